Context: an optimization exercise on an open-source flow, tuned for small area and a short achievable clock period. The choices shown serve that exercise and are no tape-out recipe.
At most, simulation tests tie the RTL to the original design; equivalence was not proved.
Order is by start time. A run may have started before the one above it ended, and the first run may already hold edits.
Not every run is shown, and edits may drop behaviour that the tests do not exercise.
No functional check of the RTL was part of runs 1, 2 and 4.

--- flow/design.v ---
module AccumulatorScale(
  input         clock,
                reset,
  output        io_in_ready,	 
  input         io_in_valid,	 
  input  [31:0] io_in_bits_acc_read_resp_data_0_0,	 
                io_in_bits_acc_read_resp_data_1_0,	 
                io_in_bits_acc_read_resp_data_2_0,	 
                io_in_bits_acc_read_resp_data_3_0,	 
                io_in_bits_acc_read_resp_data_4_0,	 
                io_in_bits_acc_read_resp_data_5_0,	 
                io_in_bits_acc_read_resp_data_6_0,	 
                io_in_bits_acc_read_resp_data_7_0,	 
  input         io_in_bits_acc_read_resp_fromDMA,	 
  input  [31:0] io_in_bits_acc_read_resp_scale_bits,	 
  input  [2:0]  io_in_bits_acc_read_resp_act,	 
  input  [1:0]  io_in_bits_acc_read_resp_acc_bank_id,	 
  input         io_out_ready,	 
  output        io_out_valid,	 
  output [31:0] io_out_bits_full_data_0_0,	 
                io_out_bits_full_data_1_0,	 
                io_out_bits_full_data_2_0,	 
                io_out_bits_full_data_3_0,	 
                io_out_bits_full_data_4_0,	 
                io_out_bits_full_data_5_0,	 
                io_out_bits_full_data_6_0,	 
                io_out_bits_full_data_7_0,	 
  output [7:0]  io_out_bits_data_0_0,	 
                io_out_bits_data_1_0,	 
                io_out_bits_data_2_0,	 
                io_out_bits_data_3_0,	 
                io_out_bits_data_4_0,	 
                io_out_bits_data_5_0,	 
                io_out_bits_data_6_0,	 
                io_out_bits_data_7_0,	 
  output [1:0]  io_out_bits_acc_bank_id,	 
  output        io_out_bits_fromDMA	 
);
  wire [31:0] _pipe_out_p_io_out_bits_resp_data_0_0;	 
  wire [31:0] _pipe_out_p_io_out_bits_resp_data_1_0;	 
  wire [31:0] _pipe_out_p_io_out_bits_resp_data_2_0;	 
  wire [31:0] _pipe_out_p_io_out_bits_resp_data_3_0;	 
  wire [31:0] _pipe_out_p_io_out_bits_resp_data_4_0;	 
  wire [31:0] _pipe_out_p_io_out_bits_resp_data_5_0;	 
  wire [31:0] _pipe_out_p_io_out_bits_resp_data_6_0;	 
  wire [31:0] _pipe_out_p_io_out_bits_resp_data_7_0;	 
  wire [31:0] _activated_data_e_scaled_rec_fn_to_in_7_io_out;	 
  wire [2:0]  _activated_data_e_scaled_rec_fn_to_in_7_io_intExceptionFlags;	 
  wire [32:0] _activated_data_e_scaled_muladder_7_io_out;	 
  wire [32:0] _activated_data_e_scaled_in_to_rec_fn_7_io_out;	 
  wire [31:0] _activated_data_e_scaled_rec_fn_to_in_6_io_out;	 
  wire [2:0]  _activated_data_e_scaled_rec_fn_to_in_6_io_intExceptionFlags;	 
  wire [32:0] _activated_data_e_scaled_muladder_6_io_out;	 
  wire [32:0] _activated_data_e_scaled_in_to_rec_fn_6_io_out;	 
  wire [31:0] _activated_data_e_scaled_rec_fn_to_in_5_io_out;	 
  wire [2:0]  _activated_data_e_scaled_rec_fn_to_in_5_io_intExceptionFlags;	 
  wire [32:0] _activated_data_e_scaled_muladder_5_io_out;	 
  wire [32:0] _activated_data_e_scaled_in_to_rec_fn_5_io_out;	 
  wire [31:0] _activated_data_e_scaled_rec_fn_to_in_4_io_out;	 
  wire [2:0]  _activated_data_e_scaled_rec_fn_to_in_4_io_intExceptionFlags;	 
  wire [32:0] _activated_data_e_scaled_muladder_4_io_out;	 
  wire [32:0] _activated_data_e_scaled_in_to_rec_fn_4_io_out;	 
  wire [31:0] _activated_data_e_scaled_rec_fn_to_in_3_io_out;	 
  wire [2:0]  _activated_data_e_scaled_rec_fn_to_in_3_io_intExceptionFlags;	 
  wire [32:0] _activated_data_e_scaled_muladder_3_io_out;	 
  wire [32:0] _activated_data_e_scaled_in_to_rec_fn_3_io_out;	 
  wire [31:0] _activated_data_e_scaled_rec_fn_to_in_2_io_out;	 
  wire [2:0]  _activated_data_e_scaled_rec_fn_to_in_2_io_intExceptionFlags;	 
  wire [32:0] _activated_data_e_scaled_muladder_2_io_out;	 
  wire [32:0] _activated_data_e_scaled_in_to_rec_fn_2_io_out;	 
  wire [31:0] _activated_data_e_scaled_rec_fn_to_in_1_io_out;	 
  wire [2:0]  _activated_data_e_scaled_rec_fn_to_in_1_io_intExceptionFlags;	 
  wire [32:0] _activated_data_e_scaled_muladder_1_io_out;	 
  wire [32:0] _activated_data_e_scaled_in_to_rec_fn_1_io_out;	 
  wire [31:0] _activated_data_e_scaled_rec_fn_to_in_io_out;	 
  wire [2:0]  _activated_data_e_scaled_rec_fn_to_in_io_intExceptionFlags;	 
  wire [32:0] _activated_data_e_scaled_muladder_io_out;	 
  wire [32:0] _activated_data_e_scaled_in_to_rec_fn_io_out;	 
  wire        _GEN = io_in_bits_acc_read_resp_act != 3'h1;	 
  wire        activated_data_e_scaled_f_rec_rawIn_isZeroExpIn = io_in_bits_acc_read_resp_scale_bits[30:23] == 8'h0;	 
  wire [4:0]  activated_data_e_scaled_f_rec_rawIn_normDist = io_in_bits_acc_read_resp_scale_bits[22] ? 5'h0 : io_in_bits_acc_read_resp_scale_bits[21] ? 5'h1 : io_in_bits_acc_read_resp_scale_bits[20] ? 5'h2 : io_in_bits_acc_read_resp_scale_bits[19] ? 5'h3 : io_in_bits_acc_read_resp_scale_bits[18] ? 5'h4 : io_in_bits_acc_read_resp_scale_bits[17] ? 5'h5 : io_in_bits_acc_read_resp_scale_bits[16] ? 5'h6 : io_in_bits_acc_read_resp_scale_bits[15] ? 5'h7 : io_in_bits_acc_read_resp_scale_bits[14] ? 5'h8 : io_in_bits_acc_read_resp_scale_bits[13] ? 5'h9 : io_in_bits_acc_read_resp_scale_bits[12] ? 5'hA : io_in_bits_acc_read_resp_scale_bits[11] ? 5'hB : io_in_bits_acc_read_resp_scale_bits[10] ? 5'hC : io_in_bits_acc_read_resp_scale_bits[9] ? 5'hD : io_in_bits_acc_read_resp_scale_bits[8] ? 5'hE : io_in_bits_acc_read_resp_scale_bits[7] ? 5'hF : io_in_bits_acc_read_resp_scale_bits[6] ? 5'h10 : io_in_bits_acc_read_resp_scale_bits[5] ? 5'h11 : io_in_bits_acc_read_resp_scale_bits[4] ? 5'h12 : io_in_bits_acc_read_resp_scale_bits[3] ? 5'h13 : io_in_bits_acc_read_resp_scale_bits[2] ? 5'h14 : io_in_bits_acc_read_resp_scale_bits[1] ? 5'h15 : 5'h16;	 
  wire [53:0] _activated_data_e_scaled_f_rec_rawIn_subnormFract_T = {31'h0, io_in_bits_acc_read_resp_scale_bits[22:0]} << activated_data_e_scaled_f_rec_rawIn_normDist;	 
  wire [8:0]  _activated_data_e_scaled_f_rec_rawIn_adjustedExp_T_4 = (activated_data_e_scaled_f_rec_rawIn_isZeroExpIn ? {4'hF, ~activated_data_e_scaled_f_rec_rawIn_normDist} : {1'h0, io_in_bits_acc_read_resp_scale_bits[30:23]}) + {7'h20, activated_data_e_scaled_f_rec_rawIn_isZeroExpIn ? 2'h2 : 2'h1};	 
  wire [2:0]  _activated_data_e_scaled_f_rec_T_1 = activated_data_e_scaled_f_rec_rawIn_isZeroExpIn & ~(|(io_in_bits_acc_read_resp_scale_bits[22:0])) ? 3'h0 : _activated_data_e_scaled_f_rec_rawIn_adjustedExp_T_4[8:6];	 
  wire [31:0] activated_data_e_scaled = _activated_data_e_scaled_rec_fn_to_in_io_intExceptionFlags[1] ? (_activated_data_e_scaled_muladder_io_out[32] ? 32'h80000000 : 32'h7FFFFFFF) : _activated_data_e_scaled_rec_fn_to_in_io_out;	 
  wire [7:0]  activated_data_0_0 = $signed(activated_data_e_scaled) > 32'sh7F ? 8'h7F : $signed(activated_data_e_scaled) < -32'sh80 ? 8'h80 : activated_data_e_scaled[7:0];	 
  wire        activated_data_e_scaled_f_rec_rawIn_isZeroExpIn_1 = io_in_bits_acc_read_resp_scale_bits[30:23] == 8'h0;	 
  wire [4:0]  activated_data_e_scaled_f_rec_rawIn_normDist_1 = io_in_bits_acc_read_resp_scale_bits[22] ? 5'h0 : io_in_bits_acc_read_resp_scale_bits[21] ? 5'h1 : io_in_bits_acc_read_resp_scale_bits[20] ? 5'h2 : io_in_bits_acc_read_resp_scale_bits[19] ? 5'h3 : io_in_bits_acc_read_resp_scale_bits[18] ? 5'h4 : io_in_bits_acc_read_resp_scale_bits[17] ? 5'h5 : io_in_bits_acc_read_resp_scale_bits[16] ? 5'h6 : io_in_bits_acc_read_resp_scale_bits[15] ? 5'h7 : io_in_bits_acc_read_resp_scale_bits[14] ? 5'h8 : io_in_bits_acc_read_resp_scale_bits[13] ? 5'h9 : io_in_bits_acc_read_resp_scale_bits[12] ? 5'hA : io_in_bits_acc_read_resp_scale_bits[11] ? 5'hB : io_in_bits_acc_read_resp_scale_bits[10] ? 5'hC : io_in_bits_acc_read_resp_scale_bits[9] ? 5'hD : io_in_bits_acc_read_resp_scale_bits[8] ? 5'hE : io_in_bits_acc_read_resp_scale_bits[7] ? 5'hF : io_in_bits_acc_read_resp_scale_bits[6] ? 5'h10 : io_in_bits_acc_read_resp_scale_bits[5] ? 5'h11 : io_in_bits_acc_read_resp_scale_bits[4] ? 5'h12 : io_in_bits_acc_read_resp_scale_bits[3] ? 5'h13 : io_in_bits_acc_read_resp_scale_bits[2] ? 5'h14 : io_in_bits_acc_read_resp_scale_bits[1] ? 5'h15 : 5'h16;	 
  wire [53:0] _activated_data_e_scaled_f_rec_rawIn_subnormFract_T_2 = {31'h0, io_in_bits_acc_read_resp_scale_bits[22:0]} << activated_data_e_scaled_f_rec_rawIn_normDist_1;	 
  wire [8:0]  _activated_data_e_scaled_f_rec_rawIn_adjustedExp_T_9 = (activated_data_e_scaled_f_rec_rawIn_isZeroExpIn_1 ? {4'hF, ~activated_data_e_scaled_f_rec_rawIn_normDist_1} : {1'h0, io_in_bits_acc_read_resp_scale_bits[30:23]}) + {7'h20, activated_data_e_scaled_f_rec_rawIn_isZeroExpIn_1 ? 2'h2 : 2'h1};	 
  wire [2:0]  _activated_data_e_scaled_f_rec_T_9 = activated_data_e_scaled_f_rec_rawIn_isZeroExpIn_1 & ~(|(io_in_bits_acc_read_resp_scale_bits[22:0])) ? 3'h0 : _activated_data_e_scaled_f_rec_rawIn_adjustedExp_T_9[8:6];	 
  wire [31:0] activated_data_e_scaled_1 = _activated_data_e_scaled_rec_fn_to_in_1_io_intExceptionFlags[1] ? (_activated_data_e_scaled_muladder_1_io_out[32] ? 32'h80000000 : 32'h7FFFFFFF) : _activated_data_e_scaled_rec_fn_to_in_1_io_out;	 
  wire [7:0]  activated_data_1_0 = $signed(activated_data_e_scaled_1) > 32'sh7F ? 8'h7F : $signed(activated_data_e_scaled_1) < -32'sh80 ? 8'h80 : activated_data_e_scaled_1[7:0];	 
  wire        activated_data_e_scaled_f_rec_rawIn_isZeroExpIn_2 = io_in_bits_acc_read_resp_scale_bits[30:23] == 8'h0;	 
  wire [4:0]  activated_data_e_scaled_f_rec_rawIn_normDist_2 = io_in_bits_acc_read_resp_scale_bits[22] ? 5'h0 : io_in_bits_acc_read_resp_scale_bits[21] ? 5'h1 : io_in_bits_acc_read_resp_scale_bits[20] ? 5'h2 : io_in_bits_acc_read_resp_scale_bits[19] ? 5'h3 : io_in_bits_acc_read_resp_scale_bits[18] ? 5'h4 : io_in_bits_acc_read_resp_scale_bits[17] ? 5'h5 : io_in_bits_acc_read_resp_scale_bits[16] ? 5'h6 : io_in_bits_acc_read_resp_scale_bits[15] ? 5'h7 : io_in_bits_acc_read_resp_scale_bits[14] ? 5'h8 : io_in_bits_acc_read_resp_scale_bits[13] ? 5'h9 : io_in_bits_acc_read_resp_scale_bits[12] ? 5'hA : io_in_bits_acc_read_resp_scale_bits[11] ? 5'hB : io_in_bits_acc_read_resp_scale_bits[10] ? 5'hC : io_in_bits_acc_read_resp_scale_bits[9] ? 5'hD : io_in_bits_acc_read_resp_scale_bits[8] ? 5'hE : io_in_bits_acc_read_resp_scale_bits[7] ? 5'hF : io_in_bits_acc_read_resp_scale_bits[6] ? 5'h10 : io_in_bits_acc_read_resp_scale_bits[5] ? 5'h11 : io_in_bits_acc_read_resp_scale_bits[4] ? 5'h12 : io_in_bits_acc_read_resp_scale_bits[3] ? 5'h13 : io_in_bits_acc_read_resp_scale_bits[2] ? 5'h14 : io_in_bits_acc_read_resp_scale_bits[1] ? 5'h15 : 5'h16;	 
  wire [53:0] _activated_data_e_scaled_f_rec_rawIn_subnormFract_T_4 = {31'h0, io_in_bits_acc_read_resp_scale_bits[22:0]} << activated_data_e_scaled_f_rec_rawIn_normDist_2;	 
  wire [8:0]  _activated_data_e_scaled_f_rec_rawIn_adjustedExp_T_14 = (activated_data_e_scaled_f_rec_rawIn_isZeroExpIn_2 ? {4'hF, ~activated_data_e_scaled_f_rec_rawIn_normDist_2} : {1'h0, io_in_bits_acc_read_resp_scale_bits[30:23]}) + {7'h20, activated_data_e_scaled_f_rec_rawIn_isZeroExpIn_2 ? 2'h2 : 2'h1};	 
  wire [2:0]  _activated_data_e_scaled_f_rec_T_17 = activated_data_e_scaled_f_rec_rawIn_isZeroExpIn_2 & ~(|(io_in_bits_acc_read_resp_scale_bits[22:0])) ? 3'h0 : _activated_data_e_scaled_f_rec_rawIn_adjustedExp_T_14[8:6];	 
  wire [31:0] activated_data_e_scaled_2 = _activated_data_e_scaled_rec_fn_to_in_2_io_intExceptionFlags[1] ? (_activated_data_e_scaled_muladder_2_io_out[32] ? 32'h80000000 : 32'h7FFFFFFF) : _activated_data_e_scaled_rec_fn_to_in_2_io_out;	 
  wire [7:0]  activated_data_2_0 = $signed(activated_data_e_scaled_2) > 32'sh7F ? 8'h7F : $signed(activated_data_e_scaled_2) < -32'sh80 ? 8'h80 : activated_data_e_scaled_2[7:0];	 
  wire        activated_data_e_scaled_f_rec_rawIn_isZeroExpIn_3 = io_in_bits_acc_read_resp_scale_bits[30:23] == 8'h0;	 
  wire [4:0]  activated_data_e_scaled_f_rec_rawIn_normDist_3 = io_in_bits_acc_read_resp_scale_bits[22] ? 5'h0 : io_in_bits_acc_read_resp_scale_bits[21] ? 5'h1 : io_in_bits_acc_read_resp_scale_bits[20] ? 5'h2 : io_in_bits_acc_read_resp_scale_bits[19] ? 5'h3 : io_in_bits_acc_read_resp_scale_bits[18] ? 5'h4 : io_in_bits_acc_read_resp_scale_bits[17] ? 5'h5 : io_in_bits_acc_read_resp_scale_bits[16] ? 5'h6 : io_in_bits_acc_read_resp_scale_bits[15] ? 5'h7 : io_in_bits_acc_read_resp_scale_bits[14] ? 5'h8 : io_in_bits_acc_read_resp_scale_bits[13] ? 5'h9 : io_in_bits_acc_read_resp_scale_bits[12] ? 5'hA : io_in_bits_acc_read_resp_scale_bits[11] ? 5'hB : io_in_bits_acc_read_resp_scale_bits[10] ? 5'hC : io_in_bits_acc_read_resp_scale_bits[9] ? 5'hD : io_in_bits_acc_read_resp_scale_bits[8] ? 5'hE : io_in_bits_acc_read_resp_scale_bits[7] ? 5'hF : io_in_bits_acc_read_resp_scale_bits[6] ? 5'h10 : io_in_bits_acc_read_resp_scale_bits[5] ? 5'h11 : io_in_bits_acc_read_resp_scale_bits[4] ? 5'h12 : io_in_bits_acc_read_resp_scale_bits[3] ? 5'h13 : io_in_bits_acc_read_resp_scale_bits[2] ? 5'h14 : io_in_bits_acc_read_resp_scale_bits[1] ? 5'h15 : 5'h16;	 
  wire [53:0] _activated_data_e_scaled_f_rec_rawIn_subnormFract_T_6 = {31'h0, io_in_bits_acc_read_resp_scale_bits[22:0]} << activated_data_e_scaled_f_rec_rawIn_normDist_3;	 
  wire [8:0]  _activated_data_e_scaled_f_rec_rawIn_adjustedExp_T_19 = (activated_data_e_scaled_f_rec_rawIn_isZeroExpIn_3 ? {4'hF, ~activated_data_e_scaled_f_rec_rawIn_normDist_3} : {1'h0, io_in_bits_acc_read_resp_scale_bits[30:23]}) + {7'h20, activated_data_e_scaled_f_rec_rawIn_isZeroExpIn_3 ? 2'h2 : 2'h1};	 
  wire [2:0]  _activated_data_e_scaled_f_rec_T_25 = activated_data_e_scaled_f_rec_rawIn_isZeroExpIn_3 & ~(|(io_in_bits_acc_read_resp_scale_bits[22:0])) ? 3'h0 : _activated_data_e_scaled_f_rec_rawIn_adjustedExp_T_19[8:6];	 
  wire [31:0] activated_data_e_scaled_3 = _activated_data_e_scaled_rec_fn_to_in_3_io_intExceptionFlags[1] ? (_activated_data_e_scaled_muladder_3_io_out[32] ? 32'h80000000 : 32'h7FFFFFFF) : _activated_data_e_scaled_rec_fn_to_in_3_io_out;	 
  wire [7:0]  activated_data_3_0 = $signed(activated_data_e_scaled_3) > 32'sh7F ? 8'h7F : $signed(activated_data_e_scaled_3) < -32'sh80 ? 8'h80 : activated_data_e_scaled_3[7:0];	 
  wire        activated_data_e_scaled_f_rec_rawIn_isZeroExpIn_4 = io_in_bits_acc_read_resp_scale_bits[30:23] == 8'h0;	 
  wire [4:0]  activated_data_e_scaled_f_rec_rawIn_normDist_4 = io_in_bits_acc_read_resp_scale_bits[22] ? 5'h0 : io_in_bits_acc_read_resp_scale_bits[21] ? 5'h1 : io_in_bits_acc_read_resp_scale_bits[20] ? 5'h2 : io_in_bits_acc_read_resp_scale_bits[19] ? 5'h3 : io_in_bits_acc_read_resp_scale_bits[18] ? 5'h4 : io_in_bits_acc_read_resp_scale_bits[17] ? 5'h5 : io_in_bits_acc_read_resp_scale_bits[16] ? 5'h6 : io_in_bits_acc_read_resp_scale_bits[15] ? 5'h7 : io_in_bits_acc_read_resp_scale_bits[14] ? 5'h8 : io_in_bits_acc_read_resp_scale_bits[13] ? 5'h9 : io_in_bits_acc_read_resp_scale_bits[12] ? 5'hA : io_in_bits_acc_read_resp_scale_bits[11] ? 5'hB : io_in_bits_acc_read_resp_scale_bits[10] ? 5'hC : io_in_bits_acc_read_resp_scale_bits[9] ? 5'hD : io_in_bits_acc_read_resp_scale_bits[8] ? 5'hE : io_in_bits_acc_read_resp_scale_bits[7] ? 5'hF : io_in_bits_acc_read_resp_scale_bits[6] ? 5'h10 : io_in_bits_acc_read_resp_scale_bits[5] ? 5'h11 : io_in_bits_acc_read_resp_scale_bits[4] ? 5'h12 : io_in_bits_acc_read_resp_scale_bits[3] ? 5'h13 : io_in_bits_acc_read_resp_scale_bits[2] ? 5'h14 : io_in_bits_acc_read_resp_scale_bits[1] ? 5'h15 : 5'h16;	 
  wire [53:0] _activated_data_e_scaled_f_rec_rawIn_subnormFract_T_8 = {31'h0, io_in_bits_acc_read_resp_scale_bits[22:0]} << activated_data_e_scaled_f_rec_rawIn_normDist_4;	 
  wire [8:0]  _activated_data_e_scaled_f_rec_rawIn_adjustedExp_T_24 = (activated_data_e_scaled_f_rec_rawIn_isZeroExpIn_4 ? {4'hF, ~activated_data_e_scaled_f_rec_rawIn_normDist_4} : {1'h0, io_in_bits_acc_read_resp_scale_bits[30:23]}) + {7'h20, activated_data_e_scaled_f_rec_rawIn_isZeroExpIn_4 ? 2'h2 : 2'h1};	 
  wire [2:0]  _activated_data_e_scaled_f_rec_T_33 = activated_data_e_scaled_f_rec_rawIn_isZeroExpIn_4 & ~(|(io_in_bits_acc_read_resp_scale_bits[22:0])) ? 3'h0 : _activated_data_e_scaled_f_rec_rawIn_adjustedExp_T_24[8:6];	 
  wire [31:0] activated_data_e_scaled_4 = _activated_data_e_scaled_rec_fn_to_in_4_io_intExceptionFlags[1] ? (_activated_data_e_scaled_muladder_4_io_out[32] ? 32'h80000000 : 32'h7FFFFFFF) : _activated_data_e_scaled_rec_fn_to_in_4_io_out;	 
  wire [7:0]  activated_data_4_0 = $signed(activated_data_e_scaled_4) > 32'sh7F ? 8'h7F : $signed(activated_data_e_scaled_4) < -32'sh80 ? 8'h80 : activated_data_e_scaled_4[7:0];	 
  wire        activated_data_e_scaled_f_rec_rawIn_isZeroExpIn_5 = io_in_bits_acc_read_resp_scale_bits[30:23] == 8'h0;	 
  wire [4:0]  activated_data_e_scaled_f_rec_rawIn_normDist_5 = io_in_bits_acc_read_resp_scale_bits[22] ? 5'h0 : io_in_bits_acc_read_resp_scale_bits[21] ? 5'h1 : io_in_bits_acc_read_resp_scale_bits[20] ? 5'h2 : io_in_bits_acc_read_resp_scale_bits[19] ? 5'h3 : io_in_bits_acc_read_resp_scale_bits[18] ? 5'h4 : io_in_bits_acc_read_resp_scale_bits[17] ? 5'h5 : io_in_bits_acc_read_resp_scale_bits[16] ? 5'h6 : io_in_bits_acc_read_resp_scale_bits[15] ? 5'h7 : io_in_bits_acc_read_resp_scale_bits[14] ? 5'h8 : io_in_bits_acc_read_resp_scale_bits[13] ? 5'h9 : io_in_bits_acc_read_resp_scale_bits[12] ? 5'hA : io_in_bits_acc_read_resp_scale_bits[11] ? 5'hB : io_in_bits_acc_read_resp_scale_bits[10] ? 5'hC : io_in_bits_acc_read_resp_scale_bits[9] ? 5'hD : io_in_bits_acc_read_resp_scale_bits[8] ? 5'hE : io_in_bits_acc_read_resp_scale_bits[7] ? 5'hF : io_in_bits_acc_read_resp_scale_bits[6] ? 5'h10 : io_in_bits_acc_read_resp_scale_bits[5] ? 5'h11 : io_in_bits_acc_read_resp_scale_bits[4] ? 5'h12 : io_in_bits_acc_read_resp_scale_bits[3] ? 5'h13 : io_in_bits_acc_read_resp_scale_bits[2] ? 5'h14 : io_in_bits_acc_read_resp_scale_bits[1] ? 5'h15 : 5'h16;	 
  wire [53:0] _activated_data_e_scaled_f_rec_rawIn_subnormFract_T_10 = {31'h0, io_in_bits_acc_read_resp_scale_bits[22:0]} << activated_data_e_scaled_f_rec_rawIn_normDist_5;	 
  wire [8:0]  _activated_data_e_scaled_f_rec_rawIn_adjustedExp_T_29 = (activated_data_e_scaled_f_rec_rawIn_isZeroExpIn_5 ? {4'hF, ~activated_data_e_scaled_f_rec_rawIn_normDist_5} : {1'h0, io_in_bits_acc_read_resp_scale_bits[30:23]}) + {7'h20, activated_data_e_scaled_f_rec_rawIn_isZeroExpIn_5 ? 2'h2 : 2'h1};	 
  wire [2:0]  _activated_data_e_scaled_f_rec_T_41 = activated_data_e_scaled_f_rec_rawIn_isZeroExpIn_5 & ~(|(io_in_bits_acc_read_resp_scale_bits[22:0])) ? 3'h0 : _activated_data_e_scaled_f_rec_rawIn_adjustedExp_T_29[8:6];	 
  wire [31:0] activated_data_e_scaled_5 = _activated_data_e_scaled_rec_fn_to_in_5_io_intExceptionFlags[1] ? (_activated_data_e_scaled_muladder_5_io_out[32] ? 32'h80000000 : 32'h7FFFFFFF) : _activated_data_e_scaled_rec_fn_to_in_5_io_out;	 
  wire [7:0]  activated_data_5_0 = $signed(activated_data_e_scaled_5) > 32'sh7F ? 8'h7F : $signed(activated_data_e_scaled_5) < -32'sh80 ? 8'h80 : activated_data_e_scaled_5[7:0];	 
  wire        activated_data_e_scaled_f_rec_rawIn_isZeroExpIn_6 = io_in_bits_acc_read_resp_scale_bits[30:23] == 8'h0;	 
  wire [4:0]  activated_data_e_scaled_f_rec_rawIn_normDist_6 = io_in_bits_acc_read_resp_scale_bits[22] ? 5'h0 : io_in_bits_acc_read_resp_scale_bits[21] ? 5'h1 : io_in_bits_acc_read_resp_scale_bits[20] ? 5'h2 : io_in_bits_acc_read_resp_scale_bits[19] ? 5'h3 : io_in_bits_acc_read_resp_scale_bits[18] ? 5'h4 : io_in_bits_acc_read_resp_scale_bits[17] ? 5'h5 : io_in_bits_acc_read_resp_scale_bits[16] ? 5'h6 : io_in_bits_acc_read_resp_scale_bits[15] ? 5'h7 : io_in_bits_acc_read_resp_scale_bits[14] ? 5'h8 : io_in_bits_acc_read_resp_scale_bits[13] ? 5'h9 : io_in_bits_acc_read_resp_scale_bits[12] ? 5'hA : io_in_bits_acc_read_resp_scale_bits[11] ? 5'hB : io_in_bits_acc_read_resp_scale_bits[10] ? 5'hC : io_in_bits_acc_read_resp_scale_bits[9] ? 5'hD : io_in_bits_acc_read_resp_scale_bits[8] ? 5'hE : io_in_bits_acc_read_resp_scale_bits[7] ? 5'hF : io_in_bits_acc_read_resp_scale_bits[6] ? 5'h10 : io_in_bits_acc_read_resp_scale_bits[5] ? 5'h11 : io_in_bits_acc_read_resp_scale_bits[4] ? 5'h12 : io_in_bits_acc_read_resp_scale_bits[3] ? 5'h13 : io_in_bits_acc_read_resp_scale_bits[2] ? 5'h14 : io_in_bits_acc_read_resp_scale_bits[1] ? 5'h15 : 5'h16;	 
  wire [53:0] _activated_data_e_scaled_f_rec_rawIn_subnormFract_T_12 = {31'h0, io_in_bits_acc_read_resp_scale_bits[22:0]} << activated_data_e_scaled_f_rec_rawIn_normDist_6;	 
  wire [8:0]  _activated_data_e_scaled_f_rec_rawIn_adjustedExp_T_34 = (activated_data_e_scaled_f_rec_rawIn_isZeroExpIn_6 ? {4'hF, ~activated_data_e_scaled_f_rec_rawIn_normDist_6} : {1'h0, io_in_bits_acc_read_resp_scale_bits[30:23]}) + {7'h20, activated_data_e_scaled_f_rec_rawIn_isZeroExpIn_6 ? 2'h2 : 2'h1};	 
  wire [2:0]  _activated_data_e_scaled_f_rec_T_49 = activated_data_e_scaled_f_rec_rawIn_isZeroExpIn_6 & ~(|(io_in_bits_acc_read_resp_scale_bits[22:0])) ? 3'h0 : _activated_data_e_scaled_f_rec_rawIn_adjustedExp_T_34[8:6];	 
  wire [31:0] activated_data_e_scaled_6 = _activated_data_e_scaled_rec_fn_to_in_6_io_intExceptionFlags[1] ? (_activated_data_e_scaled_muladder_6_io_out[32] ? 32'h80000000 : 32'h7FFFFFFF) : _activated_data_e_scaled_rec_fn_to_in_6_io_out;	 
  wire [7:0]  activated_data_6_0 = $signed(activated_data_e_scaled_6) > 32'sh7F ? 8'h7F : $signed(activated_data_e_scaled_6) < -32'sh80 ? 8'h80 : activated_data_e_scaled_6[7:0];	 
  wire        activated_data_e_scaled_f_rec_rawIn_isZeroExpIn_7 = io_in_bits_acc_read_resp_scale_bits[30:23] == 8'h0;	 
  wire [4:0]  activated_data_e_scaled_f_rec_rawIn_normDist_7 = io_in_bits_acc_read_resp_scale_bits[22] ? 5'h0 : io_in_bits_acc_read_resp_scale_bits[21] ? 5'h1 : io_in_bits_acc_read_resp_scale_bits[20] ? 5'h2 : io_in_bits_acc_read_resp_scale_bits[19] ? 5'h3 : io_in_bits_acc_read_resp_scale_bits[18] ? 5'h4 : io_in_bits_acc_read_resp_scale_bits[17] ? 5'h5 : io_in_bits_acc_read_resp_scale_bits[16] ? 5'h6 : io_in_bits_acc_read_resp_scale_bits[15] ? 5'h7 : io_in_bits_acc_read_resp_scale_bits[14] ? 5'h8 : io_in_bits_acc_read_resp_scale_bits[13] ? 5'h9 : io_in_bits_acc_read_resp_scale_bits[12] ? 5'hA : io_in_bits_acc_read_resp_scale_bits[11] ? 5'hB : io_in_bits_acc_read_resp_scale_bits[10] ? 5'hC : io_in_bits_acc_read_resp_scale_bits[9] ? 5'hD : io_in_bits_acc_read_resp_scale_bits[8] ? 5'hE : io_in_bits_acc_read_resp_scale_bits[7] ? 5'hF : io_in_bits_acc_read_resp_scale_bits[6] ? 5'h10 : io_in_bits_acc_read_resp_scale_bits[5] ? 5'h11 : io_in_bits_acc_read_resp_scale_bits[4] ? 5'h12 : io_in_bits_acc_read_resp_scale_bits[3] ? 5'h13 : io_in_bits_acc_read_resp_scale_bits[2] ? 5'h14 : io_in_bits_acc_read_resp_scale_bits[1] ? 5'h15 : 5'h16;	 
  wire [53:0] _activated_data_e_scaled_f_rec_rawIn_subnormFract_T_14 = {31'h0, io_in_bits_acc_read_resp_scale_bits[22:0]} << activated_data_e_scaled_f_rec_rawIn_normDist_7;	 
  wire [8:0]  _activated_data_e_scaled_f_rec_rawIn_adjustedExp_T_39 = (activated_data_e_scaled_f_rec_rawIn_isZeroExpIn_7 ? {4'hF, ~activated_data_e_scaled_f_rec_rawIn_normDist_7} : {1'h0, io_in_bits_acc_read_resp_scale_bits[30:23]}) + {7'h20, activated_data_e_scaled_f_rec_rawIn_isZeroExpIn_7 ? 2'h2 : 2'h1};	 
  wire [2:0]  _activated_data_e_scaled_f_rec_T_57 = activated_data_e_scaled_f_rec_rawIn_isZeroExpIn_7 & ~(|(io_in_bits_acc_read_resp_scale_bits[22:0])) ? 3'h0 : _activated_data_e_scaled_f_rec_rawIn_adjustedExp_T_39[8:6];	 
  wire [31:0] activated_data_e_scaled_7 = _activated_data_e_scaled_rec_fn_to_in_7_io_intExceptionFlags[1] ? (_activated_data_e_scaled_muladder_7_io_out[32] ? 32'h80000000 : 32'h7FFFFFFF) : _activated_data_e_scaled_rec_fn_to_in_7_io_out;	 
  wire [7:0]  activated_data_7_0 = $signed(activated_data_e_scaled_7) > 32'sh7F ? 8'h7F : $signed(activated_data_e_scaled_7) < -32'sh80 ? 8'h80 : activated_data_e_scaled_7[7:0];	 
  INToRecFN_4 activated_data_e_scaled_in_to_rec_fn (	 
    .io_in  (_GEN | $signed(io_in_bits_acc_read_resp_data_0_0) > -32'sh1 ? io_in_bits_acc_read_resp_data_0_0 : 32'h0),	 
    .io_out (_activated_data_e_scaled_in_to_rec_fn_io_out)
  );
  MulAddRecFN activated_data_e_scaled_muladder (	 
    .io_a   (_activated_data_e_scaled_in_to_rec_fn_io_out),	 
    .io_b   ({io_in_bits_acc_read_resp_scale_bits[31], _activated_data_e_scaled_f_rec_T_1[2:1], _activated_data_e_scaled_f_rec_T_1[0] | (&(_activated_data_e_scaled_f_rec_rawIn_adjustedExp_T_4[8:7])) & (|(io_in_bits_acc_read_resp_scale_bits[22:0])), _activated_data_e_scaled_f_rec_rawIn_adjustedExp_T_4[5:0], activated_data_e_scaled_f_rec_rawIn_isZeroExpIn ? {_activated_data_e_scaled_f_rec_rawIn_subnormFract_T[21:0], 1'h0} : io_in_bits_acc_read_resp_scale_bits[22:0]}),	 
    .io_out (_activated_data_e_scaled_muladder_io_out)
  );
  RecFNToIN_4 activated_data_e_scaled_rec_fn_to_in (	 
    .io_in                (_activated_data_e_scaled_muladder_io_out),	 
    .io_out               (_activated_data_e_scaled_rec_fn_to_in_io_out),
    .io_intExceptionFlags (_activated_data_e_scaled_rec_fn_to_in_io_intExceptionFlags)
  );
  INToRecFN_4 activated_data_e_scaled_in_to_rec_fn_1 (	 
    .io_in  (_GEN | $signed(io_in_bits_acc_read_resp_data_1_0) > -32'sh1 ? io_in_bits_acc_read_resp_data_1_0 : 32'h0),	 
    .io_out (_activated_data_e_scaled_in_to_rec_fn_1_io_out)
  );
  MulAddRecFN activated_data_e_scaled_muladder_1 (	 
    .io_a   (_activated_data_e_scaled_in_to_rec_fn_1_io_out),	 
    .io_b   ({io_in_bits_acc_read_resp_scale_bits[31], _activated_data_e_scaled_f_rec_T_9[2:1], _activated_data_e_scaled_f_rec_T_9[0] | (&(_activated_data_e_scaled_f_rec_rawIn_adjustedExp_T_9[8:7])) & (|(io_in_bits_acc_read_resp_scale_bits[22:0])), _activated_data_e_scaled_f_rec_rawIn_adjustedExp_T_9[5:0], activated_data_e_scaled_f_rec_rawIn_isZeroExpIn_1 ? {_activated_data_e_scaled_f_rec_rawIn_subnormFract_T_2[21:0], 1'h0} : io_in_bits_acc_read_resp_scale_bits[22:0]}),	 
    .io_out (_activated_data_e_scaled_muladder_1_io_out)
  );
  RecFNToIN_4 activated_data_e_scaled_rec_fn_to_in_1 (	 
    .io_in                (_activated_data_e_scaled_muladder_1_io_out),	 
    .io_out               (_activated_data_e_scaled_rec_fn_to_in_1_io_out),
    .io_intExceptionFlags (_activated_data_e_scaled_rec_fn_to_in_1_io_intExceptionFlags)
  );
  INToRecFN_4 activated_data_e_scaled_in_to_rec_fn_2 (	 
    .io_in  (_GEN | $signed(io_in_bits_acc_read_resp_data_2_0) > -32'sh1 ? io_in_bits_acc_read_resp_data_2_0 : 32'h0),	 
    .io_out (_activated_data_e_scaled_in_to_rec_fn_2_io_out)
  );
  MulAddRecFN activated_data_e_scaled_muladder_2 (	 
    .io_a   (_activated_data_e_scaled_in_to_rec_fn_2_io_out),	 
    .io_b   ({io_in_bits_acc_read_resp_scale_bits[31], _activated_data_e_scaled_f_rec_T_17[2:1], _activated_data_e_scaled_f_rec_T_17[0] | (&(_activated_data_e_scaled_f_rec_rawIn_adjustedExp_T_14[8:7])) & (|(io_in_bits_acc_read_resp_scale_bits[22:0])), _activated_data_e_scaled_f_rec_rawIn_adjustedExp_T_14[5:0], activated_data_e_scaled_f_rec_rawIn_isZeroExpIn_2 ? {_activated_data_e_scaled_f_rec_rawIn_subnormFract_T_4[21:0], 1'h0} : io_in_bits_acc_read_resp_scale_bits[22:0]}),	 
    .io_out (_activated_data_e_scaled_muladder_2_io_out)
  );
  RecFNToIN_4 activated_data_e_scaled_rec_fn_to_in_2 (	 
    .io_in                (_activated_data_e_scaled_muladder_2_io_out),	 
    .io_out               (_activated_data_e_scaled_rec_fn_to_in_2_io_out),
    .io_intExceptionFlags (_activated_data_e_scaled_rec_fn_to_in_2_io_intExceptionFlags)
  );
  INToRecFN_4 activated_data_e_scaled_in_to_rec_fn_3 (	 
    .io_in  (_GEN | $signed(io_in_bits_acc_read_resp_data_3_0) > -32'sh1 ? io_in_bits_acc_read_resp_data_3_0 : 32'h0),	 
    .io_out (_activated_data_e_scaled_in_to_rec_fn_3_io_out)
  );
  MulAddRecFN activated_data_e_scaled_muladder_3 (	 
    .io_a   (_activated_data_e_scaled_in_to_rec_fn_3_io_out),	 
    .io_b   ({io_in_bits_acc_read_resp_scale_bits[31], _activated_data_e_scaled_f_rec_T_25[2:1], _activated_data_e_scaled_f_rec_T_25[0] | (&(_activated_data_e_scaled_f_rec_rawIn_adjustedExp_T_19[8:7])) & (|(io_in_bits_acc_read_resp_scale_bits[22:0])), _activated_data_e_scaled_f_rec_rawIn_adjustedExp_T_19[5:0], activated_data_e_scaled_f_rec_rawIn_isZeroExpIn_3 ? {_activated_data_e_scaled_f_rec_rawIn_subnormFract_T_6[21:0], 1'h0} : io_in_bits_acc_read_resp_scale_bits[22:0]}),	 
    .io_out (_activated_data_e_scaled_muladder_3_io_out)
  );
  RecFNToIN_4 activated_data_e_scaled_rec_fn_to_in_3 (	 
    .io_in                (_activated_data_e_scaled_muladder_3_io_out),	 
    .io_out               (_activated_data_e_scaled_rec_fn_to_in_3_io_out),
    .io_intExceptionFlags (_activated_data_e_scaled_rec_fn_to_in_3_io_intExceptionFlags)
  );
  INToRecFN_4 activated_data_e_scaled_in_to_rec_fn_4 (	 
    .io_in  (_GEN | $signed(io_in_bits_acc_read_resp_data_4_0) > -32'sh1 ? io_in_bits_acc_read_resp_data_4_0 : 32'h0),	 
    .io_out (_activated_data_e_scaled_in_to_rec_fn_4_io_out)
  );
  MulAddRecFN activated_data_e_scaled_muladder_4 (	 
    .io_a   (_activated_data_e_scaled_in_to_rec_fn_4_io_out),	 
    .io_b   ({io_in_bits_acc_read_resp_scale_bits[31], _activated_data_e_scaled_f_rec_T_33[2:1], _activated_data_e_scaled_f_rec_T_33[0] | (&(_activated_data_e_scaled_f_rec_rawIn_adjustedExp_T_24[8:7])) & (|(io_in_bits_acc_read_resp_scale_bits[22:0])), _activated_data_e_scaled_f_rec_rawIn_adjustedExp_T_24[5:0], activated_data_e_scaled_f_rec_rawIn_isZeroExpIn_4 ? {_activated_data_e_scaled_f_rec_rawIn_subnormFract_T_8[21:0], 1'h0} : io_in_bits_acc_read_resp_scale_bits[22:0]}),	 
    .io_out (_activated_data_e_scaled_muladder_4_io_out)
  );
  RecFNToIN_4 activated_data_e_scaled_rec_fn_to_in_4 (	 
    .io_in                (_activated_data_e_scaled_muladder_4_io_out),	 
    .io_out               (_activated_data_e_scaled_rec_fn_to_in_4_io_out),
    .io_intExceptionFlags (_activated_data_e_scaled_rec_fn_to_in_4_io_intExceptionFlags)
  );
  INToRecFN_4 activated_data_e_scaled_in_to_rec_fn_5 (	 
    .io_in  (_GEN | $signed(io_in_bits_acc_read_resp_data_5_0) > -32'sh1 ? io_in_bits_acc_read_resp_data_5_0 : 32'h0),	 
    .io_out (_activated_data_e_scaled_in_to_rec_fn_5_io_out)
  );
  MulAddRecFN activated_data_e_scaled_muladder_5 (	 
    .io_a   (_activated_data_e_scaled_in_to_rec_fn_5_io_out),	 
    .io_b   ({io_in_bits_acc_read_resp_scale_bits[31], _activated_data_e_scaled_f_rec_T_41[2:1], _activated_data_e_scaled_f_rec_T_41[0] | (&(_activated_data_e_scaled_f_rec_rawIn_adjustedExp_T_29[8:7])) & (|(io_in_bits_acc_read_resp_scale_bits[22:0])), _activated_data_e_scaled_f_rec_rawIn_adjustedExp_T_29[5:0], activated_data_e_scaled_f_rec_rawIn_isZeroExpIn_5 ? {_activated_data_e_scaled_f_rec_rawIn_subnormFract_T_10[21:0], 1'h0} : io_in_bits_acc_read_resp_scale_bits[22:0]}),	 
    .io_out (_activated_data_e_scaled_muladder_5_io_out)
  );
  RecFNToIN_4 activated_data_e_scaled_rec_fn_to_in_5 (	 
    .io_in                (_activated_data_e_scaled_muladder_5_io_out),	 
    .io_out               (_activated_data_e_scaled_rec_fn_to_in_5_io_out),
    .io_intExceptionFlags (_activated_data_e_scaled_rec_fn_to_in_5_io_intExceptionFlags)
  );
  INToRecFN_4 activated_data_e_scaled_in_to_rec_fn_6 (	 
    .io_in  (_GEN | $signed(io_in_bits_acc_read_resp_data_6_0) > -32'sh1 ? io_in_bits_acc_read_resp_data_6_0 : 32'h0),	 
    .io_out (_activated_data_e_scaled_in_to_rec_fn_6_io_out)
  );
  MulAddRecFN activated_data_e_scaled_muladder_6 (	 
    .io_a   (_activated_data_e_scaled_in_to_rec_fn_6_io_out),	 
    .io_b   ({io_in_bits_acc_read_resp_scale_bits[31], _activated_data_e_scaled_f_rec_T_49[2:1], _activated_data_e_scaled_f_rec_T_49[0] | (&(_activated_data_e_scaled_f_rec_rawIn_adjustedExp_T_34[8:7])) & (|(io_in_bits_acc_read_resp_scale_bits[22:0])), _activated_data_e_scaled_f_rec_rawIn_adjustedExp_T_34[5:0], activated_data_e_scaled_f_rec_rawIn_isZeroExpIn_6 ? {_activated_data_e_scaled_f_rec_rawIn_subnormFract_T_12[21:0], 1'h0} : io_in_bits_acc_read_resp_scale_bits[22:0]}),	 
    .io_out (_activated_data_e_scaled_muladder_6_io_out)
  );
  RecFNToIN_4 activated_data_e_scaled_rec_fn_to_in_6 (	 
    .io_in                (_activated_data_e_scaled_muladder_6_io_out),	 
    .io_out               (_activated_data_e_scaled_rec_fn_to_in_6_io_out),
    .io_intExceptionFlags (_activated_data_e_scaled_rec_fn_to_in_6_io_intExceptionFlags)
  );
  INToRecFN_4 activated_data_e_scaled_in_to_rec_fn_7 (	 
    .io_in  (_GEN | $signed(io_in_bits_acc_read_resp_data_7_0) > -32'sh1 ? io_in_bits_acc_read_resp_data_7_0 : 32'h0),	 
    .io_out (_activated_data_e_scaled_in_to_rec_fn_7_io_out)
  );
  MulAddRecFN activated_data_e_scaled_muladder_7 (	 
    .io_a   (_activated_data_e_scaled_in_to_rec_fn_7_io_out),	 
    .io_b   ({io_in_bits_acc_read_resp_scale_bits[31], _activated_data_e_scaled_f_rec_T_57[2:1], _activated_data_e_scaled_f_rec_T_57[0] | (&(_activated_data_e_scaled_f_rec_rawIn_adjustedExp_T_39[8:7])) & (|(io_in_bits_acc_read_resp_scale_bits[22:0])), _activated_data_e_scaled_f_rec_rawIn_adjustedExp_T_39[5:0], activated_data_e_scaled_f_rec_rawIn_isZeroExpIn_7 ? {_activated_data_e_scaled_f_rec_rawIn_subnormFract_T_14[21:0], 1'h0} : io_in_bits_acc_read_resp_scale_bits[22:0]}),	 
    .io_out (_activated_data_e_scaled_muladder_7_io_out)
  );
  RecFNToIN_4 activated_data_e_scaled_rec_fn_to_in_7 (	 
    .io_in                (_activated_data_e_scaled_muladder_7_io_out),	 
    .io_out               (_activated_data_e_scaled_rec_fn_to_in_7_io_out),
    .io_intExceptionFlags (_activated_data_e_scaled_rec_fn_to_in_7_io_intExceptionFlags)
  );
  Pipeline_9 pipe_out_p (	 
    .clock                        (clock),
    .reset                        (reset),
    .io_in_ready                  (io_in_ready),
    .io_in_valid                  (io_in_valid),
    .io_in_bits_resp_data_0_0     ({{24{activated_data_0_0[7]}}, activated_data_0_0}),	 
    .io_in_bits_resp_data_1_0     ({{24{activated_data_1_0[7]}}, activated_data_1_0}),	 
    .io_in_bits_resp_data_2_0     ({{24{activated_data_2_0[7]}}, activated_data_2_0}),	 
    .io_in_bits_resp_data_3_0     ({{24{activated_data_3_0[7]}}, activated_data_3_0}),	 
    .io_in_bits_resp_data_4_0     ({{24{activated_data_4_0[7]}}, activated_data_4_0}),	 
    .io_in_bits_resp_data_5_0     ({{24{activated_data_5_0[7]}}, activated_data_5_0}),	 
    .io_in_bits_resp_data_6_0     ({{24{activated_data_6_0[7]}}, activated_data_6_0}),	 
    .io_in_bits_resp_data_7_0     ({{24{activated_data_7_0[7]}}, activated_data_7_0}),	 
    .io_in_bits_resp_fromDMA      (io_in_bits_acc_read_resp_fromDMA),
    .io_in_bits_resp_acc_bank_id  (io_in_bits_acc_read_resp_acc_bank_id),
    .io_in_bits_full_data_0_0     (io_in_bits_acc_read_resp_data_0_0),
    .io_in_bits_full_data_1_0     (io_in_bits_acc_read_resp_data_1_0),
    .io_in_bits_full_data_2_0     (io_in_bits_acc_read_resp_data_2_0),
    .io_in_bits_full_data_3_0     (io_in_bits_acc_read_resp_data_3_0),
    .io_in_bits_full_data_4_0     (io_in_bits_acc_read_resp_data_4_0),
    .io_in_bits_full_data_5_0     (io_in_bits_acc_read_resp_data_5_0),
    .io_in_bits_full_data_6_0     (io_in_bits_acc_read_resp_data_6_0),
    .io_in_bits_full_data_7_0     (io_in_bits_acc_read_resp_data_7_0),
    .io_out_ready                 (io_out_ready),
    .io_out_valid                 (io_out_valid),
    .io_out_bits_resp_data_0_0    (_pipe_out_p_io_out_bits_resp_data_0_0),
    .io_out_bits_resp_data_1_0    (_pipe_out_p_io_out_bits_resp_data_1_0),
    .io_out_bits_resp_data_2_0    (_pipe_out_p_io_out_bits_resp_data_2_0),
    .io_out_bits_resp_data_3_0    (_pipe_out_p_io_out_bits_resp_data_3_0),
    .io_out_bits_resp_data_4_0    (_pipe_out_p_io_out_bits_resp_data_4_0),
    .io_out_bits_resp_data_5_0    (_pipe_out_p_io_out_bits_resp_data_5_0),
    .io_out_bits_resp_data_6_0    (_pipe_out_p_io_out_bits_resp_data_6_0),
    .io_out_bits_resp_data_7_0    (_pipe_out_p_io_out_bits_resp_data_7_0),
    .io_out_bits_resp_fromDMA     (io_out_bits_fromDMA),
    .io_out_bits_resp_acc_bank_id (io_out_bits_acc_bank_id),
    .io_out_bits_full_data_0_0    (io_out_bits_full_data_0_0),
    .io_out_bits_full_data_1_0    (io_out_bits_full_data_1_0),
    .io_out_bits_full_data_2_0    (io_out_bits_full_data_2_0),
    .io_out_bits_full_data_3_0    (io_out_bits_full_data_3_0),
    .io_out_bits_full_data_4_0    (io_out_bits_full_data_4_0),
    .io_out_bits_full_data_5_0    (io_out_bits_full_data_5_0),
    .io_out_bits_full_data_6_0    (io_out_bits_full_data_6_0),
    .io_out_bits_full_data_7_0    (io_out_bits_full_data_7_0)
  );
  assign io_out_bits_data_0_0 = _pipe_out_p_io_out_bits_resp_data_0_0[7:0];	 
  assign io_out_bits_data_1_0 = _pipe_out_p_io_out_bits_resp_data_1_0[7:0];	 
  assign io_out_bits_data_2_0 = _pipe_out_p_io_out_bits_resp_data_2_0[7:0];	 
  assign io_out_bits_data_3_0 = _pipe_out_p_io_out_bits_resp_data_3_0[7:0];	 
  assign io_out_bits_data_4_0 = _pipe_out_p_io_out_bits_resp_data_4_0[7:0];	 
  assign io_out_bits_data_5_0 = _pipe_out_p_io_out_bits_resp_data_5_0[7:0];	 
  assign io_out_bits_data_6_0 = _pipe_out_p_io_out_bits_resp_data_6_0[7:0];	 
  assign io_out_bits_data_7_0 = _pipe_out_p_io_out_bits_resp_data_7_0[7:0];	 
endmodule
module Pipeline_9(
  input         clock,
                reset,
  output        io_in_ready,	 
  input         io_in_valid,	 
  input  [31:0] io_in_bits_resp_data_0_0,	 
                io_in_bits_resp_data_1_0,	 
                io_in_bits_resp_data_2_0,	 
                io_in_bits_resp_data_3_0,	 
                io_in_bits_resp_data_4_0,	 
                io_in_bits_resp_data_5_0,	 
                io_in_bits_resp_data_6_0,	 
                io_in_bits_resp_data_7_0,	 
  input         io_in_bits_resp_fromDMA,	 
  input  [1:0]  io_in_bits_resp_acc_bank_id,	 
  input  [31:0] io_in_bits_full_data_0_0,	 
                io_in_bits_full_data_1_0,	 
                io_in_bits_full_data_2_0,	 
                io_in_bits_full_data_3_0,	 
                io_in_bits_full_data_4_0,	 
                io_in_bits_full_data_5_0,	 
                io_in_bits_full_data_6_0,	 
                io_in_bits_full_data_7_0,	 
  input         io_out_ready,	 
  output        io_out_valid,	 
  output [31:0] io_out_bits_resp_data_0_0,	 
                io_out_bits_resp_data_1_0,	 
                io_out_bits_resp_data_2_0,	 
                io_out_bits_resp_data_3_0,	 
                io_out_bits_resp_data_4_0,	 
                io_out_bits_resp_data_5_0,	 
                io_out_bits_resp_data_6_0,	 
                io_out_bits_resp_data_7_0,	 
  output        io_out_bits_resp_fromDMA,	 
  output [1:0]  io_out_bits_resp_acc_bank_id,	 
  output [31:0] io_out_bits_full_data_0_0,	 
                io_out_bits_full_data_1_0,	 
                io_out_bits_full_data_2_0,	 
                io_out_bits_full_data_3_0,	 
                io_out_bits_full_data_4_0,	 
                io_out_bits_full_data_5_0,	 
                io_out_bits_full_data_6_0,	 
                io_out_bits_full_data_7_0	 
);
  wire        stalling_6;	 
  wire        stalling_5;	 
  wire        stalling_4;	 
  wire        stalling_3;	 
  wire        stalling_2;	 
  wire        stalling_1;	 
  reg  [31:0] stages_0_resp_data_0_0;	 
  reg  [31:0] stages_0_resp_data_1_0;	 
  reg  [31:0] stages_0_resp_data_2_0;	 
  reg  [31:0] stages_0_resp_data_3_0;	 
  reg  [31:0] stages_0_resp_data_4_0;	 
  reg  [31:0] stages_0_resp_data_5_0;	 
  reg  [31:0] stages_0_resp_data_6_0;	 
  reg  [31:0] stages_0_resp_data_7_0;	 
  reg         stages_0_resp_fromDMA;	 
  reg  [1:0]  stages_0_resp_acc_bank_id;	 
  reg  [31:0] stages_0_full_data_0_0;	 
  reg  [31:0] stages_0_full_data_1_0;	 
  reg  [31:0] stages_0_full_data_2_0;	 
  reg  [31:0] stages_0_full_data_3_0;	 
  reg  [31:0] stages_0_full_data_4_0;	 
  reg  [31:0] stages_0_full_data_5_0;	 
  reg  [31:0] stages_0_full_data_6_0;	 
  reg  [31:0] stages_0_full_data_7_0;	 
  reg  [31:0] stages_1_resp_data_0_0;	 
  reg  [31:0] stages_1_resp_data_1_0;	 
  reg  [31:0] stages_1_resp_data_2_0;	 
  reg  [31:0] stages_1_resp_data_3_0;	 
  reg  [31:0] stages_1_resp_data_4_0;	 
  reg  [31:0] stages_1_resp_data_5_0;	 
  reg  [31:0] stages_1_resp_data_6_0;	 
  reg  [31:0] stages_1_resp_data_7_0;	 
  reg         stages_1_resp_fromDMA;	 
  reg  [1:0]  stages_1_resp_acc_bank_id;	 
  reg  [31:0] stages_1_full_data_0_0;	 
  reg  [31:0] stages_1_full_data_1_0;	 
  reg  [31:0] stages_1_full_data_2_0;	 
  reg  [31:0] stages_1_full_data_3_0;	 
  reg  [31:0] stages_1_full_data_4_0;	 
  reg  [31:0] stages_1_full_data_5_0;	 
  reg  [31:0] stages_1_full_data_6_0;	 
  reg  [31:0] stages_1_full_data_7_0;	 
  reg  [31:0] stages_2_resp_data_0_0;	 
  reg  [31:0] stages_2_resp_data_1_0;	 
  reg  [31:0] stages_2_resp_data_2_0;	 
  reg  [31:0] stages_2_resp_data_3_0;	 
  reg  [31:0] stages_2_resp_data_4_0;	 
  reg  [31:0] stages_2_resp_data_5_0;	 
  reg  [31:0] stages_2_resp_data_6_0;	 
  reg  [31:0] stages_2_resp_data_7_0;	 
  reg         stages_2_resp_fromDMA;	 
  reg  [1:0]  stages_2_resp_acc_bank_id;	 
  reg  [31:0] stages_2_full_data_0_0;	 
  reg  [31:0] stages_2_full_data_1_0;	 
  reg  [31:0] stages_2_full_data_2_0;	 
  reg  [31:0] stages_2_full_data_3_0;	 
  reg  [31:0] stages_2_full_data_4_0;	 
  reg  [31:0] stages_2_full_data_5_0;	 
  reg  [31:0] stages_2_full_data_6_0;	 
  reg  [31:0] stages_2_full_data_7_0;	 
  reg  [31:0] stages_3_resp_data_0_0;	 
  reg  [31:0] stages_3_resp_data_1_0;	 
  reg  [31:0] stages_3_resp_data_2_0;	 
  reg  [31:0] stages_3_resp_data_3_0;	 
  reg  [31:0] stages_3_resp_data_4_0;	 
  reg  [31:0] stages_3_resp_data_5_0;	 
  reg  [31:0] stages_3_resp_data_6_0;	 
  reg  [31:0] stages_3_resp_data_7_0;	 
  reg         stages_3_resp_fromDMA;	 
  reg  [1:0]  stages_3_resp_acc_bank_id;	 
  reg  [31:0] stages_3_full_data_0_0;	 
  reg  [31:0] stages_3_full_data_1_0;	 
  reg  [31:0] stages_3_full_data_2_0;	 
  reg  [31:0] stages_3_full_data_3_0;	 
  reg  [31:0] stages_3_full_data_4_0;	 
  reg  [31:0] stages_3_full_data_5_0;	 
  reg  [31:0] stages_3_full_data_6_0;	 
  reg  [31:0] stages_3_full_data_7_0;	 
  reg  [31:0] stages_4_resp_data_0_0;	 
  reg  [31:0] stages_4_resp_data_1_0;	 
  reg  [31:0] stages_4_resp_data_2_0;	 
  reg  [31:0] stages_4_resp_data_3_0;	 
  reg  [31:0] stages_4_resp_data_4_0;	 
  reg  [31:0] stages_4_resp_data_5_0;	 
  reg  [31:0] stages_4_resp_data_6_0;	 
  reg  [31:0] stages_4_resp_data_7_0;	 
  reg         stages_4_resp_fromDMA;	 
  reg  [1:0]  stages_4_resp_acc_bank_id;	 
  reg  [31:0] stages_4_full_data_0_0;	 
  reg  [31:0] stages_4_full_data_1_0;	 
  reg  [31:0] stages_4_full_data_2_0;	 
  reg  [31:0] stages_4_full_data_3_0;	 
  reg  [31:0] stages_4_full_data_4_0;	 
  reg  [31:0] stages_4_full_data_5_0;	 
  reg  [31:0] stages_4_full_data_6_0;	 
  reg  [31:0] stages_4_full_data_7_0;	 
  reg  [31:0] stages_5_resp_data_0_0;	 
  reg  [31:0] stages_5_resp_data_1_0;	 
  reg  [31:0] stages_5_resp_data_2_0;	 
  reg  [31:0] stages_5_resp_data_3_0;	 
  reg  [31:0] stages_5_resp_data_4_0;	 
  reg  [31:0] stages_5_resp_data_5_0;	 
  reg  [31:0] stages_5_resp_data_6_0;	 
  reg  [31:0] stages_5_resp_data_7_0;	 
  reg         stages_5_resp_fromDMA;	 
  reg  [1:0]  stages_5_resp_acc_bank_id;	 
  reg  [31:0] stages_5_full_data_0_0;	 
  reg  [31:0] stages_5_full_data_1_0;	 
  reg  [31:0] stages_5_full_data_2_0;	 
  reg  [31:0] stages_5_full_data_3_0;	 
  reg  [31:0] stages_5_full_data_4_0;	 
  reg  [31:0] stages_5_full_data_5_0;	 
  reg  [31:0] stages_5_full_data_6_0;	 
  reg  [31:0] stages_5_full_data_7_0;	 
  reg  [31:0] stages_6_resp_data_0_0;	 
  reg  [31:0] stages_6_resp_data_1_0;	 
  reg  [31:0] stages_6_resp_data_2_0;	 
  reg  [31:0] stages_6_resp_data_3_0;	 
  reg  [31:0] stages_6_resp_data_4_0;	 
  reg  [31:0] stages_6_resp_data_5_0;	 
  reg  [31:0] stages_6_resp_data_6_0;	 
  reg  [31:0] stages_6_resp_data_7_0;	 
  reg         stages_6_resp_fromDMA;	 
  reg  [1:0]  stages_6_resp_acc_bank_id;	 
  reg  [31:0] stages_6_full_data_0_0;	 
  reg  [31:0] stages_6_full_data_1_0;	 
  reg  [31:0] stages_6_full_data_2_0;	 
  reg  [31:0] stages_6_full_data_3_0;	 
  reg  [31:0] stages_6_full_data_4_0;	 
  reg  [31:0] stages_6_full_data_5_0;	 
  reg  [31:0] stages_6_full_data_6_0;	 
  reg  [31:0] stages_6_full_data_7_0;	 
  reg  [31:0] stages_7_resp_data_0_0;	 
  reg  [31:0] stages_7_resp_data_1_0;	 
  reg  [31:0] stages_7_resp_data_2_0;	 
  reg  [31:0] stages_7_resp_data_3_0;	 
  reg  [31:0] stages_7_resp_data_4_0;	 
  reg  [31:0] stages_7_resp_data_5_0;	 
  reg  [31:0] stages_7_resp_data_6_0;	 
  reg  [31:0] stages_7_resp_data_7_0;	 
  reg         stages_7_resp_fromDMA;	 
  reg  [1:0]  stages_7_resp_acc_bank_id;	 
  reg  [31:0] stages_7_full_data_0_0;	 
  reg  [31:0] stages_7_full_data_1_0;	 
  reg  [31:0] stages_7_full_data_2_0;	 
  reg  [31:0] stages_7_full_data_3_0;	 
  reg  [31:0] stages_7_full_data_4_0;	 
  reg  [31:0] stages_7_full_data_5_0;	 
  reg  [31:0] stages_7_full_data_6_0;	 
  reg  [31:0] stages_7_full_data_7_0;	 
  reg         valids_0;	 
  reg         valids_1;	 
  reg         valids_2;	 
  reg         valids_3;	 
  reg         valids_4;	 
  reg         valids_5;	 
  reg         valids_6;	 
  reg         valids_7;	 
  wire        stalling_7 = valids_7 & ~io_out_ready;	 
  wire        stalling_0 = valids_0 & stalling_1;	 
  assign stalling_1 = valids_1 & stalling_2;	 
  assign stalling_2 = valids_2 & stalling_3;	 
  assign stalling_3 = valids_3 & stalling_4;	 
  assign stalling_4 = valids_4 & stalling_5;	 
  assign stalling_5 = valids_5 & stalling_6;	 
  assign stalling_6 = valids_6 & stalling_7;	 
  wire        _GEN = ~stalling_0 & io_in_valid;	 
  always @(posedge clock) begin
    if (_GEN) begin	 
      stages_0_resp_data_0_0 <= io_in_bits_resp_data_0_0;	 
      stages_0_resp_data_1_0 <= io_in_bits_resp_data_1_0;	 
      stages_0_resp_data_2_0 <= io_in_bits_resp_data_2_0;	 
      stages_0_resp_data_3_0 <= io_in_bits_resp_data_3_0;	 
      stages_0_resp_data_4_0 <= io_in_bits_resp_data_4_0;	 
      stages_0_resp_data_5_0 <= io_in_bits_resp_data_5_0;	 
      stages_0_resp_data_6_0 <= io_in_bits_resp_data_6_0;	 
      stages_0_resp_data_7_0 <= io_in_bits_resp_data_7_0;	 
      stages_0_resp_fromDMA <= io_in_bits_resp_fromDMA;	 
      stages_0_resp_acc_bank_id <= io_in_bits_resp_acc_bank_id;	 
      stages_0_full_data_0_0 <= io_in_bits_full_data_0_0;	 
      stages_0_full_data_1_0 <= io_in_bits_full_data_1_0;	 
      stages_0_full_data_2_0 <= io_in_bits_full_data_2_0;	 
      stages_0_full_data_3_0 <= io_in_bits_full_data_3_0;	 
      stages_0_full_data_4_0 <= io_in_bits_full_data_4_0;	 
      stages_0_full_data_5_0 <= io_in_bits_full_data_5_0;	 
      stages_0_full_data_6_0 <= io_in_bits_full_data_6_0;	 
      stages_0_full_data_7_0 <= io_in_bits_full_data_7_0;	 
    end
    if (~stalling_1) begin	 
      stages_1_resp_data_0_0 <= stages_0_resp_data_0_0;	 
      stages_1_resp_data_1_0 <= stages_0_resp_data_1_0;	 
      stages_1_resp_data_2_0 <= stages_0_resp_data_2_0;	 
      stages_1_resp_data_3_0 <= stages_0_resp_data_3_0;	 
      stages_1_resp_data_4_0 <= stages_0_resp_data_4_0;	 
      stages_1_resp_data_5_0 <= stages_0_resp_data_5_0;	 
      stages_1_resp_data_6_0 <= stages_0_resp_data_6_0;	 
      stages_1_resp_data_7_0 <= stages_0_resp_data_7_0;	 
      stages_1_resp_fromDMA <= stages_0_resp_fromDMA;	 
      stages_1_resp_acc_bank_id <= stages_0_resp_acc_bank_id;	 
      stages_1_full_data_0_0 <= stages_0_full_data_0_0;	 
      stages_1_full_data_1_0 <= stages_0_full_data_1_0;	 
      stages_1_full_data_2_0 <= stages_0_full_data_2_0;	 
      stages_1_full_data_3_0 <= stages_0_full_data_3_0;	 
      stages_1_full_data_4_0 <= stages_0_full_data_4_0;	 
      stages_1_full_data_5_0 <= stages_0_full_data_5_0;	 
      stages_1_full_data_6_0 <= stages_0_full_data_6_0;	 
      stages_1_full_data_7_0 <= stages_0_full_data_7_0;	 
    end
    if (~stalling_2) begin	 
      stages_2_resp_data_0_0 <= stages_1_resp_data_0_0;	 
      stages_2_resp_data_1_0 <= stages_1_resp_data_1_0;	 
      stages_2_resp_data_2_0 <= stages_1_resp_data_2_0;	 
      stages_2_resp_data_3_0 <= stages_1_resp_data_3_0;	 
      stages_2_resp_data_4_0 <= stages_1_resp_data_4_0;	 
      stages_2_resp_data_5_0 <= stages_1_resp_data_5_0;	 
      stages_2_resp_data_6_0 <= stages_1_resp_data_6_0;	 
      stages_2_resp_data_7_0 <= stages_1_resp_data_7_0;	 
      stages_2_resp_fromDMA <= stages_1_resp_fromDMA;	 
      stages_2_resp_acc_bank_id <= stages_1_resp_acc_bank_id;	 
      stages_2_full_data_0_0 <= stages_1_full_data_0_0;	 
      stages_2_full_data_1_0 <= stages_1_full_data_1_0;	 
      stages_2_full_data_2_0 <= stages_1_full_data_2_0;	 
      stages_2_full_data_3_0 <= stages_1_full_data_3_0;	 
      stages_2_full_data_4_0 <= stages_1_full_data_4_0;	 
      stages_2_full_data_5_0 <= stages_1_full_data_5_0;	 
      stages_2_full_data_6_0 <= stages_1_full_data_6_0;	 
      stages_2_full_data_7_0 <= stages_1_full_data_7_0;	 
    end
    if (~stalling_3) begin	 
      stages_3_resp_data_0_0 <= stages_2_resp_data_0_0;	 
      stages_3_resp_data_1_0 <= stages_2_resp_data_1_0;	 
      stages_3_resp_data_2_0 <= stages_2_resp_data_2_0;	 
      stages_3_resp_data_3_0 <= stages_2_resp_data_3_0;	 
      stages_3_resp_data_4_0 <= stages_2_resp_data_4_0;	 
      stages_3_resp_data_5_0 <= stages_2_resp_data_5_0;	 
      stages_3_resp_data_6_0 <= stages_2_resp_data_6_0;	 
      stages_3_resp_data_7_0 <= stages_2_resp_data_7_0;	 
      stages_3_resp_fromDMA <= stages_2_resp_fromDMA;	 
      stages_3_resp_acc_bank_id <= stages_2_resp_acc_bank_id;	 
      stages_3_full_data_0_0 <= stages_2_full_data_0_0;	 
      stages_3_full_data_1_0 <= stages_2_full_data_1_0;	 
      stages_3_full_data_2_0 <= stages_2_full_data_2_0;	 
      stages_3_full_data_3_0 <= stages_2_full_data_3_0;	 
      stages_3_full_data_4_0 <= stages_2_full_data_4_0;	 
      stages_3_full_data_5_0 <= stages_2_full_data_5_0;	 
      stages_3_full_data_6_0 <= stages_2_full_data_6_0;	 
      stages_3_full_data_7_0 <= stages_2_full_data_7_0;	 
    end
    if (~stalling_4) begin	 
      stages_4_resp_data_0_0 <= stages_3_resp_data_0_0;	 
      stages_4_resp_data_1_0 <= stages_3_resp_data_1_0;	 
      stages_4_resp_data_2_0 <= stages_3_resp_data_2_0;	 
      stages_4_resp_data_3_0 <= stages_3_resp_data_3_0;	 
      stages_4_resp_data_4_0 <= stages_3_resp_data_4_0;	 
      stages_4_resp_data_5_0 <= stages_3_resp_data_5_0;	 
      stages_4_resp_data_6_0 <= stages_3_resp_data_6_0;	 
      stages_4_resp_data_7_0 <= stages_3_resp_data_7_0;	 
      stages_4_resp_fromDMA <= stages_3_resp_fromDMA;	 
      stages_4_resp_acc_bank_id <= stages_3_resp_acc_bank_id;	 
      stages_4_full_data_0_0 <= stages_3_full_data_0_0;	 
      stages_4_full_data_1_0 <= stages_3_full_data_1_0;	 
      stages_4_full_data_2_0 <= stages_3_full_data_2_0;	 
      stages_4_full_data_3_0 <= stages_3_full_data_3_0;	 
      stages_4_full_data_4_0 <= stages_3_full_data_4_0;	 
      stages_4_full_data_5_0 <= stages_3_full_data_5_0;	 
      stages_4_full_data_6_0 <= stages_3_full_data_6_0;	 
      stages_4_full_data_7_0 <= stages_3_full_data_7_0;	 
    end
    if (~stalling_5) begin	 
      stages_5_resp_data_0_0 <= stages_4_resp_data_0_0;	 
      stages_5_resp_data_1_0 <= stages_4_resp_data_1_0;	 
      stages_5_resp_data_2_0 <= stages_4_resp_data_2_0;	 
      stages_5_resp_data_3_0 <= stages_4_resp_data_3_0;	 
      stages_5_resp_data_4_0 <= stages_4_resp_data_4_0;	 
      stages_5_resp_data_5_0 <= stages_4_resp_data_5_0;	 
      stages_5_resp_data_6_0 <= stages_4_resp_data_6_0;	 
      stages_5_resp_data_7_0 <= stages_4_resp_data_7_0;	 
      stages_5_resp_fromDMA <= stages_4_resp_fromDMA;	 
      stages_5_resp_acc_bank_id <= stages_4_resp_acc_bank_id;	 
      stages_5_full_data_0_0 <= stages_4_full_data_0_0;	 
      stages_5_full_data_1_0 <= stages_4_full_data_1_0;	 
      stages_5_full_data_2_0 <= stages_4_full_data_2_0;	 
      stages_5_full_data_3_0 <= stages_4_full_data_3_0;	 
      stages_5_full_data_4_0 <= stages_4_full_data_4_0;	 
      stages_5_full_data_5_0 <= stages_4_full_data_5_0;	 
      stages_5_full_data_6_0 <= stages_4_full_data_6_0;	 
      stages_5_full_data_7_0 <= stages_4_full_data_7_0;	 
    end
    if (~stalling_6) begin	 
      stages_6_resp_data_0_0 <= stages_5_resp_data_0_0;	 
      stages_6_resp_data_1_0 <= stages_5_resp_data_1_0;	 
      stages_6_resp_data_2_0 <= stages_5_resp_data_2_0;	 
      stages_6_resp_data_3_0 <= stages_5_resp_data_3_0;	 
      stages_6_resp_data_4_0 <= stages_5_resp_data_4_0;	 
      stages_6_resp_data_5_0 <= stages_5_resp_data_5_0;	 
      stages_6_resp_data_6_0 <= stages_5_resp_data_6_0;	 
      stages_6_resp_data_7_0 <= stages_5_resp_data_7_0;	 
      stages_6_resp_fromDMA <= stages_5_resp_fromDMA;	 
      stages_6_resp_acc_bank_id <= stages_5_resp_acc_bank_id;	 
      stages_6_full_data_0_0 <= stages_5_full_data_0_0;	 
      stages_6_full_data_1_0 <= stages_5_full_data_1_0;	 
      stages_6_full_data_2_0 <= stages_5_full_data_2_0;	 
      stages_6_full_data_3_0 <= stages_5_full_data_3_0;	 
      stages_6_full_data_4_0 <= stages_5_full_data_4_0;	 
      stages_6_full_data_5_0 <= stages_5_full_data_5_0;	 
      stages_6_full_data_6_0 <= stages_5_full_data_6_0;	 
      stages_6_full_data_7_0 <= stages_5_full_data_7_0;	 
    end
    if (~stalling_7) begin	 
      stages_7_resp_data_0_0 <= stages_6_resp_data_0_0;	 
      stages_7_resp_data_1_0 <= stages_6_resp_data_1_0;	 
      stages_7_resp_data_2_0 <= stages_6_resp_data_2_0;	 
      stages_7_resp_data_3_0 <= stages_6_resp_data_3_0;	 
      stages_7_resp_data_4_0 <= stages_6_resp_data_4_0;	 
      stages_7_resp_data_5_0 <= stages_6_resp_data_5_0;	 
      stages_7_resp_data_6_0 <= stages_6_resp_data_6_0;	 
      stages_7_resp_data_7_0 <= stages_6_resp_data_7_0;	 
      stages_7_resp_fromDMA <= stages_6_resp_fromDMA;	 
      stages_7_resp_acc_bank_id <= stages_6_resp_acc_bank_id;	 
      stages_7_full_data_0_0 <= stages_6_full_data_0_0;	 
      stages_7_full_data_1_0 <= stages_6_full_data_1_0;	 
      stages_7_full_data_2_0 <= stages_6_full_data_2_0;	 
      stages_7_full_data_3_0 <= stages_6_full_data_3_0;	 
      stages_7_full_data_4_0 <= stages_6_full_data_4_0;	 
      stages_7_full_data_5_0 <= stages_6_full_data_5_0;	 
      stages_7_full_data_6_0 <= stages_6_full_data_6_0;	 
      stages_7_full_data_7_0 <= stages_6_full_data_7_0;	 
    end
    if (reset) begin
      valids_0 <= 1'h0;	 
      valids_1 <= 1'h0;	 
      valids_2 <= 1'h0;	 
      valids_3 <= 1'h0;	 
      valids_4 <= 1'h0;	 
      valids_5 <= 1'h0;	 
      valids_6 <= 1'h0;	 
      valids_7 <= 1'h0;	 
    end
    else begin
      valids_0 <= _GEN | stalling_1 & valids_0;	 
      valids_1 <= valids_0 | stalling_2 & valids_1;	 
      valids_2 <= valids_1 | stalling_3 & valids_2;	 
      valids_3 <= valids_2 | stalling_4 & valids_3;	 
      valids_4 <= valids_3 | stalling_5 & valids_4;	 
      valids_5 <= valids_4 | stalling_6 & valids_5;	 
      valids_6 <= valids_5 | stalling_7 & valids_6;	 
      valids_7 <= valids_6 | ~io_out_ready & valids_7;	 
    end
  end  
  assign io_in_ready = ~stalling_0;	 
  assign io_out_valid = valids_7;	 
  assign io_out_bits_resp_data_0_0 = stages_7_resp_data_0_0;	 
  assign io_out_bits_resp_data_1_0 = stages_7_resp_data_1_0;	 
  assign io_out_bits_resp_data_2_0 = stages_7_resp_data_2_0;	 
  assign io_out_bits_resp_data_3_0 = stages_7_resp_data_3_0;	 
  assign io_out_bits_resp_data_4_0 = stages_7_resp_data_4_0;	 
  assign io_out_bits_resp_data_5_0 = stages_7_resp_data_5_0;	 
  assign io_out_bits_resp_data_6_0 = stages_7_resp_data_6_0;	 
  assign io_out_bits_resp_data_7_0 = stages_7_resp_data_7_0;	 
  assign io_out_bits_resp_fromDMA = stages_7_resp_fromDMA;	 
  assign io_out_bits_resp_acc_bank_id = stages_7_resp_acc_bank_id;	 
  assign io_out_bits_full_data_0_0 = stages_7_full_data_0_0;	 
  assign io_out_bits_full_data_1_0 = stages_7_full_data_1_0;	 
  assign io_out_bits_full_data_2_0 = stages_7_full_data_2_0;	 
  assign io_out_bits_full_data_3_0 = stages_7_full_data_3_0;	 
  assign io_out_bits_full_data_4_0 = stages_7_full_data_4_0;	 
  assign io_out_bits_full_data_5_0 = stages_7_full_data_5_0;	 
  assign io_out_bits_full_data_6_0 = stages_7_full_data_6_0;	 
  assign io_out_bits_full_data_7_0 = stages_7_full_data_7_0;	 
endmodule
module INToRecFN_4(
  input  [31:0] io_in,	 
  output [32:0] io_out	 
);
  wire [31:0] intAsRawFloat_absIn = io_in[31] ? 32'h0 - io_in : io_in;	 
  wire [4:0]  intAsRawFloat_adjustedNormDist = intAsRawFloat_absIn[31] ? 5'h0 : intAsRawFloat_absIn[30] ? 5'h1 : intAsRawFloat_absIn[29] ? 5'h2 : intAsRawFloat_absIn[28] ? 5'h3 : intAsRawFloat_absIn[27] ? 5'h4 : intAsRawFloat_absIn[26] ? 5'h5 : intAsRawFloat_absIn[25] ? 5'h6 : intAsRawFloat_absIn[24] ? 5'h7 : intAsRawFloat_absIn[23] ? 5'h8 : intAsRawFloat_absIn[22] ? 5'h9 : intAsRawFloat_absIn[21] ? 5'hA : intAsRawFloat_absIn[20] ? 5'hB : intAsRawFloat_absIn[19] ? 5'hC : intAsRawFloat_absIn[18] ? 5'hD : intAsRawFloat_absIn[17] ? 5'hE : intAsRawFloat_absIn[16] ? 5'hF : intAsRawFloat_absIn[15] ? 5'h10 : intAsRawFloat_absIn[14] ? 5'h11 : intAsRawFloat_absIn[13] ? 5'h12 : intAsRawFloat_absIn[12] ? 5'h13 : intAsRawFloat_absIn[11] ? 5'h14 : intAsRawFloat_absIn[10] ? 5'h15 : intAsRawFloat_absIn[9] ? 5'h16 : intAsRawFloat_absIn[8] ? 5'h17 : intAsRawFloat_absIn[7] ? 5'h18 : intAsRawFloat_absIn[6] ? 5'h19 : intAsRawFloat_absIn[5] ? 5'h1A : intAsRawFloat_absIn[4] ? 5'h1B : intAsRawFloat_absIn[3] ? 5'h1C : intAsRawFloat_absIn[2] ? 5'h1D : {4'hF, ~(intAsRawFloat_absIn[1])};	 
  wire [62:0] _intAsRawFloat_sig_T = {31'h0, intAsRawFloat_absIn} << intAsRawFloat_adjustedNormDist;	 
  RoundAnyRawFNToRecFN_8 roundAnyRawFNToRecFN (	 
    .io_in_isZero (~(_intAsRawFloat_sig_T[31])),	 
    .io_in_sign   (io_in[31]),	 
    .io_in_sExp   ({3'h2, ~intAsRawFloat_adjustedNormDist}),	 
    .io_in_sig    ({1'h0, _intAsRawFloat_sig_T[31:0]}),	 
    .io_out       (io_out)
  );
endmodule
module RoundAnyRawFNToRecFN_8(
  input         io_in_isZero,	 
                io_in_sign,	 
  input  [7:0]  io_in_sExp,	 
  input  [32:0] io_in_sig,	 
  output [32:0] io_out	 
);
  wire [25:0] roundedSig = io_in_sig[7] ? {1'h0, io_in_sig[32:8]} + 26'h1 & {25'h1FFFFFF, ~(io_in_sig[7] & io_in_sig[6:0] == 7'h0)} : {1'h0, io_in_sig[32:8]};	 
  assign io_out = {io_in_sign, {io_in_sExp[7], io_in_sExp} + {7'h0, roundedSig[25:24]} + 9'hC0 & ~(io_in_isZero ? 9'h1C0 : 9'h0), io_in_isZero ? 23'h0 : roundedSig[22:0]};	 
endmodule
module MulAddRecFN(
  input  [32:0] io_a,	 
                io_b,	 
  output [32:0] io_out	 
);
  wire        _mulAddRecFNToRaw_postMul_io_invalidExc;	 
  wire        _mulAddRecFNToRaw_postMul_io_rawOut_isNaN;	 
  wire        _mulAddRecFNToRaw_postMul_io_rawOut_isInf;	 
  wire        _mulAddRecFNToRaw_postMul_io_rawOut_isZero;	 
  wire        _mulAddRecFNToRaw_postMul_io_rawOut_sign;	 
  wire [9:0]  _mulAddRecFNToRaw_postMul_io_rawOut_sExp;	 
  wire [26:0] _mulAddRecFNToRaw_postMul_io_rawOut_sig;	 
  wire [23:0] _mulAddRecFNToRaw_preMul_io_mulAddA;	 
  wire [23:0] _mulAddRecFNToRaw_preMul_io_mulAddB;	 
  wire [47:0] _mulAddRecFNToRaw_preMul_io_mulAddC;	 
  wire        _mulAddRecFNToRaw_preMul_io_toPostMul_isSigNaNAny;	 
  wire        _mulAddRecFNToRaw_preMul_io_toPostMul_isNaNAOrB;	 
  wire        _mulAddRecFNToRaw_preMul_io_toPostMul_isInfA;	 
  wire        _mulAddRecFNToRaw_preMul_io_toPostMul_isZeroA;	 
  wire        _mulAddRecFNToRaw_preMul_io_toPostMul_isInfB;	 
  wire        _mulAddRecFNToRaw_preMul_io_toPostMul_isZeroB;	 
  wire        _mulAddRecFNToRaw_preMul_io_toPostMul_signProd;	 
  wire [9:0]  _mulAddRecFNToRaw_preMul_io_toPostMul_sExpSum;	 
  wire        _mulAddRecFNToRaw_preMul_io_toPostMul_doSubMags;	 
  wire [25:0] _mulAddRecFNToRaw_preMul_io_toPostMul_highAlignedSigC;	 
  wire        _mulAddRecFNToRaw_preMul_io_toPostMul_bit0AlignedSigC;	 
  MulAddRecFNToRaw_preMul mulAddRecFNToRaw_preMul (	 
    .io_a                         (io_a),
    .io_b                         (io_b),
    .io_mulAddA                   (_mulAddRecFNToRaw_preMul_io_mulAddA),
    .io_mulAddB                   (_mulAddRecFNToRaw_preMul_io_mulAddB),
    .io_mulAddC                   (_mulAddRecFNToRaw_preMul_io_mulAddC),
    .io_toPostMul_isSigNaNAny     (_mulAddRecFNToRaw_preMul_io_toPostMul_isSigNaNAny),
    .io_toPostMul_isNaNAOrB       (_mulAddRecFNToRaw_preMul_io_toPostMul_isNaNAOrB),
    .io_toPostMul_isInfA          (_mulAddRecFNToRaw_preMul_io_toPostMul_isInfA),
    .io_toPostMul_isZeroA         (_mulAddRecFNToRaw_preMul_io_toPostMul_isZeroA),
    .io_toPostMul_isInfB          (_mulAddRecFNToRaw_preMul_io_toPostMul_isInfB),
    .io_toPostMul_isZeroB         (_mulAddRecFNToRaw_preMul_io_toPostMul_isZeroB),
    .io_toPostMul_signProd        (_mulAddRecFNToRaw_preMul_io_toPostMul_signProd),
    .io_toPostMul_sExpSum         (_mulAddRecFNToRaw_preMul_io_toPostMul_sExpSum),
    .io_toPostMul_doSubMags       (_mulAddRecFNToRaw_preMul_io_toPostMul_doSubMags),
    .io_toPostMul_highAlignedSigC (_mulAddRecFNToRaw_preMul_io_toPostMul_highAlignedSigC),
    .io_toPostMul_bit0AlignedSigC (_mulAddRecFNToRaw_preMul_io_toPostMul_bit0AlignedSigC)
  );
  MulAddRecFNToRaw_postMul mulAddRecFNToRaw_postMul (	 
    .io_fromPreMul_isSigNaNAny     (_mulAddRecFNToRaw_preMul_io_toPostMul_isSigNaNAny),	 
    .io_fromPreMul_isNaNAOrB       (_mulAddRecFNToRaw_preMul_io_toPostMul_isNaNAOrB),	 
    .io_fromPreMul_isInfA          (_mulAddRecFNToRaw_preMul_io_toPostMul_isInfA),	 
    .io_fromPreMul_isZeroA         (_mulAddRecFNToRaw_preMul_io_toPostMul_isZeroA),	 
    .io_fromPreMul_isInfB          (_mulAddRecFNToRaw_preMul_io_toPostMul_isInfB),	 
    .io_fromPreMul_isZeroB         (_mulAddRecFNToRaw_preMul_io_toPostMul_isZeroB),	 
    .io_fromPreMul_signProd        (_mulAddRecFNToRaw_preMul_io_toPostMul_signProd),	 
    .io_fromPreMul_sExpSum         (_mulAddRecFNToRaw_preMul_io_toPostMul_sExpSum),	 
    .io_fromPreMul_doSubMags       (_mulAddRecFNToRaw_preMul_io_toPostMul_doSubMags),	 
    .io_fromPreMul_highAlignedSigC (_mulAddRecFNToRaw_preMul_io_toPostMul_highAlignedSigC),	 
    .io_fromPreMul_bit0AlignedSigC (_mulAddRecFNToRaw_preMul_io_toPostMul_bit0AlignedSigC),	 
    .io_mulAddResult               ({1'h0, {24'h0, _mulAddRecFNToRaw_preMul_io_mulAddA} * {24'h0, _mulAddRecFNToRaw_preMul_io_mulAddB}} + {1'h0, _mulAddRecFNToRaw_preMul_io_mulAddC}),	 
    .io_invalidExc                 (_mulAddRecFNToRaw_postMul_io_invalidExc),
    .io_rawOut_isNaN               (_mulAddRecFNToRaw_postMul_io_rawOut_isNaN),
    .io_rawOut_isInf               (_mulAddRecFNToRaw_postMul_io_rawOut_isInf),
    .io_rawOut_isZero              (_mulAddRecFNToRaw_postMul_io_rawOut_isZero),
    .io_rawOut_sign                (_mulAddRecFNToRaw_postMul_io_rawOut_sign),
    .io_rawOut_sExp                (_mulAddRecFNToRaw_postMul_io_rawOut_sExp),
    .io_rawOut_sig                 (_mulAddRecFNToRaw_postMul_io_rawOut_sig)
  );
  RoundRawFNToRecFN roundRawFNToRecFN (	 
    .io_invalidExc (_mulAddRecFNToRaw_postMul_io_invalidExc),	 
    .io_in_isNaN   (_mulAddRecFNToRaw_postMul_io_rawOut_isNaN),	 
    .io_in_isInf   (_mulAddRecFNToRaw_postMul_io_rawOut_isInf),	 
    .io_in_isZero  (_mulAddRecFNToRaw_postMul_io_rawOut_isZero),	 
    .io_in_sign    (_mulAddRecFNToRaw_postMul_io_rawOut_sign),	 
    .io_in_sExp    (_mulAddRecFNToRaw_postMul_io_rawOut_sExp),	 
    .io_in_sig     (_mulAddRecFNToRaw_postMul_io_rawOut_sig),	 
    .io_out        (io_out)
  );
endmodule
module MulAddRecFNToRaw_preMul(
  input  [32:0] io_a,	 
                io_b,	 
  output [23:0] io_mulAddA,	 
                io_mulAddB,	 
  output [47:0] io_mulAddC,	 
  output        io_toPostMul_isSigNaNAny,	 
                io_toPostMul_isNaNAOrB,	 
                io_toPostMul_isInfA,	 
                io_toPostMul_isZeroA,	 
                io_toPostMul_isInfB,	 
                io_toPostMul_isZeroB,	 
                io_toPostMul_signProd,	 
  output [9:0]  io_toPostMul_sExpSum,	 
  output        io_toPostMul_doSubMags,	 
  output [25:0] io_toPostMul_highAlignedSigC,	 
  output        io_toPostMul_bit0AlignedSigC	 
);
  wire        rawA_isNaN = (&(io_a[31:30])) & io_a[29];	 
  wire        rawB_isNaN = (&(io_b[31:30])) & io_b[29];	 
  wire        _signProd_T = io_a[32] ^ io_b[32];	 
  wire [10:0] _sExpAlignedProd_T_1 = {2'h0, io_a[31:23]} + {2'h0, io_b[31:23]} - 11'hE5;	 
  wire [77:0] mainAlignedSigC = $signed($signed({78{_signProd_T}}) >>> (~(|(io_a[31:29])) | ~(|(io_b[31:29])) | $signed(_sExpAlignedProd_T_1) < 11'sh0 ? 7'h0 : _sExpAlignedProd_T_1[9:0] < 10'h4A ? _sExpAlignedProd_T_1[6:0] : 7'h4A));	 
  assign io_mulAddA = {|(io_a[31:29]), io_a[22:0]};	 
  assign io_mulAddB = {|(io_b[31:29]), io_b[22:0]};	 
  assign io_mulAddC = mainAlignedSigC[50:3];	 
  assign io_toPostMul_isSigNaNAny = rawA_isNaN & ~(io_a[22]) | rawB_isNaN & ~(io_b[22]);	 
  assign io_toPostMul_isNaNAOrB = rawA_isNaN | rawB_isNaN;	 
  assign io_toPostMul_isInfA = (&(io_a[31:30])) & ~(io_a[29]);	 
  assign io_toPostMul_isZeroA = ~(|(io_a[31:29]));	 
  assign io_toPostMul_isInfB = (&(io_b[31:30])) & ~(io_b[29]);	 
  assign io_toPostMul_isZeroB = ~(|(io_b[31:29]));	 
  assign io_toPostMul_signProd = _signProd_T;	 
  assign io_toPostMul_sExpSum = _sExpAlignedProd_T_1[9:0] - 10'h18;	 
  assign io_toPostMul_doSubMags = _signProd_T;	 
  assign io_toPostMul_highAlignedSigC = mainAlignedSigC[76:51];	 
  assign io_toPostMul_bit0AlignedSigC = _signProd_T ? (&(mainAlignedSigC[2:0])) : (|(mainAlignedSigC[2:0]));	 
endmodule
module MulAddRecFNToRaw_postMul(
  input         io_fromPreMul_isSigNaNAny,	 
                io_fromPreMul_isNaNAOrB,	 
                io_fromPreMul_isInfA,	 
                io_fromPreMul_isZeroA,	 
                io_fromPreMul_isInfB,	 
                io_fromPreMul_isZeroB,	 
                io_fromPreMul_signProd,	 
  input  [9:0]  io_fromPreMul_sExpSum,	 
  input         io_fromPreMul_doSubMags,	 
  input  [25:0] io_fromPreMul_highAlignedSigC,	 
  input         io_fromPreMul_bit0AlignedSigC,	 
  input  [48:0] io_mulAddResult,	 
  output        io_invalidExc,	 
                io_rawOut_isNaN,	 
                io_rawOut_isInf,	 
                io_rawOut_isZero,	 
                io_rawOut_sign,	 
  output [9:0]  io_rawOut_sExp,	 
  output [26:0] io_rawOut_sig	 
);
  wire [2:0]   _sigSum_T_3 = io_mulAddResult[48] ? io_fromPreMul_highAlignedSigC[2:0] + 3'h1 : io_fromPreMul_highAlignedSigC[2:0];	 
  wire [50:0]  notCDom_absSigSum = _sigSum_T_3[2] ? ~{_sigSum_T_3[1:0], io_mulAddResult[47:0], io_fromPreMul_bit0AlignedSigC} : {_sigSum_T_3[1:0], io_mulAddResult[47:0], io_fromPreMul_bit0AlignedSigC} + {50'h0, io_fromPreMul_doSubMags};	 
  wire [4:0]   notCDom_normDistReduced2 = notCDom_absSigSum[50] ? 5'h0 : (|(notCDom_absSigSum[49:48])) ? 5'h1 : (|(notCDom_absSigSum[47:46])) ? 5'h2 : (|(notCDom_absSigSum[45:44])) ? 5'h3 : (|(notCDom_absSigSum[43:42])) ? 5'h4 : (|(notCDom_absSigSum[41:40])) ? 5'h5 : (|(notCDom_absSigSum[39:38])) ? 5'h6 : (|(notCDom_absSigSum[37:36])) ? 5'h7 : (|(notCDom_absSigSum[35:34])) ? 5'h8 : (|(notCDom_absSigSum[33:32])) ? 5'h9 : (|(notCDom_absSigSum[31:30])) ? 5'hA : (|(notCDom_absSigSum[29:28])) ? 5'hB : (|(notCDom_absSigSum[27:26])) ? 5'hC : (|(notCDom_absSigSum[25:24])) ? 5'hD : (|(notCDom_absSigSum[23:22])) ? 5'hE : (|(notCDom_absSigSum[21:20])) ? 5'hF : (|(notCDom_absSigSum[19:18])) ? 5'h10 : (|(notCDom_absSigSum[17:16])) ? 5'h11 : (|(notCDom_absSigSum[15:14])) ? 5'h12 : (|(notCDom_absSigSum[13:12])) ? 5'h13 : (|(notCDom_absSigSum[11:10])) ? 5'h14 : (|(notCDom_absSigSum[9:8])) ? 5'h15 : (|(notCDom_absSigSum[7:6])) ? 5'h16 : (|(notCDom_absSigSum[5:4])) ? 5'h17 : {4'hC, ~(|(notCDom_absSigSum[3:2]))};	 
  wire [113:0] _notCDom_mainSig_T = {63'h0, notCDom_absSigSum} << {108'h0, notCDom_normDistReduced2, 1'h0};	 
  wire [16:0]  notCDom_reduced4SigExtra_shift = $signed(17'sh10000 >>> ~(notCDom_normDistReduced2[4:1]));	 
  wire         notCDom_completeCancellation = _notCDom_mainSig_T[51:50] == 2'h0;	 
  wire         notNaN_isInfProd = io_fromPreMul_isInfA | io_fromPreMul_isInfB;	 
  wire         _notNaN_addZeros_T = io_fromPreMul_isZeroA | io_fromPreMul_isZeroB;	 
  assign io_invalidExc = io_fromPreMul_isSigNaNAny | io_fromPreMul_isInfA & io_fromPreMul_isZeroB | io_fromPreMul_isZeroA & io_fromPreMul_isInfB;	 
  assign io_rawOut_isNaN = io_fromPreMul_isNaNAOrB;
  assign io_rawOut_isInf = notNaN_isInfProd;	 
  assign io_rawOut_isZero = _notNaN_addZeros_T | notCDom_completeCancellation;	 
  assign io_rawOut_sign = notNaN_isInfProd & io_fromPreMul_signProd | _notNaN_addZeros_T & io_fromPreMul_signProd & (io_fromPreMul_signProd ^ io_fromPreMul_doSubMags) | ~notNaN_isInfProd & ~_notNaN_addZeros_T & ~notCDom_completeCancellation & (io_fromPreMul_signProd ^ _sigSum_T_3[2]);	 
  assign io_rawOut_sExp = io_fromPreMul_sExpSum - {4'h0, notCDom_normDistReduced2, 1'h0};	 
  assign io_rawOut_sig = {_notCDom_mainSig_T[51:26], (|(_notCDom_mainSig_T[25:23])) | (|({|{|(notCDom_absSigSum[23:22]), |(notCDom_absSigSum[21:20])}, |{|(notCDom_absSigSum[19:18]), |(notCDom_absSigSum[17:16])}, |{|(notCDom_absSigSum[15:14]), |(notCDom_absSigSum[13:12])}, |{|(notCDom_absSigSum[11:10]), |(notCDom_absSigSum[9:8])}, |{|(notCDom_absSigSum[7:6]), |(notCDom_absSigSum[5:4])}, |{|(notCDom_absSigSum[3:2]), |(notCDom_absSigSum[1:0])}} & {notCDom_reduced4SigExtra_shift[1], notCDom_reduced4SigExtra_shift[2], notCDom_reduced4SigExtra_shift[3], notCDom_reduced4SigExtra_shift[4], notCDom_reduced4SigExtra_shift[5], notCDom_reduced4SigExtra_shift[6]}))};	 
endmodule
module RoundRawFNToRecFN(
  input         io_invalidExc,	 
                io_in_isNaN,	 
                io_in_isInf,	 
                io_in_isZero,	 
                io_in_sign,	 
  input  [9:0]  io_in_sExp,	 
  input  [26:0] io_in_sig,	 
  output [32:0] io_out	 
);
  RoundAnyRawFNToRecFN_1 roundAnyRawFNToRecFN (	 
    .io_invalidExc (io_invalidExc),
    .io_in_isNaN   (io_in_isNaN),
    .io_in_isInf   (io_in_isInf),
    .io_in_isZero  (io_in_isZero),
    .io_in_sign    (io_in_sign),
    .io_in_sExp    (io_in_sExp),
    .io_in_sig     (io_in_sig),
    .io_out        (io_out)
  );
endmodule
module RoundAnyRawFNToRecFN_1(
  input         io_invalidExc,	 
                io_in_isNaN,	 
                io_in_isInf,	 
                io_in_isZero,	 
                io_in_sign,	 
  input  [9:0]  io_in_sExp,	 
  input  [26:0] io_in_sig,	 
  output [32:0] io_out	 
);
  wire [8:0]  _roundMask_T_1 = ~(io_in_sExp[8:0]);	 
  wire [64:0] _GEN = {59'h0, _roundMask_T_1[5:0]};	 
  wire [64:0] roundMask_shift = $signed(65'sh10000000000000000 >>> _GEN);	 
  wire [64:0] roundMask_shift_1 = $signed(65'sh10000000000000000 >>> _GEN);	 
  wire [24:0] _roundMask_T_73 = _roundMask_T_1[8] ? (_roundMask_T_1[7] ? {~(_roundMask_T_1[6] ? 22'h0 : ~{roundMask_shift[42], roundMask_shift[43], roundMask_shift[44], roundMask_shift[45], roundMask_shift[46], {{roundMask_shift[47:46], roundMask_shift[49]} & 3'h5, 1'h0} | {roundMask_shift[49:48], roundMask_shift[51:50]} & 4'h5, roundMask_shift[51], roundMask_shift[52], roundMask_shift[53], roundMask_shift[54], roundMask_shift[55], roundMask_shift[56], roundMask_shift[57], roundMask_shift[58], roundMask_shift[59], roundMask_shift[60], roundMask_shift[61], roundMask_shift[62], roundMask_shift[63]}), 3'h7} : {22'h0, _roundMask_T_1[6] ? {roundMask_shift_1[0], roundMask_shift_1[1], roundMask_shift_1[2]} : 3'h0}) : 25'h0;	 
  wire        _GEN_0 = _roundMask_T_73[0] | io_in_sig[26];	 
  wire [25:0] _GEN_1 = {_roundMask_T_73[24:1], _GEN_0, 1'h1};	 
  wire [25:0] _roundPosBit_T = io_in_sig[26:1] & {1'h1, ~(_roundMask_T_73[24:1]), ~_GEN_0} & _GEN_1;	 
  wire [25:0] roundedSig = (|_roundPosBit_T) ? {1'h0, io_in_sig[26:2] | {_roundMask_T_73[24:1], _GEN_0}} + 26'h1 & ~((|_roundPosBit_T) & (io_in_sig[25:0] & _GEN_1) == 26'h0 ? {_roundMask_T_73[24:1], _GEN_0, 1'h1} : 26'h0) : {1'h0, io_in_sig[26:2] & {~(_roundMask_T_73[24:1]), ~_GEN_0}};	 
  wire [10:0] sRoundedExp = {io_in_sExp[9], io_in_sExp} + {9'h0, roundedSig[25:24]};	 
  wire        common_totalUnderflow = $signed(sRoundedExp) < 11'sh6B;	 
  wire        isNaNOut = io_invalidExc | io_in_isNaN;	 
  wire        notNaN_isInfOut = io_in_isInf | ~isNaNOut & ~io_in_isInf & ~io_in_isZero & $signed(sRoundedExp[10:7]) > 4'sh2;	 
  assign io_out = {~isNaNOut & io_in_sign, sRoundedExp[8:0] & ~(io_in_isZero | common_totalUnderflow ? 9'h1C0 : 9'h0) & {2'h3, ~notNaN_isInfOut, 6'h3F} | (notNaN_isInfOut ? 9'h180 : 9'h0) | (isNaNOut ? 9'h1C0 : 9'h0), isNaNOut | io_in_isZero | common_totalUnderflow ? {isNaNOut, 22'h0} : io_in_sig[26] ? roundedSig[23:1] : roundedSig[22:0]};	 
endmodule
module RecFNToIN_4(
  input  [32:0] io_in,	 
  output [31:0] io_out,	 
  output [2:0]  io_intExceptionFlags	 
);
  wire        rawIn_isNaN = (&(io_in[31:30])) & io_in[29];	 
  wire [54:0] shiftedSig = {31'h0, io_in[31], io_in[22:0]} << (io_in[31] ? io_in[27:23] : 5'h0);	 
  wire [1:0]  _roundIncr_near_even_T_6 = {shiftedSig[22], |(shiftedSig[21:0])};	 
  wire        roundIncr_near_even = io_in[31] & ((&(shiftedSig[23:22])) | (&_roundIncr_near_even_T_6)) | ~(io_in[31]) & (&(io_in[30:23])) & (|_roundIncr_near_even_T_6);	 
  wire [31:0] complUnroundedInt = {32{io_in[32]}} ^ shiftedSig[54:23];	 
  wire        magGeOne_atOverflowEdge = io_in[30:23] == 8'h1F;	 
  wire        common_overflow = io_in[31] & ((|(io_in[30:28])) | (io_in[32] ? magGeOne_atOverflowEdge & ((|(shiftedSig[53:23])) | roundIncr_near_even) : magGeOne_atOverflowEdge | io_in[30:23] == 8'h1E & (&(shiftedSig[52:23])) & roundIncr_near_even));	 
  wire        invalidExc = rawIn_isNaN | (&(io_in[31:30])) & ~(io_in[29]);	 
  wire        excSign = ~rawIn_isNaN & io_in[32];	 
  assign io_out = invalidExc | common_overflow ? {excSign, {31{~excSign}}} : roundIncr_near_even ^ io_in[32] ? complUnroundedInt + 32'h1 : complUnroundedInt;	 
  assign io_intExceptionFlags = {invalidExc, ~invalidExc & common_overflow, ~invalidExc & ~common_overflow & (io_in[31] ? (|_roundIncr_near_even_T_6) : (|(io_in[31:29])))};	 
endmodule
--- flow/run.sh ---
#!/bin/bash
# synth_recipe.tcl (not shown) runs the flow's synth.tcl, then flattens the netlist and writes it again
# the make line also repeats each setting of config.mk as NAME=value (left out here)
make -C /OpenROAD-flow-scripts/flow DESIGN_CONFIG=/design/flow/config.mk WORK_HOME=/design/flow/orfs CLKGATE_MAP_FILE= SYNTH_SCRIPT=/design/flow/synth_recipe.tcl finish
--- flow/config.mk ---
export PLATFORM = sky130hd
export DESIGN_NAME = AccumulatorScale
export DESIGN_NICKNAME = AccumulatorScale
export VERILOG_FILES = /design/flow/design.v
export SDC_FILE = /design/flow/constraint.sdc
export NUM_CORES = 8
export LEC_CHECK = 0
export CAP_MARGIN = 20
export CORE_MARGIN = 2
export CORE_UTILIZATION = 40
export SLEW_MARGIN = 20
--- flow/constraint.sdc ---
create_clock -name core_clock -period 48.0 [get_ports {clock}]
set_input_delay 9.6000 -clock core_clock [delete_from_list [all_inputs] [get_ports {clock}]]
set_output_delay 9.6000 -clock core_clock [all_outputs]
set_load 0.01 [all_outputs]
==> metrics.md, run 1 <==
| Metric | Value |
|---|---|
| Clk sinks | 2592 |
| Total GRT Usage | 36.2% |
| Min-Delay Path Class | flip-flop to flip-flop |
| Post-CTS setup repair buffer count | 0 |
| Inserted Clock Buffers | 293 |
| Pre-antenna DRT Iters | 9 |
| EDFF count, synth | 2584 |
| Initial antenna violation count | 183 |
| Vias | 388k |
| Overflow after GRT | 0 |
| IO Pins | 623 |
| Worst EP required | 48.82 ns |
| Syn. warnings | 1 |
| Status | timing/DRC/antenna clean |
| Initial Util | 40.1% |
| Maximum clock frequency | 0.0219 GHz |
| Routed len/inst | 30.9 microns |
| Post-route clock skew | 0.131 ns |
| Max cap viols | 0 |
| CTS tree | built |
| Clock transition at path regs | 0.06 ns |
| Largest net degree at the start of global routing | 128 |
| Post-synthesis cell area | 398000 sq um |
| Die height | 1000 microns |
| Cell row count | 366 |
| Number of remaining DRC errors | 0 |
| Crit end category | flip-flop |
| Filler cells | 98.4k |
| Max Slew Vio Count | 0 |
| Unrepaired setup endpoints after global routing | no |
| Startpoint Class | primary input |
| Die Area | 1000000 sq um |
| Largest fanout on the critical path | 58 |
| Setup TNS | 0 ns |
| Sequential area share after synthesis | 19.5% |
| Synth Flop Type | edfxtp_1 |
| Avg Synthesized Cell Area | 8.46 sq um |
| Crit Path Class | primary input to flip-flop |
| Longest Clk Path Bufs | 5 |
| Most common cell on crit path | a21oi_1 |
| Bufs and invs on worst path | 16 |
| Vias in the first global route | 385k |
| Hold_buf cts | 0 |
| # port buffers | 622 |
| Slowest stage delay, CP | 0.99 ns |
| Critical Path AT | 46.51 ns |
| Fin Hold WS | 0.318 ns |
| First-pass GRT wire length | 2710000 microns |
| Delay-heaviest family, CP | simple AND/OR/NAND/NOR gates |
| Die width | 1000 microns |
| Tcrit/Tclk final | 95.2% |
| HPWL Detailed | 1490000 microns |
| FF+latch area | 77800 sq um |
| Cts repair resizes | 0 |
| Synth-to-Final Area Change | 9.23% |
| Yosys cell types | 189 |
| Rel. slew slack | 11.4% |
| Initial detailed-routing violation count | 45.9k |
| Area of the multi-input gates | 291000 sq um |
| Fin. Hold Viols | 0 |
| Layout cells sized above 1 | 7.58% |
| Nets@finish | 53.3k |
| Antenna Nets Post-Route | 0 |
| Synth Register Bits | 2592 |
| Total Wirelength | 1870000 microns |
| Async set or reset register ratio after synthesis | 0% |
| Clock latency (worst-skew pair) | 1.09 ns |
| Final min period | 45.68 ns |
| Core area | 992000 sq um |
| H-tree depth | 5 |
| DR vias/cell | 6.41 |
| Final setup violation count | 0 |
| Slowest cell on the critical path | clkinv_1 |
| Mapped Cells | 47.0k |
| Clock Tree Root | clkbuf_16 |
| Final RePlAce weighted congestion | 1.04 |
| Worst Tran Pin Value | 1.29 ns |
[placed cells by master, fill, tap and decap left out, drive strengths merged, types with 245 or more instances in the layout]
master | netlist | layout
nand2 | 5098 | 5098
xor2 | 495 | 495
and3 | 470 | 470
o21ai | 1957 | 1957
o211ai | 604 | 604
inv | 5630 | 5651
or2 | 245 | 245
nor3 | 1410 | 1410
xnor2 | 1054 | 1054
or3 | 415 | 415
and2 | 836 | 836
ha | 1673 | 1673
edfxtp | 2584 | 2584
nand2b | 301 | 301
mux2i | 881 | 881
a21o | 397 | 397
o31ai | 357 | 357
fa | 4256 | 4256
nand4 | 580 | 580
buf | 607 | 1644
clkbuf | 1917 | 342
nand3 | 1297 | 1297
nor2 | 4696 | 4696
a211oi | 570 | 570
o22ai | 356 | 356
a21oi | 2197 | 2197
a31oi | 517 | 517
nor4 | 562 | 562
a22oi | 301 | 301
clkdlybuf4s50 | 2 | 617
[worst paths after layout]
path | slack (ns) | startpoint | cells past startpoint | endpoint
worst max-delay path | 2.32 | io_in_bits_acc_read_resp_act[0] | 116 | pipe_out_p.stages_0_resp_data_2_0[4]
worst min-delay path | 0.32 | pipe_out_p.stages_2_full_data_5_0[3] | 0 | pipe_out_p.stages_3_full_data_5_0[3]
worst max register to register | 40.98 | pipe_out_p.valids_7 | 12 | pipe_out_p.stages_1_resp_data_0_0[7]
worst min register to register | 0.32 | pipe_out_p.stages_2_full_data_5_0[3] | 0 | pipe_out_p.stages_3_full_data_5_0[3]
[Yosys cell counts (all sizes together) (125+ instances only)]
library cell | n | area [sq um]
ha | 1673 | 20900
a311oi | 125 | 1230
clkbuf | 1917 | 7840
mux2 | 240 | 2700
fa | 4256 | 85200
inv | 5630 | 21100
a221oi | 210 | 1910
a21boi | 134 | 1020
a22oi | 301 | 2290
mux2i | 881 | 8840
xnor2 | 1054 | 9250
o311ai | 130 | 1250
nand2b | 301 | 1890
o21bai | 130 | 983
nand4 | 580 | 3690
o2111ai | 187 | 1660
nor3 | 1410 | 7290
buf | 607 | 3370
and3 | 470 | 2950
a21oi | 2197 | 11100
o22ai | 356 | 2240
nor2 | 4696 | 17700
o211ai | 604 | 4590
nand2 | 5098 | 19200
o21a | 233 | 1750
edfxtp | 2584 | 77600
a211o | 178 | 1570
o21ai | 1957 | 9880
o211a | 130 | 1310
a211oi | 570 | 4420
a31oi | 517 | 3290
and4 | 174 | 1530
a21o | 397 | 3000
o31ai | 357 | 2740
nor2b | 159 | 995
and2 | 836 | 5250
nor4 | 562 | 3990
or2 | 245 | 1530
xor2 | 495 | 4340
nand3 | 1297 | 6560
or4 | 184 | 1400
o221ai | 224 | 1980
or3 | 415 | 2620
a2111oi | 188 | 1900
[cell families after synthesis]
| family | synth area share (%) |
|---|---|
| simple gates | 20.3 |
| compound gates | 18.9 |
| buf+inv | 8.17 |
| fa+ha+maj | 26.7 |
| flops | 19.5 |
| xor+xnor | 3.43 |
| mux | 2.98 |
| other cells | 0.000943 |
[per-stage QoR]
step / area [sq um] / util [%] / setup WS (ns) / instances
2_1_floorplan: 398000 / - / 7.28 / 47000
3_3_place_gp: 425000 / 42.8 / 2.42 / 60000
3_5_place_dp: 425000 / 42.8 / 2.26 / 60000
4_1_cts: 434000 / 43.7 / 3.22 / 60500
5_1_grt: 434000 / 43.8 / 0.348 / 60500
6_report: 435000 / 43.8 / 2.32 / 60600
[per-layer routing]
metal  vias to the layer above  share of wire (%)  track usage [%]
met3                      5049                 10             8.31
met1                    194000                 39             46.5
li1                     166000                  -                -
met2                     23200                 44             56.5
met5                         -              0.034                0
met4                        86                6.6             20.0
[final cells by class]
class / instances / share of cell area (%)
multi-input combinational: 36200 / 66.9
sequential: 2592 / 17.9
inverter: 5664 / 4.90
timing repair buffer: 2262 / 4.38
tap: 13200 / 3.81
clock buffer: 341 / 1.76
clock inverter: 156 / 0.316
antenna: 136 / 0.0783
Power of run 1 is left out: the tool's default activity adds up to more than one toggle a clock period on the data nets, which glitch-free logic cannot reach.
==> run 2: changes to the inputs <==
==> flow/design.v (replaced) <==
module AccumulatorScale(
  input         clock,
  input         reset,
  output        io_in_ready,
  input         io_in_valid,
  input  [31:0] io_in_bits_acc_read_resp_data_0_0,
  input  [31:0] io_in_bits_acc_read_resp_data_1_0,
  input  [31:0] io_in_bits_acc_read_resp_data_2_0,
  input  [31:0] io_in_bits_acc_read_resp_data_3_0,
  input  [31:0] io_in_bits_acc_read_resp_data_4_0,
  input  [31:0] io_in_bits_acc_read_resp_data_5_0,
  input  [31:0] io_in_bits_acc_read_resp_data_6_0,
  input  [31:0] io_in_bits_acc_read_resp_data_7_0,
  input         io_in_bits_acc_read_resp_fromDMA,
  input  [31:0] io_in_bits_acc_read_resp_scale_bits,
  input  [2:0]  io_in_bits_acc_read_resp_act,
  input  [1:0]  io_in_bits_acc_read_resp_acc_bank_id,
  input         io_out_ready,
  output        io_out_valid,
  output [31:0] io_out_bits_full_data_0_0,
  output [31:0] io_out_bits_full_data_1_0,
  output [31:0] io_out_bits_full_data_2_0,
  output [31:0] io_out_bits_full_data_3_0,
  output [31:0] io_out_bits_full_data_4_0,
  output [31:0] io_out_bits_full_data_5_0,
  output [31:0] io_out_bits_full_data_6_0,
  output [31:0] io_out_bits_full_data_7_0,
  output [7:0]  io_out_bits_data_0_0,
  output [7:0]  io_out_bits_data_1_0,
  output [7:0]  io_out_bits_data_2_0,
  output [7:0]  io_out_bits_data_3_0,
  output [7:0]  io_out_bits_data_4_0,
  output [7:0]  io_out_bits_data_5_0,
  output [7:0]  io_out_bits_data_6_0,
  output [7:0]  io_out_bits_data_7_0,
  output [1:0]  io_out_bits_acc_bank_id,
  output        io_out_bits_fromDMA
);
  reg  [7:0]   valid;
  wire [7:0]   stalled;
  assign stalled[7] = valid[7] & ~io_out_ready;
  genvar g;
  generate for (g = 0; g < 7; g = g + 1) begin : stall_chain
    assign stalled[g] = valid[g] & stalled[g + 1];
  end endgenerate
  wire         load0 = io_in_valid & ~stalled[0];
  assign io_in_ready  = ~stalled[0];
  assign io_out_valid = valid[7];
  always @(posedge clock) begin
    if (reset) valid <= 8'h0;
    else valid <= {valid[6:0], load0} | (valid & stalled);
  end
  reg [255:0] fd0, fd1, fd2, fd3, fd4, fd5, fd6, fd7;
  reg [2:0]   sb0, sb1, sb2, sb3, sb4, sb5, sb6, sb7;
  reg [32:0]  sc0, sc1, sc2, sc3, sc4, sc5, sc6;
  reg [63:0]  res7;
  wire [63:0] res6;
  always @(posedge clock) begin
    if (load0) begin
      fd0 <= {io_in_bits_acc_read_resp_data_7_0, io_in_bits_acc_read_resp_data_6_0, io_in_bits_acc_read_resp_data_5_0, io_in_bits_acc_read_resp_data_4_0, io_in_bits_acc_read_resp_data_3_0, io_in_bits_acc_read_resp_data_2_0, io_in_bits_acc_read_resp_data_1_0, io_in_bits_acc_read_resp_data_0_0};
      sb0 <= {io_in_bits_acc_read_resp_acc_bank_id, io_in_bits_acc_read_resp_fromDMA};
      sc0 <= {io_in_bits_acc_read_resp_act == 3'd1, io_in_bits_acc_read_resp_scale_bits};
    end
    if (~stalled[1]) begin fd1 <= fd0; sb1 <= sb0; sc1 <= sc0; end
    if (~stalled[2]) begin fd2 <= fd1; sb2 <= sb1; sc2 <= sc1; end
    if (~stalled[3]) begin fd3 <= fd2; sb3 <= sb2; sc3 <= sc2; end
    if (~stalled[4]) begin fd4 <= fd3; sb4 <= sb3; sc4 <= sc3; end
    if (~stalled[5]) begin fd5 <= fd4; sb5 <= sb4; sc5 <= sc4; end
    if (~stalled[6]) begin fd6 <= fd5; sb6 <= sb5; sc6 <= sc5; end
    if (~stalled[7]) begin fd7 <= fd6; sb7 <= sb6; res7 <= res6; end
  end
  ScaleRow scale_row (
    .x     (fd6),
    .relu  (sc6[32]),
    .scale (sc6[31:0]),
    .y     (res6)
  );
  assign io_out_bits_full_data_0_0 = fd7[31:0];
  assign io_out_bits_full_data_1_0 = fd7[63:32];
  assign io_out_bits_full_data_2_0 = fd7[95:64];
  assign io_out_bits_full_data_3_0 = fd7[127:96];
  assign io_out_bits_full_data_4_0 = fd7[159:128];
  assign io_out_bits_full_data_5_0 = fd7[191:160];
  assign io_out_bits_full_data_6_0 = fd7[223:192];
  assign io_out_bits_full_data_7_0 = fd7[255:224];
  assign io_out_bits_data_0_0 = res7[7:0];
  assign io_out_bits_data_1_0 = res7[15:8];
  assign io_out_bits_data_2_0 = res7[23:16];
  assign io_out_bits_data_3_0 = res7[31:24];
  assign io_out_bits_data_4_0 = res7[39:32];
  assign io_out_bits_data_5_0 = res7[47:40];
  assign io_out_bits_data_6_0 = res7[55:48];
  assign io_out_bits_data_7_0 = res7[63:56];
  assign io_out_bits_fromDMA     = sb7[0];
  assign io_out_bits_acc_bank_id = sb7[2:1];
endmodule
module ScaleLane(
  input  [31:0] x,       
  input         relu,    
  input  [23:0] m1,      
  input  [25:0] m3,      
  input  [7:0]  es,      
  input         ssign,   
  input         sinf,    
  input         snan,    
  input         szero,   
  output [7:0]  y
);
  wire sx = x[31] & ~relu;
  wire zx = ~|x | (x[31] & relu);
  wire [31:0] below;    
  assign below[0] = 1'b0;
  genvar gi;
  generate for (gi = 1; gi < 32; gi = gi + 1) begin : pfx
    assign below[gi] = below[gi-1] | x[gi-1];
  end endgenerate
  wire [31:0] mag = x ^ (below & {32{sx}});
  wire z16 = ~|mag[31:16];
  wire [31:0] n1 = z16 ? {mag[15:0], 16'd0} : mag;
  wire z8 = ~|n1[31:24];
  wire [31:0] n2 = z8 ? {n1[23:0], 8'd0} : n1;
  wire z4 = ~|n2[31:28];
  wire [31:0] n3 = z4 ? {n2[27:0], 4'd0} : n2;
  wire z2 = ~|n3[31:30];
  wire [31:0] n4 = z2 ? {n3[29:0], 2'd0} : n3;
  wire z1 = ~n4[31];
  wire [30:0] n5 = z1 ? n4[29:0] << 1 : n4[30:0];
  wire [4:0] lz = {z16, z8, z4, z2, z1};
  wire [23:0] T = {1'b1, n5[30:8]};
  wire inc = n5[7] & (n5[8] | (|n5[6:0]));    
  wire e0_1 = T[0] & ~T[1];
  wire e0_2 = ~T[0] & T[1];
  wire e0_3 = T[0] & T[1];
  wire pn0_0 = ~((e0_1 & m1[0]) | (e0_3 & m3[0]));
  wire pn0_1; PPS upn0_1 (.e1(e0_1), .e2(e0_2), .e3(e0_3), .a(m1[1]), .b(m1[0]), .c(m3[1]), .pn(pn0_1));
  wire pn0_2; PPS upn0_2 (.e1(e0_1), .e2(e0_2), .e3(e0_3), .a(m1[2]), .b(m1[1]), .c(m3[2]), .pn(pn0_2));
  wire pn0_3; PPS upn0_3 (.e1(e0_1), .e2(e0_2), .e3(e0_3), .a(m1[3]), .b(m1[2]), .c(m3[3]), .pn(pn0_3));
  wire pn0_4; PPS upn0_4 (.e1(e0_1), .e2(e0_2), .e3(e0_3), .a(m1[4]), .b(m1[3]), .c(m3[4]), .pn(pn0_4));
  wire pn0_5; PPS upn0_5 (.e1(e0_1), .e2(e0_2), .e3(e0_3), .a(m1[5]), .b(m1[4]), .c(m3[5]), .pn(pn0_5));
  wire pn0_6; PPS upn0_6 (.e1(e0_1), .e2(e0_2), .e3(e0_3), .a(m1[6]), .b(m1[5]), .c(m3[6]), .pn(pn0_6));
  wire pn0_7; PPS upn0_7 (.e1(e0_1), .e2(e0_2), .e3(e0_3), .a(m1[7]), .b(m1[6]), .c(m3[7]), .pn(pn0_7));
  wire pn0_8; PPS upn0_8 (.e1(e0_1), .e2(e0_2), .e3(e0_3), .a(m1[8]), .b(m1[7]), .c(m3[8]), .pn(pn0_8));
  wire pn0_9; PPS upn0_9 (.e1(e0_1), .e2(e0_2), .e3(e0_3), .a(m1[9]), .b(m1[8]), .c(m3[9]), .pn(pn0_9));
  wire pn0_10; PPS upn0_10 (.e1(e0_1), .e2(e0_2), .e3(e0_3), .a(m1[10]), .b(m1[9]), .c(m3[10]), .pn(pn0_10));
  wire pn0_11; PPS upn0_11 (.e1(e0_1), .e2(e0_2), .e3(e0_3), .a(m1[11]), .b(m1[10]), .c(m3[11]), .pn(pn0_11));
  wire pn0_12; PPS upn0_12 (.e1(e0_1), .e2(e0_2), .e3(e0_3), .a(m1[12]), .b(m1[11]), .c(m3[12]), .pn(pn0_12));
  wire pn0_13; PPS upn0_13 (.e1(e0_1), .e2(e0_2), .e3(e0_3), .a(m1[13]), .b(m1[12]), .c(m3[13]), .pn(pn0_13));
  wire pn0_14; PPS upn0_14 (.e1(e0_1), .e2(e0_2), .e3(e0_3), .a(m1[14]), .b(m1[13]), .c(m3[14]), .pn(pn0_14));
  wire pn0_15; PPS upn0_15 (.e1(e0_1), .e2(e0_2), .e3(e0_3), .a(m1[15]), .b(m1[14]), .c(m3[15]), .pn(pn0_15));
  wire pn0_16; PPS upn0_16 (.e1(e0_1), .e2(e0_2), .e3(e0_3), .a(m1[16]), .b(m1[15]), .c(m3[16]), .pn(pn0_16));
  wire pn0_17; PPS upn0_17 (.e1(e0_1), .e2(e0_2), .e3(e0_3), .a(m1[17]), .b(m1[16]), .c(m3[17]), .pn(pn0_17));
  wire pn0_18; PPS upn0_18 (.e1(e0_1), .e2(e0_2), .e3(e0_3), .a(m1[18]), .b(m1[17]), .c(m3[18]), .pn(pn0_18));
  wire pn0_19; PPS upn0_19 (.e1(e0_1), .e2(e0_2), .e3(e0_3), .a(m1[19]), .b(m1[18]), .c(m3[19]), .pn(pn0_19));
  wire pn0_20; PPS upn0_20 (.e1(e0_1), .e2(e0_2), .e3(e0_3), .a(m1[20]), .b(m1[19]), .c(m3[20]), .pn(pn0_20));
  wire pn0_21; PPS upn0_21 (.e1(e0_1), .e2(e0_2), .e3(e0_3), .a(m1[21]), .b(m1[20]), .c(m3[21]), .pn(pn0_21));
  wire pn0_22; PPS upn0_22 (.e1(e0_1), .e2(e0_2), .e3(e0_3), .a(m1[22]), .b(m1[21]), .c(m3[22]), .pn(pn0_22));
  wire pn0_23; PPS upn0_23 (.e1(e0_1), .e2(e0_2), .e3(e0_3), .a(m1[23]), .b(m1[22]), .c(m3[23]), .pn(pn0_23));
  wire pn0_24 = ~((e0_2 & m1[23]) | (e0_3 & m3[24]));
  wire pn0_25 = ~(e0_3 & m3[25]);
  wire e1_1 = T[2] & ~T[3];
  wire e1_2 = ~T[2] & T[3];
  wire e1_3 = T[2] & T[3];
  wire pn1_0 = ~((e1_1 & m1[0]) | (e1_3 & m3[0]));
  wire pn1_1; PPS upn1_1 (.e1(e1_1), .e2(e1_2), .e3(e1_3), .a(m1[1]), .b(m1[0]), .c(m3[1]), .pn(pn1_1));
  wire pn1_2; PPS upn1_2 (.e1(e1_1), .e2(e1_2), .e3(e1_3), .a(m1[2]), .b(m1[1]), .c(m3[2]), .pn(pn1_2));
  wire pn1_3; PPS upn1_3 (.e1(e1_1), .e2(e1_2), .e3(e1_3), .a(m1[3]), .b(m1[2]), .c(m3[3]), .pn(pn1_3));
  wire pn1_4; PPS upn1_4 (.e1(e1_1), .e2(e1_2), .e3(e1_3), .a(m1[4]), .b(m1[3]), .c(m3[4]), .pn(pn1_4));
  wire pn1_5; PPS upn1_5 (.e1(e1_1), .e2(e1_2), .e3(e1_3), .a(m1[5]), .b(m1[4]), .c(m3[5]), .pn(pn1_5));
  wire pn1_6; PPS upn1_6 (.e1(e1_1), .e2(e1_2), .e3(e1_3), .a(m1[6]), .b(m1[5]), .c(m3[6]), .pn(pn1_6));
  wire pn1_7; PPS upn1_7 (.e1(e1_1), .e2(e1_2), .e3(e1_3), .a(m1[7]), .b(m1[6]), .c(m3[7]), .pn(pn1_7));
  wire pn1_8; PPS upn1_8 (.e1(e1_1), .e2(e1_2), .e3(e1_3), .a(m1[8]), .b(m1[7]), .c(m3[8]), .pn(pn1_8));
  wire pn1_9; PPS upn1_9 (.e1(e1_1), .e2(e1_2), .e3(e1_3), .a(m1[9]), .b(m1[8]), .c(m3[9]), .pn(pn1_9));
  wire pn1_10; PPS upn1_10 (.e1(e1_1), .e2(e1_2), .e3(e1_3), .a(m1[10]), .b(m1[9]), .c(m3[10]), .pn(pn1_10));
  wire pn1_11; PPS upn1_11 (.e1(e1_1), .e2(e1_2), .e3(e1_3), .a(m1[11]), .b(m1[10]), .c(m3[11]), .pn(pn1_11));
  wire pn1_12; PPS upn1_12 (.e1(e1_1), .e2(e1_2), .e3(e1_3), .a(m1[12]), .b(m1[11]), .c(m3[12]), .pn(pn1_12));
  wire pn1_13; PPS upn1_13 (.e1(e1_1), .e2(e1_2), .e3(e1_3), .a(m1[13]), .b(m1[12]), .c(m3[13]), .pn(pn1_13));
  wire pn1_14; PPS upn1_14 (.e1(e1_1), .e2(e1_2), .e3(e1_3), .a(m1[14]), .b(m1[13]), .c(m3[14]), .pn(pn1_14));
  wire pn1_15; PPS upn1_15 (.e1(e1_1), .e2(e1_2), .e3(e1_3), .a(m1[15]), .b(m1[14]), .c(m3[15]), .pn(pn1_15));
  wire pn1_16; PPS upn1_16 (.e1(e1_1), .e2(e1_2), .e3(e1_3), .a(m1[16]), .b(m1[15]), .c(m3[16]), .pn(pn1_16));
  wire pn1_17; PPS upn1_17 (.e1(e1_1), .e2(e1_2), .e3(e1_3), .a(m1[17]), .b(m1[16]), .c(m3[17]), .pn(pn1_17));
  wire pn1_18; PPS upn1_18 (.e1(e1_1), .e2(e1_2), .e3(e1_3), .a(m1[18]), .b(m1[17]), .c(m3[18]), .pn(pn1_18));
  wire pn1_19; PPS upn1_19 (.e1(e1_1), .e2(e1_2), .e3(e1_3), .a(m1[19]), .b(m1[18]), .c(m3[19]), .pn(pn1_19));
  wire pn1_20; PPS upn1_20 (.e1(e1_1), .e2(e1_2), .e3(e1_3), .a(m1[20]), .b(m1[19]), .c(m3[20]), .pn(pn1_20));
  wire pn1_21; PPS upn1_21 (.e1(e1_1), .e2(e1_2), .e3(e1_3), .a(m1[21]), .b(m1[20]), .c(m3[21]), .pn(pn1_21));
  wire pn1_22; PPS upn1_22 (.e1(e1_1), .e2(e1_2), .e3(e1_3), .a(m1[22]), .b(m1[21]), .c(m3[22]), .pn(pn1_22));
  wire pn1_23; PPS upn1_23 (.e1(e1_1), .e2(e1_2), .e3(e1_3), .a(m1[23]), .b(m1[22]), .c(m3[23]), .pn(pn1_23));
  wire pn1_24 = ~((e1_2 & m1[23]) | (e1_3 & m3[24]));
  wire pn1_25 = ~(e1_3 & m3[25]);
  wire e2_1 = T[4] & ~T[5];
  wire e2_2 = ~T[4] & T[5];
  wire e2_3 = T[4] & T[5];
  wire pn2_0 = ~((e2_1 & m1[0]) | (e2_3 & m3[0]));
  wire pn2_1; PPS upn2_1 (.e1(e2_1), .e2(e2_2), .e3(e2_3), .a(m1[1]), .b(m1[0]), .c(m3[1]), .pn(pn2_1));
  wire pn2_2; PPS upn2_2 (.e1(e2_1), .e2(e2_2), .e3(e2_3), .a(m1[2]), .b(m1[1]), .c(m3[2]), .pn(pn2_2));
  wire pn2_3; PPS upn2_3 (.e1(e2_1), .e2(e2_2), .e3(e2_3), .a(m1[3]), .b(m1[2]), .c(m3[3]), .pn(pn2_3));
  wire pn2_4; PPS upn2_4 (.e1(e2_1), .e2(e2_2), .e3(e2_3), .a(m1[4]), .b(m1[3]), .c(m3[4]), .pn(pn2_4));
  wire pn2_5; PPS upn2_5 (.e1(e2_1), .e2(e2_2), .e3(e2_3), .a(m1[5]), .b(m1[4]), .c(m3[5]), .pn(pn2_5));
  wire pn2_6; PPS upn2_6 (.e1(e2_1), .e2(e2_2), .e3(e2_3), .a(m1[6]), .b(m1[5]), .c(m3[6]), .pn(pn2_6));
  wire pn2_7; PPS upn2_7 (.e1(e2_1), .e2(e2_2), .e3(e2_3), .a(m1[7]), .b(m1[6]), .c(m3[7]), .pn(pn2_7));
  wire pn2_8; PPS upn2_8 (.e1(e2_1), .e2(e2_2), .e3(e2_3), .a(m1[8]), .b(m1[7]), .c(m3[8]), .pn(pn2_8));
  wire pn2_9; PPS upn2_9 (.e1(e2_1), .e2(e2_2), .e3(e2_3), .a(m1[9]), .b(m1[8]), .c(m3[9]), .pn(pn2_9));
  wire pn2_10; PPS upn2_10 (.e1(e2_1), .e2(e2_2), .e3(e2_3), .a(m1[10]), .b(m1[9]), .c(m3[10]), .pn(pn2_10));
  wire pn2_11; PPS upn2_11 (.e1(e2_1), .e2(e2_2), .e3(e2_3), .a(m1[11]), .b(m1[10]), .c(m3[11]), .pn(pn2_11));
  wire pn2_12; PPS upn2_12 (.e1(e2_1), .e2(e2_2), .e3(e2_3), .a(m1[12]), .b(m1[11]), .c(m3[12]), .pn(pn2_12));
  wire pn2_13; PPS upn2_13 (.e1(e2_1), .e2(e2_2), .e3(e2_3), .a(m1[13]), .b(m1[12]), .c(m3[13]), .pn(pn2_13));
  wire pn2_14; PPS upn2_14 (.e1(e2_1), .e2(e2_2), .e3(e2_3), .a(m1[14]), .b(m1[13]), .c(m3[14]), .pn(pn2_14));
  wire pn2_15; PPS upn2_15 (.e1(e2_1), .e2(e2_2), .e3(e2_3), .a(m1[15]), .b(m1[14]), .c(m3[15]), .pn(pn2_15));
  wire pn2_16; PPS upn2_16 (.e1(e2_1), .e2(e2_2), .e3(e2_3), .a(m1[16]), .b(m1[15]), .c(m3[16]), .pn(pn2_16));
  wire pn2_17; PPS upn2_17 (.e1(e2_1), .e2(e2_2), .e3(e2_3), .a(m1[17]), .b(m1[16]), .c(m3[17]), .pn(pn2_17));
  wire pn2_18; PPS upn2_18 (.e1(e2_1), .e2(e2_2), .e3(e2_3), .a(m1[18]), .b(m1[17]), .c(m3[18]), .pn(pn2_18));
  wire pn2_19; PPS upn2_19 (.e1(e2_1), .e2(e2_2), .e3(e2_3), .a(m1[19]), .b(m1[18]), .c(m3[19]), .pn(pn2_19));
  wire pn2_20; PPS upn2_20 (.e1(e2_1), .e2(e2_2), .e3(e2_3), .a(m1[20]), .b(m1[19]), .c(m3[20]), .pn(pn2_20));
  wire pn2_21; PPS upn2_21 (.e1(e2_1), .e2(e2_2), .e3(e2_3), .a(m1[21]), .b(m1[20]), .c(m3[21]), .pn(pn2_21));
  wire pn2_22; PPS upn2_22 (.e1(e2_1), .e2(e2_2), .e3(e2_3), .a(m1[22]), .b(m1[21]), .c(m3[22]), .pn(pn2_22));
  wire pn2_23; PPS upn2_23 (.e1(e2_1), .e2(e2_2), .e3(e2_3), .a(m1[23]), .b(m1[22]), .c(m3[23]), .pn(pn2_23));
  wire pn2_24 = ~((e2_2 & m1[23]) | (e2_3 & m3[24]));
  wire pn2_25 = ~(e2_3 & m3[25]);
  wire e3_1 = T[6] & ~T[7];
  wire e3_2 = ~T[6] & T[7];
  wire e3_3 = T[6] & T[7];
  wire pn3_0 = ~((e3_1 & m1[0]) | (e3_3 & m3[0]));
  wire pn3_1; PPS upn3_1 (.e1(e3_1), .e2(e3_2), .e3(e3_3), .a(m1[1]), .b(m1[0]), .c(m3[1]), .pn(pn3_1));
  wire pn3_2; PPS upn3_2 (.e1(e3_1), .e2(e3_2), .e3(e3_3), .a(m1[2]), .b(m1[1]), .c(m3[2]), .pn(pn3_2));
  wire pn3_3; PPS upn3_3 (.e1(e3_1), .e2(e3_2), .e3(e3_3), .a(m1[3]), .b(m1[2]), .c(m3[3]), .pn(pn3_3));
  wire pn3_4; PPS upn3_4 (.e1(e3_1), .e2(e3_2), .e3(e3_3), .a(m1[4]), .b(m1[3]), .c(m3[4]), .pn(pn3_4));
  wire pn3_5; PPS upn3_5 (.e1(e3_1), .e2(e3_2), .e3(e3_3), .a(m1[5]), .b(m1[4]), .c(m3[5]), .pn(pn3_5));
  wire pn3_6; PPS upn3_6 (.e1(e3_1), .e2(e3_2), .e3(e3_3), .a(m1[6]), .b(m1[5]), .c(m3[6]), .pn(pn3_6));
  wire pn3_7; PPS upn3_7 (.e1(e3_1), .e2(e3_2), .e3(e3_3), .a(m1[7]), .b(m1[6]), .c(m3[7]), .pn(pn3_7));
  wire pn3_8; PPS upn3_8 (.e1(e3_1), .e2(e3_2), .e3(e3_3), .a(m1[8]), .b(m1[7]), .c(m3[8]), .pn(pn3_8));
  wire pn3_9; PPS upn3_9 (.e1(e3_1), .e2(e3_2), .e3(e3_3), .a(m1[9]), .b(m1[8]), .c(m3[9]), .pn(pn3_9));
  wire pn3_10; PPS upn3_10 (.e1(e3_1), .e2(e3_2), .e3(e3_3), .a(m1[10]), .b(m1[9]), .c(m3[10]), .pn(pn3_10));
  wire pn3_11; PPS upn3_11 (.e1(e3_1), .e2(e3_2), .e3(e3_3), .a(m1[11]), .b(m1[10]), .c(m3[11]), .pn(pn3_11));
  wire pn3_12; PPS upn3_12 (.e1(e3_1), .e2(e3_2), .e3(e3_3), .a(m1[12]), .b(m1[11]), .c(m3[12]), .pn(pn3_12));
  wire pn3_13; PPS upn3_13 (.e1(e3_1), .e2(e3_2), .e3(e3_3), .a(m1[13]), .b(m1[12]), .c(m3[13]), .pn(pn3_13));
  wire pn3_14; PPS upn3_14 (.e1(e3_1), .e2(e3_2), .e3(e3_3), .a(m1[14]), .b(m1[13]), .c(m3[14]), .pn(pn3_14));
  wire pn3_15; PPS upn3_15 (.e1(e3_1), .e2(e3_2), .e3(e3_3), .a(m1[15]), .b(m1[14]), .c(m3[15]), .pn(pn3_15));
  wire pn3_16; PPS upn3_16 (.e1(e3_1), .e2(e3_2), .e3(e3_3), .a(m1[16]), .b(m1[15]), .c(m3[16]), .pn(pn3_16));
  wire pn3_17; PPS upn3_17 (.e1(e3_1), .e2(e3_2), .e3(e3_3), .a(m1[17]), .b(m1[16]), .c(m3[17]), .pn(pn3_17));
  wire pn3_18; PPS upn3_18 (.e1(e3_1), .e2(e3_2), .e3(e3_3), .a(m1[18]), .b(m1[17]), .c(m3[18]), .pn(pn3_18));
  wire pn3_19; PPS upn3_19 (.e1(e3_1), .e2(e3_2), .e3(e3_3), .a(m1[19]), .b(m1[18]), .c(m3[19]), .pn(pn3_19));
  wire pn3_20; PPS upn3_20 (.e1(e3_1), .e2(e3_2), .e3(e3_3), .a(m1[20]), .b(m1[19]), .c(m3[20]), .pn(pn3_20));
  wire pn3_21; PPS upn3_21 (.e1(e3_1), .e2(e3_2), .e3(e3_3), .a(m1[21]), .b(m1[20]), .c(m3[21]), .pn(pn3_21));
  wire pn3_22; PPS upn3_22 (.e1(e3_1), .e2(e3_2), .e3(e3_3), .a(m1[22]), .b(m1[21]), .c(m3[22]), .pn(pn3_22));
  wire pn3_23; PPS upn3_23 (.e1(e3_1), .e2(e3_2), .e3(e3_3), .a(m1[23]), .b(m1[22]), .c(m3[23]), .pn(pn3_23));
  wire pn3_24 = ~((e3_2 & m1[23]) | (e3_3 & m3[24]));
  wire pn3_25 = ~(e3_3 & m3[25]);
  wire e4_1 = T[8] & ~T[9];
  wire e4_2 = ~T[8] & T[9];
  wire e4_3 = T[8] & T[9];
  wire pn4_0 = ~((e4_1 & m1[0]) | (e4_3 & m3[0]));
  wire pn4_1; PPS upn4_1 (.e1(e4_1), .e2(e4_2), .e3(e4_3), .a(m1[1]), .b(m1[0]), .c(m3[1]), .pn(pn4_1));
  wire pn4_2; PPS upn4_2 (.e1(e4_1), .e2(e4_2), .e3(e4_3), .a(m1[2]), .b(m1[1]), .c(m3[2]), .pn(pn4_2));
  wire pn4_3; PPS upn4_3 (.e1(e4_1), .e2(e4_2), .e3(e4_3), .a(m1[3]), .b(m1[2]), .c(m3[3]), .pn(pn4_3));
  wire pn4_4; PPS upn4_4 (.e1(e4_1), .e2(e4_2), .e3(e4_3), .a(m1[4]), .b(m1[3]), .c(m3[4]), .pn(pn4_4));
  wire pn4_5; PPS upn4_5 (.e1(e4_1), .e2(e4_2), .e3(e4_3), .a(m1[5]), .b(m1[4]), .c(m3[5]), .pn(pn4_5));
  wire pn4_6; PPS upn4_6 (.e1(e4_1), .e2(e4_2), .e3(e4_3), .a(m1[6]), .b(m1[5]), .c(m3[6]), .pn(pn4_6));
  wire pn4_7; PPS upn4_7 (.e1(e4_1), .e2(e4_2), .e3(e4_3), .a(m1[7]), .b(m1[6]), .c(m3[7]), .pn(pn4_7));
  wire pn4_8; PPS upn4_8 (.e1(e4_1), .e2(e4_2), .e3(e4_3), .a(m1[8]), .b(m1[7]), .c(m3[8]), .pn(pn4_8));
  wire pn4_9; PPS upn4_9 (.e1(e4_1), .e2(e4_2), .e3(e4_3), .a(m1[9]), .b(m1[8]), .c(m3[9]), .pn(pn4_9));
  wire pn4_10; PPS upn4_10 (.e1(e4_1), .e2(e4_2), .e3(e4_3), .a(m1[10]), .b(m1[9]), .c(m3[10]), .pn(pn4_10));
  wire pn4_11; PPS upn4_11 (.e1(e4_1), .e2(e4_2), .e3(e4_3), .a(m1[11]), .b(m1[10]), .c(m3[11]), .pn(pn4_11));
  wire pn4_12; PPS upn4_12 (.e1(e4_1), .e2(e4_2), .e3(e4_3), .a(m1[12]), .b(m1[11]), .c(m3[12]), .pn(pn4_12));
  wire pn4_13; PPS upn4_13 (.e1(e4_1), .e2(e4_2), .e3(e4_3), .a(m1[13]), .b(m1[12]), .c(m3[13]), .pn(pn4_13));
  wire pn4_14; PPS upn4_14 (.e1(e4_1), .e2(e4_2), .e3(e4_3), .a(m1[14]), .b(m1[13]), .c(m3[14]), .pn(pn4_14));
  wire pn4_15; PPS upn4_15 (.e1(e4_1), .e2(e4_2), .e3(e4_3), .a(m1[15]), .b(m1[14]), .c(m3[15]), .pn(pn4_15));
  wire pn4_16; PPS upn4_16 (.e1(e4_1), .e2(e4_2), .e3(e4_3), .a(m1[16]), .b(m1[15]), .c(m3[16]), .pn(pn4_16));
  wire pn4_17; PPS upn4_17 (.e1(e4_1), .e2(e4_2), .e3(e4_3), .a(m1[17]), .b(m1[16]), .c(m3[17]), .pn(pn4_17));
  wire pn4_18; PPS upn4_18 (.e1(e4_1), .e2(e4_2), .e3(e4_3), .a(m1[18]), .b(m1[17]), .c(m3[18]), .pn(pn4_18));
  wire pn4_19; PPS upn4_19 (.e1(e4_1), .e2(e4_2), .e3(e4_3), .a(m1[19]), .b(m1[18]), .c(m3[19]), .pn(pn4_19));
  wire pn4_20; PPS upn4_20 (.e1(e4_1), .e2(e4_2), .e3(e4_3), .a(m1[20]), .b(m1[19]), .c(m3[20]), .pn(pn4_20));
  wire pn4_21; PPS upn4_21 (.e1(e4_1), .e2(e4_2), .e3(e4_3), .a(m1[21]), .b(m1[20]), .c(m3[21]), .pn(pn4_21));
  wire pn4_22; PPS upn4_22 (.e1(e4_1), .e2(e4_2), .e3(e4_3), .a(m1[22]), .b(m1[21]), .c(m3[22]), .pn(pn4_22));
  wire pn4_23; PPS upn4_23 (.e1(e4_1), .e2(e4_2), .e3(e4_3), .a(m1[23]), .b(m1[22]), .c(m3[23]), .pn(pn4_23));
  wire pn4_24 = ~((e4_2 & m1[23]) | (e4_3 & m3[24]));
  wire pn4_25 = ~(e4_3 & m3[25]);
  wire e5_1 = T[10] & ~T[11];
  wire e5_2 = ~T[10] & T[11];
  wire e5_3 = T[10] & T[11];
  wire pn5_0 = ~((e5_1 & m1[0]) | (e5_3 & m3[0]));
  wire pn5_1; PPS upn5_1 (.e1(e5_1), .e2(e5_2), .e3(e5_3), .a(m1[1]), .b(m1[0]), .c(m3[1]), .pn(pn5_1));
  wire pn5_2; PPS upn5_2 (.e1(e5_1), .e2(e5_2), .e3(e5_3), .a(m1[2]), .b(m1[1]), .c(m3[2]), .pn(pn5_2));
  wire pn5_3; PPS upn5_3 (.e1(e5_1), .e2(e5_2), .e3(e5_3), .a(m1[3]), .b(m1[2]), .c(m3[3]), .pn(pn5_3));
  wire pn5_4; PPS upn5_4 (.e1(e5_1), .e2(e5_2), .e3(e5_3), .a(m1[4]), .b(m1[3]), .c(m3[4]), .pn(pn5_4));
  wire pn5_5; PPS upn5_5 (.e1(e5_1), .e2(e5_2), .e3(e5_3), .a(m1[5]), .b(m1[4]), .c(m3[5]), .pn(pn5_5));
  wire pn5_6; PPS upn5_6 (.e1(e5_1), .e2(e5_2), .e3(e5_3), .a(m1[6]), .b(m1[5]), .c(m3[6]), .pn(pn5_6));
  wire pn5_7; PPS upn5_7 (.e1(e5_1), .e2(e5_2), .e3(e5_3), .a(m1[7]), .b(m1[6]), .c(m3[7]), .pn(pn5_7));
  wire pn5_8; PPS upn5_8 (.e1(e5_1), .e2(e5_2), .e3(e5_3), .a(m1[8]), .b(m1[7]), .c(m3[8]), .pn(pn5_8));
  wire pn5_9; PPS upn5_9 (.e1(e5_1), .e2(e5_2), .e3(e5_3), .a(m1[9]), .b(m1[8]), .c(m3[9]), .pn(pn5_9));
  wire pn5_10; PPS upn5_10 (.e1(e5_1), .e2(e5_2), .e3(e5_3), .a(m1[10]), .b(m1[9]), .c(m3[10]), .pn(pn5_10));
  wire pn5_11; PPS upn5_11 (.e1(e5_1), .e2(e5_2), .e3(e5_3), .a(m1[11]), .b(m1[10]), .c(m3[11]), .pn(pn5_11));
  wire pn5_12; PPS upn5_12 (.e1(e5_1), .e2(e5_2), .e3(e5_3), .a(m1[12]), .b(m1[11]), .c(m3[12]), .pn(pn5_12));
  wire pn5_13; PPS upn5_13 (.e1(e5_1), .e2(e5_2), .e3(e5_3), .a(m1[13]), .b(m1[12]), .c(m3[13]), .pn(pn5_13));
  wire pn5_14; PPS upn5_14 (.e1(e5_1), .e2(e5_2), .e3(e5_3), .a(m1[14]), .b(m1[13]), .c(m3[14]), .pn(pn5_14));
  wire pn5_15; PPS upn5_15 (.e1(e5_1), .e2(e5_2), .e3(e5_3), .a(m1[15]), .b(m1[14]), .c(m3[15]), .pn(pn5_15));
  wire pn5_16; PPS upn5_16 (.e1(e5_1), .e2(e5_2), .e3(e5_3), .a(m1[16]), .b(m1[15]), .c(m3[16]), .pn(pn5_16));
  wire pn5_17; PPS upn5_17 (.e1(e5_1), .e2(e5_2), .e3(e5_3), .a(m1[17]), .b(m1[16]), .c(m3[17]), .pn(pn5_17));
  wire pn5_18; PPS upn5_18 (.e1(e5_1), .e2(e5_2), .e3(e5_3), .a(m1[18]), .b(m1[17]), .c(m3[18]), .pn(pn5_18));
  wire pn5_19; PPS upn5_19 (.e1(e5_1), .e2(e5_2), .e3(e5_3), .a(m1[19]), .b(m1[18]), .c(m3[19]), .pn(pn5_19));
  wire pn5_20; PPS upn5_20 (.e1(e5_1), .e2(e5_2), .e3(e5_3), .a(m1[20]), .b(m1[19]), .c(m3[20]), .pn(pn5_20));
  wire pn5_21; PPS upn5_21 (.e1(e5_1), .e2(e5_2), .e3(e5_3), .a(m1[21]), .b(m1[20]), .c(m3[21]), .pn(pn5_21));
  wire pn5_22; PPS upn5_22 (.e1(e5_1), .e2(e5_2), .e3(e5_3), .a(m1[22]), .b(m1[21]), .c(m3[22]), .pn(pn5_22));
  wire pn5_23; PPS upn5_23 (.e1(e5_1), .e2(e5_2), .e3(e5_3), .a(m1[23]), .b(m1[22]), .c(m3[23]), .pn(pn5_23));
  wire pn5_24 = ~((e5_2 & m1[23]) | (e5_3 & m3[24]));
  wire pn5_25 = ~(e5_3 & m3[25]);
  wire e6_1 = T[12] & ~T[13];
  wire e6_2 = ~T[12] & T[13];
  wire e6_3 = T[12] & T[13];
  wire pn6_0 = ~((e6_1 & m1[0]) | (e6_3 & m3[0]));
  wire pn6_1; PPS upn6_1 (.e1(e6_1), .e2(e6_2), .e3(e6_3), .a(m1[1]), .b(m1[0]), .c(m3[1]), .pn(pn6_1));
  wire pn6_2; PPS upn6_2 (.e1(e6_1), .e2(e6_2), .e3(e6_3), .a(m1[2]), .b(m1[1]), .c(m3[2]), .pn(pn6_2));
  wire pn6_3; PPS upn6_3 (.e1(e6_1), .e2(e6_2), .e3(e6_3), .a(m1[3]), .b(m1[2]), .c(m3[3]), .pn(pn6_3));
  wire pn6_4; PPS upn6_4 (.e1(e6_1), .e2(e6_2), .e3(e6_3), .a(m1[4]), .b(m1[3]), .c(m3[4]), .pn(pn6_4));
  wire pn6_5; PPS upn6_5 (.e1(e6_1), .e2(e6_2), .e3(e6_3), .a(m1[5]), .b(m1[4]), .c(m3[5]), .pn(pn6_5));
  wire pn6_6; PPS upn6_6 (.e1(e6_1), .e2(e6_2), .e3(e6_3), .a(m1[6]), .b(m1[5]), .c(m3[6]), .pn(pn6_6));
  wire pn6_7; PPS upn6_7 (.e1(e6_1), .e2(e6_2), .e3(e6_3), .a(m1[7]), .b(m1[6]), .c(m3[7]), .pn(pn6_7));
  wire pn6_8; PPS upn6_8 (.e1(e6_1), .e2(e6_2), .e3(e6_3), .a(m1[8]), .b(m1[7]), .c(m3[8]), .pn(pn6_8));
  wire pn6_9; PPS upn6_9 (.e1(e6_1), .e2(e6_2), .e3(e6_3), .a(m1[9]), .b(m1[8]), .c(m3[9]), .pn(pn6_9));
  wire pn6_10; PPS upn6_10 (.e1(e6_1), .e2(e6_2), .e3(e6_3), .a(m1[10]), .b(m1[9]), .c(m3[10]), .pn(pn6_10));
  wire pn6_11; PPS upn6_11 (.e1(e6_1), .e2(e6_2), .e3(e6_3), .a(m1[11]), .b(m1[10]), .c(m3[11]), .pn(pn6_11));
  wire pn6_12; PPS upn6_12 (.e1(e6_1), .e2(e6_2), .e3(e6_3), .a(m1[12]), .b(m1[11]), .c(m3[12]), .pn(pn6_12));
  wire pn6_13; PPS upn6_13 (.e1(e6_1), .e2(e6_2), .e3(e6_3), .a(m1[13]), .b(m1[12]), .c(m3[13]), .pn(pn6_13));
  wire pn6_14; PPS upn6_14 (.e1(e6_1), .e2(e6_2), .e3(e6_3), .a(m1[14]), .b(m1[13]), .c(m3[14]), .pn(pn6_14));
  wire pn6_15; PPS upn6_15 (.e1(e6_1), .e2(e6_2), .e3(e6_3), .a(m1[15]), .b(m1[14]), .c(m3[15]), .pn(pn6_15));
  wire pn6_16; PPS upn6_16 (.e1(e6_1), .e2(e6_2), .e3(e6_3), .a(m1[16]), .b(m1[15]), .c(m3[16]), .pn(pn6_16));
  wire pn6_17; PPS upn6_17 (.e1(e6_1), .e2(e6_2), .e3(e6_3), .a(m1[17]), .b(m1[16]), .c(m3[17]), .pn(pn6_17));
  wire pn6_18; PPS upn6_18 (.e1(e6_1), .e2(e6_2), .e3(e6_3), .a(m1[18]), .b(m1[17]), .c(m3[18]), .pn(pn6_18));
  wire pn6_19; PPS upn6_19 (.e1(e6_1), .e2(e6_2), .e3(e6_3), .a(m1[19]), .b(m1[18]), .c(m3[19]), .pn(pn6_19));
  wire pn6_20; PPS upn6_20 (.e1(e6_1), .e2(e6_2), .e3(e6_3), .a(m1[20]), .b(m1[19]), .c(m3[20]), .pn(pn6_20));
  wire pn6_21; PPS upn6_21 (.e1(e6_1), .e2(e6_2), .e3(e6_3), .a(m1[21]), .b(m1[20]), .c(m3[21]), .pn(pn6_21));
  wire pn6_22; PPS upn6_22 (.e1(e6_1), .e2(e6_2), .e3(e6_3), .a(m1[22]), .b(m1[21]), .c(m3[22]), .pn(pn6_22));
  wire pn6_23; PPS upn6_23 (.e1(e6_1), .e2(e6_2), .e3(e6_3), .a(m1[23]), .b(m1[22]), .c(m3[23]), .pn(pn6_23));
  wire pn6_24 = ~((e6_2 & m1[23]) | (e6_3 & m3[24]));
  wire pn6_25 = ~(e6_3 & m3[25]);
  wire e7_1 = T[14] & ~T[15];
  wire e7_2 = ~T[14] & T[15];
  wire e7_3 = T[14] & T[15];
  wire pn7_0 = ~((e7_1 & m1[0]) | (e7_3 & m3[0]));
  wire pn7_1; PPS upn7_1 (.e1(e7_1), .e2(e7_2), .e3(e7_3), .a(m1[1]), .b(m1[0]), .c(m3[1]), .pn(pn7_1));
  wire pn7_2; PPS upn7_2 (.e1(e7_1), .e2(e7_2), .e3(e7_3), .a(m1[2]), .b(m1[1]), .c(m3[2]), .pn(pn7_2));
  wire pn7_3; PPS upn7_3 (.e1(e7_1), .e2(e7_2), .e3(e7_3), .a(m1[3]), .b(m1[2]), .c(m3[3]), .pn(pn7_3));
  wire pn7_4; PPS upn7_4 (.e1(e7_1), .e2(e7_2), .e3(e7_3), .a(m1[4]), .b(m1[3]), .c(m3[4]), .pn(pn7_4));
  wire pn7_5; PPS upn7_5 (.e1(e7_1), .e2(e7_2), .e3(e7_3), .a(m1[5]), .b(m1[4]), .c(m3[5]), .pn(pn7_5));
  wire pn7_6; PPS upn7_6 (.e1(e7_1), .e2(e7_2), .e3(e7_3), .a(m1[6]), .b(m1[5]), .c(m3[6]), .pn(pn7_6));
  wire pn7_7; PPS upn7_7 (.e1(e7_1), .e2(e7_2), .e3(e7_3), .a(m1[7]), .b(m1[6]), .c(m3[7]), .pn(pn7_7));
  wire pn7_8; PPS upn7_8 (.e1(e7_1), .e2(e7_2), .e3(e7_3), .a(m1[8]), .b(m1[7]), .c(m3[8]), .pn(pn7_8));
  wire pn7_9; PPS upn7_9 (.e1(e7_1), .e2(e7_2), .e3(e7_3), .a(m1[9]), .b(m1[8]), .c(m3[9]), .pn(pn7_9));
  wire pn7_10; PPS upn7_10 (.e1(e7_1), .e2(e7_2), .e3(e7_3), .a(m1[10]), .b(m1[9]), .c(m3[10]), .pn(pn7_10));
  wire pn7_11; PPS upn7_11 (.e1(e7_1), .e2(e7_2), .e3(e7_3), .a(m1[11]), .b(m1[10]), .c(m3[11]), .pn(pn7_11));
  wire pn7_12; PPS upn7_12 (.e1(e7_1), .e2(e7_2), .e3(e7_3), .a(m1[12]), .b(m1[11]), .c(m3[12]), .pn(pn7_12));
  wire pn7_13; PPS upn7_13 (.e1(e7_1), .e2(e7_2), .e3(e7_3), .a(m1[13]), .b(m1[12]), .c(m3[13]), .pn(pn7_13));
  wire pn7_14; PPS upn7_14 (.e1(e7_1), .e2(e7_2), .e3(e7_3), .a(m1[14]), .b(m1[13]), .c(m3[14]), .pn(pn7_14));
  wire pn7_15; PPS upn7_15 (.e1(e7_1), .e2(e7_2), .e3(e7_3), .a(m1[15]), .b(m1[14]), .c(m3[15]), .pn(pn7_15));
  wire pn7_16; PPS upn7_16 (.e1(e7_1), .e2(e7_2), .e3(e7_3), .a(m1[16]), .b(m1[15]), .c(m3[16]), .pn(pn7_16));
  wire pn7_17; PPS upn7_17 (.e1(e7_1), .e2(e7_2), .e3(e7_3), .a(m1[17]), .b(m1[16]), .c(m3[17]), .pn(pn7_17));
  wire pn7_18; PPS upn7_18 (.e1(e7_1), .e2(e7_2), .e3(e7_3), .a(m1[18]), .b(m1[17]), .c(m3[18]), .pn(pn7_18));
  wire pn7_19; PPS upn7_19 (.e1(e7_1), .e2(e7_2), .e3(e7_3), .a(m1[19]), .b(m1[18]), .c(m3[19]), .pn(pn7_19));
  wire pn7_20; PPS upn7_20 (.e1(e7_1), .e2(e7_2), .e3(e7_3), .a(m1[20]), .b(m1[19]), .c(m3[20]), .pn(pn7_20));
  wire pn7_21; PPS upn7_21 (.e1(e7_1), .e2(e7_2), .e3(e7_3), .a(m1[21]), .b(m1[20]), .c(m3[21]), .pn(pn7_21));
  wire pn7_22; PPS upn7_22 (.e1(e7_1), .e2(e7_2), .e3(e7_3), .a(m1[22]), .b(m1[21]), .c(m3[22]), .pn(pn7_22));
  wire pn7_23; PPS upn7_23 (.e1(e7_1), .e2(e7_2), .e3(e7_3), .a(m1[23]), .b(m1[22]), .c(m3[23]), .pn(pn7_23));
  wire pn7_24 = ~((e7_2 & m1[23]) | (e7_3 & m3[24]));
  wire pn7_25 = ~(e7_3 & m3[25]);
  wire e8_1 = T[16] & ~T[17];
  wire e8_2 = ~T[16] & T[17];
  wire e8_3 = T[16] & T[17];
  wire pn8_0 = ~((e8_1 & m1[0]) | (e8_3 & m3[0]));
  wire pn8_1; PPS upn8_1 (.e1(e8_1), .e2(e8_2), .e3(e8_3), .a(m1[1]), .b(m1[0]), .c(m3[1]), .pn(pn8_1));
  wire pn8_2; PPS upn8_2 (.e1(e8_1), .e2(e8_2), .e3(e8_3), .a(m1[2]), .b(m1[1]), .c(m3[2]), .pn(pn8_2));
  wire pn8_3; PPS upn8_3 (.e1(e8_1), .e2(e8_2), .e3(e8_3), .a(m1[3]), .b(m1[2]), .c(m3[3]), .pn(pn8_3));
  wire pn8_4; PPS upn8_4 (.e1(e8_1), .e2(e8_2), .e3(e8_3), .a(m1[4]), .b(m1[3]), .c(m3[4]), .pn(pn8_4));
  wire pn8_5; PPS upn8_5 (.e1(e8_1), .e2(e8_2), .e3(e8_3), .a(m1[5]), .b(m1[4]), .c(m3[5]), .pn(pn8_5));
  wire pn8_6; PPS upn8_6 (.e1(e8_1), .e2(e8_2), .e3(e8_3), .a(m1[6]), .b(m1[5]), .c(m3[6]), .pn(pn8_6));
  wire pn8_7; PPS upn8_7 (.e1(e8_1), .e2(e8_2), .e3(e8_3), .a(m1[7]), .b(m1[6]), .c(m3[7]), .pn(pn8_7));
  wire pn8_8; PPS upn8_8 (.e1(e8_1), .e2(e8_2), .e3(e8_3), .a(m1[8]), .b(m1[7]), .c(m3[8]), .pn(pn8_8));
  wire pn8_9; PPS upn8_9 (.e1(e8_1), .e2(e8_2), .e3(e8_3), .a(m1[9]), .b(m1[8]), .c(m3[9]), .pn(pn8_9));
  wire pn8_10; PPS upn8_10 (.e1(e8_1), .e2(e8_2), .e3(e8_3), .a(m1[10]), .b(m1[9]), .c(m3[10]), .pn(pn8_10));
  wire pn8_11; PPS upn8_11 (.e1(e8_1), .e2(e8_2), .e3(e8_3), .a(m1[11]), .b(m1[10]), .c(m3[11]), .pn(pn8_11));
  wire pn8_12; PPS upn8_12 (.e1(e8_1), .e2(e8_2), .e3(e8_3), .a(m1[12]), .b(m1[11]), .c(m3[12]), .pn(pn8_12));
  wire pn8_13; PPS upn8_13 (.e1(e8_1), .e2(e8_2), .e3(e8_3), .a(m1[13]), .b(m1[12]), .c(m3[13]), .pn(pn8_13));
  wire pn8_14; PPS upn8_14 (.e1(e8_1), .e2(e8_2), .e3(e8_3), .a(m1[14]), .b(m1[13]), .c(m3[14]), .pn(pn8_14));
  wire pn8_15; PPS upn8_15 (.e1(e8_1), .e2(e8_2), .e3(e8_3), .a(m1[15]), .b(m1[14]), .c(m3[15]), .pn(pn8_15));
  wire pn8_16; PPS upn8_16 (.e1(e8_1), .e2(e8_2), .e3(e8_3), .a(m1[16]), .b(m1[15]), .c(m3[16]), .pn(pn8_16));
  wire pn8_17; PPS upn8_17 (.e1(e8_1), .e2(e8_2), .e3(e8_3), .a(m1[17]), .b(m1[16]), .c(m3[17]), .pn(pn8_17));
  wire pn8_18; PPS upn8_18 (.e1(e8_1), .e2(e8_2), .e3(e8_3), .a(m1[18]), .b(m1[17]), .c(m3[18]), .pn(pn8_18));
  wire pn8_19; PPS upn8_19 (.e1(e8_1), .e2(e8_2), .e3(e8_3), .a(m1[19]), .b(m1[18]), .c(m3[19]), .pn(pn8_19));
  wire pn8_20; PPS upn8_20 (.e1(e8_1), .e2(e8_2), .e3(e8_3), .a(m1[20]), .b(m1[19]), .c(m3[20]), .pn(pn8_20));
  wire pn8_21; PPS upn8_21 (.e1(e8_1), .e2(e8_2), .e3(e8_3), .a(m1[21]), .b(m1[20]), .c(m3[21]), .pn(pn8_21));
  wire pn8_22; PPS upn8_22 (.e1(e8_1), .e2(e8_2), .e3(e8_3), .a(m1[22]), .b(m1[21]), .c(m3[22]), .pn(pn8_22));
  wire pn8_23; PPS upn8_23 (.e1(e8_1), .e2(e8_2), .e3(e8_3), .a(m1[23]), .b(m1[22]), .c(m3[23]), .pn(pn8_23));
  wire pn8_24 = ~((e8_2 & m1[23]) | (e8_3 & m3[24]));
  wire pn8_25 = ~(e8_3 & m3[25]);
  wire e9_1 = T[18] & ~T[19];
  wire e9_2 = ~T[18] & T[19];
  wire e9_3 = T[18] & T[19];
  wire pn9_0 = ~((e9_1 & m1[0]) | (e9_3 & m3[0]));
  wire pn9_1; PPS upn9_1 (.e1(e9_1), .e2(e9_2), .e3(e9_3), .a(m1[1]), .b(m1[0]), .c(m3[1]), .pn(pn9_1));
  wire pn9_2; PPS upn9_2 (.e1(e9_1), .e2(e9_2), .e3(e9_3), .a(m1[2]), .b(m1[1]), .c(m3[2]), .pn(pn9_2));
  wire pn9_3; PPS upn9_3 (.e1(e9_1), .e2(e9_2), .e3(e9_3), .a(m1[3]), .b(m1[2]), .c(m3[3]), .pn(pn9_3));
  wire pn9_4; PPS upn9_4 (.e1(e9_1), .e2(e9_2), .e3(e9_3), .a(m1[4]), .b(m1[3]), .c(m3[4]), .pn(pn9_4));
  wire pn9_5; PPS upn9_5 (.e1(e9_1), .e2(e9_2), .e3(e9_3), .a(m1[5]), .b(m1[4]), .c(m3[5]), .pn(pn9_5));
  wire pn9_6; PPS upn9_6 (.e1(e9_1), .e2(e9_2), .e3(e9_3), .a(m1[6]), .b(m1[5]), .c(m3[6]), .pn(pn9_6));
  wire pn9_7; PPS upn9_7 (.e1(e9_1), .e2(e9_2), .e3(e9_3), .a(m1[7]), .b(m1[6]), .c(m3[7]), .pn(pn9_7));
  wire pn9_8; PPS upn9_8 (.e1(e9_1), .e2(e9_2), .e3(e9_3), .a(m1[8]), .b(m1[7]), .c(m3[8]), .pn(pn9_8));
  wire pn9_9; PPS upn9_9 (.e1(e9_1), .e2(e9_2), .e3(e9_3), .a(m1[9]), .b(m1[8]), .c(m3[9]), .pn(pn9_9));
  wire pn9_10; PPS upn9_10 (.e1(e9_1), .e2(e9_2), .e3(e9_3), .a(m1[10]), .b(m1[9]), .c(m3[10]), .pn(pn9_10));
  wire pn9_11; PPS upn9_11 (.e1(e9_1), .e2(e9_2), .e3(e9_3), .a(m1[11]), .b(m1[10]), .c(m3[11]), .pn(pn9_11));
  wire pn9_12; PPS upn9_12 (.e1(e9_1), .e2(e9_2), .e3(e9_3), .a(m1[12]), .b(m1[11]), .c(m3[12]), .pn(pn9_12));
  wire pn9_13; PPS upn9_13 (.e1(e9_1), .e2(e9_2), .e3(e9_3), .a(m1[13]), .b(m1[12]), .c(m3[13]), .pn(pn9_13));
  wire pn9_14; PPS upn9_14 (.e1(e9_1), .e2(e9_2), .e3(e9_3), .a(m1[14]), .b(m1[13]), .c(m3[14]), .pn(pn9_14));
  wire pn9_15; PPS upn9_15 (.e1(e9_1), .e2(e9_2), .e3(e9_3), .a(m1[15]), .b(m1[14]), .c(m3[15]), .pn(pn9_15));
  wire pn9_16; PPS upn9_16 (.e1(e9_1), .e2(e9_2), .e3(e9_3), .a(m1[16]), .b(m1[15]), .c(m3[16]), .pn(pn9_16));
  wire pn9_17; PPS upn9_17 (.e1(e9_1), .e2(e9_2), .e3(e9_3), .a(m1[17]), .b(m1[16]), .c(m3[17]), .pn(pn9_17));
  wire pn9_18; PPS upn9_18 (.e1(e9_1), .e2(e9_2), .e3(e9_3), .a(m1[18]), .b(m1[17]), .c(m3[18]), .pn(pn9_18));
  wire pn9_19; PPS upn9_19 (.e1(e9_1), .e2(e9_2), .e3(e9_3), .a(m1[19]), .b(m1[18]), .c(m3[19]), .pn(pn9_19));
  wire pn9_20; PPS upn9_20 (.e1(e9_1), .e2(e9_2), .e3(e9_3), .a(m1[20]), .b(m1[19]), .c(m3[20]), .pn(pn9_20));
  wire pn9_21; PPS upn9_21 (.e1(e9_1), .e2(e9_2), .e3(e9_3), .a(m1[21]), .b(m1[20]), .c(m3[21]), .pn(pn9_21));
  wire pn9_22; PPS upn9_22 (.e1(e9_1), .e2(e9_2), .e3(e9_3), .a(m1[22]), .b(m1[21]), .c(m3[22]), .pn(pn9_22));
  wire pn9_23; PPS upn9_23 (.e1(e9_1), .e2(e9_2), .e3(e9_3), .a(m1[23]), .b(m1[22]), .c(m3[23]), .pn(pn9_23));
  wire pn9_24 = ~((e9_2 & m1[23]) | (e9_3 & m3[24]));
  wire pn9_25 = ~(e9_3 & m3[25]);
  wire e10_1 = T[20] & ~T[21];
  wire e10_2 = ~T[20] & T[21];
  wire e10_3 = T[20] & T[21];
  wire pn10_0 = ~((e10_1 & m1[0]) | (e10_3 & m3[0]));
  wire pn10_1; PPS upn10_1 (.e1(e10_1), .e2(e10_2), .e3(e10_3), .a(m1[1]), .b(m1[0]), .c(m3[1]), .pn(pn10_1));
  wire pn10_2; PPS upn10_2 (.e1(e10_1), .e2(e10_2), .e3(e10_3), .a(m1[2]), .b(m1[1]), .c(m3[2]), .pn(pn10_2));
  wire pn10_3; PPS upn10_3 (.e1(e10_1), .e2(e10_2), .e3(e10_3), .a(m1[3]), .b(m1[2]), .c(m3[3]), .pn(pn10_3));
  wire pn10_4; PPS upn10_4 (.e1(e10_1), .e2(e10_2), .e3(e10_3), .a(m1[4]), .b(m1[3]), .c(m3[4]), .pn(pn10_4));
  wire pn10_5; PPS upn10_5 (.e1(e10_1), .e2(e10_2), .e3(e10_3), .a(m1[5]), .b(m1[4]), .c(m3[5]), .pn(pn10_5));
  wire pn10_6; PPS upn10_6 (.e1(e10_1), .e2(e10_2), .e3(e10_3), .a(m1[6]), .b(m1[5]), .c(m3[6]), .pn(pn10_6));
  wire pn10_7; PPS upn10_7 (.e1(e10_1), .e2(e10_2), .e3(e10_3), .a(m1[7]), .b(m1[6]), .c(m3[7]), .pn(pn10_7));
  wire pn10_8; PPS upn10_8 (.e1(e10_1), .e2(e10_2), .e3(e10_3), .a(m1[8]), .b(m1[7]), .c(m3[8]), .pn(pn10_8));
  wire pn10_9; PPS upn10_9 (.e1(e10_1), .e2(e10_2), .e3(e10_3), .a(m1[9]), .b(m1[8]), .c(m3[9]), .pn(pn10_9));
  wire pn10_10; PPS upn10_10 (.e1(e10_1), .e2(e10_2), .e3(e10_3), .a(m1[10]), .b(m1[9]), .c(m3[10]), .pn(pn10_10));
  wire pn10_11; PPS upn10_11 (.e1(e10_1), .e2(e10_2), .e3(e10_3), .a(m1[11]), .b(m1[10]), .c(m3[11]), .pn(pn10_11));
  wire pn10_12; PPS upn10_12 (.e1(e10_1), .e2(e10_2), .e3(e10_3), .a(m1[12]), .b(m1[11]), .c(m3[12]), .pn(pn10_12));
  wire pn10_13; PPS upn10_13 (.e1(e10_1), .e2(e10_2), .e3(e10_3), .a(m1[13]), .b(m1[12]), .c(m3[13]), .pn(pn10_13));
  wire pn10_14; PPS upn10_14 (.e1(e10_1), .e2(e10_2), .e3(e10_3), .a(m1[14]), .b(m1[13]), .c(m3[14]), .pn(pn10_14));
  wire pn10_15; PPS upn10_15 (.e1(e10_1), .e2(e10_2), .e3(e10_3), .a(m1[15]), .b(m1[14]), .c(m3[15]), .pn(pn10_15));
  wire pn10_16; PPS upn10_16 (.e1(e10_1), .e2(e10_2), .e3(e10_3), .a(m1[16]), .b(m1[15]), .c(m3[16]), .pn(pn10_16));
  wire pn10_17; PPS upn10_17 (.e1(e10_1), .e2(e10_2), .e3(e10_3), .a(m1[17]), .b(m1[16]), .c(m3[17]), .pn(pn10_17));
  wire pn10_18; PPS upn10_18 (.e1(e10_1), .e2(e10_2), .e3(e10_3), .a(m1[18]), .b(m1[17]), .c(m3[18]), .pn(pn10_18));
  wire pn10_19; PPS upn10_19 (.e1(e10_1), .e2(e10_2), .e3(e10_3), .a(m1[19]), .b(m1[18]), .c(m3[19]), .pn(pn10_19));
  wire pn10_20; PPS upn10_20 (.e1(e10_1), .e2(e10_2), .e3(e10_3), .a(m1[20]), .b(m1[19]), .c(m3[20]), .pn(pn10_20));
  wire pn10_21; PPS upn10_21 (.e1(e10_1), .e2(e10_2), .e3(e10_3), .a(m1[21]), .b(m1[20]), .c(m3[21]), .pn(pn10_21));
  wire pn10_22; PPS upn10_22 (.e1(e10_1), .e2(e10_2), .e3(e10_3), .a(m1[22]), .b(m1[21]), .c(m3[22]), .pn(pn10_22));
  wire pn10_23; PPS upn10_23 (.e1(e10_1), .e2(e10_2), .e3(e10_3), .a(m1[23]), .b(m1[22]), .c(m3[23]), .pn(pn10_23));
  wire pn10_24 = ~((e10_2 & m1[23]) | (e10_3 & m3[24]));
  wire pn10_25 = ~(e10_3 & m3[25]);
  wire pn11_0 = ~(T[22] ? m3[0] : 1'b0);
  wire pn11_1 = ~(T[22] ? m3[1] : m1[0]);
  wire pn11_2 = ~(T[22] ? m3[2] : m1[1]);
  wire pn11_3 = ~(T[22] ? m3[3] : m1[2]);
  wire pn11_4 = ~(T[22] ? m3[4] : m1[3]);
  wire pn11_5 = ~(T[22] ? m3[5] : m1[4]);
  wire pn11_6 = ~(T[22] ? m3[6] : m1[5]);
  wire pn11_7 = ~(T[22] ? m3[7] : m1[6]);
  wire pn11_8 = ~(T[22] ? m3[8] : m1[7]);
  wire pn11_9 = ~(T[22] ? m3[9] : m1[8]);
  wire pn11_10 = ~(T[22] ? m3[10] : m1[9]);
  wire pn11_11 = ~(T[22] ? m3[11] : m1[10]);
  wire pn11_12 = ~(T[22] ? m3[12] : m1[11]);
  wire pn11_13 = ~(T[22] ? m3[13] : m1[12]);
  wire pn11_14 = ~(T[22] ? m3[14] : m1[13]);
  wire pn11_15 = ~(T[22] ? m3[15] : m1[14]);
  wire pn11_16 = ~(T[22] ? m3[16] : m1[15]);
  wire pn11_17 = ~(T[22] ? m3[17] : m1[16]);
  wire pn11_18 = ~(T[22] ? m3[18] : m1[17]);
  wire pn11_19 = ~(T[22] ? m3[19] : m1[18]);
  wire pn11_20 = ~(T[22] ? m3[20] : m1[19]);
  wire pn11_21 = ~(T[22] ? m3[21] : m1[20]);
  wire pn11_22 = ~(T[22] ? m3[22] : m1[21]);
  wire pn11_23 = ~(T[22] ? m3[23] : m1[22]);
  wire pn11_24 = ~(T[22] ? m3[24] : m1[23]);
  wire pn11_25 = ~(T[22] ? m3[25] : 1'b0);
  wire pni_0 = ~(inc & m1[0]);
  wire pni_1 = ~(inc & m1[1]);
  wire pni_2 = ~(inc & m1[2]);
  wire pni_3 = ~(inc & m1[3]);
  wire pni_4 = ~(inc & m1[4]);
  wire pni_5 = ~(inc & m1[5]);
  wire pni_6 = ~(inc & m1[6]);
  wire pni_7 = ~(inc & m1[7]);
  wire pni_8 = ~(inc & m1[8]);
  wire pni_9 = ~(inc & m1[9]);
  wire pni_10 = ~(inc & m1[10]);
  wire pni_11 = ~(inc & m1[11]);
  wire pni_12 = ~(inc & m1[12]);
  wire pni_13 = ~(inc & m1[13]);
  wire pni_14 = ~(inc & m1[14]);
  wire pni_15 = ~(inc & m1[15]);
  wire pni_16 = ~(inc & m1[16]);
  wire pni_17 = ~(inc & m1[17]);
  wire pni_18 = ~(inc & m1[18]);
  wire pni_19 = ~(inc & m1[19]);
  wire pni_20 = ~(inc & m1[20]);
  wire pni_21 = ~(inc & m1[21]);
  wire pni_22 = ~(inc & m1[22]);
  wire pni_23 = ~(inc & m1[23]);
  wire s1, c2;
  HAN us1 (.an(pn0_16), .bn(pn1_14), .sn(s1), .con(c2));
  wire s3, c4;
  FA us3 (.a(pn0_17), .b(pn1_15), .ci(pn2_13), .s(s3), .co(c4));
  wire s5, c6;
  FA us5 (.a(pn0_18), .b(pn1_16), .ci(pn2_14), .s(s5), .co(c6));
  wire s7, c8;
  HAN us7 (.an(pn3_12), .bn(pn4_10), .sn(s7), .con(c8));
  wire s9, c10;
  FA us9 (.a(pn0_19), .b(pn1_17), .ci(pn2_15), .s(s9), .co(c10));
  wire s11, c12;
  FA us11 (.a(pn3_13), .b(pn4_11), .ci(pn5_9), .s(s11), .co(c12));
  wire s13, c14;
  FA us13 (.a(pn0_20), .b(pn1_18), .ci(pn2_16), .s(s13), .co(c14));
  wire s15, c16;
  FA us15 (.a(pn3_14), .b(pn4_12), .ci(pn5_10), .s(s15), .co(c16));
  wire s17, c18;
  HAN us17 (.an(pn6_8), .bn(pn7_6), .sn(s17), .con(c18));
  wire s19, c20;
  FA us19 (.a(pn0_21), .b(pn1_19), .ci(pn2_17), .s(s19), .co(c20));
  wire s21, c22;
  FA us21 (.a(pn3_15), .b(pn4_13), .ci(pn5_11), .s(s21), .co(c22));
  wire s23, c24;
  FA us23 (.a(pn6_9), .b(pn7_7), .ci(pn8_5), .s(s23), .co(c24));
  wire s25, c26;
  FA us25 (.a(pn0_22), .b(pn1_20), .ci(pn2_18), .s(s25), .co(c26));
  wire s27, c28;
  FA us27 (.a(pn3_16), .b(pn4_14), .ci(pn5_12), .s(s27), .co(c28));
  wire s29, c30;
  FA us29 (.a(pn6_10), .b(pn7_8), .ci(pn8_6), .s(s29), .co(c30));
  wire s31, c32;
  HAN us31 (.an(pn9_4), .bn(pn10_2), .sn(s31), .con(c32));
  wire s33, c34;
  FA us33 (.a(pn0_23), .b(pn1_21), .ci(pn2_19), .s(s33), .co(c34));
  wire s35, c36;
  FA us35 (.a(pn3_17), .b(pn4_15), .ci(pn5_13), .s(s35), .co(c36));
  wire s37, c38;
  FA us37 (.a(pn6_11), .b(pn7_9), .ci(pn8_7), .s(s37), .co(c38));
  wire s39, c40;
  FA us39 (.a(pn9_5), .b(pn10_3), .ci(pn11_1), .s(s39), .co(c40));
  wire s41, c42;
  FA us41 (.a(pn0_24), .b(pn1_22), .ci(pn2_20), .s(s41), .co(c42));
  wire s43, c44;
  FA us43 (.a(pn3_18), .b(pn4_16), .ci(pn5_14), .s(s43), .co(c44));
  wire s45, c46;
  FA us45 (.a(pn6_12), .b(pn7_10), .ci(pn8_8), .s(s45), .co(c46));
  wire s47, c48;
  HAN us47 (.an(pn9_6), .bn(pn10_4), .sn(s47), .con(c48));
  wire s49, c50;
  FA us49 (.a(pn0_25), .b(pn1_23), .ci(pn2_21), .s(s49), .co(c50));
  wire s51, c52;
  FA us51 (.a(pn3_19), .b(pn4_17), .ci(pn5_15), .s(s51), .co(c52));
  wire s53, c54;
  FA us53 (.a(pn6_13), .b(pn7_11), .ci(pn8_9), .s(s53), .co(c54));
  wire s55, c56;
  HAN us55 (.an(pn9_7), .bn(pn10_5), .sn(s55), .con(c56));
  wire s57, c58;
  FA us57 (.a(pn1_24), .b(pn2_22), .ci(pn3_20), .s(s57), .co(c58));
  wire s59, c60;
  FA us59 (.a(pn4_18), .b(pn5_16), .ci(pn6_14), .s(s59), .co(c60));
  wire s61, c62;
  FA us61 (.a(pn7_12), .b(pn8_10), .ci(pn9_8), .s(s61), .co(c62));
  wire s63, c64;
  FA us63 (.a(pn1_25), .b(pn2_23), .ci(pn3_21), .s(s63), .co(c64));
  wire s65, c66;
  FA us65 (.a(pn4_19), .b(pn5_17), .ci(pn6_15), .s(s65), .co(c66));
  wire s67, c68;
  HAN us67 (.an(pn7_13), .bn(pn8_11), .sn(s67), .con(c68));
  wire s69, c70;
  FA us69 (.a(pn2_24), .b(pn3_22), .ci(pn4_20), .s(s69), .co(c70));
  wire s71, c72;
  FA us71 (.a(pn5_18), .b(pn6_16), .ci(pn7_14), .s(s71), .co(c72));
  wire s73, c74;
  FA us73 (.a(pn2_25), .b(pn3_23), .ci(pn4_21), .s(s73), .co(c74));
  wire s75, c76;
  HAN us75 (.an(pn5_19), .bn(pn6_17), .sn(s75), .con(c76));
  wire s77, c78;
  FA us77 (.a(pn3_24), .b(pn4_22), .ci(pn5_20), .s(s77), .co(c78));
  wire s79, c80;
  HAN us79 (.an(pn3_25), .bn(pn4_23), .sn(s79), .con(c80));
  wire s81, c82;
  HAN us81 (.an(pn0_10), .bn(pn1_8), .sn(s81), .con(c82));
  wire s83, c84;
  FA us83 (.a(pn0_11), .b(pn1_9), .ci(pn2_7), .s(s83), .co(c84));
  wire s85, c86;
  FA us85 (.a(pn0_12), .b(pn1_10), .ci(pn2_8), .s(s85), .co(c86));
  wire s87, c88;
  HAN us87 (.an(pn3_6), .bn(pn4_4), .sn(s87), .con(c88));
  wire s89, c90;
  FA us89 (.a(pn0_13), .b(pn1_11), .ci(pn2_9), .s(s89), .co(c90));
  wire s91, c92;
  FA us91 (.a(pn3_7), .b(pn4_5), .ci(pn5_3), .s(s91), .co(c92));
  wire s93, c94;
  FA us93 (.a(pn0_14), .b(pn1_12), .ci(pn2_10), .s(s93), .co(c94));
  wire s95, c96;
  FA us95 (.a(pn3_8), .b(pn4_6), .ci(pn5_4), .s(s95), .co(c96));
  wire s97, c98;
  HAN us97 (.an(pn6_2), .bn(pn7_0), .sn(s97), .con(c98));
  wire s99, c100;
  FA us99 (.a(pn0_15), .b(pn1_13), .ci(pn2_11), .s(s99), .co(c100));
  wire s101, c102;
  FA us101 (.a(pn3_9), .b(pn4_7), .ci(pn5_5), .s(s101), .co(c102));
  wire s103, c104;
  FA us103 (.a(pn6_3), .b(pn7_1), .ci(pni_15), .s(s103), .co(c104));
  wire s105, c106;
  FA us105 (.a(s1), .b(pn2_12), .ci(pn3_10), .s(s105), .co(c106));
  wire s107, c108;
  FA us107 (.a(pn4_8), .b(pn5_6), .ci(pn6_4), .s(s107), .co(c108));
  wire s109, c110;
  FA us109 (.a(pn7_2), .b(pn8_0), .ci(pni_16), .s(s109), .co(c110));
  wire s111, c112;
  FA us111 (.a(s3), .b(pn3_11), .ci(pn4_9), .s(s111), .co(c112));
  wire s113, c114;
  FA us113 (.a(pn5_7), .b(pn6_5), .ci(pn7_3), .s(s113), .co(c114));
  wire s115, c116;
  FA us115 (.a(pn8_1), .b(pni_17), .ci(c2), .s(s115), .co(c116));
  wire s117, c118;
  FA us117 (.a(s5), .b(s7), .ci(pn5_8), .s(s117), .co(c118));
  wire s119, c120;
  FA us119 (.a(pn6_6), .b(pn7_4), .ci(pn8_2), .s(s119), .co(c120));
  wire s121, c122;
  FA us121 (.a(pn9_0), .b(pni_18), .ci(c4), .s(s121), .co(c122));
  wire s123, c124;
  FA us123 (.a(s9), .b(s11), .ci(pn6_7), .s(s123), .co(c124));
  wire s125, c126;
  FA us125 (.a(pn7_5), .b(pn8_3), .ci(pn9_1), .s(s125), .co(c126));
  wire s127, c128;
  FA us127 (.a(pni_19), .b(c6), .ci(c8), .s(s127), .co(c128));
  wire s129, c130;
  FA us129 (.a(s13), .b(s15), .ci(s17), .s(s129), .co(c130));
  wire s131, c132;
  FA us131 (.a(pn8_4), .b(pn9_2), .ci(pn10_0), .s(s131), .co(c132));
  wire s133, c134;
  FA us133 (.a(pni_20), .b(c10), .ci(c12), .s(s133), .co(c134));
  wire s135, c136;
  FA us135 (.a(s19), .b(s21), .ci(s23), .s(s135), .co(c136));
  wire s137, c138;
  FA us137 (.a(pn9_3), .b(pn10_1), .ci(pni_21), .s(s137), .co(c138));
  wire s139, c140;
  FA us139 (.a(c14), .b(c16), .ci(c18), .s(s139), .co(c140));
  wire s141, c142;
  FA us141 (.a(s25), .b(s27), .ci(s29), .s(s141), .co(c142));
  wire s143, c144;
  FA us143 (.a(s31), .b(pn11_0), .ci(pni_22), .s(s143), .co(c144));
  wire s145, c146;
  FA us145 (.a(c20), .b(c22), .ci(c24), .s(s145), .co(c146));
  wire s147, c148;
  FA us147 (.a(s33), .b(s35), .ci(s37), .s(s147), .co(c148));
  wire s149, c150;
  FA us149 (.a(s39), .b(pni_23), .ci(c26), .s(s149), .co(c150));
  wire s151, c152;
  FA us151 (.a(c28), .b(c30), .ci(c32), .s(s151), .co(c152));
  wire s153, c154;
  FA us153 (.a(s41), .b(s43), .ci(s45), .s(s153), .co(c154));
  wire s155, c156;
  FA us155 (.a(s47), .b(pn11_2), .ci(c34), .s(s155), .co(c156));
  wire s157, c158;
  FA us157 (.a(c36), .b(c38), .ci(c40), .s(s157), .co(c158));
  wire s159, c160;
  FA us159 (.a(s49), .b(s51), .ci(s53), .s(s159), .co(c160));
  wire s161, c162;
  FA us161 (.a(s55), .b(pn11_3), .ci(c42), .s(s161), .co(c162));
  wire s163, c164;
  FA us163 (.a(c44), .b(c46), .ci(c48), .s(s163), .co(c164));
  wire s165, c166;
  FA us165 (.a(s57), .b(s59), .ci(s61), .s(s165), .co(c166));
  wire s167, c168;
  FA us167 (.a(pn10_6), .b(pn11_4), .ci(c50), .s(s167), .co(c168));
  wire s169, c170;
  FA us169 (.a(c52), .b(c54), .ci(c56), .s(s169), .co(c170));
  wire s171, c172;
  FA us171 (.a(s63), .b(s65), .ci(s67), .s(s171), .co(c172));
  wire s173, c174;
  FA us173 (.a(pn9_9), .b(pn10_7), .ci(pn11_5), .s(s173), .co(c174));
  wire s175, c176;
  FA us175 (.a(c58), .b(c60), .ci(c62), .s(s175), .co(c176));
  wire s177, c178;
  FA us177 (.a(s69), .b(s71), .ci(pn8_12), .s(s177), .co(c178));
  wire s179, c180;
  FA us179 (.a(pn9_10), .b(pn10_8), .ci(pn11_6), .s(s179), .co(c180));
  wire s181, c182;
  FA us181 (.a(c64), .b(c66), .ci(c68), .s(s181), .co(c182));
  wire s183, c184;
  FA us183 (.a(s73), .b(s75), .ci(pn7_15), .s(s183), .co(c184));
  wire s185, c186;
  FA us185 (.a(pn8_13), .b(pn9_11), .ci(pn10_9), .s(s185), .co(c186));
  wire s187, c188;
  FA us187 (.a(pn11_7), .b(c70), .ci(c72), .s(s187), .co(c188));
  wire s189, c190;
  FA us189 (.a(s77), .b(pn6_18), .ci(pn7_16), .s(s189), .co(c190));
  wire s191, c192;
  FA us191 (.a(pn8_14), .b(pn9_12), .ci(pn10_10), .s(s191), .co(c192));
  wire s193, c194;
  FA us193 (.a(pn11_8), .b(c74), .ci(c76), .s(s193), .co(c194));
  wire s195, c196;
  FA us195 (.a(s79), .b(pn5_21), .ci(pn6_19), .s(s195), .co(c196));
  wire s197, c198;
  FA us197 (.a(pn7_17), .b(pn8_15), .ci(pn9_13), .s(s197), .co(c198));
  wire s199, c200;
  FA us199 (.a(pn10_11), .b(pn11_9), .ci(c78), .s(s199), .co(c200));
  wire s201, c202;
  FA us201 (.a(pn4_24), .b(pn5_22), .ci(pn6_20), .s(s201), .co(c202));
  wire s203, c204;
  FA us203 (.a(pn7_18), .b(pn8_16), .ci(pn9_14), .s(s203), .co(c204));
  wire s205, c206;
  FA us205 (.a(pn10_12), .b(pn11_10), .ci(c80), .s(s205), .co(c206));
  wire s207, c208;
  FA us207 (.a(pn4_25), .b(pn5_23), .ci(pn6_21), .s(s207), .co(c208));
  wire s209, c210;
  FA us209 (.a(pn7_19), .b(pn8_17), .ci(pn9_15), .s(s209), .co(c210));
  wire s211, c212;
  HAN us211 (.an(pn10_13), .bn(pn11_11), .sn(s211), .con(c212));
  wire s213, c214;
  FA us213 (.a(pn5_24), .b(pn6_22), .ci(pn7_20), .s(s213), .co(c214));
  wire s215, c216;
  FA us215 (.a(pn8_18), .b(pn9_16), .ci(pn10_14), .s(s215), .co(c216));
  wire s217, c218;
  FA us217 (.a(pn5_25), .b(pn6_23), .ci(pn7_21), .s(s217), .co(c218));
  wire s219, c220;
  HAN us219 (.an(pn8_19), .bn(pn9_17), .sn(s219), .con(c220));
  wire s221, c222;
  FA us221 (.a(pn6_24), .b(pn7_22), .ci(pn8_20), .s(s221), .co(c222));
  wire s223, c224;
  HAN us223 (.an(pn6_25), .bn(pn7_23), .sn(s223), .con(c224));
  wire s225, c226;
  HAN us225 (.an(pn0_6), .bn(pn1_4), .sn(s225), .con(c226));
  wire s227, c228;
  FA us227 (.a(pn0_7), .b(pn1_5), .ci(pn2_3), .s(s227), .co(c228));
  wire s229, c230;
  FA us229 (.a(pn0_8), .b(pn1_6), .ci(pn2_4), .s(s229), .co(c230));
  wire s231, c232;
  HAN us231 (.an(pn3_2), .bn(pn4_0), .sn(s231), .con(c232));
  wire s233, c234;
  FA us233 (.a(pn0_9), .b(pn1_7), .ci(pn2_5), .s(s233), .co(c234));
  wire s235, c236;
  FA us235 (.a(pn3_3), .b(pn4_1), .ci(pni_9), .s(s235), .co(c236));
  wire s237, c238;
  FA us237 (.a(s81), .b(pn2_6), .ci(pn3_4), .s(s237), .co(c238));
  wire s239, c240;
  FA us239 (.a(pn4_2), .b(pn5_0), .ci(pni_10), .s(s239), .co(c240));
  wire s241, c242;
  FA us241 (.a(s83), .b(pn3_5), .ci(pn4_3), .s(s241), .co(c242));
  wire s243, c244;
  FA us243 (.a(pn5_1), .b(pni_11), .ci(c82), .s(s243), .co(c244));
  wire s245, c246;
  FA us245 (.a(s85), .b(s87), .ci(pn5_2), .s(s245), .co(c246));
  wire s247, c248;
  FA us247 (.a(pn6_0), .b(pni_12), .ci(c84), .s(s247), .co(c248));
  wire s249, c250;
  FA us249 (.a(s89), .b(s91), .ci(pn6_1), .s(s249), .co(c250));
  wire s251, c252;
  FA us251 (.a(pni_13), .b(c86), .ci(c88), .s(s251), .co(c252));
  wire s253, c254;
  FA us253 (.a(s93), .b(s95), .ci(s97), .s(s253), .co(c254));
  wire s255, c256;
  FA us255 (.a(pni_14), .b(c90), .ci(c92), .s(s255), .co(c256));
  wire s257, c258;
  FA us257 (.a(s99), .b(s101), .ci(s103), .s(s257), .co(c258));
  wire s259, c260;
  FA us259 (.a(c94), .b(c96), .ci(c98), .s(s259), .co(c260));
  wire s261, c262;
  FA us261 (.a(s105), .b(s107), .ci(s109), .s(s261), .co(c262));
  wire s263, c264;
  FA us263 (.a(c100), .b(c102), .ci(c104), .s(s263), .co(c264));
  wire s265, c266;
  FA us265 (.a(s111), .b(s113), .ci(s115), .s(s265), .co(c266));
  wire s267, c268;
  FA us267 (.a(c106), .b(c108), .ci(c110), .s(s267), .co(c268));
  wire s269, c270;
  FA us269 (.a(s117), .b(s119), .ci(s121), .s(s269), .co(c270));
  wire s271, c272;
  FA us271 (.a(c112), .b(c114), .ci(c116), .s(s271), .co(c272));
  wire s273, c274;
  FA us273 (.a(s123), .b(s125), .ci(s127), .s(s273), .co(c274));
  wire s275, c276;
  FA us275 (.a(c118), .b(c120), .ci(c122), .s(s275), .co(c276));
  wire s277, c278;
  FA us277 (.a(s129), .b(s131), .ci(s133), .s(s277), .co(c278));
  wire s279, c280;
  FA us279 (.a(c124), .b(c126), .ci(c128), .s(s279), .co(c280));
  wire s281, c282;
  FA us281 (.a(s135), .b(s137), .ci(s139), .s(s281), .co(c282));
  wire s283, c284;
  FA us283 (.a(c130), .b(c132), .ci(c134), .s(s283), .co(c284));
  wire s285, c286;
  FA us285 (.a(s141), .b(s143), .ci(s145), .s(s285), .co(c286));
  wire s287, c288;
  FA us287 (.a(c136), .b(c138), .ci(c140), .s(s287), .co(c288));
  wire s289, c290;
  FA us289 (.a(s147), .b(s149), .ci(s151), .s(s289), .co(c290));
  wire s291, c292;
  FA us291 (.a(c142), .b(c144), .ci(c146), .s(s291), .co(c292));
  wire s293, c294;
  FA us293 (.a(s153), .b(s155), .ci(s157), .s(s293), .co(c294));
  wire s295, c296;
  FA us295 (.a(c148), .b(c150), .ci(c152), .s(s295), .co(c296));
  wire s297, c298;
  FA us297 (.a(s159), .b(s161), .ci(s163), .s(s297), .co(c298));
  wire s299, c300;
  FA us299 (.a(c154), .b(c156), .ci(c158), .s(s299), .co(c300));
  wire s301, c302;
  FA us301 (.a(s165), .b(s167), .ci(s169), .s(s301), .co(c302));
  wire s303, c304;
  FA us303 (.a(c160), .b(c162), .ci(c164), .s(s303), .co(c304));
  wire s305, c306;
  FA us305 (.a(s171), .b(s173), .ci(s175), .s(s305), .co(c306));
  wire s307, c308;
  FA us307 (.a(c166), .b(c168), .ci(c170), .s(s307), .co(c308));
  wire s309, c310;
  FA us309 (.a(s177), .b(s179), .ci(s181), .s(s309), .co(c310));
  wire s311, c312;
  FA us311 (.a(c172), .b(c174), .ci(c176), .s(s311), .co(c312));
  wire s313, c314;
  FA us313 (.a(s183), .b(s185), .ci(s187), .s(s313), .co(c314));
  wire s315, c316;
  FA us315 (.a(c178), .b(c180), .ci(c182), .s(s315), .co(c316));
  wire s317, c318;
  FA us317 (.a(s189), .b(s191), .ci(s193), .s(s317), .co(c318));
  wire s319, c320;
  FA us319 (.a(c184), .b(c186), .ci(c188), .s(s319), .co(c320));
  wire s321, c322;
  FA us321 (.a(s195), .b(s197), .ci(s199), .s(s321), .co(c322));
  wire s323, c324;
  FA us323 (.a(c190), .b(c192), .ci(c194), .s(s323), .co(c324));
  wire s325, c326;
  FA us325 (.a(s201), .b(s203), .ci(s205), .s(s325), .co(c326));
  wire s327, c328;
  FA us327 (.a(c196), .b(c198), .ci(c200), .s(s327), .co(c328));
  wire s329, c330;
  FA us329 (.a(s207), .b(s209), .ci(s211), .s(s329), .co(c330));
  wire s331, c332;
  FA us331 (.a(c202), .b(c204), .ci(c206), .s(s331), .co(c332));
  wire s333, c334;
  FA us333 (.a(s213), .b(s215), .ci(pn11_12), .s(s333), .co(c334));
  wire s335, c336;
  FA us335 (.a(c208), .b(c210), .ci(c212), .s(s335), .co(c336));
  wire s337, c338;
  FA us337 (.a(s217), .b(s219), .ci(pn10_15), .s(s337), .co(c338));
  wire s339, c340;
  FA us339 (.a(pn11_13), .b(c214), .ci(c216), .s(s339), .co(c340));
  wire s341, c342;
  FA us341 (.a(s221), .b(pn9_18), .ci(pn10_16), .s(s341), .co(c342));
  wire s343, c344;
  FA us343 (.a(pn11_14), .b(c218), .ci(c220), .s(s343), .co(c344));
  wire s345, c346;
  FA us345 (.a(s223), .b(pn8_21), .ci(pn9_19), .s(s345), .co(c346));
  wire s347, c348;
  FA us347 (.a(pn10_17), .b(pn11_15), .ci(c222), .s(s347), .co(c348));
  wire s349, c350;
  FA us349 (.a(pn7_24), .b(pn8_22), .ci(pn9_20), .s(s349), .co(c350));
  wire s351, c352;
  FA us351 (.a(pn10_18), .b(pn11_16), .ci(c224), .s(s351), .co(c352));
  wire s353, c354;
  FA us353 (.a(pn7_25), .b(pn8_23), .ci(pn9_21), .s(s353), .co(c354));
  wire s355, c356;
  HAN us355 (.an(pn10_19), .bn(pn11_17), .sn(s355), .con(c356));
  wire s357, c358;
  FA us357 (.a(pn8_24), .b(pn9_22), .ci(pn10_20), .s(s357), .co(c358));
  wire s359, c360;
  HAN us359 (.an(pn8_25), .bn(pn9_23), .sn(s359), .con(c360));
  wire s361, c362;
  HAN us361 (.an(pn0_4), .bn(pn1_2), .sn(s361), .con(c362));
  wire s363, c364;
  FA us363 (.a(pn0_5), .b(pn1_3), .ci(pn2_1), .s(s363), .co(c364));
  wire s365, c366;
  FA us365 (.a(s225), .b(pn2_2), .ci(pn3_0), .s(s365), .co(c366));
  wire s367, c368;
  FA us367 (.a(s227), .b(pn3_1), .ci(pni_7), .s(s367), .co(c368));
  wire s369, c370;
  FA us369 (.a(s229), .b(s231), .ci(pni_8), .s(s369), .co(c370));
  wire s371, c372;
  FA us371 (.a(s233), .b(s235), .ci(c230), .s(s371), .co(c372));
  wire s373, c374;
  FA us373 (.a(s237), .b(s239), .ci(c234), .s(s373), .co(c374));
  wire s375, c376;
  FA us375 (.a(s241), .b(s243), .ci(c238), .s(s375), .co(c376));
  wire s377, c378;
  FA us377 (.a(s245), .b(s247), .ci(c242), .s(s377), .co(c378));
  wire s379, c380;
  FA us379 (.a(s249), .b(s251), .ci(c246), .s(s379), .co(c380));
  wire s381, c382;
  FA us381 (.a(s253), .b(s255), .ci(c250), .s(s381), .co(c382));
  wire s383, c384;
  FA us383 (.a(s257), .b(s259), .ci(c254), .s(s383), .co(c384));
  wire s385, c386;
  FA us385 (.a(s261), .b(s263), .ci(c258), .s(s385), .co(c386));
  wire s387, c388;
  FA us387 (.a(s265), .b(s267), .ci(c262), .s(s387), .co(c388));
  wire s389, c390;
  FA us389 (.a(s269), .b(s271), .ci(c266), .s(s389), .co(c390));
  wire s391, c392;
  FA us391 (.a(s273), .b(s275), .ci(c270), .s(s391), .co(c392));
  wire s393, c394;
  FA us393 (.a(s277), .b(s279), .ci(c274), .s(s393), .co(c394));
  wire s395, c396;
  FA us395 (.a(s281), .b(s283), .ci(c278), .s(s395), .co(c396));
  wire s397, c398;
  FA us397 (.a(s285), .b(s287), .ci(c282), .s(s397), .co(c398));
  wire s399, c400;
  FA us399 (.a(s289), .b(s291), .ci(c286), .s(s399), .co(c400));
  wire s401, c402;
  FA us401 (.a(s293), .b(s295), .ci(c290), .s(s401), .co(c402));
  wire s403, c404;
  FA us403 (.a(s297), .b(s299), .ci(c294), .s(s403), .co(c404));
  wire s405, c406;
  FA us405 (.a(s301), .b(s303), .ci(c298), .s(s405), .co(c406));
  wire s407, c408;
  FA us407 (.a(s305), .b(s307), .ci(c302), .s(s407), .co(c408));
  wire s409, c410;
  FA us409 (.a(s309), .b(s311), .ci(c306), .s(s409), .co(c410));
  wire s411, c412;
  FA us411 (.a(s313), .b(s315), .ci(c310), .s(s411), .co(c412));
  wire s413, c414;
  FA us413 (.a(s317), .b(s319), .ci(c314), .s(s413), .co(c414));
  wire s415, c416;
  FA us415 (.a(s321), .b(s323), .ci(c318), .s(s415), .co(c416));
  wire s417, c418;
  FA us417 (.a(s325), .b(s327), .ci(c322), .s(s417), .co(c418));
  wire s419, c420;
  FA us419 (.a(s329), .b(s331), .ci(c326), .s(s419), .co(c420));
  wire s421, c422;
  FA us421 (.a(s333), .b(s335), .ci(c330), .s(s421), .co(c422));
  wire s423, c424;
  FA us423 (.a(s337), .b(s339), .ci(c334), .s(s423), .co(c424));
  wire s425, c426;
  FA us425 (.a(s341), .b(s343), .ci(c338), .s(s425), .co(c426));
  wire s427, c428;
  FA us427 (.a(s345), .b(s347), .ci(c342), .s(s427), .co(c428));
  wire s429, c430;
  FA us429 (.a(s349), .b(s351), .ci(c346), .s(s429), .co(c430));
  wire s431, c432;
  FA us431 (.a(s353), .b(s355), .ci(c350), .s(s431), .co(c432));
  wire s433, c434;
  FA us433 (.a(s357), .b(pn11_18), .ci(c354), .s(s433), .co(c434));
  wire s435, c436;
  FA us435 (.a(s359), .b(pn10_21), .ci(pn11_19), .s(s435), .co(c436));
  wire s437, c438;
  FA us437 (.a(pn9_24), .b(pn10_22), .ci(pn11_20), .s(s437), .co(c438));
  wire s439, c440;
  HAN us439 (.an(pn9_25), .bn(pn10_23), .sn(s439), .con(c440));
  wire s441, c442;
  HAN us441 (.an(pn0_2), .bn(pn1_0), .sn(s441), .con(c442));
  wire s443, c444;
  FA us443 (.a(pn0_3), .b(pn1_1), .ci(pni_3), .s(s443), .co(c444));
  wire s445, c446;
  FA us445 (.a(s361), .b(pn2_0), .ci(pni_4), .s(s445), .co(c446));
  wire s447, c448;
  FA us447 (.a(s363), .b(pni_5), .ci(c362), .s(s447), .co(c448));
  wire s449, c450;
  FA us449 (.a(s365), .b(pni_6), .ci(c364), .s(s449), .co(c450));
  wire s451, c452;
  FA us451 (.a(s367), .b(c226), .ci(c366), .s(s451), .co(c452));
  wire s453, c454;
  FA us453 (.a(s369), .b(c228), .ci(c368), .s(s453), .co(c454));
  wire s455, c456;
  FA us455 (.a(s371), .b(c232), .ci(c370), .s(s455), .co(c456));
  wire s457, c458;
  FA us457 (.a(s373), .b(c236), .ci(c372), .s(s457), .co(c458));
  wire s459, c460;
  FA us459 (.a(s375), .b(c240), .ci(c374), .s(s459), .co(c460));
  wire s461, c462;
  FA us461 (.a(s377), .b(c244), .ci(c376), .s(s461), .co(c462));
  wire s463, c464;
  FA us463 (.a(s379), .b(c248), .ci(c378), .s(s463), .co(c464));
  wire s465, c466;
  FA us465 (.a(s381), .b(c252), .ci(c380), .s(s465), .co(c466));
  wire s467, c468;
  FA us467 (.a(s383), .b(c256), .ci(c382), .s(s467), .co(c468));
  wire s469, c470;
  FA us469 (.a(s385), .b(c260), .ci(c384), .s(s469), .co(c470));
  wire s471, c472;
  FA us471 (.a(s387), .b(c264), .ci(c386), .s(s471), .co(c472));
  wire s473, c474;
  FA us473 (.a(s389), .b(c268), .ci(c388), .s(s473), .co(c474));
  wire s475, c476;
  FA us475 (.a(s391), .b(c272), .ci(c390), .s(s475), .co(c476));
  wire s477, c478;
  FA us477 (.a(s393), .b(c276), .ci(c392), .s(s477), .co(c478));
  wire s479, c480;
  FA us479 (.a(s395), .b(c280), .ci(c394), .s(s479), .co(c480));
  wire s481, c482;
  FA us481 (.a(s397), .b(c284), .ci(c396), .s(s481), .co(c482));
  wire s483, c484;
  FA us483 (.a(s399), .b(c288), .ci(c398), .s(s483), .co(c484));
  wire s485, c486;
  FA us485 (.a(s401), .b(c292), .ci(c400), .s(s485), .co(c486));
  wire s487, c488;
  FA us487 (.a(s403), .b(c296), .ci(c402), .s(s487), .co(c488));
  wire s489, c490;
  FA us489 (.a(s405), .b(c300), .ci(c404), .s(s489), .co(c490));
  wire s491, c492;
  FA us491 (.a(s407), .b(c304), .ci(c406), .s(s491), .co(c492));
  wire s493, c494;
  FA us493 (.a(s409), .b(c308), .ci(c408), .s(s493), .co(c494));
  wire s495, c496;
  FA us495 (.a(s411), .b(c312), .ci(c410), .s(s495), .co(c496));
  wire s497, c498;
  FA us497 (.a(s413), .b(c316), .ci(c412), .s(s497), .co(c498));
  wire s499, c500;
  FA us499 (.a(s415), .b(c320), .ci(c414), .s(s499), .co(c500));
  wire s501, c502;
  FA us501 (.a(s417), .b(c324), .ci(c416), .s(s501), .co(c502));
  wire s503, c504;
  FA us503 (.a(s419), .b(c328), .ci(c418), .s(s503), .co(c504));
  wire s505, c506;
  FA us505 (.a(s421), .b(c332), .ci(c420), .s(s505), .co(c506));
  wire s507, c508;
  FA us507 (.a(s423), .b(c336), .ci(c422), .s(s507), .co(c508));
  wire s509, c510;
  FA us509 (.a(s425), .b(c340), .ci(c424), .s(s509), .co(c510));
  wire s511, c512;
  FA us511 (.a(s427), .b(c344), .ci(c426), .s(s511), .co(c512));
  wire s513, c514;
  FA us513 (.a(s429), .b(c348), .ci(c428), .s(s513), .co(c514));
  wire s515, c516;
  FA us515 (.a(s431), .b(c352), .ci(c430), .s(s515), .co(c516));
  wire s517, c518;
  FA us517 (.a(s433), .b(c356), .ci(c432), .s(s517), .co(c518));
  wire s519, c520;
  FA us519 (.a(s435), .b(c358), .ci(c434), .s(s519), .co(c520));
  wire s521, c522;
  FA us521 (.a(s437), .b(c360), .ci(c436), .s(s521), .co(c522));
  wire s523, c524;
  FA us523 (.a(s439), .b(pn11_21), .ci(c438), .s(s523), .co(c524));
  wire s525, c526;
  FA us525 (.a(pn10_24), .b(pn11_22), .ci(c440), .s(s525), .co(c526));
  wire s527, c528;
  HAN us527 (.an(pn10_25), .bn(pn11_23), .sn(s527), .con(c528));
  wire [47:0] ra = {~pn11_25, ~pn11_24, ~s527, ~s525, ~s523, ~s521, ~s519, ~s517, ~s515, ~s513, ~s511, ~s509, ~s507, ~s505, ~s503, ~s501, ~s499, ~s497, ~s495, ~s493, ~s491, ~s489, ~s487, ~s485, ~s483, ~s481, ~s479, ~s477, ~s475, ~s473, ~s471, ~s469, ~s467, ~s465, ~s463, ~s461, ~s459, ~s457, ~s455, ~s453, ~s451, ~s449, ~s447, ~s445, ~s443, ~s441, ~pn0_1, ~pn0_0};
  wire [47:0] rb = {1'b0, ~c528, ~c526, ~c524, ~c522, ~c520, ~c518, ~c516, ~c514, ~c512, ~c510, ~c508, ~c506, ~c504, ~c502, ~c500, ~c498, ~c496, ~c494, ~c492, ~c490, ~c488, ~c486, ~c484, ~c482, ~c480, ~c478, ~c476, ~c474, ~c472, ~c470, ~c468, ~c466, ~c464, ~c462, ~c460, ~c458, ~c456, ~c454, ~c452, ~c450, ~c448, ~c446, ~c444, ~c442, ~pni_2, ~pni_1, ~pni_0};
  wire [47:0] gg = ra & rb;
  wire [47:0] pp = ra ^ rb;
  wire bg529 = gg[1] | (pp[1] & gg[0]);
  wire bg531 = gg[3] | (pp[3] & gg[2]);
  wire bp532 = pp[3] & pp[2];
  wire bg533 = gg[5] | (pp[5] & gg[4]);
  wire bp534 = pp[5] & pp[4];
  wire bg535 = gg[7] | (pp[7] & gg[6]);
  wire bp536 = pp[7] & pp[6];
  wire bg537 = gg[9] | (pp[9] & gg[8]);
  wire bp538 = pp[9] & pp[8];
  wire bg539 = gg[11] | (pp[11] & gg[10]);
  wire bp540 = pp[11] & pp[10];
  wire bg541 = gg[13] | (pp[13] & gg[12]);
  wire bp542 = pp[13] & pp[12];
  wire bg543 = gg[15] | (pp[15] & gg[14]);
  wire bp544 = pp[15] & pp[14];
  wire bg545 = gg[17] | (pp[17] & gg[16]);
  wire bp546 = pp[17] & pp[16];
  wire bg547 = gg[19] | (pp[19] & gg[18]);
  wire bp548 = pp[19] & pp[18];
  wire bg549 = gg[21] | (pp[21] & gg[20]);
  wire bp550 = pp[21] & pp[20];
  wire bg551 = gg[23] | (pp[23] & gg[22]);
  wire bp552 = pp[23] & pp[22];
  wire bg553 = gg[25] | (pp[25] & gg[24]);
  wire bp554 = pp[25] & pp[24];
  wire bg555 = gg[27] | (pp[27] & gg[26]);
  wire bp556 = pp[27] & pp[26];
  wire bg557 = gg[29] | (pp[29] & gg[28]);
  wire bp558 = pp[29] & pp[28];
  wire bg559 = gg[31] | (pp[31] & gg[30]);
  wire bp560 = pp[31] & pp[30];
  wire bg561 = gg[33] | (pp[33] & gg[32]);
  wire bp562 = pp[33] & pp[32];
  wire bg563 = gg[35] | (pp[35] & gg[34]);
  wire bp564 = pp[35] & pp[34];
  wire bg565 = gg[37] | (pp[37] & gg[36]);
  wire bp566 = pp[37] & pp[36];
  wire bg567 = gg[39] | (pp[39] & gg[38]);
  wire bp568 = pp[39] & pp[38];
  wire bg569 = gg[41] | (pp[41] & gg[40]);
  wire bp570 = pp[41] & pp[40];
  wire bg571 = gg[43] | (pp[43] & gg[42]);
  wire bp572 = pp[43] & pp[42];
  wire bg573 = gg[45] | (pp[45] & gg[44]);
  wire bp574 = pp[45] & pp[44];
  wire bg575 = gg[47] | (pp[47] & gg[46]);
  wire bp576 = pp[47] & pp[46];
  wire bg577 = bg531 | (bp532 & bg529);
  wire bg579 = bg535 | (bp536 & bg533);
  wire bp580 = bp536 & bp534;
  wire bg581 = bg539 | (bp540 & bg537);
  wire bp582 = bp540 & bp538;
  wire bg583 = bg543 | (bp544 & bg541);
  wire bp584 = bp544 & bp542;
  wire bg585 = bg547 | (bp548 & bg545);
  wire bp586 = bp548 & bp546;
  wire bg587 = bg551 | (bp552 & bg549);
  wire bp588 = bp552 & bp550;
  wire bg589 = bg555 | (bp556 & bg553);
  wire bp590 = bp556 & bp554;
  wire bg591 = bg559 | (bp560 & bg557);
  wire bp592 = bp560 & bp558;
  wire bg593 = bg563 | (bp564 & bg561);
  wire bp594 = bp564 & bp562;
  wire bg595 = bg567 | (bp568 & bg565);
  wire bp596 = bp568 & bp566;
  wire bg597 = bg571 | (bp572 & bg569);
  wire bp598 = bp572 & bp570;
  wire bg599 = bg575 | (bp576 & bg573);
  wire bp600 = bp576 & bp574;
  wire bg601 = bg579 | (bp580 & bg577);
  wire bg603 = bg583 | (bp584 & bg581);
  wire bp604 = bp584 & bp582;
  wire bg605 = bg587 | (bp588 & bg585);
  wire bp606 = bp588 & bp586;
  wire bg607 = bg591 | (bp592 & bg589);
  wire bp608 = bp592 & bp590;
  wire bg609 = bg595 | (bp596 & bg593);
  wire bp610 = bp596 & bp594;
  wire bg611 = bg599 | (bp600 & bg597);
  wire bp612 = bp600 & bp598;
  wire bg613 = bg603 | (bp604 & bg601);
  wire bg615 = bg607 | (bp608 & bg605);
  wire bp616 = bp608 & bp606;
  wire bg617 = bg611 | (bp612 & bg609);
  wire bp618 = bp612 & bp610;
  wire bg619 = bg615 | (bp616 & bg613);
  wire bg621 = bg617 | (bp618 & bg619);
  wire bg623 = bg605 | (bp606 & bg613);
  wire bg625 = bg609 | (bp610 & bg619);
  wire bg627 = bg581 | (bp582 & bg601);
  wire bg629 = bg585 | (bp586 & bg613);
  wire bg631 = bg589 | (bp590 & bg623);
  wire bg633 = bg593 | (bp594 & bg619);
  wire bg635 = bg597 | (bp598 & bg625);
  wire bg637 = bg533 | (bp534 & bg577);
  wire bg639 = bg537 | (bp538 & bg601);
  wire bg641 = bg541 | (bp542 & bg627);
  wire bg643 = bg545 | (bp546 & bg613);
  wire bg645 = bg549 | (bp550 & bg629);
  wire bg647 = bg553 | (bp554 & bg623);
  wire bg649 = bg557 | (bp558 & bg631);
  wire bg651 = bg561 | (bp562 & bg619);
  wire bg653 = bg565 | (bp566 & bg633);
  wire bg655 = bg569 | (bp570 & bg625);
  wire bg657 = bg573 | (bp574 & bg635);
  wire bg659 = gg[2] | (pp[2] & bg529);
  wire bg661 = gg[4] | (pp[4] & bg577);
  wire bg663 = gg[6] | (pp[6] & bg637);
  wire bg665 = gg[8] | (pp[8] & bg601);
  wire bg667 = gg[10] | (pp[10] & bg639);
  wire bg669 = gg[12] | (pp[12] & bg627);
  wire bg671 = gg[14] | (pp[14] & bg641);
  wire bg673 = gg[16] | (pp[16] & bg613);
  wire bg675 = gg[18] | (pp[18] & bg643);
  wire bg677 = gg[20] | (pp[20] & bg629);
  wire bg679 = gg[22] | (pp[22] & bg645);
  wire bg681 = gg[24] | (pp[24] & bg623);
  wire bg683 = gg[26] | (pp[26] & bg647);
  wire bg685 = gg[28] | (pp[28] & bg631);
  wire bg687 = gg[30] | (pp[30] & bg649);
  wire bg689 = gg[32] | (pp[32] & bg619);
  wire bg691 = gg[34] | (pp[34] & bg651);
  wire bg693 = gg[36] | (pp[36] & bg633);
  wire bg695 = gg[38] | (pp[38] & bg653);
  wire bg697 = gg[40] | (pp[40] & bg625);
  wire bg699 = gg[42] | (pp[42] & bg655);
  wire bg701 = gg[44] | (pp[44] & bg635);
  wire bg703 = gg[46] | (pp[46] & bg657);
  wire [47:0] cy = {bg703, bg657, bg701, bg635, bg699, bg655, bg697, bg625, bg695, bg653, bg693, bg633, bg691, bg651, bg689, bg619, bg687, bg649, bg685, bg631, bg683, bg647, bg681, bg623, bg679, bg645, bg677, bg629, bg675, bg643, bg673, bg613, bg671, bg641, bg669, bg627, bg667, bg639, bg665, bg601, bg663, bg637, bg661, bg577, bg659, bg529, gg[0], 1'b0};
  wire [47:0] Q = pp ^ cy;    
  wire q47 = Q[47];
  wire [8:0] el = {1'b0, es} - {4'd0, lz};
  wire hlo = ~el[8] & (el[7:0] > 8'd102);    
  wire hhi = el[8] | (el[7:0] < 8'd94);      
  wire [3:0] sh = 8'd102 - el[7:0];           
  wire [16:0] qs = Q[47:31] >> sh;
  wire [7:0] A = qs[16:9];                    
  wire H = qs[8];                             
  wire [7:0] mm = (8'd1 << sh) - 8'd1;        
  wire mid_zero = ~|Q[38:24] & (q47 | ~Q[23]) & ~|(Q[46:39] & mm);
  wire mid_ones = &Q[38:24] & (q47 | Q[23]) & &(Q[46:39] | ~mm);
  wire L0 = q47 ? Q[24] : Q[23];
  wire G  = q47 ? Q[23] : Q[22];
  wire S  = (|Q[21:0]) | (q47 & Q[22]);
  wire incF = G & (S | L0);
  wire dlt = incF ? (mid_ones ? (H | A[0]) : H) : (H & (~mid_zero | A[0]));
  wire neg = sx ^ ssign;
  wire [7:0] ymag = (A ^ {8{neg}}) + {7'd0, dlt ^ neg};
  wire satR = A[7] | ((A == 8'd127) & dlt);
  wire [7:0] ysat = neg ? 8'h80 : 8'h7F;
  assign y = (snan | (sinf & zx)) ? 8'h7F :
             sinf ? ysat :
             (szero | zx | hhi) ? 8'h00 :
             (hlo | satR) ? ysat : ymag;
endmodule
module FA(input a, input b, input ci, output s, output co);
  assign s  = a ^ b ^ ci;
  assign co = (a & b) | (a & ci) | (b & ci);
endmodule
module HA(input a, input b, output s, output co);
  assign s  = a ^ b;
  assign co = a & b;
endmodule
module HAN(input an, input bn, output sn, output con);
  assign sn  = ~(an ^ bn);
  assign con = an | bn;
endmodule
module PPS(input e1, input e2, input e3, input a, input b, input c, output pn);
  assign pn = ~((e1 & a) | (e2 & b) | (e3 & c));
endmodule
module ScaleRow(
  input  [255:0] x,
  input          relu,
  input  [31:0]  scale,
  output [63:0]  y
);
  wire [7:0]  es = scale[30:23];
  wire [23:0] m1 = {1'b1, scale[22:0]};
  wire [25:0] m3 = {2'b0, m1} + {1'b0, m1, 1'b0};
  wire        emax = &es;
  wire        fz = ~|scale[22:0];
  genvar k;
  generate for (k = 0; k < 8; k = k + 1) begin : lane
    ScaleLane l (
      .x(x[k*32 +: 32]), .relu(relu), .m1(m1), .m3(m3), .es(es), .ssign(scale[31]),
      .sinf(emax & fz), .snan(emax & ~fz), .szero(~|es), .y(y[k*8 +: 8])
    );
  end endgenerate
endmodule
--- a/flow/config.mk
+++ b/flow/config.mk
@@ -5,7 +5,10 @@
 export SDC_FILE = /design/flow/constraint.sdc
 export NUM_CORES = 8
 export LEC_CHECK = 0
+export ABC_AREA = 1
 export CAP_MARGIN = 20
 export CORE_MARGIN = 2
 export CORE_UTILIZATION = 40
 export SLEW_MARGIN = 20
+export SYNTH_HIERARCHICAL = 1
+export SYNTH_MINIMUM_KEEP_SIZE = 0
==> run 2 against run 1 <==
  * Count of clock-buffer cells in the layout decreased by 39
  * Critical path type is now primary input to primary output
  * Synthesized cell count decreased by 39%
  * Routed wire length decreased by 55%
  * Still clean on timing, DRC and antenna
  * Sequential share of layout area increased by 10 points
  * Final cell count decreased by 38%
==> metrics.md, run 2 <==
| Metric | Value |
|---|---|
| Status | timing/DRC/antenna clean |
| Bufs and invs on worst path | 3 (-13) |
| Wl on met1 | 340000 microns (-54%) |
| H-tree depth | 4 (-1) |
| Fin. Hold Viols | 0 (unchanged) |
| Most instantiated cells after synthesis | nand2_1 (11.3k), inv_1 (5142), edfxtp_1 (2367), fa_1 (2121), nor2_2 (2088) |
| Core area | 564000 sq um (-43%) |
| Sequential area share after synthesis | 31.5% (+12 points) |
| Vias in the first global route | 190k (-51%) |
| Die height | 756 microns (-24%) |
| Slowest cell on the critical path | nor3_4 |
| Post-synthesis cell area | 226000 sq um (-43%) |
| DR vias/cell | 5.21 (-19%) |
| Async set or reset register ratio after synthesis | 0% (unchanged) |
| Die Area | 572000 sq um (-43%) |
| Clock Tree Root | clkbuf_16 |
| Final min period | 21.76 ns (-23.92 ns) |
| Crit Path Class | primary input to primary output |
| Layout cells sized above 1 | 11.8% (+4.3 points) |
| Met2 WL | 348000 microns (-58%) |
| Post-synthesis mux area share | 0.814% (-2.2 points) |
| Routed len/inst | 22.1 microns (-29%) |
| Synth Flop Type | edfxtp_1 |
| Startpoint Class | primary input |
| Metal3 WL | 102000 microns (-45%) |
| Largest fanout on the critical path | 26 (-55%) |
| Cell row count | 276 (-25%) |
| Synth Register Bits | 2375 (-8.4%) |
| Overflow after GRT | 0 (unchanged) |
| Final setup violation count | 0 (unchanged) |
| Max Slew Vio Count | 0 (unchanged) |
| Yosys cell types | 57 (-70%) |
| Clk sinks | 2375 (-8.4%) |
| Worst Tran Pin Value | 1.30 ns (+0.00132 ns) |
| Min-Delay Path Class | flip-flop to flip-flop |
| Total GRT Usage | 28.6% (-7.6 points) |
| Antenna Nets Post-Route | 0 (unchanged) |
| Critical Path, Cell by Cell | clkdlybuf4s50_1 > inv_1 > nand4_4 > nor3_4 > nand4_2 > clkdlybuf4s50_1 |
| Tcrit/Tclk final | 45.3% (-50 points) |
| Synth area leaders | edfxtp_1 (31%), fa_1 (19%), nand2_1 (19%) |
| Setup TNS | 0 ns (unchanged) |
| Critical Path AT | 12.16 ns (-34.35 ns) |
| Delay-heaviest family, CP | simple AND/OR/NAND/NOR gates |
| Initial antenna violation count | 42 (-77%) |
| Maximum clock frequency | 0.0459 GHz (+110%) |
| First-pass GRT wire length | 1230000 microns (-55%) |
| Slowest stage delay, CP | 0.64 ns (-0.35 ns) |
| Compound-Gate Fraction of Synth Area | 4.31% (-15 points) |
| Largest net degree at the start of global routing | 101 (-21%) |
| Crit end category | primary output |
| Synth-to-Final Area Change | 12.2% |
| Longest Clk Path Bufs | 4 (-1) |
| IO Pins | 623 (unchanged) |
| Simple-Gate Fraction of Synth Area | 30.2% (+9.9 points) |
| Most frequent cells in the layout | nand2_1 (11.2k), inv_1 (5139), edfxtp_1 (2367) |
| Syn. warnings | 7 (+6) |
| Post-synthesis adder-cell area fraction | 22.5% (-4.2 points) |
| EDFF count, synth | 2367 (-8.4%) |
| Inserted Clock Buffers | 242 (-17%) |
| HPWL Detailed | 548000 microns (-63%) |
| Post-Synth XOR/XNOR Area | 1.37% (-2.1 points) |
| Nets@finish | 33.2k (-38%) |
| Final RePlAce weighted congestion | 0.939 (-10%) |
| Total Wirelength | 835000 microns (-55%) |
| Max cap viols | 0 (unchanged) |
| Clock latency (worst-skew pair) | 1.00 ns (-0.09 ns) |
| Number of remaining DRC errors | 0 (unchanged) |
| Pre-antenna DRT Iters | 9 (unchanged) |
| Filler cells | 55.3k (-44%) |
| Mapped Cells | 28.8k (-39%) |
| Worst EP required | 38.40 ns (-10.42 ns) |
| Hold_buf cts | 0 (unchanged) |
| Top routing layer used | met5 |
| Largest family of logic cells by synthesized area | simple AND/OR/NAND/NOR gates |
| Synth top area share | 31.4% (+10 points) |
| Initial Util | 40.1% (about the same) |
| Avg Synthesized Cell Area | 7.85 sq um (-7.2%) |
| Initial detailed-routing violation count | 21.6k (-53%) |
| Most frequent cell after synthesis | nand2_1 |
| Most common cell on crit path | clkdlybuf4s50_1 |
| Leading area contributor after synthesis | edfxtp_1 |
| Post-route clock skew | 0.0786 ns (-0.0525 ns) |
| # port buffers | 622 (unchanged) |
| Most common cell after layout, fill and taps aside | nand2_1 |
| Rel. slew slack | 12.7% (+1.2 points) |
| Cts repair resizes | 0 (unchanged) |
| CTS tree | built |
| Clock transition at path regs | 0.06 ns (about the same) |
| Die width | 756 microns (-24%) |
| Vias | 197k (-49%) |
| Unrepaired setup endpoints after global routing | no |
| Post-CTS setup repair buffer count | 0 (unchanged) |
## run 2: cell types whose count changed in the layout (fill, tap and decap cells not counted), sizes merged, moves of 562 or more
cell / previous run / this run
and2: 836 / 8
buf: 1644 / 544
o21ai: 1957 / 1178
a21oi: 2197 / 249
o211ai: 604 / 40
nand2: 5098 / 11560
mux2i: 881 / 184
nor2: 4696 / 3148
fa: 4256 / 2121
xnor2: 1054 / 80
a211oi: 570 / 8
nor3: 1410 / 30
ha: 1673 / 674
## run 2: logic make-up after synthesis
logic type / after synthesis
DFF: 2375
xor gates and xnor gates: 353
buffers and inverters: 5536
AOI/OAI and AO/OA: 1756
and+or+nand+nor: 15800
adders and majority gates: 2795
other: 1
muxes: 184
## run 2: final cells by class
cell class / count / area (sq um) / area share, %
diodes: 36 / 90.1 / 0.0355
clock buffers: 302 / 6280 / 2.47
clock inverters: 138 / 1560 / 0.614
inverters: 5255 / 19800 / 7.78
multi-input cells: 21000 / 135000 / 53.1
flip-flops and latches: 2375 / 71200 / 28.1
well taps: 7506 / 9390 / 3.70
repair buffers: 1166 / 10700 / 4.21
## run 2: path summary, 6_finish.rpt
kind	start	slack (ns)	cells past startpoint	to
setup / recovery	io_out_ready	26.24	6	io_in_ready
hold / removal	fd1[97]	0.37	0	fd2[97]
setup reg to reg	sc6[32]	31.10	79	res7[21]
hold reg to reg	fd1[97]	0.37	0	fd2[97]
## run 2: worst reg2reg max path: cells and delay by family, from the launching register on
family | cells | cell delay (ns)
flops | 1 | 0.86
compound gates | 13 | 4.13
xor+xnor | 1 | 0.13
fa+ha+maj | 8 | 3.48
buf+inv | 9 | 1.98
simple gates | 48 | 6.12
## run 2: stage by stage
stage / hold WS [ns] / setup WS (ns) / area, sq um / util, % / cells
global route: 0.375 / 26.05 / 254000 / 45.0 / 37800
floorplan: 0.400 / 22.87 / 227000 / - / 28900
global placement: 0.400 / 26.24 / 246000 / 43.6 / 37300
finish: 0.369 / 26.24 / 254000 / 45.0 / 37800
detailed placement: 0.405 / 26.23 / 246000 / 43.6 / 37300
CTS: 0.330 / 26.19 / 254000 / 45.0 / 37800
## run 2: modules after synthesis (local to each module, per instance)
module / area, sq um / cells / copies in the design / flip-flops and latches
AccumulatorScale: 71400 / 2406 / 1 / 2375
PPS: 25.0 / 6 / 2024 / 0
ScaleRow: 2010 / 391 / 1 / 0
HAN: 27.5 / 5 / 184 / 0
ScaleLane: 7320 / 1380 / 8 / 0
FA: 20.0 / 1 / 1928 / 0
## run 2: metal layers
layer	up-vias	GRT usage (%)
met5	-	0
met4	28	12.9
met3	2355	8.51
met2	10900	42.4
met1	93200	38.5
li1	90400	-
Power of run 2 is left out for the same reason.
==> run 3: changes to the inputs <==
--- a/flow/design.v
+++ b/flow/design.v
@@ -36,19 +36,31 @@
   output [1:0]  io_out_bits_acc_bank_id,
   output        io_out_bits_fromDMA
 );
-  reg  [7:0]   valid;
+  reg          valid_0, valid_1, valid_2, valid_3, valid_4, valid_5, valid_6, valid_7;
+  wire [7:0]   valid = {valid_7, valid_6, valid_5, valid_4, valid_3, valid_2, valid_1, valid_0};
   wire [7:0]   stalled;
-  assign stalled[7] = valid[7] & ~io_out_ready;
+  assign stalled[7] = valid_7 & ~io_out_ready;
   genvar g;
   generate for (g = 0; g < 7; g = g + 1) begin : stall_chain
     assign stalled[g] = valid[g] & stalled[g + 1];
   end endgenerate
   wire         load0 = io_in_valid & ~stalled[0];
   assign io_in_ready  = ~stalled[0];
-  assign io_out_valid = valid[7];
+  assign io_out_valid = valid_7;
   always @(posedge clock) begin
-    if (reset) valid <= 8'h0;
-    else valid <= {valid[6:0], load0} | (valid & stalled);
+    if (reset) begin
+      valid_0 <= 1'b0; valid_1 <= 1'b0; valid_2 <= 1'b0; valid_3 <= 1'b0;
+      valid_4 <= 1'b0; valid_5 <= 1'b0; valid_6 <= 1'b0; valid_7 <= 1'b0;
+    end else begin
+      valid_0 <= load0 | stalled[1] & valid_0;
+      valid_1 <= valid_0 | stalled[2] & valid_1;
+      valid_2 <= valid_1 | stalled[3] & valid_2;
+      valid_3 <= valid_2 | stalled[4] & valid_3;
+      valid_4 <= valid_3 | stalled[5] & valid_4;
+      valid_5 <= valid_4 | stalled[6] & valid_5;
+      valid_6 <= valid_5 | stalled[7] & valid_6;
+      valid_7 <= valid_6 | ~io_out_ready & valid_7;
+    end
   end
   reg [255:0] fd0, fd1, fd2, fd3, fd4, fd5, fd6, fd7;
   reg [2:0]   sb0, sb1, sb2, sb3, sb4, sb5, sb6, sb7;
==> run 3 against run 2 <==
  * Still clean on timing, DRC and antenna
  * Clock skew is 0.058 ns higher
  * Maximum frequency grew 3.0%
  * Count of clock-buffer cells in the layout shrank 22
  * Area after synthesis about the same
  * Critical path type unchanged
  * Critical endpoint unchanged
  * Largest cell class unchanged
==> metrics.md, run 3 <==
| Metric | Value |
|---|---|
| Status | timing/DRC/antenna clean |
| Simple-Gate Fraction of Synth Area | 30.2% (about the same) |
| Worst Tran Pin Value | 1.26 ns (-0.0312 ns) |
| Sequential area share after synthesis | 31.5% (about the same) |
| Syn. warnings | 7 (unchanged) |
| Async set or reset register ratio after synthesis | 0% (unchanged) |
| Final setup violation count | 0 (unchanged) |
| Most instantiated cells after synthesis | nand2_1 (11.3k), inv_1 (5152), edfxtp_1 (2367), fa_1 (2121), nor2_2 (2089) |
| Initial detailed-routing violation count | 21.8k (+0.83%) |
| Worst EP required | 38.40 ns (about the same) |
| Avg Synthesized Cell Area | 7.85 sq um (about the same) |
| Delay-heaviest family, CP | buffers and inverters |
| R2R cell count | 80 (+1.3%) |
| Compound-Gate Fraction of Synth Area | 4.31% (about the same) |
| Startpoint Class | primary input |
| Final RePlAce weighted congestion | 0.936 (-0.34%) |
| Pre-antenna DRT Iters | 9 (unchanged) |
| Most common cell after layout, fill and taps aside | nand2_1 |
| Layout cells sized above 1 | 12.0% (+0.11 points) |
| Slowest stage delay, CP | 0.55 ns (-0.09 ns) |
| Total GRT Usage | 29.3% (+0.70 points) |
| Nets@finish | 33.2k (+0.075%) |
| Inserted Clock Buffers | 236 (-2.5%) |
| Crit end category | primary output |
| Launch point of the worst reg-to-reg path | sc6[32] |
| EDFF count, synth | 2367 (unchanged) |
| Max cap viols | 0 (unchanged) |
| H-tree depth | 4 (unchanged) |
| Cts repair resizes | 0 (unchanged) |
| DR vias/cell | 5.21 (+0.15%) |
| Post-route clock skew | 0.137 ns (+0.0582 ns) |
| Unrepaired setup endpoints after global routing | no |
| Final min period | 21.13 ns (-0.637 ns) |
| Most common cell on crit path | clkdlybuf4s50_1 |
| Setup TNS | 0 ns (unchanged) |
| Post-synthesis mux area share | 0.814% (about the same) |
| Yosys cell types | 58 (+1.8%) |
| Initial antenna violation count | 35 (-17%) |
| WP depth | 6 (unchanged) |
| Antenna Nets Post-Route | 0 (unchanged) |
| Synth-to-Final Area Change | 12.3% |
| Routed len/inst | 22.6 microns (+2.3%) |
| Min-Delay Path Class | flip-flop to flip-flop |
| Tcrit/Tclk final | 44.0% (-1.3 points) |
| Most frequent cell after synthesis | nand2_1 |
| Clk sinks | 2375 (unchanged) |
| Post-synthesis adder-cell area fraction | 22.5% (about the same) |
| Critical Path, Cell by Cell | clkdlybuf4s50_1 > inv_1 > nand4_4 > nor3_4 > nand4_2 > clkdlybuf4s50_1 |
| CP startpoint | io_out_ready |
| Critical Path AT | 11.53 ns (-0.63 ns) |
| Clock latency (worst-skew pair) | 1.02 ns (+0.02 ns) |
| Slowest cell on the critical path | clkdlybuf4s50_1 |
| First-pass GRT wire length | 1250000 microns (+1.9%) |
| Largest family of logic cells by synthesized area | simple AND/OR/NAND/NOR gates |
| Post-CTS setup repair buffer count | 0 (unchanged) |
| Bufs and invs on worst path | 3 (unchanged) |
| Largest fanout on the critical path | 5 (-81%) |
| Die height | 756 microns (unchanged) |
| Vias | 197k (+0.22%) |
| Rel. slew slack | 15.5% (+2.8 points) |
| Largest net degree at the start of global routing | 135 (+34%) |
| Synth top area share | 31.4% (about the same) |
| Total Wirelength | 854000 microns (+2.3%) |
| Crit Reg-Reg Endpoint | res7[44] |
| Hold_buf cts | 0 (unchanged) |
| Post-synthesis cell area | 226000 sq um (about the same) |
| Slack of the worst reg-to-reg path | 31.44 ns (+0.34 ns) |
| Setup crit end | io_in_ready |
| Die Area | 572000 sq um (unchanged) |
| Initial Util | 40.1% (about the same) |
| Core area | 564000 sq um (unchanged) |
| Synth area leaders | edfxtp_1 (31%), fa_1 (19%), nand2_1 (19%) |
| Synth Register Bits | 2375 (unchanged) |
| Cell row count | 276 (unchanged) |
| Max Slew Vio Count | 0 (unchanged) |
| Post-Synth XOR/XNOR Area | 1.37% (+0.0077 points) |
| HPWL Detailed | 561000 microns (+2.3%) |
| Die width | 756 microns (unchanged) |
| Mapped Cells | 28.8k (+0.031%) |
| Clock Tree Root | clkbuf_16 |
| CTS tree | built |
| # port buffers | 622 (unchanged) |
| Maximum clock frequency | 0.0473 GHz (+3.0%) |
| Leading area contributor after synthesis | edfxtp_1 |
| Overflow after GRT | 0 (unchanged) |
| Number of remaining DRC errors | 0 (unchanged) |
| Synth Flop Type | edfxtp_1 |
| Clock transition at path regs | 0.06 ns (about the same) |
| Longest Clk Path Bufs | 4 (unchanged) |
| Fin. Hold Viols | 0 (unchanged) |
| Crit Path Class | primary input to primary output |
| IO Pins | 623 (unchanged) |
| Most frequent cells in the layout | nand2_1 (11.3k), inv_1 (5149), edfxtp_1 (2367) |
| Vias in the first global route | 191k (+0.41%) |
[run 3: worst min path at each step]
stage               slack (ns)        to  startpoint  cells after the start
floorplan                 0.40    fd1[0]      fd0[0]                      0
CTS                       0.33  fd3[247]    fd2[247]                      0
global route              0.34  fd5[216]    fd4[216]                      0
detailed placement        0.40  fd1[123]    fd0[123]                      0
global placement          0.40  fd5[104]    fd4[104]                      0
finish                    0.32  fd3[247]    fd2[247]                      0
[run 3: layer usage]
metal / share of wire, % / up-vias / global-route usage (%) / routed length, microns
met5: 0.020 / - / 0.0758 / 172
met4: 5.9 / 20 / 14.3 / 50300
met3: 12 / 2374 / 7.93 / 98700
met2: 42 / 10700 / 43.7 / 357000
met1: 41 / 93700 / 39.3 / 348000
li1: - / 90500 / - / -
[run 3: metrics by stage]
stage / worst slack (ns) / instance area (sq um) / instances / util (%) / hold WS, ns
after detailed placement: 26.88 / 246000 / 37400 / 43.6 / 0.405
after global placement: 26.89 / 246000 / 37400 / 43.6 / 0.400
after floorplan: 22.87 / 227000 / 29000 / - / 0.400
final: 26.87 / 254000 / 37800 / 45.1 / 0.319
after global routing: 26.75 / 254000 / 37800 / 45.0 / 0.340
after CTS: 26.86 / 254000 / 37800 / 45.0 / 0.325
[run 3: kinds of logic (layout without fill, tap and decap cells)]
family / Yosys count / in the layout
xor gates and xnor gates: 355 / 355
and+or+nand+nor: 15800 / 15800
muxes: 184 / 184
adders and majority gates: 2795 / 2795
AOI/OAI and AO/OA: 1758 / 1758
buffers and inverters: 5538 / 6889
DFF: 2375 / 2375
other: 1 / 146
[run 3: cell type report]
cell class                 count  area (sq um)
fill                       55400        310000
sequential                  2375         71200
inverter                    5257         19800
clock buffer                 280          6150
clock inverter               164          1820
antenna                       26          65.1
multi-input combinational  21000        135000
timing repair buffer        1188         10800
tap                         7506          9390
[run 3: worst register-to-register path: cells and delay by family (launching register included)]
family                     cells  cell delay, ns
buffers and inverters         10            2.21
and+or+nand+nor               47            5.83
adders and majority gates      9            3.88
AOI/OAI and AO/OA             12            3.66
xor gates and xnor gates       2            0.29
DFF                            1            0.40
[run 3: Yosys stat by module (local to each module, per instance)]
module            cells inside  cell area (sq um)  copies in the design
AccumulatorScale          2406              71400                     1
FA                           1               20.0                  1928
HAN                          5               27.5                   184
ScaleLane                 1380               7320                     8
PPS                          6               25.0                  2024
ScaleRow                   400               2010                     1
Power of run 3 is left out for the same reason.
==> run 4: too many edits to list; what changed since run 3 <==
flow/design.v: 1233 -> 1774 lines; modules unchanged: 3
  AccumulatorScale: edited, 108 -> 108 lines
  ScaleRow: edited, 19 -> 158 lines
  ScaleLane: edited, 1091 -> 1398 lines, shown in part
  LaneNorm: new, 50 lines
  LaneRound: new, 40 lines
  ReadyGate: new, 3 lines
  HXNOR: new, 3 lines
  HOR: new, 3 lines
  removed: HAN
==> module AccumulatorScale, changes in run 4 <==
@@ -45,7 +45,7 @@
     assign stalled[g] = valid[g] & stalled[g + 1];
   end endgenerate
   wire         load0 = io_in_valid & ~stalled[0];
-  assign io_in_ready  = ~stalled[0];
+  ReadyGate ready_gate (.all_valid(&valid), .out_ready(io_out_ready), .in_ready(io_in_ready));
   assign io_out_valid = valid_7;
   always @(posedge clock) begin
     if (reset) begin
==> module ScaleRow as of run 4 <==
module ScaleRow(
  input  [255:0] x,
  input          relu,
  input  [31:0]  scale,
  output [63:0]  y
);
  wire [7:0]  es = scale[30:23];
  wire [23:0] m1 = {1'b1, scale[22:0]};
  wire g1 = m1[1] & m1[0];
  wire p2 = m1[1] ^ m1[0];
  wire g3 = m1[2] & m1[1];
  wire p4 = m1[2] ^ m1[1];
  wire g5 = m1[3] & m1[2];
  wire p6 = m1[3] ^ m1[2];
  wire g7 = m1[4] & m1[3];
  wire p8 = m1[4] ^ m1[3];
  wire g9 = m1[5] & m1[4];
  wire p10 = m1[5] ^ m1[4];
  wire g11 = m1[6] & m1[5];
  wire p12 = m1[6] ^ m1[5];
  wire g13 = m1[7] & m1[6];
  wire p14 = m1[7] ^ m1[6];
  wire g15 = m1[8] & m1[7];
  wire p16 = m1[8] ^ m1[7];
  wire g17 = m1[9] & m1[8];
  wire p18 = m1[9] ^ m1[8];
  wire g19 = m1[10] & m1[9];
  wire p20 = m1[10] ^ m1[9];
  wire g21 = m1[11] & m1[10];
  wire p22 = m1[11] ^ m1[10];
  wire g23 = m1[12] & m1[11];
  wire p24 = m1[12] ^ m1[11];
  wire g25 = m1[13] & m1[12];
  wire p26 = m1[13] ^ m1[12];
  wire g27 = m1[14] & m1[13];
  wire p28 = m1[14] ^ m1[13];
  wire g29 = m1[15] & m1[14];
  wire p30 = m1[15] ^ m1[14];
  wire g31 = m1[16] & m1[15];
  wire p32 = m1[16] ^ m1[15];
  wire g33 = m1[17] & m1[16];
  wire p34 = m1[17] ^ m1[16];
  wire g35 = m1[18] & m1[17];
  wire p36 = m1[18] ^ m1[17];
  wire g37 = m1[19] & m1[18];
  wire p38 = m1[19] ^ m1[18];
  wire g39 = m1[20] & m1[19];
  wire p40 = m1[20] ^ m1[19];
  wire g41 = m1[21] & m1[20];
  wire p42 = m1[21] ^ m1[20];
  wire g43 = m1[22] & m1[21];
  wire p44 = m1[22] ^ m1[21];
  wire g45 = m1[23] & m1[22];
  wire p46 = m1[23] ^ m1[22];
  wire bg47 = g1 | (p2 & 1'b0);
  wire bg48 = g5 | (p6 & g3);
  wire bp49 = p6 & p4;
  wire bg50 = g9 | (p10 & g7);
  wire bp51 = p10 & p8;
  wire bg52 = g13 | (p14 & g11);
  wire bp53 = p14 & p12;
  wire bg54 = g17 | (p18 & g15);
  wire bp55 = p18 & p16;
  wire bg56 = g21 | (p22 & g19);
  wire bp57 = p22 & p20;
  wire bg58 = g25 | (p26 & g23);
  wire bp59 = p26 & p24;
  wire bg60 = g29 | (p30 & g27);
  wire bp61 = p30 & p28;
  wire bg62 = g33 | (p34 & g31);
  wire bp63 = p34 & p32;
  wire bg64 = g37 | (p38 & g35);
  wire bp65 = p38 & p36;
  wire bg66 = g41 | (p42 & g39);
  wire bp67 = p42 & p40;
  wire bg68 = g45 | (p46 & g43);
  wire bp69 = p46 & p44;
  wire bg70 = 1'b0 | (1'b0 & 1'b0);
  wire bp71 = 1'b0 & m1[23];
  wire bg72 = bg48 | (bp49 & bg47);
  wire bg73 = bg52 | (bp53 & bg50);
  wire bp74 = bp53 & bp51;
  wire bg75 = bg56 | (bp57 & bg54);
  wire bp76 = bp57 & bp55;
  wire bg77 = bg60 | (bp61 & bg58);
  wire bp78 = bp61 & bp59;
  wire bg79 = bg64 | (bp65 & bg62);
  wire bp80 = bp65 & bp63;
  wire bg81 = bg68 | (bp69 & bg66);
  wire bp82 = bp69 & bp67;
  wire bg83 = bg73 | (bp74 & bg72);
  wire bg84 = bg77 | (bp78 & bg75);
  wire bp85 = bp78 & bp76;
  wire bg86 = bg81 | (bp82 & bg79);
  wire bp87 = bp82 & bp80;
  wire bg88 = bg84 | (bp85 & bg83);
  wire bg89 = bg86 | (bp87 & bg88);
  wire bg90 = bg75 | (bp76 & bg83);
  wire bg91 = bg79 | (bp80 & bg88);
  wire bg92 = bg50 | (bp51 & bg72);
  wire bg93 = bg54 | (bp55 & bg83);
  wire bg94 = bg58 | (bp59 & bg90);
  wire bg95 = bg62 | (bp63 & bg88);
  wire bg96 = bg66 | (bp67 & bg91);
  wire bg97 = bg70 | (bp71 & bg89);
  wire bg98 = g3 | (p4 & bg47);
  wire bg99 = g7 | (p8 & bg72);
  wire bg100 = g11 | (p12 & bg92);
  wire bg101 = g15 | (p16 & bg83);
  wire bg102 = g19 | (p20 & bg93);
  wire bg103 = g23 | (p24 & bg90);
  wire bg104 = g27 | (p28 & bg94);
  wire bg105 = g31 | (p32 & bg88);
  wire bg106 = g35 | (p36 & bg95);
  wire bg107 = g39 | (p40 & bg91);
  wire bg108 = g43 | (p44 & bg96);
  wire bg109 = 1'b0 | (m1[23] & bg89);
  wire [25:0] m3;
  assign m3[0] = m1[0];
  assign m3[1] = p2 ^ 1'b0;
  assign m3[2] = p4 ^ bg47;
  assign m3[3] = p6 ^ bg98;
  assign m3[4] = p8 ^ bg72;
  assign m3[5] = p10 ^ bg99;
  assign m3[6] = p12 ^ bg92;
  assign m3[7] = p14 ^ bg100;
  assign m3[8] = p16 ^ bg83;
  assign m3[9] = p18 ^ bg101;
  assign m3[10] = p20 ^ bg93;
  assign m3[11] = p22 ^ bg102;
  assign m3[12] = p24 ^ bg90;
  assign m3[13] = p26 ^ bg103;
  assign m3[14] = p28 ^ bg94;
  assign m3[15] = p30 ^ bg104;
  assign m3[16] = p32 ^ bg88;
  assign m3[17] = p34 ^ bg105;
  assign m3[18] = p36 ^ bg95;
  assign m3[19] = p38 ^ bg106;
  assign m3[20] = p40 ^ bg91;
  assign m3[21] = p42 ^ bg107;
  assign m3[22] = p44 ^ bg96;
  assign m3[23] = p46 ^ bg108;
  assign m3[24] = m1[23] ^ bg89;
  assign m3[25] = 1'b0 ^ bg109;
  wire [8:0]  e102 = 9'd102 - {1'b0, es};
  wire        emax = &es;
  wire        fz = ~|scale[22:0];
  wire        sinf = emax & fz;
  wire        snan = emax & ~fz;
  wire        szero = ~|es;
  genvar k;
  generate for (k = 0; k < 8; k = k + 1) begin : lane
    ScaleLane l (
      .x(x[k*32 +: 32]), .relu(relu), .m1(m1[22:0]), .m3(m3), .e102(e102), .ssign(scale[31]),
      .sinf(sinf), .snan(snan), .szero(szero), .y(y[k*8 +: 8])
    );
  end endgenerate
endmodule
==> module ScaleLane as of run 4, first 58 of 1398 lines <==
module ScaleLane(
  input  [31:0] x,       
  input         relu,    
  input  [22:0] m1,      
  input  [25:0] m3,      
  input  [8:0]  e102,    
  input         ssign,   
  input         sinf,    
  input         snan,    
  input         szero,   
  output [7:0]  y
);
  wire sx, zx, inc;
  wire [4:0] lz;
  wire [23:0] T;
  LaneNorm u_norm (.x(x), .relu(relu), .sx(sx), .zx(zx), .lz(lz), .T(T), .inc(inc));
  wire [2:0] d0 = {1'b0, T[1:0]} + {2'b0, inc};
  wire e0_1 = d0 == 3'd1;
  wire e0_2 = d0 == 3'd2;
  wire e0_3 = d0 == 3'd3;
  wire e0_4 = d0[2];
  wire e1_1 = T[2] & ~T[3];
  wire e1_2 = ~T[2] & T[3];
  wire e1_3 = T[2] & T[3];
  wire e2_1 = T[4] & ~T[5];
  wire e2_2 = ~T[4] & T[5];
  wire e2_3 = T[4] & T[5];
  wire e3_1 = T[6] & ~T[7];
  wire e3_2 = ~T[6] & T[7];
  wire e3_3 = T[6] & T[7];
  wire e4_1 = T[8] & ~T[9];
  wire e4_2 = ~T[8] & T[9];
  wire e4_3 = T[8] & T[9];
  wire e5_1 = T[10] & ~T[11];
  wire e5_2 = ~T[10] & T[11];
  wire e5_3 = T[10] & T[11];
  wire e6_1 = T[12] & ~T[13];
  wire e6_2 = ~T[12] & T[13];
  wire e6_3 = T[12] & T[13];
  wire e7_1 = T[14] & ~T[15];
  wire e7_2 = ~T[14] & T[15];
  wire e7_3 = T[14] & T[15];
  wire e8_1 = T[16] & ~T[17];
  wire e8_2 = ~T[16] & T[17];
  wire e8_3 = T[16] & T[17];
  wire e9_1 = T[18] & ~T[19];
  wire e9_2 = ~T[18] & T[19];
  wire e9_3 = T[18] & T[19];
  wire e10_1 = T[20] & ~T[21];
  wire e10_2 = ~T[20] & T[21];
  wire e10_3 = T[20] & T[21];
  wire pn0_0 = ~((e0_1 & m1[0]) | (e0_3 & m3[0]));
  wire pn0_1;
  PPS upn0_1 (.e1(e0_1), .e2(e0_2), .e3(e0_3), .a(m1[1]), .b(m1[0]), .c(m3[1]), .pn(pn0_1));
  wire pn0_2a;
  PPS upn0_2 (.e1(e0_1), .e2(e0_2), .e3(e0_3), .a(m1[2]), .b(m1[1]), .c(m3[2]), .pn(pn0_2a));
  wire pn0_2 = pn0_2a & ~(e0_4 & m1[0]);
  wire pn0_3a;
==> module LaneNorm as of run 4 <==
module LaneNorm(
  input  [31:0] x,
  input         relu,
  output        sx,
  output        zx,
  output [4:0]  lz,
  output [23:0] T,
  output        inc
);
  assign sx = x[31] & ~relu;
  wire [31:0] o1, o2, o3, o4, o5;
  genvar i;
  generate for (i = 0; i < 32; i = i + 1) begin : sk
    assign o1[i] = (i % 2 >= 1)  ? x[i]  | x[(i / 2) * 2]           : x[i];
    assign o2[i] = (i % 4 >= 2)  ? o1[i] | o1[(i / 4) * 4 + 1]      : o1[i];
    assign o3[i] = (i % 8 >= 4)  ? o2[i] | o2[(i / 8) * 8 + 3]      : o2[i];
    assign o4[i] = (i % 16 >= 8) ? o3[i] | o3[(i / 16) * 16 + 7]    : o3[i];
    assign o5[i] = (i >= 16)     ? o4[i] | o4[15]                   : o4[i];
  end endgenerate
  assign zx = ~o5[31] | (x[31] & relu);
  wire [31:0] mag = x ^ ({o5[30:0], 1'b0} & {32{sx}});
  wire [15:0] z2;
  wire [7:0]  z4;
  wire [3:0]  z8;
  generate for (i = 0; i < 16; i = i + 1) begin : zz2
    assign z2[i] = ~(mag[2*i] | mag[2*i+1]);
  end endgenerate
  generate for (i = 0; i < 8; i = i + 1) begin : zz4
    assign z4[i] = z2[2*i] & z2[2*i+1];
  end endgenerate
  generate for (i = 0; i < 4; i = i + 1) begin : zz8
    assign z8[i] = z4[2*i] & z4[2*i+1];
  end endgenerate
  wire l4 = z8[2] & z8[3];
  wire l3 = l4 ? z8[1] : z8[3];
  wire [1:0] s43 = {l4, l3};
  wire l2 = s43 == 2'b11 ? z4[1] : s43 == 2'b10 ? z4[3] : s43 == 2'b01 ? z4[5] : z4[7];
  wire [2:0] ns42 = ~{l4, l3, l2};
  wire l1 = z2[{ns42, 1'b1}];
  wire [3:0] ns41 = ~{l4, l3, l2, l1};
  wire l0 = ~mag[{ns41, 1'b1}];
  assign lz = {l4, l3, l2, l1, l0};
  wire [31:0] n1 = l4 ? {mag[15:0], 16'd0} : mag;
  wire [31:0] n2 = l3 ? {n1[23:0], 8'd0} : n1;
  wire [31:0] n3 = l2 ? {n2[27:0], 4'd0} : n2;
  wire [31:0] n4 = l1 ? {n3[29:0], 2'd0} : n3;
  wire [30:0] n5 = l0 ? n4[29:0] << 1 : n4[30:0];
  assign T = {1'b1, n5[30:8]};
  assign inc = n5[7] & (n5[8] | (|n5[6:0]));
endmodule
==> module LaneRound as of run 4 <==
module LaneRound(
  input  [47:0] Q,
  input  [4:0]  lz,
  input  [8:0]  e102,
  input         sx,
  input         zx,
  input         ssign,
  input         sinf,
  input         snan,
  input         szero,
  output [7:0]  y
);
  wire [8:0] t = e102 + {4'd0, lz};           
  wire hlo = t[8];                            
  wire hhi = ~t[8] & (t[7:4] != 4'd0 | t[3] & (t[2:0] != 3'd0));    
  wire [3:0] sh = t[3:0];
  wire q47 = Q[47];
  wire [16:0] qs = Q[47:31] >> sh;
  wire [7:0] A = qs[16:9];                    
  wire H = qs[8];                             
  wire [7:0] mm = (8'd1 << sh) - 8'd1;        
  wire mid_zero = ~|Q[38:24] & (q47 | ~Q[23]) & ~|(Q[46:39] & mm);
  wire mid_ones = &Q[38:24] & (q47 | Q[23]) & &(Q[46:39] | ~mm);
  wire L0 = q47 ? Q[24] : Q[23];
  wire G  = q47 ? Q[23] : Q[22];
  wire S  = (|Q[21:0]) | (q47 & Q[22]);
  wire incF = G & (S | L0);
  wire dlt = incF ? (mid_ones ? (H | A[0]) : H) : (H & (~mid_zero | A[0]));
  wire neg = sx ^ ssign;
  wire [7:0] An = A ^ {8{neg}};
  wire [7:0] Aup = An + 8'd1;
  wire [7:0] ysat = neg ? 8'h80 : 8'h7F;
  wire force7f = snan | (sinf & zx);
  wire force0 = ~sinf & (szero | zx | hhi);
  wire sat0 = sinf | hlo | A[7];
  wire sat1 = sat0 | (A == 8'd127);
  wire [7:0] y0 = force7f ? 8'h7F : force0 ? 8'h00 : sat0 ? ysat : (neg ? Aup : An);
  wire [7:0] y1 = force7f ? 8'h7F : force0 ? 8'h00 : sat1 ? ysat : (neg ? An : Aup);
  assign y = dlt ? y1 : y0;
endmodule
==> module ReadyGate as of run 4 <==
module ReadyGate(input all_valid, input out_ready, output in_ready);
  assign in_ready = ~all_valid | out_ready;
endmodule
==> module HXNOR as of run 4 <==
module HXNOR(input a, input b, output y);
  assign y = ~(a ^ b);
endmodule
==> module HOR as of run 4 <==
module HOR(input a, input b, output y);
  assign y = a | b;
endmodule
removed: flow/run.sh
==> flow/flow/run.sh (new file) <==
#!/bin/bash
# Layout flow: the standard ORFS flow, with one change to synthesis: the
# technology mapping (ABC) is run per module with scripts chosen for area
# (see myabc.tcl). Registers are untouched by that step; the script checks
# that the netlist keeps the standard synthesis's registers (names and cell
# types) and falls back to the standard netlist if not.
set -uo pipefail
W=$PWD
F=$W/flow
R=$W/orfs/results/sky130hd/AccumulatorScale/base
EXTRA_VARS="$(cat $F/extra_vars.txt 2>/dev/null | tr '\n' ' ')"

# 1. standard synthesis (reference for the registers)
bash standard.sh synth > $W/log_synth_std.log 2>&1 || { echo "standard synth failed"; exit 1; }
cp $R/1_2_yosys.v $W/std_1_2_yosys.v

# 2. own synthesis: ORFS synth.tcl with the abc call replaced
sed 's|^\(\s*\)log_cmd abc {\*}\$abc_args|\1source $::env(MYABC_TCL)|' $FLOW_HOME/scripts/synth.tcl > $W/my_synth.tcl
grep -q 'MYABC_TCL' $W/my_synth.tcl || { echo "patch of synth.tcl failed"; exit 1; }
sed "s|source \$::env(SCRIPTS_DIR)/synth.tcl|source $W/my_synth.tcl|" synth_recipe.tcl > $W/my_synth_recipe.tcl
grep -q "my_synth.tcl" $W/my_synth_recipe.tcl || { echo "patch of synth_recipe.tcl failed"; exit 1; }
sed "s|SYNTH_SCRIPT=[^ ]*|SYNTH_SCRIPT=$W/my_synth_recipe.tcl|" standard.sh > $W/my_synth.sh
export MYABC_TCL=$F/myabc.tcl MYABC_DIR=$F
if bash $W/my_synth.sh do-yosys > $W/log_synth_own.log 2>&1 && \
   python3 $F/regcheck.py $W/std_1_2_yosys.v $R/1_2_yosys.v > $W/log_regcheck.log 2>&1; then
  echo "own synthesis used"
else
  echo "own synthesis not used; standard netlist restored"
  cp $W/std_1_2_yosys.v $R/1_2_yosys.v
fi
rm -f $R/1_synth.odb $R/1_synth.sdc
touch $R/1_2_yosys.v

# 3. the rest of the standard flow (optionally with extra ORFS variables)
sed "s|\"\${@:-finish}\"|$EXTRA_VARS \"\${@:-finish}\"|" standard.sh > $W/my_standard.sh
bash $W/my_standard.sh finish > $W/log_layout.log 2>&1 || { echo "layout failed"; tail -20 $W/log_layout.log; exit 1; }
test -f out/final.def || { echo "no final.def"; exit 1; }
echo "done"
==> flow/flow/abc_cell.scr (new file) <==
strash; dch; amap; topo; stime -c
==> flow/flow/abc_lane.scr (new file) <==
strash; dch; map -D 3000; topo; stime -c; upsize -c; dnsize -c
==> flow/flow/abc_norm.scr (new file) <==
strash; dch; map -D 3000; topo; stime -c; upsize -c; dnsize -c
==> flow/flow/abc_round.scr (new file) <==
strash; dch; map -D 2500; topo; stime -c; upsize -c; dnsize -c
==> flow/flow/extra_vars.txt (new file) <==
BUFFER_PORTS_ARGS="-buffer_cell sky130_fd_sc_hd__buf_1"
SETUP_SLACK_MARGIN=28
==> flow/flow/myabc.tcl (new file) <==
# Technology mapping, run per module (sourced by synth.tcl in place of its
# single abc call). abc_args holds ORFS's arguments: liberty, dont_use, constr.
set myabc_base {}
set myabc_skip 0
foreach a $abc_args {
  if {$myabc_skip} { set myabc_skip 0; continue }
  if {$a eq "-script" || $a eq "-D"} { set myabc_skip 1; continue }
  lappend myabc_base $a
}
set myabc_dir $::env(MYABC_DIR)
set myabc_mods {}
foreach l [split [tee -q -s result.string ls] "\n"] {
  set t [string trim $l]
  if {$t ne "" && ![string match "*modules:" $t] && ![string match "*:" $t]} { lappend myabc_mods $t }
}
proc myabc_run {script mods} {
  global myabc_base myabc_mods
  foreach m $mods {
    if {[lsearch -exact $myabc_mods $m] < 0} { continue }
    log_cmd abc -script $script {*}$myabc_base $m
  }
}
# small cell modules: area-optimal mapping (each becomes one or two cells)
myabc_run $myabc_dir/abc_cell.scr {PPS HXOR HNOR HXNOR HOR HA ReadyGate}
# datapath modules on the critical path: delay-constrained mapping
myabc_run $myabc_dir/abc_norm.scr {LaneNorm}
myabc_run $myabc_dir/abc_round.scr {LaneRound}
myabc_run $myabc_dir/abc_lane.scr {ScaleLane ScaleRow}
# whatever is left (pipeline control): ORFS's own script
log_cmd abc -script $::env(SCRIPTS_DIR)/abc_area.script {*}$myabc_base -D 48000
==> flow/flow/regcheck.py (new file) <==
#!/usr/bin/env python3
"""Compare the sequential cells (instance name -> cell type) of two netlists."""
import re, sys
SEQ = re.compile(r'^\s*(sky130_fd_sc_hd__(?:e?dfx\w*|df\w*|sdf\w*|dl\w*))\s+(\S+)\s*\(', re.M)
def regs(path):
    txt = open(path).read()
    out = {}
    for typ, name in SEQ.findall(txt):
        out[name] = re.sub(r'_\d+$', '', typ)
    return out
a, b = regs(sys.argv[1]), regs(sys.argv[2])
print(f"standard: {len(a)} registers, own: {len(b)} registers")
bad = 0
for n in sorted(set(a) | set(b)):
    if a.get(n) != b.get(n):
        bad += 1
        if bad <= 20:
            print("mismatch", n, a.get(n), b.get(n))
print("mismatches:", bad)
sys.exit(1 if bad or not a else 0)
==> flow/standard.sh (new file) <==
#!/bin/bash
# synth_recipe.tcl (not shown) runs the flow's synth.tcl, then flattens the netlist and writes it again
# the make line also repeats each setting of config.mk as NAME=value (left out here)
make -C /OpenROAD-flow-scripts/flow DESIGN_CONFIG=/design/flow/config.mk WORK_HOME=/design/flow/orfs CLKGATE_MAP_FILE= SYNTH_SCRIPT=/design/flow/synth_recipe.tcl "${@:-finish}"
--- a/flow/config.mk
+++ b/flow/config.mk
@@ -7,8 +7,12 @@
 export LEC_CHECK = 0
 export ABC_AREA = 1
 export CAP_MARGIN = 20
+export CELL_PAD_IN_SITES_DETAIL_PLACEMENT = 1
+export CELL_PAD_IN_SITES_GLOBAL_PLACEMENT = 1
 export CORE_MARGIN = 2
-export CORE_UTILIZATION = 40
+export CORE_UTILIZATION = 35
+export CTS_BUF_LIST = sky130_fd_sc_hd__clkbuf_8
+export PLACE_DENSITY = 0.5
 export SLEW_MARGIN = 20
 export SYNTH_HIERARCHICAL = 1
 export SYNTH_MINIMUM_KEEP_SIZE = 0
==> run 4 against run 3 <==
  * Still clean on timing, DRC and antenna
  * Via count shrank 23%
  * Routed wire length shrank 6.0%
  * Synthesized cell count down 48%
==> metrics.md, run 4 <==
| Metric | Value |
|---|---|
| Final min period | 19.59 ns (-1.53 ns) |
| Cts repair resizes | 0 (unchanged) |
| Mapped Cells | 15.1k (-48%) |
| H-tree depth | 5 (+1) |
| Core area | 520000 sq um (-7.9%) |
| Hold_buf cts | 0 (unchanged) |
| Non-Filler Instances | 23.8k (-37%) |
| Cell Area, Placed | 198000 sq um (-20%) |
| Setup WS pre-CTS | 28.39 ns (+1.51 ns) |
| Unrepaired setup endpoints after global routing | no |
| Vias in the first global route | 157k (-18%) |
| Max cap viols | 0 (unchanged) |
| Crit path setup slack, layout | 28.41 ns (+1.53 ns) |
| Crit Path Class | primary input to primary output |
| Number of remaining DRC errors | 0 (unchanged) |
| Initial detailed-routing violation count | 27.2k (+25%) |
| Post-CTS setup repair buffer count | 0 (unchanged) |
| Routed len/inst | 33.7 microns (+49%) |
| Status | timing/DRC/antenna clean |
| Max Slew Vio Count | 0 (unchanged) |
| Die width | 726 microns (-4.0%) |
| Most common cell after layout, fill and taps aside | edfxtp_1 |
| Min-Delay Path Class | flip-flop to flip-flop |
| Vias | 152k (-23%) |
| Most frequent cells in the layout | edfxtp_1 (2367), fa_1 (1943), a222oi_1 (1936) |
| Clock latency (worst-skew pair) | 1.31 ns (+0.29 ns) |
| Final setup violation count | 0 (unchanged) |
| Fin. Hold Viols | 0 (unchanged) |
| CTS tree | built |
| Overflow after GRT | 0 (unchanged) |
| Critical Path AT | 9.99 ns (-1.54 ns) |
| Final RePlAce weighted congestion | 0.899 (-3.9%) |
| Dpl cells | 23.1k (-38%) |
| Clk sinks | 2375 (unchanged) |
| First-pass GRT wire length | 1140000 microns (-8.8%) |
| Post-route clock skew | 0.245 ns (+0.109 ns) |
| Total Wirelength | 803000 microns (-6.0%) |
| Largest fanout on the critical path | 2 (-3) |
| Die height | 726 microns (-4.0%) |
| Worst Hold Depth | 0 (unchanged) |
| Avg Synthesized Cell Area | 12.1 sq um (+54%) |
| Setup TNS | 0 ns (unchanged) |
| Antenna Nets Post-Route | 0 (unchanged) |
| Synth-to-Final Area Change | 12.6% |
| Startpoint Class | primary input |
| Syn. warnings | 7 (unchanged) |
| HPWL Detailed | 525000 microns (-6.5%) |
| Maximum clock frequency | 0.0510 GHz (+7.8%) |
| Largest net degree at the start of global routing | 134 (-0.74%) |
| Rel. slew slack | 10.6% (-4.9 points) |
| R2R cell count | 60 (-25%) |
| Post-synthesis cell area | 182000 sq um (-19%) |
| Filler cells | 56.3k (+1.6%) |
| Longest Clk Path Bufs | 4 (unchanged) |
| Tcrit/Tclk final | 40.8% (-3.2 points) |
| Crit end category | primary output |
| Layout cells sized above 1 | 10.1% (-1.8 points) |
| Pre-antenna DRT Iters | 17 (+8) |
| Inserted Clock Buffers | 391 (+66%) |
| Clock Tree Root | clkbuf_8 |
| Design Area, Final | 205000 sq um (-19%) |
| Clock transition at path regs | 0.07 ns (about the same) |
| IO Pins | 623 (unchanged) |
| Area of the multi-input gates | 106000 sq um (-22%) |
| Die Area | 527000 sq um (-7.9%) |
| Initial antenna violation count | 33 (-5.7%) |
| FF+latch area | 71200 sq um (unchanged) |
| Worst EP required | 38.40 ns (about the same) |
| Total GRT Usage | 29.4% (+0.098 points) |
| Worst Tran Pin Value | 1.33 ns (+0.0620 ns) |
| Cell row count | 265 (-4.0%) |
| Initial Util | 35.1% (-5.1 points) |
| Nets@finish | 19.3k (-42%) |
| DR vias/cell | 6.38 (+22%) |
| # port buffers | 622 (unchanged) |
[run 4: per-layer routing]
layer  share of wire, %  global-route usage (%)
met1                 43                    41.9
met4                4.4                    11.7
met2                 42                    42.5
met3                 10                    7.69
met5              0.034                   0.272
[run 4: stage by stage]
| stage | utilization [%] | hold WS [ns] |
|---|---|---|
| floorplan | - | 0.400 |
| finish | 39.5 | 0.214 |
| global route | 39.5 | 0.169 |
| global placement | 38.0 | 0.400 |
| detailed placement | 38.0 | 0.405 |
| CTS | 39.4 | 0.178 |
[run 4: layout make-up]
class / instances / area share [%]
multi-input combinational: 11300 / 51.6
clock buffer: 392 / 2.63
tap: 6942 / 4.23
clock inverter: 314 / 0.906
inverter: 1377 / 2.62
sequential: 2375 / 34.7
timing repair buffer: 1146 / 3.23
antenna: 18 / 0.0220
[run 4: worst max-delay path, cell delays in order]
cell and delay, ns:
buf_1 0.13, nand2b_1 0.12, buf_1 0.14
[run 4: worst paths after layout]
check               start  slack, ns     endpoint
max reg2reg       sc6[32]      31.21     res7[22]
min               sc5[29]       0.21      sc6[29]
max          io_out_ready      28.41  io_in_ready
min reg2reg       sc5[29]       0.21      sc6[29]
Power of run 4 is left out for the same reason.
==> run 5: changes to the inputs <==
--- a/flow/design.v
+++ b/flow/design.v
@@ -279,7 +279,46 @@
   wire sx, zx, inc;
   wire [4:0] lz;
   wire [23:0] T;
-  LaneNorm u_norm (.x(x), .relu(relu), .sx(sx), .zx(zx), .lz(lz), .T(T), .inc(inc));
+  assign sx = x[31] & ~relu;
+  wire [31:0] o1, o2, o3, o4, o5;
+  genvar i;
+  generate for (i = 0; i < 32; i = i + 1) begin : sk
+    assign o1[i] = (i % 2 >= 1)  ? x[i]  | x[(i / 2) * 2]           : x[i];
+    assign o2[i] = (i % 4 >= 2)  ? o1[i] | o1[(i / 4) * 4 + 1]      : o1[i];
+    assign o3[i] = (i % 8 >= 4)  ? o2[i] | o2[(i / 8) * 8 + 3]      : o2[i];
+    assign o4[i] = (i % 16 >= 8) ? o3[i] | o3[(i / 16) * 16 + 7]    : o3[i];
+    assign o5[i] = (i >= 16)     ? o4[i] | o4[15]                   : o4[i];
+  end endgenerate
+  assign zx = ~o5[31] | (x[31] & relu);
+  wire [31:0] mag = x ^ ({o5[30:0], 1'b0} & {32{sx}});
+  wire [15:0] z2;
+  wire [7:0]  z4;
+  wire [3:0]  z8;
+  generate for (i = 0; i < 16; i = i + 1) begin : zz2
+    assign z2[i] = ~(mag[2*i] | mag[2*i+1]);
+  end endgenerate
+  generate for (i = 0; i < 8; i = i + 1) begin : zz4
+    assign z4[i] = z2[2*i] & z2[2*i+1];
+  end endgenerate
+  generate for (i = 0; i < 4; i = i + 1) begin : zz8
+    assign z8[i] = z4[2*i] & z4[2*i+1];
+  end endgenerate
+  wire l4 = z8[2] & z8[3];
+  wire l3 = l4 ? z8[1] : z8[3];
+  wire [1:0] lzsel43 = {l4, l3};
+  wire l2 = lzsel43 == 2'b11 ? z4[1] : lzsel43 == 2'b10 ? z4[3] : lzsel43 == 2'b01 ? z4[5] : z4[7];
+  wire [2:0] lzn42 = ~{l4, l3, l2};
+  wire l1 = z2[{lzn42, 1'b1}];
+  wire [3:0] lzn41 = ~{l4, l3, l2, l1};
+  wire l0 = ~mag[{lzn41, 1'b1}];
+  assign lz = {l4, l3, l2, l1, l0};
+  wire [31:0] n1 = l4 ? {mag[15:0], 16'd0} : mag;
+  wire [31:0] n2 = l3 ? {n1[23:0], 8'd0} : n1;
+  wire [31:0] n3 = l2 ? {n2[27:0], 4'd0} : n2;
+  wire [31:0] n4 = l1 ? {n3[29:0], 2'd0} : n3;
+  wire [30:0] n5 = l0 ? n4[29:0] << 1 : n4[30:0];
+  assign T = {1'b1, n5[30:8]};
+  assign inc = n5[7] & (n5[8] | (|n5[6:0]));
   wire [2:0] d0 = {1'b0, T[1:0]} + {2'b0, inc};
   wire e0_1 = d0 == 3'd1;
   wire e0_2 = d0 == 3'd2;
@@ -316,551 +355,309 @@
   wire e10_2 = ~T[20] & T[21];
   wire e10_3 = T[20] & T[21];
   wire pn0_0 = ~((e0_1 & m1[0]) | (e0_3 & m3[0]));
-  wire pn0_1;
-  PPS upn0_1 (.e1(e0_1), .e2(e0_2), .e3(e0_3), .a(m1[1]), .b(m1[0]), .c(m3[1]), .pn(pn0_1));
-  wire pn0_2a;
-  PPS upn0_2 (.e1(e0_1), .e2(e0_2), .e3(e0_3), .a(m1[2]), .b(m1[1]), .c(m3[2]), .pn(pn0_2a));
+  wire pn0_1 = ~((e0_1 & m1[1]) | (e0_2 & m1[0]) | (e0_3 & m3[1]));
+  wire pn0_2a = ~((e0_1 & m1[2]) | (e0_2 & m1[1]) | (e0_3 & m3[2]));
   wire pn0_2 = pn0_2a & ~(e0_4 & m1[0]);
-  wire pn0_3a;
-  PPS upn0_3 (.e1(e0_1), .e2(e0_2), .e3(e0_3), .a(m1[3]), .b(m1[2]), .c(m3[3]), .pn(pn0_3a));
+  wire pn0_3a = ~((e0_1 & m1[3]) | (e0_2 & m1[2]) | (e0_3 & m3[3]));
   wire pn0_3 = pn0_3a & ~(e0_4 & m1[1]);
-  wire pn0_4a;
-  PPS upn0_4 (.e1(e0_1), .e2(e0_2), .e3(e0_3), .a(m1[4]), .b(m1[3]), .c(m3[4]), .pn(pn0_4a));
+  wire pn0_4a = ~((e0_1 & m1[4]) | (e0_2 & m1[3]) | (e0_3 & m3[4]));
   wire pn0_4 = pn0_4a & ~(e0_4 & m1[2]);
-  wire pn0_5a;
-  PPS upn0_5 (.e1(e0_1), .e2(e0_2), .e3(e0_3), .a(m1[5]), .b(m1[4]), .c(m3[5]), .pn(pn0_5a));
+  wire pn0_5a = ~((e0_1 & m1[5]) | (e0_2 & m1[4]) | (e0_3 & m3[5]));
   wire pn0_5 = pn0_5a & ~(e0_4 & m1[3]);
-  wire pn0_6a;
-  PPS upn0_6 (.e1(e0_1), .e2(e0_2), .e3(e0_3), .a(m1[6]), .b(m1[5]), .c(m3[6]), .pn(pn0_6a));
+  wire pn0_6a = ~((e0_1 & m1[6]) | (e0_2 & m1[5]) | (e0_3 & m3[6]));
   wire pn0_6 = pn0_6a & ~(e0_4 & m1[4]);
-  wire pn0_7a;
-  PPS upn0_7 (.e1(e0_1), .e2(e0_2), .e3(e0_3), .a(m1[7]), .b(m1[6]), .c(m3[7]), .pn(pn0_7a));
+  wire pn0_7a = ~((e0_1 & m1[7]) | (e0_2 & m1[6]) | (e0_3 & m3[7]));
   wire pn0_7 = pn0_7a & ~(e0_4 & m1[5]);
-  wire pn0_8a;
-  PPS upn0_8 (.e1(e0_1), .e2(e0_2), .e3(e0_3), .a(m1[8]), .b(m1[7]), .c(m3[8]), .pn(pn0_8a));
+  wire pn0_8a = ~((e0_1 & m1[8]) | (e0_2 & m1[7]) | (e0_3 & m3[8]));
   wire pn0_8 = pn0_8a & ~(e0_4 & m1[6]);
-  wire pn0_9a;
-  PPS upn0_9 (.e1(e0_1), .e2(e0_2), .e3(e0_3), .a(m1[9]), .b(m1[8]), .c(m3[9]), .pn(pn0_9a));
+  wire pn0_9a = ~((e0_1 & m1[9]) | (e0_2 & m1[8]) | (e0_3 & m3[9]));
   wire pn0_9 = pn0_9a & ~(e0_4 & m1[7]);
-  wire pn0_10a;
-  PPS upn0_10 (.e1(e0_1), .e2(e0_2), .e3(e0_3), .a(m1[10]), .b(m1[9]), .c(m3[10]), .pn(pn0_10a));
+  wire pn0_10a = ~((e0_1 & m1[10]) | (e0_2 & m1[9]) | (e0_3 & m3[10]));
   wire pn0_10 = pn0_10a & ~(e0_4 & m1[8]);
-  wire pn0_11a;
-  PPS upn0_11 (.e1(e0_1), .e2(e0_2), .e3(e0_3), .a(m1[11]), .b(m1[10]), .c(m3[11]), .pn(pn0_11a));
+  wire pn0_11a = ~((e0_1 & m1[11]) | (e0_2 & m1[10]) | (e0_3 & m3[11]));
   wire pn0_11 = pn0_11a & ~(e0_4 & m1[9]);
-  wire pn0_12a;
-  PPS upn0_12 (.e1(e0_1), .e2(e0_2), .e3(e0_3), .a(m1[12]), .b(m1[11]), .c(m3[12]), .pn(pn0_12a));
+  wire pn0_12a = ~((e0_1 & m1[12]) | (e0_2 & m1[11]) | (e0_3 & m3[12]));
   wire pn0_12 = pn0_12a & ~(e0_4 & m1[10]);
-  wire pn0_13a;
-  PPS upn0_13 (.e1(e0_1), .e2(e0_2), .e3(e0_3), .a(m1[13]), .b(m1[12]), .c(m3[13]), .pn(pn0_13a));
+  wire pn0_13a = ~((e0_1 & m1[13]) | (e0_2 & m1[12]) | (e0_3 & m3[13]));
   wire pn0_13 = pn0_13a & ~(e0_4 & m1[11]);
-  wire pn0_14a;
-  PPS upn0_14 (.e1(e0_1), .e2(e0_2), .e3(e0_3), .a(m1[14]), .b(m1[13]), .c(m3[14]), .pn(pn0_14a));
+  wire pn0_14a = ~((e0_1 & m1[14]) | (e0_2 & m1[13]) | (e0_3 & m3[14]));
   wire pn0_14 = pn0_14a & ~(e0_4 & m1[12]);
-  wire pn0_15a;
-  PPS upn0_15 (.e1(e0_1), .e2(e0_2), .e3(e0_3), .a(m1[15]), .b(m1[14]), .c(m3[15]), .pn(pn0_15a));
+  wire pn0_15a = ~((e0_1 & m1[15]) | (e0_2 & m1[14]) | (e0_3 & m3[15]));
   wire pn0_15 = pn0_15a & ~(e0_4 & m1[13]);
-  wire pn0_16a;
-  PPS upn0_16 (.e1(e0_1), .e2(e0_2), .e3(e0_3), .a(m1[16]), .b(m1[15]), .c(m3[16]), .pn(pn0_16a));
+  wire pn0_16a = ~((e0_1 & m1[16]) | (e0_2 & m1[15]) | (e0_3 & m3[16]));
   wire pn0_16 = pn0_16a & ~(e0_4 & m1[14]);
-  wire pn0_17a;
-  PPS upn0_17 (.e1(e0_1), .e2(e0_2), .e3(e0_3), .a(m1[17]), .b(m1[16]), .c(m3[17]), .pn(pn0_17a));
+  wire pn0_17a = ~((e0_1 & m1[17]) | (e0_2 & m1[16]) | (e0_3 & m3[17]));
   wire pn0_17 = pn0_17a & ~(e0_4 & m1[15]);
-  wire pn0_18a;
-  PPS upn0_18 (.e1(e0_1), .e2(e0_2), .e3(e0_3), .a(m1[18]), .b(m1[17]), .c(m3[18]), .pn(pn0_18a));
+  wire pn0_18a = ~((e0_1 & m1[18]) | (e0_2 & m1[17]) | (e0_3 & m3[18]));
   wire pn0_18 = pn0_18a & ~(e0_4 & m1[16]);
-  wire pn0_19a;
-  PPS upn0_19 (.e1(e0_1), .e2(e0_2), .e3(e0_3), .a(m1[19]), .b(m1[18]), .c(m3[19]), .pn(pn0_19a));
+  wire pn0_19a = ~((e0_1 & m1[19]) | (e0_2 & m1[18]) | (e0_3 & m3[19]));
   wire pn0_19 = pn0_19a & ~(e0_4 & m1[17]);
-  wire pn0_20a;
-  PPS upn0_20 (.e1(e0_1), .e2(e0_2), .e3(e0_3), .a(m1[20]), .b(m1[19]), .c(m3[20]), .pn(pn0_20a));
+  wire pn0_20a = ~((e0_1 & m1[20]) | (e0_2 & m1[19]) | (e0_3 & m3[20]));
   wire pn0_20 = pn0_20a & ~(e0_4 & m1[18]);
-  wire pn0_21a;
-  PPS upn0_21 (.e1(e0_1), .e2(e0_2), .e3(e0_3), .a(m1[21]), .b(m1[20]), .c(m3[21]), .pn(pn0_21a));
+  wire pn0_21a = ~((e0_1 & m1[21]) | (e0_2 & m1[20]) | (e0_3 & m3[21]));
   wire pn0_21 = pn0_21a & ~(e0_4 & m1[19]);
-  wire pn0_22a;
-  PPS upn0_22 (.e1(e0_1), .e2(e0_2), .e3(e0_3), .a(m1[22]), .b(m1[21]), .c(m3[22]), .pn(pn0_22a));
+  wire pn0_22a = ~((e0_1 & m1[22]) | (e0_2 & m1[21]) | (e0_3 & m3[22]));
   wire pn0_22 = pn0_22a & ~(e0_4 & m1[20]);
   wire pn0_23 = ~(e0_1 | (e0_2 & m1[22]) | (e0_3 & m3[23]) | (e0_4 & m1[21]));
   wire pn0_24 = ~(e0_2 | (e0_3 & m3[24]) | (e0_4 & m1[22]));
   wire pn0_25 = ~((e0_3 & m3[25]) | e0_4);
   wire pn1_0 = ~((e1_1 & m1[0]) | (e1_3 & m3[0]));
-  wire pn1_1;
-  PPS upn1_1 (.e1(e1_1), .e2(e1_2), .e3(e1_3), .a(m1[1]), .b(m1[0]), .c(m3[1]), .pn(pn1_1));
-  wire pn1_2;
-  PPS upn1_2 (.e1(e1_1), .e2(e1_2), .e3(e1_3), .a(m1[2]), .b(m1[1]), .c(m3[2]), .pn(pn1_2));
-  wire pn1_3;
-  PPS upn1_3 (.e1(e1_1), .e2(e1_2), .e3(e1_3), .a(m1[3]), .b(m1[2]), .c(m3[3]), .pn(pn1_3));
-  wire pn1_4;
-  PPS upn1_4 (.e1(e1_1), .e2(e1_2), .e3(e1_3), .a(m1[4]), .b(m1[3]), .c(m3[4]), .pn(pn1_4));
-  wire pn1_5;
-  PPS upn1_5 (.e1(e1_1), .e2(e1_2), .e3(e1_3), .a(m1[5]), .b(m1[4]), .c(m3[5]), .pn(pn1_5));
-  wire pn1_6;
-  PPS upn1_6 (.e1(e1_1), .e2(e1_2), .e3(e1_3), .a(m1[6]), .b(m1[5]), .c(m3[6]), .pn(pn1_6));
-  wire pn1_7;
-  PPS upn1_7 (.e1(e1_1), .e2(e1_2), .e3(e1_3), .a(m1[7]), .b(m1[6]), .c(m3[7]), .pn(pn1_7));
-  wire pn1_8;
-  PPS upn1_8 (.e1(e1_1), .e2(e1_2), .e3(e1_3), .a(m1[8]), .b(m1[7]), .c(m3[8]), .pn(pn1_8));
-  wire pn1_9;
-  PPS upn1_9 (.e1(e1_1), .e2(e1_2), .e3(e1_3), .a(m1[9]), .b(m1[8]), .c(m3[9]), .pn(pn1_9));
-  wire pn1_10;
-  PPS upn1_10 (.e1(e1_1), .e2(e1_2), .e3(e1_3), .a(m1[10]), .b(m1[9]), .c(m3[10]), .pn(pn1_10));
-  wire pn1_11;
-  PPS upn1_11 (.e1(e1_1), .e2(e1_2), .e3(e1_3), .a(m1[11]), .b(m1[10]), .c(m3[11]), .pn(pn1_11));
-  wire pn1_12;
-  PPS upn1_12 (.e1(e1_1), .e2(e1_2), .e3(e1_3), .a(m1[12]), .b(m1[11]), .c(m3[12]), .pn(pn1_12));
-  wire pn1_13;
-  PPS upn1_13 (.e1(e1_1), .e2(e1_2), .e3(e1_3), .a(m1[13]), .b(m1[12]), .c(m3[13]), .pn(pn1_13));
-  wire pn1_14;
-  PPS upn1_14 (.e1(e1_1), .e2(e1_2), .e3(e1_3), .a(m1[14]), .b(m1[13]), .c(m3[14]), .pn(pn1_14));
-  wire pn1_15;
-  PPS upn1_15 (.e1(e1_1), .e2(e1_2), .e3(e1_3), .a(m1[15]), .b(m1[14]), .c(m3[15]), .pn(pn1_15));
-  wire pn1_16;
-  PPS upn1_16 (.e1(e1_1), .e2(e1_2), .e3(e1_3), .a(m1[16]), .b(m1[15]), .c(m3[16]), .pn(pn1_16));
-  wire pn1_17;
-  PPS upn1_17 (.e1(e1_1), .e2(e1_2), .e3(e1_3), .a(m1[17]), .b(m1[16]), .c(m3[17]), .pn(pn1_17));
-  wire pn1_18;
-  PPS upn1_18 (.e1(e1_1), .e2(e1_2), .e3(e1_3), .a(m1[18]), .b(m1[17]), .c(m3[18]), .pn(pn1_18));
-  wire pn1_19;
-  PPS upn1_19 (.e1(e1_1), .e2(e1_2), .e3(e1_3), .a(m1[19]), .b(m1[18]), .c(m3[19]), .pn(pn1_19));
-  wire pn1_20;
-  PPS upn1_20 (.e1(e1_1), .e2(e1_2), .e3(e1_3), .a(m1[20]), .b(m1[19]), .c(m3[20]), .pn(pn1_20));
-  wire pn1_21;
-  PPS upn1_21 (.e1(e1_1), .e2(e1_2), .e3(e1_3), .a(m1[21]), .b(m1[20]), .c(m3[21]), .pn(pn1_21));
-  wire pn1_22;
-  PPS upn1_22 (.e1(e1_1), .e2(e1_2), .e3(e1_3), .a(m1[22]), .b(m1[21]), .c(m3[22]), .pn(pn1_22));
+  wire pn1_1 = ~((e1_1 & m1[1]) | (e1_2 & m1[0]) | (e1_3 & m3[1]));
+  wire pn1_2 = ~((e1_1 & m1[2]) | (e1_2 & m1[1]) | (e1_3 & m3[2]));
+  wire pn1_3 = ~((e1_1 & m1[3]) | (e1_2 & m1[2]) | (e1_3 & m3[3]));
+  wire pn1_4 = ~((e1_1 & m1[4]) | (e1_2 & m1[3]) | (e1_3 & m3[4]));
+  wire pn1_5 = ~((e1_1 & m1[5]) | (e1_2 & m1[4]) | (e1_3 & m3[5]));
+  wire pn1_6 = ~((e1_1 & m1[6]) | (e1_2 & m1[5]) | (e1_3 & m3[6]));
+  wire pn1_7 = ~((e1_1 & m1[7]) | (e1_2 & m1[6]) | (e1_3 & m3[7]));
+  wire pn1_8 = ~((e1_1 & m1[8]) | (e1_2 & m1[7]) | (e1_3 & m3[8]));
+  wire pn1_9 = ~((e1_1 & m1[9]) | (e1_2 & m1[8]) | (e1_3 & m3[9]));
+  wire pn1_10 = ~((e1_1 & m1[10]) | (e1_2 & m1[9]) | (e1_3 & m3[10]));
+  wire pn1_11 = ~((e1_1 & m1[11]) | (e1_2 & m1[10]) | (e1_3 & m3[11]));
+  wire pn1_12 = ~((e1_1 & m1[12]) | (e1_2 & m1[11]) | (e1_3 & m3[12]));
+  wire pn1_13 = ~((e1_1 & m1[13]) | (e1_2 & m1[12]) | (e1_3 & m3[13]));
+  wire pn1_14 = ~((e1_1 & m1[14]) | (e1_2 & m1[13]) | (e1_3 & m3[14]));
+  wire pn1_15 = ~((e1_1 & m1[15]) | (e1_2 & m1[14]) | (e1_3 & m3[15]));
+  wire pn1_16 = ~((e1_1 & m1[16]) | (e1_2 & m1[15]) | (e1_3 & m3[16]));
+  wire pn1_17 = ~((e1_1 & m1[17]) | (e1_2 & m1[16]) | (e1_3 & m3[17]));
+  wire pn1_18 = ~((e1_1 & m1[18]) | (e1_2 & m1[17]) | (e1_3 & m3[18]));
+  wire pn1_19 = ~((e1_1 & m1[19]) | (e1_2 & m1[18]) | (e1_3 & m3[19]));
+  wire pn1_20 = ~((e1_1 & m1[20]) | (e1_2 & m1[19]) | (e1_3 & m3[20]));
+  wire pn1_21 = ~((e1_1 & m1[21]) | (e1_2 & m1[20]) | (e1_3 & m3[21]));
+  wire pn1_22 = ~((e1_1 & m1[22]) | (e1_2 & m1[21]) | (e1_3 & m3[22]));
   wire pn1_23 = ~(e1_1 | (e1_2 & m1[22]) | (e1_3 & m3[23]));
   wire pn1_24 = ~(e1_2 | (e1_3 & m3[24]));
   wire pn1_25 = ~((e1_3 & m3[25]));
   wire pn2_0 = ~((e2_1 & m1[0]) | (e2_3 & m3[0]));
-  wire pn2_1;
-  PPS upn2_1 (.e1(e2_1), .e2(e2_2), .e3(e2_3), .a(m1[1]), .b(m1[0]), .c(m3[1]), .pn(pn2_1));
-  wire pn2_2;
-  PPS upn2_2 (.e1(e2_1), .e2(e2_2), .e3(e2_3), .a(m1[2]), .b(m1[1]), .c(m3[2]), .pn(pn2_2));
-  wire pn2_3;
-  PPS upn2_3 (.e1(e2_1), .e2(e2_2), .e3(e2_3), .a(m1[3]), .b(m1[2]), .c(m3[3]), .pn(pn2_3));
-  wire pn2_4;
-  PPS upn2_4 (.e1(e2_1), .e2(e2_2), .e3(e2_3), .a(m1[4]), .b(m1[3]), .c(m3[4]), .pn(pn2_4));
-  wire pn2_5;
-  PPS upn2_5 (.e1(e2_1), .e2(e2_2), .e3(e2_3), .a(m1[5]), .b(m1[4]), .c(m3[5]), .pn(pn2_5));
-  wire pn2_6;
-  PPS upn2_6 (.e1(e2_1), .e2(e2_2), .e3(e2_3), .a(m1[6]), .b(m1[5]), .c(m3[6]), .pn(pn2_6));
-  wire pn2_7;
-  PPS upn2_7 (.e1(e2_1), .e2(e2_2), .e3(e2_3), .a(m1[7]), .b(m1[6]), .c(m3[7]), .pn(pn2_7));
-  wire pn2_8;
-  PPS upn2_8 (.e1(e2_1), .e2(e2_2), .e3(e2_3), .a(m1[8]), .b(m1[7]), .c(m3[8]), .pn(pn2_8));
-  wire pn2_9;
-  PPS upn2_9 (.e1(e2_1), .e2(e2_2), .e3(e2_3), .a(m1[9]), .b(m1[8]), .c(m3[9]), .pn(pn2_9));
-  wire pn2_10;
-  PPS upn2_10 (.e1(e2_1), .e2(e2_2), .e3(e2_3), .a(m1[10]), .b(m1[9]), .c(m3[10]), .pn(pn2_10));
-  wire pn2_11;
-  PPS upn2_11 (.e1(e2_1), .e2(e2_2), .e3(e2_3), .a(m1[11]), .b(m1[10]), .c(m3[11]), .pn(pn2_11));
-  wire pn2_12;
-  PPS upn2_12 (.e1(e2_1), .e2(e2_2), .e3(e2_3), .a(m1[12]), .b(m1[11]), .c(m3[12]), .pn(pn2_12));
-  wire pn2_13;
-  PPS upn2_13 (.e1(e2_1), .e2(e2_2), .e3(e2_3), .a(m1[13]), .b(m1[12]), .c(m3[13]), .pn(pn2_13));
-  wire pn2_14;
-  PPS upn2_14 (.e1(e2_1), .e2(e2_2), .e3(e2_3), .a(m1[14]), .b(m1[13]), .c(m3[14]), .pn(pn2_14));
-  wire pn2_15;
-  PPS upn2_15 (.e1(e2_1), .e2(e2_2), .e3(e2_3), .a(m1[15]), .b(m1[14]), .c(m3[15]), .pn(pn2_15));
-  wire pn2_16;
-  PPS upn2_16 (.e1(e2_1), .e2(e2_2), .e3(e2_3), .a(m1[16]), .b(m1[15]), .c(m3[16]), .pn(pn2_16));
-  wire pn2_17;
-  PPS upn2_17 (.e1(e2_1), .e2(e2_2), .e3(e2_3), .a(m1[17]), .b(m1[16]), .c(m3[17]), .pn(pn2_17));
-  wire pn2_18;
-  PPS upn2_18 (.e1(e2_1), .e2(e2_2), .e3(e2_3), .a(m1[18]), .b(m1[17]), .c(m3[18]), .pn(pn2_18));
-  wire pn2_19;
-  PPS upn2_19 (.e1(e2_1), .e2(e2_2), .e3(e2_3), .a(m1[19]), .b(m1[18]), .c(m3[19]), .pn(pn2_19));
-  wire pn2_20;
-  PPS upn2_20 (.e1(e2_1), .e2(e2_2), .e3(e2_3), .a(m1[20]), .b(m1[19]), .c(m3[20]), .pn(pn2_20));
-  wire pn2_21;
-  PPS upn2_21 (.e1(e2_1), .e2(e2_2), .e3(e2_3), .a(m1[21]), .b(m1[20]), .c(m3[21]), .pn(pn2_21));
-  wire pn2_22;
-  PPS upn2_22 (.e1(e2_1), .e2(e2_2), .e3(e2_3), .a(m1[22]), .b(m1[21]), .c(m3[22]), .pn(pn2_22));
+  wire pn2_1 = ~((e2_1 & m1[1]) | (e2_2 & m1[0]) | (e2_3 & m3[1]));
+  wire pn2_2 = ~((e2_1 & m1[2]) | (e2_2 & m1[1]) | (e2_3 & m3[2]));
+  wire pn2_3 = ~((e2_1 & m1[3]) | (e2_2 & m1[2]) | (e2_3 & m3[3]));
+  wire pn2_4 = ~((e2_1 & m1[4]) | (e2_2 & m1[3]) | (e2_3 & m3[4]));
+  wire pn2_5 = ~((e2_1 & m1[5]) | (e2_2 & m1[4]) | (e2_3 & m3[5]));
+  wire pn2_6 = ~((e2_1 & m1[6]) | (e2_2 & m1[5]) | (e2_3 & m3[6]));
+  wire pn2_7 = ~((e2_1 & m1[7]) | (e2_2 & m1[6]) | (e2_3 & m3[7]));
+  wire pn2_8 = ~((e2_1 & m1[8]) | (e2_2 & m1[7]) | (e2_3 & m3[8]));
+  wire pn2_9 = ~((e2_1 & m1[9]) | (e2_2 & m1[8]) | (e2_3 & m3[9]));
+  wire pn2_10 = ~((e2_1 & m1[10]) | (e2_2 & m1[9]) | (e2_3 & m3[10]));
+  wire pn2_11 = ~((e2_1 & m1[11]) | (e2_2 & m1[10]) | (e2_3 & m3[11]));
+  wire pn2_12 = ~((e2_1 & m1[12]) | (e2_2 & m1[11]) | (e2_3 & m3[12]));
+  wire pn2_13 = ~((e2_1 & m1[13]) | (e2_2 & m1[12]) | (e2_3 & m3[13]));
+  wire pn2_14 = ~((e2_1 & m1[14]) | (e2_2 & m1[13]) | (e2_3 & m3[14]));
+  wire pn2_15 = ~((e2_1 & m1[15]) | (e2_2 & m1[14]) | (e2_3 & m3[15]));
+  wire pn2_16 = ~((e2_1 & m1[16]) | (e2_2 & m1[15]) | (e2_3 & m3[16]));
+  wire pn2_17 = ~((e2_1 & m1[17]) | (e2_2 & m1[16]) | (e2_3 & m3[17]));
+  wire pn2_18 = ~((e2_1 & m1[18]) | (e2_2 & m1[17]) | (e2_3 & m3[18]));
+  wire pn2_19 = ~((e2_1 & m1[19]) | (e2_2 & m1[18]) | (e2_3 & m3[19]));
+  wire pn2_20 = ~((e2_1 & m1[20]) | (e2_2 & m1[19]) | (e2_3 & m3[20]));
+  wire pn2_21 = ~((e2_1 & m1[21]) | (e2_2 & m1[20]) | (e2_3 & m3[21]));
+  wire pn2_22 = ~((e2_1 & m1[22]) | (e2_2 & m1[21]) | (e2_3 & m3[22]));
   wire pn2_23 = ~(e2_1 | (e2_2 & m1[22]) | (e2_3 & m3[23]));
   wire pn2_24 = ~(e2_2 | (e2_3 & m3[24]));
   wire pn2_25 = ~((e2_3 & m3[25]));
   wire pn3_0 = ~((e3_1 & m1[0]) | (e3_3 & m3[0]));
-  wire pn3_1;
-  PPS upn3_1 (.e1(e3_1), .e2(e3_2), .e3(e3_3), .a(m1[1]), .b(m1[0]), .c(m3[1]), .pn(pn3_1));
-  wire pn3_2;
-  PPS upn3_2 (.e1(e3_1), .e2(e3_2), .e3(e3_3), .a(m1[2]), .b(m1[1]), .c(m3[2]), .pn(pn3_2));
-  wire pn3_3;
-  PPS upn3_3 (.e1(e3_1), .e2(e3_2), .e3(e3_3), .a(m1[3]), .b(m1[2]), .c(m3[3]), .pn(pn3_3));
-  wire pn3_4;
-  PPS upn3_4 (.e1(e3_1), .e2(e3_2), .e3(e3_3), .a(m1[4]), .b(m1[3]), .c(m3[4]), .pn(pn3_4));
-  wire pn3_5;
-  PPS upn3_5 (.e1(e3_1), .e2(e3_2), .e3(e3_3), .a(m1[5]), .b(m1[4]), .c(m3[5]), .pn(pn3_5));
-  wire pn3_6;
-  PPS upn3_6 (.e1(e3_1), .e2(e3_2), .e3(e3_3), .a(m1[6]), .b(m1[5]), .c(m3[6]), .pn(pn3_6));
-  wire pn3_7;
-  PPS upn3_7 (.e1(e3_1), .e2(e3_2), .e3(e3_3), .a(m1[7]), .b(m1[6]), .c(m3[7]), .pn(pn3_7));
-  wire pn3_8;
-  PPS upn3_8 (.e1(e3_1), .e2(e3_2), .e3(e3_3), .a(m1[8]), .b(m1[7]), .c(m3[8]), .pn(pn3_8));
-  wire pn3_9;
-  PPS upn3_9 (.e1(e3_1), .e2(e3_2), .e3(e3_3), .a(m1[9]), .b(m1[8]), .c(m3[9]), .pn(pn3_9));
-  wire pn3_10;
-  PPS upn3_10 (.e1(e3_1), .e2(e3_2), .e3(e3_3), .a(m1[10]), .b(m1[9]), .c(m3[10]), .pn(pn3_10));
-  wire pn3_11;
-  PPS upn3_11 (.e1(e3_1), .e2(e3_2), .e3(e3_3), .a(m1[11]), .b(m1[10]), .c(m3[11]), .pn(pn3_11));
-  wire pn3_12;
-  PPS upn3_12 (.e1(e3_1), .e2(e3_2), .e3(e3_3), .a(m1[12]), .b(m1[11]), .c(m3[12]), .pn(pn3_12));
-  wire pn3_13;
-  PPS upn3_13 (.e1(e3_1), .e2(e3_2), .e3(e3_3), .a(m1[13]), .b(m1[12]), .c(m3[13]), .pn(pn3_13));
-  wire pn3_14;
-  PPS upn3_14 (.e1(e3_1), .e2(e3_2), .e3(e3_3), .a(m1[14]), .b(m1[13]), .c(m3[14]), .pn(pn3_14));
-  wire pn3_15;
-  PPS upn3_15 (.e1(e3_1), .e2(e3_2), .e3(e3_3), .a(m1[15]), .b(m1[14]), .c(m3[15]), .pn(pn3_15));
-  wire pn3_16;
-  PPS upn3_16 (.e1(e3_1), .e2(e3_2), .e3(e3_3), .a(m1[16]), .b(m1[15]), .c(m3[16]), .pn(pn3_16));
-  wire pn3_17;
-  PPS upn3_17 (.e1(e3_1), .e2(e3_2), .e3(e3_3), .a(m1[17]), .b(m1[16]), .c(m3[17]), .pn(pn3_17));
-  wire pn3_18;
-  PPS upn3_18 (.e1(e3_1), .e2(e3_2), .e3(e3_3), .a(m1[18]), .b(m1[17]), .c(m3[18]), .pn(pn3_18));
-  wire pn3_19;
-  PPS upn3_19 (.e1(e3_1), .e2(e3_2), .e3(e3_3), .a(m1[19]), .b(m1[18]), .c(m3[19]), .pn(pn3_19));
-  wire pn3_20;
-  PPS upn3_20 (.e1(e3_1), .e2(e3_2), .e3(e3_3), .a(m1[20]), .b(m1[19]), .c(m3[20]), .pn(pn3_20));
-  wire pn3_21;
-  PPS upn3_21 (.e1(e3_1), .e2(e3_2), .e3(e3_3), .a(m1[21]), .b(m1[20]), .c(m3[21]), .pn(pn3_21));
-  wire pn3_22;
-  PPS upn3_22 (.e1(e3_1), .e2(e3_2), .e3(e3_3), .a(m1[22]), .b(m1[21]), .c(m3[22]), .pn(pn3_22));
+  wire pn3_1 = ~((e3_1 & m1[1]) | (e3_2 & m1[0]) | (e3_3 & m3[1]));
+  wire pn3_2 = ~((e3_1 & m1[2]) | (e3_2 & m1[1]) | (e3_3 & m3[2]));
+  wire pn3_3 = ~((e3_1 & m1[3]) | (e3_2 & m1[2]) | (e3_3 & m3[3]));
+  wire pn3_4 = ~((e3_1 & m1[4]) | (e3_2 & m1[3]) | (e3_3 & m3[4]));
+  wire pn3_5 = ~((e3_1 & m1[5]) | (e3_2 & m1[4]) | (e3_3 & m3[5]));
+  wire pn3_6 = ~((e3_1 & m1[6]) | (e3_2 & m1[5]) | (e3_3 & m3[6]));
+  wire pn3_7 = ~((e3_1 & m1[7]) | (e3_2 & m1[6]) | (e3_3 & m3[7]));
+  wire pn3_8 = ~((e3_1 & m1[8]) | (e3_2 & m1[7]) | (e3_3 & m3[8]));
+  wire pn3_9 = ~((e3_1 & m1[9]) | (e3_2 & m1[8]) | (e3_3 & m3[9]));
+  wire pn3_10 = ~((e3_1 & m1[10]) | (e3_2 & m1[9]) | (e3_3 & m3[10]));
+  wire pn3_11 = ~((e3_1 & m1[11]) | (e3_2 & m1[10]) | (e3_3 & m3[11]));
+  wire pn3_12 = ~((e3_1 & m1[12]) | (e3_2 & m1[11]) | (e3_3 & m3[12]));
+  wire pn3_13 = ~((e3_1 & m1[13]) | (e3_2 & m1[12]) | (e3_3 & m3[13]));
+  wire pn3_14 = ~((e3_1 & m1[14]) | (e3_2 & m1[13]) | (e3_3 & m3[14]));
+  wire pn3_15 = ~((e3_1 & m1[15]) | (e3_2 & m1[14]) | (e3_3 & m3[15]));
+  wire pn3_16 = ~((e3_1 & m1[16]) | (e3_2 & m1[15]) | (e3_3 & m3[16]));
+  wire pn3_17 = ~((e3_1 & m1[17]) | (e3_2 & m1[16]) | (e3_3 & m3[17]));
+  wire pn3_18 = ~((e3_1 & m1[18]) | (e3_2 & m1[17]) | (e3_3 & m3[18]));
+  wire pn3_19 = ~((e3_1 & m1[19]) | (e3_2 & m1[18]) | (e3_3 & m3[19]));
+  wire pn3_20 = ~((e3_1 & m1[20]) | (e3_2 & m1[19]) | (e3_3 & m3[20]));
+  wire pn3_21 = ~((e3_1 & m1[21]) | (e3_2 & m1[20]) | (e3_3 & m3[21]));
+  wire pn3_22 = ~((e3_1 & m1[22]) | (e3_2 & m1[21]) | (e3_3 & m3[22]));
   wire pn3_23 = ~(e3_1 | (e3_2 & m1[22]) | (e3_3 & m3[23]));
   wire pn3_24 = ~(e3_2 | (e3_3 & m3[24]));
   wire pn3_25 = ~((e3_3 & m3[25]));
   wire pn4_0 = ~((e4_1 & m1[0]) | (e4_3 & m3[0]));
-  wire pn4_1;
-  PPS upn4_1 (.e1(e4_1), .e2(e4_2), .e3(e4_3), .a(m1[1]), .b(m1[0]), .c(m3[1]), .pn(pn4_1));
-  wire pn4_2;
-  PPS upn4_2 (.e1(e4_1), .e2(e4_2), .e3(e4_3), .a(m1[2]), .b(m1[1]), .c(m3[2]), .pn(pn4_2));
-  wire pn4_3;
-  PPS upn4_3 (.e1(e4_1), .e2(e4_2), .e3(e4_3), .a(m1[3]), .b(m1[2]), .c(m3[3]), .pn(pn4_3));
-  wire pn4_4;
-  PPS upn4_4 (.e1(e4_1), .e2(e4_2), .e3(e4_3), .a(m1[4]), .b(m1[3]), .c(m3[4]), .pn(pn4_4));
-  wire pn4_5;
-  PPS upn4_5 (.e1(e4_1), .e2(e4_2), .e3(e4_3), .a(m1[5]), .b(m1[4]), .c(m3[5]), .pn(pn4_5));
-  wire pn4_6;
-  PPS upn4_6 (.e1(e4_1), .e2(e4_2), .e3(e4_3), .a(m1[6]), .b(m1[5]), .c(m3[6]), .pn(pn4_6));
-  wire pn4_7;
-  PPS upn4_7 (.e1(e4_1), .e2(e4_2), .e3(e4_3), .a(m1[7]), .b(m1[6]), .c(m3[7]), .pn(pn4_7));
-  wire pn4_8;
-  PPS upn4_8 (.e1(e4_1), .e2(e4_2), .e3(e4_3), .a(m1[8]), .b(m1[7]), .c(m3[8]), .pn(pn4_8));
-  wire pn4_9;
-  PPS upn4_9 (.e1(e4_1), .e2(e4_2), .e3(e4_3), .a(m1[9]), .b(m1[8]), .c(m3[9]), .pn(pn4_9));
-  wire pn4_10;
-  PPS upn4_10 (.e1(e4_1), .e2(e4_2), .e3(e4_3), .a(m1[10]), .b(m1[9]), .c(m3[10]), .pn(pn4_10));
-  wire pn4_11;
-  PPS upn4_11 (.e1(e4_1), .e2(e4_2), .e3(e4_3), .a(m1[11]), .b(m1[10]), .c(m3[11]), .pn(pn4_11));
-  wire pn4_12;
-  PPS upn4_12 (.e1(e4_1), .e2(e4_2), .e3(e4_3), .a(m1[12]), .b(m1[11]), .c(m3[12]), .pn(pn4_12));
-  wire pn4_13;
-  PPS upn4_13 (.e1(e4_1), .e2(e4_2), .e3(e4_3), .a(m1[13]), .b(m1[12]), .c(m3[13]), .pn(pn4_13));
-  wire pn4_14;
-  PPS upn4_14 (.e1(e4_1), .e2(e4_2), .e3(e4_3), .a(m1[14]), .b(m1[13]), .c(m3[14]), .pn(pn4_14));
-  wire pn4_15;
-  PPS upn4_15 (.e1(e4_1), .e2(e4_2), .e3(e4_3), .a(m1[15]), .b(m1[14]), .c(m3[15]), .pn(pn4_15));
-  wire pn4_16;
-  PPS upn4_16 (.e1(e4_1), .e2(e4_2), .e3(e4_3), .a(m1[16]), .b(m1[15]), .c(m3[16]), .pn(pn4_16));
-  wire pn4_17;
-  PPS upn4_17 (.e1(e4_1), .e2(e4_2), .e3(e4_3), .a(m1[17]), .b(m1[16]), .c(m3[17]), .pn(pn4_17));
-  wire pn4_18;
-  PPS upn4_18 (.e1(e4_1), .e2(e4_2), .e3(e4_3), .a(m1[18]), .b(m1[17]), .c(m3[18]), .pn(pn4_18));
-  wire pn4_19;
-  PPS upn4_19 (.e1(e4_1), .e2(e4_2), .e3(e4_3), .a(m1[19]), .b(m1[18]), .c(m3[19]), .pn(pn4_19));
-  wire pn4_20;
-  PPS upn4_20 (.e1(e4_1), .e2(e4_2), .e3(e4_3), .a(m1[20]), .b(m1[19]), .c(m3[20]), .pn(pn4_20));
-  wire pn4_21;
-  PPS upn4_21 (.e1(e4_1), .e2(e4_2), .e3(e4_3), .a(m1[21]), .b(m1[20]), .c(m3[21]), .pn(pn4_21));
-  wire pn4_22;
-  PPS upn4_22 (.e1(e4_1), .e2(e4_2), .e3(e4_3), .a(m1[22]), .b(m1[21]), .c(m3[22]), .pn(pn4_22));
+  wire pn4_1 = ~((e4_1 & m1[1]) | (e4_2 & m1[0]) | (e4_3 & m3[1]));
+  wire pn4_2 = ~((e4_1 & m1[2]) | (e4_2 & m1[1]) | (e4_3 & m3[2]));
+  wire pn4_3 = ~((e4_1 & m1[3]) | (e4_2 & m1[2]) | (e4_3 & m3[3]));
+  wire pn4_4 = ~((e4_1 & m1[4]) | (e4_2 & m1[3]) | (e4_3 & m3[4]));
+  wire pn4_5 = ~((e4_1 & m1[5]) | (e4_2 & m1[4]) | (e4_3 & m3[5]));
+  wire pn4_6 = ~((e4_1 & m1[6]) | (e4_2 & m1[5]) | (e4_3 & m3[6]));
+  wire pn4_7 = ~((e4_1 & m1[7]) | (e4_2 & m1[6]) | (e4_3 & m3[7]));
+  wire pn4_8 = ~((e4_1 & m1[8]) | (e4_2 & m1[7]) | (e4_3 & m3[8]));
+  wire pn4_9 = ~((e4_1 & m1[9]) | (e4_2 & m1[8]) | (e4_3 & m3[9]));
+  wire pn4_10 = ~((e4_1 & m1[10]) | (e4_2 & m1[9]) | (e4_3 & m3[10]));
+  wire pn4_11 = ~((e4_1 & m1[11]) | (e4_2 & m1[10]) | (e4_3 & m3[11]));
+  wire pn4_12 = ~((e4_1 & m1[12]) | (e4_2 & m1[11]) | (e4_3 & m3[12]));
+  wire pn4_13 = ~((e4_1 & m1[13]) | (e4_2 & m1[12]) | (e4_3 & m3[13]));
+  wire pn4_14 = ~((e4_1 & m1[14]) | (e4_2 & m1[13]) | (e4_3 & m3[14]));
+  wire pn4_15 = ~((e4_1 & m1[15]) | (e4_2 & m1[14]) | (e4_3 & m3[15]));
+  wire pn4_16 = ~((e4_1 & m1[16]) | (e4_2 & m1[15]) | (e4_3 & m3[16]));
+  wire pn4_17 = ~((e4_1 & m1[17]) | (e4_2 & m1[16]) | (e4_3 & m3[17]));
+  wire pn4_18 = ~((e4_1 & m1[18]) | (e4_2 & m1[17]) | (e4_3 & m3[18]));
+  wire pn4_19 = ~((e4_1 & m1[19]) | (e4_2 & m1[18]) | (e4_3 & m3[19]));
+  wire pn4_20 = ~((e4_1 & m1[20]) | (e4_2 & m1[19]) | (e4_3 & m3[20]));
+  wire pn4_21 = ~((e4_1 & m1[21]) | (e4_2 & m1[20]) | (e4_3 & m3[21]));
+  wire pn4_22 = ~((e4_1 & m1[22]) | (e4_2 & m1[21]) | (e4_3 & m3[22]));
   wire pn4_23 = ~(e4_1 | (e4_2 & m1[22]) | (e4_3 & m3[23]));
   wire pn4_24 = ~(e4_2 | (e4_3 & m3[24]));
   wire pn4_25 = ~((e4_3 & m3[25]));
   wire pn5_0 = ~((e5_1 & m1[0]) | (e5_3 & m3[0]));
-  wire pn5_1;
-  PPS upn5_1 (.e1(e5_1), .e2(e5_2), .e3(e5_3), .a(m1[1]), .b(m1[0]), .c(m3[1]), .pn(pn5_1));
-  wire pn5_2;
-  PPS upn5_2 (.e1(e5_1), .e2(e5_2), .e3(e5_3), .a(m1[2]), .b(m1[1]), .c(m3[2]), .pn(pn5_2));
-  wire pn5_3;
-  PPS upn5_3 (.e1(e5_1), .e2(e5_2), .e3(e5_3), .a(m1[3]), .b(m1[2]), .c(m3[3]), .pn(pn5_3));
-  wire pn5_4;
-  PPS upn5_4 (.e1(e5_1), .e2(e5_2), .e3(e5_3), .a(m1[4]), .b(m1[3]), .c(m3[4]), .pn(pn5_4));
-  wire pn5_5;
-  PPS upn5_5 (.e1(e5_1), .e2(e5_2), .e3(e5_3), .a(m1[5]), .b(m1[4]), .c(m3[5]), .pn(pn5_5));
-  wire pn5_6;
-  PPS upn5_6 (.e1(e5_1), .e2(e5_2), .e3(e5_3), .a(m1[6]), .b(m1[5]), .c(m3[6]), .pn(pn5_6));
-  wire pn5_7;
-  PPS upn5_7 (.e1(e5_1), .e2(e5_2), .e3(e5_3), .a(m1[7]), .b(m1[6]), .c(m3[7]), .pn(pn5_7));
-  wire pn5_8;
-  PPS upn5_8 (.e1(e5_1), .e2(e5_2), .e3(e5_3), .a(m1[8]), .b(m1[7]), .c(m3[8]), .pn(pn5_8));
-  wire pn5_9;
-  PPS upn5_9 (.e1(e5_1), .e2(e5_2), .e3(e5_3), .a(m1[9]), .b(m1[8]), .c(m3[9]), .pn(pn5_9));
-  wire pn5_10;
-  PPS upn5_10 (.e1(e5_1), .e2(e5_2), .e3(e5_3), .a(m1[10]), .b(m1[9]), .c(m3[10]), .pn(pn5_10));
-  wire pn5_11;
-  PPS upn5_11 (.e1(e5_1), .e2(e5_2), .e3(e5_3), .a(m1[11]), .b(m1[10]), .c(m3[11]), .pn(pn5_11));
-  wire pn5_12;
-  PPS upn5_12 (.e1(e5_1), .e2(e5_2), .e3(e5_3), .a(m1[12]), .b(m1[11]), .c(m3[12]), .pn(pn5_12));
-  wire pn5_13;
-  PPS upn5_13 (.e1(e5_1), .e2(e5_2), .e3(e5_3), .a(m1[13]), .b(m1[12]), .c(m3[13]), .pn(pn5_13));
-  wire pn5_14;
-  PPS upn5_14 (.e1(e5_1), .e2(e5_2), .e3(e5_3), .a(m1[14]), .b(m1[13]), .c(m3[14]), .pn(pn5_14));
-  wire pn5_15;
-  PPS upn5_15 (.e1(e5_1), .e2(e5_2), .e3(e5_3), .a(m1[15]), .b(m1[14]), .c(m3[15]), .pn(pn5_15));
-  wire pn5_16;
-  PPS upn5_16 (.e1(e5_1), .e2(e5_2), .e3(e5_3), .a(m1[16]), .b(m1[15]), .c(m3[16]), .pn(pn5_16));
-  wire pn5_17;
-  PPS upn5_17 (.e1(e5_1), .e2(e5_2), .e3(e5_3), .a(m1[17]), .b(m1[16]), .c(m3[17]), .pn(pn5_17));
-  wire pn5_18;
-  PPS upn5_18 (.e1(e5_1), .e2(e5_2), .e3(e5_3), .a(m1[18]), .b(m1[17]), .c(m3[18]), .pn(pn5_18));
-  wire pn5_19;
-  PPS upn5_19 (.e1(e5_1), .e2(e5_2), .e3(e5_3), .a(m1[19]), .b(m1[18]), .c(m3[19]), .pn(pn5_19));
-  wire pn5_20;
-  PPS upn5_20 (.e1(e5_1), .e2(e5_2), .e3(e5_3), .a(m1[20]), .b(m1[19]), .c(m3[20]), .pn(pn5_20));
-  wire pn5_21;
-  PPS upn5_21 (.e1(e5_1), .e2(e5_2), .e3(e5_3), .a(m1[21]), .b(m1[20]), .c(m3[21]), .pn(pn5_21));
-  wire pn5_22;
-  PPS upn5_22 (.e1(e5_1), .e2(e5_2), .e3(e5_3), .a(m1[22]), .b(m1[21]), .c(m3[22]), .pn(pn5_22));
+  wire pn5_1 = ~((e5_1 & m1[1]) | (e5_2 & m1[0]) | (e5_3 & m3[1]));
+  wire pn5_2 = ~((e5_1 & m1[2]) | (e5_2 & m1[1]) | (e5_3 & m3[2]));
+  wire pn5_3 = ~((e5_1 & m1[3]) | (e5_2 & m1[2]) | (e5_3 & m3[3]));
+  wire pn5_4 = ~((e5_1 & m1[4]) | (e5_2 & m1[3]) | (e5_3 & m3[4]));
+  wire pn5_5 = ~((e5_1 & m1[5]) | (e5_2 & m1[4]) | (e5_3 & m3[5]));
+  wire pn5_6 = ~((e5_1 & m1[6]) | (e5_2 & m1[5]) | (e5_3 & m3[6]));
+  wire pn5_7 = ~((e5_1 & m1[7]) | (e5_2 & m1[6]) | (e5_3 & m3[7]));
+  wire pn5_8 = ~((e5_1 & m1[8]) | (e5_2 & m1[7]) | (e5_3 & m3[8]));
+  wire pn5_9 = ~((e5_1 & m1[9]) | (e5_2 & m1[8]) | (e5_3 & m3[9]));
+  wire pn5_10 = ~((e5_1 & m1[10]) | (e5_2 & m1[9]) | (e5_3 & m3[10]));
+  wire pn5_11 = ~((e5_1 & m1[11]) | (e5_2 & m1[10]) | (e5_3 & m3[11]));
+  wire pn5_12 = ~((e5_1 & m1[12]) | (e5_2 & m1[11]) | (e5_3 & m3[12]));
+  wire pn5_13 = ~((e5_1 & m1[13]) | (e5_2 & m1[12]) | (e5_3 & m3[13]));
+  wire pn5_14 = ~((e5_1 & m1[14]) | (e5_2 & m1[13]) | (e5_3 & m3[14]));
+  wire pn5_15 = ~((e5_1 & m1[15]) | (e5_2 & m1[14]) | (e5_3 & m3[15]));
+  wire pn5_16 = ~((e5_1 & m1[16]) | (e5_2 & m1[15]) | (e5_3 & m3[16]));
+  wire pn5_17 = ~((e5_1 & m1[17]) | (e5_2 & m1[16]) | (e5_3 & m3[17]));
+  wire pn5_18 = ~((e5_1 & m1[18]) | (e5_2 & m1[17]) | (e5_3 & m3[18]));
+  wire pn5_19 = ~((e5_1 & m1[19]) | (e5_2 & m1[18]) | (e5_3 & m3[19]));
+  wire pn5_20 = ~((e5_1 & m1[20]) | (e5_2 & m1[19]) | (e5_3 & m3[20]));
+  wire pn5_21 = ~((e5_1 & m1[21]) | (e5_2 & m1[20]) | (e5_3 & m3[21]));
+  wire pn5_22 = ~((e5_1 & m1[22]) | (e5_2 & m1[21]) | (e5_3 & m3[22]));
   wire pn5_23 = ~(e5_1 | (e5_2 & m1[22]) | (e5_3 & m3[23]));
   wire pn5_24 = ~(e5_2 | (e5_3 & m3[24]));
   wire pn5_25 = ~((e5_3 & m3[25]));
   wire pn6_0 = ~((e6_1 & m1[0]) | (e6_3 & m3[0]));
-  wire pn6_1;
-  PPS upn6_1 (.e1(e6_1), .e2(e6_2), .e3(e6_3), .a(m1[1]), .b(m1[0]), .c(m3[1]), .pn(pn6_1));
-  wire pn6_2;
-  PPS upn6_2 (.e1(e6_1), .e2(e6_2), .e3(e6_3), .a(m1[2]), .b(m1[1]), .c(m3[2]), .pn(pn6_2));
-  wire pn6_3;
-  PPS upn6_3 (.e1(e6_1), .e2(e6_2), .e3(e6_3), .a(m1[3]), .b(m1[2]), .c(m3[3]), .pn(pn6_3));
-  wire pn6_4;
-  PPS upn6_4 (.e1(e6_1), .e2(e6_2), .e3(e6_3), .a(m1[4]), .b(m1[3]), .c(m3[4]), .pn(pn6_4));
-  wire pn6_5;
-  PPS upn6_5 (.e1(e6_1), .e2(e6_2), .e3(e6_3), .a(m1[5]), .b(m1[4]), .c(m3[5]), .pn(pn6_5));
-  wire pn6_6;
-  PPS upn6_6 (.e1(e6_1), .e2(e6_2), .e3(e6_3), .a(m1[6]), .b(m1[5]), .c(m3[6]), .pn(pn6_6));
-  wire pn6_7;
-  PPS upn6_7 (.e1(e6_1), .e2(e6_2), .e3(e6_3), .a(m1[7]), .b(m1[6]), .c(m3[7]), .pn(pn6_7));
-  wire pn6_8;
-  PPS upn6_8 (.e1(e6_1), .e2(e6_2), .e3(e6_3), .a(m1[8]), .b(m1[7]), .c(m3[8]), .pn(pn6_8));
-  wire pn6_9;
-  PPS upn6_9 (.e1(e6_1), .e2(e6_2), .e3(e6_3), .a(m1[9]), .b(m1[8]), .c(m3[9]), .pn(pn6_9));
-  wire pn6_10;
-  PPS upn6_10 (.e1(e6_1), .e2(e6_2), .e3(e6_3), .a(m1[10]), .b(m1[9]), .c(m3[10]), .pn(pn6_10));
-  wire pn6_11;
-  PPS upn6_11 (.e1(e6_1), .e2(e6_2), .e3(e6_3), .a(m1[11]), .b(m1[10]), .c(m3[11]), .pn(pn6_11));
-  wire pn6_12;
-  PPS upn6_12 (.e1(e6_1), .e2(e6_2), .e3(e6_3), .a(m1[12]), .b(m1[11]), .c(m3[12]), .pn(pn6_12));
-  wire pn6_13;
-  PPS upn6_13 (.e1(e6_1), .e2(e6_2), .e3(e6_3), .a(m1[13]), .b(m1[12]), .c(m3[13]), .pn(pn6_13));
-  wire pn6_14;
-  PPS upn6_14 (.e1(e6_1), .e2(e6_2), .e3(e6_3), .a(m1[14]), .b(m1[13]), .c(m3[14]), .pn(pn6_14));
-  wire pn6_15;
-  PPS upn6_15 (.e1(e6_1), .e2(e6_2), .e3(e6_3), .a(m1[15]), .b(m1[14]), .c(m3[15]), .pn(pn6_15));
-  wire pn6_16;
-  PPS upn6_16 (.e1(e6_1), .e2(e6_2), .e3(e6_3), .a(m1[16]), .b(m1[15]), .c(m3[16]), .pn(pn6_16));
-  wire pn6_17;
-  PPS upn6_17 (.e1(e6_1), .e2(e6_2), .e3(e6_3), .a(m1[17]), .b(m1[16]), .c(m3[17]), .pn(pn6_17));
-  wire pn6_18;
-  PPS upn6_18 (.e1(e6_1), .e2(e6_2), .e3(e6_3), .a(m1[18]), .b(m1[17]), .c(m3[18]), .pn(pn6_18));
-  wire pn6_19;
-  PPS upn6_19 (.e1(e6_1), .e2(e6_2), .e3(e6_3), .a(m1[19]), .b(m1[18]), .c(m3[19]), .pn(pn6_19));
-  wire pn6_20;
-  PPS upn6_20 (.e1(e6_1), .e2(e6_2), .e3(e6_3), .a(m1[20]), .b(m1[19]), .c(m3[20]), .pn(pn6_20));
-  wire pn6_21;
-  PPS upn6_21 (.e1(e6_1), .e2(e6_2), .e3(e6_3), .a(m1[21]), .b(m1[20]), .c(m3[21]), .pn(pn6_21));
-  wire pn6_22;
-  PPS upn6_22 (.e1(e6_1), .e2(e6_2), .e3(e6_3), .a(m1[22]), .b(m1[21]), .c(m3[22]), .pn(pn6_22));
+  wire pn6_1 = ~((e6_1 & m1[1]) | (e6_2 & m1[0]) | (e6_3 & m3[1]));
+  wire pn6_2 = ~((e6_1 & m1[2]) | (e6_2 & m1[1]) | (e6_3 & m3[2]));
+  wire pn6_3 = ~((e6_1 & m1[3]) | (e6_2 & m1[2]) | (e6_3 & m3[3]));
+  wire pn6_4 = ~((e6_1 & m1[4]) | (e6_2 & m1[3]) | (e6_3 & m3[4]));
+  wire pn6_5 = ~((e6_1 & m1[5]) | (e6_2 & m1[4]) | (e6_3 & m3[5]));
+  wire pn6_6 = ~((e6_1 & m1[6]) | (e6_2 & m1[5]) | (e6_3 & m3[6]));
+  wire pn6_7 = ~((e6_1 & m1[7]) | (e6_2 & m1[6]) | (e6_3 & m3[7]));
+  wire pn6_8 = ~((e6_1 & m1[8]) | (e6_2 & m1[7]) | (e6_3 & m3[8]));
+  wire pn6_9 = ~((e6_1 & m1[9]) | (e6_2 & m1[8]) | (e6_3 & m3[9]));
+  wire pn6_10 = ~((e6_1 & m1[10]) | (e6_2 & m1[9]) | (e6_3 & m3[10]));
+  wire pn6_11 = ~((e6_1 & m1[11]) | (e6_2 & m1[10]) | (e6_3 & m3[11]));
+  wire pn6_12 = ~((e6_1 & m1[12]) | (e6_2 & m1[11]) | (e6_3 & m3[12]));
+  wire pn6_13 = ~((e6_1 & m1[13]) | (e6_2 & m1[12]) | (e6_3 & m3[13]));
+  wire pn6_14 = ~((e6_1 & m1[14]) | (e6_2 & m1[13]) | (e6_3 & m3[14]));
+  wire pn6_15 = ~((e6_1 & m1[15]) | (e6_2 & m1[14]) | (e6_3 & m3[15]));
+  wire pn6_16 = ~((e6_1 & m1[16]) | (e6_2 & m1[15]) | (e6_3 & m3[16]));
+  wire pn6_17 = ~((e6_1 & m1[17]) | (e6_2 & m1[16]) | (e6_3 & m3[17]));
+  wire pn6_18 = ~((e6_1 & m1[18]) | (e6_2 & m1[17]) | (e6_3 & m3[18]));
+  wire pn6_19 = ~((e6_1 & m1[19]) | (e6_2 & m1[18]) | (e6_3 & m3[19]));
+  wire pn6_20 = ~((e6_1 & m1[20]) | (e6_2 & m1[19]) | (e6_3 & m3[20]));
+  wire pn6_21 = ~((e6_1 & m1[21]) | (e6_2 & m1[20]) | (e6_3 & m3[21]));
+  wire pn6_22 = ~((e6_1 & m1[22]) | (e6_2 & m1[21]) | (e6_3 & m3[22]));
   wire pn6_23 = ~(e6_1 | (e6_2 & m1[22]) | (e6_3 & m3[23]));
   wire pn6_24 = ~(e6_2 | (e6_3 & m3[24]));
   wire pn6_25 = ~((e6_3 & m3[25]));
   wire pn7_0 = ~((e7_1 & m1[0]) | (e7_3 & m3[0]));
-  wire pn7_1;
-  PPS upn7_1 (.e1(e7_1), .e2(e7_2), .e3(e7_3), .a(m1[1]), .b(m1[0]), .c(m3[1]), .pn(pn7_1));
-  wire pn7_2;
-  PPS upn7_2 (.e1(e7_1), .e2(e7_2), .e3(e7_3), .a(m1[2]), .b(m1[1]), .c(m3[2]), .pn(pn7_2));
-  wire pn7_3;
-  PPS upn7_3 (.e1(e7_1), .e2(e7_2), .e3(e7_3), .a(m1[3]), .b(m1[2]), .c(m3[3]), .pn(pn7_3));
-  wire pn7_4;
-  PPS upn7_4 (.e1(e7_1), .e2(e7_2), .e3(e7_3), .a(m1[4]), .b(m1[3]), .c(m3[4]), .pn(pn7_4));
-  wire pn7_5;
-  PPS upn7_5 (.e1(e7_1), .e2(e7_2), .e3(e7_3), .a(m1[5]), .b(m1[4]), .c(m3[5]), .pn(pn7_5));
-  wire pn7_6;
-  PPS upn7_6 (.e1(e7_1), .e2(e7_2), .e3(e7_3), .a(m1[6]), .b(m1[5]), .c(m3[6]), .pn(pn7_6));
-  wire pn7_7;
-  PPS upn7_7 (.e1(e7_1), .e2(e7_2), .e3(e7_3), .a(m1[7]), .b(m1[6]), .c(m3[7]), .pn(pn7_7));
-  wire pn7_8;
-  PPS upn7_8 (.e1(e7_1), .e2(e7_2), .e3(e7_3), .a(m1[8]), .b(m1[7]), .c(m3[8]), .pn(pn7_8));
-  wire pn7_9;
-  PPS upn7_9 (.e1(e7_1), .e2(e7_2), .e3(e7_3), .a(m1[9]), .b(m1[8]), .c(m3[9]), .pn(pn7_9));
-  wire pn7_10;
-  PPS upn7_10 (.e1(e7_1), .e2(e7_2), .e3(e7_3), .a(m1[10]), .b(m1[9]), .c(m3[10]), .pn(pn7_10));
-  wire pn7_11;
-  PPS upn7_11 (.e1(e7_1), .e2(e7_2), .e3(e7_3), .a(m1[11]), .b(m1[10]), .c(m3[11]), .pn(pn7_11));
-  wire pn7_12;
-  PPS upn7_12 (.e1(e7_1), .e2(e7_2), .e3(e7_3), .a(m1[12]), .b(m1[11]), .c(m3[12]), .pn(pn7_12));
-  wire pn7_13;
-  PPS upn7_13 (.e1(e7_1), .e2(e7_2), .e3(e7_3), .a(m1[13]), .b(m1[12]), .c(m3[13]), .pn(pn7_13));
-  wire pn7_14;
-  PPS upn7_14 (.e1(e7_1), .e2(e7_2), .e3(e7_3), .a(m1[14]), .b(m1[13]), .c(m3[14]), .pn(pn7_14));
-  wire pn7_15;
-  PPS upn7_15 (.e1(e7_1), .e2(e7_2), .e3(e7_3), .a(m1[15]), .b(m1[14]), .c(m3[15]), .pn(pn7_15));
-  wire pn7_16;
-  PPS upn7_16 (.e1(e7_1), .e2(e7_2), .e3(e7_3), .a(m1[16]), .b(m1[15]), .c(m3[16]), .pn(pn7_16));
-  wire pn7_17;
-  PPS upn7_17 (.e1(e7_1), .e2(e7_2), .e3(e7_3), .a(m1[17]), .b(m1[16]), .c(m3[17]), .pn(pn7_17));
-  wire pn7_18;
-  PPS upn7_18 (.e1(e7_1), .e2(e7_2), .e3(e7_3), .a(m1[18]), .b(m1[17]), .c(m3[18]), .pn(pn7_18));
-  wire pn7_19;
-  PPS upn7_19 (.e1(e7_1), .e2(e7_2), .e3(e7_3), .a(m1[19]), .b(m1[18]), .c(m3[19]), .pn(pn7_19));
-  wire pn7_20;
-  PPS upn7_20 (.e1(e7_1), .e2(e7_2), .e3(e7_3), .a(m1[20]), .b(m1[19]), .c(m3[20]), .pn(pn7_20));
-  wire pn7_21;
-  PPS upn7_21 (.e1(e7_1), .e2(e7_2), .e3(e7_3), .a(m1[21]), .b(m1[20]), .c(m3[21]), .pn(pn7_21));
-  wire pn7_22;
-  PPS upn7_22 (.e1(e7_1), .e2(e7_2), .e3(e7_3), .a(m1[22]), .b(m1[21]), .c(m3[22]), .pn(pn7_22));
+  wire pn7_1 = ~((e7_1 & m1[1]) | (e7_2 & m1[0]) | (e7_3 & m3[1]));
+  wire pn7_2 = ~((e7_1 & m1[2]) | (e7_2 & m1[1]) | (e7_3 & m3[2]));
+  wire pn7_3 = ~((e7_1 & m1[3]) | (e7_2 & m1[2]) | (e7_3 & m3[3]));
+  wire pn7_4 = ~((e7_1 & m1[4]) | (e7_2 & m1[3]) | (e7_3 & m3[4]));
+  wire pn7_5 = ~((e7_1 & m1[5]) | (e7_2 & m1[4]) | (e7_3 & m3[5]));
+  wire pn7_6 = ~((e7_1 & m1[6]) | (e7_2 & m1[5]) | (e7_3 & m3[6]));
+  wire pn7_7 = ~((e7_1 & m1[7]) | (e7_2 & m1[6]) | (e7_3 & m3[7]));
+  wire pn7_8 = ~((e7_1 & m1[8]) | (e7_2 & m1[7]) | (e7_3 & m3[8]));
+  wire pn7_9 = ~((e7_1 & m1[9]) | (e7_2 & m1[8]) | (e7_3 & m3[9]));
+  wire pn7_10 = ~((e7_1 & m1[10]) | (e7_2 & m1[9]) | (e7_3 & m3[10]));
+  wire pn7_11 = ~((e7_1 & m1[11]) | (e7_2 & m1[10]) | (e7_3 & m3[11]));
+  wire pn7_12 = ~((e7_1 & m1[12]) | (e7_2 & m1[11]) | (e7_3 & m3[12]));
+  wire pn7_13 = ~((e7_1 & m1[13]) | (e7_2 & m1[12]) | (e7_3 & m3[13]));
+  wire pn7_14 = ~((e7_1 & m1[14]) | (e7_2 & m1[13]) | (e7_3 & m3[14]));
+  wire pn7_15 = ~((e7_1 & m1[15]) | (e7_2 & m1[14]) | (e7_3 & m3[15]));
+  wire pn7_16 = ~((e7_1 & m1[16]) | (e7_2 & m1[15]) | (e7_3 & m3[16]));
+  wire pn7_17 = ~((e7_1 & m1[17]) | (e7_2 & m1[16]) | (e7_3 & m3[17]));
+  wire pn7_18 = ~((e7_1 & m1[18]) | (e7_2 & m1[17]) | (e7_3 & m3[18]));
+  wire pn7_19 = ~((e7_1 & m1[19]) | (e7_2 & m1[18]) | (e7_3 & m3[19]));
+  wire pn7_20 = ~((e7_1 & m1[20]) | (e7_2 & m1[19]) | (e7_3 & m3[20]));
+  wire pn7_21 = ~((e7_1 & m1[21]) | (e7_2 & m1[20]) | (e7_3 & m3[21]));
+  wire pn7_22 = ~((e7_1 & m1[22]) | (e7_2 & m1[21]) | (e7_3 & m3[22]));
   wire pn7_23 = ~(e7_1 | (e7_2 & m1[22]) | (e7_3 & m3[23]));
   wire pn7_24 = ~(e7_2 | (e7_3 & m3[24]));
   wire pn7_25 = ~((e7_3 & m3[25]));
   wire pn8_0 = ~((e8_1 & m1[0]) | (e8_3 & m3[0]));
-  wire pn8_1;
-  PPS upn8_1 (.e1(e8_1), .e2(e8_2), .e3(e8_3), .a(m1[1]), .b(m1[0]), .c(m3[1]), .pn(pn8_1));
-  wire pn8_2;
-  PPS upn8_2 (.e1(e8_1), .e2(e8_2), .e3(e8_3), .a(m1[2]), .b(m1[1]), .c(m3[2]), .pn(pn8_2));
-  wire pn8_3;
-  PPS upn8_3 (.e1(e8_1), .e2(e8_2), .e3(e8_3), .a(m1[3]), .b(m1[2]), .c(m3[3]), .pn(pn8_3));
-  wire pn8_4;
-  PPS upn8_4 (.e1(e8_1), .e2(e8_2), .e3(e8_3), .a(m1[4]), .b(m1[3]), .c(m3[4]), .pn(pn8_4));
-  wire pn8_5;
-  PPS upn8_5 (.e1(e8_1), .e2(e8_2), .e3(e8_3), .a(m1[5]), .b(m1[4]), .c(m3[5]), .pn(pn8_5));
-  wire pn8_6;
-  PPS upn8_6 (.e1(e8_1), .e2(e8_2), .e3(e8_3), .a(m1[6]), .b(m1[5]), .c(m3[6]), .pn(pn8_6));
-  wire pn8_7;
-  PPS upn8_7 (.e1(e8_1), .e2(e8_2), .e3(e8_3), .a(m1[7]), .b(m1[6]), .c(m3[7]), .pn(pn8_7));
-  wire pn8_8;
-  PPS upn8_8 (.e1(e8_1), .e2(e8_2), .e3(e8_3), .a(m1[8]), .b(m1[7]), .c(m3[8]), .pn(pn8_8));
-  wire pn8_9;
-  PPS upn8_9 (.e1(e8_1), .e2(e8_2), .e3(e8_3), .a(m1[9]), .b(m1[8]), .c(m3[9]), .pn(pn8_9));
-  wire pn8_10;
-  PPS upn8_10 (.e1(e8_1), .e2(e8_2), .e3(e8_3), .a(m1[10]), .b(m1[9]), .c(m3[10]), .pn(pn8_10));
-  wire pn8_11;
-  PPS upn8_11 (.e1(e8_1), .e2(e8_2), .e3(e8_3), .a(m1[11]), .b(m1[10]), .c(m3[11]), .pn(pn8_11));
-  wire pn8_12;
-  PPS upn8_12 (.e1(e8_1), .e2(e8_2), .e3(e8_3), .a(m1[12]), .b(m1[11]), .c(m3[12]), .pn(pn8_12));
-  wire pn8_13;
-  PPS upn8_13 (.e1(e8_1), .e2(e8_2), .e3(e8_3), .a(m1[13]), .b(m1[12]), .c(m3[13]), .pn(pn8_13));
-  wire pn8_14;
-  PPS upn8_14 (.e1(e8_1), .e2(e8_2), .e3(e8_3), .a(m1[14]), .b(m1[13]), .c(m3[14]), .pn(pn8_14));
-  wire pn8_15;
-  PPS upn8_15 (.e1(e8_1), .e2(e8_2), .e3(e8_3), .a(m1[15]), .b(m1[14]), .c(m3[15]), .pn(pn8_15));
-  wire pn8_16;
-  PPS upn8_16 (.e1(e8_1), .e2(e8_2), .e3(e8_3), .a(m1[16]), .b(m1[15]), .c(m3[16]), .pn(pn8_16));
-  wire pn8_17;
-  PPS upn8_17 (.e1(e8_1), .e2(e8_2), .e3(e8_3), .a(m1[17]), .b(m1[16]), .c(m3[17]), .pn(pn8_17));
-  wire pn8_18;
-  PPS upn8_18 (.e1(e8_1), .e2(e8_2), .e3(e8_3), .a(m1[18]), .b(m1[17]), .c(m3[18]), .pn(pn8_18));
-  wire pn8_19;
-  PPS upn8_19 (.e1(e8_1), .e2(e8_2), .e3(e8_3), .a(m1[19]), .b(m1[18]), .c(m3[19]), .pn(pn8_19));
-  wire pn8_20;
-  PPS upn8_20 (.e1(e8_1), .e2(e8_2), .e3(e8_3), .a(m1[20]), .b(m1[19]), .c(m3[20]), .pn(pn8_20));
-  wire pn8_21;
-  PPS upn8_21 (.e1(e8_1), .e2(e8_2), .e3(e8_3), .a(m1[21]), .b(m1[20]), .c(m3[21]), .pn(pn8_21));
-  wire pn8_22;
-  PPS upn8_22 (.e1(e8_1), .e2(e8_2), .e3(e8_3), .a(m1[22]), .b(m1[21]), .c(m3[22]), .pn(pn8_22));
+  wire pn8_1 = ~((e8_1 & m1[1]) | (e8_2 & m1[0]) | (e8_3 & m3[1]));
+  wire pn8_2 = ~((e8_1 & m1[2]) | (e8_2 & m1[1]) | (e8_3 & m3[2]));
+  wire pn8_3 = ~((e8_1 & m1[3]) | (e8_2 & m1[2]) | (e8_3 & m3[3]));
+  wire pn8_4 = ~((e8_1 & m1[4]) | (e8_2 & m1[3]) | (e8_3 & m3[4]));
+  wire pn8_5 = ~((e8_1 & m1[5]) | (e8_2 & m1[4]) | (e8_3 & m3[5]));
+  wire pn8_6 = ~((e8_1 & m1[6]) | (e8_2 & m1[5]) | (e8_3 & m3[6]));
+  wire pn8_7 = ~((e8_1 & m1[7]) | (e8_2 & m1[6]) | (e8_3 & m3[7]));
+  wire pn8_8 = ~((e8_1 & m1[8]) | (e8_2 & m1[7]) | (e8_3 & m3[8]));
+  wire pn8_9 = ~((e8_1 & m1[9]) | (e8_2 & m1[8]) | (e8_3 & m3[9]));
+  wire pn8_10 = ~((e8_1 & m1[10]) | (e8_2 & m1[9]) | (e8_3 & m3[10]));
+  wire pn8_11 = ~((e8_1 & m1[11]) | (e8_2 & m1[10]) | (e8_3 & m3[11]));
+  wire pn8_12 = ~((e8_1 & m1[12]) | (e8_2 & m1[11]) | (e8_3 & m3[12]));
+  wire pn8_13 = ~((e8_1 & m1[13]) | (e8_2 & m1[12]) | (e8_3 & m3[13]));
+  wire pn8_14 = ~((e8_1 & m1[14]) | (e8_2 & m1[13]) | (e8_3 & m3[14]));
+  wire pn8_15 = ~((e8_1 & m1[15]) | (e8_2 & m1[14]) | (e8_3 & m3[15]));
+  wire pn8_16 = ~((e8_1 & m1[16]) | (e8_2 & m1[15]) | (e8_3 & m3[16]));
+  wire pn8_17 = ~((e8_1 & m1[17]) | (e8_2 & m1[16]) | (e8_3 & m3[17]));
+  wire pn8_18 = ~((e8_1 & m1[18]) | (e8_2 & m1[17]) | (e8_3 & m3[18]));
+  wire pn8_19 = ~((e8_1 & m1[19]) | (e8_2 & m1[18]) | (e8_3 & m3[19]));
+  wire pn8_20 = ~((e8_1 & m1[20]) | (e8_2 & m1[19]) | (e8_3 & m3[20]));
+  wire pn8_21 = ~((e8_1 & m1[21]) | (e8_2 & m1[20]) | (e8_3 & m3[21]));
+  wire pn8_22 = ~((e8_1 & m1[22]) | (e8_2 & m1[21]) | (e8_3 & m3[22]));
   wire pn8_23 = ~(e8_1 | (e8_2 & m1[22]) | (e8_3 & m3[23]));
   wire pn8_24 = ~(e8_2 | (e8_3 & m3[24]));
   wire pn8_25 = ~((e8_3 & m3[25]));
   wire pn9_0 = ~((e9_1 & m1[0]) | (e9_3 & m3[0]));
-  wire pn9_1;
-  PPS upn9_1 (.e1(e9_1), .e2(e9_2), .e3(e9_3), .a(m1[1]), .b(m1[0]), .c(m3[1]), .pn(pn9_1));
-  wire pn9_2;
-  PPS upn9_2 (.e1(e9_1), .e2(e9_2), .e3(e9_3), .a(m1[2]), .b(m1[1]), .c(m3[2]), .pn(pn9_2));
-  wire pn9_3;
-  PPS upn9_3 (.e1(e9_1), .e2(e9_2), .e3(e9_3), .a(m1[3]), .b(m1[2]), .c(m3[3]), .pn(pn9_3));
-  wire pn9_4;
-  PPS upn9_4 (.e1(e9_1), .e2(e9_2), .e3(e9_3), .a(m1[4]), .b(m1[3]), .c(m3[4]), .pn(pn9_4));
-  wire pn9_5;
-  PPS upn9_5 (.e1(e9_1), .e2(e9_2), .e3(e9_3), .a(m1[5]), .b(m1[4]), .c(m3[5]), .pn(pn9_5));
-  wire pn9_6;
-  PPS upn9_6 (.e1(e9_1), .e2(e9_2), .e3(e9_3), .a(m1[6]), .b(m1[5]), .c(m3[6]), .pn(pn9_6));
-  wire pn9_7;
-  PPS upn9_7 (.e1(e9_1), .e2(e9_2), .e3(e9_3), .a(m1[7]), .b(m1[6]), .c(m3[7]), .pn(pn9_7));
-  wire pn9_8;
-  PPS upn9_8 (.e1(e9_1), .e2(e9_2), .e3(e9_3), .a(m1[8]), .b(m1[7]), .c(m3[8]), .pn(pn9_8));
-  wire pn9_9;
-  PPS upn9_9 (.e1(e9_1), .e2(e9_2), .e3(e9_3), .a(m1[9]), .b(m1[8]), .c(m3[9]), .pn(pn9_9));
-  wire pn9_10;
-  PPS upn9_10 (.e1(e9_1), .e2(e9_2), .e3(e9_3), .a(m1[10]), .b(m1[9]), .c(m3[10]), .pn(pn9_10));
-  wire pn9_11;
-  PPS upn9_11 (.e1(e9_1), .e2(e9_2), .e3(e9_3), .a(m1[11]), .b(m1[10]), .c(m3[11]), .pn(pn9_11));
-  wire pn9_12;
-  PPS upn9_12 (.e1(e9_1), .e2(e9_2), .e3(e9_3), .a(m1[12]), .b(m1[11]), .c(m3[12]), .pn(pn9_12));
-  wire pn9_13;
-  PPS upn9_13 (.e1(e9_1), .e2(e9_2), .e3(e9_3), .a(m1[13]), .b(m1[12]), .c(m3[13]), .pn(pn9_13));
-  wire pn9_14;
-  PPS upn9_14 (.e1(e9_1), .e2(e9_2), .e3(e9_3), .a(m1[14]), .b(m1[13]), .c(m3[14]), .pn(pn9_14));
-  wire pn9_15;
-  PPS upn9_15 (.e1(e9_1), .e2(e9_2), .e3(e9_3), .a(m1[15]), .b(m1[14]), .c(m3[15]), .pn(pn9_15));
-  wire pn9_16;
-  PPS upn9_16 (.e1(e9_1), .e2(e9_2), .e3(e9_3), .a(m1[16]), .b(m1[15]), .c(m3[16]), .pn(pn9_16));
-  wire pn9_17;
-  PPS upn9_17 (.e1(e9_1), .e2(e9_2), .e3(e9_3), .a(m1[17]), .b(m1[16]), .c(m3[17]), .pn(pn9_17));
-  wire pn9_18;
-  PPS upn9_18 (.e1(e9_1), .e2(e9_2), .e3(e9_3), .a(m1[18]), .b(m1[17]), .c(m3[18]), .pn(pn9_18));
-  wire pn9_19;
-  PPS upn9_19 (.e1(e9_1), .e2(e9_2), .e3(e9_3), .a(m1[19]), .b(m1[18]), .c(m3[19]), .pn(pn9_19));
-  wire pn9_20;
-  PPS upn9_20 (.e1(e9_1), .e2(e9_2), .e3(e9_3), .a(m1[20]), .b(m1[19]), .c(m3[20]), .pn(pn9_20));
-  wire pn9_21;
-  PPS upn9_21 (.e1(e9_1), .e2(e9_2), .e3(e9_3), .a(m1[21]), .b(m1[20]), .c(m3[21]), .pn(pn9_21));
-  wire pn9_22;
-  PPS upn9_22 (.e1(e9_1), .e2(e9_2), .e3(e9_3), .a(m1[22]), .b(m1[21]), .c(m3[22]), .pn(pn9_22));
+  wire pn9_1 = ~((e9_1 & m1[1]) | (e9_2 & m1[0]) | (e9_3 & m3[1]));
+  wire pn9_2 = ~((e9_1 & m1[2]) | (e9_2 & m1[1]) | (e9_3 & m3[2]));
+  wire pn9_3 = ~((e9_1 & m1[3]) | (e9_2 & m1[2]) | (e9_3 & m3[3]));
+  wire pn9_4 = ~((e9_1 & m1[4]) | (e9_2 & m1[3]) | (e9_3 & m3[4]));
+  wire pn9_5 = ~((e9_1 & m1[5]) | (e9_2 & m1[4]) | (e9_3 & m3[5]));
+  wire pn9_6 = ~((e9_1 & m1[6]) | (e9_2 & m1[5]) | (e9_3 & m3[6]));
+  wire pn9_7 = ~((e9_1 & m1[7]) | (e9_2 & m1[6]) | (e9_3 & m3[7]));
+  wire pn9_8 = ~((e9_1 & m1[8]) | (e9_2 & m1[7]) | (e9_3 & m3[8]));
+  wire pn9_9 = ~((e9_1 & m1[9]) | (e9_2 & m1[8]) | (e9_3 & m3[9]));
+  wire pn9_10 = ~((e9_1 & m1[10]) | (e9_2 & m1[9]) | (e9_3 & m3[10]));
+  wire pn9_11 = ~((e9_1 & m1[11]) | (e9_2 & m1[10]) | (e9_3 & m3[11]));
+  wire pn9_12 = ~((e9_1 & m1[12]) | (e9_2 & m1[11]) | (e9_3 & m3[12]));
+  wire pn9_13 = ~((e9_1 & m1[13]) | (e9_2 & m1[12]) | (e9_3 & m3[13]));
+  wire pn9_14 = ~((e9_1 & m1[14]) | (e9_2 & m1[13]) | (e9_3 & m3[14]));
+  wire pn9_15 = ~((e9_1 & m1[15]) | (e9_2 & m1[14]) | (e9_3 & m3[15]));
+  wire pn9_16 = ~((e9_1 & m1[16]) | (e9_2 & m1[15]) | (e9_3 & m3[16]));
+  wire pn9_17 = ~((e9_1 & m1[17]) | (e9_2 & m1[16]) | (e9_3 & m3[17]));
+  wire pn9_18 = ~((e9_1 & m1[18]) | (e9_2 & m1[17]) | (e9_3 & m3[18]));
+  wire pn9_19 = ~((e9_1 & m1[19]) | (e9_2 & m1[18]) | (e9_3 & m3[19]));
+  wire pn9_20 = ~((e9_1 & m1[20]) | (e9_2 & m1[19]) | (e9_3 & m3[20]));
+  wire pn9_21 = ~((e9_1 & m1[21]) | (e9_2 & m1[20]) | (e9_3 & m3[21]));
+  wire pn9_22 = ~((e9_1 & m1[22]) | (e9_2 & m1[21]) | (e9_3 & m3[22]));
   wire pn9_23 = ~(e9_1 | (e9_2 & m1[22]) | (e9_3 & m3[23]));
   wire pn9_24 = ~(e9_2 | (e9_3 & m3[24]));
   wire pn9_25 = ~((e9_3 & m3[25]));
   wire pn10_0 = ~((e10_1 & m1[0]) | (e10_3 & m3[0]));
-  wire pn10_1;
-  PPS upn10_1 (.e1(e10_1), .e2(e10_2), .e3(e10_3), .a(m1[1]), .b(m1[0]), .c(m3[1]), .pn(pn10_1));
-  wire pn10_2;
-  PPS upn10_2 (.e1(e10_1), .e2(e10_2), .e3(e10_3), .a(m1[2]), .b(m1[1]), .c(m3[2]), .pn(pn10_2));
-  wire pn10_3;
-  PPS upn10_3 (.e1(e10_1), .e2(e10_2), .e3(e10_3), .a(m1[3]), .b(m1[2]), .c(m3[3]), .pn(pn10_3));
-  wire pn10_4;
-  PPS upn10_4 (.e1(e10_1), .e2(e10_2), .e3(e10_3), .a(m1[4]), .b(m1[3]), .c(m3[4]), .pn(pn10_4));
-  wire pn10_5;
-  PPS upn10_5 (.e1(e10_1), .e2(e10_2), .e3(e10_3), .a(m1[5]), .b(m1[4]), .c(m3[5]), .pn(pn10_5));
-  wire pn10_6;
-  PPS upn10_6 (.e1(e10_1), .e2(e10_2), .e3(e10_3), .a(m1[6]), .b(m1[5]), .c(m3[6]), .pn(pn10_6));
-  wire pn10_7;
-  PPS upn10_7 (.e1(e10_1), .e2(e10_2), .e3(e10_3), .a(m1[7]), .b(m1[6]), .c(m3[7]), .pn(pn10_7));
-  wire pn10_8;
-  PPS upn10_8 (.e1(e10_1), .e2(e10_2), .e3(e10_3), .a(m1[8]), .b(m1[7]), .c(m3[8]), .pn(pn10_8));
-  wire pn10_9;
-  PPS upn10_9 (.e1(e10_1), .e2(e10_2), .e3(e10_3), .a(m1[9]), .b(m1[8]), .c(m3[9]), .pn(pn10_9));
-  wire pn10_10;
-  PPS upn10_10 (.e1(e10_1), .e2(e10_2), .e3(e10_3), .a(m1[10]), .b(m1[9]), .c(m3[10]), .pn(pn10_10));
-  wire pn10_11;
-  PPS upn10_11 (.e1(e10_1), .e2(e10_2), .e3(e10_3), .a(m1[11]), .b(m1[10]), .c(m3[11]), .pn(pn10_11));
-  wire pn10_12;
-  PPS upn10_12 (.e1(e10_1), .e2(e10_2), .e3(e10_3), .a(m1[12]), .b(m1[11]), .c(m3[12]), .pn(pn10_12));
-  wire pn10_13;
-  PPS upn10_13 (.e1(e10_1), .e2(e10_2), .e3(e10_3), .a(m1[13]), .b(m1[12]), .c(m3[13]), .pn(pn10_13));
-  wire pn10_14;
-  PPS upn10_14 (.e1(e10_1), .e2(e10_2), .e3(e10_3), .a(m1[14]), .b(m1[13]), .c(m3[14]), .pn(pn10_14));
-  wire pn10_15;
-  PPS upn10_15 (.e1(e10_1), .e2(e10_2), .e3(e10_3), .a(m1[15]), .b(m1[14]), .c(m3[15]), .pn(pn10_15));
-  wire pn10_16;
-  PPS upn10_16 (.e1(e10_1), .e2(e10_2), .e3(e10_3), .a(m1[16]), .b(m1[15]), .c(m3[16]), .pn(pn10_16));
-  wire pn10_17;
-  PPS upn10_17 (.e1(e10_1), .e2(e10_2), .e3(e10_3), .a(m1[17]), .b(m1[16]), .c(m3[17]), .pn(pn10_17));
-  wire pn10_18;
-  PPS upn10_18 (.e1(e10_1), .e2(e10_2), .e3(e10_3), .a(m1[18]), .b(m1[17]), .c(m3[18]), .pn(pn10_18));
-  wire pn10_19;
-  PPS upn10_19 (.e1(e10_1), .e2(e10_2), .e3(e10_3), .a(m1[19]), .b(m1[18]), .c(m3[19]), .pn(pn10_19));
-  wire pn10_20;
-  PPS upn10_20 (.e1(e10_1), .e2(e10_2), .e3(e10_3), .a(m1[20]), .b(m1[19]), .c(m3[20]), .pn(pn10_20));
-  wire pn10_21;
-  PPS upn10_21 (.e1(e10_1), .e2(e10_2), .e3(e10_3), .a(m1[21]), .b(m1[20]), .c(m3[21]), .pn(pn10_21));
-  wire pn10_22;
-  PPS upn10_22 (.e1(e10_1), .e2(e10_2), .e3(e10_3), .a(m1[22]), .b(m1[21]), .c(m3[22]), .pn(pn10_22));
+  wire pn10_1 = ~((e10_1 & m1[1]) | (e10_2 & m1[0]) | (e10_3 & m3[1]));
+  wire pn10_2 = ~((e10_1 & m1[2]) | (e10_2 & m1[1]) | (e10_3 & m3[2]));
+  wire pn10_3 = ~((e10_1 & m1[3]) | (e10_2 & m1[2]) | (e10_3 & m3[3]));
+  wire pn10_4 = ~((e10_1 & m1[4]) | (e10_2 & m1[3]) | (e10_3 & m3[4]));
+  wire pn10_5 = ~((e10_1 & m1[5]) | (e10_2 & m1[4]) | (e10_3 & m3[5]));
+  wire pn10_6 = ~((e10_1 & m1[6]) | (e10_2 & m1[5]) | (e10_3 & m3[6]));
+  wire pn10_7 = ~((e10_1 & m1[7]) | (e10_2 & m1[6]) | (e10_3 & m3[7]));
+  wire pn10_8 = ~((e10_1 & m1[8]) | (e10_2 & m1[7]) | (e10_3 & m3[8]));
+  wire pn10_9 = ~((e10_1 & m1[9]) | (e10_2 & m1[8]) | (e10_3 & m3[9]));
+  wire pn10_10 = ~((e10_1 & m1[10]) | (e10_2 & m1[9]) | (e10_3 & m3[10]));
+  wire pn10_11 = ~((e10_1 & m1[11]) | (e10_2 & m1[10]) | (e10_3 & m3[11]));
+  wire pn10_12 = ~((e10_1 & m1[12]) | (e10_2 & m1[11]) | (e10_3 & m3[12]));
+  wire pn10_13 = ~((e10_1 & m1[13]) | (e10_2 & m1[12]) | (e10_3 & m3[13]));
+  wire pn10_14 = ~((e10_1 & m1[14]) | (e10_2 & m1[13]) | (e10_3 & m3[14]));
+  wire pn10_15 = ~((e10_1 & m1[15]) | (e10_2 & m1[14]) | (e10_3 & m3[15]));
+  wire pn10_16 = ~((e10_1 & m1[16]) | (e10_2 & m1[15]) | (e10_3 & m3[16]));
+  wire pn10_17 = ~((e10_1 & m1[17]) | (e10_2 & m1[16]) | (e10_3 & m3[17]));
+  wire pn10_18 = ~((e10_1 & m1[18]) | (e10_2 & m1[17]) | (e10_3 & m3[18]));
+  wire pn10_19 = ~((e10_1 & m1[19]) | (e10_2 & m1[18]) | (e10_3 & m3[19]));
+  wire pn10_20 = ~((e10_1 & m1[20]) | (e10_2 & m1[19]) | (e10_3 & m3[20]));
+  wire pn10_21 = ~((e10_1 & m1[21]) | (e10_2 & m1[20]) | (e10_3 & m3[21]));
+  wire pn10_22 = ~((e10_1 & m1[22]) | (e10_2 & m1[21]) | (e10_3 & m3[22]));
   wire pn10_23 = ~(e10_1 | (e10_2 & m1[22]) | (e10_3 & m3[23]));
   wire pn10_24 = ~(e10_2 | (e10_3 & m3[24]));
   wire pn10_25 = ~((e10_3 & m3[25]));
@@ -1660,70 +1457,6 @@
   assign Q[45] = ~(p568 ^ bg699);
   assign Q[46] = ~(p570 ^ bg677);
   assign Q[47] = ~(~pn11_25 ^ bg700);
-  LaneRound u_round (.Q(Q), .lz(lz), .e102(e102), .sx(sx), .zx(zx), .ssign(ssign), .sinf(sinf), .snan(snan), .szero(szero), .y(y));
-endmodule
-module LaneNorm(
-  input  [31:0] x,
-  input         relu,
-  output        sx,
-  output        zx,
-  output [4:0]  lz,
-  output [23:0] T,
-  output        inc
-);
-  assign sx = x[31] & ~relu;
-  wire [31:0] o1, o2, o3, o4, o5;
-  genvar i;
-  generate for (i = 0; i < 32; i = i + 1) begin : sk
-    assign o1[i] = (i % 2 >= 1)  ? x[i]  | x[(i / 2) * 2]           : x[i];
-    assign o2[i] = (i % 4 >= 2)  ? o1[i] | o1[(i / 4) * 4 + 1]      : o1[i];
-    assign o3[i] = (i % 8 >= 4)  ? o2[i] | o2[(i / 8) * 8 + 3]      : o2[i];
-    assign o4[i] = (i % 16 >= 8) ? o3[i] | o3[(i / 16) * 16 + 7]    : o3[i];
-    assign o5[i] = (i >= 16)     ? o4[i] | o4[15]                   : o4[i];
-  end endgenerate
-  assign zx = ~o5[31] | (x[31] & relu);
-  wire [31:0] mag = x ^ ({o5[30:0], 1'b0} & {32{sx}});
-  wire [15:0] z2;
-  wire [7:0]  z4;
-  wire [3:0]  z8;
-  generate for (i = 0; i < 16; i = i + 1) begin : zz2
-    assign z2[i] = ~(mag[2*i] | mag[2*i+1]);
-  end endgenerate
-  generate for (i = 0; i < 8; i = i + 1) begin : zz4
-    assign z4[i] = z2[2*i] & z2[2*i+1];
-  end endgenerate
-  generate for (i = 0; i < 4; i = i + 1) begin : zz8
-    assign z8[i] = z4[2*i] & z4[2*i+1];
-  end endgenerate
-  wire l4 = z8[2] & z8[3];
-  wire l3 = l4 ? z8[1] : z8[3];
-  wire [1:0] s43 = {l4, l3};
-  wire l2 = s43 == 2'b11 ? z4[1] : s43 == 2'b10 ? z4[3] : s43 == 2'b01 ? z4[5] : z4[7];
-  wire [2:0] ns42 = ~{l4, l3, l2};
-  wire l1 = z2[{ns42, 1'b1}];
-  wire [3:0] ns41 = ~{l4, l3, l2, l1};
-  wire l0 = ~mag[{ns41, 1'b1}];
-  assign lz = {l4, l3, l2, l1, l0};
-  wire [31:0] n1 = l4 ? {mag[15:0], 16'd0} : mag;
-  wire [31:0] n2 = l3 ? {n1[23:0], 8'd0} : n1;
-  wire [31:0] n3 = l2 ? {n2[27:0], 4'd0} : n2;
-  wire [31:0] n4 = l1 ? {n3[29:0], 2'd0} : n3;
-  wire [30:0] n5 = l0 ? n4[29:0] << 1 : n4[30:0];
-  assign T = {1'b1, n5[30:8]};
-  assign inc = n5[7] & (n5[8] | (|n5[6:0]));
-endmodule
-module LaneRound(
-  input  [47:0] Q,
-  input  [4:0]  lz,
-  input  [8:0]  e102,
-  input         sx,
-  input         zx,
-  input         ssign,
-  input         sinf,
-  input         snan,
-  input         szero,
-  output [7:0]  y
-);
   wire [8:0] t = e102 + {4'd0, lz};           
   wire hlo = t[8];                            
   wire hhi = ~t[8] & (t[7:4] != 4'd0 | t[3] & (t[2:0] != 3'd0));    
==> flow/flow/run.sh (replaced) <==
#!/bin/bash
# Layout flow: the standard ORFS flow (standard.sh, synthesis included,
# unchanged) with extra ORFS variables for the layout steps, read from
# extra_vars.txt beside this script: the cell used for the port buffers and
# the setup margin that timing repair aims for.
# Each tool's output goes to log_layout.log in the work folder (and ORFS's
# own per-step logs under orfs/logs).
set -uo pipefail
W=$PWD
EXTRA_VARS="$(cat $W/flow/extra_vars.txt | tr '\n' ' ')"
sed "s|\"\${@:-finish}\"|$EXTRA_VARS \"\${@:-finish}\"|" standard.sh > $W/my_standard.sh
grep -q "SETUP_SLACK_MARGIN" $W/my_standard.sh || { echo "could not add the extra variables"; exit 1; }
bash $W/my_standard.sh finish > $W/log_layout.log 2>&1 || { echo "layout failed"; tail -20 $W/log_layout.log; exit 1; }
test -f out/final.def || { echo "no final.def"; exit 1; }
echo "done"
--- a/flow/config.mk
+++ b/flow/config.mk
@@ -10,9 +10,11 @@
 export CELL_PAD_IN_SITES_DETAIL_PLACEMENT = 1
 export CELL_PAD_IN_SITES_GLOBAL_PLACEMENT = 1
 export CORE_MARGIN = 2
-export CORE_UTILIZATION = 35
+export CORE_UTILIZATION = 30
 export CTS_BUF_LIST = sky130_fd_sc_hd__clkbuf_8
-export PLACE_DENSITY = 0.5
+export CTS_CLUSTER_DIAMETER = 50
+export CTS_CLUSTER_SIZE = 16
+export PLACE_DENSITY = 0.45
 export SLEW_MARGIN = 20
 export SYNTH_HIERARCHICAL = 1
 export SYNTH_MINIMUM_KEEP_SIZE = 0
removed: flow/flow/abc_cell.scr
removed: flow/flow/abc_lane.scr
removed: flow/flow/abc_norm.scr
removed: flow/flow/abc_round.scr
removed: flow/flow/myabc.tcl
removed: flow/flow/regcheck.py
==> run 5 against run 4 <==
  * Worst hold slack improved by 0.12 ns
  * Critical path depth grew 1
  * Still clean
  * Core utilization decreased by 6.5 points
  * Global-route usage fell by 2.4 points
  * Maximum frequency is 0.23% lower
  * First-iteration DRC count down 44%
  * Register-to-register slack better by 0.96 ns
  * Routed wire length grew 16%
==> metrics.md, run 5 <==
| Metric | Value |
|---|---|
| Status | timing/DRC/antenna clean |
| Final setup violation count | 0 (unchanged) |
| Min-Delay Path Class | flip-flop to flip-flop |
| Synth top area share | 35.7% |
| Total Wirelength | 931000 microns (+16%) |
| Overflow after GRT | 0 (unchanged) |
| Most instantiated cells after synthesis | nand2_1 (4042), inv_1 (2790), edfxtp_1 (2367), a21oi_1 (2062), o22ai_1 (2032) |
| Setup crit end | io_in_ready |
| Initial detailed-routing violation count | 15.3k (-44%) |
| Critical Path AT | 10.04 ns (+0.05 ns) |
| Inserted Clock Buffers | 245 (-37%) |
| Synth area leaders | edfxtp_1 (36%), fa_1 (20%), nand2_1 (7.6%) |
| Pre-antenna DRT Iters | 9 (-8) |
| Largest net degree at the start of global routing | 89 (-34%) |
| First-pass GRT wire length | 1330000 microns (+16%) |
| Slowest cell on the critical path | buf_1 |
| Clk sinks | 2375 (unchanged) |
| R2R cell count | 71 (+18%) |
| Die height | 819 microns (+13%) |
| GR peak layer | met2 |
| Hold path start | sc5[15] |
| Post-synthesis cell area | 199000 sq um (+9.4%) |
| Vias in the first global route | 179k (+14%) |
| Mapped Cells | 22.0k (+46%) |
| Launch point of the worst reg-to-reg path | sc6[32] |
| Critical Path, Cell by Cell | buf_1 > inv_1 > nand2_1 > buf_1 |
| Tcrit/Tclk final | 40.9% (+0.095 points) |
| Nets@finish | 24.9k (+29%) |
| Slack of the worst reg-to-reg path | 32.17 ns (+0.96 ns) |
| # port buffers | 622 (unchanged) |
| M3 GR Usage | 4.90% (-2.8 points) |
| Total GRT Usage | 27.0% (-2.4 points) |
| Worst Tran Pin Value | 1.18 ns (-0.142 ns) |
| Rel. slew slack | 20.3% (+9.7 points) |
| Clock latency (worst-skew pair) | 1.27 ns (-0.04 ns) |
| Dpl cells | 30.8k (+33%) |
| Synth Register Bits | 2375 |
| Core area | 663000 sq um (+27%) |
| Setup TNS | 0 ns (unchanged) |
| Yosys cell types | 58 |
| Async set or reset register ratio after synthesis | 0% |
| Layout cells sized above 1 | 8.33% (-1.8 points) |
| Vias | 172k (+13%) |
| IO Pins | 623 (unchanged) |
| Max Slew Vio Count | 0 (unchanged) |
| Die Area | 671000 sq um (+27%) |
| Max cap viols | 0 (unchanged) |
| Post-route clock skew | 0.134 ns (-0.111 ns) |
| Most common cell after layout, fill and taps aside | nand2_1 |
| Cell Area, Placed | 213000 sq um (+7.4%) |
| Bufs and invs on worst path | 3 (+1) |
| Synth-to-Final Area Change | 9.53% |
| Syn. warnings | 7 (unchanged) |
| Cts repair resizes | 0 (unchanged) |
| Final RePlAce weighted congestion | 0.927 (+3.2%) |
| Hold_buf cts | 0 (unchanged) |
| Avg Synthesized Cell Area | 9.08 sq um (-25%) |
| Most frequent cells in the layout | nand2_1 (4037), inv_1 (2792), edfxtp_1 (2367) |
| Slowest stage delay, CP | 0.16 ns (+0.02 ns) |
| GR met1 Demand/Resource | 38.0% (-3.9 points) |
| DR vias/cell | 5.51 (-14%) |
| GRT met2 Usage | 41.5% (-1.0 points) |
| Worst EP required | 38.40 ns (about the same) |
| Crit Reg-Reg Endpoint | res7[4] |
| Initial antenna violation count | 42 (+27%) |
| Startpoint Class | primary input |
| H-tree depth | 4 (-1) |
| Non-Filler Instances | 31.3k (+31%) |
| Synth Flop Type | edfxtp_1 |
| Design Area, Final | 218000 sq um (+6.4%) |
| Cell row count | 299 (+13%) |
| Fin. Hold Viols | 0 (unchanged) |
| Final min period | 19.64 ns (+0.0456 ns) |
| Antenna Nets Post-Route | 0 (unchanged) |
| Sequential area share after synthesis | 35.7% |
| Leading area contributor after synthesis | edfxtp_1 |
| EDFF count, synth | 2367 |
| Longest Clk Path Bufs | 4 (unchanged) |
| HPWL Detailed | 676000 microns (+29%) |
| WP depth | 4 (+1) |
| Maximum clock frequency | 0.0509 GHz (-0.23%) |
| Crit end category | primary output |
| Clock transition at path regs | 0.09 ns (+0.02 ns) |
| Most frequent cell after synthesis | nand2_1 |
| Initial Util | 30.1% (-5.0 points) |
| Unrepaired setup endpoints after global routing | no |
| Clock Tree Root | clkbuf_8 |
| Delay-heaviest family, CP | buffers and inverters |
| Post-CTS setup repair buffer count | 0 (unchanged) |
| CP startpoint | io_out_ready |
| Largest fanout on the critical path | 2 (unchanged) |
| Routed len/inst | 29.8 microns (-12%) |
| CTS tree | built |
| Number of remaining DRC errors | 0 (unchanged) |
| Crit Path Class | primary input to primary output |
| Most common cell on crit path | buf_1 |
| Die width | 819 microns (+13%) |
[run 5: changes by cell type in the layout (fill, tap and decap cells not counted), sizes merged, moves of 336 or more]
cell,previous run,this run
nand2,1431,4248
inv,397,3041
a222oi,1936,0
o22ai,128,2032
a21oi,624,2071
clkinv,1277,304
nand3,286,809
mux2i,360,24
[run 5: layer usage]
| layer | routed length (microns) | share of wire [%] | vias to the layer above |
|---|---|---|---|
| li1 | - | - | 75600 |
| met1 | 418000 | 45 | 87600 |
| met2 | 405000 | 43 | 7347 |
| met3 | 67400 | 7.2 | 1829 |
| met4 | 40600 | 4.4 | 14 |
| met5 | 89 | 0.0096 | - |
[run 5: worst register-to-register path: cells and delay by family (launching register included)]
family | cells | cell delay (ns)
and+or+nand+nor | 43 | 6.09
AOI/OAI and AO/OA | 11 | 3.38
adders and majority gates | 7 | 3.25
buffers and inverters | 9 | 2.24
DFF | 1 | 0.39
xor gates and xnor gates | 1 | 0.18
[run 5: final cells by class]
type	count	area [sq um]
diodes	15	37.5
inverters	3192	12000
repair buffers	1161	6680
multi-input cells	15200	112000
flip-flops and latches	2375	71200
well taps	8879	11100
fillers	76500	444000
clock inverters	199	2250
clock buffers	247	3400
[run 5: worst min path at each step]
| stage | cells past startpoint | endpoint | slack [ns] |
|---|---|---|---|
| floorplan | 0 | fd1[0] | 0.40 |
| global placement | 0 | fd6[45] | 0.40 |
| detailed placement | 0 | fd3[21] | 0.41 |
| CTS | 0 | sc6[15] | 0.28 |
| global route | 0 | fd5[55] | 0.33 |
| finish | 0 | sc6[15] | 0.34 |
[run 5: cell families after synthesis]
kind of cell	Yosys count	synth area share, %
DFF	2375	35.7
adders and majority gates	2399	22.4
and+or+nand+nor	6651	15.1
xor gates and xnor gates	257	1.13
muxes	24	0.121
buffers and inverters	4393	8.51
AOI/OAI and AO/OA	5861	17.1
[run 5: metrics by stage]
| step | utilization, % | hold slack [ns] | setup slack [ns] |
|---|---|---|---|
| 2_1_floorplan | - | 0.400 | 28.28 |
| 3_3_place_gp | 32.1 | 0.400 | 28.30 |
| 3_5_place_dp | 32.1 | 0.405 | 28.33 |
| 4_1_cts | 32.9 | 0.281 | 28.33 |
| 5_1_grt | 32.9 | 0.329 | 28.30 |
| 6_report | 33.0 | 0.338 | 28.36 |
[run 5: modules after synthesis, one instance, submodules excluded]
module            cells inside  times used
ReadyGate                    2           1
FA                           1        1752
HXNOR                        5         168
ScaleLane                 2031           8
ScaleRow                   204           1
AccumulatorScale          2410           1
HOR                          3         168
Power of run 5 is left out for the same reason.
==> run 6: too many edits to list; what changed since run 5 <==
flow/design.v: 1507 -> 1485 lines; modules unchanged: 8
  ScaleLane: edited, 1221 -> 1199 lines, shown in part
==> module ScaleLane as of run 6, first 49 of 1199 lines <==
module ScaleLane(
  input  [31:0] x,       
  input         relu,    
  input  [22:0] m1,      
  input  [25:0] m3,      
  input  [8:0]  e102,    
  input         ssign,   
  input         sinf,    
  input         snan,    
  input         szero,   
  output [7:0]  y
);
  wire sx, zx, inc;
  wire [4:0] lz;
  wire [23:0] T;
  assign sx = x[31] & ~relu;
  wire [31:0] o1, o2, o3, o4, o5;
  genvar i;
  generate for (i = 0; i < 32; i = i + 1) begin : sk
    assign o1[i] = (i % 2 >= 1)  ? x[i]  | x[(i / 2) * 2]           : x[i];
    assign o2[i] = (i % 4 >= 2)  ? o1[i] | o1[(i / 4) * 4 + 1]      : o1[i];
    assign o3[i] = (i % 8 >= 4)  ? o2[i] | o2[(i / 8) * 8 + 3]      : o2[i];
    assign o4[i] = (i % 16 >= 8) ? o3[i] | o3[(i / 16) * 16 + 7]    : o3[i];
    assign o5[i] = (i >= 16)     ? o4[i] | o4[15]                   : o4[i];
  end endgenerate
  assign zx = ~o5[31] | (x[31] & relu);
  wire [31:0] mag = x ^ ({o5[30:0], 1'b0} & {32{sx}});
  wire [15:0] z2;
  wire [7:0]  z4;
  wire [3:0]  z8;
  generate for (i = 0; i < 16; i = i + 1) begin : zz2
    assign z2[i] = ~(mag[2*i] | mag[2*i+1]);
  end endgenerate
  generate for (i = 0; i < 8; i = i + 1) begin : zz4
    assign z4[i] = z2[2*i] & z2[2*i+1];
  end endgenerate
  generate for (i = 0; i < 4; i = i + 1) begin : zz8
    assign z8[i] = z4[2*i] & z4[2*i+1];
  end endgenerate
  wire l4 = z8[2] & z8[3];
  wire l3 = l4 ? z8[1] : z8[3];
  wire [1:0] lzsel43 = {l4, l3};
  wire l2 = lzsel43 == 2'b11 ? z4[1] : lzsel43 == 2'b10 ? z4[3] : lzsel43 == 2'b01 ? z4[5] : z4[7];
  wire [2:0] lzn42 = ~{l4, l3, l2};
  wire l1 = z2[{lzn42, 1'b1}];
  wire [3:0] lzn41 = ~{l4, l3, l2, l1};
  wire l0 = ~mag[{lzn41, 1'b1}];
  assign lz = {l4, l3, l2, l1, l0};
  wire [31:0] n1 = l4 ? {mag[15:0], 16'd0} : mag;
==> run 6 against run 5 <==
  * Global-route usage shrank 1.1 points
  * Register-to-register slack got worse by 1.6 ns
  * Critical path depth unchanged
  * Clock skew is 0.016 ns higher
  * Still clean on timing, DRC and antenna
  * Count of clock-buffer cells in the layout fell by 12
  * Final cell count fell by 5.1%
==> metrics.md, run 6 <==
| Metric | Value |
|---|---|
| Pre-antenna DRT Iters | 6 (-3) |
| H-tree depth | 4 (unchanged) |
| Startpoint Class | primary input |
| Slowest cell on the critical path | buf_1 |
| Post-synthesis cell area | 198000 sq um (-0.83%) |
| Routed len/inst | 29.9 microns (+0.39%) |
| Clock latency (worst-skew pair) | 1.21 ns (-0.06 ns) |
| Worst Tran Pin Value | 1.16 ns (-0.0228 ns) |
| Filler cells | 75.0k (-1.9%) |
| Total Wirelength | 887000 microns (-4.7%) |
| Leading area contributor after synthesis | edfxtp_1 |
| Final min period | 19.60 ns (-0.0393 ns) |
| Synth Flop Type | edfxtp_1 |
| # port buffers | 622 (unchanged) |
| Min-Delay Path Class | flip-flop to flip-flop |
| Most frequent cell after synthesis | nand2_1 |
| Final RePlAce weighted congestion | 0.876 (-5.5%) |
| Hold_buf cts | 0 (unchanged) |
| Synth Register Bits | 2375 (unchanged) |
| Rel. slew slack | 22.1% (+1.8 points) |
| DR vias/cell | 5.56 (+0.83%) |
| Max Slew Vio Count | 0 (unchanged) |
| Synth-to-Final Area Change | 8.87% |
| Mapped Cells | 20.8k (-5.4%) |
| Syn. warnings | 7 (unchanged) |
| Clock Tree Root | clkbuf_8 |
| Most common cell after layout, fill and taps aside | nand2_1 |
| Post-route clock skew | 0.150 ns (+0.0157 ns) |
| CTS tree | built |
| Post-CTS setup repair buffer count | 0 (unchanged) |
| Longest Clk Path Bufs | 4 (unchanged) |
| EDFF count, synth | 2367 (unchanged) |
| Crit end category | primary output |
| Most frequent cells in the layout | nand2_1 (5053), edfxtp_1 (2367), inv_1 (2205) |
| Overflow after GRT | 0 (unchanged) |
| Tcrit/Tclk final | 40.8% (-0.082 points) |
| Clk sinks | 2375 (unchanged) |
| Fin. Hold Viols | 0 (unchanged) |
| Cts repair resizes | 0 (unchanged) |
| Status | timing/DRC/antenna clean |
| Total GRT Usage | 25.8% (-1.1 points) |
| Sequential area share after synthesis | 36.0% (+0.30 points) |
| Setup TNS | 0 ns (unchanged) |
| Unrepaired setup endpoints after global routing | no |
| Initial detailed-routing violation count | 14.3k (-6.4%) |
| Initial antenna violation count | 41 (-2.4%) |
| Critical Path AT | 10.00 ns (-0.04 ns) |
| Die Area | 665000 sq um (-0.82%) |
| Die width | 816 microns (-0.41%) |
| Synth top area share | 36.0% (+0.30 points) |
| Yosys cell types | 61 (+5.2%) |
| Antenna Nets Post-Route | 0 (unchanged) |
| Largest net degree at the start of global routing | 112 (+26%) |
| Inserted Clock Buffers | 235 (-4.1%) |
| Avg Synthesized Cell Area | 9.52 sq um (+4.8%) |
| Crit Path Class | primary input to primary output |
| Number of remaining DRC errors | 0 (unchanged) |
| Initial Util | 30.1% (-0.030 points) |
| Die height | 816 microns (-0.41%) |
| Async set or reset register ratio after synthesis | 0% (unchanged) |
| Maximum clock frequency | 0.0510 GHz (+0.20%) |
| Synth area leaders | edfxtp_1 (36%), fa_1 (20%), nand2_1 (9.6%) |
| Critical Path, Cell by Cell | buf_1 > inv_1 > nand2_1 > buf_1 |
| First-pass GRT wire length | 1270000 microns (-4.0%) |
| HPWL Detailed | 626000 microns (-7.3%) |
| Bufs and invs on worst path | 3 (unchanged) |
| Largest fanout on the critical path | 2 (unchanged) |
| Core area | 658000 sq um (-0.73%) |
| Most common cell on crit path | buf_1 |
| Slowest stage delay, CP | 0.15 ns (about the same) |
| Final setup violation count | 0 (unchanged) |
| Clock transition at path regs | 0.09 ns (about the same) |
| Layout cells sized above 1 | 7.25% (-1.1 points) |
| Worst EP required | 38.40 ns (about the same) |
| IO Pins | 623 (unchanged) |
| Vias | 165k (-4.3%) |
| Cell row count | 298 (-0.33%) |
| Delay-heaviest family, CP | buffers and inverters |
| Max cap viols | 0 (unchanged) |
| Most instantiated cells after synthesis | nand2_1 (5058), edfxtp_1 (2367), inv_1 (2198), fa_1 (1955), o221ai_1 (1816) |
| Vias in the first global route | 174k (-3.3%) |
| Nets@finish | 23.6k (-5.0%) |
## run 6: cell types whose count changed after synthesis, sizes merged, moves of 736 or more
cell,delta
o221ai,+1808
o22ai,-1736
a21oi,-1584
nand2,+976
inv,-736
## run 6: per-module statistics from Yosys (local to each module, per instance)
module	cells inside	copies in the design	area [sq um]	flip-flops and latches
AccumulatorScale	2410	1	71400	2375
FA	1	1752	20.0	0
HA	1	168	12.5	0
ReadyGate	2	1	7.51	0
ScaleLane	2030	8	11000	0
ScaleRow	204	1	1420	0
## run 6: path summary, 6_finish.rpt
path,start,endpoint,slack (ns),cells after the start
setup / recovery,io_out_ready,io_in_ready,28.40,4
hold / removal,fd5[38],fd6[38],0.32,0
setup reg to reg,sc6[32],res7[36],30.53,72
hold reg to reg,fd5[38],fd6[38],0.32,0
## run 6: area by class of cell
cell class	count	area, sq um	area share (%)
diodes	21	52.6	0.0244
well taps	8700	10900	5.06
clock buffers	235	3230	1.50
repair buffers	1167	6680	3.10
multi-input cells	14700	112000	52.2
flip-flops and latches	2375	71200	33.1
inverters	2272	8550	3.97
clock inverters	182	2130	0.991
## run 6: cell families (layout without fill, tap and decap cells)
group | count (synthesis) | after routing | share of synthesized area (%)
AO/OA/AOI/OAI | 4261 | 4261 | 15.1
other | 0 | 21 | 0
XOR/XNOR | 281 | 281 | 1.24
flip-flops | 2375 | 2375 | 36.0
adder cells (fa/ha/maj) | 2559 | 2559 | 23.6
multiplexers | 32 | 32 | 0.162
AND/OR/NAND/NOR | 7579 | 7579 | 16.6
buffers and inverters | 3689 | 3856 | 7.24
## run 6: metrics by stage
step	hold slack [ns]	instance area [sq um]	setup slack, ns	std cells	utilization (%)
after floorplan	0.400	198000	28.28	20800	-
after global routing	0.308	215000	28.37	29600	32.7
after global placement	0.400	210000	28.33	29200	31.9
after CTS	0.314	215000	28.39	29600	32.7
final	0.324	215000	28.40	29700	32.7
after detailed placement	0.405	210000	28.40	29200	31.9
## run 6: layer usage
layer	GRT usage [%]	up-vias	share of wire, %
met5	0	-	0.0094
li1	-	72100	-
met1	35.1	84900	44
met2	41.8	6349	46
met3	4.47	1522	6.6
met4	8.59	12	3.7
## run 6: worst register-to-register path, delay by kind of cell (launching register included)
family / cells / cell delay [ns]
adders and majority gates: 8 / 3.12
buffers and inverters: 11 / 2.98
AOI/OAI and AO/OA: 13 / 3.64
and+or+nand+nor: 38 / 6.29
DFF: 1 / 0.72
xor gates and xnor gates: 2 / 0.43
Power of run 6 is left out for the same reason.
==> run 7: changes to the inputs <==
--- a/flow/design.v
+++ b/flow/design.v
@@ -280,45 +280,27 @@
   wire [4:0] lz;
   wire [23:0] T;
   assign sx = x[31] & ~relu;
-  wire [31:0] o1, o2, o3, o4, o5;
-  genvar i;
-  generate for (i = 0; i < 32; i = i + 1) begin : sk
-    assign o1[i] = (i % 2 >= 1)  ? x[i]  | x[(i / 2) * 2]           : x[i];
-    assign o2[i] = (i % 4 >= 2)  ? o1[i] | o1[(i / 4) * 4 + 1]      : o1[i];
-    assign o3[i] = (i % 8 >= 4)  ? o2[i] | o2[(i / 8) * 8 + 3]      : o2[i];
-    assign o4[i] = (i % 16 >= 8) ? o3[i] | o3[(i / 16) * 16 + 7]    : o3[i];
-    assign o5[i] = (i >= 16)     ? o4[i] | o4[15]                   : o4[i];
+  assign zx = ~|x | (x[31] & relu);
+  wire [31:0] below;    
+  assign below[0] = 1'b0;
+  genvar gi;
+  generate for (gi = 1; gi < 32; gi = gi + 1) begin : pfx
+    assign below[gi] = below[gi-1] | x[gi-1];
   end endgenerate
-  assign zx = ~o5[31] | (x[31] & relu);
-  wire [31:0] mag = x ^ ({o5[30:0], 1'b0} & {32{sx}});
-  wire [15:0] z2;
-  wire [7:0]  z4;
-  wire [3:0]  z8;
-  generate for (i = 0; i < 16; i = i + 1) begin : zz2
-    assign z2[i] = ~(mag[2*i] | mag[2*i+1]);
-  end endgenerate
-  generate for (i = 0; i < 8; i = i + 1) begin : zz4
-    assign z4[i] = z2[2*i] & z2[2*i+1];
-  end endgenerate
-  generate for (i = 0; i < 4; i = i + 1) begin : zz8
-    assign z8[i] = z4[2*i] & z4[2*i+1];
-  end endgenerate
-  wire l4 = z8[2] & z8[3];
-  wire l3 = l4 ? z8[1] : z8[3];
-  wire [1:0] lzsel43 = {l4, l3};
-  wire l2 = lzsel43 == 2'b11 ? z4[1] : lzsel43 == 2'b10 ? z4[3] : lzsel43 == 2'b01 ? z4[5] : z4[7];
-  wire [2:0] lzn42 = ~{l4, l3, l2};
-  wire l1 = z2[{lzn42, 1'b1}];
-  wire [3:0] lzn41 = ~{l4, l3, l2, l1};
-  wire l0 = ~mag[{lzn41, 1'b1}];
-  assign lz = {l4, l3, l2, l1, l0};
-  wire [31:0] n1 = l4 ? {mag[15:0], 16'd0} : mag;
-  wire [31:0] n2 = l3 ? {n1[23:0], 8'd0} : n1;
-  wire [31:0] n3 = l2 ? {n2[27:0], 4'd0} : n2;
-  wire [31:0] n4 = l1 ? {n3[29:0], 2'd0} : n3;
-  wire [30:0] n5 = l0 ? n4[29:0] << 1 : n4[30:0];
+  wire [31:0] mag = x ^ (below & {32{sx}});
+  wire z16 = ~|mag[31:16];
+  wire [31:0] n1 = z16 ? {mag[15:0], 16'd0} : mag;
+  wire z8 = ~|n1[31:24];
+  wire [31:0] n2 = z8 ? {n1[23:0], 8'd0} : n1;
+  wire z4 = ~|n2[31:28];
+  wire [31:0] n3 = z4 ? {n2[27:0], 4'd0} : n2;
+  wire z2 = ~|n3[31:30];
+  wire [31:0] n4 = z2 ? {n3[29:0], 2'd0} : n3;
+  wire z1 = ~n4[31];
+  wire [30:0] n5 = z1 ? n4[29:0] << 1 : n4[30:0];
+  assign lz = {z16, z8, z4, z2, z1};
   assign T = {1'b1, n5[30:8]};
-  assign inc = n5[7] & (n5[8] | (|n5[6:0]));
+  assign inc = n5[7] & (n5[8] | (|n5[6:0]));    
   wire [2:0] d0 = {1'b0, T[1:0]} + {2'b0, inc};
   wire e0_1 = d0 == 3'd1;
   wire e0_2 = d0 == 3'd2;
==> run 7 against run 6 <==
  * Critical path depth stayed put
  * Worst setup slack worse by 0.031 ns
  * Via count is 1.1% lower
  * Area after synthesis decreased by 0.55%
  * Highest routed layer unchanged
  * Final cell count fell by 0.81%
  * Count of clock-buffer cells in the layout increased by 7
  * Worst hold slack improved by 0.0056 ns
  * Clock skew increased by 0.038 ns
  * Register-to-register slack improved by 1.4 ns
  * Still clean
==> metrics.md, run 7 <==
| Metric | Value |
|---|---|
| Bufs and invs on worst path | 3 (unchanged) |
| Synth Register Bits | 2375 (unchanged) |
| Post-route clock skew | 0.187 ns (+0.0376 ns) |
| Post-CTS setup repair buffer count | 0 (unchanged) |
| CTS tree | built |
| Vias in the first global route | 170k (-1.8%) |
| Slowest cell on the critical path | buf_1 |
| Async set or reset register ratio after synthesis | 0% (unchanged) |
| Critical Path, Cell by Cell | buf_1 > inv_1 > nand2_1 > buf_1 |
| Clock Tree Root | clkbuf_8 |
| Delay-heaviest family, CP | buffers and inverters |
| Initial Util | 30.1% (about the same) |
| Maximum clock frequency | 0.0509 GHz (-0.16%) |
| Synth area leaders | edfxtp_1 (36%), fa_1 (20%), nand2_1 (9.4%) |
| R2R cell count | 66 (-8.3%) |
| Max Slew Vio Count | 0 (unchanged) |
| Crit path setup slack, layout | 28.37 ns (-0.0314 ns) |
| Critical Path AT | 10.03 ns (+0.03 ns) |
| Synth-to-Final Area Change | 9.46% |
| Longest Clk Path Bufs | 4 (unchanged) |
| Die width | 814 microns (-0.27%) |
| Largest net degree at the start of global routing | 83 (-26%) |
| Syn. warnings | 7 (unchanged) |
| Most common cell after layout, fill and taps aside | nand2_1 |
| Worst Hold Depth | 0 (unchanged) |
| Most common cell on crit path | buf_1 |
| Clock latency (worst-skew pair) | 1.27 ns (+0.06 ns) |
| Filler cells | 74.0k (-1.3%) |
| IO Pins | 623 (unchanged) |
| Core area | 654000 sq um (-0.62%) |
| Layout cells sized above 1 | 9.01% (+1.8 points) |
| DR vias/cell | 5.54 (-0.33%) |
| H-tree depth | 4 (unchanged) |
| Overflow after GRT | 0 (unchanged) |
| Hold_buf cts | 0 (unchanged) |
| Cts repair resizes | 0 (unchanged) |
| Avg Synthesized Cell Area | 9.66 sq um (+1.5%) |
| Fin. Hold Viols | 0 (unchanged) |
| Worst EP required | 38.40 ns (about the same) |
| Status | timing/DRC/antenna clean |
| Initial antenna violation count | 41 (unchanged) |
| Total Wirelength | 894000 microns (+0.76%) |
| Post-synthesis cell area | 197000 sq um (-0.55%) |
| HPWL Detailed | 645000 microns (+3.0%) |
| Hold Path Sink | fd3[63] |
| Final setup violation count | 0 (unchanged) |
| Setup TNS | 0 ns (unchanged) |
| Yosys cell types | 62 (+1.6%) |
| Min-Delay Path Class | flip-flop to flip-flop |
| Vias | 163k (-1.1%) |
| Mapped Cells | 20.4k (-2.0%) |
| First-pass GRT wire length | 1270000 microns (-0.13%) |
| Clock transition at path regs | 0.10 ns (about the same) |
| # port buffers | 622 (unchanged) |
| Most frequent cell after synthesis | nand2_1 |
| Initial detailed-routing violation count | 14.3k (-0.45%) |
| Launch point of the worst reg-to-reg path | sc6[32] |
| Antenna Nets Post-Route | 0 (unchanged) |
| Utilization after layout | 32.9% (+0.20 points) |
| Crit Path Class | primary input to primary output |
| WP depth | 4 (unchanged) |
| Crit end category | primary output |
| Largest fanout on the critical path | 2 (unchanged) |
| Final min period | 19.63 ns (+0.0314 ns) |
| Fin Hold WS | 0.330 ns (+0.00562 ns) |
| Inserted Clock Buffers | 240 (+2.1%) |
| Routed len/inst | 30.4 microns (+1.6%) |
| Most instantiated cells after synthesis | nand2_1 (4930), edfxtp_1 (2367), inv_1 (1958), fa_1 (1947), o221ai_1 (1872) |
| Nets@finish | 23.4k (-1.1%) |
| Pre-antenna DRT Iters | 8 (+2) |
| Rel. slew slack | 20.7% (-1.4 points) |
| Leading area contributor after synthesis | edfxtp_1 |
| Cell row count | 297 (-0.34%) |
| Synth Flop Type | edfxtp_1 |
| Most frequent cells in the layout | nand2_1 (4925), edfxtp_1 (2367), inv_1 (1962) |
| Sequential area share after synthesis | 36.2% (+0.20 points) |
| Clk sinks | 2375 (unchanged) |
| Slowest stage delay, CP | 0.15 ns (about the same) |
| Unrepaired setup endpoints after global routing | no |
| Final RePlAce weighted congestion | 0.889 (+1.5%) |
| Number of remaining DRC errors | 0 (unchanged) |
| Max cap viols | 0 (unchanged) |
| Setup WS pre-CTS | 28.35 ns (-0.0503 ns) |
| Tcrit/Tclk final | 40.9% (+0.065 points) |
| Synth top area share | 36.2% (+0.20 points) |
| Startpoint Class | primary input |
| Die height | 814 microns (-0.27%) |
| Slack of the worst reg-to-reg path | 31.91 ns (+1.38 ns) |
| Total GRT Usage | 26.3% (+0.45 points) |
| Worst Tran Pin Value | 1.19 ns (+0.0266 ns) |
| Die Area | 662000 sq um (-0.54%) |
| Crit Reg-Reg Endpoint | res7[52] |
| EDFF count, synth | 2367 (unchanged) |
| Hold path start | fd2[63] |
==> run 7: cell count changes after synthesis, moves of 56 or more <==
cell      previous run  this run
buf_2               64       200
clkbuf_1          1161       873
nor2_1            1002       842
o22ai_1            296       232
inv_2               50       186
o21ai_0           1209      1121
nand2_2            102       206
o21ai_1             40       160
clkinv_1            24       120
a21oi_1            478       382
o221ai_1          1816      1872
nand2_1           5058      4930
xor2_1             191       255
inv_1             2198      1958
==> run 7: cells by family after synthesis <==
kind of cell	count (synthesis)	synth area share [%]
buffers and inverters	3521	6.99
XOR/XNOR	337	1.50
multiplexers	8	0.0407
flip-flops	2375	36.2
AO/OA/AOI/OAI	4133	14.8
adder cells (fa/ha/maj)	2543	23.6
AND/OR/NAND/NOR	7435	16.8
==> run 7: through the flow <==
stage / instances / area [sq um]
after floorplan: 20400 / 197000
after global placement: 29000 / 209000
after detailed placement: 29000 / 209000
after CTS: 29400 / 215000
after global routing: 29400 / 215000
final: 29400 / 215000
==> run 7: how the worst max path moves through the flow <==
| stage | from | to | slack [ns] |
|---|---|---|---|
| after floorplan | io_out_ready | fd2[0] | 28.28 |
| after global placement | io_out_ready | io_in_ready | 28.34 |
| after detailed placement | io_out_ready | io_in_ready | 28.35 |
| after CTS | io_out_ready | io_in_ready | 28.35 |
| after global routing | io_out_ready | io_in_ready | 28.33 |
| final | io_out_ready | io_in_ready | 28.37 |
==> run 7: final cells by class <==
class / count / area [sq um] / share of cell area, %
Clock buffer: 242 / 3330 / 1.55
Timing Repair Buffer: 1179 / 6730 / 3.13
Inverter: 2272 / 8560 / 3.98
Clock inverter: 197 / 2430 / 1.13
Multi-Input combinational cell: 14500 / 112000 / 52.0
Tap cell: 8671 / 10800 / 5.04
Sequential cell: 2375 / 71200 / 33.1
Antenna cell: 32 / 80.1 / 0.0372
==> run 7: routing by layer <==
layer  up-vias  track usage, %  part of all wire, %  wire length [microns]
li1      71200               -                    -                      -
met1     83500            36.0                   44                 394000
met2      6645            40.9                   44                 395000
met3      1670            5.86                  7.6                  68000
met4        26            9.40                  4.1                  36400
met5         -               0                0.019                    173
==> run 7: worst register-to-register path, delay by kind of cell, from the launching register on <==
kind	cells	cell delay, ns
buffers and inverters	9	2.44
DFF	1	0.37
xor gates and xnor gates	1	0.23
adders and majority gates	7	2.98
and+or+nand+nor	34	5.65
AOI/OAI and AO/OA	15	4.04
==> run 7: per-module statistics from Yosys (local to each module, per instance) <==
| module | flops+latches | copies in the design | cells inside | cell area (sq um) |
|---|---|---|---|---|
| ReadyGate | 0 | 1 | 2 | 7.51 |
| HA | 0 | 168 | 1 | 12.5 |
| FA | 0 | 1752 | 1 | 20.0 |
| AccumulatorScale | 2375 | 1 | 2410 | 71400 |
| ScaleRow | 0 | 1 | 204 | 1420 |
| ScaleLane | 0 | 8 | 1977 | 10800 |
Power of run 7 is left out for the same reason.
==> run 8: changes to the inputs <==
==> flow/design.v: back to that of run 6 <==
==> flow/flow/run.sh (replaced) <==
#!/bin/bash
# Layout flow: the standard ORFS flow (standard.sh) with two changes.
#  1. After the standard synthesis, every combinational cell is set to the
#     smallest drive strength of its family (downsize.py; same function and
#     pins, registers untouched); the layout's repair steps size up again
#     where timing or slew needs it.
#  2. Extra ORFS variables for the layout steps, from extra_vars.txt: the
#     cell used for the port buffers and the setup margin that timing repair
#     aims for.
# Each step's output goes to a log_*.log file in the work folder (and ORFS's
# own per-step logs under orfs/logs).
set -uo pipefail
W=$PWD
R=$W/orfs/results/sky130hd/AccumulatorScale/base
EXTRA_VARS="$(cat $W/flow/extra_vars.txt | tr '\n' ' ')"
sed "s|\"\${@:-finish}\"|$EXTRA_VARS \"\${@:-finish}\"|" standard.sh > $W/my_standard.sh
grep -q "SETUP_SLACK_MARGIN" $W/my_standard.sh || { echo "could not add the extra variables"; exit 1; }
bash $W/my_standard.sh synth > $W/log_synth.log 2>&1 || { echo "synthesis failed"; exit 1; }
cp $R/1_2_yosys.v $W/synth_1_2_yosys.v
if python3 $W/flow/downsize.py $FLOW_HOME/platforms/sky130hd/lib/sky130_fd_sc_hd__tt_025C_1v80.lib $W/synth_1_2_yosys.v $R/1_2_yosys.v > $W/log_downsize.log 2>&1; then
  rm -f $R/1_synth.odb $R/1_synth.sdc
  touch $R/1_2_yosys.v
else
  echo "downsize step failed; the synthesis netlist is used as it is"
  cp $W/synth_1_2_yosys.v $R/1_2_yosys.v
fi
bash $W/my_standard.sh finish > $W/log_layout.log 2>&1 || { echo "layout failed"; tail -20 $W/log_layout.log; exit 1; }
test -f out/final.def || { echo "no final.def"; exit 1; }
echo "done"
==> flow/flow/downsize.py (new file) <==
#!/usr/bin/env python3
"""Replace each combinational cell of a netlist by the smallest-area cell of
the same family (same name but for the drive-strength suffix) that has the
same pins. Flip-flops are left alone. Usage: downsize.py LIB IN OUT"""
import re, sys
lib = open(sys.argv[1]).read()

def group(text, start):
    i = text.index("{", start); d = 0
    for j in range(i, len(text)):
        if text[j] == "{": d += 1
        elif text[j] == "}":
            d -= 1
            if d == 0: return text[i + 1:j]

cells = {}
for m in re.finditer(r'\n    cell \("(sky130_fd_sc_hd__\w+)"\)', lib):
    body = group(lib, m.end())
    area = float(re.search(r'area : ([\d.]+)', body).group(1))
    pins = tuple(sorted(re.findall(r'\bpin \("(\w+)"\)', body)))
    dont = 'dont_use : true' in body
    cells[m.group(1)] = (area, pins, dont)
fam = {}
for c in cells:
    mm = re.match(r'(sky130_fd_sc_hd__[a-z0-9]+(?:_[a-z0-9]+)*?)_(\d+)$', c)
    if mm: fam.setdefault(mm.group(1), []).append(c)
best = {}
for f, cs in fam.items():
    for c in cs:
        opts = [d for d in cs if cells[d][1] == cells[c][1] and not cells[d][2]]
        best[c] = min(opts, key=lambda d: cells[d][0])
txt = open(sys.argv[2]).read()
skip = re.compile(r'df|dl|sdf|edf|clkbuf|clkdly|dlygate|dlymetal|conb|lpflow|probe|tap|fill|decap')
n = 0
lines = txt.split("\n")
for i, l in enumerate(lines):
    mm = re.match(r'^(\s*)(sky130_fd_sc_hd__\w+)(\s.*)$', l)
    if mm:
        c = mm.group(2)
        if not skip.search(c) and c in best and best[c] != c:
            lines[i] = mm.group(1) + best[c] + mm.group(3)
            n += 1
open(sys.argv[3], "w").write("\n".join(lines))
sys.stderr.write(f"downsized {n} cells\n")
==> run 8 against run 7 <==
  * Cell area shrank 0.51%
  * Global-route usage grew 0.69 points
  * Routed wire length grew 1.9%
  * Maximum frequency grew 0.43%
  * Critical path type unchanged
  * Critical endpoint unchanged
  * Largest cell class unchanged
==> metrics.md, run 8 <==
| Metric | Value |
|---|---|
| Hold_buf cts | 0 (unchanged) |
| HPWL Detailed | 650000 microns (+0.83%) |
| Layout cells sized above 1 | 5.49% (-3.5 points) |
| Cts repair resizes | 0 (unchanged) |
| Die Area | 655000 sq um (-0.98%) |
| Most frequent cells in the layout | nand2_1 (5219), edfxtp_1 (2367), inv_1 (2255) |
| Largest fanout on the critical path | 2 (unchanged) |
| Mapped Cells | 20.8k (+2.1%) |
| Routed len/inst | 30.6 microns (+0.83%) |
| Slowest cell on the critical path | buf_1 |
| IO Pins | 623 (unchanged) |
| Max cap viols | 0 (unchanged) |
| Avg Synthesized Cell Area | 9.37 sq um (-3.0%) |
| Vias in the first global route | 174k (+1.9%) |
| Clock Tree Root | clkbuf_8 |
| Cell row count | 295 (-0.67%) |
| DR vias/cell | 5.57 (+0.43%) |
| Total GRT Usage | 27.0% (+0.69 points) |
| Vias | 166k (+1.5%) |
| Final setup violation count | 0 (unchanged) |
| Maximum clock frequency | 0.0512 GHz (+0.43%) |
| Core area | 646000 sq um (-1.2%) |
| Syn. warnings | 7 (unchanged) |
| Post-route clock skew | 0.132 ns (-0.0555 ns) |
| Initial detailed-routing violation count | 14.8k (+3.5%) |
| Initial antenna violation count | 47 (+15%) |
| Number of remaining DRC errors | 0 (unchanged) |
| Overflow after GRT | 0 (unchanged) |
| Most common cell after layout, fill and taps aside | nand2_1 |
| Launch point of the worst reg-to-reg path | fd6[40] |
| Final min period | 19.55 ns (-0.0849 ns) |
| CTS tree | built |
| Startpoint Class | primary input |
| Clock transition at path regs | 0.09 ns (about the same) |
| Nets@finish | 23.8k (+1.7%) |
| Filler cells | 74.1k (+0.082%) |
| Die height | 810 microns (-0.49%) |
| Total Wirelength | 911000 microns (+1.9%) |
| Rel. slew slack | 18.4% (-2.3 points) |
| Crit end category | primary output |
| Clk sinks | 2375 (unchanged) |
| Post-synthesis cell area | 195000 sq um (-0.98%) |
| Worst Tran Pin Value | 1.22 ns (+0.0291 ns) |
| Synth-to-Final Area Change | 9.98% |
| Fin. Hold Viols | 0 (unchanged) |
| Min-Delay Path Class | flip-flop to flip-flop |
| Longest Clk Path Bufs | 4 (unchanged) |
| Hold path start | sc4[13] |
| Post-CTS setup repair buffer count | 0 (unchanged) |
| CP startpoint | io_out_ready |
| Clock latency (worst-skew pair) | 1.21 ns (-0.06 ns) |
| Largest net degree at the start of global routing | 94 (+13%) |
| Setup TNS | 0 ns (unchanged) |
| Most common cell on crit path | buf_1 |
| Worst EP required | 38.40 ns (about the same) |
| # port buffers | 622 (unchanged) |
| Critical Path AT | 9.95 ns (-0.08 ns) |
| First-pass GRT wire length | 1300000 microns (+2.1%) |
| Unrepaired setup endpoints after global routing | no |
| Initial Util | 30.1% (+0.061 points) |
| Tcrit/Tclk final | 40.7% (-0.18 points) |
| H-tree depth | 5 (+1) |
| Antenna Nets Post-Route | 0 (unchanged) |
| Die width | 810 microns (-0.49%) |
| Pre-antenna DRT Iters | 6 (-2) |
| Crit Path Class | primary input to primary output |
| Max Slew Vio Count | 0 (unchanged) |
| Final RePlAce weighted congestion | 0.885 (-0.41%) |
| Slowest stage delay, CP | 0.15 ns (about the same) |
| Inserted Clock Buffers | 269 (+12%) |
| Status | timing/DRC/antenna clean |
| Critical Path, Cell by Cell | buf_1 > inv_1 > nand2_1 > buf_1 |
run 8: worst paths after layout:
path / endpoint / slack, ns / depth (start not counted)
worst max-delay path: io_in_ready / 28.45 / 4
worst min-delay path: sc5[13] / 0.33 / 0
worst max register to register: res7[11] / 29.92 / 71
worst min register to register: sc5[13] / 0.33 / 0
run 8: cell type report:
cell class	instances	area, sq um	share of cell area [%]
multi-input combinational	14700	110000	51.4
clock buffer	269	3700	1.73
timing repair buffer	1283	7480	3.49
sequential	2375	71200	33.3
inverter	2272	8550	3.99
antenna	13	32.5	0.0152
clock inverter	211	2330	1.09
tap	8613	10800	5.03
run 8: metal layers:
| layer | GRT usage [%] | vias up | part of all wire [%] |
|---|---|---|---|
| met2 | 41.8 | 6726 | 44 |
| met5 | 0.0511 | - | 0.040 |
| met3 | 5.89 | 1698 | 7.7 |
| li1 | - | 72400 | - |
| met4 | 10.1 | 46 | 4.4 |
| met1 | 37.0 | 84700 | 44 |
run 8: worst max-delay path: cells and delay by family:
family | cells | cell delay [ns]
buf+inv | 3 | 0.30
simple gates | 1 | 0.06
run 8: per-stage QoR:
| step | instance area, sq um | worst slack (ns) | std cells | hold WS, ns | util (%) |
|---|---|---|---|---|---|
| 2_1_floorplan | 195000 | 28.70 | 20800 | 0.400 | - |
| 3_3_place_gp | 208000 | 28.38 | 29300 | 0.400 | 32.2 |
| 3_5_place_dp | 208000 | 28.44 | 29300 | 0.405 | 32.2 |
| 4_1_cts | 214000 | 28.43 | 29700 | 0.325 | 33.1 |
| 5_1_grt | 214000 | 28.24 | 29700 | 0.348 | 33.1 |
| 6_report | 214000 | 28.45 | 29700 | 0.334 | 33.1 |
Power of run 8 is left out for the same reason.
==> run 9: changes to the inputs <==
--- a/flow/config.mk
+++ b/flow/config.mk
@@ -11,9 +11,9 @@
 export CELL_PAD_IN_SITES_GLOBAL_PLACEMENT = 1
 export CORE_MARGIN = 2
 export CORE_UTILIZATION = 30
-export CTS_BUF_LIST = sky130_fd_sc_hd__clkbuf_8
-export CTS_CLUSTER_DIAMETER = 50
-export CTS_CLUSTER_SIZE = 16
+export CTS_BUF_LIST = sky130_fd_sc_hd__clkbuf_16
+export CTS_CLUSTER_DIAMETER = 80
+export CTS_CLUSTER_SIZE = 30
 export PLACE_DENSITY = 0.45
 export SLEW_MARGIN = 20
 export SYNTH_HIERARCHICAL = 1
==> run 9 against run 8 <==
  * First-iteration DRC count decreased by 1.3%
  * Die area unchanged
  * Routed wire length decreased by 0.29%
  * Worst setup slack about the same
  * Sequential share of layout area about the same
  * Clock skew decreased by 0.026 ns
==> metrics.md, run 9 <==
| Metric | Value |
|---|---|
| Core area | 646000 sq um (unchanged) |
| Post-synthesis cell area | 195000 sq um (unchanged) |
| Met2 WL | 400000 microns (+0.28%) |
| Wl on met1 | 404000 microns (+0.53%) |
| Min-Delay Path Class | flip-flop to flip-flop |
| Unrepaired setup endpoints after global routing | no |
| Max cap viols | 0 (unchanged) |
| Filler cells | 73.9k (-0.19%) |
| # port buffers | 622 (unchanged) |
| Crit path setup slack, layout | 28.45 ns (+0.000200 ns) |
| Critical Path, Cell by Cell | buf_1 > inv_1 > nand2_1 > buf_1 |
| Slowest cell on the critical path | buf_1 |
| First-pass GRT wire length | 1290000 microns (-0.39%) |
| Startpoint Class | primary input |
| Vias | 165k (-0.16%) |
| Largest net degree at the start of global routing | 94 (unchanged) |
| Clock Tree Root | clkbuf_16 |
| Final RePlAce weighted congestion | 0.885 (unchanged) |
| Worst Hold Depth | 0 (unchanged) |
| Max Slew Vio Count | 0 (unchanged) |
| H-tree depth | 4 (-1) |
| Fin Hold WS | 0.352 ns (+0.0181 ns) |
| Top routing layer used | met5 |
| Most common cell on crit path | buf_1 |
| Post-route clock skew | 0.106 ns (-0.0256 ns) |
| Total Wirelength | 908000 microns (-0.29%) |
| Area of the multi-input gates | 110000 sq um (unchanged) |
| Routed len/inst | 30.8 microns (+0.41%) |
| Initial Util | 30.1% (unchanged) |
| Clk sinks | 2375 (unchanged) |
| Pre-antenna DRT Iters | 8 (+2) |
| Die height | 810 microns (unchanged) |
| FF+latch area | 71200 sq um (unchanged) |
| Initial detailed-routing violation count | 14.6k (-1.3%) |
| Inserted Clock Buffers | 153 (-43%) |
| HPWL Detailed | 650000 microns (unchanged) |
| Critical Path AT | 9.95 ns (about the same) |
| DR vias/cell | 5.60 (+0.54%) |
| Most frequent cells in the layout | nand2_1 (5219), edfxtp_1 (2367), inv_1 (2246) |
| WP depth | 4 (unchanged) |
| Largest fanout on the critical path | 2 (unchanged) |
| Slowest stage delay, CP | 0.15 ns (about the same) |
| Post-CTS setup repair buffer count | 0 (unchanged) |
| Layout cells sized above 1 | 4.67% (-0.82 points) |
| Worst EP required | 38.40 ns (about the same) |
| Nets@finish | 23.7k (-0.49%) |
| Clock transition at path regs | 0.11 ns (+0.02 ns) |
| Vias in the first global route | 172k (-0.70%) |
| Synth-to-Final Area Change | 9.83% |
| Overflow after GRT | 0 (unchanged) |
| Mapped Cells | 20.8k (unchanged) |
| Antenna Nets Post-Route | 0 (unchanged) |
| Tcrit/Tclk final | 40.7% (about the same) |
| Setup TNS | 0 ns (unchanged) |
| Initial antenna violation count | 43 (-8.5%) |
| Slack of the worst reg-to-reg path | 29.77 ns (-0.15 ns) |
| Longest Clk Path Bufs | 4 (unchanged) |
| Syn. warnings | 7 (unchanged) |
| Fin. Hold Viols | 0 (unchanged) |
| Setup WS pre-CTS | 28.44 ns (unchanged) |
| CTS tree | built |
| Crit Path Class | primary input to primary output |
| Status | timing/DRC/antenna clean |
| Avg Synthesized Cell Area | 9.37 sq um (unchanged) |
| Cell row count | 295 (unchanged) |
| Delay-heaviest family, CP | buffers and inverters |
| Crit end category | primary output |
| Die Area | 655000 sq um (unchanged) |
| Maximum clock frequency | 0.0512 GHz (about the same) |
| Metal3 WL | 67600 microns (-4.0%) |
| Most common cell after layout, fill and taps aside | nand2_1 |
| Number of remaining DRC errors | 0 (unchanged) |
| Total GRT Usage | 26.9% (-0.096 points) |
| Final setup violation count | 0 (unchanged) |
| Cts repair resizes | 0 (unchanged) |
| Final min period | 19.55 ns (-0.000200 ns) |
| IO Pins | 623 (unchanged) |
| Worst Tran Pin Value | 1.16 ns (-0.0534 ns) |
| Bufs and invs on worst path | 3 (unchanged) |
| Die width | 810 microns (unchanged) |
| Clock latency (worst-skew pair) | 0.98 ns (-0.23 ns) |
| R2R cell count | 72 (+1.4%) |
| Hold_buf cts | 0 (unchanged) |
| Rel. slew slack | 22.0% (+3.6 points) |
run 9: cell count changes in the layout (fill, tap and decap cells not counted), moves of 6 or more:
cell / previous run / this run
clkinv_2: 27 / 4
clkbuf_16: 0 / 155
inv_1: 2255 / 2246
inv_16: 4 / 16
clkinv_16: 0 / 14
bufinv_16: 20 / 3
clkinv_4: 32 / 7
clkinv_1: 43 / 28
inv_8: 26 / 18
inv_12: 14 / 8
clkinvlp_4: 26 / 2
clkinv_8: 19 / 31
clkbuf_8: 269 / 0
run 9: layout make-up:
cell class              count  share of cell area (%)
clock buffers             155                    1.81
multi-input cells       14700                    51.4
well taps                8613                    5.04
flip-flops and latches   2375                    33.3
repair buffers           1283                    3.50
inverters                2272                    4.00
diodes                     12                  0.0140
clock inverters           118                   0.866
run 9: per-stage QoR:
stage                     instance area [sq um]  util (%)  instances
final                                    214000      33.1      29500
after global routing                     214000      33.1      29500
after CTS                                214000      33.1      29500
after detailed placement                 208000      32.2      29300
after global placement                   208000      32.2      29300
after floorplan                          195000         -      20800
run 9: layer usage:
metal  up-vias  track usage [%]
li1      72100                -
met1     85000             37.0
met2      6596             41.8
met3      1549             5.77
met4        26             9.54
met5         -           0.0511
run 9: final timing paths:
kind,start,endpoint
setup / recovery,io_out_ready,io_in_ready
hold / removal,fd2[168],fd3[168]
setup reg to reg,fd6[40],res7[11]
hold reg to reg,fd2[168],fd3[168]
Power of run 9 is left out for the same reason.
==> run 10: changes to the inputs <==
==> flow/flow/extra_vars.txt (replaced) <==
BUFFER_PORTS_ARGS="-buffer_cell sky130_fd_sc_hd__buf_1"
SETUP_SLACK_MARGIN=28.5
--- a/flow/config.mk
+++ b/flow/config.mk
@@ -11,9 +11,9 @@
 export CELL_PAD_IN_SITES_GLOBAL_PLACEMENT = 1
 export CORE_MARGIN = 2
 export CORE_UTILIZATION = 30
-export CTS_BUF_LIST = sky130_fd_sc_hd__clkbuf_16
-export CTS_CLUSTER_DIAMETER = 80
-export CTS_CLUSTER_SIZE = 30
+export CTS_BUF_LIST = sky130_fd_sc_hd__clkbuf_8
+export CTS_CLUSTER_DIAMETER = 50
+export CTS_CLUSTER_SIZE = 16
 export PLACE_DENSITY = 0.45
 export SLEW_MARGIN = 20
 export SYNTH_HIERARCHICAL = 1
==> run 10 against run 9 <==
  * Maximum frequency grew 0.19%
  * Sequential cell count is the same
  * Sequential share of layout area shrank 0.053 points
  * Synthesized cell count is the same
  * Largest cell class unchanged
  * Area after synthesis is the same
  * Routed wire length grew 0.31%
  * Worst setup slack gained 0.037 ns
  * Die area is the same
  * Register-to-register slack gained 0.40 ns
==> metrics.md, run 10 <==
| Metric | Value |
|---|---|
| Unrepaired setup endpoints after global routing | yes |
| Initial detailed-routing violation count | 14.4k (-1.2%) |
| Total GRT Usage | 27.0% (+0.096 points) |
| Clk sinks | 2375 (unchanged) |
| Fin. Hold Viols | 0 (unchanged) |
| CTS tree | built |
| Post-synthesis cell area | 195000 sq um (unchanged) |
| DR vias/cell | 5.57 (-0.40%) |
| Startpoint Class | primary input |
| Slowest cell on the critical path | buf_6 |
| First-pass GRT wire length | 1300000 microns (+0.39%) |
| Cell Area, Placed | 208000 sq um (unchanged) |
| Antenna Nets Post-Route | 0 (unchanged) |
| Number of remaining DRC errors | 0 (unchanged) |
| Rel. slew slack | 19.4% (-2.6 points) |
| Status | timing/DRC/antenna clean |
| Clock latency (worst-skew pair) | 1.20 ns (+0.22 ns) |
| Core area | 646000 sq um (unchanged) |
| Syn. warnings | 7 (unchanged) |
| Total Wirelength | 911000 microns (+0.31%) |
| Tcrit/Tclk final | 40.6% (-0.076 points) |
| Most frequent cells in the layout | nand2_1 (5217), edfxtp_1 (2367), inv_1 (2253) |
| Vias in the first global route | 174k (+0.70%) |
| IO Pins | 623 (unchanged) |
| HPWL Detailed | 650000 microns (unchanged) |
| Clock Tree Root | clkbuf_8 |
| Mapped Cells | 20.8k (unchanged) |
| Routed len/inst | 30.6 microns (-0.39%) |
| Utilization after layout | 33.2% (+0.053 points) |
| Max cap viols | 0 (unchanged) |
| Layout cells sized above 1 | 5.52% (+0.85 points) |
| Longest Clk Path Bufs | 4 (unchanged) |
| Worst EP required | 38.40 ns (about the same) |
| Avg Synthesized Cell Area | 9.37 sq um (unchanged) |
| Crit Path Class | primary input to primary output |
| Largest fanout on the critical path | 2 (unchanged) |
| Inserted Clock Buffers | 269 (+76%) |
| Min-Delay Path Class | flip-flop to flip-flop |
| Die Area | 655000 sq um (unchanged) |
| Clock transition at path regs | 0.09 ns (-0.02 ns) |
| Crit end category | primary output |
| Initial Util | 30.1% (unchanged) |
| # port buffers | 622 (unchanged) |
| Die width | 810 microns (unchanged) |
| Synth-to-Final Area Change | 10.0% |
| Worst Tran Pin Value | 1.20 ns (+0.0382 ns) |
| Post-route clock skew | 0.126 ns (+0.0193 ns) |
| Cell row count | 295 (unchanged) |
| Setup TNS | 0 ns (unchanged) |
| Pre-antenna DRT Iters | 7 (-1) |
| Nets@finish | 23.8k (+0.49%) |
| Die height | 810 microns (unchanged) |
| Final RePlAce weighted congestion | 0.885 (unchanged) |
| Slowest stage delay, CP | 0.13 ns (-0.02 ns) |
| Maximum clock frequency | 0.0513 GHz (+0.19%) |
| Vias | 166k (+0.31%) |
| Critical Path AT | 9.91 ns (-0.04 ns) |
| Critical Path, Cell by Cell | buf_6 > inv_2 > nand2_2 > buf_6 |
| Most common cell on crit path | buf_6 |
| Non-Filler Instances | 29.8k (+0.71%) |
| Most common cell after layout, fill and taps aside | nand2_1 |
| Design Area, Final | 214000 sq um (+0.16%) |
| Dpl cells | 29.3k (unchanged) |
| Initial antenna violation count | 47 (+9.3%) |
| Final min period | 19.51 ns (-0.0367 ns) |
| Largest net degree at the start of global routing | 94 (unchanged) |
| Max Slew Vio Count | 0 (unchanged) |
| H-tree depth | 5 (+1) |
| Overflow after GRT | 0 (unchanged) |
| Final setup violation count | 0 (unchanged) |
[run 10: worst paths after layout]
kind / start / endpoint / slack [ns] / cells after the start
worst max-delay path: io_out_ready / io_in_ready / 28.49 / 4
worst min-delay path: sc4[13] / sc5[13] / 0.33 / 0
worst max register to register: fd6[40] / res7[11] / 30.17 / 71
worst min register to register: sc4[13] / sc5[13] / 0.33 / 0
[run 10: worst max-delay path: cells and delay by family]
family / cells / cell delay (ns)
buf+inv: 3 / 0.26
simple gates: 1 / 0.04
[run 10: routing by layer]
layer | vias up | track usage [%] | routed length (microns) | part of all wire [%]
li1 | 72400 | - | - | -
met1 | 84900 | 37.0 | 402000 | 44
met2 | 6693 | 41.8 | 399000 | 44
met3 | 1727 | 5.89 | 70200 | 7.7
met4 | 42 | 10.1 | 39400 | 4.3
met5 | - | 0.0511 | 737 | 0.081
[run 10: repair_timing]
item / in CTS / in global routing
buffers inserted: 1 / 0
resized for setup: 1 / 7
hold buffers: 0 / 0
setup endpoints to repair: 1 / 9
pin swaps: 0 / 0
[run 10: per-stage QoR]
stage	setup slack [ns]	hold slack, ns
final	28.49	0.330
after global routing	28.47	0.348
after CTS	28.47	0.325
after detailed placement	28.44	0.405
after global placement	28.38	0.400
after floorplan	28.70	0.400
[run 10: cell type report]
type | count | area [sq um]
sequential | 2375 | 71200
clock inverter | 211 | 2330
fill | 74100 | 432000
tap | 8613 | 10800
inverter | 2272 | 8560
clock buffer | 269 | 3700
timing repair buffer | 1284 | 7500
multi-input combinational | 14700 | 110000
antenna | 14 | 35.0
Power of run 10 is left out for the same reason.
==> run 11: changes to the inputs <==
--- a/flow/config.mk
+++ b/flow/config.mk
@@ -10,11 +10,11 @@
 export CELL_PAD_IN_SITES_DETAIL_PLACEMENT = 1
 export CELL_PAD_IN_SITES_GLOBAL_PLACEMENT = 1
 export CORE_MARGIN = 2
-export CORE_UTILIZATION = 30
-export CTS_BUF_LIST = sky130_fd_sc_hd__clkbuf_8
-export CTS_CLUSTER_DIAMETER = 50
-export CTS_CLUSTER_SIZE = 16
-export PLACE_DENSITY = 0.45
+export CORE_UTILIZATION = 48
+export CTS_BUF_LIST = sky130_fd_sc_hd__clkbuf_16
+export CTS_CLUSTER_DIAMETER = 80
+export CTS_CLUSTER_SIZE = 30
+export PLACE_DENSITY = 0.62
 export SLEW_MARGIN = 20
 export SYNTH_HIERARCHICAL = 1
 export SYNTH_MINIMUM_KEEP_SIZE = 0
==> run 11 against run 10 <==
  * Worst setup slack better by 0.0058 ns
  * Sequential share of layout area up 1.2 points
  * Maximum frequency about the same
  * Die area down 37%
  * Sequential cell count unchanged
  * Area after synthesis unchanged
  * Synthesized cell count unchanged
  * Cell area down 3.3%
  * Clock skew up 0.014 ns
  * Largest cell class unchanged
==> metrics.md, run 11 <==
| Metric | Value |
|---|---|
| Status | timing/DRC/antenna clean |
| Utilization after layout | 51.3% (+18 points) |
| Initial detailed-routing violation count | 20.1k (+39%) |
| Syn. warnings | 7 (unchanged) |
| Critical Path AT | 9.90 ns (about the same) |
| Crit Reg-Reg Endpoint | res7[26] |
| Clock Tree Root | clkbuf_16 |
| Final min period | 19.50 ns (-0.00580 ns) |
| Hold path start | fd3[197] |
| Worst EP required | 38.40 ns (about the same) |
| Worst Tran Pin Value | 1.33 ns (+0.131 ns) |
| Largest net degree at the start of global routing | 125 (+33%) |
| Longest Clk Path Bufs | 4 (unchanged) |
| Slowest stage delay, CP | 0.15 ns (+0.02 ns) |
| Slowest cell on the critical path | buf_2 |
| Hold Path Sink | fd4[197] |
| DR vias/cell | 6.55 (+18%) |
| Largest fanout on the critical path | 2 (unchanged) |
| Crit Path Class | primary input to primary output |
| Final setup violation count | 0 (unchanged) |
| Hold_buf cts | 0 (unchanged) |
| Fin. Hold Viols | 0 (unchanged) |
| Tcrit/Tclk final | 40.6% (about the same) |
| Most frequent cells in the layout | nand2_1 (5218), edfxtp_1 (2367), inv_1 (2259) |
| Overflow after GRT | 0 (unchanged) |
| Die height | 641 microns (-21%) |
| Die width | 641 microns (-21%) |
| Post-route clock skew | 0.140 ns (+0.0143 ns) |
| Synth-to-Final Area Change | 6.32% |
| Antenna Nets Post-Route | 0 (unchanged) |
| Final RePlAce weighted congestion | 0.987 (+12%) |
| # port buffers | 622 (unchanged) |
| Cell row count | 233 (-21%) |
| Clock transition at path regs | 0.11 ns (+0.02 ns) |
| CTS tree | built |
| Vias | 171k (+3.2%) |
| Filler cells | 45.8k (-38%) |
| Avg Synthesized Cell Area | 9.37 sq um (unchanged) |
| H-tree depth | 3 (-2) |
| Clock latency (worst-skew pair) | 1.00 ns (-0.20 ns) |
| Setup TNS | 0 ns (unchanged) |
| IO Pins | 623 (unchanged) |
| Critical Path, Cell by Cell | buf_6 > inv_2 > nand2_1 > buf_2 |
| Max Slew Vio Count | 0 (unchanged) |
| Crit end category | primary output |
| Worst Hold Depth | 0 (unchanged) |
| Maximum clock frequency | 0.0513 GHz (about the same) |
| Bufs and invs on worst path | 3 (unchanged) |
| Rel. slew slack | 9.83% (-9.6 points) |
| Most common cell after layout, fill and taps aside | nand2_1 |
| R2R cell count | 68 (-4.2%) |
| Routed len/inst | 31.2 microns (+1.8%) |
| Pre-antenna DRT Iters | 9 (+2) |
| Core area | 403000 sq um (-38%) |
| Nets@finish | 23.5k (-1.2%) |
| Die Area | 411000 sq um (-37%) |
| First-pass GRT wire length | 1180000 microns (-9.1%) |
| Unrepaired setup endpoints after global routing | yes |
| Initial antenna violation count | 50 (+6.4%) |
| Initial Util | 48.3% (+18 points) |
| Startpoint Class | primary input |
| Total GRT Usage | 38.8% (+12 points) |
| Post-synthesis cell area | 195000 sq um (unchanged) |
| Inserted Clock Buffers | 112 (-58%) |
| Clk sinks | 2375 (unchanged) |
| Layout cells sized above 1 | 3.63% (-1.9 points) |
| Launch point of the worst reg-to-reg path | sc6[32] |
| Min-Delay Path Class | flip-flop to flip-flop |
| Number of remaining DRC errors | 0 (unchanged) |
| Total Wirelength | 815000 microns (-11%) |
| Slack of the worst reg-to-reg path | 29.78 ns (-0.39 ns) |
| Delay-heaviest family, CP | buffers and inverters |
| Mapped Cells | 20.8k (unchanged) |
| Max cap viols | 0 (unchanged) |
| HPWL Detailed | 577000 microns (-11%) |
| Vias in the first global route | 176k (+1.2%) |
-- run 11: cell count changes in the layout (fill, tap and decap cells not counted), moves of 14 or more --
cell        before  now
clkbuf_16        0  112
clkinv_1        43   27
diode_2         14   32
inv_6           15    1
clkinvlp_4      27    6
inv_8           26    6
buf_4          648  514
clkbuf_8       269    0
bufinv_16       20    1
clkinv_4        32    0
clkinv_2        27    1
-- run 11: layout make-up --
class	instances	area, sq um	share of cell area [%]
diodes	32	80.1	0.0387
clock buffers	112	2800	1.35
clock inverters	65	893	0.432
inverters	2272	8560	4.13
multi-input cells	14700	110000	53.2
flip-flops and latches	2375	71200	34.4
well taps	5405	6760	3.27
repair buffers	1156	6610	3.19
-- run 11: metrics by stage --
step / cells / hold WS, ns / cell area [sq um] / worst slack [ns]
3_3_place_gp: 25900 / 0.400 / 203000 / 28.45
4_1_cts: 26100 / 0.385 / 207000 / 28.48
6_report: 26100 / 0.400 / 207000 / 28.50
3_5_place_dp: 25900 / 0.405 / 203000 / 28.46
5_1_grt: 26100 / 0.411 / 207000 / 28.46
2_1_floorplan: 20800 / 0.400 / 195000 / 28.70
-- run 11: what timing repair did --
action / 4_1_cts / 5_1_grt
resized for setup: 1 / 9
setup buffers: 1 / 1
setup endpoints to repair: 1 / 32
cloned: 0 / 4
pin swaps: 0 / 4
hold endpoints to repair: 0 / 0
-- run 11: per-layer routing --
layer | vias up | global-route usage, % | part of all wire (%)
met2 | 11000 | 60.3 | 44
met4 | 56 | 21.0 | 6.5
li1 | 71700 | - | -
met5 | - | 0.0354 | 0.051
met1 | 85300 | 48.8 | 38
met3 | 3039 | 11.7 | 11
-- run 11: worst max path at each step --
| stage | from | endpoint | slack, ns | depth (start not counted) |
|---|---|---|---|---|
| 2_1_floorplan | io_out_ready | io_in_ready | 28.70 | 2 |
| 3_3_place_gp | io_out_ready | io_in_ready | 28.45 | 4 |
| 3_5_place_dp | io_out_ready | io_in_ready | 28.46 | 4 |
| 4_1_cts | io_out_ready | io_in_ready | 28.48 | 4 |
| 5_1_grt | io_out_ready | io_in_ready | 28.46 | 4 |
| 6_report | io_out_ready | io_in_ready | 28.50 | 4 |
Power of run 11 is left out for the same reason.
==> run 12: changes to the inputs <==
--- a/flow/config.mk
+++ b/flow/config.mk
@@ -10,11 +10,11 @@
 export CELL_PAD_IN_SITES_DETAIL_PLACEMENT = 1
 export CELL_PAD_IN_SITES_GLOBAL_PLACEMENT = 1
 export CORE_MARGIN = 2
-export CORE_UTILIZATION = 48
+export CORE_UTILIZATION = 40
 export CTS_BUF_LIST = sky130_fd_sc_hd__clkbuf_16
 export CTS_CLUSTER_DIAMETER = 80
 export CTS_CLUSTER_SIZE = 30
-export PLACE_DENSITY = 0.62
+export PLACE_DENSITY = 0.55
 export SLEW_MARGIN = 20
 export SYNTH_HIERARCHICAL = 1
 export SYNTH_MINIMUM_KEEP_SIZE = 0
==> run 12 against run 11 <==
  * Synthesized cell count stayed put
  * Routed wire length is 2.5% higher
  * First-iteration DRC count is 13% lower
  * Worst hold slack worse by 0.060 ns
  * Clock skew is 0.014 ns higher
  * Area after synthesis stayed put
  * Via count is 2.5% lower
  * Die area is 20% higher
==> metrics.md, run 12 <==
| Metric | Value |
|---|---|
| Status | timing/DRC/antenna clean |
| Layout cells sized above 1 | 3.92% (+0.29 points) |
| Crit end category | primary output |
| Clock Tree Root | clkbuf_16 |
| # port buffers | 622 (unchanged) |
| Inserted Clock Buffers | 119 (+6.3%) |
| Routed len/inst | 30.7 microns (-1.6%) |
| HPWL Detailed | 596000 microns (+3.2%) |
| Post-synthesis cell area | 195000 sq um (unchanged) |
| GR met1 Demand/Resource | 45.3% (-3.4 points) |
| Total Wirelength | 835000 microns (+2.5%) |
| Nets@finish | 23.5k (+0.19%) |
| Die width | 702 microns (+9.5%) |
| Hold_buf cts | 0 (unchanged) |
| Utilization after layout | 43.0% (-8.3 points) |
| Worst EP required | 38.40 ns (about the same) |
| Min-Delay Path Class | flip-flop to flip-flop |
| Max Slew Vio Count | 0 (unchanged) |
| Largest net degree at the start of global routing | 113 (-9.6%) |
| Clock transition at path regs | 0.11 ns (about the same) |
| Mapped Cells | 20.8k (unchanged) |
| Unrepaired setup endpoints after global routing | yes |
| Syn. warnings | 7 (unchanged) |
| Rel. slew slack | 21.3% (+11 points) |
| M3 GR Usage | 8.29% (-3.4 points) |
| Final setup violation count | 0 (unchanged) |
| Critical Path AT | 9.93 ns (+0.03 ns) |
| Final min period | 19.53 ns (+0.0212 ns) |
| Maximum clock frequency | 0.0512 GHz (-0.11%) |
| Avg Synthesized Cell Area | 9.37 sq um (unchanged) |
| Most common cell after layout, fill and taps aside | nand2_1 |
| Worst Tran Pin Value | 1.16 ns (-0.169 ns) |
| Core area | 485000 sq um (+20%) |
| Fin. Hold Viols | 0 (unchanged) |
| Vias | 167k (-2.5%) |
| Clk sinks | 2375 (unchanged) |
| Hold Path Sink | fd4[34] |
| Initial detailed-routing violation count | 17.5k (-13%) |
| Largest fanout on the critical path | 2 (unchanged) |
| GRT met2 Usage | 49.9% (-10 points) |
| Startpoint Class | primary input |
| H-tree depth | 3 (unchanged) |
| Most frequent cells in the layout | nand2_1 (5218), edfxtp_1 (2367), inv_1 (2247) |
| Longest Clk Path Bufs | 4 (unchanged) |
| CTS tree | built |
| Total GRT Usage | 33.1% (-5.7 points) |
| Hold path start | fd3[34] |
| Max cap viols | 0 (unchanged) |
| IO Pins | 623 (unchanged) |
| Initial Util | 40.1% (-8.2 points) |
| Pre-antenna DRT Iters | 8 (-1) |
| CP startpoint | io_out_ready |
| Number of remaining DRC errors | 0 (unchanged) |
| Post-route clock skew | 0.154 ns (+0.0143 ns) |
| Crit Path Class | primary input to primary output |
| Crit Reg-Reg Endpoint | res7[31] |
| Initial antenna violation count | 35 (-30%) |
| Clock latency (worst-skew pair) | 0.99 ns (about the same) |
| Die height | 702 microns (+9.5%) |
| Cell row count | 256 (+9.9%) |
| Fin Hold WS | 0.340 ns (-0.0602 ns) |
| Launch point of the worst reg-to-reg path | sc6[32] |
| R2R cell count | 73 (+7.4%) |
| First-pass GRT wire length | 1200000 microns (+2.1%) |
| GR peak layer | met2 |
| Vias in the first global route | 170k (-3.0%) |
| Overflow after GRT | 0 (unchanged) |
| Tcrit/Tclk final | 40.7% (+0.044 points) |
| Synth-to-Final Area Change | 7.31% |
| Die Area | 492000 sq um (+20%) |
| Worst Hold Depth | 0 (unchanged) |
| DR vias/cell | 6.13 (-6.4%) |
| Final RePlAce weighted congestion | 0.937 (-5.1%) |
| Antenna Nets Post-Route | 0 (unchanged) |
| Setup TNS | 0 ns (unchanged) |
| Slack of the worst reg-to-reg path | 30.10 ns (+0.32 ns) |
## run 12: cell count changes in the layout (fill, tap and decap cells not counted), sizes merged
cell,change
clkbuf,+7
clkinv,+15
buf,+41
bufinv,+3
diode,-14
clkinvlp,-3
nor2,-4
inv,-10
## run 12: what timing repair did
action                                  in CTS  in global routing
setup buffers                                1                  0
resized for setup                            1                  9
gates cloned                                 0                  1
endpoints found under the setup margin       1                 17
## run 12: how the worst max path moves through the flow
| stage | to | slack, ns | cells past startpoint |
|---|---|---|---|
| 3_5_place_dp | io_in_ready | 28.45 | 4 |
| 4_1_cts | io_in_ready | 28.47 | 4 |
| 5_1_grt | io_in_ready | 28.46 | 4 |
| 2_1_floorplan | io_in_ready | 28.70 | 2 |
| 6_report | io_in_ready | 28.47 | 4 |
| 3_3_place_gp | io_in_ready | 28.41 | 4 |
## run 12: cell type report
type	count	area, sq um
fill	55200	276000
multi-input combinational	14700	110000
sequential	2375	71200
inverter	2272	8560
tap	6450	8070
timing repair buffer	1197	6840
clock buffer	119	2980
clock inverter	69	1160
antenna	18	45.0
timing repair inverter	1	5.00
## run 12: worst max-delay path, cell delays in order
cell	delay (ns)
buf_6	0.09
inv_2	0.04
nand2_1	0.04
buf_2	0.15
## run 12: per-stage QoR
stage	cell area [sq um]	setup slack (ns)	std cells
after CTS	209000	28.47	27200
after floorplan	195000	28.70	20800
final	209000	28.47	27200
after detailed placement	205000	28.45	27000
after global placement	205000	28.41	27000
after global routing	209000	28.46	27200
## run 12: routing by layer
layer / part of all wire (%) / up-vias
met5: 0.017 / -
met4: 5.2 / 20
met3: 9.8 / 2001
met2: 43 / 8773
met1: 42 / 84200
li1: - / 71800
Power of run 12 is left out for the same reason.
==> run 13: changes to the inputs <==
--- a/flow/config.mk
+++ b/flow/config.mk
@@ -10,11 +10,11 @@
 export CELL_PAD_IN_SITES_DETAIL_PLACEMENT = 1
 export CELL_PAD_IN_SITES_GLOBAL_PLACEMENT = 1
 export CORE_MARGIN = 2
-export CORE_UTILIZATION = 40
+export CORE_UTILIZATION = 66
 export CTS_BUF_LIST = sky130_fd_sc_hd__clkbuf_16
 export CTS_CLUSTER_DIAMETER = 80
 export CTS_CLUSTER_SIZE = 30
-export PLACE_DENSITY = 0.55
+export PLACE_DENSITY = 0.78
 export SLEW_MARGIN = 20
 export SYNTH_HIERARCHICAL = 1
 export SYNTH_MINIMUM_KEEP_SIZE = 0
==> run 13 against run 12 <==
  * The run now fails in detailed placement
  * Area after synthesis stayed put
  * Synthesized cell count stayed put
==> metrics.md, run 13 <==
| Metric | Value |
|---|---|
| IO Pins | 623 (unchanged) |
| Final RePlAce weighted congestion | 1.06 (+13%) |
| Status | did not finish |
| Initial Util | 66.3% (+26 points) |
| Err | [ERROR DPL-0033] detailed placement checks failed during check placement. |
| Mapped Cells | 20.8k (unchanged) |
| HPWL Detailed | 667000 microns (+12%) |
| # port buffers | 622 (unchanged) |
| Avg Synthesized Cell Area | 9.37 sq um (unchanged) |
| Die height | 547 microns (-22%) |
| Post-synthesis cell area | 195000 sq um (unchanged) |
| Stage where the flow stopped | detailed placement |
| Syn. warnings | 7 (unchanged) |
| Die width | 547 microns (-22%) |
| Cell row count | 199 (-22%) |
## run 13: worst max-delay path by stage
stage            startpoint           to  cells past startpoint
2_1_floorplan  io_out_ready  io_in_ready                      2
3_3_place_gp   io_out_ready  io_in_ready                      4
## run 13: per-stage QoR
stage	std cells	hold slack (ns)	instance area (sq um)
after global placement	24400	0.400	201000
after floorplan	20800	0.400	195000
==> run 14: changes to the inputs <==
--- a/flow/config.mk
+++ b/flow/config.mk
@@ -10,11 +10,12 @@
 export CELL_PAD_IN_SITES_DETAIL_PLACEMENT = 1
 export CELL_PAD_IN_SITES_GLOBAL_PLACEMENT = 1
 export CORE_MARGIN = 2
-export CORE_UTILIZATION = 66
+export CORE_UTILIZATION = 48
 export CTS_BUF_LIST = sky130_fd_sc_hd__clkbuf_16
 export CTS_CLUSTER_DIAMETER = 80
 export CTS_CLUSTER_SIZE = 30
-export PLACE_DENSITY = 0.78
+export PLACE_DENSITY = 0.62
 export SLEW_MARGIN = 20
 export SYNTH_HIERARCHICAL = 1
 export SYNTH_MINIMUM_KEEP_SIZE = 0
+export TNS_END_PERCENT = 5
==> run 14 against run 13 <==
  * The run now finishes clean
  * Area after synthesis unchanged
  * Synthesized cell count unchanged
==> metrics.md, run 14 <==
| Metric | Value |
|---|---|
| Startpoint Class | primary input |
| Die height | 641 microns (+17%) |
| Non-Filler Instances | 26.2k |
| Initial Util | 48.3% (-18 points) |
| CTS tree | built |
| Vias in the first global route | 176k |
| Largest fanout on the critical path | 2 |
| Die width | 641 microns (+17%) |
| Fin. Hold Viols | 0 |
| Antenna Nets Post-Route | 0 |
| Tcrit/Tclk final | 40.7% |
| Layout cells sized above 1 | 3.60% |
| Crit end category | primary output |
| Most common cell after layout, fill and taps aside | nand2_1 |
| Setup TNS | 0 ns |
| Number of remaining DRC errors | 0 |
| # port buffers | 622 (unchanged) |
| Synth-to-Final Area Change | 6.39% |
| Status | timing/DRC/antenna clean |
| Rel. slew slack | 19.9% |
| Cell row count | 233 (+17%) |
| Clock Tree Root | clkbuf_16 |
| Clock latency (worst-skew pair) | 0.96 ns |
| Slowest stage delay, CP | 0.15 ns |
| Mapped Cells | 20.8k (unchanged) |
| IO Pins | 623 (unchanged) |
| Final min period | 19.56 ns |
| Longest Clk Path Bufs | 4 |
| Critical Path AT | 9.96 ns |
| Min-Delay Path Class | flip-flop to flip-flop |
| Final RePlAce weighted congestion | 0.991 (-6.7%) |
| Total GRT Usage | 39.0% |
| Die Area | 411000 sq um |
| Initial detailed-routing violation count | 19.9k |
| Worst Tran Pin Value | 1.20 ns |
| First-pass GRT wire length | 1180000 microns |
| Hold_buf cts | 0 |
| Max cap viols | 0 |
| Inserted Clock Buffers | 114 |
| Pre-antenna DRT Iters | 9 |
| Final setup violation count | 0 |
| Syn. warnings | 7 (unchanged) |
| Unrepaired setup endpoints after global routing | yes |
| Crit Path Class | primary input to primary output |
| Max Slew Vio Count | 0 |
| Clk sinks | 2375 |
| H-tree depth | 3 |
| Post-route clock skew | 0.110 ns |
| Clock transition at path regs | 0.10 ns |
| Critical Path, Cell by Cell | buf_1 > inv_1 > nand2_1 > buf_2 |
| Avg Synthesized Cell Area | 9.37 sq um (unchanged) |
| Total Wirelength | 816000 microns |
| Core area | 403000 sq um |
| Post-synthesis cell area | 195000 sq um (unchanged) |
| Slowest cell on the critical path | buf_2 |
| Bufs and invs on worst path | 3 |
| Maximum clock frequency | 0.0511 GHz |
| Overflow after GRT | 0 |
| HPWL Detailed | 574000 microns (-14%) |
| Initial antenna violation count | 73 |
| Post-CTS setup repair buffer count | 0 |
| Nets@finish | 23.5k |
| Worst EP required | 38.40 ns |
| Vias | 171k |
| Delay-heaviest family, CP | buffers and inverters |
| Largest net degree at the start of global routing | 131 |
| Routed len/inst | 31.2 microns |
| DR vias/cell | 6.54 |
| Dpl cells | 25.9k |
| Most frequent cells in the layout | nand2_1 (5218), edfxtp_1 (2367), inv_1 (2254) |
run 14: worst reg2reg max path, delay by kind of cell, from the launching register on:
family	cells	cell delay (ns)
AO/OA/AOI/OAI	15	4.50
buffers and inverters	15	3.26
AND/OR/NAND/NOR	32	5.74
adder cells (fa/ha/maj)	8	3.28
flip-flops	1	0.43
XOR/XNOR	2	0.49
run 14: layout make-up:
class	instances	area (sq um)
Tap cell	5405	6760
Inverter	2272	8550
Antenna cell	85	213
Timing Repair Buffer	1153	6530
Sequential cell	2375	71200
Clock buffer	114	2850
Fill cell	45800	196000
Multi-Input combinational cell	14700	110000
Clock inverter	58	967
run 14: repair_timing:
| action | 4_1_cts | 5_1_grt |
|---|---|---|
| endpoints found under the setup margin | 1 | 9 |
| resized for setup | 1 | 4 |
| pin swaps | 0 | 1 |
| gates cloned | 0 | 1 |
run 14: stage by stage:
step	setup WS [ns]	utilization (%)	hold WS [ns]	cell area (sq um)
final	28.44	51.4	0.366	207000
after global routing	28.42	51.3	0.390	207000
after CTS	28.45	51.3	0.357	207000
after detailed placement	28.43	50.4	0.405	203000
after global placement	28.44	50.4	0.400	203000
after floorplan	27.00	-	0.400	195000
run 14: path summary, 6_finish.rpt:
check	end	slack (ns)	cells after the start	startpoint
setup / recovery	io_in_ready	28.44	4	io_out_ready
hold / removal	fd5[38]	0.37	0	fd4[38]
setup reg to reg	res7[58]	30.04	72	sc6[32]
hold reg to reg	fd5[38]	0.37	0	fd4[38]
run 14: per-layer routing:
layer / part of all wire (%) / wire length (microns) / GRT usage [%]
met1: 38 / 309000 / 49.1
met3: 11 / 90600 / 11.4
met4: 7.1 / 57700 / 23.4
met5: 0.049 / 397 / 0.142
met2: 44 / 359000 / 59.3
Power of run 14 is left out for the same reason.
==> run 15: changes to the inputs <==
==> flow/config.mk (replaced) <==
export PLATFORM = sky130hd
export DESIGN_NAME = AccumulatorScale
export DESIGN_NICKNAME = AccumulatorScale
export VERILOG_FILES = /design/flow/design.v
export SDC_FILE = /design/flow/constraint.sdc
export NUM_CORES = 8
export LEC_CHECK = 0
export ABC_AREA = 1
export CAP_MARGIN = 20
export CORE_MARGIN = 2
export CORE_UTILIZATION = 62
export CTS_BUF_LIST = sky130_fd_sc_hd__clkbuf_16
export CTS_CLUSTER_DIAMETER = 80
export CTS_CLUSTER_SIZE = 30
export PLACE_DENSITY = 0.72
export SLEW_MARGIN = 20
export SYNTH_HIERARCHICAL = 1
export SYNTH_MINIMUM_KEEP_SIZE = 0
==> run 15 against run 14 <==
  * Register-to-register slack got worse by 0.68 ns
  * Count of clock-buffer cells in the layout shrank 2
  * Global-route usage grew 6.6 points
  * Clock skew rose by 0.0030 ns
  * Critical path type unchanged
  * Via count is 0.65% higher
  * Non-clock buffer count fell by 50
==> metrics.md, run 15 <==
| Metric | Value |
|---|---|
| Initial antenna violation count | 46 (-37%) |
| Post-synthesis cell area | 195000 sq um (unchanged) |
| Status | timing/DRC/antenna clean |
| Hold_buf cts | 0 (unchanged) |
| CP startpoint | io_out_ready |
| Worst Tran Pin Value | 1.44 ns (+0.238 ns) |
| Routed len/inst | 29.7 microns (-4.7%) |
| Final RePlAce weighted congestion | 1.08 (+9.3%) |
| Slack of the worst reg-to-reg path | 29.36 ns (-0.68 ns) |
| HPWL Detailed | 504000 microns (-12%) |
| Most frequent cells in the layout | nand2_1 (5218), edfxtp_1 (2367), inv_1 (2248) |
| Synth-to-Final Area Change | 5.31% |
| Antenna Nets Post-Route | 0 (unchanged) |
| Avg Synthesized Cell Area | 9.37 sq um (unchanged) |
| Unrepaired setup endpoints after global routing | yes |
| Crit Path Class | primary input to primary output |
| Worst EP required | 38.40 ns (about the same) |
| Clk sinks | 2375 (unchanged) |
| Clock Tree Root | clkbuf_16 |
| Setup TNS | 0 ns (unchanged) |
| Largest net degree at the start of global routing | 130 (-0.76%) |
| Post-route clock skew | 0.113 ns (+0.00296 ns) |
| Crit end category | primary output |
| Tcrit/Tclk final | 40.7% (-0.089 points) |
| Most common cell after layout, fill and taps aside | nand2_1 |
| Rel. slew slack | 4.25% (-16 points) |
| Total GRT Usage | 45.6% (+6.6 points) |
| Filler cells | 25.1k (-45%) |
| Critical Path AT | 9.92 ns (-0.04 ns) |
| Utilization after layout | 65.7% (+14 points) |
| Die height | 564 microns (-12%) |
| CTS tree | built |
| IO Pins | 623 (unchanged) |
| Layout cells sized above 1 | 3.45% (-0.15 points) |
| Inserted Clock Buffers | 112 (-1.8%) |
| Syn. warnings | 7 (unchanged) |
| Clock transition at path regs | 0.10 ns (about the same) |
| Pre-antenna DRT Iters | 17 (+8) |
| Mapped Cells | 20.8k (unchanged) |
| Vias in the first global route | 165k (-6.1%) |
| Cell row count | 205 (-12%) |
| Initial Util | 62.4% (+14 points) |
| Startpoint Class | primary input |
| Number of remaining DRC errors | 0 (unchanged) |
| Overflow after GRT | 0 (unchanged) |
| R2R cell count | 77 (+6.9%) |
| H-tree depth | 3 (unchanged) |
| Vias | 172k (+0.65%) |
| Min-Delay Path Class | flip-flop to flip-flop |
| Crit Reg-Reg Endpoint | res7[30] |
| Die Area | 318000 sq um (-22%) |
| Total Wirelength | 738000 microns (-9.6%) |
| Nets@finish | 23.4k (-0.23%) |
| # port buffers | 622 (unchanged) |
| Maximum clock frequency | 0.0512 GHz (+0.22%) |
| Final setup violation count | 0 (unchanged) |
| DR vias/cell | 6.94 (+6.1%) |
| Die width | 564 microns (-12%) |
| Core area | 312000 sq um (-23%) |
| Final min period | 19.52 ns (-0.0428 ns) |
| First-pass GRT wire length | 1070000 microns (-9.2%) |
| Initial detailed-routing violation count | 28.7k (+44%) |
| Setup crit end | io_in_ready |
| Max cap viols | 0 (unchanged) |
| Clock latency (worst-skew pair) | 0.96 ns (about the same) |
| Largest fanout on the critical path | 2 (unchanged) |
| Max Slew Vio Count | 0 (unchanged) |
| Launch point of the worst reg-to-reg path | fd6[98] |
| Longest Clk Path Bufs | 4 (unchanged) |
| Worst Hold Depth | 0 (unchanged) |
| Fin. Hold Viols | 0 (unchanged) |
==> run 15: final cells by class <==
| cell class | instances | area (sq um) | area share [%] |
|---|---|---|---|
| Timing Repair Buffer | 1103 | 6170 | 3.01 |
| Antenna cell | 70 | 175 | 0.0854 |
| Clock inverter | 47 | 818 | 0.399 |
| Clock buffer | 112 | 2800 | 1.37 |
| Tap cell | 4140 | 5180 | 2.53 |
| Multi-Input combinational cell | 14700 | 110000 | 53.7 |
| Inverter | 2272 | 8560 | 4.17 |
| Sequential cell | 2375 | 71200 | 34.7 |
==> run 15: worst max-delay path, stage by stage <==
cell and delay (ns):
buf_6 0.10, inv_2 0.04, nand2_1 0.04, buf_2 0.14
==> run 15: how the worst min path moves through the flow <==
stage / end / start
detailed placement: fd1[104] / fd0[104]
CTS: fd5[106] / fd4[106]
finish: fd5[106] / fd4[106]
floorplan: fd1[0] / fd0[0]
global route: fd5[106] / fd4[106]
global placement: fd4[121] / fd3[121]
==> run 15: per-stage QoR <==
stage	worst slack (ns)	hold slack (ns)	cell area, sq um	cells
5_1_grt	28.47	0.330	205000	24800
6_report	28.48	0.346	205000	24800
2_1_floorplan	28.70	0.400	195000	20800
3_5_place_dp	28.43	0.405	201000	24600
3_3_place_gp	28.42	0.400	201000	24600
4_1_cts	28.49	0.319	205000	24800
==> run 15: repair_timing <==
| action | in CTS | in global routing |
|---|---|---|
| buffers inserted | 1 | 0 |
| setup endpoints to repair | 1 | 17 |
| resized for setup | 4 | 4 |
==> run 15: routing by layer <==
| layer | up-vias | routed length (microns) | share of wire (%) | GRT usage [%] |
|---|---|---|---|---|
| li1 | 71600 | - | - | - |
| met1 | 81000 | 259000 | 35 | 57.8 |
| met2 | 15200 | 294000 | 40 | 62.1 |
| met3 | 4522 | 121000 | 16 | 21.7 |
| met4 | 45 | 63100 | 8.5 | 29.4 |
| met5 | - | 680 | 0.092 | 2.11 |
Power of run 15 is left out for the same reason.
==> run 16: changes to the inputs <==
--- a/flow/config.mk
+++ b/flow/config.mk
@@ -8,11 +8,11 @@
 export ABC_AREA = 1
 export CAP_MARGIN = 20
 export CORE_MARGIN = 2
-export CORE_UTILIZATION = 62
+export CORE_UTILIZATION = 55
 export CTS_BUF_LIST = sky130_fd_sc_hd__clkbuf_16
 export CTS_CLUSTER_DIAMETER = 80
 export CTS_CLUSTER_SIZE = 30
-export PLACE_DENSITY = 0.72
+export PLACE_DENSITY = 0.66
 export SLEW_MARGIN = 20
 export SYNTH_HIERARCHICAL = 1
 export SYNTH_MINIMUM_KEEP_SIZE = 0
==> run 16 against run 15 <==
  * Synthesized cell count did not move
  * Non-clock buffer count rose by 22
  * Worst hold slack improved by 0.023 ns
  * Critical endpoint unchanged
  * Largest cell class unchanged
  * Highest routed layer unchanged
==> metrics.md, run 16 <==
| Metric | Value |
|---|---|
| Worst Tran Pin Value | 1.38 ns (-0.0538 ns) |
| Mapped Cells | 20.8k (unchanged) |
| Layout cells sized above 1 | 3.50% (+0.047 points) |
| Non-Filler Instances | 25.5k (+2.5%) |
| HPWL Detailed | 491000 microns (-2.6%) |
| Vias in the first global route | 161k (-2.3%) |
| Clock latency (worst-skew pair) | 0.94 ns (-0.02 ns) |
| Clock Tree Root | clkbuf_16 |
| Status | timing/DRC/antenna clean |
| H-tree depth | 3 (unchanged) |
| Post-synthesis cell area | 195000 sq um (unchanged) |
| Final setup violation count | 0 (unchanged) |
| Max cap viols | 0 (unchanged) |
| FF+latch area | 71200 sq um (unchanged) |
| Crit Path Class | primary input to primary output |
| Setup WS pre-CTS | 28.46 ns (+0.0296 ns) |
| Initial antenna violation count | 42 (-8.7%) |
| Worst EP required | 38.40 ns (about the same) |
| Unrepaired setup endpoints after global routing | yes |
| Fin. Hold Viols | 0 (unchanged) |
| IO Pins | 623 (unchanged) |
| Die height | 599 microns (+6.1%) |
| Max Slew Vio Count | 0 (unchanged) |
| Slack of the worst reg-to-reg path | 30.07 ns (+0.71 ns) |
| Vias | 169k (-2.2%) |
| First-pass GRT wire length | 1050000 microns (-2.5%) |
| DR vias/cell | 6.62 (-4.6%) |
| Largest net degree at the start of global routing | 114 (-12%) |
| Initial detailed-routing violation count | 25.6k (-11%) |
| Total GRT Usage | 39.2% (-6.4 points) |
| Metal3 WL | 106000 microns (-13%) |
| Tcrit/Tclk final | 40.6% (about the same) |
| Hold path start | sc3[12] |
| Crit path setup slack, layout | 28.50 ns (+0.0149 ns) |
| Largest fanout on the critical path | 2 (unchanged) |
| Clk sinks | 2375 (unchanged) |
| Most frequent cells in the layout | nand2_1 (5218), edfxtp_1 (2367), inv_1 (2254) |
| Post-route clock skew | 0.0735 ns (-0.0391 ns) |
| Die Area | 359000 sq um (+13%) |
| Hold Path Sink | sc4[12] |
| Min-Delay Path Class | flip-flop to flip-flop |
| Dpl cells | 25.2k (+2.5%) |
| Die width | 599 microns (+6.1%) |
| Crit Reg-Reg Endpoint | res7[49] |
| Top routing layer used | met5 |
| Filler cells | 30.8k (+23%) |
| Core area | 352000 sq um (+13%) |
| Maximum clock frequency | 0.0513 GHz (about the same) |
| Rel. slew slack | 7.73% (+3.5 points) |
| Cell row count | 218 (+6.3%) |
| Worst Hold Depth | 0 (unchanged) |
| Met2 WL | 294000 microns (about the same) |
| Setup TNS | 0 ns (unchanged) |
| Longest Clk Path Bufs | 4 (unchanged) |
| Clock transition at path regs | 0.11 ns (about the same) |
| Startpoint Class | primary input |
| Crit end category | primary output |
| Overflow after GRT | 0 (unchanged) |
| Final RePlAce weighted congestion | 1.03 (-4.8%) |
| Antenna Nets Post-Route | 0 (unchanged) |
| Avg Synthesized Cell Area | 9.37 sq um (unchanged) |
| CTS tree | built |
| Nets@finish | 23.5k (+0.11%) |
| Wl on met1 | 268000 microns (+3.4%) |
| Total Wirelength | 719000 microns (-2.5%) |
| Inserted Clock Buffers | 115 (+2.7%) |
| Number of remaining DRC errors | 0 (unchanged) |
| Syn. warnings | 7 (unchanged) |
| R2R cell count | 69 (-10%) |
| Pre-antenna DRT Iters | 13 (-4) |
| Routed len/inst | 28.3 microns (-4.9%) |
| Area of the multi-input gates | 110000 sq um (about the same) |
| Initial Util | 55.2% (-7.1 points) |
| Synth-to-Final Area Change | 5.88% |
| Launch point of the worst reg-to-reg path | fd6[200] |
| Critical Path AT | 9.90 ns (-0.02 ns) |
| # port buffers | 622 (unchanged) |
| Final min period | 19.50 ns (-0.0149 ns) |
| Most common cell after layout, fill and taps aside | nand2_1 |
## run 16: how the worst max path moves through the flow
| stage | startpoint | to | slack (ns) | depth (start not counted) |
|---|---|---|---|---|
| after floorplan | io_out_ready | io_in_ready | 28.70 | 2 |
| after global placement | io_out_ready | io_in_ready | 28.42 | 4 |
| after detailed placement | io_out_ready | io_in_ready | 28.46 | 4 |
| after CTS | io_out_ready | io_in_ready | 28.49 | 4 |
| after global routing | io_out_ready | io_in_ready | 28.47 | 4 |
| final | io_out_ready | io_in_ready | 28.50 | 4 |
## run 16: stage by stage
stage	util [%]	instance area, sq um	hold WS, ns
2_1_floorplan	-	195000	0.400
3_3_place_gp	57.3	202000	0.400
3_5_place_dp	57.3	202000	0.405
4_1_cts	58.4	206000	0.371
5_1_grt	58.5	206000	0.375
6_report	58.5	206000	0.369
## run 16: repair_timing
item / 4_1_cts / 5_1_grt
endpoints found under the hold margin: 0 / 0
gates cloned: 0 / 0
resized for setup: 1 / 3
setup buffers: 1 / 0
hold buffers: 0 / 0
endpoints found under the setup margin: 1 / 1
## run 16: area by class of cell
cell class,instances,share of cell area [%]
Multi-Input combinational cell,14700,53.4
Clock inverter,56,0.478
Antenna cell,64,0.0777
Tap cell,4730,2.87
Sequential cell,2375,34.6
Timing Repair Buffer,1125,3.09
Inverter,2272,4.15
Clock buffer,116,1.41
## run 16: per-layer routing
metal  up-vias  track usage [%]
met5         -             2.01
met4        56             21.4
met3      3573             16.3
met2     13400             55.4
met1     79800             50.8
li1      71700                -
## run 16: worst max-delay path, stage by stage
cell	delay (ns)
buf_6	0.09
inv_2	0.03
nand2_1	0.03
buf_2	0.14
Power of run 16 is left out for the same reason.
==> run 17: changes to the inputs <==
==> flow/flow/extra_vars.txt (replaced) <==
BUFFER_PORTS_ARGS="-buffer_cell sky130_fd_sc_hd__buf_1"
SETUP_SLACK_MARGIN=28.6
--- a/flow/config.mk
+++ b/flow/config.mk
@@ -8,11 +8,11 @@
 export ABC_AREA = 1
 export CAP_MARGIN = 20
 export CORE_MARGIN = 2
-export CORE_UTILIZATION = 55
+export CORE_UTILIZATION = 62
 export CTS_BUF_LIST = sky130_fd_sc_hd__clkbuf_16
 export CTS_CLUSTER_DIAMETER = 80
 export CTS_CLUSTER_SIZE = 30
-export PLACE_DENSITY = 0.66
+export PLACE_DENSITY = 0.72
 export SLEW_MARGIN = 20
 export SYNTH_HIERARCHICAL = 1
 export SYNTH_MINIMUM_KEEP_SIZE = 0
==> run 17 against run 16 <==
  * The layout now fails its checks (capacitance limit)
  * Clock skew increased by 0.040 ns
  * Worst hold slack got worse by 0.023 ns
  * Register-to-register slack got worse by 0.51 ns
  * Worst setup slack worse by 0.015 ns
  * Synthesized cell count unchanged
  * Maximum frequency barely moved
  * Core utilization grew 7.2 points
  * Sequential cell count stayed put
  * Routed wire length up 2.7%
  * Cell area shrank 0.54%
  * Critical path depth unchanged
==> metrics.md, run 17 <==
| Metric | Value |
|---|---|
| Status | finished with violations |
| Violated checks | capacitance limit |
| Min-Delay Path Class | flip-flop to flip-flop |
| Number of remaining DRC errors | 0 (unchanged) |
| Setup TNS | 0 ns (unchanged) |
| Crit end category | primary output |
| Die width | 564 microns (-5.8%) |
| Clock latency (worst-skew pair) | 0.96 ns (+0.02 ns) |
| Startpoint Class | primary input |
| IO Pins | 623 (unchanged) |
| Hold path start | fd4[106] |
| Launch point of the worst reg-to-reg path | fd6[127] |
| First-pass GRT wire length | 1070000 microns (+2.6%) |
| Critical Path AT | 9.92 ns (+0.02 ns) |
| Hold Path Sink | fd5[106] |
| Bufs and invs on worst path | 3 (unchanged) |
| # port buffers | 622 (unchanged) |
| R2R cell count | 76 (+10%) |
| Post-route clock skew | 0.114 ns (+0.0401 ns) |
| Delay-heaviest family, CP | buffers and inverters |
| Filler cells | 25.1k (-19%) |
| Post-synthesis cell area | 195000 sq um (unchanged) |
| Die height | 564 microns (-5.8%) |
| Syn. warnings | 7 (unchanged) |
| Worst Tran Pin Value | 1.51 ns (+0.123 ns) |
| Core area | 312000 sq um (-11%) |
| Inserted Clock Buffers | 112 (-2.6%) |
| Nets@finish | 23.4k (-0.11%) |
| Final RePlAce weighted congestion | 1.08 (+5.0%) |
| Setup WS pre-CTS | 28.43 ns (-0.0296 ns) |
| DR vias/cell | 6.95 (+4.9%) |
| Hold_buf cts | 0 (unchanged) |
| Tcrit/Tclk final | 40.7% (about the same) |
| Cell row count | 205 (-6.0%) |
| Critical Path, Cell by Cell | buf_6 > inv_2 > nand2_1 > buf_2 |
| Routed len/inst | 29.7 microns (+5.3%) |
| HPWL Detailed | 504000 microns (+2.6%) |
| Slowest stage delay, CP | 0.14 ns (about the same) |
| Clock Tree Root | clkbuf_16 |
| CTS tree | built |
| Longest Clk Path Bufs | 4 (unchanged) |
| Pre-antenna DRT Iters | 20 (+7) |
| Max cap viols | 1 (+1) |
| Avg Synthesized Cell Area | 9.37 sq um (unchanged) |
| Initial antenna violation count | 46 (+9.5%) |
| Slack of the worst reg-to-reg path | 29.56 ns (-0.51 ns) |
| Vias | 173k (+2.4%) |
| Most common cell after layout, fill and taps aside | nand2_1 |
| Worst EP required | 38.40 ns (about the same) |
| Crit path setup slack, layout | 28.48 ns (-0.0149 ns) |
| Clock transition at path regs | 0.10 ns (about the same) |
| Final min period | 19.52 ns (+0.0149 ns) |
| Initial Util | 62.4% (+7.1 points) |
| Crit Reg-Reg Endpoint | res7[30] |
| Fin. Hold Viols | 0 (unchanged) |
| Crit Path Class | primary input to primary output |
| Total GRT Usage | 45.6% (+6.4 points) |
| Rel. slew slack | -0.395% (-8.1 points) |
| H-tree depth | 3 (unchanged) |
| Total Wirelength | 739000 microns (+2.7%) |
| Largest net degree at the start of global routing | 130 (+14%) |
| Layout cells sized above 1 | 3.46% (-0.043 points) |
| Die Area | 318000 sq um (-11%) |
| Most frequent cells in the layout | nand2_1 (5218), edfxtp_1 (2367), inv_1 (2248) |
| Maximum clock frequency | 0.0512 GHz (about the same) |
| Mapped Cells | 20.8k (unchanged) |
| Unrepaired setup endpoints after global routing | yes |
| Initial detailed-routing violation count | 28.9k (+13%) |
| Clk sinks | 2375 (unchanged) |
| Slowest cell on the critical path | buf_2 |
| Max Slew Vio Count | 12 (+12) |
| Synth-to-Final Area Change | 5.31% |
| Worst Hold Depth | 0 (unchanged) |
| Antenna Nets Post-Route | 0 (unchanged) |
| Overflow after GRT | 0 (unchanged) |
| Vias in the first global route | 165k (+2.4%) |
| Largest fanout on the critical path | 2 (unchanged) |
| Final setup violation count | 0 (unchanged) |
[run 17: changes by cell type in the layout (fill, tap and decap cells not counted), moves of 7 or more]
cell     before   now
o21ai_1       8    18
o21ai_0    1265  1254
nor2_1     1126  1117
nor2_2       15    23
buf_4       482   464
diode_2      64    71
[run 17: stage by stage]
| stage | hold WS [ns] | utilization (%) | instances | instance area [sq um] |
|---|---|---|---|---|
| after floorplan | 0.400 | - | 20800 | 195000 |
| after global routing | 0.330 | 65.6 | 24800 | 205000 |
| after detailed placement | 0.405 | 64.4 | 24600 | 201000 |
| final | 0.346 | 65.7 | 24800 | 205000 |
| after global placement | 0.400 | 64.4 | 24600 | 201000 |
| after CTS | 0.319 | 65.6 | 24800 | 205000 |
[run 17: worst register-to-register path: cells and delay by family, from the launching register on]
| kind | cells | cell delay, ns |
|---|---|---|
| simple gates | 44 | 7.35 |
| compound gates | 14 | 5.16 |
| buf+inv | 13 | 3.08 |
| fa+ha+maj | 4 | 1.53 |
| flops | 1 | 0.71 |
| xor+xnor | 1 | 0.34 |
[run 17: routing by layer]
layer  up-vias  wire length, microns  global-route usage, %
li1      71700                     -                      -
met1     81200                260000                   57.8
met2     15200                294000                   62.1
met3      4541                121000                   21.7
met4        34                 63700                   29.4
met5         -                   617                   2.11
[run 17: layout make-up]
class / count / area [sq um] / share of cell area, %
diodes: 71 / 178 / 0.0867
multi-input cells: 14700 / 110000 / 53.7
flip-flops and latches: 2375 / 71200 / 34.7
repair buffers: 1103 / 6170 / 3.01
clock inverters: 47 / 818 / 0.399
inverters: 2272 / 8560 / 4.17
well taps: 4140 / 5180 / 2.53
clock buffers: 112 / 2800 / 1.37
[run 17: timing repair]
action / CTS / global route
cloned: 0 / 0
resized for setup: 4 / 5
buffers inserted: 1 / 0
endpoints found under the setup margin: 1 / 20
[run 17: worst max path at each step]
stage	from	end	slack [ns]	depth (start not counted)
2_1_floorplan	io_out_ready	io_in_ready	28.70	2
3_3_place_gp	io_out_ready	io_in_ready	28.42	4
3_5_place_dp	io_out_ready	io_in_ready	28.43	4
4_1_cts	io_out_ready	io_in_ready	28.49	4
5_1_grt	io_out_ready	io_in_ready	28.47	4
6_report	io_out_ready	io_in_ready	28.48	4
Power of run 17 is left out for the same reason.
==> run 18: changes to the inputs <==
==> flow/flow/extra_vars.txt (replaced) <==
BUFFER_PORTS_ARGS="-buffer_cell sky130_fd_sc_hd__buf_1"
SETUP_SLACK_MARGIN=28.5
--- a/flow/config.mk
+++ b/flow/config.mk
@@ -8,11 +8,11 @@
 export ABC_AREA = 1
 export CAP_MARGIN = 20
 export CORE_MARGIN = 2
-export CORE_UTILIZATION = 62
+export CORE_UTILIZATION = 68
 export CTS_BUF_LIST = sky130_fd_sc_hd__clkbuf_16
 export CTS_CLUSTER_DIAMETER = 80
 export CTS_CLUSTER_SIZE = 30
-export PLACE_DENSITY = 0.72
+export PLACE_DENSITY = 0.78
 export SLEW_MARGIN = 20
 export SYNTH_HIERARCHICAL = 1
 export SYNTH_MINIMUM_KEEP_SIZE = 0
==> run 18 against run 17 <==
  * The flow now stops in global routing
  * Area after synthesis did not move
  * Synthesized cell count is the same
==> metrics.md, run 18 <==
| Metric | Value |
|---|---|
| Status | did not finish |
| Stage where the flow stopped | global routing |
| Err | [ERROR GRT-0116] Global routing finished with congestion. Check the congestion regions in the DRC Viewer. |
| Longest Clk Path Bufs | 4 (unchanged) |
| Final RePlAce weighted congestion | 1.08 (-0.34%) |
| Cell row count | 196 (-4.4%) |
| Initial Util | 68.3% (+6.0 points) |
| Syn. warnings | 7 (unchanged) |
| H-tree depth | 3 (unchanged) |
| Avg Synthesized Cell Area | 9.37 sq um (unchanged) |
| Post-CTS setup repair buffer count | 0 (-1) |
| # port buffers | 622 (unchanged) |
| HPWL Detailed | 490000 microns (-2.8%) |
| Vias in the first global route | 171k |
| Total GRT Usage | 49.6% |
| Inserted Clock Buffers | 111 (-0.89%) |
| Overflow after GRT | 2 |
| Dpl cells | 24.2k (-1.7%) |
| IO Pins | 623 (unchanged) |
| First-pass GRT wire length | 1080000 microns |
| Mapped Cells | 20.8k (unchanged) |
| Die width | 539 microns (-4.5%) |
| Post-synthesis cell area | 195000 sq um (unchanged) |
| Clock Tree Root | clkbuf_16 |
| Largest net degree at the start of global routing | 129 |
| Die height | 539 microns (-4.5%) |
==> run 18: how the worst max path moves through the flow <==
| stage | end | slack (ns) | cells past startpoint | from |
|---|---|---|---|---|
| detailed placement | io_in_ready | 28.39 | 4 | io_out_ready |
| floorplan | io_in_ready | 28.70 | 2 | io_out_ready |
| global placement | io_in_ready | 28.45 | 4 | io_out_ready |
| CTS | io_in_ready | 28.45 | 4 | io_out_ready |
==> run 18: metal layers <==
metal	GRT usage, %	overflow
met2	67.6	0
met5	5.52	0
met4	34.2	2
met1	60.3	0
met3	25.6	0
==> run 18: stage by stage <==
stage               setup WS [ns]  util [%]  area, sq um
floorplan                   28.70         -       195000
global placement            28.45      70.3       200000
detailed placement          28.39      70.3       200000
CTS                         28.45      71.6       204000
==> run 18: what timing repair did <==
item / 4_1_cts
setup endpoints to repair: 1
hold buffers: 0
gates resized for setup: 9

port drivers added, routing unchanged:
The flow's constraints put no driver on any port. The routed layouts listed below were extracted and timed again, unchanged, in two steps.
Step 1 sets driving cells, clkbuf_16 on the clock port and buf_2 on the other inputs (assumed; they add their load-dependent delay and slew).
Step 2 adds t to the input delays and takes it off the output delays; t is the mean of the earliest and latest rising clock arrival at the registers after step 1. Input paths then give back, and output paths get back, about the clock's delay inside the block.
Slacks: no drivers / after step 1 / after step 2; pairs: no drivers / after step 1.
run | shift t [ns] | setup slack, ns | latest minus earliest clock arrival (ns) | max-slew violations
run 1 | 1.195 | 2.317 / 2.465 / 1.270 | 0.137 / 0.138 | 0 / 0
run 2 | 1.087 | 26.236 / 26.214 / 26.214 | 0.083 / 0.083 | 0 / 0
run 3 | 1.103 | 26.872 / 26.850 / 26.850 | 0.163 / 0.163 | 0 / 0
run 4 | 1.306 | 28.405 / 28.384 / 28.384 | 0.259 / 0.259 | 0 / 0
run 5 | 1.321 | 28.360 / 28.338 / 28.338 | 0.171 / 0.171 | 0 / 0
run 6 | 1.268 | 28.399 / 28.370 / 28.370 | 0.161 / 0.161 | 0 / 0
run 7 | 1.315 | 28.368 / 28.339 / 28.339 | 0.188 / 0.188 | 0 / 0
run 8 | 1.280 | 28.452 / 28.430 / 28.430 | 0.137 / 0.137 | 0 / 0
run 9 | 1.066 | 28.453 / 28.430 / 28.430 | 0.110 / 0.111 | 0 / 0
run 10 | 1.276 | 28.489 / 28.458 / 28.458 | 0.131 / 0.131 | 0 / 0
run 11 | 1.060 | 28.495 / 28.464 / 28.464 | 0.143 / 0.143 | 0 / 0
run 12 | 1.051 | 28.474 / 28.443 / 28.443 | 0.158 / 0.157 | 0 / 0
run 14 | 1.045 | 28.442 / 28.416 / 28.416 | 0.132 / 0.132 | 0 / 0
run 15 | 1.018 | 28.484 / 28.452 / 28.452 | 0.137 / 0.137 | 0 / 0
run 16 | 1.030 | 28.499 / 28.464 / 28.464 | 0.083 / 0.083 | 0 / 0
run 17 | 1.014 | 28.484 / 28.452 / 28.452 | 0.137 / 0.137 | 12 / 13
The drivers bring new slew violations in run 17. The setup slack of run 1, which loses most, moves by +0.148 ns with the drivers and by -1.047 ns with both steps.
